Background: an optimization exercise with open tools, aiming at small area. Do not read the settings as production practice.
RTL that was checked went through simulation tests only; none was proved equivalent to the original.
The runs stand in the order in which they began. Some may have run side by side, so a run need not build on the results above it, and the first need not be the original design.
Not every run is shown, and edits may drop behaviour that the tests do not exercise.
For runs 1 and 5 to 7, only the layout was checked, not whether the RTL still works.

==> flow/config.mk <==
export PLATFORM = sky130hd
export DESIGN_NAME = uart_secded_top
export DESIGN_NICKNAME = uart_secded_top
export VERILOG_FILES = /design/flow/design.v
export SDC_FILE = /design/flow/constraint.sdc
export NUM_CORES = 4
export LEC_CHECK = 0
export CAP_MARGIN = 20
export CORE_MARGIN = 2
export CORE_UTILIZATION = 40
export SLEW_MARGIN = 20
==> flow/constraint.sdc <==
create_clock -name core_clock -period 20.0 [get_ports {clk}]
set_input_delay 4.0000 -clock core_clock [delete_from_list [all_inputs] [get_ports {clk}]]
set_output_delay 4.0000 -clock core_clock [all_outputs]
set_load 0.01 [all_outputs]
==> flow/design.v <==
module hamming84_encoder(
    input  wire [3:0] data_in,
    output wire [7:0] code_out
);
  wire d0 = data_in[0];
  wire d1 = data_in[1];
  wire d2 = data_in[2];
  wire d3 = data_in[3];
  wire p0 = d0 ^ d1 ^ d3;    
  wire p1 = d0 ^ d2 ^ d3;    
  wire p2 = d1 ^ d2 ^ d3;    
  wire [6:0] h = {d3, d2, d1, p2, d0, p1, p0};
  wire p3 = ^h;              
  assign code_out = {p3, h};
endmodule
module hamming84_decoder(
    input  wire [7:0] code_in,         
    output reg  [3:0] data_out,        
    output reg        error_corrected, 
    output reg        double_error     
);
  wire s0 = code_in[0] ^ code_in[2] ^ code_in[4] ^ code_in[6];   
  wire s1 = code_in[1] ^ code_in[2] ^ code_in[5] ^ code_in[6];   
  wire s2 = code_in[3] ^ code_in[4] ^ code_in[5] ^ code_in[6];   
  wire [2:0] syndrome = {s2, s1, s0};   
  wire overall_parity = ^code_in;       
  wire two_bit_err = (syndrome != 3'b000) && (overall_parity == 1'b0);
  wire single_bit_err = overall_parity == 1'b1;
  reg [7:0] corrected;
  always @* begin
    corrected       = code_in;
    error_corrected = 1'b0;
    double_error    = 1'b0;
    if (two_bit_err) begin
      double_error = 1'b1;
    end
    else if (single_bit_err) begin
      if (syndrome != 3'b000) begin
        corrected[syndrome-1] = ~corrected[syndrome-1];
      end else begin
        corrected[7] = ~corrected[7];
      end
      error_corrected = 1'b1;
    end
    data_out = { corrected[6],   
                 corrected[5],   
                 corrected[4],   
                 corrected[2]    
               };
  end
endmodule
module nibble_splitter(
  input  wire [7:0] data_in,      
  output wire [3:0] low_nibble,   
  output wire [3:0] high_nibble   
);
  assign low_nibble  = data_in[3:0];
  assign high_nibble = data_in[7:4];
endmodule
module bit_joiner #(
  parameter LOW_WIDTH  = 4,
  parameter HIGH_WIDTH = 4
) (
  input  wire [LOW_WIDTH-1:0]  low_bits,
  input  wire [HIGH_WIDTH-1:0] high_bits,
  input  wire                  low_ok,
  input  wire                  high_ok,
  output wire 						 join_ok,
  output wire [LOW_WIDTH+HIGH_WIDTH-1:0] data_out
);
assign data_out = (low_ok && high_ok) ? {high_bits, low_bits} : {LOW_WIDTH+HIGH_WIDTH{1'b0}};
assign join_ok = low_ok & high_ok;
endmodule
module uart_sampling_tick #(
    parameter SYS_FREQ  = 50000000,
    parameter BAUD_RATE = 921600,
    parameter CLOCK     = SYS_FREQ/BAUD_RATE,
    parameter SAMPLE    = 32,
	 parameter BAUD_DVSR = (SYS_FREQ * 2 + SAMPLE * BAUD_RATE) / (2 * SAMPLE * BAUD_RATE)
) (
    input wire      clk, reset_n,
    output wire     s_tick
);
    parameter N = $clog2(BAUD_DVSR);
    reg [N-1:0] cnt_reg;
    wire [N-1:0] cnt_next;
    always @(posedge clk or negedge reset_n) begin
        if (~reset_n) begin
            cnt_reg<=0;
        end
        else cnt_reg <= cnt_next;
    end
    assign cnt_next = (cnt_reg == (BAUD_DVSR-1)) ? 0 : (cnt_reg + 1);
    assign s_tick = (cnt_reg == (BAUD_DVSR-1)) ? 1'b1 : 1'b0;
endmodule
module uart_tx #(
  parameter DATA_SIZE       = 8,
            BIT_COUNT_SIZE  = $clog2(DATA_SIZE+1)
  )  (
  input                         clk, s_tick,  
  input                         reset_n, 
  input                         tx_start,  
  input   [DATA_SIZE - 1 : 0]   data_in,  
  output wire                   tx, 
  output wire                   tx_done_tick        
);
reg [DATA_SIZE-1:0]           TX_shift_reg, TX_shift_next; 
reg [BIT_COUNT_SIZE - 1:0]    bit_count; 
reg [4:0]                     sample_count;
reg                           tx_reg;  
wire [BIT_COUNT_SIZE - 1:0]   bit_count_next;
wire [4:0]                    sample_count_next;
wire                          tx_next;
reg                       load_TX_shift_reg;
reg                       inc_bit_count;
reg                       clr_bit_count;
reg                       inc_sample_count;
reg                       clr_sample_count;
reg                       add_start_bit_tx;
reg                       add_data_bit_tx;
reg                       add_stop_bit_tx;
reg                       shift;
reg                       tx_done;
reg [1:0]                 state, next_state;
localparam [1:0] 
  IDLE      = 2'b00,
  START     = 2'b01,
  DATA      = 2'b10,
  STOP      = 2'b11;
always @(posedge clk or negedge reset_n) begin 
  if(~reset_n) begin
    state <= IDLE;
  end
  else if (s_tick) begin
    state <= next_state;
  end
end
always @(posedge clk or negedge reset_n) begin
  if (~reset_n) begin
    bit_count <= 0;
    sample_count <= 0;
    TX_shift_reg <= {(DATA_SIZE){1'b1}};
    tx_reg <= 1'b1;
  end
  else if (s_tick) begin
    bit_count <= bit_count_next;
    sample_count <= sample_count_next;
    TX_shift_reg <= TX_shift_next;
    tx_reg <= tx_next;
  end
end
assign bit_count_next = (clr_bit_count) ? 0 : (inc_bit_count) ? bit_count + 1'b1 : bit_count;
assign sample_count_next = (clr_sample_count) ? 0 : (inc_sample_count) ? sample_count + 1'b1 : sample_count;
assign tx_next = (add_start_bit_tx) ? 1'b0 : (add_data_bit_tx) ? TX_shift_reg[0] : (add_stop_bit_tx) ? 1'b1 : tx_reg;
always @* begin
  if (load_TX_shift_reg) begin
    TX_shift_next = data_in;
  end
  else if (shift) begin
    TX_shift_next = {1'b1,TX_shift_reg[DATA_SIZE-1:1]};
  end
  else begin
    TX_shift_next = TX_shift_reg;
  end
end
assign tx = tx_reg;  
always @* begin 
  inc_sample_count    = 0;
  clr_sample_count    = 0;
  inc_bit_count       = 0;
  clr_bit_count       = 0;
  load_TX_shift_reg   = 0;
  shift               = 0;
  add_start_bit_tx    = 0;
  add_data_bit_tx     = 0;
  add_stop_bit_tx     = 0;
  tx_done             = 0;
  case (state)
    IDLE: begin
      if (tx_start) begin
        load_TX_shift_reg = 1;
        next_state = START;
      end
      else begin
        next_state = IDLE;
      end
    end
    START: begin
      add_start_bit_tx = 1;
      if (sample_count == 5'd15) begin
        clr_sample_count = 1;
        inc_bit_count = 1;
        next_state = DATA;
      end
      else begin
        inc_sample_count = 1;
        next_state = START;
      end
    end
    DATA: begin
      add_data_bit_tx = 1;
      if (sample_count == 5'd15) begin
        clr_sample_count = 1;
        if (bit_count == 4'd8) begin
          clr_bit_count = 1;
          next_state = STOP;
        end
        else begin
          shift = 1;
          inc_bit_count = 1;
          next_state = DATA;
        end
      end
      else begin
        inc_sample_count = 1;
        next_state = DATA;
      end
    end
    STOP: begin
      add_stop_bit_tx = 1;
      if (sample_count == 5'd31) begin
        clr_sample_count = 1;
        tx_done = 1;
        next_state = IDLE;
      end
      else begin
        inc_sample_count = 1;
        next_state = STOP;
      end    
    end
    default : next_state = IDLE;
  endcase
end
assign tx_done_tick = tx_done;  
endmodule 
module uart_rx #(
  parameter DATA_SIZE       = 8,
            BIT_COUNT_SIZE  = $clog2(DATA_SIZE)
  )  (
  input                         clk, s_tick,  
  input                         reset_n, 
  input                         rx,
  input                         rx_start,
  output [DATA_SIZE- 1:0]       data_out,
  output wire                   rx_done_tick       
);
reg [DATA_SIZE-1:0]         RX_shift_reg, RX_shift_next;
reg [BIT_COUNT_SIZE:0]      bit_count;
reg [3:0]                   sample_count;
wire [BIT_COUNT_SIZE:0]     bit_count_next;
wire [3:0]                  sample_count_next;
reg                       load_RX_shift_reg;
reg                       inc_bit_count;
reg                       clr_bit_count;
reg                       inc_sample_count;
reg                       clr_sample_count;
reg                       shift;
reg                       rx_done;
reg [1:0]                 state, next_state;
assign rx_done_tick = rx_done;
localparam [1:0] 
  IDLE      = 2'b00,
  START     = 2'b01,
  DATA      = 2'b10,
  STOP      = 2'b11;
always @(posedge clk or negedge reset_n) begin 
  if(~reset_n) begin
    state <= IDLE;
  end
  else if (s_tick) begin
    state <= next_state;
  end
end
always @(posedge clk or negedge reset_n) begin
  if (~reset_n) begin
    bit_count <= 0;
    sample_count <= 0;
    RX_shift_reg <= 0;
  end
  else if (s_tick) begin
    bit_count <= bit_count_next;
    sample_count <= sample_count_next;
    RX_shift_reg <= RX_shift_next;
  end
end
assign bit_count_next = (clr_bit_count) ? 0 : (inc_bit_count) ? bit_count + 1'b1 : bit_count;
assign sample_count_next = (clr_sample_count) ? 0 : (inc_sample_count) ? sample_count + 1'b1 : sample_count;
always @* begin
  if (load_RX_shift_reg) begin
    RX_shift_next = RX_shift_reg; 
  end
  else if (shift) begin
    RX_shift_next = {rx,RX_shift_reg[DATA_SIZE-1: 1]};
  end
  else begin
    RX_shift_next = RX_shift_reg;
  end
end
assign data_out = RX_shift_reg;  
always @* begin 
  inc_sample_count    = 0;
  clr_sample_count    = 0;
  inc_bit_count       = 0;
  clr_bit_count       = 0;
  load_RX_shift_reg   = 0;
  shift               = 0;
  rx_done             = 0;
  case (state)
    IDLE: begin
      if (~rx_start) begin
        next_state        = IDLE;
      end
      else begin
        if (rx == 1'b0) begin
          next_state      = START;
        end
        else begin
          next_state      = IDLE;
        end
      end
    end
    START: begin
      if (rx == 1'b1) begin  
        clr_sample_count  = 1'b1;
        next_state        = IDLE;
      end
      else begin
        if (sample_count == 4'd7) begin
          clr_sample_count= 1'b1;
          next_state      = DATA;
        end
        else begin
          inc_sample_count = 1;
          next_state      = START;
        end
      end
    end
    DATA: begin
      if (sample_count == 4'd15) begin
        if (bit_count == 4'd8) begin 
            clr_sample_count  = 1'b1;
            clr_bit_count     = 1'b1;
            next_state  = STOP;
        end
        else begin
            shift           = 1;
            inc_bit_count   = 1;
            clr_sample_count= 1;
            next_state      = DATA;
        end
      end
      else begin
        inc_sample_count    = 1;
        next_state        = DATA;
      end
    end
    STOP: begin
      if (sample_count == 4'd15) begin
        clr_sample_count = 1;
        rx_done = 1;
        next_state = IDLE;
      end
      else begin
        inc_sample_count = 1;
        next_state = STOP;
      end
    end
    default : next_state  = IDLE;
  endcase
end
assign rx_done_tick = rx_done;  
endmodule 
module uart_fifo #(
  parameter DATA_SIZE   = 8,
            SIZE_FIFO   = 16,
            ADDR_WIDTH  = $clog2(SIZE_FIFO)
  )  (
  input                             clk, s_tick,
  input                             reset_n, 
  input  [DATA_SIZE - 1 : 0]        w_data,
  input                             wr,
  input                             rd,
  output  [DATA_SIZE - 1 : 0]       r_data,
  output wire                       full,
  output wire                       empty     
);
reg [DATA_SIZE - 1 : 0]   fifo [SIZE_FIFO - 1 : 0];
reg [ADDR_WIDTH -1:0] w_ptr_reg, w_ptr_next, w_ptr_succ;
reg [ADDR_WIDTH -1:0] r_ptr_reg, r_ptr_next, r_ptr_succ;
reg full_reg, full_next;
reg empty_reg, empty_next;
wire wr_en;
always @(posedge clk or negedge reset_n) begin
  if (~reset_n) begin
    w_ptr_reg <= 0;
    r_ptr_reg <= 0;
    full_reg <= 0;
    empty_reg <= 1;
  end
  else if (s_tick) begin
    if (wr_en) fifo[w_ptr_reg] <= w_data;
    w_ptr_reg <= w_ptr_next;
    r_ptr_reg <= r_ptr_next;
    full_reg <= full_next;
    empty_reg <= empty_next;
  end  
end
assign wr_en = wr & (~full_reg | rd);  
assign full = full_reg;
assign empty = empty_reg;
assign r_data = fifo[r_ptr_reg];
always @(*) begin
  w_ptr_succ = w_ptr_reg + 1'b1;
  r_ptr_succ = r_ptr_reg + 1'b1;
  w_ptr_next = w_ptr_reg;
  r_ptr_next = r_ptr_reg;
  full_next = full_reg;
  empty_next = empty_reg;
  case ({wr, rd}) 
    2'b01: begin  
      if (~empty_reg) begin
        r_ptr_next = r_ptr_succ;
        full_next = 0;
        if (r_ptr_succ == w_ptr_reg) empty_next = 1;
      end
    end
    2'b10: begin  
      if (~full_reg) begin
        w_ptr_next = w_ptr_succ;
        empty_next = 0;
        if (w_ptr_succ == r_ptr_reg) full_next = 1;
      end
    end
    2'b11: begin  
      if (empty_reg) begin  
        w_ptr_next = w_ptr_succ;
        empty_next = 0;
      end
      else begin
        w_ptr_next = w_ptr_succ;
        r_ptr_next = r_ptr_succ;
      end
    end
  endcase
end
endmodule 
module uart_fifo_out #(
  parameter DATA_SIZE   = 10,
            SIZE_FIFO   = 16,
            ADDR_WIDTH  = $clog2(SIZE_FIFO)
  )  (
  input                             clk, s_tick,
  input                             reset_n, 
  input  [DATA_SIZE - 1 : 0]        w_data,
  input                             wr,
  input                             rd,
  output  [DATA_SIZE - 1 : 0]       r_data,
  output wire                       full,
  output wire                       empty     
);
reg [DATA_SIZE - 1 : 0]   fifo [SIZE_FIFO - 1 : 0];
reg [ADDR_WIDTH -1:0] w_ptr_reg, w_ptr_next, w_ptr_succ;
reg [ADDR_WIDTH -1:0] r_ptr_reg, r_ptr_next, r_ptr_succ;
reg full_reg, full_next;
reg empty_reg, empty_next;
wire wr_en;
always @(posedge clk or negedge reset_n) begin
  if (~reset_n) begin
    w_ptr_reg <= 0;
    r_ptr_reg <= 0;
    full_reg <= 0;
    empty_reg <= 1;
  end
  else if (s_tick) begin
    if (wr_en) fifo[w_ptr_reg] <= w_data;
    w_ptr_reg <= w_ptr_next;
    r_ptr_reg <= r_ptr_next;
    full_reg <= full_next;
    empty_reg <= empty_next;
  end  
end
assign wr_en = wr & (~full_reg | rd);  
assign full = full_reg;
assign empty = empty_reg;
assign r_data = fifo[r_ptr_reg];
always @(*) begin
  w_ptr_succ = w_ptr_reg + 1'b1;
  r_ptr_succ = r_ptr_reg + 1'b1;
  w_ptr_next = w_ptr_reg;
  r_ptr_next = r_ptr_reg;
  full_next = full_reg;
  empty_next = empty_reg;
  case ({wr, rd}) 
    2'b01: begin  
      if (~empty_reg) begin
        r_ptr_next = r_ptr_succ;
        full_next = 0;
        if (r_ptr_succ == w_ptr_reg) empty_next = 1;
      end
    end
    2'b10: begin  
      if (~full_reg) begin
        w_ptr_next = w_ptr_succ;
        empty_next = 0;
        if (w_ptr_succ == r_ptr_reg) full_next = 1;
      end
    end
    2'b11: begin  
      if (empty_reg) begin  
        w_ptr_next = w_ptr_succ;
        empty_next = 0;
      end
      else begin
        w_ptr_next = w_ptr_succ;
        r_ptr_next = r_ptr_succ;
      end
    end
  endcase
end
endmodule 
module uart_trans #(
  parameter DATA_SIZE       = 8,
            SIZE_FIFO       = 16,
            SYS_FREQ        = 50000000,
            BAUD_RATE       = 115200, 
            SAMPLE          = 16,
            BAUD_DVSR       = SYS_FREQ/(SAMPLE*BAUD_RATE)
  )  (
  input 	  							trans,
  input                       clk               ,   
  input                       reset_n           ,   
  input       [DATA_SIZE-1:0] bus_data_in       ,   
  output                      tx                ,   
  output      [2:0]           TX_status_register,
  output								wait_request,
  output reg waiting_nibble,
  output								s_tick
);
wire [DATA_SIZE-1:0] tx_data_in;
wire                 tx_done, tx_full, tx_empty;
reg  [3:0]           sub_highlow;     
wire  [DATA_SIZE-1:0] sub_bus_data;    
reg                  highOrLow;       
reg                  fifo_tx_wr;      
wire						tx_start;
wire	[DATA_SIZE-1:0] data_to_be_mod;			
wire [3:0] low_in, high_in;
assign tx_start = !tx_empty;
nibble_splitter splitter (
  .data_in     (bus_data_in),
  .low_nibble  (low_in),
  .high_nibble (high_in)
);
hamming84_encoder en_tx (
  .data_in  (sub_highlow),
  .code_out (sub_bus_data)
);
uart_sampling_tick #(
  .SYS_FREQ  (SYS_FREQ),
  .BAUD_RATE (BAUD_RATE),
  .SAMPLE    (SAMPLE),
  .BAUD_DVSR (BAUD_DVSR)
) uart_sampling_tick_inst (
  .clk      (clk),
  .reset_n  (reset_n),
  .s_tick   (s_tick)
);
uart_tx #(
  .DATA_SIZE (DATA_SIZE)
) uart_tx_inst (
  .clk          (clk),
  .s_tick       (s_tick),
  .reset_n      (reset_n),
  .tx_start     (tx_start),
  .data_in      (tx_data_in),
  .tx           (tx),
  .tx_done_tick (tx_done)
);
uart_fifo #(
  .DATA_SIZE (DATA_SIZE),
  .SIZE_FIFO (SIZE_FIFO)
) uart_fifo_tx (
  .clk     (clk),
  .s_tick  (s_tick),
  .reset_n (reset_n),
  .w_data  (sub_bus_data),
  .r_data  (tx_data_in),  
  .wr      (fifo_tx_wr),
  .rd      (tx_done),
  .full    (tx_full),
  .empty   (tx_empty)
);
always @(posedge clk or negedge reset_n) begin
  if (!reset_n) 
  begin
    highOrLow   <= 0;
    fifo_tx_wr  <= 0;
    sub_highlow <= 0;
	 waiting_nibble <= 1;
  end 
  else
		begin
			if (waiting_nibble == 0)
				waiting_nibble <= 1;
			if(s_tick) 
				begin
				 fifo_tx_wr <= 0;  
				 if (!tx_full&&trans) 
					 begin
						if (!highOrLow) 
							begin
							  sub_highlow <= low_in;
							  fifo_tx_wr  <= 1;
							  highOrLow   <= 1;  
							end 
						else 
							begin
							  sub_highlow <= high_in;
							  fifo_tx_wr  <= 1;
							  highOrLow   <= 0;  
							  waiting_nibble <= 0;
							end
						end
					end
		end
end
assign wait_request = (trans && waiting_nibble) || tx_full;
assign TX_status_register = {tx_done, tx_empty, tx_full};
endmodule
module uart_re#(
  parameter DATA_SIZE       = 8,
            SIZE_FIFO       = 16,
            BIT_COUNT_SIZE  = $clog2(DATA_SIZE+1),
            SYS_FREQ        = 50000000,
            BAUD_RATE       = 115200, 
            CLOCK           = SYS_FREQ/BAUD_RATE,
            SAMPLE          = 16,
            BAUD_DVSR       = SYS_FREQ/(SAMPLE*BAUD_RATE)
  )  (
  input                       clk               ,
  input                       reset_n           ,
  input                       rx                ,
  input								read_en,
  output      [7:0]           out_rx             ,
  output		reg  [7:0]				real_output,
  output      [2:0]           RX_status_register,
  output      [7:0]           rx_data_out,
  output      [3:0]           sub_low_de1,
  output      [3:0]           sub_high_de1,
  output 	  [7:0]           mstate,
  output 	[9:0]				dout,
  output   dout_empty,
  output   wire double_error,
  output   wire error_corrected,
  output      h_ok,
  output 	  l_ok,
  output			join_ok,
  output			s_tick,
  output			wait_request,
  output reg wait_req,
	output reg read_latch
);
wire [DATA_SIZE-1:0] bus_data_out;
wire                 rx_done;
wire                 rx_full;
wire                 rx_empty;
reg                  fifo_rx_rd;
reg [7:0] real_output_reg;
wire double_error_l, double_error_h,  error_corrected_l, error_corrected_h;
reg  [7:0]	         bus_data_out_high;
reg  [7:0]	         bus_data_out_low;
wire  [3:0]           sub_low_de;
wire  [3:0]           sub_high_de;
assign sub_low_de1 = sub_low_de;
assign sub_high_de1 = sub_high_de;
reg  [1:0]           state;
reg low_ok;
reg high_ok;
assign h_ok = high_ok;
assign l_ok = low_ok;
assign double_error = double_error_h || double_error_l;
assign error_corrected = error_corrected_h||error_corrected_l;
assign outrx = out_rx;
assign RX_status_register = {rx_done, rx_empty, rx_full};
wire [9:0] data_in_fifo;
reg condition;
uart_sampling_tick #(
  .SYS_FREQ   (SYS_FREQ),
  .BAUD_RATE  (BAUD_RATE),
  .CLOCK      (CLOCK),
  .SAMPLE     (SAMPLE),
  .BAUD_DVSR  (BAUD_DVSR)
) uart_sampling_tick_inst (
  .clk      (clk),
  .reset_n  (reset_n),
  .s_tick   (s_tick)
);
uart_rx #(
  .DATA_SIZE (DATA_SIZE)
) uart_rx_inst (
  .clk          (clk),
  .s_tick       (s_tick),
  .reset_n      (reset_n),
  .rx_start     (~rx_full),
  .rx           (rx),
  .data_out     (rx_data_out),
  .rx_done_tick (rx_done)
);
uart_fifo #(
  .DATA_SIZE (DATA_SIZE),
  .SIZE_FIFO (SIZE_FIFO)
) uart_fifo_rx (
  .clk     (clk),
  .s_tick  (s_tick),
  .reset_n (reset_n),
  .w_data  (rx_data_out),
  .r_data  (bus_data_out),
  .wr      (rx_done),
  .rd      (fifo_rx_rd),
  .full    (rx_full),
  .empty   (rx_empty)
);
hamming84_decoder rx_high (
  .code_in  (bus_data_out_high),
  .data_out (sub_high_de),
  .error_corrected (error_corrected_h),
  .double_error (double_error_h)
);
hamming84_decoder rx_low (
  .code_in  (bus_data_out_low),
  .data_out (sub_low_de),
  .error_corrected (error_corrected_l),
  .double_error (double_error_l)
);
bit_joiner join_rx (
  .high_ok	 (high_ok),
  .low_ok	 (low_ok),
  .low_bits  (sub_low_de),
  .high_bits (sub_high_de),
  .data_out  (out_rx),
  .join_ok (join_ok)
);
uart_fifo_out #(
  .DATA_SIZE (10),
  .SIZE_FIFO (SIZE_FIFO)
) uart_fifo_out (
  .clk     (clk),
  .s_tick  (s_tick),
  .reset_n (reset_n),
  .w_data  (data_in_fifo),
  .r_data  (dout),
  .wr      (join_ok),
  .rd      (wait_req),
  .full    (),
  .empty   (dout_empty)
);
always @(posedge clk or negedge reset_n) begin
  if (!reset_n) 
	  begin
		 fifo_rx_rd    <= 0;
		 state         <= 4;
		 wait_req 		<= 0;
		 read_latch <= 0;
		 low_ok <= 0;
		 high_ok <= 0;
		 bus_data_out_low <= 0;
		 bus_data_out_high <= 0;
	  end 
  else
	  begin
			if (read_en)
				read_latch <= 1;
				wait_req <= read_latch;	
		  if(s_tick)  
			begin
				read_latch <= 0;
				 fifo_rx_rd <= 0;
				 if (join_ok) 
					 begin 
						 low_ok<=0;high_ok<=0; state <= 0; 
						 bus_data_out_low<=0;
						 bus_data_out_high<=0;
					 end
				 case (state)
					0: begin
					  if (!rx_empty) 
						  begin
							 fifo_rx_rd     <= 1;
							 bus_data_out_low <= bus_data_out;
							 low_ok <=1;
							 state          <= 1;
						  end
						end
					1: begin
					 if(rx_done) 
						 begin 
							state      <= 2;
						 end
						end
					2: begin
					  if (!rx_empty) 
						  begin
								fifo_rx_rd     <= 1;
								bus_data_out_high <= bus_data_out;
								high_ok <=1;
								state          <= 3;
						  end
					end
					3: begin
							state       <= 4;  
						end
				 endcase
			  end
		end
end
assign mstate = state;
	assign wait_request = (read_en && wait_req);
	assign data_in_fifo = {double_error,error_corrected,out_rx};
endmodule
module uart_secded_top (
  input        clk,
  input        reset_n,              
  input        trans,
  input  [7:0] bus_data_in,
  output       tx,
  output [2:0] tx_status,            
  output       wait_request_write,
  input        rx,
  input        read_en,
  output [2:0] rx_status,            
  output       wait_request_read,
  output [9:0] rx_dout,              
  output       rx_valid              
);
  wire       tx_s_tick, tx_waiting_nibble;
  uart_trans u_trans (
    .trans              (trans),
    .clk                (clk),
    .reset_n            (reset_n),
    .bus_data_in        (bus_data_in),
    .tx                 (tx),
    .TX_status_register (tx_status),
    .wait_request       (wait_request_write),
    .waiting_nibble     (tx_waiting_nibble),
    .s_tick             (tx_s_tick)
  );
  wire [7:0] out_rx, real_output, rx_data_out, mstate;
  wire [3:0] sub_low_de1, sub_high_de1;
  wire       double_error, error_corrected, h_ok, l_ok, join_ok, rx_s_tick;
  wire       wait_req, read_latch, out_empty;
  uart_re u_re (
    .clk                (clk),
    .reset_n            (reset_n),
    .rx                 (rx),
    .read_en            (read_en),
    .out_rx             (out_rx),
    .real_output        (real_output),
    .RX_status_register (rx_status),
    .rx_data_out        (rx_data_out),
    .sub_low_de1        (sub_low_de1),
    .sub_high_de1       (sub_high_de1),
    .mstate             (mstate),
    .dout               (rx_dout),
    .dout_empty         (out_empty),
    .double_error       (double_error),
    .error_corrected    (error_corrected),
    .h_ok               (h_ok),
    .l_ok               (l_ok),
    .join_ok            (join_ok),
    .s_tick             (rx_s_tick),
    .wait_request       (wait_request_read),
    .wait_req           (wait_req),
    .read_latch         (read_latch)
  );
  assign rx_valid = ~out_empty;
endmodule
==> flow/run.sh <==
#!/bin/bash
# synth_recipe.tcl (not shown) runs the flow's synth.tcl, then flattens the netlist and writes it again
# the make line also repeats each setting of config.mk as NAME=value (left out here)
make -C /OpenROAD-flow-scripts/flow DESIGN_CONFIG=/design/flow/config.mk WORK_HOME=/design/flow/orfs CLKGATE_MAP_FILE= SYNTH_SCRIPT=/design/flow/synth_recipe.tcl finish
==> results of run 1 <==
-- per-stage QoR --
step | utilization | worst slack (ns)
floorplan | - | 11.83
global placement | 0.424 | 10.87
detailed placement | 0.424 | 10.88
CTS | 0.459 | 10.88
global route | 0.459 | 10.86
finish | 0.459 | 10.89
-- worst max-delay path: cells and delay by family --
kind | cells | cell delay (ns)
buf+inv | 2 | 1.00
simple gates | 1 | 0.12
-- cells by family (layout without fill, tap and decap cells) --
| group | Yosys count | after routing | synth area share |
|---|---|---|---|
| AOI/OAI and AO/OA | 380 | 380 | 0.118 |
| adders and majority gates | 55 | 55 | 0.0301 |
| and+or+nand+nor | 409 | 409 | 0.0827 |
| DFF | 524 | 524 | 0.673 |
| muxes | 56 | 56 | 0.0323 |
| xor gates and xnor gates | 90 | 90 | 0.0385 |
| buffers and inverters | 138 | 215 | 0.0253 |
-- final timing paths --
path	start	endpoint	slack [ns]	cells past startpoint
min in group asynchronous	reset_n	u_re.bus_data_out_low[2]$_DFFE_PN0P_	3.34	1
max in group asynchronous	reset_n	u_trans.uart_fifo_tx.w_ptr_reg[0]$_DFFE_PN0P_	15.61	2
setup / recovery	read_en	wait_request_read	10.89	3
setup reg to reg	u_re.bus_data_out_high[6]$_DFFE_PN0P_	u_re.uart_fifo_out.fifo[14][6]$_DFFE_PP_	16.05	7
hold reg to reg	u_re.read_latch$_DFFE_PN0P_	u_re.wait_req$_DFF_PN0_	0.38	0
hold / removal	u_re.read_latch$_DFFE_PN0P_	u_re.wait_req$_DFF_PN0_	0.38	0
-- cells in the mapped netlist (all sizes together), types with 9 or more instances --
cell	number	area [um^2]
a211oi	11	82.6
xnor2	62	607
a221oi	29	254
o211ai	13	97.6
o21ai	76	380
a222oi	28	280
mux2	26	293
clkbuf	64	240
nand3	55	275
nor2b	20	125
nor3	17	101
mux2i	19	190
buf	34	183
inv	39	146
dfrtp	95	2380
a311oi	9	78.8
ha	51	638
a31oi	17	106
nand2	144	541
a22oi	50	375
dfstp	13	342
edfxtp	416	12500
mux4	11	248
a22o	31	273
nor2	116	438
xor2	28	264
a21oi	67	335
nand2b	10	62.6
-- cell type report --
class / instances / area (um^2)
inverter: 40 / 150
fill: 4914 / 30400
sequential: 524 / 15200
clock buffer: 62 / 1400
timing repair buffer: 73 / 626
multi-input combinational: 990 / 6910
tap: 756 / 946
clock inverter: 40 / 558
-- routing by layer --
metal,up-vias,part of all wire,routed length (um)
met4,0,0.021,1110
met5,-,0,0
met2,363,0.48,24900
li1,6383,-,-
met3,77,0.056,2950
met1,6967,0.45,23300
==> reports/results.md, run 1 <==
| Result | Reported |
| --- | --- |
| Initial antenna violation count | 0 |
| Unrepaired setup endpoints after global routing | no |
| Number of flops mapped to enable cells by yosys | 416 |
| Area after DPL | 23800 um^2 |
| WL/cell | 21.0 um |
| Hold violation count in the final report | 0 |
| Congestion Overflow GR | 0 |
| Path type of the worst setup path | input port to output port |
| Detailed-route via count | 13.8k |
| Register with the most flip-flops | u_re.uart_fifo_out.fifo |
| DIE HEIGHT | 242 um |
| Top FF cell, synth | sky130_fd_sc_hd__edfxtp_1 |
| Vias in the first global route | 13.7k |
| Syn_area_per_cell | 13.7 um^2 |
| Min Tclk post-route | 9.11 ns |
| Number of cells after detailed placement | 2383 |
| Net total in the final layout | 1747 |
| Final non-filler cell area | 25800 um^2 |
| Final setup TNS | 0 ns |
| Standard cell core area | 56200 um^2 |
| Pin count of the biggest net entering global routing | 52 |
| Critical path arrival | 5.11 ns |
| Number of flip-flops in the largest register | 160 |
| CTS sink count | 524 |
| Antenna Cells | 0 |
| Final setup skew | 0.0311 ns |
| Number of nets still failing antenna checks after routing | 0 |
| Site Rows | 87 |
| Number of gates given a new drive strength after cts | 0 |
| Setup repair bufs after CTS | 0 |
| Global-route met2 utilization | 0.288 |
| Tightest Pin Transition | 1.15 ns |
| Post-synthesis cell count | 1652 |
| Share of the yosys chip area belonging to registers | 0.673 |
| Max frequency | 0.110 GHz |
| Full die area | 58400 um^2 |
| Starting Density | 0.402 |
| Share of layout cells above drive strength 1 | 0.126 |
| CP Cell Sequence | clkdlybuf4s50_1, and2_1, clkdlybuf4s50_1 |
| CTS Buf Count | 54 |
| Starting DRT DRC Count | 1333 |
| Ports | 33 |
| Result of the run | finished clean |
| Hold buffers post-CTS | 0 |
| Critical Path Max Stage Delay | 0.53 ns |
| Kind of path behind the tightest hold check | flip-flop to flip-flop |
| Type of element capturing the critical path | output port |
| Net Count, Synth | 1716 |
| Width of the die | 242 um |
| GR met3 Demand/Resource | 0.0319 |
| CTS Root Buffer Type | sky130_fd_sc_hd__clkbuf_16 |
| Worst Path Max Fanout | 2 |
| Required time reported for the critical path endpoint | 16.00 ns |
| Post-synthesis instance area | 22600 um^2 |
| Cell occurring most often along the worst timing path | sky130_fd_sc_hd__clkdlybuf4s50_1 |
| Crit path launch type | input port |
| CTS H-tree depth | 2 |
| Commonest cells after routing, fill and taps aside | sky130_fd_sc_hd__edfxtp_1, sky130_fd_sc_hd__nand2_1, sky130_fd_sc_hd__nor2_1 |
| Worst-Skew Late Latency | 0.62 ns |
| Final max-slew violation count | 0 |
| Synthesis-stage register bit count | 524 |
| Maxcap violations | 0 |
| Post-synth cell types | 76 |
| Register clock-pin slew on the reported worst setup and hold paths | 0.06 ns |
| Total wirelength of the detailed-routed design | 52300 um |
| Slowest stage cell on the critical path | sky130_fd_sc_hd__clkdlybuf4s50_1 |
| Commonest non-fill, non-tap cell in the layout | sky130_fd_sc_hd__edfxtp_1 |
| Iteration count of the initial detailed-routing pass | 7 |
| Portion of the clock cycle consumed by the worst path in the final layout | 0.456 |
| Number of standard cells in the layout, taps in and fillers out | 2485 |
| Area added between synthesis and finish | 14.1% |
| Clock tree from TritonCTS | done |
| Met1 global-route usage | 0.246 |
| Warning count from the yosys run | 12 |
| Wire length of the first global-routing pass | 81400 um |
| Final GP Congestion | 0.780 |
| Final-report setup violation count | 0 |
| Final routed DRC violation total | 0 |
| Maximum buffer depth of the clock tree | 3 |
| Share of async-settable or async-resettable flops after synthesis | 0.206 |
| Count of input and output buffers | 32 |
| Busiest layer in global routing | met2 |
| Post-detail-place hpwl | 31400 um |
| Biggest registers after layout | u_re.uart_fifo_out.fifo (160), u_re.uart_fifo_rx.fifo (128), u_trans.uart_fifo_tx.fifo (128) |
| Post-route worst hold slack | 0.377 ns |
| Post-detailed-route via-to-cell ratio | 5.55 |
| Max_slew headroom | 0.230 |
| GRT Resource Usage Total | 0.177 |
Power of run 1 is not shown: the default activity estimate is doubtful for this run.
==> inputs of run 2 (changes only) <==
--- a/flow/design.v
+++ b/flow/design.v
@@ -833,44 +833,183 @@
   output       rx_valid              
 );
-  wire       tx_s_tick, tx_waiting_nibble;
-  uart_trans u_trans (
-    .trans              (trans),
-    .clk                (clk),
-    .reset_n            (reset_n),
-    .bus_data_in        (bus_data_in),
-    .tx                 (tx),
-    .TX_status_register (tx_status),
-    .wait_request       (wait_request_write),
-    .waiting_nibble     (tx_waiting_nibble),
-    .s_tick             (tx_s_tick)
-  );
-  wire [7:0] out_rx, real_output, rx_data_out, mstate;
-  wire [3:0] sub_low_de1, sub_high_de1;
-  wire       double_error, error_corrected, h_ok, l_ok, join_ok, rx_s_tick;
-  wire       wait_req, read_latch, out_empty;
-  uart_re u_re (
-    .clk                (clk),
-    .reset_n            (reset_n),
-    .rx                 (rx),
-    .read_en            (read_en),
-    .out_rx             (out_rx),
-    .real_output        (real_output),
-    .RX_status_register (rx_status),
-    .rx_data_out        (rx_data_out),
-    .sub_low_de1        (sub_low_de1),
-    .sub_high_de1       (sub_high_de1),
-    .mstate             (mstate),
-    .dout               (rx_dout),
-    .dout_empty         (out_empty),
-    .double_error       (double_error),
-    .error_corrected    (error_corrected),
-    .h_ok               (h_ok),
-    .l_ok               (l_ok),
-    .join_ok            (join_ok),
-    .s_tick             (rx_s_tick),
-    .wait_request       (wait_request_read),
-    .wait_req           (wait_req),
-    .read_latch         (read_latch)
-  );
-  assign rx_valid = ~out_empty;
+  reg  [4:0] tcnt;
+  wire       tick = (tcnt == 5'd26);
+  always @(posedge clk or negedge reset_n)
+    if (!reset_n) tcnt <= 5'd0;
+    else          tcnt <= tick ? 5'd0 : tcnt + 5'd1;
+  reg       hol;           
+  reg       twr;           
+  reg       wn;            
+  reg [3:0] nib;
+  wire      tx_full, tx_empty, tx_done;
+  wire      take = tick & trans & ~tx_full;
+  always @(posedge clk or negedge reset_n)
+    if (!reset_n) begin
+      hol <= 1'b0;
+      twr <= 1'b0;
+      wn  <= 1'b0;
+    end else begin
+      wn <= take & hol;
+      if (tick) twr <= trans & ~tx_full;
+      if (take) hol <= ~hol;
+    end
+  always @(posedge clk)
+    if (take) nib <= hol ? bus_data_in[7:4] : bus_data_in[3:0];
+  assign wait_request_write = (trans & ~wn) | tx_full;
+  reg [3:0] tmem [0:15];
+  reg [3:0] twp, trp;
+  reg       tfull, tempty;
+  wire      twe = twr & (~tfull | tx_done);
+  always @(posedge clk)
+    if (tick & twe) tmem[twp] <= nib;
+  always @(posedge clk or negedge reset_n)
+    if (!reset_n) begin
+      twp <= 4'd0; trp <= 4'd0; tfull <= 1'b0; tempty <= 1'b1;
+    end else if (tick) begin
+      case ({twr, tx_done})
+        2'b01: if (~tempty) begin
+                 trp <= trp + 4'd1; tfull <= 1'b0;
+                 if (trp + 4'd1 == twp) tempty <= 1'b1;
+               end
+        2'b10: if (~tfull) begin
+                 twp <= twp + 4'd1; tempty <= 1'b0;
+                 if (twp + 4'd1 == trp) tfull <= 1'b1;
+               end
+        2'b11: begin
+                 twp <= twp + 4'd1;
+                 if (tempty) tempty <= 1'b0;
+                 else        trp <= trp + 4'd1;
+               end
+        default: ;
+      endcase
+    end
+  assign tx_full  = tfull;
+  assign tx_empty = tempty;
+  localparam [1:0] IDLE = 2'b00, START = 2'b01, DATA = 2'b10, STOP = 2'b11;
+  reg [1:0] ts;
+  reg [4:0] tsc;
+  reg [3:0] tbc;
+  reg       txr;
+  wire [3:0] hd = tmem[trp];
+  wire [7:0] code = {hd[0] ^ hd[1] ^ hd[2], hd[3], hd[2], hd[1],
+                     hd[1] ^ hd[2] ^ hd[3], hd[0],
+                     hd[0] ^ hd[2] ^ hd[3], hd[0] ^ hd[1] ^ hd[3]};
+  wire       tend = (ts == STOP) ? (tsc == 5'd31) : (tsc[3:0] == 4'd15);
+  assign tx_done = (ts == STOP) & (tsc == 5'd31);
+  always @(posedge clk or negedge reset_n)
+    if (!reset_n) begin
+      ts <= IDLE; tsc <= 5'd0; tbc <= 4'd0; txr <= 1'b1;
+    end else if (tick) begin
+      case (ts)
+        IDLE:  if (~tempty) ts <= START;
+        START: begin
+                 txr <= 1'b0;
+                 if (tend) begin tsc <= 5'd0; tbc <= tbc + 4'd1; ts <= DATA; end
+                 else tsc <= tsc + 5'd1;
+               end
+        DATA:  begin
+                 txr <= code[tbc[2:0] - 3'd1];
+                 if (tend) begin
+                   tsc <= 5'd0;
+                   if (tbc == 4'd8) begin tbc <= 4'd0; ts <= STOP; end
+                   else tbc <= tbc + 4'd1;
+                 end else tsc <= tsc + 5'd1;
+               end
+        STOP:  begin
+                 txr <= 1'b1;
+                 if (tend) begin tsc <= 5'd0; ts <= IDLE; end
+                 else tsc <= tsc + 5'd1;
+               end
+      endcase
+    end
+  assign tx        = txr;
+  assign tx_status = {tx_done, tx_empty, tx_full};
+  reg [1:0] rs;
+  reg [3:0] rsc;
+  reg [3:0] rbc;
+  reg [7:0] rsh;
+  wire      rx_done = (rs == STOP) & (rsc == 4'd15);
+  always @(posedge clk or negedge reset_n)
+    if (!reset_n) begin
+      rs <= IDLE; rsc <= 4'd0; rbc <= 4'd0; rsh <= 8'd0;
+    end else if (tick) begin
+      case (rs)
+        IDLE:  if (~rx) rs <= START;
+        START: if (rx) begin rsc <= 4'd0; rs <= IDLE; end
+               else if (rsc == 4'd7) begin rsc <= 4'd0; rs <= DATA; end
+               else rsc <= rsc + 4'd1;
+        DATA:  if (rsc == 4'd15) begin
+                 rsc <= 4'd0;
+                 if (rbc == 4'd8) begin rbc <= 4'd0; rs <= STOP; end
+                 else begin rbc <= rbc + 4'd1; rsh <= {rx, rsh[7:1]}; end
+               end else rsc <= rsc + 4'd1;
+        STOP:  if (rsc == 4'd15) begin rsc <= 4'd0; rs <= IDLE; end
+               else rsc <= rsc + 4'd1;
+      endcase
+    end
+  wire s0 = rsh[0] ^ rsh[2] ^ rsh[4] ^ rsh[6];
+  wire s1 = rsh[1] ^ rsh[2] ^ rsh[5] ^ rsh[6];
+  wire s2 = rsh[3] ^ rsh[4] ^ rsh[5] ^ rsh[6];
+  wire [2:0] syn = {s2, s1, s0};
+  wire par = ^rsh;
+  wire de  = (syn != 3'd0) & ~par;
+  wire ec  = par;
+  wire [3:0] dd = {rsh[6] ^ (par & (syn == 3'd7)),
+                   rsh[5] ^ (par & (syn == 3'd6)),
+                   rsh[4] ^ (par & (syn == 3'd5)),
+                   rsh[2] ^ (par & (syn == 3'd3))};
+  reg       d1, d2;        
+  reg       hph;           
+  reg [5:0] lo;            
+  always @(posedge clk or negedge reset_n)
+    if (!reset_n) begin
+      d1 <= 1'b0; d2 <= 1'b0; hph <= 1'b0;
+    end else if (tick) begin
+      d1 <= rx_done;
+      d2 <= d1;
+      if (d1) hph <= ~hph;
+    end
+  always @(posedge clk)
+    if (tick & d1 & ~hph) lo <= {de, ec, dd};
+  wire       join_ok = d2 & ~hph;
+  wire [9:0] wdata   = {de | lo[5], ec | lo[4], dd, lo[3:0]};
+  assign rx_status = {rx_done, ~(d1 | d2), 1'b0};
+  reg rlatch, wreq;
+  always @(posedge clk or negedge reset_n)
+    if (!reset_n) begin
+      rlatch <= 1'b0; wreq <= 1'b0;
+    end else begin
+      rlatch <= ~tick & (read_en | rlatch);
+      wreq   <= rlatch;
+    end
+  assign wait_request_read = read_en & wreq;
+  reg [9:0] omem [0:15];
+  reg [3:0] owp, orp;
+  reg       ofull, oempty;
+  wire      owe = join_ok & (~ofull | wreq);
+  always @(posedge clk)
+    if (tick & owe) omem[owp] <= wdata;
+  always @(posedge clk or negedge reset_n)
+    if (!reset_n) begin
+      owp <= 4'd0; orp <= 4'd0; ofull <= 1'b0; oempty <= 1'b1;
+    end else if (tick) begin
+      case ({join_ok, wreq})
+        2'b01: if (~oempty) begin
+                 orp <= orp + 4'd1; ofull <= 1'b0;
+                 if (orp + 4'd1 == owp) oempty <= 1'b1;
+               end
+        2'b10: if (~ofull) begin
+                 owp <= owp + 4'd1; oempty <= 1'b0;
+                 if (owp + 4'd1 == orp) ofull <= 1'b1;
+               end
+        2'b11: begin
+                 owp <= owp + 4'd1;
+                 if (oempty) oempty <= 1'b0;
+                 else        orp <= orp + 4'd1;
+               end
+        default: ;
+      endcase
+    end
+  assign rx_dout  = omem[orp];
+  assign rx_valid = ~oempty;
 endmodule
==> run 2 against run 1 <==
  * Routed wire length shrank 54%
  * Via count fell by 52%
  * Highest routed layer unchanged
  * Still clean
  * First-iteration DRC count fell by 63%
  * Utilization is 0.93 points higher
  * Synthesized cell count is 53% lower
  * Critical path depth increased by 1
==> reports/results.md, run 2 <==
| Result | Reported | vs previous |
| --- | --- | --- |
| Iteration count of the initial detailed-routing pass | 4 | -3 |
| Maxcap violations | 0 | unchanged |
| Site Rows | 65 | -25% |
| Warning count from the yosys run | 1 | -11 |
| Area added between synthesis and finish | 15.3% |  |
| Commonest non-fill, non-tap cell in the layout | sky130_fd_sc_hd__edfxtp_1 |  |
| Worst R2R Path Depth | 7 | unchanged |
| Pin count of the biggest net entering global routing | 64 | +23% |
| Post-synth cell types | 57 | -25% |
| Post-detail-place hpwl | 14700 um | -53% |
| Final setup TNS | 0 ns | unchanged |
| Wire length of the first global-routing pass | 37800 um | -54% |
| CTS Root Buffer Type | sky130_fd_sc_hd__clkbuf_16 |  |
| WL/cell | 19.1 um | -9.1% |
| Worst-Skew Late Latency | 0.51 ns | -0.11 ns |
| Tightest Pin Transition | 0.947 ns | -0.204 ns |
| Maximum buffer depth of the clock tree | 3 | unchanged |
| Number of flip-flops in the largest register | 160 | unchanged |
| Biggest area consumer among synthesized cells | sky130_fd_sc_hd__edfxtp_1 |  |
| Portion of the clock cycle consumed by the worst path in the final layout | 0.461 | +0.00544 |
| R2r endpoint | omem[15][2]$_DFFE_PP_ |  |
| Required time reported for the critical path endpoint | 16.00 ns | about the same |
| Area share of the leading cell type in the synthesized netlist | 0.547 | -0.00598 |
| Minimum setup slack after placement | 10.77 ns | -0.106 ns |
| CTS Buf Count | 34 | -37% |
| Net total in the final layout | 865 | -50% |
| Crit path launch type | input port |  |
| Cells taking the most area after synthesis | sky130_fd_sc_hd__edfxtp_1, sky130_fd_sc_hd__dfrtp_1, sky130_fd_sc_hd__mux4_2 |  |
| Full die area | 33600 um^2 | -43% |
| CP Cell Sequence | clkdlybuf4s50_1, inv_1, o21ai_0, clkdlybuf4s50_1 |  |
| Setup repair bufs after CTS | 0 | unchanged |
| Number of fill cells | 2632 | -46% |
| Beginning of the critical path | trans |  |
| Number of flops mapped to enable cells by yosys | 234 | -44% |
| Top cells by instance count after synthesis | sky130_fd_sc_hd__edfxtp_1, sky130_fd_sc_hd__mux4_2, sky130_fd_sc_hd__dfrtp_1 |  |
| Ports | 33 | unchanged |
| Buffers plus inverters on the worst setup path | 3 | +1 |
| Biggest registers after layout | omem (160), tmem (64), rsh (8) |  |
| Starting Density | 0.406 | +0.00387 |
| Post-synthesis instance area | 12900 um^2 | -43% |
| Final-report setup violation count | 0 | unchanged |
| Standard cell core area | 31600 um^2 | -44% |
| Max frequency | 0.108 GHz | -1.2% |
| Antenna Cells | 0 | unchanged |
| Detailed-route via count | 6585 | -52% |
| Clock tree from TritonCTS | done |  |
| Share of async-settable or async-resettable flops after synthesis | 0.212 | +0.00601 |
| Final GP Congestion | 0.743 | -4.8% |
| Net Count, Synth | 819 | -52% |
| Starting DRT DRC Count | 492 | -63% |
| Max_slew headroom | 0.369 | +0.139 |
| DIE HEIGHT | 183 um | -24% |
| CTS H-tree depth | 2 | unchanged |
| Library cell with the highest instance count after synthesis | sky130_fd_sc_hd__edfxtp_1 |  |
| Synthesis-stage register bit count | 297 | -43% |
| Type of element capturing the critical path | output port |  |
| Critical path arrival | 5.22 ns | +0.11 ns |
| Total wirelength of the detailed-routed design | 24000 um | -54% |
| Number of standard cells in the layout, taps in and fillers out | 1255 | -49% |
| Minimum setup slack in the final design | 10.78 ns | -0.109 ns |
| Congestion Overflow GR | 0 | unchanged |
| Path type of the worst setup path | input port to output port |  |
| Final routed DRC violation total | 0 | unchanged |
| Hold violation count in the final report | 0 | unchanged |
| Min Tclk post-route | 9.22 ns | +0.109 ns |
| Result of the run | finished clean |  |
| Worst reg2reg setup slack | 16.45 ns | +0.40 ns |
| Register with the most flip-flops | omem |  |
| Commonest cells after routing, fill and taps aside | sky130_fd_sc_hd__edfxtp_1, sky130_fd_sc_hd__mux4_2, sky130_fd_sc_hd__dfrtp_1 |  |
| Launch instance of the worst register-to-register path | tcnt[0]$_DFF_PN0_ |  |
| Share of the yosys chip area belonging to registers | 0.669 | -0.00332 |
| Critical Path Max Stage Delay | 0.57 ns | +0.04 ns |
| Final max-slew violation count | 0 | unchanged |
| Slowest stage cell on the critical path | sky130_fd_sc_hd__clkdlybuf4s50_1 |  |
| CTS sink count | 297 | -43% |
| Timing endpoint of the critical path | wait_request_write |  |
| Vias in the first global route | 6636 | -52% |
| Number of gates given a new drive strength after cts | 0 | unchanged |
| Post-detailed-route via-to-cell ratio | 5.25 | -5.4% |
| Worst Path Max Fanout | 2 | unchanged |
| Width of the die | 183 um | -24% |
| Kind of path behind the tightest hold check | flip-flop to flip-flop |  |
| Post-synthesis cell count | 782 | -53% |
| Hold buffers post-CTS | 0 | unchanged |
| Kind of cell adding the most delay to the critical path | buffers and inverters |  |
| Register clock-pin slew on the reported worst setup and hold paths | 0.06 ns | about the same |
| Cell occurring most often along the worst timing path | sky130_fd_sc_hd__clkdlybuf4s50_1 |  |
| Number of cells after detailed placement | 1194 | -50% |
| Number of nets still failing antenna checks after routing | 0 | unchanged |
| Post-route worst hold slack | 0.377 ns | -0.000275 ns |
| Syn_area_per_cell | 16.4 um^2 | +20% |
| GRT Resource Usage Total | 0.147 | -0.0302 |
| Top FF cell, synth | sky130_fd_sc_hd__edfxtp_1 |  |
| Initial antenna violation count | 0 | unchanged |
| Unrepaired setup endpoints after global routing | no |  |
| Count of input and output buffers | 31 | -3.1% |
| Final setup skew | 0.0236 ns | -0.00752 ns |
| WP depth | 4 | +1 |
| Share of layout cells above drive strength 1 | 0.209 | +0.0832 |
==> run 2: cell count changes in the layout (fill, tap and decap cells not counted), moves of 36 or more <==
cell                       change
sky130_fd_sc_hd__mux4_2       +50
sky130_fd_sc_hd__a21oi_1      -56
sky130_fd_sc_hd__nand3_1      -44
sky130_fd_sc_hd__o21ai_0      -52
sky130_fd_sc_hd__edfxtp_1    -182
sky130_fd_sc_hd__dfrtp_1      -36
sky130_fd_sc_hd__nand2_1      -97
sky130_fd_sc_hd__nor2_1       -71
sky130_fd_sc_hd__a22oi_1      -48
==> run 2: area by class of cell <==
cell class | instances | area [um^2] | area share
Clock buffer | 42 | 922 | 0.0622
Inverter | 22 | 82.6 | 0.00557
Sequential cell | 297 | 8610 | 0.581
Timing Repair Buffer | 48 | 433 | 0.0292
Multi-Input combinational cell | 425 | 3990 | 0.269
Clock inverter | 19 | 288 | 0.0194
Tap cell | 402 | 503 | 0.0339
==> run 2: kinds of logic after synthesis <==
| kind of cell | after synthesis | share of synthesized area |
|---|---|---|
| flip-flops | 297 | 0.669 |
| AND/OR/NAND/NOR | 181 | 0.0690 |
| multiplexers | 99 | 0.142 |
| AO/OA/AOI/OAI | 66 | 0.0343 |
| buffers and inverters | 60 | 0.0243 |
| XOR/XNOR | 54 | 0.0374 |
| adder cells (fa/ha/maj) | 24 | 0.0234 |
| other | 1 | 0.000292 |
==> run 2: worst min path at each step <==
stage | startpoint | end | slack (ns) | cells past startpoint
floorplan | rlatch$_DFF_PN0_ | wreq$_DFF_PN0_ | 0.35 | 0
global placement | rlatch$_DFF_PN0_ | wreq$_DFF_PN0_ | 0.37 | 0
detailed placement | rlatch$_DFF_PN0_ | wreq$_DFF_PN0_ | 0.37 | 0
CTS | rlatch$_DFF_PN0_ | wreq$_DFF_PN0_ | 0.38 | 0
global route | rlatch$_DFF_PN0_ | wreq$_DFF_PN0_ | 0.40 | 0
finish | rlatch$_DFF_PN0_ | wreq$_DFF_PN0_ | 0.38 | 0
==> run 2: stage by stage <==
step           instance area (um^2)   util
2_1_floorplan                 12900      -
3_3_place_gp                  13600  0.429
3_5_place_dp                  13600  0.430
4_1_cts                       14800  0.468
5_1_grt                       14800  0.469
6_report                      14800  0.469
==> run 2: worst reg2reg max path, delay by kind of cell (launching register included) <==
| kind | cells | cell delay [ns] |
|---|---|---|
| DFF | 1 | 0.40 |
| buffers and inverters | 2 | 0.37 |
| adders and majority gates | 1 | 0.17 |
| and+or+nand+nor | 4 | 2.29 |
==> run 2: per-layer routing <==
metal | vias up | GRT usage | wire (um)
met4 | 0 | 0.0416 | 489
li1 | 3073 | - | -
met1 | 3330 | 0.214 | 11200
met5 | - | 0 | 0
met3 | 43 | 0.0276 | 1240
met2 | 139 | 0.229 | 11100
Power of run 2 is not shown: the default activity estimate is doubtful for this run.
==> inputs of run 3 (changes only) <==
--- a/flow/design.v
+++ b/flow/design.v
@@ -857,30 +857,28 @@
     if (take) nib <= hol ? bus_data_in[7:4] : bus_data_in[3:0];
   assign wait_request_write = (trans & ~wn) | tx_full;
-  reg [3:0] tmem [0:15];
-  reg [3:0] twp, trp;
-  reg       tfull, tempty;
-  wire      twe = twr & (~tfull | tx_done);
+  reg [63:0] tr;
+  reg [3:0]  twp, trp;
+  reg        tfull, tempty;
+  wire       tpush = twr & (~tfull | tx_done);
+  wire       tpop  = tx_done & ~tempty;
+  wire       tins  = tpush & (twp == 4'd15);
   always @(posedge clk)
-    if (tick & twe) tmem[twp] <= nib;
+    tr <= {tr[59:0], tins ? nib : tr[63:60]};
   always @(posedge clk or negedge reset_n)
     if (!reset_n) begin
       twp <= 4'd0; trp <= 4'd0; tfull <= 1'b0; tempty <= 1'b1;
-    end else if (tick) begin
-      case ({twr, tx_done})
-        2'b01: if (~tempty) begin
-                 trp <= trp + 4'd1; tfull <= 1'b0;
-                 if (trp + 4'd1 == twp) tempty <= 1'b1;
-               end
-        2'b10: if (~tfull) begin
-                 twp <= twp + 4'd1; tempty <= 1'b0;
-                 if (twp + 4'd1 == trp) tfull <= 1'b1;
-               end
-        2'b11: begin
-                 twp <= twp + 4'd1;
-                 if (tempty) tempty <= 1'b0;
-                 else        trp <= trp + 4'd1;
-               end
-        default: ;
-      endcase
+    end else begin
+      twp <= twp + {2'd0, tick & tpush, ~(tick & tpush)};
+      trp <= trp + {2'd0, tick & tpop,  ~(tick & tpop)};
+      if (tick) begin
+        if (tpush & ~tpop) begin
+          tempty <= 1'b0;
+          tfull  <= (twp + 4'd1 == trp);
+        end
+        if (tpop & ~tpush) begin
+          tfull  <= 1'b0;
+          tempty <= (trp + 4'd1 == twp);
+        end
+      end
     end
   assign tx_full  = tfull;
@@ -891,5 +889,6 @@
   reg [3:0] tbc;
   reg       txr;
-  wire [3:0] hd = tmem[trp];
+  reg       txbit;
+  wire [3:0] hd = tr[63:60];
   wire [7:0] code = {hd[0] ^ hd[1] ^ hd[2], hd[3], hd[2], hd[1],
                      hd[1] ^ hd[2] ^ hd[3], hd[0],
@@ -897,4 +896,6 @@
   wire       tend = (ts == STOP) ? (tsc == 5'd31) : (tsc[3:0] == 4'd15);
   assign tx_done = (ts == STOP) & (tsc == 5'd31);
+  always @(posedge clk)
+    if ((ts == DATA) & (trp == 4'd15)) txbit <= code[tbc[2:0] - 3'd1];
   always @(posedge clk or negedge reset_n)
     if (!reset_n) begin
@@ -909,5 +910,5 @@
                end
         DATA:  begin
-                 txr <= code[tbc[2:0] - 3'd1];
+                 txr <= txbit;
                  if (tend) begin
                    tsc <= 5'd0;
@@ -932,5 +933,5 @@
   always @(posedge clk or negedge reset_n)
     if (!reset_n) begin
-      rs <= IDLE; rsc <= 4'd0; rbc <= 4'd0; rsh <= 8'd0;
+      rs <= IDLE; rsc <= 4'd0; rbc <= 4'd0;
     end else if (tick) begin
       case (rs)
@@ -942,5 +943,5 @@
                  rsc <= 4'd0;
                  if (rbc == 4'd8) begin rbc <= 4'd0; rs <= STOP; end
-                 else begin rbc <= rbc + 4'd1; rsh <= {rx, rsh[7:1]}; end
+                 else rbc <= rbc + 4'd1;
                end else rsc <= rsc + 4'd1;
         STOP:  if (rsc == 4'd15) begin rsc <= 4'd0; rs <= IDLE; end
@@ -948,4 +949,6 @@
       endcase
     end
+  always @(posedge clk)
+    if (tick & (rs == DATA) & (rsc == 4'd15) & (rbc != 4'd8)) rsh <= {rx, rsh[7:1]};
   wire s0 = rsh[0] ^ rsh[2] ^ rsh[4] ^ rsh[6];
   wire s1 = rsh[1] ^ rsh[2] ^ rsh[5] ^ rsh[6];
@@ -984,32 +987,32 @@
     end
   assign wait_request_read = read_en & wreq;
-  reg [9:0] omem [0:15];
-  reg [3:0] owp, orp;
-  reg       ofull, oempty;
-  wire      owe = join_ok & (~ofull | wreq);
+  reg [159:0] orr;
+  reg [3:0]   owp, orp;
+  reg         ofull, oempty, opend;
+  wire        opush = join_ok & (~ofull | wreq);
+  wire        opop  = wreq & ~oempty;
+  wire        oins  = (join_ok & ~ofull & (owp == 4'd15)) | (opend & (owp == 4'd0));
   always @(posedge clk)
-    if (tick & owe) omem[owp] <= wdata;
+    orr <= {orr[149:0], oins ? wdata : orr[159:150]};
   always @(posedge clk or negedge reset_n)
     if (!reset_n) begin
-      owp <= 4'd0; orp <= 4'd0; ofull <= 1'b0; oempty <= 1'b1;
-    end else if (tick) begin
-      case ({join_ok, wreq})
-        2'b01: if (~oempty) begin
-                 orp <= orp + 4'd1; ofull <= 1'b0;
-                 if (orp + 4'd1 == owp) oempty <= 1'b1;
-               end
-        2'b10: if (~ofull) begin
-                 owp <= owp + 4'd1; oempty <= 1'b0;
-                 if (owp + 4'd1 == orp) ofull <= 1'b1;
-               end
-        2'b11: begin
-                 owp <= owp + 4'd1;
-                 if (oempty) oempty <= 1'b0;
-                 else        orp <= orp + 4'd1;
-               end
-        default: ;
-      endcase
+      owp <= 4'd0; orp <= 4'd0; ofull <= 1'b0; oempty <= 1'b1; opend <= 1'b0;
+    end else begin
+      owp <= owp + {2'd0, tick & opush, ~(tick & opush)};
+      orp <= orp + {2'd0, tick & opop,  ~(tick & opop)};
+      if (tick & join_ok & ofull & wreq) opend <= 1'b1;
+      else if (owp == 4'd0)              opend <= 1'b0;
+      if (tick) begin
+        if (opush & ~opop) begin
+          oempty <= 1'b0;
+          ofull  <= (owp + 4'd1 == orp);
+        end
+        if (opop & ~opush) begin
+          ofull  <= 1'b0;
+          oempty <= (orp + 4'd1 == owp);
+        end
+      end
     end
-  assign rx_dout  = omem[orp];
+  assign rx_dout  = orr[orp * 10 +: 10];
   assign rx_valid = ~oempty;
 endmodule
==> run 3 against run 2 <==
  * First-iteration DRC count is 50% lower
  * Global-route usage is 1.6 points lower
  * Final area is 21% lower
  * Still clean
  * Worst hold slack worse by 0.054 ns
  * Synthesized cell count is 7.2% lower
==> reports/results.md, run 3 <==
| Result | Reported | vs previous |
| --- | --- | --- |
| Full die area | 26600 um^2 | -21% |
| WL/cell | 14.9 um | -22% |
| Final setup TNS | 0 ns | unchanged |
| Buffers plus inverters on the worst setup path | 2 | -1 |
| Kind of path behind the tightest hold check | flip-flop to flip-flop |  |
| Register with the most flip-flops | orr |  |
| Maxcap violations | 0 | unchanged |
| Crit path launch type | input port |  |
| Number of nets still failing antenna checks after routing | 0 | unchanged |
| Kind of cell adding the most delay to the critical path | buffers and inverters |  |
| Required time reported for the critical path endpoint | 16.00 ns | about the same |
| CTS H-tree depth | 1 | -1 |
| Type of element capturing the critical path | output port |  |
| Post-detail-place hpwl | 10600 um | -28% |
| Minimum setup slack in the final design | 10.88 ns | +0.0960 ns |
| Share of layout cells above drive strength 1 | 0.174 | -0.0344 |
| Hold violation count in the final report | 0 | unchanged |
| Max frequency | 0.110 GHz | +1.1% |
| Standard cell core area | 25000 um^2 | -21% |
| Biggest registers after layout | orr (160), tr (64), rsh (8) |  |
| Net total in the final layout | 808 | -6.6% |
| DIE HEIGHT | 163 um | -11% |
| GRT Resource Usage Total | 0.131 | -0.0158 |
| Warning count from the yosys run | 1 | unchanged |
| Commonest cells after routing, fill and taps aside | sky130_fd_sc_hd__dfxtp_1, sky130_fd_sc_hd__dfrtp_1, sky130_fd_sc_hd__mux4_2 |  |
| CTS sink count | 299 | +0.67% |
| Library cell with the highest instance count after synthesis | sky130_fd_sc_hd__dfxtp_1 |  |
| Synthesis-stage register bit count | 299 | +0.67% |
| Post-synth cell types | 51 | -11% |
| Hold buffers post-CTS | 0 | unchanged |
| Final routed DRC violation total | 0 | unchanged |
| Pin count of the biggest net entering global routing | 57 | -11% |
| Top FF cell, synth | sky130_fd_sc_hd__dfxtp_1 |  |
| Starting DRT DRC Count | 244 | -50% |
| Initial antenna violation count | 0 | unchanged |
| Maximum buffer depth of the clock tree | 3 | unchanged |
| Final setup skew | 0.0134 ns | -0.0102 ns |
| Top cells by instance count after synthesis | sky130_fd_sc_hd__dfxtp_1, sky130_fd_sc_hd__dfrtp_1, sky130_fd_sc_hd__mux4_2 |  |
| Iteration count of the initial detailed-routing pass | 6 | +2 |
| Worst reg2reg setup slack | 17.37 ns | +0.92 ns |
| Result of the run | finished clean |  |
| Congestion Overflow GR | 0 | unchanged |
| Number of standard cells in the layout, taps in and fillers out | 1116 | -11% |
| Share of the yosys chip area belonging to registers | 0.639 | -0.0304 |
| Detailed-route via count | 5388 | -18% |
| Register clock-pin slew on the reported worst setup and hold paths | 0.06 ns | about the same |
| CP Cell Sequence | clkdlybuf4s50_1, and2_1, clkdlybuf4s50_1 |  |
| Vias in the first global route | 5620 | -15% |
| Critical Path Max Stage Delay | 0.53 ns | -0.04 ns |
| Cell occurring most often along the worst timing path | sky130_fd_sc_hd__clkdlybuf4s50_1 |  |
| Post-detailed-route via-to-cell ratio | 4.83 | -8.0% |
| Width of the die | 163 um | -11% |
| Final max-slew violation count | 0 | unchanged |
| Final GP Congestion | 0.823 | +11% |
| Minimum setup slack after placement | 10.89 ns | +0.116 ns |
| Launch instance of the worst register-to-register path | tcnt[0]$_DFF_PN0_ |  |
| Commonest non-fill, non-tap cell in the layout | sky130_fd_sc_hd__dfxtp_1 |  |
| Area added between synthesis and finish | 16.5% |  |
| Critical path arrival | 5.12 ns | -0.10 ns |
| Number of flops mapped to enable cells by yosys | 19 | -92% |
| Post-synthesis instance area | 10100 um^2 | -21% |
| Post-synthesis cell count | 726 | -7.2% |
| Setup repair bufs after CTS | 0 | unchanged |
| Syn_area_per_cell | 13.9 um^2 | -15% |
| Antenna Cells | 0 | unchanged |
| Post-route worst hold slack | 0.323 ns | -0.0540 ns |
| Count of input and output buffers | 31 | unchanged |
| Starting Density | 0.405 | -0.00145 |
| Site Rows | 58 | -11% |
| Worst Path Max Fanout | 2 | unchanged |
| Net Count, Synth | 772 | -5.7% |
| Clock tree from TritonCTS | done |  |
| CTS Buf Count | 30 | -12% |
| Launch point of the worst hold path | tr[13]$_DFF_P_ |  |
| Cells taking the most area after synthesis | sky130_fd_sc_hd__dfxtp_1, sky130_fd_sc_hd__dfrtp_1, sky130_fd_sc_hd__mux4_2 |  |
| Number of cells after detailed placement | 1060 | -11% |
| Biggest area consumer among synthesized cells | sky130_fd_sc_hd__dfxtp_1 |  |
| Number of fill cells | 2183 | -17% |
| Tightest Pin Transition | 0.989 ns | +0.0419 ns |
| Final-report setup violation count | 0 | unchanged |
| CTS Root Buffer Type | sky130_fd_sc_hd__clkbuf_16 |  |
| Wire length of the first global-routing pass | 28300 um | -25% |
| Number of gates given a new drive strength after cts | 0 | unchanged |
| Slowest stage cell on the critical path | sky130_fd_sc_hd__clkdlybuf4s50_1 |  |
| Max_slew headroom | 0.341 | -0.0279 |
| Area share of the leading cell type in the synthesized netlist | 0.444 | -0.103 |
| Ports | 33 | unchanged |
| Unrepaired setup endpoints after global routing | no |  |
| Path type of the worst setup path | input port to output port |  |
| Portion of the clock cycle consumed by the worst path in the final layout | 0.456 | -0.00480 |
| Worst-Skew Late Latency | 0.55 ns | +0.04 ns |
| Share of async-settable or async-resettable flops after synthesis | 0.187 | -0.0248 |
| Min Tclk post-route | 9.12 ns | -0.0960 ns |
| Total wirelength of the detailed-routed design | 16700 um | -31% |
| Beginning of the critical path | read_en |  |
| Number of flip-flops in the largest register | 160 | unchanged |
-- run 3: cell count changes after synthesis, moves of 5 or more --
| cell | previous run | this run |
|---|---|---|
| sky130_fd_sc_hd__nor3_1 | 21 | 16 |
| sky130_fd_sc_hd__mux2i_1 | 15 | 6 |
| sky130_fd_sc_hd__nand3_1 | 11 | 19 |
| sky130_fd_sc_hd__mux4_2 | 61 | 50 |
| sky130_fd_sc_hd__nor2_1 | 43 | 32 |
| sky130_fd_sc_hd__xor2_1 | 14 | 24 |
| sky130_fd_sc_hd__and2_1 | 20 | 3 |
| sky130_fd_sc_hd__edfxtp_1 | 234 | 19 |
| sky130_fd_sc_hd__xnor2_1 | 39 | 27 |
| sky130_fd_sc_hd__nor2b_1 | 9 | 2 |
| sky130_fd_sc_hd__dfrtp_1 | 60 | 53 |
| sky130_fd_sc_hd__dfxtp_1 | 0 | 224 |
| sky130_fd_sc_hd__ha_1 | 24 | 29 |
-- run 3: path summary, 6_finish.rpt --
check                                     to  cells after the start
setup reg to reg            rsh[0]$_DFFE_PP_                      5
max in group asynchronous   orp[1]$_DFF_PN0_                      2
setup / recovery           wait_request_read                      3
hold / removal                tr[17]$_DFF_P_                      0
min in group asynchronous       wn$_DFF_PN0_                      2
hold reg to reg               tr[17]$_DFF_P_                      0
-- run 3: logic make-up after synthesis --
group,synth area share
DFF,0.639
and+or+nand+nor,0.0666
muxes,0.141
AOI/OAI and AO/OA,0.0425
buffers and inverters,0.0228
xor gates and xnor gates,0.0442
adders and majority gates,0.0438
other,0.000371
-- run 3: cell type report --
type | count | area, um^2 | area share
Sequential cell | 299 | 6460 | 0.549
Multi-Input combinational cell | 373 | 3420 | 0.290
Inverter | 23 | 86.3 | 0.00733
Clock buffer | 42 | 888 | 0.0754
Tap cell | 330 | 413 | 0.0351
Timing Repair Buffer | 35 | 335 | 0.0285
Clock inverter | 14 | 169 | 0.0143
-- run 3: metrics by stage --
stage / cell area [um^2] / util
finish: 11800 / 0.472
global route: 11800 / 0.472
CTS: 11800 / 0.472
detailed placement: 10700 / 0.429
global placement: 10700 / 0.429
floorplan: 10100 / -
-- run 3: routing by layer --
layer / global-route usage / vias up / share of wire
li1: - / 2626 / -
met1: 0.183 / 2661 / 0.48
met2: 0.209 / 76 / 0.46
met3: 0.0257 / 25 / 0.038
met4: 0.0390 / 0 / 0.020
met5: 0 / - / 0
Power of run 3 is not shown: the default activity estimate is doubtful for this run.
==> inputs of run 4 (changes only) <==
--- a/flow/config.mk
+++ b/flow/config.mk
@@ -9,3 +9,5 @@
 export CORE_MARGIN = 2
 export CORE_UTILIZATION = 40
+export CTS_BUF_LIST = sky130_fd_sc_hd__clkbuf_4
+export CTS_CLUSTER_SIZE = 30
 export SLEW_MARGIN = 20
==> run 4 against run 3 <==
  * Utilization decreased by 0.25 points
  * Still clean on timing, DRC and antenna
  * Critical path depth unchanged
  * Via count increased by 5.0%
  * Die area unchanged
  * First-iteration DRC count increased by 7.4%
  * Maximum frequency about the same
==> reports/results.md, run 4 <==
| Result | Reported | vs previous |
| --- | --- | --- |
| CTS Root Buffer Type | sky130_fd_sc_hd__clkbuf_4 |  |
| Type of element capturing the critical path | output port |  |
| Number of fill cells | 2218 | +1.6% |
| Pin count of the biggest net entering global routing | 57 | unchanged |
| Final max-slew violation count | 0 | unchanged |
| DIE HEIGHT | 163 um | unchanged |
| CTS H-tree depth | 3 | +2 |
| Unrepaired setup endpoints after global routing | no |  |
| Site Rows | 58 | unchanged |
| Post-synthesis cell count | 726 | unchanged |
| Max_slew headroom | 0.341 | about the same |
| Clock tree from TritonCTS | done |  |
| Commonest non-fill, non-tap cell in the layout | sky130_fd_sc_hd__dfxtp_1 |  |
| R2r endpoint | rsh[2]$_DFFE_PP_ |  |
| Launch instance of the worst register-to-register path | tcnt[0]$_DFF_PN0_ |  |
| Buffers plus inverters on the worst setup path | 2 | unchanged |
| Worst reg2reg setup slack | 17.35 ns | -0.02 ns |
| Final GP Congestion | 0.823 | unchanged |
| Post-detail-place hpwl | 10600 um | unchanged |
| Congestion Overflow GR | 0 | unchanged |
| Launch point of the worst hold path | tr[13]$_DFF_P_ |  |
| Number of gates given a new drive strength after cts | 0 | unchanged |
| Maximum buffer depth of the clock tree | 3 | unchanged |
| Starting DRT DRC Count | 262 | +7.4% |
| Library cell with the highest instance count after synthesis | sky130_fd_sc_hd__dfxtp_1 |  |
| Min Tclk post-route | 9.12 ns | +0.000200 ns |
| Standard cell core area | 25000 um^2 | unchanged |
| Count of input and output buffers | 31 | unchanged |
| Setup repair bufs after CTS | 0 | unchanged |
| Share of async-settable or async-resettable flops after synthesis | 0.187 | unchanged |
| Cell occurring most often along the worst timing path | sky130_fd_sc_hd__clkdlybuf4s50_1 |  |
| Number of cells after detailed placement | 1060 | unchanged |
| CTS sink count | 299 | unchanged |
| Initial antenna violation count | 1 | +1 |
| Share of layout cells above drive strength 1 | 0.240 | +0.0653 |
| Wire length of the first global-routing pass | 29000 um | +2.5% |
| Warning count from the yosys run | 1 | unchanged |
| Vias in the first global route | 6100 | +8.5% |
| Synthesis-stage register bit count | 299 | unchanged |
| Full die area | 26600 um^2 | unchanged |
| Post-synth cell types | 51 | unchanged |
| Biggest registers after layout | orr (160), tr (64), rsh (8) |  |
| Worst Path Max Fanout | 2 | unchanged |
| Post-detailed-route via-to-cell ratio | 4.74 | -1.9% |
| Cells taking the most area after synthesis | sky130_fd_sc_hd__dfxtp_1, sky130_fd_sc_hd__dfrtp_1, sky130_fd_sc_hd__mux4_2 |  |
| Commonest cells after routing, fill and taps aside | sky130_fd_sc_hd__dfxtp_1, sky130_fd_sc_hd__clkbuf_4, sky130_fd_sc_hd__dfrtp_1 |  |
| CP Cell Sequence | clkdlybuf4s50_1, and2_1, clkdlybuf4s50_1 |  |
| Synthesized-area fraction occupied by ao, oa, aoi and oai cells | 0.0425 | unchanged |
| Iteration count of the initial detailed-routing pass | 4 | -2 |
| CTS Buf Count | 77 | +160% |
| Tightest Pin Transition | 0.988 ns | -0.000422 ns |
| Xor and xnor fraction of the mapped netlist area | 0.0442 | unchanged |
| Kind of path behind the tightest hold check | flip-flop to flip-flop |  |
| Number of standard cells in the layout, taps in and fillers out | 1195 | +7.1% |
| WL/cell | 14.3 um | -4.5% |
| Post-synthesis instance area | 10100 um^2 | unchanged |
| Critical Path Max Stage Delay | 0.53 ns | about the same |
| Detailed-route via count | 5660 | +5.0% |
| Biggest area consumer among synthesized cells | sky130_fd_sc_hd__dfxtp_1 |  |
| Number of flip-flops in the largest register | 160 | unchanged |
| Cell count of the worst hold path | 0 | unchanged |
| Kind of cell adding the most delay to the critical path | buffers and inverters |  |
| Top cells by instance count after synthesis | sky130_fd_sc_hd__dfxtp_1, sky130_fd_sc_hd__dfrtp_1, sky130_fd_sc_hd__mux4_2 |  |
| Path type of the worst setup path | input port to output port |  |
| Max frequency | 0.110 GHz | about the same |
| Final-report setup violation count | 0 | unchanged |
| Portion of the clock cycle consumed by the worst path in the final layout | 0.456 | about the same |
| Required time reported for the critical path endpoint | 16.00 ns | about the same |
| Register clock-pin slew on the reported worst setup and hold paths | 0.07 ns | about the same |
| Area share of the leading cell type in the synthesized netlist | 0.444 | unchanged |
| Register with the most flip-flops | orr |  |
| Final setup TNS | 0 ns | unchanged |
| Critical path arrival | 5.12 ns | about the same |
| Net Count, Synth | 772 | unchanged |
| Number of nets still failing antenna checks after routing | 0 | unchanged |
| Final routed DRC violation total | 0 | unchanged |
| Number of flops mapped to enable cells by yosys | 19 | unchanged |
| Hold-critical path endpoint | tr[17]$_DFF_P_ |  |
| Slowest stage cell on the critical path | sky130_fd_sc_hd__clkdlybuf4s50_1 |  |
| Worst-Skew Late Latency | 0.66 ns | +0.11 ns |
| Starting Density | 0.405 | unchanged |
| Hold violation count in the final report | 0 | unchanged |
| Synthesized-area fraction occupied by adder cells | 0.0438 | unchanged |
| Final setup skew | 0.0416 ns | +0.0282 ns |
| Maxcap violations | 0 | unchanged |
| Syn_area_per_cell | 13.9 um^2 | unchanged |
| Share of the yosys chip area belonging to registers | 0.639 | unchanged |
| Net total in the final layout | 855 | +5.8% |
| Combinational family with the most area after synthesis | multiplexers |  |
| Width of the die | 163 um | unchanged |
| Top FF cell, synth | sky130_fd_sc_hd__dfxtp_1 |  |
| Post-synthesis mux area share | 0.141 | unchanged |
| Crit path launch type | input port |  |
| Result of the run | finished clean |  |
| Hold buffers post-CTS | 0 | unchanged |
| Simple-Gate Fraction of Synth Area | 0.0666 | unchanged |
| Worst R2R Path Depth | 5 | unchanged |
| Ports | 33 | unchanged |
| GRT Resource Usage Total | 0.136 | +0.00476 |
| Total wirelength of the detailed-routed design | 17100 um | +2.2% |
| Area added between synthesis and finish | 15.9% |  |
## run 4: routing by layer
layer | track usage | vias to the layer above | routed length [um]
met1 | 0.178 | 2760 | 8000
met3 | 0.0395 | 29 | 600
met2 | 0.208 | 108 | 8050
li1 | - | 2763 | -
met4 | 0.0660 | 0 | 407
met5 | 0 | - | 0
## run 4: how the worst max path moves through the flow
stage	start	to	slack, ns	cells after the start
5_1_grt	read_en	wait_request_read	10.84	3
4_1_cts	read_en	wait_request_read	10.88	3
6_report	read_en	wait_request_read	10.88	3
2_1_floorplan	trans	wait_request_write	11.83	1
3_3_place_gp	read_en	wait_request_read	10.87	3
3_5_place_dp	read_en	wait_request_read	10.89	3
## run 4: area by class of cell
class	count	area (um^2)	share of cell area
timing repair buffer	35	335	0.0286
multi-input combinational	373	3420	0.292
inverter	23	86.3	0.00737
sequential	299	6460	0.552
clock buffer	113	848	0.0724
tap	330	413	0.0353
antenna	1	2.50	0.000214
clock inverter	21	144	0.0123
## run 4: metrics by stage
step	utilization	hold WS (ns)	worst slack (ns)	instance area (um^2)
after floorplan	-	0.310	11.83	10100
after global placement	0.429	0.309	10.87	10700
after detailed placement	0.429	0.312	10.89	10700
after CTS	0.469	0.309	10.88	11700
after global routing	0.469	0.313	10.84	11700
final	0.469	0.296	10.88	11700
## run 4: kinds of logic after synthesis
group,after synthesis
adders and majority gates,33
AOI/OAI and AO/OA,69
and+or+nand+nor,142
buffers and inverters,54
muxes,77
other,1
DFF,299
xor gates and xnor gates,51
## run 4: worst reg2reg max path, stage by stage (launching register included)
cell and delay [ns]:
sky130_fd_sc_hd__dfrtp_1 0.41, sky130_fd_sc_hd__inv_1 0.07, sky130_fd_sc_hd__ha_1 0.18, sky130_fd_sc_hd__and4b_1 0.65
sky130_fd_sc_hd__nand4_1 0.35, sky130_fd_sc_hd__nor2_1 0.61
Power of run 4 is not shown: the default activity estimate is doubtful for this run.
==> inputs of run 5 (changes only) <==
--- a/flow/design.v
+++ b/flow/design.v
@@ -987,32 +987,47 @@
     end
   assign wait_request_read = read_en & wreq;
-  reg [159:0] orr;
-  reg [3:0]   owp, orp;
-  reg         ofull, oempty, opend;
-  wire        opush = join_ok & (~ofull | wreq);
-  wire        opop  = wreq & ~oempty;
-  wire        oins  = (join_ok & ~ofull & (owp == 4'd15)) | (opend & (owp == 4'd0));
+  reg [139:0] orr;
+  reg [9:0]   hd_q, nx_q;
+  reg [4:0]   ocnt;            
+  reg [3:0]   rwp, rrp;        
+  reg         nfetch, opend;
+  wire        ofull  = ocnt[4];
+  wire        oempty = (ocnt == 5'd0);
+  wire        opush  = join_ok & (~ofull | wreq);
+  wire        opop   = wreq & ~oempty;
+  wire        c0     = oempty;
+  wire        c1     = (ocnt == 5'd1);
+  wire        c2     = (ocnt == 5'd2);
+  wire        rpush  = opush & ~c0 & ~c1 & ~(c2 & opop);
+  wire        fetch  = nfetch & (rrp == 4'd13);
+  wire        oins   = (join_ok & ~ofull & (rwp == 4'd13)) | (opend & (rwp == 4'd0));
   always @(posedge clk)
-    orr <= {orr[149:0], oins ? wdata : orr[159:150]};
+    orr <= {orr[129:0], oins ? wdata : orr[139:130]};
+  always @(posedge clk) begin
+    if (tick & (c0 & opush | c1 & opush & opop)) hd_q <= wdata;
+    else if (tick & opop & ~c1)                  hd_q <= nx_q;
+    if (tick & opush & (c1 & ~opop | c2 & opop)) nx_q <= wdata;
+    else if (fetch)                              nx_q <= orr[139:130];
+  end
+  function [3:0] inc14(input [3:0] p, input two);
+    case (p)
+      4'd12:   inc14 = two ? 4'd0 : 4'd13;
+      4'd13:   inc14 = two ? 4'd1 : 4'd0;
+      default: inc14 = p + (two ? 4'd2 : 4'd1);
+    endcase
+  endfunction
   always @(posedge clk or negedge reset_n)
     if (!reset_n) begin
-      owp <= 4'd0; orp <= 4'd0; ofull <= 1'b0; oempty <= 1'b1; opend <= 1'b0;
+      ocnt <= 5'd0; rwp <= 4'd0; rrp <= 4'd0; nfetch <= 1'b0; opend <= 1'b0;
     end else begin
-      owp <= owp + {2'd0, tick & opush, ~(tick & opush)};
-      orp <= orp + {2'd0, tick & opop,  ~(tick & opop)};
+      rwp <= inc14(rwp, tick & rpush);
+      rrp <= inc14(rrp, fetch);
+      if (tick & opop & (opush ? ~c0 & ~c1 & ~c2 : ~c0 & ~c1 & ~c2)) nfetch <= 1'b1;
+      else if (fetch)                                 nfetch <= 1'b0;
       if (tick & join_ok & ofull & wreq) opend <= 1'b1;
-      else if (owp == 4'd0)              opend <= 1'b0;
-      if (tick) begin
-        if (opush & ~opop) begin
-          oempty <= 1'b0;
-          ofull  <= (owp + 4'd1 == orp);
-        end
-        if (opop & ~opush) begin
-          ofull  <= 1'b0;
-          oempty <= (orp + 4'd1 == owp);
-        end
-      end
+      else if (rwp == 4'd0)              opend <= 1'b0;
+      if (tick) ocnt <= ocnt + {4'd0, opush & ~opop} - {4'd0, opop & ~opush};
     end
-  assign rx_dout  = orr[orp * 10 +: 10];
+  assign rx_dout  = hd_q;
   assign rx_valid = ~oempty;
 endmodule
--- a/flow/config.mk
+++ b/flow/config.mk
@@ -9,5 +9,3 @@
 export CORE_MARGIN = 2
 export CORE_UTILIZATION = 40
-export CTS_BUF_LIST = sky130_fd_sc_hd__clkbuf_4
-export CTS_CLUSTER_SIZE = 30
 export SLEW_MARGIN = 20
==> run 5 against run 4 <==
  * Sequential cell count increased by 4
  * Count of clock-buffer cells in the layout decreased by 81
  * Critical endpoint unchanged
  * Sequential share of layout area increased by 3.7 points
  * Clock skew decreased by 0.017 ns
  * Via count decreased by 7.5%
  * Final area decreased by 2.0%
  * Routed wire length decreased by 14%
  * Maximum frequency decreased by 0.85%
  * Synthesized cell count increased by 3.4%
  * Area after synthesis decreased by 2.2%
  * Register-to-register slack got worse by 0.46 ns
  * First-iteration DRC count increased by 4.6%
==> reports/results.md, run 5 <==
| Result | Reported | vs previous |
| --- | --- | --- |
| Result of the run | finished clean |  |
| Setup repair bufs after CTS | 0 | unchanged |
| Final setup TNS | 0 ns | unchanged |
| Syn_area_per_cell | 13.2 um^2 | -5.5% |
| Top FF cell, synth | sky130_fd_sc_hd__dfxtp_1 |  |
| Commonest cells after routing, fill and taps aside | sky130_fd_sc_hd__dfxtp_1, sky130_fd_sc_hd__dfrtp_1, sky130_fd_sc_hd__nand2_1 |  |
| Ports | 33 | unchanged |
| Kind of path behind the tightest hold check | flip-flop to flip-flop |  |
| Min Tclk post-route | 9.20 ns | +0.0785 ns |
| Post-detail-place hpwl | 9160 um | -14% |
| Detailed-route via count | 5236 | -7.5% |
| Worst reg2reg setup slack | 16.89 ns | -0.46 ns |
| Final-report setup violation count | 0 | unchanged |
| Hold buffers post-CTS | 0 | unchanged |
| Worst-Skew Late Latency | 0.54 ns | -0.12 ns |
| Uppermost signal routing layer after detailed routing | met4 |  |
| Share of layout cells above drive strength 1 | 0.132 | -0.107 |
| Iteration count of the initial detailed-routing pass | 4 | unchanged |
| Pin count of the biggest net entering global routing | 61 | +7.0% |
| Full die area | 26000 um^2 | -2.2% |
| Critical path arrival | 5.20 ns | +0.08 ns |
| Antenna Cells | 0 | -1 |
| Final routed DRC violation total | 0 | unchanged |
| Share of async-settable or async-resettable flops after synthesis | 0.198 | +0.0107 |
| Area added between synthesis and finish | 16.2% |  |
| Vias in the first global route | 5163 | -15% |
| Portion of the clock cycle consumed by the worst path in the final layout | 0.460 | +0.00393 |
| Share of the yosys chip area belonging to registers | 0.684 | +0.0449 |
| Number of flip-flops in the largest register | 140 | -13% |
| Crit path launch type | input port |  |
| Biggest area consumer among synthesized cells | sky130_fd_sc_hd__dfxtp_1 |  |
| Path type of the worst setup path | input port to output port |  |
| Register with the most flip-flops | orr |  |
| CTS Root Buffer Type | sky130_fd_sc_hd__clkbuf_16 |  |
| WL/cell | 12.8 um | -10% |
| Commonest non-fill, non-tap cell in the layout | sky130_fd_sc_hd__dfxtp_1 |  |
| Final max-slew violation count | 0 | unchanged |
| Amount of wire on met3 after detailed routing | 584 um | -2.7% |
| Final non-filler cell area | 11500 um^2 | -2.0% |
| Synthesis-stage register bit count | 303 | +1.3% |
| Total wirelength of the detailed-routed design | 14600 um | -14% |
| Starting Density | 0.406 | +0.00142 |
| Biggest registers after layout | orr (140), tr (64) |  |
| Library cell with the highest instance count after synthesis | sky130_fd_sc_hd__dfxtp_1 |  |
| Area after DPL | 10500 um^2 | -2.0% |
| Unrepaired setup endpoints after global routing | no |  |
| Cells taking the most area after synthesis | sky130_fd_sc_hd__dfxtp_1, sky130_fd_sc_hd__dfrtp_1, sky130_fd_sc_hd__edfxtp_1 |  |
| Area share of the leading cell type in the synthesized netlist | 0.413 | -0.0304 |
| Max frequency | 0.109 GHz | -0.85% |
| Maxcap violations | 0 | unchanged |
| CTS sink count | 303 | +1.3% |
| Required time reported for the critical path endpoint | 16.00 ns | about the same |
| Starting DRT DRC Count | 274 | +4.6% |
| Warning count from the yosys run | 1 | unchanged |
| Worst Path Max Fanout | 2 | unchanged |
| Number of gates given a new drive strength after cts | 0 | unchanged |
| Final setup skew | 0.0250 ns | -0.0166 ns |
| Standard cell core area | 24300 um^2 | -2.6% |
| Initial antenna violation count | 1 | unchanged |
| Clock tree from TritonCTS | done |  |
| Number of flops mapped to enable cells by yosys | 39 | +20 |
| Post-synthesis cell count | 751 | +3.4% |
| Launch point of the worst hold path | orr[57]$_DFF_P_ |  |
| DIE HEIGHT | 161 um | -1.1% |
| Final GP Congestion | 0.743 | -9.7% |
| Site Rows | 57 | -1.7% |
| Width of the die | 161 um | -1.1% |
| R2r endpoint | ocnt[4]$_DFFE_PN0N_ |  |
| Tightest Pin Transition | 0.989 ns | +0.000689 ns |
| M1 wire length | 7320 um | -8.5% |
| Critical Path Max Stage Delay | 0.55 ns | +0.02 ns |
| CTS Buf Count | 29 | -62% |
| Hold violation count in the final report | 0 | unchanged |
| Type of element capturing the critical path | output port |  |
| CP Cell Sequence | clkdlybuf4s50_1, and2_1, clkdlybuf4s50_1 |  |
| Net Count, Synth | 802 | +3.9% |
| Launch instance of the worst register-to-register path | ocnt[2]$_DFFE_PN0N_ |  |
| Post-synth cell types | 64 | +25% |
| Top cells by instance count after synthesis | sky130_fd_sc_hd__dfxtp_1, sky130_fd_sc_hd__dfrtp_1, sky130_fd_sc_hd__nand2_1 |  |
| Post-synthesis instance area | 9880 um^2 | -2.2% |
| Slowest stage cell on the critical path | sky130_fd_sc_hd__clkdlybuf4s50_1 |  |
| Maximum buffer depth of the clock tree | 3 | unchanged |
| Max_slew headroom | 0.339 | -0.00218 |
| CTS H-tree depth | 1 | -2 |
| Post-detailed-route via-to-cell ratio | 4.59 | -3.1% |
| Cell occurring most often along the worst timing path | sky130_fd_sc_hd__clkdlybuf4s50_1 |  |
| Register clock-pin slew on the reported worst setup and hold paths | 0.06 ns | about the same |
| Detail Route met2 WL | 6370 um | -21% |
| Worst R2R Path Depth | 14 | +9 |
| Number of nets still failing antenna checks after routing | 0 | unchanged |
| Cell count of the worst hold path | 0 | unchanged |
| Count of input and output buffers | 31 | unchanged |
| Hold-critical path endpoint | orr[67]$_DFF_P_ |  |
| Wire length of the first global-routing pass | 25000 um | -14% |
| Net total in the final layout | 845 | -1.2% |
| GRT Resource Usage Total | 0.116 | -0.0199 |
| Congestion Overflow GR | 0 | unchanged |
[run 5: worst max path at each step]
stage,to,depth (start not counted),start,slack [ns]
after global routing,wait_request_read,3,read_en,10.76
after floorplan,wait_request_write,1,trans,11.83
after global placement,wait_request_read,3,read_en,10.77
final,wait_request_read,3,read_en,10.80
after detailed placement,wait_request_read,3,read_en,10.77
after CTS,wait_request_read,3,read_en,10.77
[run 5: final cells by class]
type | instances | area, um^2
clock buffer | 32 | 758
clock inverter | 22 | 218
fill | 2128 | 12800
inverter | 38 | 143
multi-input combinational | 388 | 2870
sequential | 303 | 6760
tap | 324 | 405
timing repair buffer | 34 | 328
[run 5: critical path, delay by kind of cell]
family / cells / cell delay [ns]
AND/OR/NAND/NOR: 1 / 0.17
buffers and inverters: 2 / 1.03
[run 5: metrics by stage]
| step | worst slack, ns | hold WS [ns] | cells | utilization |
|---|---|---|---|---|
| 2_1_floorplan | 11.83 | 0.310 | 751 | - |
| 3_3_place_gp | 10.77 | 0.310 | 1087 | 0.432 |
| 3_5_place_dp | 10.77 | 0.312 | 1087 | 0.432 |
| 4_1_cts | 10.77 | 0.311 | 1141 | 0.472 |
| 5_1_grt | 10.76 | 0.309 | 1141 | 0.472 |
| 6_report | 10.80 | 0.304 | 1141 | 0.472 |
[run 5: cell families (layout without fill, tap and decap cells)]
group,Yosys count,after routing,synth area share
AOI/OAI and AO/OA,113,113,0.0726
DFF,303,303,0.684
adders and majority gates,38,38,0.0512
and+or+nand+nor,153,153,0.0756
xor gates and xnor gates,38,38,0.0394
buffers and inverters,60,126,0.0261
muxes,45,45,0.0509
other,1,1,0.000379
[run 5: per-layer routing]
metal / vias to the layer above / GRT usage
met5: - / 0
li1: 2662 / -
met3: 31 / 0.0290
met1: 2477 / 0.161
met2: 66 / 0.182
met4: 0 / 0.0333
Power of run 5 is not shown: the default activity estimate is doubtful for this run.
==> inputs of run 6 (changes only) <==
--- a/flow/design.v
+++ b/flow/design.v
@@ -884,71 +884,43 @@
   assign tx_full  = tfull;
   assign tx_empty = tempty;
-  localparam [1:0] IDLE = 2'b00, START = 2'b01, DATA = 2'b10, STOP = 2'b11;
-  reg [1:0] ts;
-  reg [4:0] tsc;
-  reg [3:0] tbc;
+  reg [7:0] tu;
   reg       txr;
   reg       txbit;
+  wire       t_idle  = (tu == 8'd0);
+  wire       t_start = (tu[7:4] == 4'd5);
+  wire       t_stop  = (tu[7:5] == 3'd7);
+  wire       t_data  = ~t_idle & ~t_start & ~t_stop;
+  assign tx_done = (tu == 8'd255);
   wire [3:0] hd = tr[63:60];
   wire [7:0] code = {hd[0] ^ hd[1] ^ hd[2], hd[3], hd[2], hd[1],
                      hd[1] ^ hd[2] ^ hd[3], hd[0],
                      hd[0] ^ hd[2] ^ hd[3], hd[0] ^ hd[1] ^ hd[3]};
-  wire       tend = (ts == STOP) ? (tsc == 5'd31) : (tsc[3:0] == 4'd15);
-  assign tx_done = (ts == STOP) & (tsc == 5'd31);
+  wire [3:0] tbi = tu[7:4] - 4'd6;
   always @(posedge clk)
-    if ((ts == DATA) & (trp == 4'd15)) txbit <= code[tbc[2:0] - 3'd1];
+    if (t_data & (trp == 4'd15)) txbit <= code[tbi[2:0]];
   always @(posedge clk or negedge reset_n)
     if (!reset_n) begin
-      ts <= IDLE; tsc <= 5'd0; tbc <= 4'd0; txr <= 1'b1;
+      tu <= 8'd0; txr <= 1'b1;
     end else if (tick) begin
-      case (ts)
-        IDLE:  if (~tempty) ts <= START;
-        START: begin
-                 txr <= 1'b0;
-                 if (tend) begin tsc <= 5'd0; tbc <= tbc + 4'd1; ts <= DATA; end
-                 else tsc <= tsc + 5'd1;
-               end
-        DATA:  begin
-                 txr <= txbit;
-                 if (tend) begin
-                   tsc <= 5'd0;
-                   if (tbc == 4'd8) begin tbc <= 4'd0; ts <= STOP; end
-                   else tbc <= tbc + 4'd1;
-                 end else tsc <= tsc + 5'd1;
-               end
-        STOP:  begin
-                 txr <= 1'b1;
-                 if (tend) begin tsc <= 5'd0; ts <= IDLE; end
-                 else tsc <= tsc + 5'd1;
-               end
-      endcase
+      if (t_idle) tu <= tempty ? 8'd0 : 8'd80;
+      else        tu <= tu + 8'd1;
+      txr <= ~t_start & (~t_data | txbit);
     end
   assign tx        = txr;
   assign tx_status = {tx_done, tx_empty, tx_full};
-  reg [1:0] rs;
-  reg [3:0] rsc;
-  reg [3:0] rbc;
+  reg [7:0] rv;
   reg [7:0] rsh;
-  wire      rx_done = (rs == STOP) & (rsc == 4'd15);
+  wire      r_idle  = (rv == 8'd0);
+  wire      r_start = (rv[7:3] == 5'd11);
+  wire      rx_done = (rv == 8'd255);
   always @(posedge clk or negedge reset_n)
-    if (!reset_n) begin
-      rs <= IDLE; rsc <= 4'd0; rbc <= 4'd0;
-    end else if (tick) begin
-      case (rs)
-        IDLE:  if (~rx) rs <= START;
-        START: if (rx) begin rsc <= 4'd0; rs <= IDLE; end
-               else if (rsc == 4'd7) begin rsc <= 4'd0; rs <= DATA; end
-               else rsc <= rsc + 4'd1;
-        DATA:  if (rsc == 4'd15) begin
-                 rsc <= 4'd0;
-                 if (rbc == 4'd8) begin rbc <= 4'd0; rs <= STOP; end
-                 else rbc <= rbc + 4'd1;
-               end else rsc <= rsc + 4'd1;
-        STOP:  if (rsc == 4'd15) begin rsc <= 4'd0; rs <= IDLE; end
-               else rsc <= rsc + 4'd1;
-      endcase
+    if (!reset_n) rv <= 8'd0;
+    else if (tick) begin
+      if (r_idle)                rv <= rx ? 8'd0 : 8'd88;
+      else if (r_start & rx)     rv <= 8'd0;
+      else                       rv <= rv + 8'd1;
     end
   always @(posedge clk)
-    if (tick & (rs == DATA) & (rsc == 4'd15) & (rbc != 4'd8)) rsh <= {rx, rsh[7:1]};
+    if (tick & (rv[3:0] == 4'd15) & (rv[7:4] >= 4'd6) & (rv[7:4] <= 4'd13)) rsh <= {rx, rsh[7:1]};
   wire s0 = rsh[0] ^ rsh[2] ^ rsh[4] ^ rsh[6];
   wire s1 = rsh[1] ^ rsh[2] ^ rsh[5] ^ rsh[6];
==> flow/flow/run.sh (new file) <==
#!/bin/bash
# Standard ORFS layout with smaller port buffers and a leaner clock tree.
set -euo pipefail
export BUFFER_PORTS_ARGS="-buffer_cell sky130_fd_sc_hd__buf_1"
export CTS_ARGS="-sink_clustering_enable -repair_clock_nets -buf_list sky130_fd_sc_hd__clkbuf_8 -root_buf sky130_fd_sc_hd__clkbuf_8 -sink_clustering_size 18 -sink_clustering_max_diameter 50 -dont_use_dummy_load"
bash standard.sh > standard.log 2>&1
==> flow/standard.sh (new file) <==
#!/bin/bash
# synth_recipe.tcl (not shown) runs the flow's synth.tcl, then flattens the netlist and writes it again
# the make line also repeats each setting of config.mk as NAME=value (left out here)
make -C /OpenROAD-flow-scripts/flow DESIGN_CONFIG=/design/flow/config.mk WORK_HOME=/design/flow/orfs CLKGATE_MAP_FILE= SYNTH_SCRIPT=/design/flow/synth_recipe.tcl "${@:-finish}"
removed: flow/run.sh
==> run 6 against run 5 <==
  * Maximum frequency increased by 10%
  * Synthesized cell count down 8.7%
  * Largest cell class unchanged
  * Worst hold slack got worse by 0.046 ns
  * First-iteration DRC count decreased by 32%
  * Cell count fell by 8.2%
  * Sequential cell count is 5 lower
  * Still clean on timing, DRC and antenna
  * Register-to-register slack gained 0.06 ns
  * Die area is 4.6% lower
==> reports/results.md, run 6 <==
| Result | Reported | vs previous |
| --- | --- | --- |
| Result of the run | finished clean |  |
| Post-synthesis instance area | 9410 um^2 | -4.7% |
| Congestion Overflow GR | 0 | unchanged |
| Final setup skew | 0.0662 ns | +0.0412 ns |
| Crit path launch type | input port |  |
| WL/cell | 13.1 um | +2.5% |
| Share of layout cells above drive strength 1 | 0.117 | -0.0154 |
| Final setup TNS | 0 ns | unchanged |
| Unrepaired setup endpoints after global routing | no |  |
| Commonest cells after routing, fill and taps aside | sky130_fd_sc_hd__dfxtp_1, sky130_fd_sc_hd__dfrtp_1, sky130_fd_sc_hd__mux2_2, sky130_fd_sc_hd__nand2_1, sky130_fd_sc_hd__edfxtp_1 |  |
| Width of the die | 157 um | -2.3% |
| Maximum buffer depth of the clock tree | 3 | unchanged |
| Critical Path Max Stage Delay | 0.15 ns | -0.40 ns |
| CTS H-tree depth | 1 | unchanged |
| Site Rows | 56 | -1.8% |
| Syn_area_per_cell | 13.7 um^2 | +4.3% |
| Critical path arrival | 4.34 ns | -0.86 ns |
| Pin count of the biggest net entering global routing | 56 | -8.2% |
| Setup repair bufs after CTS | 0 | unchanged |
| Post-synthesis cell count | 686 | -8.7% |
| Cell count of the worst hold path | 0 | unchanged |
| Clock tree from TritonCTS | done |  |
| Tightest Pin Transition | 1.06 ns | +0.0725 ns |
| Ports | 33 | unchanged |
| Area share of the leading cell type in the synthesized netlist | 0.434 | +0.0205 |
| Final-report setup violation count | 0 | unchanged |
| Library cell with the highest instance count after synthesis | sky130_fd_sc_hd__dfxtp_1 |  |
| Hold violation count in the final report | 0 | unchanged |
| CTS Buf Count | 27 | -6.9% |
| Worst-Skew Late Latency | 0.56 ns | +0.02 ns |
| Area added between synthesis and finish | 8.31% |  |
| Full die area | 24800 um^2 | -4.6% |
| Iteration count of the initial detailed-routing pass | 4 | unchanged |
| DIE HEIGHT | 157 um | -2.3% |
| Starting Density | 0.405 | -0.00165 |
| Hold buffers post-CTS | 0 | unchanged |
| Max_slew headroom | 0.291 | -0.0481 |
| Synthesis-stage register bit count | 298 | -1.7% |
| Register with the most flip-flops | orr |  |
| Standard cell core area | 23300 um^2 | -4.3% |
| Final max-slew violation count | 0 | unchanged |
| Commonest non-fill, non-tap cell in the layout | sky130_fd_sc_hd__dfxtp_1 |  |
| CTS sink count | 298 | -1.7% |
| GRT Resource Usage Total | 0.115 | -0.00113 |
| Max frequency | 0.120 GHz | +10% |
| Share of the yosys chip area belonging to registers | 0.705 | +0.0207 |
| CTS Root Buffer Type | sky130_fd_sc_hd__clkbuf_8 |  |
| Register clock-pin slew on the reported worst setup and hold paths | 0.10 ns | +0.04 ns |
| Warning count from the yosys run | 1 | unchanged |
| Portion of the clock cycle consumed by the worst path in the final layout | 0.417 | -0.0430 |
| Kind of path behind the tightest hold check | flip-flop to flip-flop |  |
| Maxcap violations | 0 | unchanged |
| Initial antenna violation count | 0 | -1 |
| Final routed DRC violation total | 0 | unchanged |
| Top cells by instance count after synthesis | sky130_fd_sc_hd__dfxtp_1, sky130_fd_sc_hd__dfrtp_1, sky130_fd_sc_hd__mux2_2, sky130_fd_sc_hd__nand2_1, sky130_fd_sc_hd__edfxtp_1 |  |
| Type of element capturing the critical path | output port |  |
| Worst Path Max Fanout | 2 | unchanged |
| Cell occurring most often along the worst timing path | sky130_fd_sc_hd__buf_1 |  |
| Biggest area consumer among synthesized cells | sky130_fd_sc_hd__dfxtp_1 |  |
| Worst R2R Path Depth | 15 | +1 |
| Share of async-settable or async-resettable flops after synthesis | 0.185 | -0.0135 |
| Final GP Congestion | 0.800 | +7.6% |
| Number of flip-flops in the largest register | 140 | unchanged |
| Top FF cell, synth | sky130_fd_sc_hd__dfxtp_1 |  |
| Antenna Cells | 0 | unchanged |
| Path type of the worst setup path | input port to output port |  |
| Post-detailed-route via-to-cell ratio | 4.64 | +1.0% |
| Post-synth cell types | 60 | -6.3% |
| Number of gates given a new drive strength after cts | 0 | unchanged |
| Required time reported for the critical path endpoint | 16.00 ns | about the same |
| Cells taking the most area after synthesis | sky130_fd_sc_hd__dfxtp_1, sky130_fd_sc_hd__dfrtp_1, sky130_fd_sc_hd__edfxtp_1 |  |
| Post-detail-place hpwl | 8870 um | -3.3% |
| Total wirelength of the detailed-routed design | 13700 um | -5.9% |
| Net total in the final layout | 774 | -8.4% |
| Net Count, Synth | 730 | -9.0% |
| Starting DRT DRC Count | 187 | -32% |
| Number of nets still failing antenna checks after routing | 0 | unchanged |
| Number of flops mapped to enable cells by yosys | 39 | unchanged |
| CP Cell Sequence | buf_1, and2_1, buf_1 |  |
| Detailed-route via count | 4854 | -7.3% |
| Count of input and output buffers | 31 | unchanged |
| Min Tclk post-route | 8.34 ns | -0.860 ns |
| Slowest stage cell on the critical path | sky130_fd_sc_hd__buf_1 |  |
| Wire length of the first global-routing pass | 23400 um | -6.6% |
| Biggest registers after layout | orr (140), tr (64) |  |
| Vias in the first global route | 4901 | -5.1% |
run 6: worst paths after layout:
check	from	slack, ns	to
min in group asynchronous	reset_n	3.60	hol$_DFFE_PN0P_
hold / removal	tr[51]$_DFF_P_	0.26	tr[55]$_DFF_P_
hold reg to reg	tr[51]$_DFF_P_	0.26	tr[55]$_DFF_P_
max in group asynchronous	reset_n	15.87	rv[7]$_DFFE_PN0N_
setup / recovery	read_en	11.66	wait_request_read
setup reg to reg	ocnt[2]$_DFFE_PN0N_	16.95	ocnt[4]$_DFFE_PN0N_
run 6: worst max-delay path: cells and delay by family:
family        cells  cell delay (ns)
simple gates      1             0.12
buf+inv           2             0.23
run 6: area by class of cell:
class / count / area (um^2)
fill: 2152 / 13100
sequential: 298 / 6630
multi-input combinational: 340 / 2550
tap: 319 / 399
clock buffer: 27 / 372
timing repair buffer: 33 / 133
inverter: 30 / 113
run 6: metal layers:
layer,wire (um),track usage,vias to the layer above,part of all wire
met5,0,0,-,0
met4,419,0.0424,0,0.031
met3,626,0.0270,37,0.046
met2,6180,0.185,95,0.45
met1,6500,0.152,2322,0.47
li1,-,-,2400,-
run 6: metrics by stage:
| stage | instances | area, um^2 | util | worst slack [ns] | hold slack [ns] |
|---|---|---|---|---|---|
| final | 1047 | 10200 | 0.438 | 11.66 | 0.259 |
| after floorplan | 686 | 9410 | - | 11.83 | 0.310 |
| after global placement | 1020 | 9820 | 0.422 | 11.64 | 0.310 |
| after detailed placement | 1020 | 9820 | 0.422 | 11.65 | 0.312 |
| after CTS | 1047 | 10200 | 0.438 | 11.65 | 0.261 |
| after global routing | 1047 | 10200 | 0.438 | 11.61 | 0.258 |
run 6: cells by family (layout without fill, tap and decap cells):
group | after synthesis | after routing | share of synthesized area
fa+ha+maj | 31 | 31 | 0.0444
flops | 298 | 298 | 0.705
mux | 46 | 46 | 0.0562
xor+xnor | 46 | 46 | 0.0444
buf+inv | 48 | 90 | 0.0254
simple gates | 139 | 139 | 0.0734
other cells | 1 | 1 | 0.000398
compound gates | 77 | 77 | 0.0512
Power of run 6 is not shown: the default activity estimate is doubtful for this run.
==> inputs of run 7 (changes only) <==
==> flow/flow/run.sh (replaced) <==
#!/bin/bash
# Standard ORFS layout with smaller port buffers and a leaner clock tree.
set -euo pipefail
export BUFFER_PORTS_ARGS="-buffer_cell sky130_fd_sc_hd__buf_1"
export CTS_ARGS="-sink_clustering_enable -repair_clock_nets -buf_list sky130_fd_sc_hd__clkbuf_8 -root_buf sky130_fd_sc_hd__clkbuf_8 -sink_clustering_size 22 -sink_clustering_max_diameter 40 -dont_use_dummy_load"
bash standard.sh > standard.log 2>&1
==> run 7 against run 6 <==
  * Maximum frequency about the same
  * Routed wire length is 0.64% higher
  * Non-clock buffer count is the same
  * Critical path depth is the same
  * Still clean on timing, DRC and antenna
  * Worst hold slack improved by 0.0091 ns
  * Die area unchanged
  * Highest routed layer unchanged
  * Clock skew increased by 0.0031 ns
==> reports/results.md, run 7 <==
| Result | Reported | vs previous |
| --- | --- | --- |
| Syn_area_per_cell | 13.7 um^2 | unchanged |
| Worst Path Max Fanout | 2 | unchanged |
| Starting DRT DRC Count | 210 | +12% |
| Number of flip-flops in the largest register | 140 | unchanged |
| Library cell with the highest instance count after synthesis | sky130_fd_sc_hd__dfxtp_1 |  |
| Starting Density | 0.405 | unchanged |
| Number of nets still failing antenna checks after routing | 0 | unchanged |
| Number of gates given a new drive strength after cts | 0 | unchanged |
| Hold buffers post-CTS | 0 | unchanged |
| Crit path launch type | input port |  |
| WL/cell | 13.1 um | about the same |
| Final GP Congestion | 0.800 | unchanged |
| Initial antenna violation count | 0 | unchanged |
| Final setup skew | 0.0693 ns | +0.00307 ns |
| Top cells by instance count after synthesis | sky130_fd_sc_hd__dfxtp_1, sky130_fd_sc_hd__dfrtp_1, sky130_fd_sc_hd__mux2_2, sky130_fd_sc_hd__nand2_1, sky130_fd_sc_hd__edfxtp_1 |  |
| Synthesis-stage register bit count | 298 | unchanged |
| Net Count, Synth | 730 | unchanged |
| Share of async-settable or async-resettable flops after synthesis | 0.185 | unchanged |
| Antenna Cells | 0 | unchanged |
| Total wirelength of the detailed-routed design | 13800 um | +0.64% |
| Kind of path behind the tightest hold check | flip-flop to flip-flop |  |
| CTS Buf Count | 34 | +26% |
| Post-detail-place hpwl | 8870 um | unchanged |
| Commonest non-fill, non-tap cell in the layout | sky130_fd_sc_hd__dfxtp_1 |  |
| GRT Resource Usage Total | 0.117 | +0.00138 |
| Critical Path Max Stage Delay | 0.15 ns | about the same |
| Biggest area consumer among synthesized cells | sky130_fd_sc_hd__dfxtp_1 |  |
| Maximum buffer depth of the clock tree | 3 | unchanged |
| Final-report setup violation count | 0 | unchanged |
| Site Rows | 56 | unchanged |
| Share of the yosys chip area belonging to registers | 0.705 | unchanged |
| Post-synth cell types | 60 | unchanged |
| Critical path arrival | 4.34 ns | about the same |
| Area added between synthesis and finish | 9.33% |  |
| Register with the most flip-flops | orr |  |
| Share of layout cells above drive strength 1 | 0.125 | +0.00841 |
| Result of the run | finished clean |  |
| Cells taking the most area after synthesis | sky130_fd_sc_hd__dfxtp_1, sky130_fd_sc_hd__dfrtp_1, sky130_fd_sc_hd__edfxtp_1 |  |
| Unrepaired setup endpoints after global routing | no |  |
| Ports | 33 | unchanged |
| Portion of the clock cycle consumed by the worst path in the final layout | 0.417 | about the same |
| Congestion Overflow GR | 0 | unchanged |
| Biggest registers after layout | orr (140), tr (64) |  |
| Commonest cells after routing, fill and taps aside | sky130_fd_sc_hd__dfxtp_1, sky130_fd_sc_hd__dfrtp_1, sky130_fd_sc_hd__mux2_2, sky130_fd_sc_hd__nand2_1, sky130_fd_sc_hd__edfxtp_1 |  |
| Max_slew headroom | 0.258 | -0.0330 |
| Full die area | 24800 um^2 | unchanged |
| Register clock-pin slew on the reported worst setup and hold paths | 0.08 ns | -0.02 ns |
| Cell occurring most often along the worst timing path | sky130_fd_sc_hd__buf_1 |  |
| Top FF cell, synth | sky130_fd_sc_hd__dfxtp_1 |  |
| Setup repair bufs after CTS | 0 | unchanged |
| Path type of the worst setup path | input port to output port |  |
| Final routed DRC violation total | 0 | unchanged |
| Post-detailed-route via-to-cell ratio | 4.65 | +0.22% |
| Wire length of the first global-routing pass | 23500 um | +0.32% |
| Worst reg2reg setup slack | 16.96 ns | about the same |
| Net total in the final layout | 781 | +0.90% |
| Worst-Skew Late Latency | 0.53 ns | -0.03 ns |
| Number of flops mapped to enable cells by yosys | 39 | unchanged |
| Maxcap violations | 0 | unchanged |
| Post-synthesis cell count | 686 | unchanged |
| Required time reported for the critical path endpoint | 16.00 ns | about the same |
| Vias in the first global route | 4963 | +1.3% |
| Count of input and output buffers | 31 | unchanged |
| Post-synthesis instance area | 9410 um^2 | unchanged |
| CTS sink count | 298 | unchanged |
| Tightest Pin Transition | 1.10 ns | +0.0415 ns |
| Pin count of the biggest net entering global routing | 56 | unchanged |
| CTS H-tree depth | 2 | +1 |
| Slowest stage cell on the critical path | sky130_fd_sc_hd__buf_1 |  |
| Type of element capturing the critical path | output port |  |
| CTS Root Buffer Type | sky130_fd_sc_hd__clkbuf_8 |  |
| Final setup TNS | 0 ns | unchanged |
| DIE HEIGHT | 157 um | unchanged |
| Width of the die | 157 um | unchanged |
| Warning count from the yosys run | 1 | unchanged |
| Min Tclk post-route | 8.34 ns | +0.000500 ns |
| Iteration count of the initial detailed-routing pass | 4 | unchanged |
| Detailed-route via count | 4897 | +0.89% |
| Cell count of the worst hold path | 0 | unchanged |
| Standard cell core area | 23300 um^2 | unchanged |
| Hold violation count in the final report | 0 | unchanged |
| Final max-slew violation count | 0 | unchanged |
| Area share of the leading cell type in the synthesized netlist | 0.434 | unchanged |
| Clock tree from TritonCTS | done |  |
| CP Cell Sequence | buf_1, and2_1, buf_1 |  |
| Worst R2R Path Depth | 15 | unchanged |
| Max frequency | 0.120 GHz | about the same |
[run 7: final cells by class]
class / count / area, um^2
fill: 2157 / 13000
sequential: 298 / 6630
multi-input combinational: 340 / 2550
clock buffer: 34 / 468
tap: 319 / 399
timing repair buffer: 33 / 133
inverter: 30 / 113
[run 7: per-stage QoR]
step | util | setup slack, ns | hold slack, ns | instance area (um^2) | instances
finish | 0.442 | 11.66 | 0.268 | 10300 | 1054
global route | 0.442 | 11.61 | 0.264 | 10300 | 1054
CTS | 0.442 | 11.65 | 0.266 | 10300 | 1054
detailed placement | 0.422 | 11.65 | 0.312 | 9820 | 1020
global placement | 0.422 | 11.64 | 0.310 | 9820 | 1020
floorplan | - | 11.83 | 0.310 | 9410 | 686
[run 7: path summary, 6_finish.rpt]
kind / endpoint / startpoint
max: wait_request_read / read_en
min: tr[38]$_DFF_P_ / tr[34]$_DFF_P_
max reg2reg: ocnt[4]$_DFFE_PN0N_ / ocnt[2]$_DFFE_PN0N_
min reg2reg: tr[38]$_DFF_P_ / tr[34]$_DFF_P_
max in group asynchronous: rv[0]$_DFFE_PN0N_ / reset_n
min in group asynchronous: hol$_DFFE_PN0P_ / reset_n
[run 7: critical path, delay by kind of cell]
| family | cells | cell delay (ns) |
|---|---|---|
| buf+inv | 2 | 0.23 |
| simple gates | 1 | 0.12 |
[run 7: metal layers]
metal  track usage  vias up  share of wire
met5             0        -              0
met4        0.0524        0          0.034
met3        0.0289       40          0.046
met2         0.185       94           0.45
met1         0.150     2343           0.47
li1              -     2420              -
[run 7: cell families after synthesis]
| family | count (synthesis) | share of synthesized area |
|---|---|---|
| xor gates and xnor gates | 46 | 0.0444 |
| buffers and inverters | 48 | 0.0254 |
| AOI/OAI and AO/OA | 77 | 0.0512 |
| muxes | 46 | 0.0562 |
| other | 1 | 0.000398 |
| DFF | 298 | 0.705 |
| adders and majority gates | 31 | 0.0444 |
| and+or+nand+nor | 139 | 0.0734 |
Power of run 7 is not shown: the default activity estimate is doubtful for this run.
==> inputs of run 8 (changes only) <==
--- a/flow/design.v
+++ b/flow/design.v
@@ -971,5 +971,5 @@
   wire        c1     = (ocnt == 5'd1);
   wire        c2     = (ocnt == 5'd2);
-  wire        rpush  = opush & ~c0 & ~c1 & ~(c2 & opop);
+  wire        rpush  = opush & ~c0 & ~(c1 & opop);
   wire        fetch  = nfetch & (rrp == 4'd13);
   wire        oins   = (join_ok & ~ofull & (rwp == 4'd13)) | (opend & (rwp == 4'd0));
@@ -979,6 +979,5 @@
     if (tick & (c0 & opush | c1 & opush & opop)) hd_q <= wdata;
     else if (tick & opop & ~c1)                  hd_q <= nx_q;
-    if (tick & opush & (c1 & ~opop | c2 & opop)) nx_q <= wdata;
-    else if (fetch)                              nx_q <= orr[139:130];
+    if (fetch) nx_q <= orr[139:130];
   end
   function [3:0] inc14(input [3:0] p, input two);
@@ -995,5 +994,5 @@
       rwp <= inc14(rwp, tick & rpush);
       rrp <= inc14(rrp, fetch);
-      if (tick & opop & (opush ? ~c0 & ~c1 & ~c2 : ~c0 & ~c1 & ~c2)) nfetch <= 1'b1;
+      if (tick & (opop ? ~c1 & ~(c2 & ~opush) : c1 & opush)) nfetch <= 1'b1;
       else if (fetch)                                 nfetch <= 1'b0;
       if (tick & join_ok & ofull & wreq) opend <= 1'b1;
==> flow/flow/run.sh (replaced) <==
#!/bin/bash
# Standard ORFS layout with smaller port buffers and a leaner clock tree.
set -euo pipefail
export BUFFER_PORTS_ARGS="-buffer_cell sky130_fd_sc_hd__buf_1"
export CTS_ARGS="-sink_clustering_enable -repair_clock_nets -buf_list sky130_fd_sc_hd__clkbuf_8 -root_buf sky130_fd_sc_hd__clkbuf_8 -sink_clustering_size 18 -sink_clustering_max_diameter 50 -dont_use_dummy_load"
bash standard.sh > standard.log 2>&1
==> run 8 against run 7 <==
  * Still clean
  * Synthesized cell count shrank 0.44%
  * Sequential share of layout area grew 1.3 points
  * Clock skew rose by 0.026 ns
  * Sequential cell count unchanged
  * Count of clock-buffer cells in the layout is 7 lower
==> reports/results.md, run 8 <==
| Result | Reported | vs previous |
| --- | --- | --- |
| DIE HEIGHT | 157 um | -0.56% |
| Register clock-pin slew on the reported worst setup and hold paths | 0.10 ns | +0.02 ns |
| Commonest cells after routing, fill and taps aside | sky130_fd_sc_hd__dfxtp_1, sky130_fd_sc_hd__dfrtp_1, sky130_fd_sc_hd__nand2_1 |  |
| Number of nets still failing antenna checks after routing | 0 | unchanged |
| Area added between synthesis and finish | 8.42% |  |
| Vias in the first global route | 4973 | +0.20% |
| Congestion Overflow GR | 0 | unchanged |
| Register with the most flip-flops | orr |  |
| Min Tclk post-route | 8.35 ns | +0.00280 ns |
| Required time reported for the critical path endpoint | 16.00 ns | about the same |
| CTS sink count | 298 | unchanged |
| Site Rows | 55 | -1.8% |
| Net Count, Synth | 727 | -0.41% |
| Wire length of the first global-routing pass | 23300 um | -0.73% |
| Max frequency | 0.120 GHz | about the same |
| Antenna Cells | 0 | unchanged |
| Maximum buffer depth of the clock tree | 3 | unchanged |
| Library cell with the highest instance count after synthesis | sky130_fd_sc_hd__dfxtp_1 |  |
| Critical path arrival | 4.35 ns | about the same |
| Iteration count of the initial detailed-routing pass | 4 | unchanged |
| Cells taking the most area after synthesis | sky130_fd_sc_hd__dfxtp_1, sky130_fd_sc_hd__dfrtp_1, sky130_fd_sc_hd__edfxtp_1 |  |
| Final routed DRC violation total | 0 | unchanged |
| Area share of the leading cell type in the synthesized netlist | 0.439 | +0.00502 |
| Worst Path Max Fanout | 2 | unchanged |
| Syn_area_per_cell | 13.6 um^2 | -0.71% |
| Warning count from the yosys run | 1 | unchanged |
| Final setup TNS | 0 ns | unchanged |
| Synthesis-stage register bit count | 298 | unchanged |
| Tightest Pin Transition | 0.959 ns | -0.144 ns |
| Kind of path behind the tightest hold check | flip-flop to flip-flop |  |
| Detailed-route via count | 4803 | -1.9% |
| Share of the yosys chip area belonging to registers | 0.713 | +0.00815 |
| Count of input and output buffers | 31 | unchanged |
| Unrepaired setup endpoints after global routing | no |  |
| Clock tree from TritonCTS | done |  |
| Portion of the clock cycle consumed by the worst path in the final layout | 0.417 | about the same |
| Full die area | 24500 um^2 | -1.1% |
| Worst-Skew Late Latency | 0.58 ns | +0.05 ns |
| Post-synthesis cell count | 683 | -0.44% |
| Number of flops mapped to enable cells by yosys | 39 | unchanged |
| Path type of the worst setup path | input port to output port |  |
| CTS Root Buffer Type | sky130_fd_sc_hd__clkbuf_8 |  |
| Biggest registers after layout | orr (140), tr (64) |  |
| Ports | 33 | unchanged |
| CTS Buf Count | 27 | -21% |
| Final max-slew violation count | 0 | unchanged |
| Max_slew headroom | 0.360 | +0.101 |
| Final GP Congestion | 0.794 | -0.69% |
| Top FF cell, synth | sky130_fd_sc_hd__dfxtp_1 |  |
| Initial antenna violation count | 1 | +1 |
| Post-synthesis instance area | 9310 um^2 | -1.1% |
| Top cells by instance count after synthesis | sky130_fd_sc_hd__dfxtp_1, sky130_fd_sc_hd__dfrtp_1, sky130_fd_sc_hd__nand2_1 |  |
| Standard cell core area | 22700 um^2 | -2.4% |
| Post-detail-place hpwl | 8630 um | -2.7% |
| Pin count of the biggest net entering global routing | 56 | unchanged |
| Net total in the final layout | 770 | -1.4% |
| Post-detailed-route via-to-cell ratio | 4.76 | +2.5% |
| WL/cell | 13.3 um | +1.1% |
| Result of the run | finished clean |  |
| Starting DRT DRC Count | 188 | -10% |
| Final-report setup violation count | 0 | unchanged |
| CTS H-tree depth | 1 | -1 |
| Share of the core filled with cells in the final layout | 0.444 | +0.00185 |
| Area after DPL | 9710 um^2 | -1.1% |
| Share of async-settable or async-resettable flops after synthesis | 0.185 | unchanged |
| Setup repair bufs after CTS | 0 | unchanged |
| Total wirelength of the detailed-routed design | 13400 um | -3.2% |
| Biggest area consumer among synthesized cells | sky130_fd_sc_hd__dfxtp_1 |  |
| GRT Resource Usage Total | 0.116 | -0.00100 |
| Maxcap violations | 0 | unchanged |
| Final setup skew | 0.0949 ns | +0.0255 ns |
| Hold buffers post-CTS | 0 | unchanged |
| Post-synth cell types | 56 | -6.7% |
| Share of layout cells above drive strength 1 | 0.106 | -0.0188 |
| Hold violation count in the final report | 0 | unchanged |
| Number of gates given a new drive strength after cts | 0 | unchanged |
| Type of element capturing the critical path | output port |  |
| Final non-filler cell area | 10100 um^2 | -2.0% |
| Starting Density | 0.410 | +0.00512 |
| Commonest non-fill, non-tap cell in the layout | sky130_fd_sc_hd__dfxtp_1 |  |
| Width of the die | 157 um | -0.56% |
| Number of flip-flops in the largest register | 140 | unchanged |
| Crit path launch type | input port |  |
==> run 8: changes by cell type after synthesis, sizes merged, moves of 3 or more <==
cell	before	now
a21oi	20	13
and2	4	7
clkbuf	9	15
mux2	42	29
nor2	28	23
o211ai	6	3
xor2	17	21
==> run 8: worst paths after layout <==
kind | from | endpoint | slack, ns | cells after the start
worst max register to register | ocnt[2]$_DFFE_PN0N_ | ocnt[4]$_DFFE_PN0N_ | 16.49 | 15
worst max-delay path | trans | wait_request_write | 11.65 | 3
min in group asynchronous | reset_n | rv[4]$_DFFE_PN0N_ | 3.56 | 2
worst min register to register | tr[54]$_DFF_P_ | tr[58]$_DFF_P_ | 0.28 | 0
max in group asynchronous | reset_n | rlatch$_DFF_PN0_ | 15.88 | 2
worst min-delay path | tr[54]$_DFF_P_ | tr[58]$_DFF_P_ | 0.28 | 0
==> run 8: final cells by class <==
| type | count | area, um^2 |
|---|---|---|
| Fill cell | 2043 | 12600 |
| Inverter | 28 | 105 |
| Sequential cell | 298 | 6630 |
| Tap cell | 285 | 357 |
| Clock buffer | 27 | 372 |
| Timing Repair Buffer | 36 | 155 |
| Multi-Input combinational cell | 335 | 2470 |
==> run 8: kinds of logic (layout without fill, tap and decap cells) <==
family / after synthesis / in the layout / synth area share
other: 1 / 1 / 0.000403
adders and majority gates: 31 / 31 / 0.0449
xor gates and xnor gates: 49 / 49 / 0.0493
AOI/OAI and AO/OA: 71 / 71 / 0.0479
buffers and inverters: 50 / 91 / 0.0227
DFF: 298 / 298 / 0.713
and+or+nand+nor: 149 / 149 / 0.0815
muxes: 34 / 34 / 0.0405
==> run 8: through the flow <==
stage               setup WS (ns)  instances  hold WS (ns)
floorplan                   11.83        683         0.310
global placement            11.64        981         0.310
detailed placement          11.65        981         0.312
CTS                         11.65       1008         0.276
global route                11.61       1009         0.280
finish                      11.65       1009         0.283
==> run 8: worst max-delay path: stages <==
cell and delay, ns:
sky130_fd_sc_hd__buf_1 0.08, sky130_fd_sc_hd__a21o_1 0.15, sky130_fd_sc_hd__buf_1 0.12
==> run 8: routing by layer <==
metal | GRT usage | vias up | wire (um)
met4 | 0.0476 | 2 | 460
met1 | 0.148 | 2319 | 6280
met3 | 0.0263 | 39 | 517
met2 | 0.190 | 76 | 6110
met5 | 0 | - | 16
li1 | - | 2367 | -
Power of run 8 is not shown: the default activity estimate is doubtful for this run.
==> inputs of run 9 (changes only) <==
==> flow/flow/run.sh (replaced) <==
#!/bin/bash
# Standard ORFS layout with smaller port buffers and a leaner clock tree.
set -euo pipefail
export BUFFER_PORTS_ARGS="-buffer_cell sky130_fd_sc_hd__buf_1"
export CTS_ARGS="-sink_clustering_enable -repair_clock_nets -buf_list sky130_fd_sc_hd__clkbuf_16 -root_buf sky130_fd_sc_hd__clkbuf_16 -sink_clustering_size 30 -sink_clustering_max_diameter 60 -dont_use_dummy_load"
bash standard.sh > standard.log 2>&1
==> run 9 against run 8 <==
  * Maximum frequency hardly changed
  * First-iteration DRC count is 1.1% higher
  * Clock skew is 0.038 ns lower
  * Sequential share of layout area is 0.67 points lower
  * Area after synthesis stayed put
  * Utilization is 0.46 points higher
  * Global-route usage is 0.070 points lower
  * Worst setup slack hardly changed
  * Synthesized cell count stayed put
==> reports/results.md, run 9 <==
| Result | Reported | vs previous |
| --- | --- | --- |
| Share of async-settable or async-resettable flops after synthesis | 0.185 | unchanged |
| Type of element capturing the critical path | output port |  |
| Unrepaired setup endpoints after global routing | no |  |
| CTS Buf Count | 19 | -30% |
| Hold violation count in the final report | 0 | unchanged |
| Post-synthesis cell count | 683 | unchanged |
| Min Tclk post-route | 8.35 ns | -0.000300 ns |
| Register clock-pin slew on the reported worst setup and hold paths | 0.10 ns | about the same |
| Tightest Pin Transition | 0.929 ns | -0.0300 ns |
| Top cells by instance count after synthesis | sky130_fd_sc_hd__dfxtp_1, sky130_fd_sc_hd__dfrtp_1, sky130_fd_sc_hd__nand2_1 |  |
| Number of gates given a new drive strength after cts | 0 | unchanged |
| Vias in the first global route | 4896 | -1.5% |
| Post-detail-place hpwl | 8630 um | unchanged |
| GRT Resource Usage Total | 0.115 | -0.000704 |
| Site Rows | 55 | unchanged |
| WL/cell | 13.3 um | +0.35% |
| Final max-slew violation count | 0 | unchanged |
| Hold buffers post-CTS | 0 | unchanged |
| Worst-Skew Late Latency | 0.51 ns | -0.07 ns |
| Count of input and output buffers | 31 | unchanged |
| Path type of the worst setup path | input port to output port |  |
| Post-synth cell types | 56 | unchanged |
| Result of the run | finished clean |  |
| Area added between synthesis and finish | 9.53% |  |
| Final setup skew | 0.0571 ns | -0.0377 ns |
| Width of the die | 157 um | unchanged |
| Critical path arrival | 4.35 ns | about the same |
| Worst Path Max Fanout | 2 | unchanged |
| Synthesis-stage register bit count | 298 | unchanged |
| Maxcap violations | 0 | unchanged |
| Commonest cells after routing, fill and taps aside | sky130_fd_sc_hd__dfxtp_1, sky130_fd_sc_hd__dfrtp_1, sky130_fd_sc_hd__nand2_1 |  |
| Share of the yosys chip area belonging to registers | 0.713 | unchanged |
| Ports | 33 | unchanged |
| Top FF cell, synth | sky130_fd_sc_hd__dfxtp_1 |  |
| Final setup TNS | 0 ns | unchanged |
| Clock tree from TritonCTS | done |  |
| CTS H-tree depth | 1 | unchanged |
| Net Count, Synth | 727 | unchanged |
| Final GP Congestion | 0.794 | unchanged |
| Setup repair bufs after CTS | 0 | unchanged |
| Detailed-route via count | 4754 | -1.0% |
| Final-report setup violation count | 0 | unchanged |
| Antenna Cells | 0 | unchanged |
| Cells taking the most area after synthesis | sky130_fd_sc_hd__dfxtp_1, sky130_fd_sc_hd__dfrtp_1, sky130_fd_sc_hd__edfxtp_1 |  |
| Commonest non-fill, non-tap cell in the layout | sky130_fd_sc_hd__dfxtp_1 |  |
| Number of flip-flops in the largest register | 140 | unchanged |
| Syn_area_per_cell | 13.6 um^2 | unchanged |
| Share of layout cells above drive strength 1 | 0.0964 | -0.00998 |
| DIE HEIGHT | 157 um | unchanged |
| Post-synthesis instance area | 9310 um^2 | unchanged |
| Initial antenna violation count | 1 | unchanged |
| Biggest area consumer among synthesized cells | sky130_fd_sc_hd__dfxtp_1 |  |
| Max frequency | 0.120 GHz | about the same |
| Iteration count of the initial detailed-routing pass | 4 | unchanged |
| Required time reported for the critical path endpoint | 16.00 ns | about the same |
| Biggest registers after layout | orr (140), tr (64) |  |
| Wire length of the first global-routing pass | 23100 um | -0.74% |
| Net total in the final layout | 762 | -1.0% |
| Number of fill cells | 2030 | -0.64% |
| Total wirelength of the detailed-routed design | 13300 um | -0.45% |
| CTS Root Buffer Type | sky130_fd_sc_hd__clkbuf_16 |  |
| Crit path launch type | input port |  |
| Max_slew headroom | 0.380 | +0.0201 |
| Starting DRT DRC Count | 190 | +1.1% |
| Starting Density | 0.410 | unchanged |
| Portion of the clock cycle consumed by the worst path in the final layout | 0.417 | about the same |
| Library cell with the highest instance count after synthesis | sky130_fd_sc_hd__dfxtp_1 |  |
| Post-detailed-route via-to-cell ratio | 4.75 | -0.23% |
| Congestion Overflow GR | 0 | unchanged |
| Area share of the leading cell type in the synthesized netlist | 0.439 | unchanged |
| Number of nets still failing antenna checks after routing | 0 | unchanged |
| Pin count of the biggest net entering global routing | 56 | unchanged |
| Maximum buffer depth of the clock tree | 3 | unchanged |
| CTS sink count | 298 | unchanged |
| Final routed DRC violation total | 0 | unchanged |
| Number of cells after detailed placement | 981 | unchanged |
| Number of standard cells in the layout, taps in and fillers out | 1001 | -0.79% |
| Standard cell core area | 22700 um^2 | unchanged |
| Number of flops mapped to enable cells by yosys | 39 | unchanged |
| Register with the most flip-flops | orr |  |
| Warning count from the yosys run | 1 | unchanged |
| Full die area | 24500 um^2 | unchanged |
| Kind of path behind the tightest hold check | flip-flop to flip-flop |  |
[run 9: logic make-up after synthesis]
kind of cell | synth area share
other | 0.000403
buffers and inverters | 0.0227
muxes | 0.0405
DFF | 0.713
adders and majority gates | 0.0449
and+or+nand+nor | 0.0815
xor gates and xnor gates | 0.0493
AOI/OAI and AO/OA | 0.0479
[run 9: critical path, stage by stage]
cell,delay [ns]
sky130_fd_sc_hd__buf_1,0.08
sky130_fd_sc_hd__a21o_1,0.15
sky130_fd_sc_hd__buf_1,0.12
[run 9: worst paths after layout]
| path | end | slack [ns] | from | cells past startpoint |
|---|---|---|---|---|
| max in group asynchronous | rlatch$_DFF_PN0_ | 15.84 | reset_n | 2 |
| min reg2reg | orr[80]$_DFF_P_ | 0.29 | orr[70]$_DFF_P_ | 0 |
| max | wait_request_write | 11.65 | trans | 3 |
| max reg2reg | ocnt[4]$_DFFE_PN0N_ | 16.51 | ocnt[2]$_DFFE_PN0N_ | 15 |
| min | orr[80]$_DFF_P_ | 0.29 | orr[70]$_DFF_P_ | 0 |
| min in group asynchronous | hol$_DFFE_PN0P_ | 3.63 | reset_n | 2 |
[run 9: routing by layer]
metal | global-route usage | wire, um | up-vias
li1 | - | - | 2361
met1 | 0.148 | 6340 | 2297
met2 | 0.190 | 6130 | 68
met3 | 0.0260 | 505 | 26
met4 | 0.0415 | 335 | 2
met5 | 0 | 16 | -
[run 9: final cells by class]
cell class,count,area [um^2],share of cell area
flip-flops and latches,298,6630,0.651
well taps,285,357,0.0350
repair buffers,36,155,0.0152
multi-input cells,335,2470,0.242
inverters,28,105,0.0103
clock buffers,19,475,0.0466
[run 9: stage by stage]
| step | setup WS (ns) | utilization | hold WS, ns | area [um^2] |
|---|---|---|---|---|
| 6_report | 11.65 | 0.449 | 0.295 | 10200 |
| 5_1_grt | 11.61 | 0.449 | 0.302 | 10200 |
| 4_1_cts | 11.65 | 0.449 | 0.298 | 10200 |
| 3_5_place_dp | 11.65 | 0.428 | 0.312 | 9710 |
| 3_3_place_gp | 11.64 | 0.428 | 0.310 | 9710 |
| 2_1_floorplan | 11.83 | - | 0.310 | 9310 |
Power of run 9 is not shown: the default activity estimate is doubtful for this run.
==> inputs of run 10 (changes only) <==
--- a/flow/design.v
+++ b/flow/design.v
@@ -834,11 +834,13 @@
 );
   reg  [4:0] tcnt;
-  wire       tick = (tcnt == 5'd26);
+  wire       tick = (tcnt == 5'd19);
   always @(posedge clk or negedge reset_n)
     if (!reset_n) tcnt <= 5'd0;
-    else          tcnt <= tick ? 5'd0 : tcnt + 5'd1;
+    else          tcnt <= tick ? 5'd0 : {tcnt[3:0], ~(tcnt[4] ^ tcnt[2])};
+  function [3:0] db4(input [3:0] q);
+    db4 = {q[2:0], q[3] ^ q[2] ^ (q[2:0] == 3'd0)};
+  endfunction
   reg       hol;           
   reg       twr;           
-  reg       wn;            
   reg [3:0] nib;
   wire      tx_full, tx_empty, tx_done;
@@ -848,7 +850,5 @@
       hol <= 1'b0;
       twr <= 1'b0;
-      wn  <= 1'b0;
     end else begin
-      wn <= take & hol;
       if (tick) twr <= trans & ~tx_full;
       if (take) hol <= ~hol;
@@ -856,4 +856,5 @@
   always @(posedge clk)
     if (take) nib <= hol ? bus_data_in[7:4] : bus_data_in[3:0];
+  wire wn = (tcnt == 5'd0) & twr & ~hol;
   assign wait_request_write = (trans & ~wn) | tx_full;
   reg [63:0] tr;
@@ -884,43 +885,57 @@
   assign tx_full  = tfull;
   assign tx_empty = tempty;
-  reg [7:0] tu;
+  reg [3:0] tph, tsc;
   reg       txr;
   reg       txbit;
-  wire       t_idle  = (tu == 8'd0);
-  wire       t_start = (tu[7:4] == 4'd5);
-  wire       t_stop  = (tu[7:5] == 3'd7);
+  wire       t_idle  = (tph == 4'd0);
+  wire       t_start = (tph == 4'd5);
+  wire       t_stop  = (tph[3:1] == 3'd7);
   wire       t_data  = ~t_idle & ~t_start & ~t_stop;
-  assign tx_done = (tu == 8'd255);
+  wire       t_end   = (tsc == 4'd8);
+  assign tx_done = (tph == 4'd15) & t_end;
   wire [3:0] hd = tr[63:60];
   wire [7:0] code = {hd[0] ^ hd[1] ^ hd[2], hd[3], hd[2], hd[1],
                      hd[1] ^ hd[2] ^ hd[3], hd[0],
                      hd[0] ^ hd[2] ^ hd[3], hd[0] ^ hd[1] ^ hd[3]};
-  wire [3:0] tbi = tu[7:4] - 4'd6;
+  wire [3:0] tbi = tph - 4'd6;
   always @(posedge clk)
     if (t_data & (trp == 4'd15)) txbit <= code[tbi[2:0]];
   always @(posedge clk or negedge reset_n)
     if (!reset_n) begin
-      tu <= 8'd0; txr <= 1'b1;
+      tph <= 4'd0; tsc <= 4'd0; txr <= 1'b1;
     end else if (tick) begin
-      if (t_idle) tu <= tempty ? 8'd0 : 8'd80;
-      else        tu <= tu + 8'd1;
+      if (t_idle) begin
+        tph <= tempty ? 4'd0 : 4'd5;
+        tsc <= 4'd0;
+      end else begin
+        if (t_end) tph <= tph + 4'd1;
+        tsc <= db4(tsc);
+      end
       txr <= ~t_start & (~t_data | txbit);
     end
   assign tx        = txr;
   assign tx_status = {tx_done, tx_empty, tx_full};
-  reg [7:0] rv;
+  reg [3:0] rph, rsc;
   reg [7:0] rsh;
-  wire      r_idle  = (rv == 8'd0);
-  wire      r_start = (rv[7:3] == 5'd11);
-  wire      rx_done = (rv == 8'd255);
+  wire      r_idle  = (rph == 4'd0);
+  wire      r_start = (rph == 4'd5);
+  wire      r_end   = (rsc == 4'd8);
+  wire      rx_done = (rph == 4'd15) & r_end;
   always @(posedge clk or negedge reset_n)
-    if (!reset_n) rv <= 8'd0;
-    else if (tick) begin
-      if (r_idle)                rv <= rx ? 8'd0 : 8'd88;
-      else if (r_start & rx)     rv <= 8'd0;
-      else                       rv <= rv + 8'd1;
+    if (!reset_n) begin
+      rph <= 4'd0; rsc <= 4'd0;
+    end else if (tick) begin
+      if (r_idle) begin
+        rph <= rx ? 4'd0 : 4'd5;
+        rsc <= 4'd10;
+      end else if (r_start & rx) begin
+        rph <= 4'd0;
+      end else begin
+        if (r_end) rph <= rph + 4'd1;
+        rsc <= db4(rsc);
+      end
     end
   always @(posedge clk)
-    if (tick & (rv[3:0] == 4'd15) & (rv[7:4] >= 4'd6) & (rv[7:4] <= 4'd13)) rsh <= {rx, rsh[7:1]};
+    if (tick & r_end & (rph >= 4'd6) & (rph <= 4'd13)) rsh <= {rx, rsh[7:1]};
   wire s0 = rsh[0] ^ rsh[2] ^ rsh[4] ^ rsh[6];
   wire s1 = rsh[1] ^ rsh[2] ^ rsh[5] ^ rsh[6];
==> flow/flow/run.sh (replaced) <==
#!/bin/bash
# Standard ORFS layout with smaller port buffers and a leaner clock tree.
set -euo pipefail
export BUFFER_PORTS_ARGS="-buffer_cell sky130_fd_sc_hd__buf_1"
export CTS_ARGS="-sink_clustering_enable -repair_clock_nets -buf_list sky130_fd_sc_hd__clkbuf_4 -root_buf sky130_fd_sc_hd__clkbuf_8 -sink_clustering_size 10 -sink_clustering_max_diameter 40 -dont_use_dummy_load"
bash standard.sh > standard.log 2>&1
==> run 10 against run 9 <==
  * Synthesized cell count decreased by 0.88%
  * Area after synthesis down 0.91%
  * Final area shrank 1.9%
  * Global-route usage increased by 0.84 points
  * Critical endpoint unchanged
  * Register-to-register slack improved by 0.30 ns
  * Worst setup slack got worse by 0.018 ns
  * Worst hold slack worse by 0.016 ns
==> reports/results.md, run 10 <==
| Result | Reported | vs previous |
| --- | --- | --- |
| Share of layout cells above drive strength 1 | 0.114 | +0.0175 |
| Register with the most flip-flops | orr |  |
| Post-synthesis cell count | 677 | -0.88% |
| Number of flops mapped to enable cells by yosys | 39 | unchanged |
| Number of flip-flops in the largest register | 140 | unchanged |
| Net Count, Synth | 724 | -0.41% |
| Area share of the leading cell type in the synthesized netlist | 0.443 | +0.00405 |
| Post-synthesis instance area | 9220 um^2 | -0.91% |
| Portion of the clock cycle consumed by the worst path in the final layout | 0.418 | +0.000915 |
| Congestion Overflow GR | 0 | unchanged |
| Net total in the final layout | 787 | +3.3% |
| Result of the run | finished clean |  |
| Final-report setup violation count | 0 | unchanged |
| Maxcap violations | 0 | unchanged |
| Setup repair bufs after CTS | 0 | unchanged |
| Number of cells after detailed placement | 981 | unchanged |
| Number of standard cells in the layout, taps in and fillers out | 1023 | +2.2% |
| DIE HEIGHT | 156 um | -0.44% |
| Critical path arrival | 4.36 ns | about the same |
| GRT Resource Usage Total | 0.123 | +0.00840 |
| Synthesis-stage register bit count | 297 | -0.34% |
| Biggest area consumer among synthesized cells | sky130_fd_sc_hd__dfxtp_1 |  |
| Minimum setup slack after placement | 11.63 ns | -0.0161 ns |
| Tightest Pin Transition | 0.990 ns | +0.0616 ns |
| Final setup skew | 0.0563 ns | -0.000794 ns |
| Clock tree from TritonCTS | done |  |
| Required time reported for the critical path endpoint | 16.00 ns | about the same |
| Number of fill cells | 2051 | +1.0% |
| Vias in the first global route | 5169 | +5.6% |
| Syn_area_per_cell | 13.6 um^2 | about the same |
| Commonest cells after routing, fill and taps aside | sky130_fd_sc_hd__dfxtp_1, sky130_fd_sc_hd__dfrtp_1, sky130_fd_sc_hd__nand2_1 |  |
| Final setup TNS | 0 ns | unchanged |
| Uppermost signal routing layer after detailed routing | met4 |  |
| Top FF cell, synth | sky130_fd_sc_hd__dfxtp_1 |  |
| CTS Buf Count | 42 | +23 |
| Register clock-pin slew on the reported worst setup and hold paths | 0.09 ns | about the same |
| Number of gates given a new drive strength after cts | 0 | unchanged |
| Iteration count of the initial detailed-routing pass | 4 | unchanged |
| CTS H-tree depth | 2 | +1 |
| Pin count of the biggest net entering global routing | 55 | -1.8% |
| Critical Path Max Stage Delay | 0.15 ns | about the same |
| CP Cell Sequence | buf_1, a21o_1, buf_1 |  |
| WL/cell | 13.7 um | +2.7% |
| Minimum setup slack in the final design | 11.64 ns | -0.0183 ns |
| Max_slew headroom | 0.339 | -0.0409 |
| Width of the die | 156 um | -0.44% |
| Hold buffers post-CTS | 0 | unchanged |
| Site Rows | 55 | unchanged |
| Full die area | 24300 um^2 | -0.89% |
| Min Tclk post-route | 8.36 ns | +0.0183 ns |
| Final max-slew violation count | 0 | unchanged |
| Antenna Cells | 0 | unchanged |
| Top cells by instance count after synthesis | sky130_fd_sc_hd__dfxtp_1, sky130_fd_sc_hd__dfrtp_1, sky130_fd_sc_hd__nand2_1 |  |
| Worst Path Max Fanout | 2 | unchanged |
| Crit path launch type | input port |  |
| Share of async-settable or async-resettable flops after synthesis | 0.182 | -0.00275 |
| Slowest stage cell on the critical path | sky130_fd_sc_hd__buf_1 |  |
| Cells taking the most area after synthesis | sky130_fd_sc_hd__dfxtp_1, sky130_fd_sc_hd__dfrtp_1, sky130_fd_sc_hd__edfxtp_1 |  |
| Starting DRT DRC Count | 230 | +21% |
| Max frequency | 0.120 GHz | -0.22% |
| Total wirelength of the detailed-routed design | 14000 um | +5.0% |
| Initial antenna violation count | 0 | -1 |
| Share of the yosys chip area belonging to registers | 0.717 | +0.00386 |
| Library cell with the highest instance count after synthesis | sky130_fd_sc_hd__dfxtp_1 |  |
| Post-detailed-route via-to-cell ratio | 4.76 | +0.20% |
| Ports | 33 | unchanged |
| Detail Route met2 WL | 6540 um | +6.7% |
| Post-synth cell types | 63 | +13% |
| Path type of the worst setup path | input port to output port |  |
| Hold violation count in the final report | 0 | unchanged |
| Final GP Congestion | 0.802 | +0.99% |
| Type of element capturing the critical path | output port |  |
| Warning count from the yosys run | 1 | unchanged |
| Wire length of the first global-routing pass | 24300 um | +5.0% |
| Kind of path behind the tightest hold check | flip-flop to flip-flop |  |
| Commonest non-fill, non-tap cell in the layout | sky130_fd_sc_hd__dfxtp_1 |  |
| M1 wire length | 6320 um | -0.28% |
| CTS sink count | 297 | -0.34% |
| Cell occurring most often along the worst timing path | sky130_fd_sc_hd__buf_1 |  |
| Amount of wire on met3 after detailed routing | 792 um | +57% |
| Detailed-route via count | 4868 | +2.4% |
| Number of nets still failing antenna checks after routing | 0 | unchanged |
| Buffers plus inverters on the worst setup path | 2 | unchanged |
| Area occupied by multi-input gates | 2380 um^2 | -3.5% |
| Starting Density | 0.407 | -0.00251 |
| Unrepaired setup endpoints after global routing | no |  |
| Kind of cell adding the most delay to the critical path | buffers and inverters |  |
| Final routed DRC violation total | 0 | unchanged |
| Maximum buffer depth of the clock tree | 3 | unchanged |
| Worst-Skew Late Latency | 0.52 ns | about the same |
| Storage cell area | 6610 um^2 | -0.38% |
| Area added between synthesis and finish | 8.45% |  |
| CTS Root Buffer Type | sky130_fd_sc_hd__clkbuf_8 |  |
| Count of input and output buffers | 31 | unchanged |
| Biggest registers after layout | orr (140), tr (64) |  |
| Post-detail-place hpwl | 9250 um | +7.3% |
| Standard cell core area | 22600 um^2 | -0.30% |
==> run 10: cell types whose count changed after synthesis, moves of 6 or more <==
| cell | change |
|---|---|
| sky130_fd_sc_hd__nand3_1 | -6 |
| sky130_fd_sc_hd__nand2b_1 | -7 |
| sky130_fd_sc_hd__nor3_1 | -6 |
| sky130_fd_sc_hd__inv_1 | +12 |
| sky130_fd_sc_hd__mux2_2 | -7 |
==> run 10: area by class of cell <==
type | instances | share of cell area
clock buffer | 42 | 0.0347
timing repair buffer | 36 | 0.0155
tap | 285 | 0.0357
multi-input combinational | 322 | 0.238
inverter | 41 | 0.0154
sequential | 297 | 0.661
==> run 10: worst paths after layout <==
check	startpoint	endpoint	depth (start not counted)	slack (ns)
hold reg to reg	orr[103]$_DFF_P_	orr[113]$_DFF_P_	0	0.28
setup / recovery	trans	wait_request_write	3	11.64
setup reg to reg	ocnt[3]$_DFFE_PN0P_	ocnt[4]$_DFFE_PN0P_	14	16.81
max in group asynchronous	reset_n	trp[0]$_DFF_PN0_	2	15.87
hold / removal	orr[103]$_DFF_P_	orr[113]$_DFF_P_	0	0.28
min in group asynchronous	reset_n	tfull$_DFFE_PN0P_	2	3.61
==> run 10: logic make-up (layout without fill, tap and decap cells) <==
family                   after synthesis  in the layout  share of synthesized area
flip-flops                           297            297                      0.717
AND/OR/NAND/NOR                      135            135                     0.0730
AO/OA/AOI/OAI                         84             84                     0.0573
buffers and inverters                 58            119                     0.0258
XOR/XNOR                              44             44                     0.0471
adder cells (fa/ha/maj)               34             34                     0.0494
multiplexers                          24             24                     0.0304
other                                  1              1                   0.000407
==> run 10: metrics by stage <==
step           utilization  cell area (um^2)  hold WS [ns]
5_1_grt              0.442             10000         0.271
2_1_floorplan            -              9220         0.310
3_3_place_gp         0.426              9650         0.311
4_1_cts              0.442             10000         0.278
6_report             0.442             10000         0.279
3_5_place_dp         0.426              9650         0.312
==> run 10: routing by layer <==
layer	track usage	up-vias
met5	0	-
met4	0.0542	0
met3	0.0356	35
met2	0.198	124
met1	0.156	2314
li1	-	2395
Power of run 10 is not shown: the default activity estimate is doubtful for this run.
==> inputs of run 11 (changes only) <==
--- a/flow/flow/run.sh
+++ b/flow/flow/run.sh
@@ -4,3 +4,4 @@
 export BUFFER_PORTS_ARGS="-buffer_cell sky130_fd_sc_hd__buf_1"
 export CTS_ARGS="-sink_clustering_enable -repair_clock_nets -buf_list sky130_fd_sc_hd__clkbuf_4 -root_buf sky130_fd_sc_hd__clkbuf_8 -sink_clustering_size 10 -sink_clustering_max_diameter 40 -dont_use_dummy_load"
+export RECOVER_POWER=100
 bash standard.sh > standard.log 2>&1
==> run 11 against run 10 <==
  * Count of clock-buffer cells in the layout unchanged
  * Die area is the same
  * Non-clock buffer count unchanged
  * Critical path depth is the same
  * Worst setup slack lost 0.0015 ns
  * Critical path type unchanged
  * Highest routed layer unchanged
  * Now fails the layout checks on capacitance limit, slew limit
  * Utilization shrank 0.23 points
  * Sequential cell count unchanged
==> reports/results.md, run 11 <==
| Result | Reported | vs previous |
| --- | --- | --- |
| Failing layout criteria | capacitance limit, slew limit |  |
| Total wirelength of the detailed-routed design | 14000 um | -0.21% |
| Final routed DRC violation total | 0 | unchanged |
| Number of gates given a new drive strength after cts | 0 | unchanged |
| Synthesis-stage register bit count | 297 | unchanged |
| CTS H-tree depth | 2 | unchanged |
| Hold violation count in the final report | 0 | unchanged |
| Min Tclk post-route | 8.37 ns | +0.00150 ns |
| Synthesized-area fraction occupied by adder cells | 0.0494 | unchanged |
| Post-detail-place hpwl | 9250 um | unchanged |
| Type of element capturing the critical path | output port |  |
| Net total in the final layout | 787 | unchanged |
| Area share of the leading cell type in the synthesized netlist | 0.443 | unchanged |
| Hold buffers post-CTS | 0 | unchanged |
| Starting DRT DRC Count | 221 | -3.9% |
| Xor and xnor fraction of the mapped netlist area | 0.0471 | unchanged |
| Wire length of the first global-routing pass | 24300 um | unchanged |
| Starting Density | 0.407 | unchanged |
| Count of input and output buffers | 31 | unchanged |
| R2r endpoint | ocnt[4]$_DFFE_PN0P_ |  |
| Final max-slew violation count | 66 | +66 |
| Worst-Skew Late Latency | 0.52 ns | about the same |
| Number of flip-flops in the largest register | 140 | unchanged |
| Register clock-pin slew on the reported worst setup and hold paths | 0.10 ns | about the same |
| DIE HEIGHT | 156 um | unchanged |
| Commonest non-fill, non-tap cell in the layout | sky130_fd_sc_hd__dfxtp_1 |  |
| Post-synthesis mux area share | 0.0304 | unchanged |
| Initial antenna violation count | 0 | unchanged |
| Maximum buffer depth of the clock tree | 3 | unchanged |
| Kind of path behind the tightest hold check | flip-flop to flip-flop |  |
| Commonest cells after routing, fill and taps aside | sky130_fd_sc_hd__dfxtp_1, sky130_fd_sc_hd__dfrtp_1, sky130_fd_sc_hd__nand2_1 |  |
| Post-synthesis cell count | 677 | unchanged |
| Site Rows | 55 | unchanged |
| WL/cell | 13.6 um | -0.21% |
| Share of the core filled with cells in the final layout | 0.439 | -0.00232 |
| GRT Resource Usage Total | 0.123 | unchanged |
| Number of fill cells | 2066 | +0.73% |
| Setup repair bufs after CTS | 0 | unchanged |
| Combinational family with the most area after synthesis | simple AND/OR/NAND/NOR gates |  |
| Synthesized-area fraction occupied by ao, oa, aoi and oai cells | 0.0573 | unchanged |
| Area added between synthesis and finish | 7.88% |  |
| Width of the die | 156 um | unchanged |
| Net Count, Synth | 724 | unchanged |
| Number of nets still failing antenna checks after routing | 0 | unchanged |
| Register with the most flip-flops | orr |  |
| Share of the yosys chip area belonging to registers | 0.717 | unchanged |
| CTS Root Buffer Type | sky130_fd_sc_hd__clkbuf_8 |  |
| Warning count from the yosys run | 1 | unchanged |
| Result of the run | complete, but fails checks |  |
| Final setup skew | 0.0571 ns | +0.000728 ns |
| Post-synthesis instance area | 9220 um^2 | unchanged |
| Beginning of the critical path | trans |  |
| Congestion Overflow GR | 0 | unchanged |
| Syn_area_per_cell | 13.6 um^2 | unchanged |
| Vias in the first global route | 5169 | unchanged |
| Final GP Congestion | 0.802 | unchanged |
| Worst reg2reg setup slack | 16.81 ns | about the same |
| Biggest area consumer among synthesized cells | sky130_fd_sc_hd__dfxtp_1 |  |
| Portion of the clock cycle consumed by the worst path in the final layout | 0.418 | about the same |
| Max frequency | 0.120 GHz | about the same |
| Clock tree from TritonCTS | done |  |
| Launch instance of the worst register-to-register path | ocnt[3]$_DFFE_PN0P_ |  |
| Library cell with the highest instance count after synthesis | sky130_fd_sc_hd__dfxtp_1 |  |
| Worst Path Max Fanout | 2 | unchanged |
| Detailed-route via count | 4861 | -0.14% |
| Share of async-settable or async-resettable flops after synthesis | 0.182 | unchanged |
| Iteration count of the initial detailed-routing pass | 5 | +1 |
| Critical path arrival | 4.37 ns | about the same |
| Full die area | 24300 um^2 | unchanged |
| Timing endpoint of the critical path | wait_request_write |  |
| Unrepaired setup endpoints after global routing | no |  |
| Path type of the worst setup path | input port to output port |  |
| Max_slew headroom | -0.962 | -1.30 |
| CTS Buf Count | 42 | unchanged |
| Post-synth cell types | 63 | unchanged |
| Cells taking the most area after synthesis | sky130_fd_sc_hd__dfxtp_1, sky130_fd_sc_hd__dfrtp_1, sky130_fd_sc_hd__edfxtp_1 |  |
| Ports | 33 | unchanged |
| Post-detailed-route via-to-cell ratio | 4.75 | -0.14% |
| Required time reported for the critical path endpoint | 16.00 ns | about the same |
| Final-report setup violation count | 0 | unchanged |
| Biggest registers after layout | orr (140), tr (64) |  |
| Share of layout cells above drive strength 1 | 0.0949 | -0.0190 |
| Tightest Pin Transition | 2.94 ns | +1.95 ns |
| Standard cell core area | 22600 um^2 | unchanged |
| Top FF cell, synth | sky130_fd_sc_hd__dfxtp_1 |  |
| Worst R2R Path Depth | 14 | unchanged |
| Antenna Cells | 0 | unchanged |
| CTS sink count | 297 | unchanged |
| Maxcap violations | 2 | +2 |
| Final setup TNS | 0 ns | unchanged |
| Crit path launch type | input port |  |
| Number of flops mapped to enable cells by yosys | 39 | unchanged |
| Simple-Gate Fraction of Synth Area | 0.0730 | unchanged |
| Top cells by instance count after synthesis | sky130_fd_sc_hd__dfxtp_1, sky130_fd_sc_hd__dfrtp_1, sky130_fd_sc_hd__nand2_1 |  |
| Pin count of the biggest net entering global routing | 55 | unchanged |
## run 11: cell count changes in the layout (fill, tap and decap cells not counted), moves of 3 or more
cell                       before  now
sky130_fd_sc_hd__clkbuf_1       0    5
sky130_fd_sc_hd__buf_4          5    0
sky130_fd_sc_hd__o21ai_0       31   34
sky130_fd_sc_hd__and2_1         4    1
sky130_fd_sc_hd__and2_0         0    3
sky130_fd_sc_hd__o21ai_1        5    2
## run 11: routing by layer
metal | track usage | vias to the layer above | part of all wire
met4 | 0.0542 | 0 | 0.024
li1 | - | 2393 | -
met2 | 0.198 | 125 | 0.47
met3 | 0.0356 | 35 | 0.060
met5 | 0 | - | 0
met1 | 0.156 | 2308 | 0.45
## run 11: worst min path at each step
| stage | cells past startpoint | end | slack (ns) | start |
|---|---|---|---|---|
| floorplan | 0 | orr[100]$_DFF_P_ | 0.31 | orr[90]$_DFF_P_ |
| global placement | 0 | orr[136]$_DFF_P_ | 0.31 | orr[126]$_DFF_P_ |
| detailed placement | 0 | orr[109]$_DFF_P_ | 0.31 | orr[99]$_DFF_P_ |
| CTS | 0 | orr[113]$_DFF_P_ | 0.28 | orr[103]$_DFF_P_ |
| global route | 0 | orr[63]$_DFF_P_ | 0.27 | orr[53]$_DFF_P_ |
| finish | 0 | orr[113]$_DFF_P_ | 0.28 | orr[103]$_DFF_P_ |
## run 11: stage by stage
stage | instances | worst slack (ns) | instance area (um^2) | hold WS, ns
floorplan | 677 | 11.83 | 9220 | 0.310
global placement | 981 | 11.65 | 9650 | 0.311
detailed placement | 981 | 11.63 | 9650 | 0.312
CTS | 1023 | 11.63 | 10000 | 0.278
global route | 1023 | 11.58 | 9950 | 0.271
finish | 1023 | 11.63 | 9950 | 0.279
## run 11: layout make-up
| cell class | instances | area (um^2) | share of cell area |
|---|---|---|---|
| well taps | 285 | 357 | 0.0358 |
| clock buffers | 42 | 347 | 0.0348 |
| inverters | 41 | 154 | 0.0155 |
| repair buffers | 36 | 136 | 0.0137 |
| flip-flops and latches | 297 | 6610 | 0.664 |
| multi-input cells | 322 | 2350 | 0.236 |
## run 11: worst max-delay path, cell delays in order
cell and delay (ns):
sky130_fd_sc_hd__buf_1 0.10, sky130_fd_sc_hd__a21o_1 0.12, sky130_fd_sc_hd__buf_1 0.15
## run 11: logic make-up (layout without fill, tap and decap cells)
| family | Yosys count | in the layout |
|---|---|---|
| AO/OA/AOI/OAI | 84 | 84 |
| XOR/XNOR | 44 | 44 |
| adder cells (fa/ha/maj) | 34 | 34 |
| buffers and inverters | 58 | 119 |
| flip-flops | 297 | 297 |
| multiplexers | 24 | 24 |
| other | 1 | 1 |
| AND/OR/NAND/NOR | 135 | 135 |
Power of run 11 is not shown: the default activity estimate is doubtful for this run.
==> inputs of run 12 (changes only) <==
==> flow/flow/run.sh (replaced) <==
#!/bin/bash
# The standard ORFS layout (standard.sh), with three changes:
#  * synthesis maps with an area-oriented ABC script (flow/abc_area.script)
#    in place of ORFS's speed script; everything else in synthesis is
#    unchanged, so the registers are those of the standard synthesis;
#  * port buffers are sky130_fd_sc_hd__buf_1;
#  * the clock tree is built from clkbuf_4 cells in clusters of up to 10
#    sinks, without dummy loads.
# Each tool's output is in orfs/logs/...; make's output is in standard.log.
set -euo pipefail
HERE=$(pwd)
rm -rf "$HERE/scripts"
cp -r "$FLOW_HOME/scripts" "$HERE/scripts"
cp "$HERE/flow/abc_area.script" "$HERE/scripts/abc_speed.script"
export SCRIPTS_DIR="$HERE/scripts"
export BUFFER_PORTS_ARGS="-buffer_cell sky130_fd_sc_hd__buf_1"
export CTS_ARGS="-sink_clustering_enable -repair_clock_nets -buf_list sky130_fd_sc_hd__clkbuf_4 -root_buf sky130_fd_sc_hd__clkbuf_4 -tree_buf sky130_fd_sc_hd__clkbuf_4 -sink_clustering_size 10 -sink_clustering_max_diameter 40 -dont_use_dummy_load"
bash standard.sh > standard.log 2>&1
==> flow/flow/abc_area.script (new file) <==
&get -n
&st
&syn2
&dch
&nf -R 1000 -p -a -F 8 -A 8
&put
topo
dnsize -c
==> run 12 against run 11 <==
  * The run now finishes clean
  * Utilization is 0.46 points higher
  * Critical path depth stayed put
  * Maximum frequency is essentially flat
  * Global-route usage shrank 0.19 points
  * Clock skew rose by 0.033 ns
  * Synthesized cell count fell by 2.4%
  * Register-to-register slack improved by 0.33 ns
  * Final area down 2.3%
  * Count of clock-buffer cells in the layout down 3
  * Sequential cell count unchanged
==> reports/results.md, run 12 <==
| Result | Reported | vs previous |
| --- | --- | --- |
| Final-report setup violation count | 0 | unchanged |
| Post-synth cell types | 45 | -29% |
| CTS H-tree depth | 2 | unchanged |
| Minimum setup slack after placement | 11.63 ns | -0.00670 ns |
| Share of layout cells above drive strength 1 | 0.0645 | -0.0304 |
| Slowest stage cell on the critical path | sky130_fd_sc_hd__buf_1 |  |
| Top FF cell, synth | sky130_fd_sc_hd__dfxtp_1 |  |
| Cells taking the most area after synthesis | sky130_fd_sc_hd__dfxtp_1, sky130_fd_sc_hd__dfrtp_1, sky130_fd_sc_hd__edfxtp_1 |  |
| CP Cell Sequence | buf_1, a21o_1, buf_1 |  |
| DIE HEIGHT | 154 um | -1.4% |
| Maxcap violations | 0 | -2 |
| Full die area | 23600 um^2 | -2.7% |
| Final routed DRC violation total | 0 | unchanged |
| Initial antenna violation count | 0 | unchanged |
| Net total in the final layout | 778 | -1.1% |
| Minimum setup slack in the final design | 11.64 ns | +0.00140 ns |
| Maximum buffer depth of the clock tree | 3 | unchanged |
| Number of fill cells | 2028 | -1.8% |
| Commonest non-fill, non-tap cell in the layout | sky130_fd_sc_hd__dfxtp_1 |  |
| Post-synthesis instance area | 8970 um^2 | -2.8% |
| Final GP Congestion | 0.783 | -2.4% |
| Type of element capturing the critical path | output port |  |
| Post-synthesis cell count | 661 | -2.4% |
| Area occupied by multi-input gates | 2170 um^2 | -7.7% |
| Detailed-route via count | 4768 | -1.9% |
| Syn_area_per_cell | 13.6 um^2 | -0.41% |
| Site Rows | 54 | -1.8% |
| Share of the core filled with cells in the final layout | 0.444 | +0.00458 |
| Hold buffers post-CTS | 0 | unchanged |
| Iteration count of the initial detailed-routing pass | 4 | -1 |
| Kind of path behind the tightest hold check | flip-flop to flip-flop |  |
| Number of flops mapped to enable cells by yosys | 39 | unchanged |
| Standard cell core area | 21900 um^2 | -3.3% |
| Post-detailed-route via-to-cell ratio | 4.73 | -0.55% |
| Number of gates given a new drive strength after cts | 0 | unchanged |
| Congestion Overflow GR | 0 | unchanged |
| Final setup TNS | 0 ns | unchanged |
| Wire length of the first global-routing pass | 23700 um | -2.2% |
| Starting Density | 0.410 | +0.00228 |
| Worst-Skew Late Latency | 0.64 ns | +0.12 ns |
| CTS Root Buffer Type | sky130_fd_sc_hd__clkbuf_4 |  |
| Area share of the leading cell type in the synthesized netlist | 0.455 | +0.0126 |
| Cell occurring most often along the worst timing path | sky130_fd_sc_hd__buf_1 |  |
| Hold violation count in the final report | 0 | unchanged |
| Critical Path Max Stage Delay | 0.15 ns | about the same |
| Post-detail-place hpwl | 9090 um | -1.8% |
| WL/cell | 13.6 um | -0.41% |
| Worst Path Max Fanout | 2 | unchanged |
| Clock tree from TritonCTS | done |  |
| Max frequency | 0.120 GHz | about the same |
| Storage cell area | 6610 um^2 | unchanged |
| Register with the most flip-flops | orr |  |
| Unrepaired setup endpoints after global routing | no |  |
| Ports | 33 | unchanged |
| Share of async-settable or async-resettable flops after synthesis | 0.182 | unchanged |
| Total wirelength of the detailed-routed design | 13700 um | -1.8% |
| Pin count of the biggest net entering global routing | 55 | unchanged |
| Portion of the clock cycle consumed by the worst path in the final layout | 0.418 | about the same |
| Setup repair bufs after CTS | 0 | unchanged |
| Min Tclk post-route | 8.36 ns | -0.00140 ns |
| Final setup skew | 0.0902 ns | +0.0332 ns |
| Number of flip-flops in the largest register | 140 | unchanged |
| Area added between synthesis and finish | 8.40% |  |
| Share of the yosys chip area belonging to registers | 0.737 | +0.0204 |
| Path type of the worst setup path | input port to output port |  |
| CTS Buf Count | 39 | -7.1% |
| Critical path arrival | 4.36 ns | about the same |
| Crit path launch type | input port |  |
| Max_slew headroom | 0.441 | +1.40 |
| GRT Resource Usage Total | 0.121 | -0.00189 |
| Vias in the first global route | 4965 | -3.9% |
| Number of nets still failing antenna checks after routing | 0 | unchanged |
| Commonest cells after routing, fill and taps aside | sky130_fd_sc_hd__dfxtp_1, sky130_fd_sc_hd__dfrtp_1, sky130_fd_sc_hd__nand2_1 |  |
| Library cell with the highest instance count after synthesis | sky130_fd_sc_hd__dfxtp_1 |  |
| Biggest area consumer among synthesized cells | sky130_fd_sc_hd__dfxtp_1 |  |
| Register clock-pin slew on the reported worst setup and hold paths | 0.11 ns | about the same |
| Starting DRT DRC Count | 219 | -0.90% |
| Antenna Cells | 0 | unchanged |
| Kind of cell adding the most delay to the critical path | buffers and inverters |  |
| Buffers plus inverters on the worst setup path | 2 | unchanged |
| Biggest registers after layout | orr (140), tr (64) |  |
| Net Count, Synth | 708 | -2.2% |
| CTS sink count | 297 | unchanged |
| Required time reported for the critical path endpoint | 16.00 ns | about the same |
| Width of the die | 154 um | -1.4% |
| Count of input and output buffers | 31 | unchanged |
| Result of the run | finished clean |  |
| Synthesis-stage register bit count | 297 | unchanged |
| Tightest Pin Transition | 0.839 ns | -2.10 ns |
| Final max-slew violation count | 0 | -100% |
| Top cells by instance count after synthesis | sky130_fd_sc_hd__dfxtp_1, sky130_fd_sc_hd__dfrtp_1, sky130_fd_sc_hd__nand2_1 |  |
| Warning count from the yosys run | 1 | unchanged |
## run 12: path summary, 6_finish.rpt
check | cells past startpoint | to | start | slack [ns]
max in group asynchronous | 2 | rsc[2]$_DFFE_PN0P_ | reset_n | 15.92
worst min register to register | 0 | orr[77]$_DFF_P_ | orr[67]$_DFF_P_ | 0.28
worst min-delay path | 0 | orr[77]$_DFF_P_ | orr[67]$_DFF_P_ | 0.28
min in group asynchronous | 2 | rph[2]$_DFFE_PN0P_ | reset_n | 3.53
worst max-delay path | 3 | wait_request_write | trans | 11.64
worst max register to register | 14 | ocnt[4]$_DFFE_PN0P_ | ocnt[2]$_DFFE_PN0P_ | 17.14
## run 12: metal layers
| layer | part of all wire | vias up | global-route usage |
|---|---|---|---|
| li1 | - | 2355 | - |
| met1 | 0.45 | 2278 | 0.152 |
| met2 | 0.47 | 101 | 0.199 |
| met3 | 0.050 | 34 | 0.0333 |
| met4 | 0.027 | 0 | 0.0498 |
| met5 | 0 | - | 0 |
## run 12: worst register-to-register path: cells and delay by family, from the launching register on
family          cells  cell delay, ns
flops               1            0.40
fa+ha+maj           4            1.04
xor+xnor            1            0.13
buf+inv             2            0.14
compound gates      4            0.47
simple gates        3            0.56
## run 12: cell families (layout without fill, tap and decap cells)
logic type | after synthesis | in the layout | synth area share
AND/OR/NAND/NOR | 137 | 137 | 0.0730
other | 1 | 1 | 0.000418
AO/OA/AOI/OAI | 89 | 89 | 0.0568
adder cells (fa/ha/maj) | 34 | 34 | 0.0508
multiplexers | 18 | 18 | 0.0225
flip-flops | 297 | 297 | 0.737
XOR/XNOR | 39 | 39 | 0.0381
buffers and inverters | 46 | 114 | 0.0214
## run 12: final cells by class
class / count / area share
clock buffer: 39 / 0.0301
multi-input combinational: 318 / 0.223
inverter: 39 / 0.0151
sequential: 297 / 0.680
tap: 280 / 0.0360
timing repair buffer: 36 / 0.0160
## run 12: metrics by stage
step	hold WS, ns	cell area, um^2	std cells
floorplan	0.310	8970	661
CTS	0.261	9720	1009
finish	0.276	9720	1009
global placement	0.311	9430	970
detailed placement	0.312	9430	970
global route	0.276	9720	1009
Power of run 12 is not shown: the default activity estimate is doubtful for this run.
==> inputs of run 13 (changes only) <==
==> flow/flow/run.sh (replaced) <==
#!/bin/bash
# Standard ORFS layout with smaller port buffers and a leaner clock tree.
set -euo pipefail
export BUFFER_PORTS_ARGS="-buffer_cell sky130_fd_sc_hd__buf_1"
export CTS_ARGS="-sink_clustering_enable -repair_clock_nets -buf_list sky130_fd_sc_hd__clkbuf_4 -root_buf sky130_fd_sc_hd__clkbuf_4 -tree_buf sky130_fd_sc_hd__clkbuf_4 -sink_clustering_size 10 -sink_clustering_max_diameter 40 -dont_use_dummy_load"
bash standard.sh > standard.log 2>&1
removed: flow/flow/abc_area.script
==> run 13 against run 12 <==
  * Sequential cell count did not move
  * Largest cell class unchanged
  * Via count rose by 2.7%
  * Maximum frequency barely moved
  * Still clean
  * Count of clock-buffer cells in the layout rose by 3
  * Critical path type unchanged
  * Critical path depth did not move
  * Final area rose by 2.6%
  * Routed wire length rose by 2.6%
  * Register-to-register slack got worse by 0.33 ns
==> reports/results.md, run 13 <==
| Result | Reported | vs previous |
| --- | --- | --- |
| Max frequency | 0.120 GHz | about the same |
| Launch instance of the worst register-to-register path | ocnt[3]$_DFFE_PN0P_ |  |
| Critical Path Max Stage Delay | 0.15 ns | about the same |
| Total wirelength of the detailed-routed design | 14100 um | +2.6% |
| Commonest non-fill, non-tap cell in the layout | sky130_fd_sc_hd__dfxtp_1 |  |
| Starting DRT DRC Count | 262 | +20% |
| Setup repair bufs after CTS | 0 | unchanged |
| Final setup TNS | 0 ns | unchanged |
| Number of fill cells | 2058 | +1.5% |
| Kind of path behind the tightest hold check | flip-flop to flip-flop |  |
| Width of the die | 156 um | +1.4% |
| DIE HEIGHT | 156 um | +1.4% |
| Detailed-route via count | 4899 | +2.7% |
| Clock tree from TritonCTS | done |  |
| Biggest area consumer among synthesized cells | sky130_fd_sc_hd__dfxtp_1 |  |
| Critical path arrival | 4.36 ns | about the same |
| Top cells by instance count after synthesis | sky130_fd_sc_hd__dfxtp_1, sky130_fd_sc_hd__dfrtp_1, sky130_fd_sc_hd__nand2_1 |  |
| Share of async-settable or async-resettable flops after synthesis | 0.182 | unchanged |
| CTS sink count | 297 | unchanged |
| Minimum setup slack in the final design | 11.64 ns | -0.000100 ns |
| Crit path launch type | input port |  |
| Pin count of the biggest net entering global routing | 55 | unchanged |
| Hold buffers post-CTS | 0 | unchanged |
| Type of element capturing the critical path | output port |  |
| Cells taking the most area after synthesis | sky130_fd_sc_hd__dfxtp_1, sky130_fd_sc_hd__dfrtp_1, sky130_fd_sc_hd__edfxtp_1 |  |
| Maximum buffer depth of the clock tree | 3 | unchanged |
| Wire length of the first global-routing pass | 24300 um | +2.2% |
| Net total in the final layout | 787 | +1.2% |
| Share of the yosys chip area belonging to registers | 0.717 | -0.0204 |
| Ports | 33 | unchanged |
| Slowest stage cell on the critical path | sky130_fd_sc_hd__buf_1 |  |
| Post-synth cell types | 63 | +40% |
| Share of layout cells above drive strength 1 | 0.114 | +0.0493 |
| Hold-critical path endpoint | orr[113]$_DFF_P_ |  |
| Worst reg2reg setup slack | 16.81 ns | -0.33 ns |
| Worst-Skew Late Latency | 0.64 ns | about the same |
| Final GP Congestion | 0.802 | +2.5% |
| Synthesis-stage register bit count | 297 | unchanged |
| Final max-slew violation count | 0 | unchanged |
| Site Rows | 55 | +1.9% |
| CP Cell Sequence | buf_1, a21o_1, buf_1 |  |
| Kind of cell adding the most delay to the critical path | buffers and inverters |  |
| CTS Buf Count | 42 | +7.7% |
| WL/cell | 13.7 um | +1.1% |
| Path type of the worst setup path | input port to output port |  |
| Result of the run | finished clean |  |
| Area occupied by multi-input gates | 2380 um^2 | +9.9% |
| Post-detail-place hpwl | 9250 um | +1.8% |
| Number of nets still failing antenna checks after routing | 0 | unchanged |
| Final routed DRC violation total | 0 | unchanged |
| Register with the most flip-flops | orr |  |
| Worst Path Max Fanout | 2 | unchanged |
| Buffers plus inverters on the worst setup path | 2 | unchanged |
| Post-synthesis cell count | 677 | +2.4% |
| Starting Density | 0.407 | -0.00228 |
| Full die area | 24300 um^2 | +2.8% |
| Unrepaired setup endpoints after global routing | no |  |
| Commonest cells after routing, fill and taps aside | sky130_fd_sc_hd__dfxtp_1, sky130_fd_sc_hd__dfrtp_1, sky130_fd_sc_hd__nand2_1 |  |
| Syn_area_per_cell | 13.6 um^2 | +0.42% |
| Area share of the leading cell type in the synthesized netlist | 0.443 | -0.0126 |
| Tightest Pin Transition | 0.991 ns | +0.152 ns |
| R2r endpoint | ocnt[4]$_DFFE_PN0P_ |  |
| Congestion Overflow GR | 0 | unchanged |
| Launch point of the worst hold path | orr[103]$_DFF_P_ |  |
| Portion of the clock cycle consumed by the worst path in the final layout | 0.418 | about the same |
| Min Tclk post-route | 8.36 ns | +0.000100 ns |
| Hold violation count in the final report | 0 | unchanged |
| Post-detailed-route via-to-cell ratio | 4.78 | +1.2% |
| Minimum setup slack after placement | 11.63 ns | +0.00670 ns |
| Cell count of the worst hold path | 0 | unchanged |
| Initial antenna violation count | 1 | +1 |
| Final-report setup violation count | 0 | unchanged |
| CTS Root Buffer Type | sky130_fd_sc_hd__clkbuf_4 |  |
| Final setup skew | 0.0656 ns | -0.0247 ns |
| Area added between synthesis and finish | 8.14% |  |
| Count of input and output buffers | 31 | unchanged |
| Iteration count of the initial detailed-routing pass | 4 | unchanged |
| GRT Resource Usage Total | 0.124 | +0.00219 |
| Required time reported for the critical path endpoint | 16.00 ns | about the same |
| Library cell with the highest instance count after synthesis | sky130_fd_sc_hd__dfxtp_1 |  |
| Storage cell area | 6610 um^2 | unchanged |
| Biggest registers after layout | orr (140), tr (64) |  |
| Number of flip-flops in the largest register | 140 | unchanged |
| Top FF cell, synth | sky130_fd_sc_hd__dfxtp_1 |  |
| Number of gates given a new drive strength after cts | 0 | unchanged |
| Worst R2R Path Depth | 14 | unchanged |
| Post-synthesis instance area | 9220 um^2 | +2.8% |
| Vias in the first global route | 5162 | +4.0% |
| Warning count from the yosys run | 1 | unchanged |
| CTS H-tree depth | 2 | unchanged |
| Cell occurring most often along the worst timing path | sky130_fd_sc_hd__buf_1 |  |
| Number of flops mapped to enable cells by yosys | 39 | unchanged |
| Maxcap violations | 0 | unchanged |
| Net Count, Synth | 724 | +2.3% |
| Standard cell core area | 22600 um^2 | +3.4% |
| Max_slew headroom | 0.338 | -0.103 |
| Register clock-pin slew on the reported worst setup and hold paths | 0.10 ns | about the same |
==> run 13: kinds of logic (layout without fill, tap and decap cells) <==
kind of cell / Yosys count / count (layout) / share of synthesized area
DFF: 297 / 297 / 0.717
and+or+nand+nor: 135 / 135 / 0.0730
AOI/OAI and AO/OA: 84 / 84 / 0.0573
buffers and inverters: 58 / 119 / 0.0258
xor gates and xnor gates: 44 / 44 / 0.0471
adders and majority gates: 34 / 34 / 0.0494
muxes: 24 / 24 / 0.0304
other: 1 / 2 / 0.000407
==> run 13: worst register-to-register path: stages, from the launching register on <==
cell                      delay, ns
sky130_fd_sc_hd__dfrtp_1       0.40
sky130_fd_sc_hd__inv_1         0.09
sky130_fd_sc_hd__ha_1          0.19
sky130_fd_sc_hd__or3b_1        0.37
sky130_fd_sc_hd__nor2_1        0.18
sky130_fd_sc_hd__nor2b_1       0.08
sky130_fd_sc_hd__ha_1          0.27
sky130_fd_sc_hd__inv_1         0.04
sky130_fd_sc_hd__ha_1          0.20
sky130_fd_sc_hd__fa_1          0.41
sky130_fd_sc_hd__a21oi_1       0.16
sky130_fd_sc_hd__nor2_1        0.06
sky130_fd_sc_hd__or3_1         0.30
sky130_fd_sc_hd__a21oi_1       0.21
sky130_fd_sc_hd__xnor2_1       0.14
==> run 13: layout make-up <==
cell class              instances  share of cell area
flip-flops and latches        297               0.663
inverters                      41              0.0154
multi-input cells             322               0.239
repair buffers                 36              0.0156
clock buffers                  42              0.0316
diodes                          1            0.000251
well taps                     285              0.0358
==> run 13: metrics by stage <==
step           utilization  std cells  area [um^2]  hold slack, ns
4_1_cts              0.440       1023         9970           0.278
3_5_place_dp         0.426        981         9650           0.312
2_1_floorplan            -        677         9220           0.310
3_3_place_gp         0.426        981         9650           0.311
5_1_grt              0.440       1024         9970           0.271
6_report             0.440       1024         9970           0.279
==> run 13: layer usage <==
layer / wire length (um) / track usage / up-vias
li1: - / - / 2397
met1: 6350 / 0.156 / 2325
met2: 6590 / 0.198 / 146
met3: 815 / 0.0353 / 31
met4: 314 / 0.0542 / 0
met5: 0 / 0 / -
==> run 13: worst max-delay path by stage <==
stage                     startpoint                  to  cells after the start
after global routing         read_en   wait_request_read                      3
after CTS                      trans  wait_request_write                      3
after detailed placement       trans  wait_request_write                      3
after floorplan                trans  wait_request_write                      1
after global placement       read_en   wait_request_read                      3
final                          trans  wait_request_write                      3
Power of run 13 is not shown: the default activity estimate is doubtful for this run.
==> inputs of run 14 (changes only) <==
==> flow/flow/run.sh (replaced) <==
#!/bin/bash
# The standard ORFS layout (standard.sh), with three changes:
#  * synthesis maps with an area-oriented ABC script (flow/abc_area.script)
#    in place of ORFS's speed script; everything else in synthesis is
#    unchanged, so the registers are those of the standard synthesis;
#    adders are left to ABC too (no ORFS adder cell mapping);
#  * port buffers are sky130_fd_sc_hd__buf_1;
#  * the clock tree is built from clkbuf_4 cells in clusters of up to 10
#    sinks, without dummy loads.
# Each tool's output is in orfs/logs/...; make's output is in standard.log.
set -euo pipefail
HERE=$(pwd)
rm -rf "$HERE/scripts"
cp -r "$FLOW_HOME/scripts" "$HERE/scripts"
cp "$HERE/flow/abc_area.script" "$HERE/scripts/abc_speed.script"
export SCRIPTS_DIR="$HERE/scripts"
export ADDER_MAP_FILE=
export BUFFER_PORTS_ARGS="-buffer_cell sky130_fd_sc_hd__buf_1"
export CTS_ARGS="-sink_clustering_enable -repair_clock_nets -buf_list sky130_fd_sc_hd__clkbuf_4 -root_buf sky130_fd_sc_hd__clkbuf_4 -tree_buf sky130_fd_sc_hd__clkbuf_4 -sink_clustering_size 10 -sink_clustering_max_diameter 40 -dont_use_dummy_load"
bash standard.sh > standard.log 2>&1
==> flow/flow/abc_area.script (new file) <==
&get -n
&st
&syn2
&dch
&nf -R 1000 -p -a -F 8 -A 8
&put
topo
dnsize -c
==> run 14 against run 13 <==
  * Still clean on timing, DRC and antenna
  * Cell count fell by 6.8%
  * Sequential share of layout area is 4.9 points higher
  * Critical path depth did not move
  * Routed wire length is 9.5% lower
  * Worst setup slack worse by 0.0060 ns
  * Worst hold slack got worse by 0.037 ns
  * Area after synthesis is 7.6% lower
  * Count of clock-buffer cells in the layout fell by 2
  * Critical endpoint is now wait_request_read
==> reports/results.md, run 14 <==
| Result | Reported | vs previous |
| --- | --- | --- |
| Critical path arrival | 4.37 ns | about the same |
| Ports | 33 | unchanged |
| Register with the most flip-flops | orr |  |
| CTS sink count | 297 | unchanged |
| Final max-slew violation count | 0 | unchanged |
| Area share of the leading cell type in the synthesized netlist | 0.479 | +0.0365 |
| Share of async-settable or async-resettable flops after synthesis | 0.182 | unchanged |
| Kind of cell adding the most delay to the critical path | buffers and inverters |  |
| Unrepaired setup endpoints after global routing | no |  |
| Max_slew headroom | 0.353 | +0.0153 |
| Crit path launch type | input port |  |
| Wire length of the first global-routing pass | 21800 um | -10% |
| Maxcap violations | 0 | unchanged |
| Count of input and output buffers | 31 | unchanged |
| WL/cell | 13.3 um | -2.9% |
| Setup repair bufs after CTS | 0 | unchanged |
| Tightest Pin Transition | 0.961 ns | -0.0300 ns |
| Maximum buffer depth of the clock tree | 3 | unchanged |
| Critical Path Max Stage Delay | 0.15 ns | about the same |
| Top FF cell, synth | sky130_fd_sc_hd__dfxtp_1 |  |
| Number of flops mapped to enable cells by yosys | 39 | unchanged |
| Pin count of the biggest net entering global routing | 55 | unchanged |
| Final-report setup violation count | 0 | unchanged |
| Biggest area consumer among synthesized cells | sky130_fd_sc_hd__dfxtp_1 |  |
| Post-route worst hold slack | 0.242 ns | -0.0374 ns |
| Cell occurring most often along the worst timing path | sky130_fd_sc_hd__buf_1 |  |
| Starting Density | 0.407 | -0.000739 |
| Area added between synthesis and finish | 9.03% |  |
| Min Tclk post-route | 8.37 ns | +0.00600 ns |
| CP Cell Sequence | buf_1, and2_0, buf_1 |  |
| DIE HEIGHT | 150 um | -3.8% |
| Final setup skew | 0.0804 ns | +0.0148 ns |
| Result of the run | finished clean |  |
| Number of fill cells | 1916 | -6.9% |
| CTS H-tree depth | 2 | unchanged |
| Path type of the worst setup path | input port to output port |  |
| Site Rows | 53 | -3.6% |
| Final routed DRC violation total | 0 | unchanged |
| Full die area | 22500 um^2 | -7.4% |
| Congestion Overflow GR | 0 | unchanged |
| Post-detailed-route via-to-cell ratio | 4.70 | -1.7% |
| Starting DRT DRC Count | 216 | -18% |
| Net Count, Synth | 621 | -14% |
| Kind of path behind the tightest hold check | flip-flop to flip-flop |  |
| Share of layout cells above drive strength 1 | 0.0737 | -0.0401 |
| CTS Root Buffer Type | sky130_fd_sc_hd__clkbuf_4 |  |
| Total wirelength of the detailed-routed design | 12700 um | -9.5% |
| Max frequency | 0.119 GHz | about the same |
| Final GP Congestion | 0.810 | +0.95% |
| Commonest cells after routing, fill and taps aside | sky130_fd_sc_hd__dfxtp_1, sky130_fd_sc_hd__dfrtp_1, sky130_fd_sc_hd__nand2_1 |  |
| Post-detail-place hpwl | 8040 um | -13% |
| Number of gates given a new drive strength after cts | 0 | unchanged |
| Hold buffers post-CTS | 0 | unchanged |
| Register clock-pin slew on the reported worst setup and hold paths | 0.09 ns | about the same |
| Net total in the final layout | 693 | -12% |
| Hold violation count in the final report | 0 | unchanged |
| Iteration count of the initial detailed-routing pass | 4 | unchanged |
| Post-synthesis cell count | 608 | -10% |
| Final setup TNS | 0 ns | unchanged |
| Worst reg2reg setup slack | 17.68 ns | +0.87 ns |
| Required time reported for the critical path endpoint | 16.00 ns | about the same |
| Warning count from the yosys run | 1 | unchanged |
| Area occupied by multi-input gates | 1840 um^2 | -23% |
| Worst-Skew Late Latency | 0.62 ns | -0.02 ns |
| Portion of the clock cycle consumed by the worst path in the final layout | 0.419 | about the same |
| Buffers plus inverters on the worst setup path | 2 | unchanged |
| Number of flip-flops in the largest register | 140 | unchanged |
| Vias in the first global route | 4537 | -12% |
| Biggest registers after layout | orr (140), tr (64) |  |
| Type of element capturing the critical path | output port |  |
| Storage cell area | 6610 um^2 | unchanged |
| Post-synthesis instance area | 8520 um^2 | -7.6% |
| Syn_area_per_cell | 14.0 um^2 | +2.9% |
| Number of nets still failing antenna checks after routing | 0 | unchanged |
| Top cells by instance count after synthesis | sky130_fd_sc_hd__dfxtp_1, sky130_fd_sc_hd__dfrtp_1, sky130_fd_sc_hd__nand2_1 |  |
| GRT Resource Usage Total | 0.121 | -0.00285 |
| Cells taking the most area after synthesis | sky130_fd_sc_hd__dfxtp_1, sky130_fd_sc_hd__dfrtp_1, sky130_fd_sc_hd__edfxtp_1 |  |
| Initial antenna violation count | 1 | unchanged |
| Post-synth cell types | 45 | -29% |
| Detailed-route via count | 4486 | -8.4% |
| Synthesis-stage register bit count | 297 | unchanged |
| Share of the yosys chip area belonging to registers | 0.776 | +0.0590 |
| Worst Path Max Fanout | 2 | unchanged |
| CTS Buf Count | 40 | -4.8% |
| Clock tree from TritonCTS | done |  |
| Commonest non-fill, non-tap cell in the layout | sky130_fd_sc_hd__dfxtp_1 |  |
| Library cell with the highest instance count after synthesis | sky130_fd_sc_hd__dfxtp_1 |  |
| Standard cell core area | 21000 um^2 | -7.4% |
| Width of the die | 150 um | -3.8% |
| Slowest stage cell on the critical path | sky130_fd_sc_hd__buf_1 |  |
-- run 14: cell count changes in the layout (fill, tap and decap cells not counted), moves of 6 or more --
cell                       before  now
sky130_fd_sc_hd__a21oi_1       11   25
sky130_fd_sc_hd__clkinv_1       0    9
sky130_fd_sc_hd__ha_1          30    0
sky130_fd_sc_hd__inv_1         40    0
sky130_fd_sc_hd__mux2_1         0   21
sky130_fd_sc_hd__mux2_2        22    0
sky130_fd_sc_hd__nand2b_1       4   12
sky130_fd_sc_hd__nor2_1        25   35
sky130_fd_sc_hd__nor3_1         5   11
-- run 14: cell type report --
class	count	share of cell area
sequential	297	0.711
multi-input combinational	295	0.198
tap	275	0.0370
clock buffer	40	0.0323
timing repair buffer	37	0.0175
inverter	9	0.00364
antenna	1	0.000269
-- run 14: layer usage --
layer  global-route usage  part of all wire
met4               0.0524             0.036
met1                0.160              0.47
met5                    0                 0
met3               0.0311             0.051
met2                0.188              0.45
-- run 14: worst reg2reg max path, stage by stage, from the launching register on --
cell                      delay, ns
sky130_fd_sc_hd__dfrtp_1       0.54
sky130_fd_sc_hd__nor4_1        0.89
sky130_fd_sc_hd__nor2_1        0.12
sky130_fd_sc_hd__nor2_1        0.26
sky130_fd_sc_hd__nand4_1       0.18
sky130_fd_sc_hd__o21ai_0       0.13
sky130_fd_sc_hd__a31oi_1       0.06
-- run 14: through the flow --
stage | cells | utilization | worst slack [ns] | cell area, um^2
finish | 954 | 0.443 | 11.63 | 9290
global route | 954 | 0.443 | 11.58 | 9290
CTS | 953 | 0.443 | 11.62 | 9280
detailed placement | 913 | 0.429 | 11.62 | 8980
global placement | 913 | 0.429 | 11.64 | 8980
floorplan | 608 | - | 11.83 | 8520
-- run 14: worst paths after layout --
kind                                 endpoint  cells past startpoint               start
setup reg to reg           tph[2]$_DFFE_PN0P_                      6  tph[1]$_DFFE_PN0P_
min in group asynchronous     hol$_DFFE_PN0P_                      2             reset_n
max in group asynchronous    rwp[0]$_DFF_PN0_                      2             reset_n
setup / recovery            wait_request_read                      3             read_en
hold / removal                orr[87]$_DFF_P_                      0     orr[77]$_DFF_P_
hold reg to reg               orr[87]$_DFF_P_                      0     orr[77]$_DFF_P_
-- run 14: cells by family after synthesis --
group                  synth area share
other                          0.000440
flip-flops                        0.776
XOR/XNOR                         0.0432
AO/OA/AOI/OAI                    0.0546
buffers and inverters           0.00925
multiplexers                     0.0313
AND/OR/NAND/NOR                  0.0855
Power of run 14 is not shown: the default activity estimate is doubtful for this run.
==> inputs of run 15 (changes only) <==
--- a/flow/flow/run.sh
+++ b/flow/flow/run.sh
@@ -6,5 +6,5 @@
 #    adders are left to ABC too (no ORFS adder cell mapping);
 #  * port buffers are sky130_fd_sc_hd__buf_1;
-#  * the clock tree is built from clkbuf_4 cells in clusters of up to 10
+#  * the clock tree is built from clkbuf_4 cells in clusters of up to 12
 #    sinks, without dummy loads.
 # Each tool's output is in orfs/logs/...; make's output is in standard.log.
@@ -17,4 +17,4 @@
 export ADDER_MAP_FILE=
 export BUFFER_PORTS_ARGS="-buffer_cell sky130_fd_sc_hd__buf_1"
-export CTS_ARGS="-sink_clustering_enable -repair_clock_nets -buf_list sky130_fd_sc_hd__clkbuf_4 -root_buf sky130_fd_sc_hd__clkbuf_4 -tree_buf sky130_fd_sc_hd__clkbuf_4 -sink_clustering_size 10 -sink_clustering_max_diameter 40 -dont_use_dummy_load"
+export CTS_ARGS="-sink_clustering_enable -repair_clock_nets -buf_list sky130_fd_sc_hd__clkbuf_4 -root_buf sky130_fd_sc_hd__clkbuf_4 -tree_buf sky130_fd_sc_hd__clkbuf_4 -sink_clustering_size 12 -sink_clustering_max_diameter 35 -dont_use_dummy_load"
 bash standard.sh > standard.log 2>&1
--- a/flow/config.mk
+++ b/flow/config.mk
@@ -8,4 +8,5 @@
 export CAP_MARGIN = 20
 export CORE_MARGIN = 2
-export CORE_UTILIZATION = 40
+export CORE_UTILIZATION = 65
+export PLACE_DENSITY = 0.75
 export SLEW_MARGIN = 20
==> run 15 against run 14 <==
  * Still clean on timing, DRC and antenna
  * Routed wire length down 6.0%
  * Via count down 2.1%
  * Cell count fell by 11%
  * First-iteration DRC count down 4.6%
  * Worst setup slack gained 0.011 ns
  * Die area shrank 38%
  * Synthesized cell count stayed put
  * Critical path depth unchanged
  * Maximum frequency up 0.13%
  * Count of clock-buffer cells in the layout fell by 3
  * Critical path type unchanged
  * Critical endpoint unchanged
  * Largest cell class unchanged
==> reports/results.md, run 15 <==
| Result | Reported | vs previous |
| --- | --- | --- |
| Warning count from the yosys run | 1 | unchanged |
| Area added between synthesis and finish | 7.14% |  |
| Critical Path Max Stage Delay | 0.15 ns | about the same |
| Width of the die | 118 um | -21% |
| Maxcap violations | 0 | unchanged |
| Library cell with the highest instance count after synthesis | sky130_fd_sc_hd__dfxtp_1 |  |
| Worst R2R Path Depth | 7 | +1 |
| Antenna Cells | 0 | -1 |
| Vias in the first global route | 4424 | -2.5% |
| Register with the most flip-flops | orr |  |
| Number of flip-flops in the largest register | 140 | unchanged |
| Post-detailed-route via-to-cell ratio | 5.19 | +10% |
| Post-synthesis instance area | 8520 um^2 | unchanged |
| Number of fill cells | 895 | -53% |
| Net total in the final layout | 689 | -0.58% |
| Net Count, Synth | 621 | unchanged |
| Initial antenna violation count | 0 | -1 |
| Crit path launch type | input port |  |
| Worst Path Max Fanout | 2 | unchanged |
| Share of the yosys chip area belonging to registers | 0.776 | unchanged |
| Number of nets still failing antenna checks after routing | 0 | unchanged |
| Min Tclk post-route | 8.36 ns | -0.0113 ns |
| Max frequency | 0.120 GHz | +0.13% |
| CP Cell Sequence | buf_1, and2_0, buf_1 |  |
| Critical path arrival | 4.36 ns | about the same |
| Congestion Overflow GR | 0 | unchanged |
| Starting DRT DRC Count | 206 | -4.6% |
| Setup repair bufs after CTS | 0 | unchanged |
| Syn_area_per_cell | 14.0 um^2 | unchanged |
| Cells taking the most area after synthesis | sky130_fd_sc_hd__dfxtp_1, sky130_fd_sc_hd__dfrtp_1, sky130_fd_sc_hd__edfxtp_1 |  |
| Top cells by instance count after synthesis | sky130_fd_sc_hd__dfxtp_1, sky130_fd_sc_hd__dfrtp_1, sky130_fd_sc_hd__nand2_1 |  |
| Cell occurring most often along the worst timing path | sky130_fd_sc_hd__buf_1 |  |
| WL/cell | 14.1 um | +6.0% |
| R2r endpoint | hd_q[0]$_DFFE_PP_ |  |
| Number of gates given a new drive strength after cts | 0 | unchanged |
| Post-synthesis cell count | 608 | unchanged |
| Number of flops mapped to enable cells by yosys | 39 | unchanged |
| CTS H-tree depth | 2 | unchanged |
| Final setup TNS | 0 ns | unchanged |
| Final GP Congestion | 0.859 | +6.1% |
| Ports | 33 | unchanged |
| Clock tree from TritonCTS | done |  |
| Buffers plus inverters on the worst setup path | 2 | unchanged |
| Area share of the leading cell type in the synthesized netlist | 0.479 | unchanged |
| Type of element capturing the critical path | output port |  |
| Required time reported for the critical path endpoint | 16.00 ns | about the same |
| Launch instance of the worst register-to-register path | tcnt[2]$_DFF_PN0_ |  |
| Commonest cells after routing, fill and taps aside | sky130_fd_sc_hd__dfxtp_1, sky130_fd_sc_hd__dfrtp_1, sky130_fd_sc_hd__nand2_1 |  |
| Kind of cell adding the most delay to the critical path | buffers and inverters |  |
| Beginning of the critical path | read_en |  |
| Portion of the clock cycle consumed by the worst path in the final layout | 0.418 | -0.000565 |
| Commonest non-fill, non-tap cell in the layout | sky130_fd_sc_hd__dfxtp_1 |  |
| DIE HEIGHT | 118 um | -21% |
| Post-synth cell types | 45 | unchanged |
| Detailed-route via count | 4394 | -2.1% |
| Hold violation count in the final report | 0 | unchanged |
| Tightest Pin Transition | 0.910 ns | -0.0511 ns |
| Maximum buffer depth of the clock tree | 3 | unchanged |
| Full die area | 14000 um^2 | -38% |
| Path type of the worst setup path | input port to output port |  |
| CTS Root Buffer Type | sky130_fd_sc_hd__clkbuf_4 |  |
| Synthesis-stage register bit count | 297 | unchanged |
| Share of layout cells above drive strength 1 | 0.0682 | -0.00550 |
| Standard cell core area | 12700 um^2 | -39% |
| Wire length of the first global-routing pass | 20900 um | -4.0% |
| Count of input and output buffers | 31 | unchanged |
| CTS Buf Count | 37 | -7.5% |
| Unrepaired setup endpoints after global routing | no |  |
| Site Rows | 41 | -23% |
| Worst-Skew Late Latency | 0.62 ns | about the same |
| GRT Resource Usage Total | 0.185 | +0.0644 |
| Starting Density | 0.670 | +0.263 |
| Iteration count of the initial detailed-routing pass | 4 | unchanged |
| Timing endpoint of the critical path | wait_request_read |  |
| Biggest area consumer among synthesized cells | sky130_fd_sc_hd__dfxtp_1 |  |
| Hold buffers post-CTS | 0 | unchanged |
| CTS sink count | 297 | unchanged |
| Final routed DRC violation total | 0 | unchanged |
| Result of the run | finished clean |  |
| Post-detail-place hpwl | 7600 um | -5.4% |
| Kind of path behind the tightest hold check | flip-flop to flip-flop |  |
| Max_slew headroom | 0.388 | +0.0344 |
| Pin count of the biggest net entering global routing | 55 | unchanged |
| WP depth | 3 | unchanged |
| Final-report setup violation count | 0 | unchanged |
| Final max-slew violation count | 0 | unchanged |
| Final setup skew | 0.0868 ns | +0.00644 ns |
| Top FF cell, synth | sky130_fd_sc_hd__dfxtp_1 |  |
| Total wirelength of the detailed-routed design | 12000 um | -6.0% |
| Slowest stage cell on the critical path | sky130_fd_sc_hd__buf_1 |  |
| Register clock-pin slew on the reported worst setup and hold paths | 0.11 ns | +0.02 ns |
| Share of async-settable or async-resettable flops after synthesis | 0.182 | unchanged |
| Worst reg2reg setup slack | 17.60 ns | -0.08 ns |
| Biggest registers after layout | orr (140), tr (64) |  |
[run 15: cell count changes in the layout (fill, tap and decap cells not counted), sizes merged]
cell / change
buf: -1
clkbuf: -3
diode: -1
[run 15: cell type report]
cell class	instances	area [um^2]	area share
Sequential cell	297	6610	0.724
Tap cell	172	215	0.0236
Timing Repair Buffer	36	155	0.0170
Clock buffer	37	278	0.0304
Multi-Input combinational cell	295	1840	0.201
Inverter	9	33.8	0.00370
[run 15: kinds of logic after synthesis]
family / Yosys count / synth area share
flip-flops: 297 / 0.776
AND/OR/NAND/NOR: 148 / 0.0855
XOR/XNOR: 42 / 0.0432
multiplexers: 24 / 0.0313
buffers and inverters: 16 / 0.00925
other: 1 / 0.000440
AO/OA/AOI/OAI: 80 / 0.0546
[run 15: worst register-to-register path, delay by kind of cell (launching register included)]
kind,cells,cell delay [ns]
DFF,1,0.42
AOI/OAI and AO/OA,1,0.18
and+or+nand+nor,4,0.98
buffers and inverters,2,0.57
[run 15: how the worst min path moves through the flow]
stage / start / endpoint / slack (ns) / cells past startpoint
2_1_floorplan: orr[90]$_DFF_P_ / orr[100]$_DFF_P_ / 0.31 / 0
3_3_place_gp: orr[23]$_DFF_P_ / orr[33]$_DFF_P_ / 0.31 / 0
3_5_place_dp: orr[99]$_DFF_P_ / orr[109]$_DFF_P_ / 0.31 / 0
4_1_cts: tr[59]$_DFF_P_ / tr[63]$_DFF_P_ / 0.29 / 0
5_1_grt: tr[59]$_DFF_P_ / tr[63]$_DFF_P_ / 0.29 / 0
6_report: tr[59]$_DFF_P_ / tr[63]$_DFF_P_ / 0.29 / 0
[run 15: per-stage QoR]
stage | instance area [um^2] | util | hold WS (ns) | cells | setup slack [ns]
5_1_grt | 9130 | 0.717 | 0.289 | 846 | 11.56
4_1_cts | 9120 | 0.717 | 0.291 | 846 | 11.64
2_1_floorplan | 8520 | - | 0.310 | 608 | 11.83
3_3_place_gp | 8840 | 0.695 | 0.312 | 809 | 11.65
3_5_place_dp | 8840 | 0.695 | 0.312 | 809 | 11.64
6_report | 9130 | 0.717 | 0.288 | 846 | 11.64
[run 15: per-layer routing]
| metal | wire (um) | track usage | up-vias |
|---|---|---|---|
| met3 | 586 | 0.0463 | 25 |
| met2 | 5530 | 0.290 | 94 |
| met4 | 314 | 0.0818 | 0 |
| met1 | 5540 | 0.247 | 2083 |
| li1 | - | - | 2192 |
| met5 | 0 | 0 | - |
Power of run 15 is not shown: the default activity estimate is doubtful for this run.
==> inputs of run 16 (changes only) <==
--- a/flow/design.v
+++ b/flow/design.v
@@ -859,27 +859,19 @@
   assign wait_request_write = (trans & ~wn) | tx_full;
   reg [63:0] tr;
-  reg [3:0]  twp, trp;
-  reg        tfull, tempty;
+  reg [3:0]  trp;
+  reg [4:0]  tcnt_q;           
+  wire       tfull  = tcnt_q[4];
+  wire       tempty = (tcnt_q == 5'd0);
   wire       tpush = twr & (~tfull | tx_done);
-  wire       tpop  = tx_done & ~tempty;
-  wire       tins  = tpush & (twp == 4'd15);
+  wire       tpop  = tx_done;         
+  wire       tins  = tpush & (tcnt_q[3:0] == ~trp);
   always @(posedge clk)
     tr <= {tr[59:0], tins ? nib : tr[63:60]};
   always @(posedge clk or negedge reset_n)
     if (!reset_n) begin
-      twp <= 4'd0; trp <= 4'd0; tfull <= 1'b0; tempty <= 1'b1;
+      trp <= 4'd0; tcnt_q <= 5'd0;
     end else begin
-      twp <= twp + {2'd0, tick & tpush, ~(tick & tpush)};
-      trp <= trp + {2'd0, tick & tpop,  ~(tick & tpop)};
-      if (tick) begin
-        if (tpush & ~tpop) begin
-          tempty <= 1'b0;
-          tfull  <= (twp + 4'd1 == trp);
-        end
-        if (tpop & ~tpush) begin
-          tfull  <= 1'b0;
-          tempty <= (trp + 4'd1 == twp);
-        end
-      end
+      trp <= trp + {2'd0, tick & tpop, ~(tick & tpop)};
+      if (tick & (tpush ^ tpop)) tcnt_q <= tpush ? tcnt_q + 5'd1 : tcnt_q - 5'd1;
     end
   assign tx_full  = tfull;
@@ -924,11 +916,9 @@
   always @(posedge clk or negedge reset_n)
     if (!reset_n) begin
-      rph <= 4'd0; rsc <= 4'd0;
+      rph <= 4'd0; rsc <= 4'd10;
     end else if (tick) begin
-      if (r_idle) begin
-        rph <= rx ? 4'd0 : 4'd5;
+      if (r_idle | r_start & rx) begin
+        rph <= r_idle & ~rx ? 4'd5 : 4'd0;
         rsc <= 4'd10;
-      end else if (r_start & rx) begin
-        rph <= 4'd0;
       end else begin
         if (r_end) rph <= rph + 4'd1;
@@ -949,12 +939,12 @@
                    rsh[4] ^ (par & (syn == 3'd5)),
                    rsh[2] ^ (par & (syn == 3'd3))};
-  reg       d1, d2;        
+  reg       d2;            
+  wire      d1 = r_idle & (rsc == 4'd0);
   reg       hph;           
   reg [5:0] lo;            
   always @(posedge clk or negedge reset_n)
     if (!reset_n) begin
-      d1 <= 1'b0; d2 <= 1'b0; hph <= 1'b0;
+      d2 <= 1'b0; hph <= 1'b0;
     end else if (tick) begin
-      d1 <= rx_done;
       d2 <= d1;
       if (d1) hph <= ~hph;
==> run 16 against run 15 <==
  * Still clean on timing, DRC and antenna
  * Non-clock buffer count unchanged
  * Worst setup slack got worse by 0.0082 ns
  * Area after synthesis decreased by 1.4%
  * Synthesized cell count decreased by 3.0%
  * Count of clock-buffer cells in the layout decreased by 1
  * Critical path depth unchanged
  * Die area decreased by 1.4%
  * Critical path type unchanged
==> reports/results.md, run 16 <==
| Result | Reported | vs previous |
| --- | --- | --- |
| Number of gates given a new drive strength after cts | 0 | unchanged |
| Warning count from the yosys run | 1 | unchanged |
| Worst Path Max Fanout | 2 | unchanged |
| DIE HEIGHT | 118 um | -0.68% |
| Pin count of the biggest net entering global routing | 53 | -3.6% |
| Final setup skew | 0.0659 ns | -0.0210 ns |
| Number of flip-flops in the largest register | 140 | unchanged |
| Worst R2R Path Depth | 5 | -2 |
| Path type of the worst setup path | input port to output port |  |
| Tightest Pin Transition | 0.909 ns | -0.000852 ns |
| CTS Root Buffer Type | sky130_fd_sc_hd__clkbuf_4 |  |
| Net total in the final layout | 670 | -2.8% |
| Top FF cell, synth | sky130_fd_sc_hd__dfxtp_1 |  |
| Commonest cells after routing, fill and taps aside | sky130_fd_sc_hd__dfxtp_1, sky130_fd_sc_hd__dfrtp_1, sky130_fd_sc_hd__nor2_1 |  |
| Biggest registers after layout | orr (140), tr (64) |  |
| Wire length of the first global-routing pass | 20500 um | -2.2% |
| Final setup TNS | 0 ns | unchanged |
| Vias in the first global route | 4361 | -1.4% |
| Starting Density | 0.666 | -0.00407 |
| Hold violation count in the final report | 0 | unchanged |
| Initial antenna violation count | 0 | unchanged |
| Post-synthesis cell count | 590 | -3.0% |
| Congestion Overflow GR | 0 | unchanged |
| Iteration count of the initial detailed-routing pass | 4 | unchanged |
| Number of flops mapped to enable cells by yosys | 39 | unchanged |
| Slowest stage cell on the critical path | sky130_fd_sc_hd__buf_1 |  |
| Syn_area_per_cell | 14.2 um^2 | +1.6% |
| Required time reported for the critical path endpoint | 16.00 ns | about the same |
| CTS Buf Count | 36 | -2.7% |
| Share of the yosys chip area belonging to registers | 0.781 | +0.00528 |
| Synthesis-stage register bit count | 295 | -0.67% |
| CTS H-tree depth | 2 | unchanged |
| Full die area | 13800 um^2 | -1.4% |
| Busiest layer in global routing | met2 |  |
| CP Cell Sequence | buf_1, a21o_1, buf_1 |  |
| Final-report setup violation count | 0 | unchanged |
| GRT Resource Usage Total | 0.184 | -0.00113 |
| Final GP Congestion | 0.770 | -10% |
| Number of cells after detailed placement | 791 | -2.2% |
| Share of the core filled with cells in the final layout | 0.713 | -0.00468 |
| Detailed-route via count | 4348 | -1.0% |
| Area share of the leading cell type in the synthesized netlist | 0.486 | +0.00686 |
| Crit path launch type | input port |  |
| Max frequency | 0.120 GHz | about the same |
| Portion of the clock cycle consumed by the worst path in the final layout | 0.418 | about the same |
| Commonest non-fill, non-tap cell in the layout | sky130_fd_sc_hd__dfxtp_1 |  |
| Met1 global-route usage | 0.259 | +0.0123 |
| Cell count of the worst hold path | 0 | unchanged |
| Hold buffers post-CTS | 0 | unchanged |
| Setup repair bufs after CTS | 0 | unchanged |
| Final routed DRC violation total | 0 | unchanged |
| WL/cell | 14.5 um | +2.6% |
| Total wirelength of the detailed-routed design | 12000 um | +0.30% |
| Register clock-pin slew on the reported worst setup and hold paths | 0.10 ns | about the same |
| Critical path arrival | 4.37 ns | about the same |
| Number of nets still failing antenna checks after routing | 0 | unchanged |
| Count of input and output buffers | 31 | unchanged |
| Post-detail-place hpwl | 7610 um | +0.11% |
| Share of layout cells above drive strength 1 | 0.0687 | +0.000453 |
| Share of async-settable or async-resettable flops after synthesis | 0.176 | -0.00555 |
| Cell occurring most often along the worst timing path | sky130_fd_sc_hd__buf_1 |  |
| Post-synth cell types | 46 | +2.2% |
| Starting DRT DRC Count | 230 | +12% |
| Library cell with the highest instance count after synthesis | sky130_fd_sc_hd__dfxtp_1 |  |
| Maximum buffer depth of the clock tree | 3 | unchanged |
| Clock tree from TritonCTS | done |  |
| Unrepaired setup endpoints after global routing | no |  |
| Net Count, Synth | 603 | -2.9% |
| Type of element capturing the critical path | output port |  |
| CTS sink count | 295 | -0.67% |
| Kind of path behind the tightest hold check | flip-flop to flip-flop |  |
| Area added between synthesis and finish | 7.09% | about the same |
| Post-detailed-route via-to-cell ratio | 5.26 | +1.2% |
| Final max-slew violation count | 0 | unchanged |
| Max_slew headroom | 0.388 | +0.000573 |
| Global-route met2 utilization | 0.273 | -0.0176 |
| Number of fill cells | 896 | +0.11% |
| Biggest area consumer among synthesized cells | sky130_fd_sc_hd__dfxtp_1 |  |
| Maxcap violations | 0 | unchanged |
| Standard cell core area | 12600 um^2 | -0.81% |
| Worst-Skew Late Latency | 0.61 ns | about the same |
| Register with the most flip-flops | orr |  |
| Post-synthesis instance area | 8400 um^2 | -1.4% |
| Width of the die | 118 um | -0.68% |
| Antenna Cells | 0 | unchanged |
| Min Tclk post-route | 8.37 ns | +0.00820 ns |
| Critical Path Max Stage Delay | 0.14 ns | about the same |
| GR met3 Demand/Resource | 0.0460 | -0.000305 |
| Cells taking the most area after synthesis | sky130_fd_sc_hd__dfxtp_1, sky130_fd_sc_hd__dfrtp_1, sky130_fd_sc_hd__edfxtp_1 |  |
| Result of the run | finished clean |  |
| Ports | 33 | unchanged |
| Number of standard cells in the layout, taps in and fillers out | 827 | -2.2% |
| Top cells by instance count after synthesis | sky130_fd_sc_hd__dfxtp_1, sky130_fd_sc_hd__dfrtp_1, sky130_fd_sc_hd__nor2_1 |  |
| Site Rows | 41 | unchanged |
[run 16: changes by cell type after synthesis, moves of 5 or more]
cell,change
sky130_fd_sc_hd__o21ai_0,-9
sky130_fd_sc_hd__nor2_1,+7
sky130_fd_sc_hd__nand2b_1,-5
sky130_fd_sc_hd__nand2_1,-14
sky130_fd_sc_hd__xor2_1,+6
sky130_fd_sc_hd__nor3_1,-6
[run 16: path summary, 6_finish.rpt]
kind	slack, ns	end	from
max reg2reg	16.93	tr[1]$_DFF_P_	tph[1]$_DFFE_PN0P_
max	11.63	wait_request_write	trans
min in group asynchronous	3.50	rwp[2]$_DFF_PN0_	reset_n
min reg2reg	0.25	orr[97]$_DFF_P_	orr[87]$_DFF_P_
max in group asynchronous	16.00	rwp[3]$_DFF_PN0_	reset_n
min	0.25	orr[97]$_DFF_P_	orr[87]$_DFF_P_
[run 16: through the flow]
| step | setup slack [ns] | hold WS [ns] | area (um^2) |
|---|---|---|---|
| after floorplan | 11.83 | 0.310 | 8400 |
| after global placement | 11.64 | 0.310 | 8720 |
| after detailed placement | 11.64 | 0.312 | 8720 |
| after CTS | 11.63 | 0.229 | 8990 |
| after global routing | 11.59 | 0.221 | 8990 |
| final | 11.63 | 0.249 | 8990 |
[run 16: worst max-delay path, delay by kind of cell]
kind	cells	cell delay, ns
buf+inv	2	0.25
compound gates	1	0.12
[run 16: kinds of logic after synthesis]
group,after synthesis,share of synthesized area
muxes,21,0.0279
AOI/OAI and AO/OA,80,0.0571
other,1,0.000446
xor gates and xnor gates,46,0.0480
DFF,295,0.781
and+or+nand+nor,131,0.0763
buffers and inverters,16,0.00939
[run 16: routing by layer]
| layer | vias up | routed length (um) |
|---|---|---|
| met2 | 86 | 5530 |
| met1 | 2099 | 5730 |
| met3 | 16 | 554 |
| met4 | 0 | 188 |
| li1 | 2147 | - |
| met5 | - | 0 |
[run 16: final cells by class]
type	count	area (um^2)	share of cell area
clock buffer	36	270	0.0300
multi-input combinational	279	1760	0.196
sequential	295	6560	0.729
inverter	9	33.8	0.00376
tap	172	215	0.0239
timing repair buffer	36	155	0.0172
Power of run 16 is not shown: the default activity estimate is doubtful for this run.
==> inputs of run 17 (changes only) <==
--- a/flow/design.v
+++ b/flow/design.v
@@ -887,10 +887,18 @@
   assign tx_done = (tph == 4'd15) & t_end;
   wire [3:0] hd = tr[63:60];
-  wire [7:0] code = {hd[0] ^ hd[1] ^ hd[2], hd[3], hd[2], hd[1],
-                     hd[1] ^ hd[2] ^ hd[3], hd[0],
-                     hd[0] ^ hd[2] ^ hd[3], hd[0] ^ hd[1] ^ hd[3]};
-  wire [3:0] tbi = tph - 4'd6;
+  reg  [3:0] cmask;
+  always @*
+    case (tph[2:0])
+      3'd6:    cmask = 4'b1011;    
+      3'd7:    cmask = 4'b1101;    
+      3'd0:    cmask = 4'b0001;    
+      3'd1:    cmask = 4'b1110;    
+      3'd2:    cmask = 4'b0010;    
+      3'd3:    cmask = 4'b0100;    
+      3'd4:    cmask = 4'b1000;    
+      default: cmask = 4'b0111;    
+    endcase
   always @(posedge clk)
-    if (t_data & (trp == 4'd15)) txbit <= code[tbi[2:0]];
+    if (t_data & (trp == 4'd15)) txbit <= ^(hd & cmask);
   always @(posedge clk or negedge reset_n)
     if (!reset_n) begin
@@ -976,13 +984,15 @@
   wire        c1     = (ocnt == 5'd1);
   wire        c2     = (ocnt == 5'd2);
-  wire        rpush  = opush & ~c0 & ~(c1 & opop);
-  wire        fetch  = nfetch & (rrp == 4'd13);
-  wire        oins   = (join_ok & ~ofull & (rwp == 4'd13)) | (opend & (rwp == 4'd0));
+  wire        rpush  = opush & ~c0 & ~c1;
+  wire        ntap   = (rrp == 4'd11);
+  wire        fetch  = nfetch & ntap;
+  wire        pref   = join_ok & (c0 | c1) & ntap;
+  wire        ins_ok = ~(nfetch & (rrp == 4'd13));
+  wire        oins   = ins_ok & ((join_ok & ~ofull & (rwp == 4'd13)) | (opend & (rwp == 4'd0)));
   always @(posedge clk)
     orr <= {orr[129:0], oins ? wdata : orr[139:130]};
   always @(posedge clk) begin
-    if (tick & (c0 & opush | c1 & opush & opop)) hd_q <= wdata;
-    else if (tick & opop & ~c1)                  hd_q <= nx_q;
-    if (fetch) nx_q <= orr[139:130];
+    if (tick & (opop | c0)) hd_q <= nx_q;
+    if (fetch | pref)       nx_q <= orr[119:110];
   end
   function [3:0] inc14(input [3:0] p, input two);
@@ -999,8 +1009,8 @@
       rwp <= inc14(rwp, tick & rpush);
       rrp <= inc14(rrp, fetch);
-      if (tick & (opop ? ~c1 & ~(c2 & ~opush) : c1 & opush)) nfetch <= 1'b1;
-      else if (fetch)                                 nfetch <= 1'b0;
-      if (tick & join_ok & ofull & wreq) opend <= 1'b1;
-      else if (rwp == 4'd0)              opend <= 1'b0;
+      if (tick & opop & ~c1 & ~(c2 & ~opush)) nfetch <= 1'b1;
+      else if (fetch)                         nfetch <= 1'b0;
+      if (tick & join_ok & ofull & wreq)         opend <= 1'b1;
+      else if (ins_ok & (rwp == 4'd0))           opend <= 1'b0;
       if (tick) ocnt <= ocnt + {4'd0, opush & ~opop} - {4'd0, opop & ~opush};
     end
==> run 17 against run 16 <==
  * Still clean
  * Cell count decreased by 2.3%
  * Area after synthesis shrank 1.5%
  * Die area is 1.5% lower
  * Global-route usage is 0.30 points higher
  * Utilization shrank 0.59 points
  * Register-to-register slack improved by 0.13 ns
  * Maximum frequency is 0.10% higher
  * Sequential cell count unchanged
  * Via count down 4.7%
  * Final area is 1.6% lower
  * Critical endpoint is now wait_request_read
==> reports/results.md, run 17 <==
| Result | Reported | vs previous |
| --- | --- | --- |
| Result of the run | finished clean |  |
| Share of the yosys chip area belonging to registers | 0.793 | +0.0119 |
| Unrepaired setup endpoints after global routing | no |  |
| Biggest registers after layout | orr (140), tr (64) |  |
| Tightest Pin Transition | 0.958 ns | +0.0489 ns |
| Full die area | 13600 um^2 | -1.5% |
| Commonest cells after routing, fill and taps aside | sky130_fd_sc_hd__dfxtp_1, sky130_fd_sc_hd__dfrtp_1, sky130_fd_sc_hd__edfxtp_1 |  |
| Post-detail-place hpwl | 7450 um | -2.1% |
| Register with the most flip-flops | orr |  |
| Hold buffers post-CTS | 0 | unchanged |
| Post-detailed-route via-to-cell ratio | 5.13 | -2.5% |
| Number of flip-flops in the largest register | 140 | unchanged |
| Commonest non-fill, non-tap cell in the layout | sky130_fd_sc_hd__dfxtp_1 |  |
| Final-report setup violation count | 0 | unchanged |
| Number of fill cells | 857 | -4.4% |
| Busiest layer in global routing | met2 |  |
| Kind of path behind the tightest hold check | flip-flop to flip-flop |  |
| Worst R2R Path Depth | 5 | unchanged |
| Detailed-route via count | 4142 | -4.7% |
| Hold violation count in the final report | 0 | unchanged |
| Standard cell core area | 12500 um^2 | -0.81% |
| Top FF cell, synth | sky130_fd_sc_hd__dfxtp_1 |  |
| Global-route met2 utilization | 0.296 | +0.0234 |
| Launch point of the worst hold path | tr[43]$_DFF_P_ |  |
| Launch instance of the worst register-to-register path | tph[1]$_DFFE_PN0P_ |  |
| Final setup skew | 0.0659 ns | +0.0000911 ns |
| Post-synth cell types | 43 | -6.5% |
| DIE HEIGHT | 117 um | -0.73% |
| Pin count of the biggest net entering global routing | 53 | unchanged |
| Worst-Skew Late Latency | 0.61 ns | about the same |
| Met1 global-route usage | 0.245 | -0.0139 |
| Wire length of the first global-routing pass | 19700 um | -3.7% |
| Count of input and output buffers | 31 | unchanged |
| Final setup TNS | 0 ns | unchanged |
| Worst reg2reg setup slack | 17.06 ns | +0.13 ns |
| Area added between synthesis and finish | 6.96% |  |
| Site Rows | 41 | unchanged |
| GRT Resource Usage Total | 0.187 | +0.00298 |
| Max_slew headroom | 0.359 | -0.0293 |
| Crit path launch type | input port |  |
| CTS sink count | 295 | unchanged |
| Storage cell area | 6560 um^2 | unchanged |
| Congestion Overflow GR | 0 | unchanged |
| Portion of the clock cycle consumed by the worst path in the final layout | 0.418 | -0.000425 |
| Clock tree from TritonCTS | done |  |
| Final max-slew violation count | 0 | unchanged |
| Maximum buffer depth of the clock tree | 3 | unchanged |
| R2r endpoint | tr[1]$_DFF_P_ |  |
| Hold-critical path endpoint | tr[47]$_DFF_P_ |  |
| Synthesis-stage register bit count | 295 | unchanged |
| Biggest area consumer among synthesized cells | sky130_fd_sc_hd__dfxtp_1 |  |
| Cells taking the most area after synthesis | sky130_fd_sc_hd__dfxtp_1, sky130_fd_sc_hd__dfrtp_1, sky130_fd_sc_hd__edfxtp_1 |  |
| Share of async-settable or async-resettable flops after synthesis | 0.176 | unchanged |
| Type of element capturing the critical path | output port |  |
| Worst Path Max Fanout | 2 | unchanged |
| Syn_area_per_cell | 14.4 um^2 | +1.2% |
| Final GP Congestion | 0.796 | +3.4% |
| Starting DRT DRC Count | 176 | -23% |
| Post-synthesis cell count | 574 | -2.7% |
| Post-synthesis instance area | 8270 um^2 | -1.5% |
| Max frequency | 0.120 GHz | +0.10% |
| Final routed DRC violation total | 0 | unchanged |
| Iteration count of the initial detailed-routing pass | 4 | unchanged |
| Number of nets still failing antenna checks after routing | 0 | unchanged |
| CTS Root Buffer Type | sky130_fd_sc_hd__clkbuf_4 |  |
| Library cell with the highest instance count after synthesis | sky130_fd_sc_hd__dfxtp_1 |  |
| Share of the core filled with cells in the final layout | 0.707 | -0.00585 |
| Total wirelength of the detailed-routed design | 11700 um | -2.6% |
| Number of gates given a new drive strength after cts | 0 | unchanged |
| Number of flops mapped to enable cells by yosys | 39 | unchanged |
| Width of the die | 117 um | -0.73% |
| Area occupied by multi-input gates | 1660 um^2 | -6.0% |
| Min Tclk post-route | 8.36 ns | -0.00850 ns |
| Starting Density | 0.661 | -0.00464 |
| Ports | 33 | unchanged |
| Number of cells after detailed placement | 773 | -2.3% |
| Maxcap violations | 0 | unchanged |
| Share of layout cells above drive strength 1 | 0.0676 | -0.00109 |
| CTS Buf Count | 35 | -2.8% |
| Initial antenna violation count | 0 | unchanged |
| Area share of the leading cell type in the synthesized netlist | 0.494 | +0.00743 |
| Warning count from the yosys run | 1 | unchanged |
| Net Count, Synth | 587 | -2.7% |
| Top cells by instance count after synthesis | sky130_fd_sc_hd__dfxtp_1, sky130_fd_sc_hd__dfrtp_1, sky130_fd_sc_hd__edfxtp_1, sky130_fd_sc_hd__nor2_1, sky130_fd_sc_hd__nand2_1 |  |
| Number of standard cells in the layout, taps in and fillers out | 808 | -2.3% |
| GR met3 Demand/Resource | 0.0494 | +0.00341 |
| Path type of the worst setup path | input port to output port |  |
| Vias in the first global route | 4191 | -3.9% |
| Critical path arrival | 4.36 ns | about the same |
| CTS H-tree depth | 2 | unchanged |
| Required time reported for the critical path endpoint | 16.00 ns | about the same |
| Post-route worst hold slack | 0.314 ns | +0.0651 ns |
| Setup repair bufs after CTS | 0 | unchanged |
| Net total in the final layout | 651 | -2.8% |
| Cell count of the worst hold path | 0 | unchanged |
| WL/cell | 14.5 um | -0.30% |
| Antenna Cells | 0 | unchanged |
| Register clock-pin slew on the reported worst setup and hold paths | 0.10 ns | about the same |
==> run 17: worst max path at each step <==
stage	end	slack [ns]	cells past startpoint	startpoint
after floorplan	wait_request_read	11.83	1	read_en
after global placement	wait_request_read	11.65	3	read_en
after detailed placement	wait_request_write	11.64	3	trans
after CTS	wait_request_write	11.64	3	trans
after global routing	wait_request_write	11.59	3	trans
final	wait_request_read	11.64	3	read_en
==> run 17: metrics by stage <==
stage               area [um^2]  setup slack [ns]
floorplan                  8270             11.83
global placement           8580             11.65
detailed placement         8580             11.64
CTS                        8850             11.64
global route               8850             11.59
finish                     8850             11.64
==> run 17: cell families after synthesis <==
| family | synth area share |
|---|---|
| flip-flops | 0.793 |
| AND/OR/NAND/NOR | 0.0839 |
| AO/OA/AOI/OAI | 0.0478 |
| XOR/XNOR | 0.0434 |
| multiplexers | 0.0242 |
| buffers and inverters | 0.00726 |
| other | 0.000453 |
==> run 17: layer usage <==
metal / wire length, um / share of wire
met1: 5300 / 0.45
met5: 0 / 0
met3: 534 / 0.046
met4: 300 / 0.026
met2: 5550 / 0.48
==> run 17: critical path: stages <==
cell,delay [ns]
sky130_fd_sc_hd__buf_1,0.09
sky130_fd_sc_hd__and2_0,0.12
sky130_fd_sc_hd__buf_1,0.15
==> run 17: layout make-up <==
| cell class | count | area share |
|---|---|---|
| clock buffer | 35 | 0.0297 |
| inverter | 4 | 0.00170 |
| multi-input combinational | 268 | 0.187 |
| sequential | 295 | 0.741 |
| tap | 172 | 0.0243 |
| timing repair buffer | 34 | 0.0158 |
Power of run 17 is not shown: the default activity estimate is doubtful for this run.
==> inputs of run 18 (changes only) <==
--- a/flow/flow/run.sh
+++ b/flow/flow/run.sh
@@ -6,5 +6,5 @@
 #    adders are left to ABC too (no ORFS adder cell mapping);
 #  * port buffers are sky130_fd_sc_hd__buf_1;
-#  * the clock tree is built from clkbuf_4 cells in clusters of up to 12
+#  * the clock tree is built from clkbuf_4 cells, with clkbuf_8 cells driving clusters of up to 20
 #    sinks, without dummy loads.
 # Each tool's output is in orfs/logs/...; make's output is in standard.log.
@@ -17,4 +17,4 @@
 export ADDER_MAP_FILE=
 export BUFFER_PORTS_ARGS="-buffer_cell sky130_fd_sc_hd__buf_1"
-export CTS_ARGS="-sink_clustering_enable -repair_clock_nets -buf_list sky130_fd_sc_hd__clkbuf_4 -root_buf sky130_fd_sc_hd__clkbuf_4 -tree_buf sky130_fd_sc_hd__clkbuf_4 -sink_clustering_size 12 -sink_clustering_max_diameter 35 -dont_use_dummy_load"
+export CTS_ARGS="-sink_clustering_enable -repair_clock_nets -buf_list sky130_fd_sc_hd__clkbuf_4 -root_buf sky130_fd_sc_hd__clkbuf_4 -tree_buf sky130_fd_sc_hd__clkbuf_4 -sink_clustering_buffer sky130_fd_sc_hd__clkbuf_8 -sink_clustering_size 20 -sink_clustering_max_diameter 40 -dont_use_dummy_load"
 bash standard.sh > standard.log 2>&1
==> run 18 against run 17 <==
  * Cell count decreased by 1.1%
  * Critical endpoint unchanged
  * Clock skew decreased by 0.014 ns
  * Global-route usage decreased by 0.52 points
  * Sequential cell count unchanged
  * Non-clock buffer count unchanged
  * Via count decreased by 0.72%
  * Routed wire length about the same
  * Register-to-register slack got worse by 0.04 ns
  * Area after synthesis unchanged
  * Die area unchanged
  * Maximum frequency about the same
  * Sequential share of layout area decreased by 0.63 points
  * Still clean
  * Largest cell class unchanged
==> reports/results.md, run 18 <==
| Result | Reported | vs previous |
| --- | --- | --- |
| Result of the run | finished clean |  |
| Worst-Skew Late Latency | 0.65 ns | +0.04 ns |
| Unrepaired setup endpoints after global routing | no |  |
| Max frequency | 0.120 GHz | about the same |
| Final setup skew | 0.0516 ns | -0.0144 ns |
| Net Count, Synth | 587 | unchanged |
| Synthesized-area fraction occupied by ao, oa, aoi and oai cells | 0.0478 | unchanged |
| Total wirelength of the detailed-routed design | 11700 um | about the same |
| Post-synthesis instance area | 8270 um^2 | unchanged |
| Maxcap violations | 0 | unchanged |
| Cells taking the most area after synthesis | sky130_fd_sc_hd__dfxtp_1, sky130_fd_sc_hd__dfrtp_1, sky130_fd_sc_hd__edfxtp_1 |  |
| Net total in the final layout | 642 | -1.4% |
| DIE HEIGHT | 117 um | unchanged |
| Global-route met2 utilization | 0.292 | -0.00385 |
| Post-synth cell types | 43 | unchanged |
| Area added between synthesis and finish | 7.88% |  |
| Commonest cells after routing, fill and taps aside | sky130_fd_sc_hd__dfxtp_1, sky130_fd_sc_hd__dfrtp_1, sky130_fd_sc_hd__edfxtp_1 |  |
| Min Tclk post-route | 8.37 ns | +0.00700 ns |
| Starting Density | 0.661 | unchanged |
| Xor and xnor fraction of the mapped netlist area | 0.0434 | unchanged |
| CTS sink count | 295 | unchanged |
| Final setup TNS | 0 ns | unchanged |
| Share of the yosys chip area belonging to registers | 0.793 | unchanged |
| WL/cell | 14.6 um | +1.1% |
| Combinational family with the most area after synthesis | simple AND/OR/NAND/NOR gates |  |
| Path type of the worst setup path | input port to output port |  |
| Top cells by instance count after synthesis | sky130_fd_sc_hd__dfxtp_1, sky130_fd_sc_hd__dfrtp_1, sky130_fd_sc_hd__edfxtp_1, sky130_fd_sc_hd__nor2_1, sky130_fd_sc_hd__nand2_1 |  |
| Simple-Gate Fraction of Synth Area | 0.0839 | unchanged |
| Critical Path Max Stage Delay | 0.15 ns | about the same |
| Detailed-route via count | 4112 | -0.72% |
| Wire length of the first global-routing pass | 19500 um | -0.87% |
| Iteration count of the initial detailed-routing pass | 4 | unchanged |
| CTS Buf Count | 26 | -26% |
| Number of flops mapped to enable cells by yosys | 39 | unchanged |
| Final-report setup violation count | 0 | unchanged |
| Synthesized-area fraction occupied by adder cells | 0 | unchanged |
| Post-synthesis cell count | 574 | unchanged |
| Number of nets still failing antenna checks after routing | 0 | unchanged |
| CTS H-tree depth | 1 | -1 |
| Register clock-pin slew on the reported worst setup and hold paths | 0.08 ns | -0.02 ns |
| Portion of the clock cycle consumed by the worst path in the final layout | 0.418 | about the same |
| Final routed DRC violation total | 0 | unchanged |
| Share of layout cells above drive strength 1 | 0.0542 | -0.0134 |
| Pin count of the biggest net entering global routing | 53 | unchanged |
| Post-detail-place hpwl | 7450 um | unchanged |
| Max_slew headroom | 0.357 | -0.00194 |
| Area share of the leading cell type in the synthesized netlist | 0.494 | unchanged |
| Worst Path Max Fanout | 2 | unchanged |
| Setup repair bufs after CTS | 0 | unchanged |
| Crit path launch type | input port |  |
| Register with the most flip-flops | orr |  |
| Clock tree from TritonCTS | done |  |
| Vias in the first global route | 4114 | -1.8% |
| Number of gates given a new drive strength after cts | 0 | unchanged |
| Starting DRT DRC Count | 237 | +35% |
| Hold buffers post-CTS | 0 | unchanged |
| Count of input and output buffers | 31 | unchanged |
| Top FF cell, synth | sky130_fd_sc_hd__dfxtp_1 |  |
| GR met3 Demand/Resource | 0.0371 | -0.0124 |
| Cell occurring most often along the worst timing path | sky130_fd_sc_hd__buf_1 |  |
| Final GP Congestion | 0.796 | unchanged |
| Standard cell core area | 12500 um^2 | unchanged |
| CTS Root Buffer Type | sky130_fd_sc_hd__clkbuf_4 |  |
| Ports | 33 | unchanged |
| Critical path arrival | 4.37 ns | about the same |
| Width of the die | 117 um | unchanged |
| Maximum buffer depth of the clock tree | 3 | unchanged |
| Number of flip-flops in the largest register | 140 | unchanged |
| Number of fill cells | 840 | -2.0% |
| Required time reported for the critical path endpoint | 16.00 ns | about the same |
| Kind of path behind the tightest hold check | flip-flop to flip-flop |  |
| Antenna Cells | 0 | unchanged |
| Warning count from the yosys run | 1 | unchanged |
| Post-synthesis mux area share | 0.0242 | unchanged |
| CP Cell Sequence | buf_1, and2_0, buf_1 |  |
| Met1 global-route usage | 0.248 | +0.00249 |
| Biggest registers after layout | orr (140), tr (64) |  |
| Site Rows | 41 | unchanged |
| Initial antenna violation count | 0 | unchanged |
| Commonest non-fill, non-tap cell in the layout | sky130_fd_sc_hd__dfxtp_1 |  |
| Minimum setup slack after placement | 11.64 ns | unchanged |
| Share of async-settable or async-resettable flops after synthesis | 0.176 | unchanged |
| Library cell with the highest instance count after synthesis | sky130_fd_sc_hd__dfxtp_1 |  |
| Final max-slew violation count | 0 | unchanged |
| Full die area | 13600 um^2 | unchanged |
| Biggest area consumer among synthesized cells | sky130_fd_sc_hd__dfxtp_1 |  |
| Minimum setup slack in the final design | 11.63 ns | -0.00700 ns |
| Congestion Overflow GR | 0 | unchanged |
| Share of the core filled with cells in the final layout | 0.713 | +0.00610 |
| Syn_area_per_cell | 14.4 um^2 | unchanged |
| Tightest Pin Transition | 0.961 ns | +0.00289 ns |
| Hold violation count in the final report | 0 | unchanged |
| Synthesis-stage register bit count | 295 | unchanged |
| Slowest stage cell on the critical path | sky130_fd_sc_hd__buf_1 |  |
| Busiest layer in global routing | met2 |  |
| GRT Resource Usage Total | 0.182 | -0.00517 |
| Post-detailed-route via-to-cell ratio | 5.15 | +0.39% |
| Type of element capturing the critical path | output port |  |
==> run 18: cells by family after synthesis <==
| kind of cell | Yosys count |
|---|---|
| DFF | 295 |
| and+or+nand+nor | 142 |
| AOI/OAI and AO/OA | 66 |
| xor gates and xnor gates | 41 |
| muxes | 18 |
| buffers and inverters | 11 |
| other | 1 |
==> run 18: layout make-up <==
| type | instances | area [um^2] | share of cell area |
|---|---|---|---|
| timing repair buffer | 34 | 140 | 0.0157 |
| clock buffer | 26 | 339 | 0.0380 |
| sequential | 295 | 6560 | 0.735 |
| inverter | 4 | 15.0 | 0.00168 |
| multi-input combinational | 268 | 1660 | 0.185 |
| tap | 172 | 215 | 0.0241 |
==> run 18: final timing paths <==
path	startpoint	end	slack [ns]	cells past startpoint
worst max-delay path	read_en	wait_request_read	11.63	3
worst min-delay path	orr[107]$_DFF_P_	orr[117]$_DFF_P_	0.29	0
worst max register to register	tph[1]$_DFFE_PN0P_	tr[2]$_DFF_P_	17.02	5
worst min register to register	orr[107]$_DFF_P_	orr[117]$_DFF_P_	0.29	0
max in group asynchronous	reset_n	rph[3]$_DFFE_PN0P_	16.06	2
min in group asynchronous	reset_n	hol$_DFFE_PN0P_	3.46	2
==> run 18: per-layer routing <==
metal,up-vias,share of wire
met3,23,0.041
met2,80,0.47
met4,0,0.029
li1,2054,-
met1,1955,0.46
met5,-,0
==> run 18: critical path, delay by kind of cell <==
family	cells	cell delay [ns]
buffers and inverters	2	0.24
and+or+nand+nor	1	0.13
==> run 18: through the flow <==
stage / cells / hold slack (ns) / area, um^2
5_1_grt: 799 / 0.299 / 8920
6_report: 799 / 0.292 / 8920
3_5_place_dp: 773 / 0.312 / 8580
3_3_place_gp: 773 / 0.310 / 8580
2_1_floorplan: 574 / 0.310 / 8270
4_1_cts: 799 / 0.296 / 8920
Power of run 18 is not shown: the default activity estimate is doubtful for this run.
==> inputs of run 19 (changes only) <==
==> flow/flow/run.sh (replaced) <==
#!/bin/bash
# The standard ORFS layout (standard.sh), with three changes:
#  * synthesis maps with an area-oriented ABC script (flow/abc_area.script)
#    in place of ORFS's speed script; everything else in synthesis is
#    unchanged, so the registers are those of the standard synthesis;
#    adders are left to ABC too (no ORFS adder cell mapping);
#  * port buffers are sky130_fd_sc_hd__buf_1;
#  * the clock tree is built from clkbuf_4 cells in clusters of up to 16
#    sinks, without dummy loads.
# Each tool's output is in orfs/logs/...; make's output is in standard.log.
set -euo pipefail
HERE=$(pwd)
rm -rf "$HERE/scripts"
cp -r "$FLOW_HOME/scripts" "$HERE/scripts"
cp "$HERE/flow/abc_area.script" "$HERE/scripts/abc_speed.script"
export SCRIPTS_DIR="$HERE/scripts"
export ADDER_MAP_FILE=
export BUFFER_PORTS_ARGS="-buffer_cell sky130_fd_sc_hd__buf_1"
export CTS_ARGS="-sink_clustering_enable -repair_clock_nets -buf_list sky130_fd_sc_hd__clkbuf_4 -root_buf sky130_fd_sc_hd__clkbuf_4 -tree_buf sky130_fd_sc_hd__clkbuf_4 -sink_clustering_size 16 -sink_clustering_max_diameter 30 -dont_use_dummy_load"
bash standard.sh > standard.log 2>&1
==> run 19 against run 18 <==
  * Still clean
  * Final area decreased by 0.43%
  * Sequential share of layout area increased by 0.32 points
  * Worst setup slack improved by 0.0051 ns
  * Register-to-register slack improved by 0.06 ns
  * Routed wire length about the same
  * Count of clock-buffer cells in the layout increased by 14
  * Die area unchanged
  * Worst hold slack got worse by 0.014 ns
  * Utilization decreased by 0.31 points
  * Maximum frequency about the same
  * Via count increased by 2.4%
  * Critical endpoint is now wait_request_write
==> reports/results.md, run 19 <==
| Result | Reported | vs previous |
| --- | --- | --- |
| Post-synthesis mux area share | 0.0242 | unchanged |
| Worst Path Max Fanout | 2 | unchanged |
| Synthesized-area fraction occupied by ao, oa, aoi and oai cells | 0.0478 | unchanged |
| Synthesized-area fraction occupied by adder cells | 0 | unchanged |
| Worst-Skew Late Latency | 0.62 ns | -0.03 ns |
| Initial antenna violation count | 0 | unchanged |
| Hold buffers post-CTS | 0 | unchanged |
| CP Cell Sequence | buf_1, a21o_1, buf_1 |  |
| Share of the core filled with cells in the final layout | 0.710 | -0.00310 |
| Syn_area_per_cell | 14.4 um^2 | unchanged |
| Area share of the leading cell type in the synthesized netlist | 0.494 | unchanged |
| Final GP Congestion | 0.796 | unchanged |
| Final routed DRC violation total | 0 | unchanged |
| Storage cell area | 6560 um^2 | unchanged |
| Site Rows | 41 | unchanged |
| Final setup TNS | 0 ns | unchanged |
| Ports | 33 | unchanged |
| Warning count from the yosys run | 1 | unchanged |
| Count of input and output buffers | 31 | unchanged |
| Kind of cell adding the most delay to the critical path | buffers and inverters |  |
| Register clock-pin slew on the reported worst setup and hold paths | 0.09 ns | about the same |
| Top FF cell, synth | sky130_fd_sc_hd__dfxtp_1 |  |
| Combinational family with the most area after synthesis | simple AND/OR/NAND/NOR gates |  |
| Congestion Overflow GR | 0 | unchanged |
| Number of standard cells in the layout, taps in and fillers out | 813 | +1.8% |
| Share of layout cells above drive strength 1 | 0.0749 | +0.0207 |
| Post-route worst hold slack | 0.278 ns | -0.0138 ns |
| Starting Density | 0.661 | unchanged |
| Share of async-settable or async-resettable flops after synthesis | 0.176 | unchanged |
| Required time reported for the critical path endpoint | 16.00 ns | about the same |
| Library cell with the highest instance count after synthesis | sky130_fd_sc_hd__dfxtp_1 |  |
| Synthesis-stage register bit count | 295 | unchanged |
| Slowest stage cell on the critical path | sky130_fd_sc_hd__buf_1 |  |
| Vias in the first global route | 4234 | +2.9% |
| Setup repair bufs after CTS | 0 | unchanged |
| Iteration count of the initial detailed-routing pass | 4 | unchanged |
| Pin count of the biggest net entering global routing | 53 | unchanged |
| Final max-slew violation count | 0 | unchanged |
| Xor and xnor fraction of the mapped netlist area | 0.0434 | unchanged |
| Number of fill cells | 853 | +1.5% |
| Biggest registers after layout | orr (140), tr (64) |  |
| Post-synthesis cell count | 574 | unchanged |
| Simple-Gate Fraction of Synth Area | 0.0839 | unchanged |
| Post-detailed-route via-to-cell ratio | 5.18 | +0.64% |
| Unrepaired setup endpoints after global routing | no |  |
| GRT Resource Usage Total | 0.186 | +0.00438 |
| Result of the run | finished clean |  |
| Commonest cells after routing, fill and taps aside | sky130_fd_sc_hd__dfxtp_1, sky130_fd_sc_hd__dfrtp_1, sky130_fd_sc_hd__clkbuf_4 |  |
| Starting DRT DRC Count | 174 | -27% |
| DIE HEIGHT | 117 um | unchanged |
| Type of element capturing the critical path | output port |  |
| Antenna Cells | 0 | unchanged |
| Maximum buffer depth of the clock tree | 3 | unchanged |
| Area added between synthesis and finish | 7.41% |  |
| Commonest non-fill, non-tap cell in the layout | sky130_fd_sc_hd__dfxtp_1 |  |
| WL/cell | 14.4 um | -1.7% |
| Post-synth cell types | 43 | unchanged |
| Register with the most flip-flops | orr |  |
| Net Count, Synth | 587 | unchanged |
| Biggest area consumer among synthesized cells | sky130_fd_sc_hd__dfxtp_1 |  |
| Total wirelength of the detailed-routed design | 11700 um | about the same |
| Hold violation count in the final report | 0 | unchanged |
| Maxcap violations | 0 | unchanged |
| Cell occurring most often along the worst timing path | sky130_fd_sc_hd__buf_1 |  |
| CTS Root Buffer Type | sky130_fd_sc_hd__clkbuf_4 |  |
| Portion of the clock cycle consumed by the worst path in the final layout | 0.418 | about the same |
| Post-detail-place hpwl | 7450 um | unchanged |
| Number of flops mapped to enable cells by yosys | 39 | unchanged |
| Kind of path behind the tightest hold check | flip-flop to flip-flop |  |
| Share of the yosys chip area belonging to registers | 0.793 | unchanged |
| Min Tclk post-route | 8.36 ns | -0.00510 ns |
| Max_slew headroom | 0.360 | +0.00285 |
| Number of cells after detailed placement | 773 | unchanged |
| Number of nets still failing antenna checks after routing | 0 | unchanged |
| Final setup skew | 0.0694 ns | +0.0179 ns |
| Buffers plus inverters on the worst setup path | 2 | unchanged |
| Critical Path Max Stage Delay | 0.14 ns | about the same |
| Max frequency | 0.120 GHz | about the same |
| Number of flip-flops in the largest register | 140 | unchanged |
| Critical path arrival | 4.36 ns | about the same |
| Top cells by instance count after synthesis | sky130_fd_sc_hd__dfxtp_1, sky130_fd_sc_hd__dfrtp_1, sky130_fd_sc_hd__edfxtp_1, sky130_fd_sc_hd__nor2_1, sky130_fd_sc_hd__nand2_1 |  |
| Path type of the worst setup path | input port to output port |  |
| Detailed-route via count | 4211 | +2.4% |
| CTS H-tree depth | 2 | +1 |
| Cells taking the most area after synthesis | sky130_fd_sc_hd__dfxtp_1, sky130_fd_sc_hd__dfrtp_1, sky130_fd_sc_hd__edfxtp_1 |  |
| CTS sink count | 295 | unchanged |
| Tightest Pin Transition | 0.957 ns | -0.00426 ns |
| Post-synthesis instance area | 8270 um^2 | unchanged |
| Final-report setup violation count | 0 | unchanged |
| Clock tree from TritonCTS | done |  |
| Net total in the final layout | 656 | +2.2% |
| CTS Buf Count | 40 | +54% |
| Wire length of the first global-routing pass | 19700 um | +0.74% |
| Number of gates given a new drive strength after cts | 0 | unchanged |
| Width of the die | 117 um | unchanged |
| Standard cell core area | 12500 um^2 | unchanged |
| Crit path launch type | input port |  |
| Full die area | 13600 um^2 | unchanged |
| Area occupied by multi-input gates | 1660 um^2 | unchanged |
## run 19: cell counts after synthesis
No cell type changed its count.
## run 19: cells by family (layout without fill, tap and decap cells)
family / after synthesis / after routing
AOI/OAI and AO/OA: 66 / 66
xor gates and xnor gates: 41 / 41
buffers and inverters: 11 / 78
DFF: 295 / 295
muxes: 18 / 18
other: 1 / 1
and+or+nand+nor: 142 / 142
## run 19: worst paths after layout
kind / slack [ns] / depth (start not counted) / startpoint / endpoint
hold reg to reg: 0.28 / 0 / orr[71]$_DFF_P_ / orr[81]$_DFF_P_
hold / removal: 0.28 / 0 / orr[71]$_DFF_P_ / orr[81]$_DFF_P_
max in group asynchronous: 15.98 / 2 / reset_n / d2$_DFFE_PN0P_
setup reg to reg: 17.08 / 5 / tph[1]$_DFFE_PN0P_ / tr[1]$_DFF_P_
setup / recovery: 11.64 / 3 / trans / wait_request_write
min in group asynchronous: 3.49 / 2 / reset_n / hol$_DFFE_PN0P_
## run 19: area by class of cell
cell class                 count  share of cell area
sequential                   295               0.738
multi-input combinational    268               0.186
clock buffer                  40              0.0338
tap                          172              0.0242
timing repair buffer          34              0.0158
inverter                       4             0.00169
## run 19: routing by layer
| layer | track usage | part of all wire |
|---|---|---|
| met2 | 0.294 | 0.47 |
| met5 | 0 | 0 |
| met4 | 0.0933 | 0.029 |
| met3 | 0.0515 | 0.050 |
| met1 | 0.239 | 0.45 |
## run 19: stage by stage
stage	cell area, um^2	setup WS [ns]
final	8890	11.64
after global routing	8890	11.59
after CTS	8880	11.64
after detailed placement	8580	11.64
after global placement	8580	11.65
after floorplan	8270	11.83
## run 19: worst register-to-register path, stage by stage, from the launching register on
cell                      delay (ns)
sky130_fd_sc_hd__dfrtp_1        0.54
sky130_fd_sc_hd__and3_1         0.25
sky130_fd_sc_hd__nor3b_1        0.66
sky130_fd_sc_hd__a21oi_1        0.36
sky130_fd_sc_hd__nor3_1         0.62
sky130_fd_sc_hd__mux2_1         0.38
Power of run 19 is not shown: the default activity estimate is doubtful for this run.
==> inputs of run 20 (changes only) <==
--- a/flow/flow/run.sh
+++ b/flow/flow/run.sh
@@ -6,5 +6,5 @@
 #    adders are left to ABC too (no ORFS adder cell mapping);
 #  * port buffers are sky130_fd_sc_hd__buf_1;
-#  * the clock tree is built from clkbuf_4 cells in clusters of up to 16
+#  * the clock tree is built from clkbuf_4 cells in clusters of up to 12
 #    sinks, without dummy loads.
 # Each tool's output is in orfs/logs/...; make's output is in standard.log.
@@ -17,4 +17,4 @@
 export ADDER_MAP_FILE=
 export BUFFER_PORTS_ARGS="-buffer_cell sky130_fd_sc_hd__buf_1"
-export CTS_ARGS="-sink_clustering_enable -repair_clock_nets -buf_list sky130_fd_sc_hd__clkbuf_4 -root_buf sky130_fd_sc_hd__clkbuf_4 -tree_buf sky130_fd_sc_hd__clkbuf_4 -sink_clustering_size 16 -sink_clustering_max_diameter 30 -dont_use_dummy_load"
+export CTS_ARGS="-sink_clustering_enable -repair_clock_nets -buf_list sky130_fd_sc_hd__clkbuf_4 -root_buf sky130_fd_sc_hd__clkbuf_4 -tree_buf sky130_fd_sc_hd__clkbuf_4 -sink_clustering_size 12 -sink_clustering_max_diameter 45 -dont_use_dummy_load"
 bash standard.sh > standard.log 2>&1
==> run 20 against run 19 <==
  * Largest cell class unchanged
  * Synthesized cell count is the same
  * Still clean on timing, DRC and antenna
  * Critical endpoint is now wait_request_read
  * Non-clock buffer count stayed put
  * Clock skew down 0.012 ns
==> reports/results.md, run 20 <==
| Result | Reported | vs previous |
| --- | --- | --- |
| Result of the run | finished clean |  |
| Slowest stage cell on the critical path | sky130_fd_sc_hd__buf_1 |  |
| Total wirelength of the detailed-routed design | 11700 um | about the same |
| Full die area | 13600 um^2 | unchanged |
| Register clock-pin slew on the reported worst setup and hold paths | 0.11 ns | +0.02 ns |
| Site Rows | 41 | unchanged |
| Cell occurring most often along the worst timing path | sky130_fd_sc_hd__buf_1 |  |
| Number of flops mapped to enable cells by yosys | 39 | unchanged |
| Launch instance of the worst register-to-register path | tph[1]$_DFFE_PN0P_ |  |
| Count of input and output buffers | 31 | unchanged |
| Detailed-route via count | 4113 | -2.3% |
| Iteration count of the initial detailed-routing pass | 4 | unchanged |
| Net Count, Synth | 587 | unchanged |
| Post-detail-place hpwl | 7450 um | unchanged |
| Final-report setup violation count | 0 | unchanged |
| Unrepaired setup endpoints after global routing | no |  |
| Initial antenna violation count | 1 | +1 |
| Clock tree from TritonCTS | done |  |
| Hold violation count in the final report | 0 | unchanged |
| Met1 global-route usage | 0.246 | +0.00702 |
| Cells taking the most area after synthesis | sky130_fd_sc_hd__dfxtp_1, sky130_fd_sc_hd__dfrtp_1, sky130_fd_sc_hd__edfxtp_1 |  |
| Biggest registers after layout | orr (140), tr (64) |  |
| Worst reg2reg setup slack | 17.05 ns | -0.03 ns |
| Library cell with the highest instance count after synthesis | sky130_fd_sc_hd__dfxtp_1 |  |
| Min Tclk post-route | 8.36 ns | +0.00370 ns |
| Final setup TNS | 0 ns | unchanged |
| Final GP Congestion | 0.796 | unchanged |
| Post-detailed-route via-to-cell ratio | 5.13 | -0.99% |
| Commonest non-fill, non-tap cell in the layout | sky130_fd_sc_hd__dfxtp_1 |  |
| Wire length of the first global-routing pass | 19700 um | about the same |
| Portion of the clock cycle consumed by the worst path in the final layout | 0.418 | about the same |
| Max frequency | 0.120 GHz | about the same |
| Starting DRT DRC Count | 232 | +33% |
| Final routed DRC violation total | 0 | unchanged |
| Width of the die | 117 um | unchanged |
| Pin count of the biggest net entering global routing | 53 | unchanged |
| CP Cell Sequence | buf_1, and2_0, buf_1 |  |
| Top FF cell, synth | sky130_fd_sc_hd__dfxtp_1 |  |
| Worst R2R Path Depth | 5 | unchanged |
| Ports | 33 | unchanged |
| Number of fill cells | 863 | +1.2% |
| Number of flip-flops in the largest register | 140 | unchanged |
| Maximum buffer depth of the clock tree | 3 | unchanged |
| CTS Root Buffer Type | sky130_fd_sc_hd__clkbuf_4 |  |
| Post-synthesis instance area | 8270 um^2 | unchanged |
| Maxcap violations | 0 | unchanged |
| DIE HEIGHT | 117 um | unchanged |
| Type of element capturing the critical path | output port |  |
| Area added between synthesis and finish | 6.41% |  |
| Path type of the worst setup path | input port to output port |  |
| Required time reported for the critical path endpoint | 16.00 ns | about the same |
| Worst-Skew Late Latency | 0.66 ns | +0.04 ns |
| Post-synth cell types | 43 | unchanged |
| Standard cell core area | 12500 um^2 | unchanged |
| Busiest layer in global routing | met2 |  |
| GR met3 Demand/Resource | 0.0489 | -0.00257 |
| Net total in the final layout | 645 | -1.7% |
| Antenna Cells | 0 | unchanged |
| Crit path launch type | input port |  |
| Worst Path Max Fanout | 2 | unchanged |
| Share of async-settable or async-resettable flops after synthesis | 0.176 | unchanged |
| Max_slew headroom | 0.369 | +0.00973 |
| Final max-slew violation count | 0 | unchanged |
| WL/cell | 14.6 um | +1.4% |
| Setup repair bufs after CTS | 0 | unchanged |
| CTS Buf Count | 29 | -28% |
| Tightest Pin Transition | 0.942 ns | -0.0145 ns |
| Vias in the first global route | 4135 | -2.3% |
| Number of nets still failing antenna checks after routing | 0 | unchanged |
| Timing endpoint of the critical path | wait_request_read |  |
| Hold buffers post-CTS | 0 | unchanged |
| Post-route worst hold slack | 0.317 ns | +0.0396 ns |
| Share of the yosys chip area belonging to registers | 0.793 | unchanged |
| Top cells by instance count after synthesis | sky130_fd_sc_hd__dfxtp_1, sky130_fd_sc_hd__dfrtp_1, sky130_fd_sc_hd__edfxtp_1, sky130_fd_sc_hd__nor2_1, sky130_fd_sc_hd__nand2_1 |  |
| Starting Density | 0.661 | unchanged |
| Global-route met2 utilization | 0.293 | -0.00154 |
| R2r endpoint | tr[2]$_DFF_P_ |  |
| Critical Path Max Stage Delay | 0.15 ns | about the same |
| Number of gates given a new drive strength after cts | 0 | unchanged |
| Register with the most flip-flops | orr |  |
| Beginning of the critical path | read_en |  |
| Warning count from the yosys run | 1 | unchanged |
| Commonest cells after routing, fill and taps aside | sky130_fd_sc_hd__dfxtp_1, sky130_fd_sc_hd__dfrtp_1, sky130_fd_sc_hd__edfxtp_1 |  |
| Syn_area_per_cell | 14.4 um^2 | unchanged |
| Synthesis-stage register bit count | 295 | unchanged |
| Post-synthesis cell count | 574 | unchanged |
| Final setup skew | 0.0579 ns | -0.0116 ns |
| Critical path arrival | 4.36 ns | about the same |
| GRT Resource Usage Total | 0.184 | -0.00216 |
| Area share of the leading cell type in the synthesized netlist | 0.494 | unchanged |
| Share of layout cells above drive strength 1 | 0.0587 | -0.0162 |
| Kind of path behind the tightest hold check | flip-flop to flip-flop |  |
| Biggest area consumer among synthesized cells | sky130_fd_sc_hd__dfxtp_1 |  |
| Congestion Overflow GR | 0 | unchanged |
| CTS H-tree depth | 1 | -1 |
| CTS sink count | 295 | unchanged |
-- run 20: cell counts after synthesis --
Identical to the previous run, type by type.
-- run 20: kinds of logic (layout without fill, tap and decap cells) --
group	count (synthesis)	after routing	synth area share
other	1	1	0.000453
flip-flops	295	295	0.793
AO/OA/AOI/OAI	66	66	0.0478
AND/OR/NAND/NOR	142	142	0.0839
XOR/XNOR	41	41	0.0434
buffers and inverters	11	67	0.00726
multiplexers	18	18	0.0242
-- run 20: per-stage QoR --
step	instances	setup slack [ns]	area [um^2]	utilization
floorplan	574	11.83	8270	-
global placement	773	11.65	8580	0.686
detailed placement	773	11.64	8580	0.686
CTS	802	11.64	8800	0.703
global route	802	11.59	8800	0.703
finish	802	11.64	8800	0.703
-- run 20: worst min-delay path by stage --
stage / startpoint / endpoint / slack [ns] / cells after the start
after floorplan: orr[90]$_DFF_P_ / orr[100]$_DFF_P_ / 0.31 / 0
after global placement: orr[106]$_DFF_P_ / orr[116]$_DFF_P_ / 0.31 / 0
after detailed placement: orr[60]$_DFF_P_ / orr[70]$_DFF_P_ / 0.31 / 0
after CTS: orr[72]$_DFF_P_ / orr[82]$_DFF_P_ / 0.28 / 0
after global routing: orr[72]$_DFF_P_ / orr[82]$_DFF_P_ / 0.29 / 0
final: orr[53]$_DFF_P_ / orr[63]$_DFF_P_ / 0.32 / 0
-- run 20: area by class of cell --
class	count	area (um^2)	share of cell area
Multi-Input combinational cell	268	1660	0.188
Clock buffer	29	218	0.0247
Timing Repair Buffer	34	140	0.0159
Sequential cell	295	6560	0.745
Inverter	4	15.0	0.00171
Tap cell	172	215	0.0244
-- run 20: worst max-delay path: cells and delay by family --
family,cells,cell delay (ns)
buffers and inverters,2,0.24
AND/OR/NAND/NOR,1,0.13
-- run 20: routing by layer --
metal	wire, um	vias to the layer above	part of all wire
met5	0	-	0
met4	350	0	0.030
met3	662	34	0.057
met1	5240	1924	0.45
met2	5450	89	0.47
li1	-	2066	-
Power of run 20 is not shown: the default activity estimate is doubtful for this run.
==> inputs of run 21 (changes only) <==
--- a/flow/design.v
+++ b/flow/design.v
@@ -903,15 +903,12 @@
   always @(posedge clk or negedge reset_n)
     if (!reset_n) begin
-      tph <= 4'd0; tsc <= 4'd0; txr <= 1'b1;
+      tph <= 4'd0; txr <= 1'b1;
     end else if (tick) begin
-      if (t_idle) begin
-        tph <= tempty ? 4'd0 : 4'd5;
-        tsc <= 4'd0;
-      end else begin
-        if (t_end) tph <= tph + 4'd1;
-        tsc <= db4(tsc);
-      end
+      if (t_idle)     tph <= tempty ? 4'd0 : 4'd5;
+      else if (t_end) tph <= tph + 4'd1;
       txr <= ~t_start & (~t_data | txbit);
     end
+  always @(posedge clk)
+    if (tick) tsc <= t_idle ? 4'd0 : db4(tsc);
   assign tx        = txr;
   assign tx_status = {tx_done, tx_empty, tx_full};
--- a/flow/flow/run.sh
+++ b/flow/flow/run.sh
@@ -17,4 +17,4 @@
 export ADDER_MAP_FILE=
 export BUFFER_PORTS_ARGS="-buffer_cell sky130_fd_sc_hd__buf_1"
-export CTS_ARGS="-sink_clustering_enable -repair_clock_nets -buf_list sky130_fd_sc_hd__clkbuf_4 -root_buf sky130_fd_sc_hd__clkbuf_4 -tree_buf sky130_fd_sc_hd__clkbuf_4 -sink_clustering_size 12 -sink_clustering_max_diameter 45 -dont_use_dummy_load"
+export CTS_ARGS="-sink_clustering_enable -repair_clock_nets -buf_list sky130_fd_sc_hd__clkbuf_4 -root_buf sky130_fd_sc_hd__clkbuf_4 -tree_buf sky130_fd_sc_hd__clkbuf_4 -sink_clustering_size 12 -sink_clustering_max_diameter 40 -dont_use_dummy_load"
 bash standard.sh > standard.log 2>&1
==> run 21 against run 20 <==
  * Still clean
  * Global-route usage fell by 0.40 points
  * Via count shrank 0.88%
  * Sequential cell count stayed put
  * Synthesized cell count shrank 2.4%
  * Clock skew is 0.0037 ns higher
  * Die area down 0.38%
  * Critical path depth stayed put
  * Cell count is 0.87% lower
  * Routed wire length fell by 3.9%
  * Sequential share of layout area up 0.12 points
  * First-iteration DRC count shrank 9.9%
  * Highest routed layer unchanged
==> reports/results.md, run 21 <==
| Result | Reported | vs previous |
| --- | --- | --- |
| Result of the run | finished clean |  |
| Post-synth cell types | 44 | +2.3% |
| Maxcap violations | 0 | unchanged |
| Post-synthesis instance area | 8240 um^2 | -0.39% |
| Synthesis-stage register bit count | 295 | unchanged |
| Hold buffers post-CTS | 0 | unchanged |
| Maximum buffer depth of the clock tree | 3 | unchanged |
| Post-synthesis mux area share | 0.0243 | +0.0000955 |
| Area added between synthesis and finish | 6.98% |  |
| CTS Root Buffer Type | sky130_fd_sc_hd__clkbuf_4 |  |
| Tightest Pin Transition | 0.975 ns | +0.0331 ns |
| Post-synthesis cell count | 560 | -2.4% |
| Hold-critical path endpoint | orr[135]$_DFF_P_ |  |
| Ports | 33 | unchanged |
| Final max-slew violation count | 0 | unchanged |
| Critical path arrival | 4.36 ns | about the same |
| Full die area | 13600 um^2 | -0.38% |
| Kind of cell adding the most delay to the critical path | buffers and inverters |  |
| Worst-Skew Late Latency | 0.60 ns | -0.06 ns |
| Area after DPL | 8550 um^2 | -0.35% |
| Portion of the clock cycle consumed by the worst path in the final layout | 0.418 | about the same |
| Commonest cells after routing, fill and taps aside | sky130_fd_sc_hd__dfxtp_1, sky130_fd_sc_hd__dfrtp_1, sky130_fd_sc_hd__edfxtp_1 |  |
| CTS sink count | 295 | unchanged |
| Number of gates given a new drive strength after cts | 0 | unchanged |
| Post-detail-place hpwl | 7080 um | -5.0% |
| Final setup skew | 0.0616 ns | +0.00370 ns |
| Top cells by instance count after synthesis | sky130_fd_sc_hd__dfxtp_1, sky130_fd_sc_hd__dfrtp_1, sky130_fd_sc_hd__edfxtp_1 |  |
| Total wirelength of the detailed-routed design | 11200 um | -3.9% |
| Critical Path Max Stage Delay | 0.15 ns | about the same |
| Share of layout cells above drive strength 1 | 0.0676 | +0.00890 |
| Library cell with the highest instance count after synthesis | sky130_fd_sc_hd__dfxtp_1 |  |
| Worst reg2reg setup slack | 17.12 ns | +0.07 ns |
| Initial antenna violation count | 1 | unchanged |
| Commonest non-fill, non-tap cell in the layout | sky130_fd_sc_hd__dfxtp_1 |  |
| Required time reported for the critical path endpoint | 16.00 ns | about the same |
| Standard cell core area | 12500 um^2 | unchanged |
| Hold violation count in the final report | 0 | unchanged |
| Top FF cell, synth | sky130_fd_sc_hd__dfxtp_1 |  |
| Register with the most flip-flops | orr |  |
| Simple-Gate Fraction of Synth Area | 0.0776 | -0.00635 |
| Count of input and output buffers | 31 | unchanged |
| GRT Resource Usage Total | 0.180 | -0.00399 |
| CTS H-tree depth | 2 | +1 |
| Path type of the worst setup path | input port to output port |  |
| Kind of path behind the tightest hold check | flip-flop to flip-flop |  |
| Synthesized-area fraction occupied by adder cells | 0 | unchanged |
| Post-detailed-route via-to-cell ratio | 5.13 | about the same |
| Combinational family with the most area after synthesis | simple AND/OR/NAND/NOR gates |  |
| Biggest registers after layout | orr (140), tr (64) |  |
| Cell count of the worst hold path | 0 | unchanged |
| Biggest area consumer among synthesized cells | sky130_fd_sc_hd__dfxtp_1 |  |
| Crit path launch type | input port |  |
| Clock tree from TritonCTS | done |  |
| Final routed DRC violation total | 0 | unchanged |
| Max frequency | 0.120 GHz | about the same |
| Slowest stage cell on the critical path | sky130_fd_sc_hd__buf_1 |  |
| Final-report setup violation count | 0 | unchanged |
| Synthesized-area fraction occupied by ao, oa, aoi and oai cells | 0.0474 | -0.000419 |
| Number of flip-flops in the largest register | 140 | unchanged |
| Pin count of the biggest net entering global routing | 49 | -7.5% |
| Buffers plus inverters on the worst setup path | 2 | unchanged |
| Worst Path Max Fanout | 2 | unchanged |
| Congestion Overflow GR | 0 | unchanged |
| Iteration count of the initial detailed-routing pass | 4 | unchanged |
| Unrepaired setup endpoints after global routing | no |  |
| Min Tclk post-route | 8.36 ns | -0.00120 ns |
| Share of the yosys chip area belonging to registers | 0.799 | +0.00556 |
| Register clock-pin slew on the reported worst setup and hold paths | 0.10 ns | about the same |
| Final non-filler cell area | 8820 um^2 | +0.14% |
| Final setup TNS | 0 ns | unchanged |
| Vias in the first global route | 3931 | -4.9% |
| CTS Buf Count | 34 | +17% |
| Net total in the final layout | 636 | -1.4% |
| Syn_area_per_cell | 14.7 um^2 | +2.1% |
| Max_slew headroom | 0.344 | -0.0257 |
| Cell occurring most often along the worst timing path | sky130_fd_sc_hd__buf_1 |  |
| Wire length of the first global-routing pass | 18900 um | -4.2% |
| Worst R2R Path Depth | 5 | unchanged |
| Warning count from the yosys run | 1 | unchanged |
| Number of flops mapped to enable cells by yosys | 43 | +10% |
| Area share of the leading cell type in the synthesized netlist | 0.496 | +0.00195 |
| Starting Density | 0.658 | -0.00260 |
| Xor and xnor fraction of the mapped netlist area | 0.0436 | +0.000171 |
| Starting DRT DRC Count | 209 | -9.9% |
| Final GP Congestion | 0.786 | -1.2% |
| Setup repair bufs after CTS | 0 | unchanged |
| Width of the die | 117 um | -0.19% |
| DIE HEIGHT | 117 um | -0.19% |
| Cells taking the most area after synthesis | sky130_fd_sc_hd__dfxtp_1, sky130_fd_sc_hd__edfxtp_1, sky130_fd_sc_hd__dfrtp_1 |  |
| Share of async-settable or async-resettable flops after synthesis | 0.163 | -0.0136 |
| Launch instance of the worst register-to-register path | tcnt[2]$_DFF_PN0_ |  |
| Number of nets still failing antenna checks after routing | 0 | unchanged |
| Site Rows | 41 | unchanged |
| R2r endpoint | nib[3]$_DFFE_PP_ |  |
| Net Count, Synth | 573 | -2.4% |
| CP Cell Sequence | buf_1, and2_0, buf_1 |  |
| Detailed-route via count | 4077 | -0.88% |
| Type of element capturing the critical path | output port |  |
| WL/cell | 14.1 um | -3.1% |
| Launch point of the worst hold path | orr[125]$_DFF_P_ |  |
==> run 21: cell families (layout without fill, tap and decap cells) <==
kind of cell / after synthesis / in the layout
multiplexers: 18 / 18
other: 1 / 3
buffers and inverters: 13 / 74
AND/OR/NAND/NOR: 129 / 129
XOR/XNOR: 41 / 41
flip-flops: 295 / 295
AO/OA/AOI/OAI: 63 / 63
==> run 21: cell type report <==
cell class / count / area [um^2]
multi-input cells: 252 / 1600
fillers: 900 / 3700
repair buffers: 34 / 143
inverters: 6 / 22.5
well taps: 172 / 215
flip-flops and latches: 295 / 6580
diodes: 2 / 5.00
clock buffers: 34 / 255
==> run 21: how the worst max path moves through the flow <==
stage | start | to | slack [ns] | cells after the start
final | read_en | wait_request_read | 11.64 | 3
after floorplan | read_en | wait_request_read | 11.83 | 1
after CTS | read_en | wait_request_read | 11.63 | 3
after global placement | read_en | wait_request_read | 11.65 | 3
after detailed placement | read_en | wait_request_read | 11.64 | 3
after global routing | read_en | wait_request_read | 11.59 | 3
==> run 21: metal layers <==
layer | up-vias | track usage | part of all wire
li1 | 2018 | - | -
met4 | 0 | 0.0675 | 0.019
met5 | - | 0 | 0
met1 | 1957 | 0.255 | 0.49
met3 | 22 | 0.0535 | 0.049
met2 | 80 | 0.267 | 0.44
==> run 21: per-stage QoR <==
stage / setup WS (ns) / hold slack (ns) / cells / utilization
global placement: 11.65 / 0.310 / 759 / 0.683
global route: 11.59 / 0.305 / 795 / 0.704
detailed placement: 11.64 / 0.312 / 759 / 0.683
floorplan: 11.83 / 0.310 / 560 / -
CTS: 11.63 / 0.294 / 793 / 0.704
finish: 11.64 / 0.306 / 795 / 0.704
Power of run 21 is not shown: the default activity estimate is doubtful for this run.
==> inputs of run 22 (changes only) <==
--- a/flow/flow/run.sh
+++ b/flow/flow/run.sh
@@ -17,4 +17,4 @@
 export ADDER_MAP_FILE=
 export BUFFER_PORTS_ARGS="-buffer_cell sky130_fd_sc_hd__buf_1"
-export CTS_ARGS="-sink_clustering_enable -repair_clock_nets -buf_list sky130_fd_sc_hd__clkbuf_4 -root_buf sky130_fd_sc_hd__clkbuf_4 -tree_buf sky130_fd_sc_hd__clkbuf_4 -sink_clustering_size 12 -sink_clustering_max_diameter 40 -dont_use_dummy_load"
+export CTS_ARGS="-sink_clustering_enable -repair_clock_nets -buf_list sky130_fd_sc_hd__clkbuf_4 -root_buf sky130_fd_sc_hd__clkbuf_4 -tree_buf sky130_fd_sc_hd__clkbuf_4 -sink_clustering_size 12 -sink_clustering_max_diameter 45 -dont_use_dummy_load"
 bash standard.sh > standard.log 2>&1
==> run 22 against run 21 <==
  * Register-to-register slack improved by 0.03 ns
  * Sequential cell count unchanged
  * Non-clock buffer count is the same
  * Worst setup slack stayed put
  * Highest routed layer unchanged
  * First-iteration DRC count up 7.2%
  * Critical path depth unchanged
  * Maximum frequency did not move
  * Worst hold slack worse by 0.0030 ns
  * Utilization is 0.28 points lower
==> reports/results.md, run 22 <==
| Result | Reported | vs previous |
| --- | --- | --- |
| Crit path launch type | input port |  |
| Maximum buffer depth of the clock tree | 3 | unchanged |
| Tightest Pin Transition | 0.976 ns | +0.000265 ns |
| Syn_area_per_cell | 14.7 um^2 | unchanged |
| Site Rows | 41 | unchanged |
| Hold violation count in the final report | 0 | unchanged |
| Result of the run | finished clean |  |
| GRT Resource Usage Total | 0.173 | -0.00737 |
| Biggest area consumer among synthesized cells | sky130_fd_sc_hd__dfxtp_1 |  |
| Top FF cell, synth | sky130_fd_sc_hd__dfxtp_1 |  |
| Vias in the first global route | 3895 | -0.92% |
| Type of element capturing the critical path | output port |  |
| Ports | 33 | unchanged |
| Buffers plus inverters on the worst setup path | 2 | unchanged |
| Area added between synthesis and finish | 6.56% |  |
| CP Cell Sequence | buf_1, and2_0, buf_1 |  |
| Number of nets still failing antenna checks after routing | 0 | unchanged |
| Post-synth cell types | 44 | unchanged |
| Number of flops mapped to enable cells by yosys | 43 | unchanged |
| Setup repair bufs after CTS | 0 | unchanged |
| Launch point of the worst hold path | orr[11]$_DFF_P_ |  |
| Worst R2R Path Depth | 5 | unchanged |
| Kind of cell adding the most delay to the critical path | buffers and inverters |  |
| R2r endpoint | nib[1]$_DFFE_PP_ |  |
| Cell count of the worst hold path | 0 | unchanged |
| DIE HEIGHT | 117 um | unchanged |
| Antenna Cells | 0 | -2 |
| Xor and xnor fraction of the mapped netlist area | 0.0436 | unchanged |
| Wire length of the first global-routing pass | 18500 um | -1.6% |
| Detailed-route via count | 4061 | -0.39% |
| Clock tree from TritonCTS | done |  |
| Combinational family with the most area after synthesis | simple AND/OR/NAND/NOR gates |  |
| Synthesized-area fraction occupied by ao, oa, aoi and oai cells | 0.0474 | unchanged |
| Min Tclk post-route | 8.36 ns | unchanged |
| Number of fill cells | 908 | +0.89% |
| Count of input and output buffers | 31 | unchanged |
| Net Count, Synth | 573 | unchanged |
| Share of layout cells above drive strength 1 | 0.0616 | -0.00604 |
| Final routed DRC violation total | 0 | unchanged |
| Congestion Overflow GR | 0 | unchanged |
| CTS Buf Count | 30 | -12% |
| Post-route worst hold slack | 0.303 ns | -0.00299 ns |
| Warning count from the yosys run | 1 | unchanged |
| Post-synthesis instance area | 8240 um^2 | unchanged |
| Initial antenna violation count | 0 | -1 |
| Unrepaired setup endpoints after global routing | no |  |
| Cells taking the most area after synthesis | sky130_fd_sc_hd__dfxtp_1, sky130_fd_sc_hd__edfxtp_1, sky130_fd_sc_hd__dfrtp_1 |  |
| Commonest cells after routing, fill and taps aside | sky130_fd_sc_hd__dfxtp_1, sky130_fd_sc_hd__dfrtp_1, sky130_fd_sc_hd__edfxtp_1 |  |
| CTS sink count | 295 | unchanged |
| Synthesized-area fraction occupied by adder cells | 0 | unchanged |
| Final max-slew violation count | 0 | unchanged |
| Final-report setup violation count | 0 | unchanged |
| Maxcap violations | 0 | unchanged |
| Commonest non-fill, non-tap cell in the layout | sky130_fd_sc_hd__dfxtp_1 |  |
| Library cell with the highest instance count after synthesis | sky130_fd_sc_hd__dfxtp_1 |  |
| Max_slew headroom | 0.344 | about the same |
| Critical Path Max Stage Delay | 0.15 ns | about the same |
| Area share of the leading cell type in the synthesized netlist | 0.496 | unchanged |
| Launch instance of the worst register-to-register path | tcnt[2]$_DFF_PN0_ |  |
| Final GP Congestion | 0.786 | unchanged |
| Full die area | 13600 um^2 | unchanged |
| Worst Path Max Fanout | 2 | unchanged |
| Register clock-pin slew on the reported worst setup and hold paths | 0.11 ns | about the same |
| Post-synthesis cell count | 560 | unchanged |
| Post-synthesis mux area share | 0.0243 | unchanged |
| WL/cell | 14.1 um | -0.58% |
| Kind of path behind the tightest hold check | flip-flop to flip-flop |  |
| Worst-Skew Late Latency | 0.63 ns | +0.03 ns |
| Cell occurring most often along the worst timing path | sky130_fd_sc_hd__buf_1 |  |
| Share of the yosys chip area belonging to registers | 0.799 | unchanged |
| Register with the most flip-flops | orr |  |
| Top cells by instance count after synthesis | sky130_fd_sc_hd__dfxtp_1, sky130_fd_sc_hd__dfrtp_1, sky130_fd_sc_hd__edfxtp_1 |  |
| Share of async-settable or async-resettable flops after synthesis | 0.163 | unchanged |
| Final setup skew | 0.0432 ns | -0.0184 ns |
| Standard cell core area | 12500 um^2 | unchanged |
| Pin count of the biggest net entering global routing | 49 | unchanged |
| Starting Density | 0.658 | unchanged |
| Width of the die | 117 um | unchanged |
| CTS H-tree depth | 1 | -1 |
| Post-detailed-route via-to-cell ratio | 5.15 | +0.37% |
| Critical path arrival | 4.36 ns | about the same |
| CTS Root Buffer Type | sky130_fd_sc_hd__clkbuf_4 |  |
| Final setup TNS | 0 ns | unchanged |
| Biggest registers after layout | orr (140), tr (64) |  |
| Slowest stage cell on the critical path | sky130_fd_sc_hd__buf_1 |  |
| Iteration count of the initial detailed-routing pass | 4 | unchanged |
| Post-detail-place hpwl | 7080 um | unchanged |
| Net total in the final layout | 632 | -0.63% |
| Path type of the worst setup path | input port to output port |  |
| Hold buffers post-CTS | 0 | unchanged |
| Starting DRT DRC Count | 224 | +7.2% |
| Number of gates given a new drive strength after cts | 0 | unchanged |
| Number of flip-flops in the largest register | 140 | unchanged |
| Total wirelength of the detailed-routed design | 11100 um | -1.3% |
| Required time reported for the critical path endpoint | 16.00 ns | about the same |
| Portion of the clock cycle consumed by the worst path in the final layout | 0.418 | unchanged |
| Synthesis-stage register bit count | 295 | unchanged |
| Worst reg2reg setup slack | 17.15 ns | +0.03 ns |
| Beginning of the critical path | read_en |  |
| Hold-critical path endpoint | orr[21]$_DFF_P_ |  |
| Simple-Gate Fraction of Synth Area | 0.0776 | unchanged |
| Max frequency | 0.120 GHz | unchanged |
run 22: cell families (layout without fill, tap and decap cells):
| kind of cell | after synthesis | after routing |
|---|---|---|
| buffers and inverters | 13 | 70 |
| and+or+nand+nor | 129 | 129 |
| other | 1 | 1 |
| AOI/OAI and AO/OA | 63 | 63 |
| muxes | 18 | 18 |
| DFF | 295 | 295 |
| xor gates and xnor gates | 41 | 41 |
run 22: worst max-delay path by stage:
stage	end	cells after the start
floorplan	wait_request_read	1
global placement	wait_request_read	3
detailed placement	wait_request_read	3
CTS	wait_request_read	3
global route	wait_request_read	3
finish	wait_request_read	3
run 22: stage by stage:
stage	util	setup WS (ns)	instance area, um^2	cells
2_1_floorplan	-	11.83	8240	560
4_1_cts	0.701	11.63	8780	789
3_5_place_dp	0.683	11.64	8550	759
3_3_place_gp	0.683	11.65	8550	759
6_report	0.702	11.64	8780	789
5_1_grt	0.702	11.59	8780	789
run 22: routing by layer:
layer  vias up  wire [um]  track usage
met2        80       5010        0.267
met5         -          0            0
met3        19        453       0.0374
met4         0        204       0.0463
met1      1947       5420        0.252
li1       2015          -            -
run 22: cell type report:
cell class | count | area [um^2] | area share
clock buffers | 30 | 225 | 0.0256
flip-flops and latches | 295 | 6580 | 0.749
inverters | 6 | 22.5 | 0.00256
multi-input cells | 252 | 1600 | 0.182
repair buffers | 34 | 143 | 0.0162
well taps | 172 | 215 | 0.0245
Power of run 22 is not shown: the default activity estimate is doubtful for this run.
==> inputs of run 23 (changes only) <==
--- a/flow/design.v
+++ b/flow/design.v
@@ -971,8 +971,8 @@
   reg [139:0] orr;
   reg [9:0]   hd_q, nx_q;
-  reg [4:0]   ocnt;            
+  reg [4:0]   ocnt;
   reg [3:0]   rwp, rrp;        
   reg         nfetch, opend;
-  wire        ofull  = ocnt[4];
+  wire        ofull  = (ocnt == 5'd23);
   wire        oempty = (ocnt == 5'd0);
   wire        opush  = join_ok & (~ofull | wreq);
@@ -980,5 +980,5 @@
   wire        c0     = oempty;
   wire        c1     = (ocnt == 5'd1);
-  wire        c2     = (ocnt == 5'd2);
+  wire        c2     = (ocnt == 5'd3);
   wire        rpush  = opush & ~c0 & ~c1;
   wire        ntap   = (rrp == 4'd11);
@@ -1010,5 +1010,6 @@
       if (tick & join_ok & ofull & wreq)         opend <= 1'b1;
       else if (ins_ok & (rwp == 4'd0))           opend <= 1'b0;
-      if (tick) ocnt <= ocnt + {4'd0, opush & ~opop} - {4'd0, opop & ~opush};
+      if (tick & opush & ~opop) ocnt <= {ocnt[3:0], ~(ocnt[4] ^ ocnt[2])};
+      if (tick & opop & ~opush) ocnt <= {~(ocnt[0] ^ ocnt[3]), ocnt[4:1]};
     end
   assign rx_dout  = hd_q;
==> flow/flow/run.sh (replaced) <==
#!/bin/bash
# The standard ORFS layout (standard.sh), with these changes:
#  * synthesis maps with an area-oriented ABC script (flow/abc_area.script)
#    in place of ORFS's speed script; everything else in synthesis is
#    unchanged, so the registers are those of the standard synthesis;
#    adders are left to ABC too (no ORFS adder cell mapping);
#  * port buffers are sky130_fd_sc_hd__buf_1;
#  * the clock tree is built from clkbuf_4 cells in clusters of up to 12
#    sinks, without dummy loads;
set -euo pipefail
HERE=$(pwd)
rm -rf "$HERE/scripts"
cp -r "$FLOW_HOME/scripts" "$HERE/scripts"
cp "$HERE/flow/abc_area.script" "$HERE/scripts/abc_speed.script"
export SCRIPTS_DIR="$HERE/scripts"
export ADDER_MAP_FILE=
export BUFFER_PORTS_ARGS="-buffer_cell sky130_fd_sc_hd__buf_1"
export CTS_ARGS="-sink_clustering_enable -repair_clock_nets -buf_list sky130_fd_sc_hd__clkbuf_4 -root_buf sky130_fd_sc_hd__clkbuf_4 -tree_buf sky130_fd_sc_hd__clkbuf_4 -sink_clustering_buffer sky130_fd_sc_hd__clkbuf_16 -sink_clustering_size 40 -sink_clustering_max_diameter 60 -dont_use_dummy_load"
bash standard.sh > standard.log 2>&1
==> run 23 against run 22 <==
  * Still clean
  * Global-route usage decreased by 0.11 points
  * Register-to-register slack got worse by 0.15 ns
  * Via count decreased by 2.2%
  * Worst setup slack improved by 0.010 ns
  * Highest routed layer unchanged
==> reports/results.md, run 23 <==
| Result | Reported | vs previous |
| --- | --- | --- |
| Post-synth cell types | 41 | -6.8% |
| Biggest registers after layout | orr (140), tr (64) |  |
| Final setup skew | 0.0649 ns | +0.0217 ns |
| Net Count, Synth | 576 | +0.52% |
| Uppermost signal routing layer after detailed routing | met4 |  |
| Commonest cells after routing, fill and taps aside | sky130_fd_sc_hd__dfxtp_1, sky130_fd_sc_hd__nor2_1, sky130_fd_sc_hd__dfrtp_1 |  |
| Starting Density | 0.660 | +0.00171 |
| Share of async-settable or async-resettable flops after synthesis | 0.163 | unchanged |
| Minimum setup slack in the final design | 11.65 ns | +0.0102 ns |
| Register clock-pin slew on the reported worst setup and hold paths | 0.11 ns | about the same |
| Cells taking the most area after synthesis | sky130_fd_sc_hd__dfxtp_1, sky130_fd_sc_hd__edfxtp_1, sky130_fd_sc_hd__dfrtp_1 |  |
| Full die area | 13600 um^2 | -0.15% |
| CP Cell Sequence | buf_1, and2_0, buf_1 |  |
| Number of gates given a new drive strength after cts | 0 | unchanged |
| Worst Path Max Fanout | 2 | unchanged |
| Area added between synthesis and finish | 7.82% |  |
| Setup repair bufs after CTS | 0 | unchanged |
| CTS Buf Count | 15 | -50% |
| Vias in the first global route | 3835 | -1.5% |
| Synthesized-area fraction occupied by ao, oa, aoi and oai cells | 0.0429 | -0.00449 |
| Area share of the leading cell type in the synthesized netlist | 0.496 | +0.000754 |
| Maxcap violations | 0 | unchanged |
| Amount of wire on met3 after detailed routing | 352 um | -22% |
| Kind of path behind the tightest hold check | flip-flop to flip-flop |  |
| Buffers plus inverters on the worst setup path | 2 | unchanged |
| Final routed DRC violation total | 0 | unchanged |
| DIE HEIGHT | 117 um | about the same |
| Wire length of the first global-routing pass | 18400 um | -0.71% |
| CTS Root Buffer Type | sky130_fd_sc_hd__clkbuf_4 |  |
| Critical Path Max Stage Delay | 0.15 ns | about the same |
| Crit path launch type | input port |  |
| Slowest stage cell on the critical path | sky130_fd_sc_hd__buf_1 |  |
| Share of layout cells above drive strength 1 | 0.0397 | -0.0219 |
| Unrepaired setup endpoints after global routing | no |  |
| Post-synthesis mux area share | 0.0255 | +0.00125 |
| Max_slew headroom | 0.294 | -0.0498 |
| Number of standard cells in the layout, taps in and fillers out | 777 | -1.5% |
| Maximum buffer depth of the clock tree | 3 | unchanged |
| Post-detail-place hpwl | 6990 um | -1.3% |
| Congestion Overflow GR | 0 | unchanged |
| Syn_area_per_cell | 14.6 um^2 | -0.68% |
| Share of the yosys chip area belonging to registers | 0.800 | +0.00121 |
| Minimum setup slack after placement | 11.64 ns | +0.00450 ns |
| Site Rows | 41 | unchanged |
| Count of input and output buffers | 31 | unchanged |
| WL/cell | 14.0 um | about the same |
| Antenna Cells | 0 | unchanged |
| Number of flip-flops in the largest register | 140 | unchanged |
| Width of the die | 117 um | about the same |
| Area after DPL | 8540 um^2 | -0.18% |
| Initial antenna violation count | 0 | unchanged |
| Clock tree from TritonCTS | done |  |
| Number of cells after detailed placement | 762 | +0.40% |
| Hold buffers post-CTS | 0 | unchanged |
| Kind of cell adding the most delay to the critical path | buffers and inverters |  |
| Iteration count of the initial detailed-routing pass | 4 | unchanged |
| Xor and xnor fraction of the mapped netlist area | 0.0405 | -0.00313 |
| Detailed-route via count | 3970 | -2.2% |
| Required time reported for the critical path endpoint | 16.00 ns | about the same |
| Net total in the final layout | 620 | -1.9% |
| Max frequency | 0.120 GHz | +0.12% |
| Commonest non-fill, non-tap cell in the layout | sky130_fd_sc_hd__dfxtp_1 |  |
| Cell occurring most often along the worst timing path | sky130_fd_sc_hd__buf_1 |  |
| GRT Resource Usage Total | 0.171 | -0.00111 |
| Hold violation count in the final report | 0 | unchanged |
| Top cells by instance count after synthesis | sky130_fd_sc_hd__dfxtp_1, sky130_fd_sc_hd__dfrtp_1, sky130_fd_sc_hd__nor2_1 |  |
| Library cell with the highest instance count after synthesis | sky130_fd_sc_hd__dfxtp_1 |  |
| Type of element capturing the critical path | output port |  |
| Starting DRT DRC Count | 221 | -1.3% |
| Standard cell core area | 12500 um^2 | -0.41% |
| Post-detailed-route via-to-cell ratio | 5.11 | -0.73% |
| Simple-Gate Fraction of Synth Area | 0.0836 | +0.00605 |
| Number of flops mapped to enable cells by yosys | 43 | unchanged |
| Portion of the clock cycle consumed by the worst path in the final layout | 0.418 | -0.000510 |
| Path type of the worst setup path | input port to output port |  |
| Result of the run | finished clean |  |
| Tightest Pin Transition | 1.05 ns | +0.0766 ns |
| Final max-slew violation count | 0 | unchanged |
| Final-report setup violation count | 0 | unchanged |
| Critical path arrival | 4.35 ns | about the same |
| Combinational family with the most area after synthesis | simple AND/OR/NAND/NOR gates |  |
| Number of nets still failing antenna checks after routing | 0 | unchanged |
| Register with the most flip-flops | orr |  |
| M1 wire length | 5180 um | -4.4% |
| Pin count of the biggest net entering global routing | 49 | unchanged |
| Top FF cell, synth | sky130_fd_sc_hd__dfxtp_1 |  |
| Min Tclk post-route | 8.35 ns | -0.0102 ns |
| Final setup TNS | 0 ns | unchanged |
| Final GP Congestion | 0.812 | +3.3% |
| Post-synthesis instance area | 8230 um^2 | -0.15% |
| Synthesized-area fraction occupied by adder cells | 0 | unchanged |
| Warning count from the yosys run | 1 | unchanged |
| Worst-Skew Late Latency | 0.65 ns | +0.02 ns |
| Synthesis-stage register bit count | 295 | unchanged |
| Total wirelength of the detailed-routed design | 10900 um | -1.6% |
| Ports | 33 | unchanged |
| Final non-filler cell area | 8870 um^2 | +1.0% |
| CTS sink count | 295 | unchanged |
| CTS H-tree depth | 1 | unchanged |
| Detail Route met2 WL | 5110 um | +1.8% |
| Post-synthesis cell count | 563 | +0.54% |
| Biggest area consumer among synthesized cells | sky130_fd_sc_hd__dfxtp_1 |  |
## run 23: changes by cell type in the layout (fill, tap and decap cells not counted), moves of 3 or more
| cell | before | now |
|---|---|---|
| sky130_fd_sc_hd__clkbuf_16 | 0 | 12 |
| sky130_fd_sc_hd__nor3_1 | 12 | 8 |
| sky130_fd_sc_hd__o211ai_1 | 3 | 0 |
| sky130_fd_sc_hd__nor2b_1 | 9 | 6 |
| sky130_fd_sc_hd__xor2_1 | 23 | 10 |
| sky130_fd_sc_hd__nand2_1 | 24 | 30 |
| sky130_fd_sc_hd__clkbuf_4 | 31 | 3 |
| sky130_fd_sc_hd__nor2_1 | 40 | 45 |
| sky130_fd_sc_hd__xnor2_1 | 18 | 28 |
| sky130_fd_sc_hd__nor4_1 | 4 | 7 |
## run 23: layout make-up
class | count | area, um^2
flip-flops and latches | 295 | 6580
well taps | 172 | 215
multi-input cells | 257 | 1600
repair buffers | 34 | 140
clock buffers | 15 | 323
inverters | 4 | 15.0
fillers | 842 | 3590
## run 23: path summary, 6_finish.rpt
kind / startpoint / endpoint / slack (ns) / cells after the start
max: read_en / wait_request_read / 11.65 / 3
min: orr[58]$_DFF_P_ / orr[68]$_DFF_P_ / 0.30 / 0
max reg2reg: tcnt[2]$_DFF_PN0_ / ocnt[3]$_DFFE_PN0P_ / 17.00 / 7
min reg2reg: orr[58]$_DFF_P_ / orr[68]$_DFF_P_ / 0.30 / 0
max in group asynchronous: reset_n / rrp[2]$_DFF_PN0_ / 16.11 / 2
min in group asynchronous: reset_n / tph[0]$_DFFE_PN0P_ / 3.45 / 2
## run 23: per-stage QoR
stage	util	hold slack, ns
final	0.712	0.302
after global placement	0.685	0.310
after global routing	0.712	0.302
after detailed placement	0.685	0.312
after CTS	0.711	0.302
after floorplan	-	0.310
## run 23: cells by family after synthesis
logic type      after synthesis
flops                       295
simple gates                139
compound gates               60
xor+xnor                     38
mux                          19
buf+inv                      11
other cells                   1
## run 23: routing by layer
metal / GRT usage / vias to the layer above
met4: 0.0508 / 0
met3: 0.0285 / 23
met2: 0.285 / 62
met5: 0 / -
met1: 0.236 / 1898
li1: - / 1987
Power of run 23 is not shown: the default activity estimate is doubtful for this run.
==> inputs of run 24 (changes only) <==
--- a/flow/flow/run.sh
+++ b/flow/flow/run.sh
@@ -16,4 +16,4 @@
 export ADDER_MAP_FILE=
 export BUFFER_PORTS_ARGS="-buffer_cell sky130_fd_sc_hd__buf_1"
-export CTS_ARGS="-sink_clustering_enable -repair_clock_nets -buf_list sky130_fd_sc_hd__clkbuf_4 -root_buf sky130_fd_sc_hd__clkbuf_4 -tree_buf sky130_fd_sc_hd__clkbuf_4 -sink_clustering_buffer sky130_fd_sc_hd__clkbuf_16 -sink_clustering_size 40 -sink_clustering_max_diameter 60 -dont_use_dummy_load"
+export CTS_ARGS="-sink_clustering_enable -repair_clock_nets -buf_list sky130_fd_sc_hd__clkbuf_4 -root_buf sky130_fd_sc_hd__clkbuf_4 -tree_buf sky130_fd_sc_hd__clkbuf_4 -sink_clustering_size 12 -sink_clustering_max_diameter 35 -dont_use_dummy_load"
 bash standard.sh > standard.log 2>&1
==> run 24 against run 23 <==
  * Still clean
  * First-iteration DRC count grew 38%
  * Worst hold slack lost 0.036 ns
  * Register-to-register slack worse by 0.04 ns
  * Worst setup slack barely moved
  * Die area unchanged
  * Sequential share of layout area grew 0.38 points
  * Via count increased by 2.8%
  * Maximum frequency is essentially flat
  * Routed wire length is 0.71% higher
  * Critical path type unchanged
  * Critical endpoint unchanged
==> reports/results.md, run 24 <==
| Result | Reported | vs previous |
| --- | --- | --- |
| Maximum buffer depth of the clock tree | 3 | unchanged |
| Syn_area_per_cell | 14.6 um^2 | unchanged |
| Buffers plus inverters on the worst setup path | 2 | unchanged |
| Area added between synthesis and finish | 7.27% |  |
| Maxcap violations | 0 | unchanged |
| Cell occurring most often along the worst timing path | sky130_fd_sc_hd__buf_1 |  |
| CTS Root Buffer Type | sky130_fd_sc_hd__clkbuf_4 |  |
| Critical Path Max Stage Delay | 0.15 ns | about the same |
| Wire length of the first global-routing pass | 18900 um | +2.8% |
| Required time reported for the critical path endpoint | 16.00 ns | about the same |
| Share of the core filled with cells in the final layout | 0.708 | -0.00361 |
| Launch point of the worst hold path | orr[13]$_DFF_P_ |  |
| Clock tree from TritonCTS | done |  |
| Count of input and output buffers | 31 | unchanged |
| Starting DRT DRC Count | 305 | +38% |
| Pin count of the biggest net entering global routing | 49 | unchanged |
| Antenna Cells | 0 | unchanged |
| Top cells by instance count after synthesis | sky130_fd_sc_hd__dfxtp_1, sky130_fd_sc_hd__dfrtp_1, sky130_fd_sc_hd__nor2_1 |  |
| Post-synth cell types | 41 | unchanged |
| Kind of cell adding the most delay to the critical path | buffers and inverters |  |
| Max frequency | 0.120 GHz | about the same |
| Number of flops mapped to enable cells by yosys | 43 | unchanged |
| Register with the most flip-flops | orr |  |
| Critical path arrival | 4.35 ns | about the same |
| Detailed-route via count | 4080 | +2.8% |
| Net Count, Synth | 576 | unchanged |
| Type of element capturing the critical path | output port |  |
| Worst-Skew Late Latency | 0.56 ns | -0.09 ns |
| Max_slew headroom | 0.300 | +0.00632 |
| DIE HEIGHT | 117 um | unchanged |
| Unrepaired setup endpoints after global routing | no |  |
| Total wirelength of the detailed-routed design | 11000 um | +0.71% |
| Slowest stage cell on the critical path | sky130_fd_sc_hd__buf_1 |  |
| WL/cell | 13.8 um | -2.1% |
| Site Rows | 41 | unchanged |
| Cells taking the most area after synthesis | sky130_fd_sc_hd__dfxtp_1, sky130_fd_sc_hd__edfxtp_1, sky130_fd_sc_hd__dfrtp_1 |  |
| Crit path launch type | input port |  |
| Tightest Pin Transition | 1.04 ns | -0.00942 ns |
| Synthesis-stage register bit count | 295 | unchanged |
| Final max-slew violation count | 0 | unchanged |
| Launch instance of the worst register-to-register path | tcnt[2]$_DFF_PN0_ |  |
| Top FF cell, synth | sky130_fd_sc_hd__dfxtp_1 |  |
| Beginning of the critical path | read_en |  |
| Post-detail-place hpwl | 6990 um | unchanged |
| Hold buffers post-CTS | 0 | unchanged |
| Share of async-settable or async-resettable flops after synthesis | 0.163 | unchanged |
| Width of the die | 117 um | unchanged |
| Final-report setup violation count | 0 | unchanged |
| Congestion Overflow GR | 0 | unchanged |
| Net total in the final layout | 642 | +3.5% |
| CP Cell Sequence | buf_1, and2_0, buf_1 |  |
| Number of nets still failing antenna checks after routing | 0 | unchanged |
| Area share of the leading cell type in the synthesized netlist | 0.496 | unchanged |
| Hold violation count in the final report | 0 | unchanged |
| Library cell with the highest instance count after synthesis | sky130_fd_sc_hd__dfxtp_1 |  |
| Number of gates given a new drive strength after cts | 0 | unchanged |
| Portion of the clock cycle consumed by the worst path in the final layout | 0.418 | about the same |
| Starting Density | 0.660 | unchanged |
| Final setup skew | 0.0692 ns | +0.00426 ns |
| Biggest registers after layout | orr (140), tr (64) |  |
| Path type of the worst setup path | input port to output port |  |
| Final routed DRC violation total | 0 | unchanged |
| Share of layout cells above drive strength 1 | 0.0734 | +0.0337 |
| Worst Path Max Fanout | 2 | unchanged |
| Setup repair bufs after CTS | 0 | unchanged |
| Number of fill cells | 852 | +1.2% |
| Full die area | 13600 um^2 | unchanged |
| Final setup TNS | 0 ns | unchanged |
| CTS sink count | 295 | unchanged |
| Iteration count of the initial detailed-routing pass | 4 | unchanged |
| CTS H-tree depth | 2 | +1 |
| Ports | 33 | unchanged |
| WP depth | 3 | unchanged |
| Cell count of the worst hold path | 0 | unchanged |
| Post-detailed-route via-to-cell ratio | 5.11 | about the same |
| Commonest non-fill, non-tap cell in the layout | sky130_fd_sc_hd__dfxtp_1 |  |
| Biggest area consumer among synthesized cells | sky130_fd_sc_hd__dfxtp_1 |  |
| Number of flip-flops in the largest register | 140 | unchanged |
| Register clock-pin slew on the reported worst setup and hold paths | 0.11 ns | about the same |
| Standard cell core area | 12500 um^2 | unchanged |
| Min Tclk post-route | 8.35 ns | +0.000300 ns |
| CTS Buf Count | 37 | +22 |
| Worst R2R Path Depth | 7 | unchanged |
| Result of the run | finished clean |  |
| Post-synthesis cell count | 563 | unchanged |
| Worst reg2reg setup slack | 16.96 ns | -0.04 ns |
| Final GP Congestion | 0.812 | unchanged |
| GRT Resource Usage Total | 0.177 | +0.00598 |
| Post-synthesis instance area | 8230 um^2 | unchanged |
| Final non-filler cell area | 8830 um^2 | -0.51% |
| Share of the yosys chip area belonging to registers | 0.800 | unchanged |
| Vias in the first global route | 4083 | +6.5% |
| Kind of path behind the tightest hold check | flip-flop to flip-flop |  |
| Initial antenna violation count | 0 | unchanged |
| Commonest cells after routing, fill and taps aside | sky130_fd_sc_hd__dfxtp_1, sky130_fd_sc_hd__nor2_1, sky130_fd_sc_hd__dfrtp_1 |  |
| Area after DPL | 8540 um^2 | unchanged |
| Warning count from the yosys run | 1 | unchanged |
==> run 24: cell counts after synthesis <==
Identical to the previous run, type by type.
==> run 24: kinds of logic after synthesis <==
kind of cell | count (synthesis) | synth area share
AOI/OAI and AO/OA | 60 | 0.0429
xor gates and xnor gates | 38 | 0.0405
buffers and inverters | 11 | 0.00730
DFF | 295 | 0.800
muxes | 19 | 0.0255
other | 1 | 0.000456
and+or+nand+nor | 139 | 0.0836
==> run 24: per-stage QoR <==
stage / cells / hold WS [ns] / setup slack [ns]
after global placement: 762 / 0.310 / 11.65
after floorplan: 563 / 0.310 / 11.83
final: 799 / 0.266 / 11.65
after detailed placement: 762 / 0.312 / 11.64
after global routing: 799 / 0.261 / 11.60
after CTS: 799 / 0.262 / 11.64
==> run 24: worst paths after layout <==
check | end
min in group asynchronous | tph[1]$_DFFE_PN0P_
worst min-delay path | orr[23]$_DFF_P_
worst min register to register | orr[23]$_DFF_P_
worst max-delay path | wait_request_read
max in group asynchronous | rwp[3]$_DFF_PN0_
worst max register to register | ocnt[3]$_DFFE_PN0P_
==> run 24: per-layer routing <==
| layer | GRT usage | wire length [um] | up-vias |
|---|---|---|---|
| li1 | - | - | 2038 |
| met1 | 0.238 | 5160 | 1933 |
| met2 | 0.284 | 5180 | 88 |
| met3 | 0.0441 | 458 | 21 |
| met4 | 0.0675 | 200 | 0 |
| met5 | 0 | 0 | - |
==> run 24: cell type report <==
cell class	count	area, um^2	area share
multi-input combinational	257	1600	0.181
clock buffer	37	278	0.0315
tap	172	215	0.0244
inverter	4	15.0	0.00170
sequential	295	6580	0.746
timing repair buffer	34	140	0.0159
Power of run 24 is not shown: the default activity estimate is doubtful for this run.
==> inputs of run 25 (changes only) <==
--- a/flow/flow/run.sh
+++ b/flow/flow/run.sh
@@ -16,4 +16,4 @@
 export ADDER_MAP_FILE=
 export BUFFER_PORTS_ARGS="-buffer_cell sky130_fd_sc_hd__buf_1"
-export CTS_ARGS="-sink_clustering_enable -repair_clock_nets -buf_list sky130_fd_sc_hd__clkbuf_4 -root_buf sky130_fd_sc_hd__clkbuf_4 -tree_buf sky130_fd_sc_hd__clkbuf_4 -sink_clustering_size 12 -sink_clustering_max_diameter 35 -dont_use_dummy_load"
+export CTS_ARGS="-sink_clustering_enable -repair_clock_nets -buf_list sky130_fd_sc_hd__clkbuf_4 -root_buf sky130_fd_sc_hd__clkbuf_4 -tree_buf sky130_fd_sc_hd__clkbuf_4 -sink_clustering_size 12 -sink_clustering_max_diameter 40 -dont_use_dummy_load"
 bash standard.sh > standard.log 2>&1
==> run 25 against run 24 <==
  * Still clean
  * Sequential cell count unchanged
  * Count of clock-buffer cells in the layout down 3
  * Final area down 0.26%
  * Global-route usage about the same
  * Non-clock buffer count unchanged
  * Routed wire length down 0.93%
  * Maximum frequency about the same
  * Register-to-register slack better by 0.02 ns
  * Utilization down 0.18 points
  * Worst hold slack worse by 0.0055 ns
  * Clock skew up 0.0044 ns
  * Synthesized cell count unchanged
  * Critical path type unchanged
  * Largest cell class unchanged
  * Highest routed layer unchanged
==> reports/results.md, run 25 <==
| Result | Reported | vs previous |
| --- | --- | --- |
| Result of the run | finished clean |  |
| Biggest area consumer among synthesized cells | sky130_fd_sc_hd__dfxtp_1 |  |
| Wire length of the first global-routing pass | 18800 um | -0.51% |
| Simple-Gate Fraction of Synth Area | 0.0836 | unchanged |
| Number of gates given a new drive strength after cts | 0 | unchanged |
| Commonest non-fill, non-tap cell in the layout | sky130_fd_sc_hd__dfxtp_1 |  |
| Congestion Overflow GR | 0 | unchanged |
| CTS Root Buffer Type | sky130_fd_sc_hd__clkbuf_4 |  |
| Xor and xnor fraction of the mapped netlist area | 0.0405 | unchanged |
| Unrepaired setup endpoints after global routing | no |  |
| Synthesized-area fraction occupied by adder cells | 0 | unchanged |
| Tightest Pin Transition | 1.05 ns | +0.00812 ns |
| Min Tclk post-route | 8.36 ns | +0.00180 ns |
| DIE HEIGHT | 117 um | unchanged |
| Antenna Cells | 0 | unchanged |
| Final setup TNS | 0 ns | unchanged |
| Post-synthesis cell count | 563 | unchanged |
| Area added between synthesis and finish | 7.00% |  |
| Register with the most flip-flops | orr |  |
| Standard cell core area | 12500 um^2 | unchanged |
| M1 wire length | 5160 um | about the same |
| Detailed-route via count | 4074 | -0.15% |
| Type of element capturing the critical path | output port |  |
| Cell occurring most often along the worst timing path | sky130_fd_sc_hd__buf_1 |  |
| Storage cell area | 6580 um^2 | unchanged |
| Combinational family with the most area after synthesis | simple AND/OR/NAND/NOR gates |  |
| Top FF cell, synth | sky130_fd_sc_hd__dfxtp_1 |  |
| Initial antenna violation count | 0 | unchanged |
| Max frequency | 0.120 GHz | about the same |
| Iteration count of the initial detailed-routing pass | 5 | +1 |
| Setup repair bufs after CTS | 0 | unchanged |
| Synthesis-stage register bit count | 295 | unchanged |
| Post-detail-place hpwl | 6990 um | unchanged |
| CTS H-tree depth | 2 | unchanged |
| Number of nets still failing antenna checks after routing | 0 | unchanged |
| Warning count from the yosys run | 1 | unchanged |
| Total wirelength of the detailed-routed design | 10900 um | -0.93% |
| Syn_area_per_cell | 14.6 um^2 | unchanged |
| Width of the die | 117 um | unchanged |
| Top cells by instance count after synthesis | sky130_fd_sc_hd__dfxtp_1, sky130_fd_sc_hd__dfrtp_1, sky130_fd_sc_hd__nor2_1 |  |
| Pin count of the biggest net entering global routing | 49 | unchanged |
| Slowest stage cell on the critical path | sky130_fd_sc_hd__buf_1 |  |
| Uppermost signal routing layer after detailed routing | met4 |  |
| Post-synthesis instance area | 8230 um^2 | unchanged |
| Commonest cells after routing, fill and taps aside | sky130_fd_sc_hd__dfxtp_1, sky130_fd_sc_hd__nor2_1, sky130_fd_sc_hd__dfrtp_1 |  |
| Cells taking the most area after synthesis | sky130_fd_sc_hd__dfxtp_1, sky130_fd_sc_hd__edfxtp_1, sky130_fd_sc_hd__dfrtp_1 |  |
| Amount of wire on met3 after detailed routing | 460 um | +0.44% |
| Share of layout cells above drive strength 1 | 0.0689 | -0.00445 |
| Final setup skew | 0.0735 ns | +0.00435 ns |
| Final-report setup violation count | 0 | unchanged |
| Crit path launch type | input port |  |
| Clock tree from TritonCTS | done |  |
| Kind of path behind the tightest hold check | flip-flop to flip-flop |  |
| Number of flops mapped to enable cells by yosys | 43 | unchanged |
| Hold buffers post-CTS | 0 | unchanged |
| Starting DRT DRC Count | 213 | -30% |
| Ports | 33 | unchanged |
| Net Count, Synth | 576 | unchanged |
| Final GP Congestion | 0.812 | unchanged |
| WL/cell | 13.7 um | -0.55% |
| Full die area | 13600 um^2 | unchanged |
| Post-synth cell types | 41 | unchanged |
| Maximum buffer depth of the clock tree | 3 | unchanged |
| Maxcap violations | 0 | unchanged |
| Biggest registers after layout | orr (140), tr (64) |  |
| Worst-Skew Late Latency | 0.57 ns | about the same |
| Register clock-pin slew on the reported worst setup and hold paths | 0.11 ns | about the same |
| Detail Route met2 WL | 5110 um | -1.4% |
| Portion of the clock cycle consumed by the worst path in the final layout | 0.418 | about the same |
| Final routed DRC violation total | 0 | unchanged |
| Number of flip-flops in the largest register | 140 | unchanged |
| Critical path arrival | 4.36 ns | about the same |
| Number of fill cells | 867 | +1.8% |
| Critical Path Max Stage Delay | 0.15 ns | about the same |
| Vias in the first global route | 4052 | -0.76% |
| Area occupied by multi-input gates | 1600 um^2 | unchanged |
| Site Rows | 41 | unchanged |
| CTS sink count | 295 | unchanged |
| Required time reported for the critical path endpoint | 16.00 ns | about the same |
| GRT Resource Usage Total | 0.177 | -0.000340 |
| Hold violation count in the final report | 0 | unchanged |
| Max_slew headroom | 0.295 | -0.00545 |
| Path type of the worst setup path | input port to output port |  |
| Post-detailed-route via-to-cell ratio | 5.12 | +0.23% |
| Starting Density | 0.660 | unchanged |
| Share of the yosys chip area belonging to registers | 0.800 | unchanged |
| Worst Path Max Fanout | 2 | unchanged |
| Synthesized-area fraction occupied by ao, oa, aoi and oai cells | 0.0429 | unchanged |
| CP Cell Sequence | buf_1, and2_0, buf_1 |  |
| Post-synthesis mux area share | 0.0255 | unchanged |
| Library cell with the highest instance count after synthesis | sky130_fd_sc_hd__dfxtp_1 |  |
| CTS Buf Count | 34 | -8.1% |
| Post-route worst hold slack | 0.261 ns | -0.00546 ns |
| Net total in the final layout | 639 | -0.47% |
| Area share of the leading cell type in the synthesized netlist | 0.496 | unchanged |
| Final max-slew violation count | 0 | unchanged |
| Count of input and output buffers | 31 | unchanged |
| Share of async-settable or async-resettable flops after synthesis | 0.163 | unchanged |
[run 25: critical path: cells and delay by family]
kind | cells | cell delay (ns)
buffers and inverters | 2 | 0.23
AND/OR/NAND/NOR | 1 | 0.12
[run 25: cells by family after synthesis]
family | Yosys count
compound gates | 60
xor+xnor | 38
mux | 19
buf+inv | 11
other cells | 1
simple gates | 139
flops | 295
[run 25: path summary, 6_finish.rpt]
path                                             to  depth (start not counted)  slack [ns]         startpoint
worst max register to register  ocnt[3]$_DFFE_PN0P_                          7       16.98  tcnt[2]$_DFF_PN0_
worst max-delay path              wait_request_read                          3       11.64            read_en
worst min register to register      orr[23]$_DFF_P_                          0        0.26    orr[13]$_DFF_P_
max in group asynchronous          rwp[3]$_DFF_PN0_                          2       16.02            reset_n
min in group asynchronous         tcnt[1]$_DFF_PN0_                          2        3.52            reset_n
worst min-delay path                orr[23]$_DFF_P_                          0        0.26    orr[13]$_DFF_P_
[run 25: layout make-up]
class,instances,share of cell area
timing repair buffer,34,0.0159
sequential,295,0.747
multi-input combinational,257,0.181
inverter,4,0.00171
tap,172,0.0244
clock buffer,34,0.0290
[run 25: layer usage]
layer | global-route usage | vias to the layer above
met2 | 0.283 | 78
met4 | 0.0675 | 0
li1 | - | 2027
met3 | 0.0436 | 17
met5 | 0 | -
met1 | 0.238 | 1952
[run 25: per-stage QoR]
stage,std cells,setup WS (ns),cell area [um^2],util
final,796,11.64,8800,0.706
after global routing,796,11.60,8800,0.706
after CTS,796,11.64,8790,0.705
after detailed placement,762,11.64,8540,0.685
after global placement,762,11.65,8540,0.685
after floorplan,563,11.83,8230,-
Power of run 25 is not shown: the default activity estimate is doubtful for this run.

## what the ideal ports hide
In the flow no input, the clock included, has a driving cell. The finished layouts below were timed again as built, in two steps.
Step 1 sets driving cells, clkbuf_16 on the clock port and buf_2 on the other inputs (assumed; they add their load-dependent delay and slew).
Step 2 also shifts input and output timing later by t, the mid clock arrival at the registers, as if the neighbouring blocks saw the same clock.
a / b / c = ideal / step 1 / step 2; a / b = the first two.
run | shift t [ns] | slack for setup (ns) | worst data-port slew with drivers (ns) | cell pins on the clock port's net
run 1 | 0.663 | 10.889 / 10.867 / 10.867 | 0.03 | 1
run 2 | 0.551 | 10.780 / 10.757 / 10.757 | 0.03 | 1
run 3 | 0.591 | 10.876 / 10.853 / 10.853 | 0.03 | 1
run 4 | 0.676 | 10.876 / 10.852 / 10.852 | 0.03 | 1
run 5 | 0.570 | 10.797 / 10.742 / 10.742 | 0.05 | 1
run 6 | 0.558 | 11.657 / 11.632 / 11.632 | 0.03 | 1
run 7 | 0.537 | 11.656 / 11.632 / 11.632 | 0.03 | 1
run 8 | 0.570 | 11.654 / 11.630 / 11.630 | 0.07 | 1
run 9 | 0.522 | 11.654 / 11.630 / 11.630 | 0.07 | 1
run 10 | 0.530 | 11.636 / 11.614 / 11.614 | 0.03 | 1
run 11 | 0.530 | 11.634 / 11.613 / 11.613 | 0.03 | 1
run 12 | 0.625 | 11.635 / 11.612 / 11.612 | 0.05 | 1
run 13 | 0.637 | 11.635 / 11.614 / 11.614 | 0.03 | 1
run 14 | 0.623 | 11.629 / 11.605 / 11.605 | 0.03 | 1
run 15 | 0.606 | 11.641 / 11.619 / 11.619 | 0.03 | 1
run 16 | 0.613 | 11.633 / 11.609 / 11.609 | 0.03 | 1
run 17 | 0.612 | 11.641 / 11.617 / 11.617 | 0.05 | 1
run 18 | 0.657 | 11.634 / 11.611 / 11.611 | 0.05 | 1
run 19 | 0.615 | 11.639 / 11.618 / 11.618 | 0.05 | 1
run 20 | 0.662 | 11.635 / 11.612 / 11.612 | 0.05 | 1
run 21 | 0.611 | 11.637 / 11.610 / 11.610 | 0.03 | 1
run 22 | 0.637 | 11.637 / 11.610 / 11.610 | 0.03 | 1
run 23 | 0.648 | 11.647 / 11.619 / 11.619 | 0.03 | 1
run 24 | 0.558 | 11.646 / 11.617 / 11.617 | 0.04 | 1
run 25 | 0.569 | 11.645 / 11.613 / 11.613 | 0.04 | 1
The setup slack of run 5, which loses most, moves by -0.055 ns with the drivers and by -0.055 ns with both steps.
